Source: an optimization exercise on an open RTL-to-GDS flow (aim: small area). Production flows keep margins and buffers that such runs may drop. RTL that was checked went through simulation tests only; none was proved equivalent to the original. Runs are listed by start time; runs that overlapped did not see each other's results, and the first one shown may already differ from the original design. Not every run is shown, and edits may drop behaviour that the tests do not exercise. The RTL of runs 4 to 7 was laid out without a check of its function. No activity file was given, so power comes from the tool's default toggle rates.

--- run.sh ---
#!/bin/bash
# synth_recipe.tcl (not shown) runs the flow's synth.tcl, then flattens the netlist and writes it again
# the make line also repeats each setting of config.mk as NAME=value (left out here)
make -C /OpenROAD-flow-scripts/flow DESIGN_CONFIG=/design/flow/config.mk WORK_HOME=/design/flow/orfs CLKGATE_MAP_FILE= SYNTH_SCRIPT=/design/flow/synth_recipe.tcl finish
--- config.mk ---
export PLATFORM = sky130hd
export DESIGN_NAME = sid_top
export DESIGN_NICKNAME = sid_top
export VERILOG_FILES = /design/flow/design.v
export SDC_FILE = /design/flow/constraint.sdc
export NUM_CORES = 4
export LEC_CHECK = 0
export CAP_MARGIN = 20
export CORE_MARGIN = 2
export CORE_UTILIZATION = 40
export SLEW_MARGIN = 20
--- constraint.sdc ---
create_clock -name core_clock -period 15.0 [get_ports {clk}]
set_input_delay 3.0000 -clock core_clock [delete_from_list [all_inputs] [get_ports {clk}]]
set_output_delay 3.0000 -clock core_clock [all_outputs]
set_load 0.01 [all_outputs]
--- design.v ---
module SID_channels(
	input [15:0] freq1,
	input [15:0] freq2,
	input [15:0] freq3,
	input [11:0] pw1,
	input [11:0] pw2,
	input [11:0] pw3,
	input [7:0] ctrl_reg1,
	input [7:0] ctrl_reg2,
	input [7:0] ctrl_reg3,
	input [7:0] atk_dec1,
	input [7:0] atk_dec2,
	input [7:0] atk_dec3,
	input [7:0] sus_rel1,
	input [7:0] sus_rel2,
	input [7:0] sus_rel3,
	input clk,
	input clk_enable,
	input rst,
	output [11:0] sample1,
	output [11:0] sample2,
	output [11:0] sample3,
	output [7:0] ch3_env
);
reg [11:0] samples [2:0];
assign sample1 = samples[0];
assign sample2 = samples[1];
assign sample3 = samples[2];
reg ring_outs [2:0];
reg sync_outs [2:0];
reg [15:0] curr_freq;
reg [11:0] curr_pw;
reg [7:0] curr_ctrl_reg;
reg [7:0] curr_atk_dec;
reg [7:0] curr_sus_rel;
reg curr_ring_in;
reg curr_sync_in;
always @(*) begin
	case(curr_channel)
		0: begin
			curr_freq = freq1;
			curr_pw = pw1;
			curr_ctrl_reg = ctrl_reg1;
			curr_atk_dec = atk_dec1;
			curr_sus_rel = sus_rel1;
			curr_ring_in = ring_outs[2];
			curr_sync_in = sync_outs[2];
		end
		1: begin
			curr_freq = freq2;
			curr_pw = pw2;
			curr_ctrl_reg = ctrl_reg2;
			curr_atk_dec = atk_dec2;
			curr_sus_rel = sus_rel2;
			curr_ring_in = ring_outs[0];
			curr_sync_in = sync_outs[0];
		end
		2: begin
			curr_freq = freq3;
			curr_pw = pw3;
			curr_ctrl_reg = ctrl_reg3;
			curr_atk_dec = atk_dec3;
			curr_sus_rel = sus_rel3;
			curr_ring_in = ring_outs[1];
			curr_sync_in = sync_outs[1];
		end
		3: begin
			curr_freq = 0;
			curr_pw = 0;
			curr_ctrl_reg = 0;
			curr_atk_dec = 0;
			curr_sus_rel = 0;
			curr_ring_in = 0;
			curr_sync_in = 0;
		end
	endcase
end
wire noise    = curr_ctrl_reg[7];
wire square   = curr_ctrl_reg[6];
wire sawtooth = curr_ctrl_reg[5];
wire triangle = curr_ctrl_reg[4];
wire test     = curr_ctrl_reg[3];
wire ringm    = curr_ctrl_reg[2];
wire sync     = curr_ctrl_reg[1];
wire gate     = curr_ctrl_reg[0];
wire [3:0] attack  = curr_atk_dec[7:4];
wire [3:0] decay   = curr_atk_dec[3:0];
wire [3:0] sustain = curr_sus_rel[7:4];
wire [3:0] releas  = curr_sus_rel[3:0];
reg [22:0] lfsr [2:0];
reg [23:0] accum [2:0];
wire lfsr_next = (lfsr[curr_channel][22] ^ lfsr[curr_channel][17]) | test;
wire [23:0] accum_next = accum[curr_channel] + {8'h00, curr_freq};
wire [7:0] noise_sample = {lfsr[curr_channel][20], lfsr[curr_channel][18], lfsr[curr_channel][14], lfsr[curr_channel][11], lfsr[curr_channel][9], lfsr[curr_channel][5], lfsr[curr_channel][2], lfsr[curr_channel][0]};
wire pulse_sample = accum[curr_channel][23:12] >= curr_pw;
wire [11:0] saw_sample = accum[curr_channel][23:12];
wire [11:0] triangle_sample = {accum[curr_channel][22:12], 1'b0} ^ {12{accum[curr_channel][23]}} ^ {12{ringm && curr_ring_in}};
wire [11:0] osc_sample = 
	(square ? {12{pulse_sample}} : 12'hFFF) &
	(sawtooth ? saw_sample : 12'hFFF) &
	(triangle ? triangle_sample : 12'hFFF) &
	(noise ? {noise_sample, 4'b0} : 12'hFFF);
reg [7:0] env_vol [2:0];
reg [4:0] exp_counter [2:0];
reg [14:0] env_counter [2:0];
reg [1:0] adsr_state [2:0];
assign ch3_env = env_vol[2];
wire [7:0] env_vol_curr = env_vol[curr_channel];
reg [4:0] exp_periods [2:0];
wire [4:0] exp_period = exp_periods[curr_channel];
wire [3:0] table_ptr = adsr_state[curr_channel] == 'b01 ? attack : (adsr_state[curr_channel] == 'b10 ? decay : releas);
reg [14:0] adsr_table;
always @(*) begin
	case(table_ptr)
	0:  adsr_table = 8;
	1:  adsr_table = 31;
	2:  adsr_table = 62;
	3:  adsr_table = 94;
	4:  adsr_table = 148;
	5:  adsr_table = 219;
	6:  adsr_table = 266;
	7:  adsr_table = 312;
	8:  adsr_table = 391;
	9:  adsr_table = 976;
	10: adsr_table = 1953;
	11: adsr_table = 3125;
	12: adsr_table = 3906;
	13: adsr_table = 11719;
	14: adsr_table = 19531;
	15: adsr_table = 31250;
	endcase
end
wire [19:0] mul_sample = osc_sample * env_vol[curr_channel]; 
reg [2:0] clk_div;
wire [1:0] curr_channel = clk_div[2:1];
wire env_top = env_counter[curr_channel] == adsr_table;
always @(posedge clk) begin
	if(rst) begin
		lfsr[0]        <= 23'h7fffff;
		lfsr[1]        <= 23'h7fffff;
		lfsr[2]        <= 23'h7fffff;
		accum[0]       <= 24'h555555;
		accum[1]       <= 24'h555555;
		accum[2]       <= 24'h555555;
		adsr_state[0]  <= 'b11;
		adsr_state[1]  <= 'b11;
		adsr_state[2]  <= 'b11;
		exp_counter[0] <= 0;
		exp_counter[1] <= 0;
		exp_counter[2] <= 0;
		env_counter[0] <= 0;
		env_counter[1] <= 0;
		env_counter[2] <= 0;
		env_vol[0]     <= 0;
		env_vol[1]     <= 0;
		env_vol[2]     <= 0;
		ring_outs[0]   <= 0;
		ring_outs[1]   <= 0;
		ring_outs[2]   <= 0;
		sync_outs[0]   <= 0;
		sync_outs[1]   <= 0;
		sync_outs[2]   <= 0;
		samples[0]     <= 0;
		samples[1]     <= 0;
		samples[2]     <= 0;
		clk_div        <= 3'h0;
		exp_periods[0] <= 5'h01;
		exp_periods[1] <= 5'h01;
		exp_periods[2] <= 5'h01;
	end else if(clk_enable) begin
		clk_div <= clk_div + 1;
		if(curr_channel != 3 && clk_div[0] == 1'b0) begin
			sync_outs[curr_channel] <= !accum[curr_channel][23] && accum_next[23];
			ring_outs[curr_channel] <= accum[curr_channel][23];
			samples[curr_channel] <= mul_sample[19:8];
			accum[curr_channel]  <= (sync && curr_sync_in) || test ? 0 : accum_next;
			if(!test && !accum[curr_channel][19] && accum_next[19]) begin
				lfsr[curr_channel][22:1] <= lfsr[curr_channel][21:0];
				lfsr[curr_channel][0] <= lfsr_next;
			end
			exp_counter[curr_channel] <= exp_counter[curr_channel] == exp_period ? 0 : exp_counter[curr_channel] + 1;
			if(exp_counter[curr_channel] == 0 || adsr_state[curr_channel] == 'b01) begin
				env_counter[curr_channel] <= env_counter[curr_channel] + 1;
			end
			if(env_top) env_counter[curr_channel] <= 0;
			if(!gate) adsr_state[curr_channel] <= 'b11;
			case(adsr_state[curr_channel])
				'b01: begin
					if(env_top) env_vol[curr_channel] <= env_vol[curr_channel] + 1;
					if(env_vol[curr_channel] == 255) adsr_state[curr_channel] <= 'b10;
				end
				'b10: begin
					if(env_top && env_vol[curr_channel] != {sustain, sustain}) env_vol[curr_channel] <= env_vol[curr_channel] - 1;
				end
				'b11: begin
					if(env_top && env_vol[curr_channel] != 0) env_vol[curr_channel] <= env_vol[curr_channel] - 1;
					if(gate) begin
						adsr_state[curr_channel] <= 'b01;
					end
				end
			endcase
		end else if(curr_channel != 3 && clk_div[0] == 1'b1) begin
			case(env_vol[curr_channel])
				8'hFF: exp_periods[curr_channel] <= 5'h01;
				8'h5D: exp_periods[curr_channel] <= 5'h02;
				8'h36: exp_periods[curr_channel] <= 5'h04;
				8'h1A: exp_periods[curr_channel] <= 5'h08;
				8'h0E: exp_periods[curr_channel] <= 5'h10;
				8'h06: exp_periods[curr_channel] <= 5'h1E;
				8'h00: exp_periods[curr_channel] <= 5'h01;
				default: exp_periods[curr_channel] <= exp_periods[curr_channel];
			endcase
		end
	end
end
endmodule
module SID_filter(
	output [14:0] sample_out,
	input [11:0] sample_1,
	input [11:0] sample_2,
	input [11:0] sample_3,
	input [10:0] reg_fc,
	input [7:0] res_filt,
	input [7:0] mode_vol,
	input clk,
	input clk_enable,
	input rst,
	output sample_ready
);
wire [16:0] cutoff_lut = {reg_fc, 6'h00};
reg [10:0] res_lut;
always @(*) begin
	case(res_filt[7:4])
		0: res_lut = 11'h5a8;
		1: res_lut = 11'h52b;
		2: res_lut = 11'h4c2;
		3: res_lut = 11'h468;
		4: res_lut = 11'h41b;
		5: res_lut = 11'h3d8;
		6: res_lut = 11'h39d;
		7: res_lut = 11'h368;
		8: res_lut = 11'h339;
		9: res_lut = 11'h30f;
		10: res_lut = 11'h2e9;
		11: res_lut = 11'h2c6;
		12: res_lut = 11'h2a7;
		13: res_lut = 11'h28a;
		14: res_lut = 11'h270;
		15: res_lut = 11'h257;
	endcase
end
wire filt_1 = res_filt[0];
wire filt_2 = res_filt[1];
wire filt_3 = res_filt[2];
wire three_off = mode_vol[7];
wire hp = mode_vol[6];
wire bp = mode_vol[5];
wire lp = mode_vol[4];
wire [3:0] vol = mode_vol[3:0];
reg [14:0] sample_buff;
assign sample_out = sample_buff;
wire [14:0] filt_in_add = (filt_1 ? {3'b000, sample_1} : 15'h0000) + (filt_2 ? {3'b000, sample_2} : 15'h0000) + (filt_3 ? {3'b000, sample_3} : 15'h0000);
wire [15:0] filt_in = {filt_in_add, 1'b0};
reg signed [31:0] high;
reg signed [31:0] band;
reg signed [31:0] low;
reg [2:0] filter_step;
wire signed [31:0] temp1 = (filter_step == 0 ? {6'h00, res_lut} : cutoff_lut) * (filter_step == 2 ? high : band);
wire signed [31:0] temp2 = temp1 >>> 20;
wire signed [31:0] band_low_next = (filter_step == 2 ? band : low) - temp2;
wire signed [31:0] temp4 = temp1 >>> 10;
wire signed [31:0] high_next = temp4 - low - {16'h0000, filt_in};
reg signed [31:0] sample_filtered;
wire signed [31:0] sample_filtered_next = sample_filtered + (filter_step == 1 ? high : (filter_step == 2 ? low : band));
wire signed [31:0] sample_filtered_adj = sample_filtered >>> 1;
assign sample_ready = filter_step == 0;
wire [14:0] sample_buff_next = sample_buff + (filter_step == 1 ? sample_1 : (filter_step == 2 ? sample_2 : (filter_step == 7 ? sample_filtered_adj : sample_3)));
always @(posedge clk) begin
	if(rst) begin
		high        <= 0;
		band        <= 0;
		low         <= 0;
		sample_buff <= 0;
		filter_step <= 0;
	end else if(clk_enable) begin
		filter_step <= filter_step + 1;
		case(filter_step)
			0: begin
				high <= high_next;
				sample_filtered <= 0;
				sample_buff <= 16384;
			end
			1: begin
				low <= band_low_next;
				if(hp) sample_filtered <= sample_filtered_next;
				if(!filt_1) sample_buff <= sample_buff_next;
			end
			2: begin
				band <= band_low_next;
				if(lp) sample_filtered <= sample_filtered_next;
				if(!filt_2) sample_buff <= sample_buff_next;
			end
			3: begin
				if(bp) sample_filtered <= sample_filtered_next;
				if(!filt_3 && !three_off) sample_buff <= sample_buff_next;
			end
			4: begin
			end
			5: begin
			end
			6: begin
			end
			7: begin
				sample_buff <= sample_buff_next;
			end
		endcase
	end
end
endmodule
`default_nettype none
module spi_dac_i(
	input [11:0] sample_in_1,
	input [11:0] sample_in_2,
	input clk,
	input rst,
	output reg spi_le,
	output reg spi_clk,
	output reg spi_dat_1,
	output reg spi_dat_2,
	input sample_ready
);
reg [11:0] spi_dat_buff_0;
reg [11:0] spi_dat_buff_1;
reg [5:0] counter;
always @(posedge clk) begin
	if(rst) begin
		spi_le <= 1;
		spi_clk <= 0;
		spi_dat_1 <= 0;
		spi_dat_2 <= 0;
		counter <= 0;
		spi_dat_buff_0 <= 0;
		spi_dat_buff_1 <= 0;
	end else begin
		if(counter[4] && counter[3]) begin
			spi_dat_buff_0 <= sample_in_1;
			spi_dat_buff_1 <= sample_in_2;
			if(sample_ready) counter <= 0;
			spi_clk <= 0;
			spi_le <= 0;
		end else begin
			spi_le <= 1;
			counter <= counter + 1;
			if(counter[0]) begin
				spi_clk <= 1;
			end else begin
				spi_dat_1 <= spi_dat_buff_0[11];
				spi_dat_2 <= spi_dat_buff_1[11];
				spi_dat_buff_0 <= {spi_dat_buff_0[10:0], 1'b0};
				spi_dat_buff_1 <= {spi_dat_buff_1[10:0], 1'b0};
				spi_clk <= 0;
			end
		end
	end
end
endmodule
/*verilator lint_off WIDTH*/
`default_nettype none
module tt_um_rejunity_sn76489 #( parameter CHANNEL_OUTPUT_BITS = 10,
                                 parameter MASTER_OUTPUT_BITS = 8,
                                 parameter SPI_MASTER_OUTPUT_BITS = 12
) (
    input clk,
    input rst,
    input [7:0] data,
    input we,
    output [SPI_MASTER_OUTPUT_BITS-1:0] spi_master,
    input clk_enable
);
    localparam NUM_TONES = 3;
    localparam NUM_NOISES = 1;
    localparam ATTENUATION_CONTROL_BITS = 4;
    localparam FREQUENCY_COUNTER_BITS = 10;
    localparam NOISE_CONTROL_BITS = 3;
    reg [$clog2(32)-1:0] clk_counter;
    wire clk_master_strobe = clk_counter == 0;
    localparam NUM_CHANNELS = NUM_TONES + NUM_NOISES;    
    reg [ATTENUATION_CONTROL_BITS-1:0]  control_attn[NUM_CHANNELS-1:0];
    reg [FREQUENCY_COUNTER_BITS-1:0]    control_tone_freq[NUM_TONES-1:0];
    reg [NOISE_CONTROL_BITS-1:0]        control_noise[NUM_NOISES-1:0];
    reg [2:0] latch_control_reg;
    reg restart_noise;
    always @(posedge clk) begin
        if (rst) begin
            clk_counter <= 0;
            control_attn[0] <= 4'b1111;
            control_attn[1] <= 4'b1111;
            control_attn[2] <= 4'b1111;
            control_attn[3] <= 4'b1111;
            control_tone_freq[0] <= 1;
            control_tone_freq[1] <= 1;
            control_tone_freq[2] <= 1;
            control_noise[0] <= 3'b100;
            latch_control_reg <= 0;
            restart_noise <= 0;
        end else if(clk_enable) begin
            clk_counter <= clk_counter + 1;                                  
            restart_noise <= 0;
            if (we) begin
                if (data[7] == 1'b1) begin
                    case(data[6:4])
                        3'b000 : control_tone_freq[0][3:0] <= data[3:0];
                        3'b010 : control_tone_freq[1][3:0] <= data[3:0];
                        3'b100 : control_tone_freq[2][3:0] <= data[3:0];
                        3'b110 : 
                            begin 
                                control_noise[0] <= data[2:0];
                                restart_noise <= 1;
                            end
                        3'b001 : control_attn[0] <= data[3:0];
                        3'b011 : control_attn[1] <= data[3:0];
                        3'b101 : control_attn[2] <= data[3:0];
                        3'b111 : control_attn[3] <= data[3:0];
                        default : begin end
                    endcase
                    latch_control_reg <= data[6:4];
                end else begin
                    case(latch_control_reg)
                        3'b000 : control_tone_freq[0][9:4] <= data[5:0];
                        3'b010 : control_tone_freq[1][9:4] <= data[5:0];
                        3'b100 : control_tone_freq[2][9:4] <= data[5:0];
                        3'b001 : control_attn[0] <= data[3:0];
                        3'b011 : control_attn[1] <= data[3:0];
                        3'b101 : control_attn[2] <= data[3:0];
                        3'b111 : control_attn[3] <= data[3:0];
                        default : begin end
                    endcase
                end
            end
        end
    end
    wire                           channels [NUM_CHANNELS-1:0];
    wire [CHANNEL_OUTPUT_BITS-1:0] volumes  [NUM_CHANNELS-1:0];
    genvar i;
    generate
        for (i = 0; i < NUM_TONES; i = i + 1) begin : tone
            tone #(.COUNTER_BITS(FREQUENCY_COUNTER_BITS)) gen (
                .clk(clk),
                .enable(clk_master_strobe),
                .reset(rst),
                .compare(control_tone_freq[i]),
                .out(channels[i])
                );
        end
        for (i = 0; i < NUM_NOISES; i = i + 1) begin : noise
            noise #(.COUNTER_BITS(FREQUENCY_COUNTER_BITS)) gen (
                .clk(clk),
                .enable(clk_master_strobe),
                .reset(rst),
                .restart_noise(restart_noise),
                .control(control_noise[i]),
                .driven_by_tone(channels[NUM_TONES-1]),  
                .out(channels[NUM_TONES+i])
                );
        end
        for (i = 0; i < NUM_CHANNELS; i = i + 1) begin : chan
            attenuation #(.VOLUME_BITS(CHANNEL_OUTPUT_BITS)) attenuation (
                .in(channels[i]),
                .control(control_attn[i]),
                .out(volumes[i])
                );
        end
    endgenerate
    assign spi_master = volumes[0] + volumes[1] + volumes[2] + volumes[3];
endmodule
module attenuation #( parameter CONTROL_BITS = 4, parameter VOLUME_BITS = 14 ) (
    input  wire in,
    input  wire [CONTROL_BITS-1:0] control,
    output reg  [VOLUME_BITS-1:0] out
);
    always @(*) begin
        case(in ? control : 15)  
            0:  out = 1023;
            1:  out = 812;
            2:  out = 645;
            3:  out = 512;
            4:  out = 407;
            5:  out = 323;
            6:  out = 256;
            7:  out = 204;
            8:  out = 162;
            9:  out = 128;
            10: out = 102;
            11: out = 81;
            12: out = 64;
            13: out = 51;
            14: out = 40;
                default:
                    out = 0;
        endcase
    end
endmodule
/*verilator lint_off WIDTH*/
module noise #( parameter LFSR_BITS = 15, LFSR_TAP0 = 0, LFSR_TAP1 = 1, parameter COUNTER_BITS = 10 ) (
    input  wire clk,
    input  wire enable,
    input  wire reset,
    input  wire restart_noise,
    input  wire [2:0] control,
    input  wire driven_by_tone,
    output wire  out
);
    localparam SHIFT_RATE_0 = 16;  
    localparam SHIFT_RATE_1 = 32;  
    localparam SHIFT_RATE_2 = 64;  
    localparam SHIFT_RATE_MAX = SHIFT_RATE_2;
    wire is_white_noise = control[2];
    reg trigger;
    always @(*) begin
        case(control[1:0])
            2'b00:  trigger = counter[$clog2(SHIFT_RATE_0)];
            2'b01:  trigger = counter[$clog2(SHIFT_RATE_1)];
            2'b10:  trigger = counter[$clog2(SHIFT_RATE_2)];
            2'b11:  trigger = driven_by_tone;
        endcase
    end
    reg [$clog2(SHIFT_RATE_MAX):0] counter;
    always @(posedge clk) begin
        if (reset)
            counter <= 0;
        else
            if (enable)
                counter <= counter + 1'b1;
    end
    wire trigger_edge;
    signal_edge signal_edge(
        .clk(clk),
        .reset(reset),
        .signal(trigger),
        .on_posedge(trigger_edge)
    );
    wire reset_lfsr = reset | restart_noise;
    reg [LFSR_BITS-1:0] lfsr;
    always @(posedge clk) begin
        if (reset_lfsr)
            lfsr <= 1'b1 << (LFSR_BITS-1);
        else begin
            if (trigger_edge) begin
                if (is_white_noise) begin
                    lfsr <= {lfsr[LFSR_TAP0] ^ lfsr[LFSR_TAP1], lfsr[LFSR_BITS-1:1]};
                end else begin
                    lfsr <= {lfsr[LFSR_TAP0]                  , lfsr[LFSR_BITS-1:1]};
                end
            end
        end
    end
    assign out = lfsr[0];
endmodule
module signal_edge(
    input  wire clk,
    input  wire reset,
    input  wire signal,
    output wire on_posedge,
    output wire on_negedge,
    output wire on_edge
);
    reg previous_signal_state_0;
    reg previous_signal_state_1;
    always @(posedge clk) begin
        if (reset) begin
            previous_signal_state_0 <= 0;  
            previous_signal_state_1 <= 1;  
        end else begin
            previous_signal_state_0 <= signal;
            previous_signal_state_1 <= signal;
        end
    end
    assign on_edge    = on_posedge | on_negedge;
    assign on_posedge = (previous_signal_state_0 != signal &&  signal);
    assign on_negedge = (previous_signal_state_1 != signal && !signal);
endmodule
module tone #( parameter COUNTER_BITS = 10 ) (
    input  wire clk,
    input  wire enable,
    input  wire reset,
    input  wire [COUNTER_BITS-1:0]  compare,
    output wire out
);
    reg [COUNTER_BITS-1:0] counter;
    reg state;
    always @(posedge clk) begin
        if (reset) begin
            counter <= 0;
            state <= 0;
        end else begin
            if (enable) begin
                if (counter == 0) begin
                    counter <= compare - 1'b1;   
                    state <= ~state;             
                end else begin
                    counter <= counter - 1'b1;
                end
             end
        end
    end
    assign out = state;
endmodule
`default_nettype none
module sid_top(
	output DAC_clk,
	output DAC_le,
	output DAC_dat_1,
	output DAC_dat_2,
	input [5:0] addr,
	input [7:0] bus_in,
	output reg [7:0] bus_out,
	input bus_cyc,
	input bus_we,
	input clk,
	input rst
);
reg [7:0] read_res;
always @(*) begin
	case(addr)
		default: read_res = 8'h00;
		0: read_res = freq_1[7:0];
		1: read_res = freq_1[15:8];
		2: read_res = pw_1[7:0];
		3: read_res = {4'h0, pw_1[11:8]};
		4: read_res = ctrl_1;
		5: read_res = atk_dec_1;
		6: read_res = sus_rel_1;
		7: read_res = freq_2[7:0];
		8: read_res = freq_2[15:8];
		9: read_res = pw_2[7:0];
		10: read_res = {4'h0, pw_2[11:8]};
		11: read_res = ctrl_2;
		12: read_res = atk_dec_2;
		13: read_res = sus_rel_2;
		14: read_res = freq_3[7:0];
		15: read_res = freq_3[15:8];
		16: read_res = pw_3[7:0];
		17: read_res = {4'h0, pw_3[11:8]};
		18: read_res = ctrl_3;
		19: read_res = atk_dec_3;
		20: read_res = sus_rel_3;
		21: read_res = {5'h00, fc[2:0]};
		22: read_res = fc[10:3];
		23: read_res = res_filt;
		24: read_res = mode_vol;
		25: read_res = {6'h20, clk_trg};
		27: read_res = sample_3[11:4];
		28: read_res = ch3_env;
	endcase
end
reg [15:0] freq_1;
reg [11:0] pw_1;
reg [7:0]  ctrl_1;
reg [7:0]  atk_dec_1;
reg [7:0]  sus_rel_1;
reg [15:0] freq_2;
reg [11:0] pw_2;
reg [7:0]  ctrl_2;
reg [7:0]  atk_dec_2;
reg [7:0]  sus_rel_2;
reg [15:0] freq_3;
reg [11:0] pw_3;
reg [7:0]  ctrl_3;
reg [7:0]  atk_dec_3;
reg [7:0]  sus_rel_3;
reg [10:0] fc;
reg [7:0]  res_filt;
reg [7:0]  mode_vol;
wire [11:0] sample_1;
wire [11:0] sample_2;
wire [11:0] sample_3;
wire [7:0] ch3_env;
reg [1:0] clk_ctr;
reg [1:0] clk_trg;
wire enable = clk_trg == 0 || clk_ctr == clk_trg;
always @(posedge clk) begin
    if(rst) begin
        clk_ctr   <= 0;
        clk_trg   <= 0;
        freq_1    <= 0;
        pw_1      <= 12'h800;
        ctrl_1    <= 0;
        atk_dec_1 <= 0;
        sus_rel_1 <= 0;
        freq_2    <= 0;
        pw_2      <= 12'h800;
        ctrl_2    <= 0;
        atk_dec_2 <= 0;
        sus_rel_2 <= 0;
        freq_3    <= 0;
        pw_3      <= 12'h800;
        ctrl_3    <= 0;
        atk_dec_3 <= 0;
        sus_rel_3 <= 0;
        fc        <= 0;
        res_filt  <= 0;
        mode_vol  <= 0;
        bus_out   <= 0;
    end else begin
        if(enable) clk_ctr <= 0;
        else clk_ctr <= clk_ctr + 1;
        if(bus_cyc) bus_out <= read_res;
        if(bus_cyc && bus_we) begin
            case(addr)
                0:  freq_1[7:0]  <= bus_in;
                1:  freq_1[15:8] <= bus_in;
                2:  pw_1[7:0]    <= bus_in;
                3:  pw_1[11:8]   <= bus_in[3:0];
                4:  ctrl_1       <= bus_in;
                5:  atk_dec_1    <= bus_in;
                6:  sus_rel_1    <= bus_in;
                7:  freq_2[7:0]  <= bus_in;
                8:  freq_2[15:8] <= bus_in;
                9:  pw_2[7:0]    <= bus_in;
                10: pw_2[11:8]   <= bus_in[3:0];
                11: ctrl_2       <= bus_in;
                12: atk_dec_2    <= bus_in;
                13: sus_rel_2    <= bus_in;
                14: freq_3[7:0]  <= bus_in;
                15: freq_3[15:8] <= bus_in;
                16: pw_3[7:0]    <= bus_in;
                17: pw_3[11:8]   <= bus_in[3:0];
                18: ctrl_3       <= bus_in;
                19: atk_dec_3    <= bus_in;
                20: sus_rel_3    <= bus_in;
                21: fc[2:0]      <= bus_in[2:0];
                22: fc[10:3]     <= bus_in;
                23: res_filt     <= bus_in;
                24: mode_vol     <= bus_in;
                25: clk_trg      <= bus_in[1:0];
                default: begin
                end
            endcase
        end
    end
end
SID_channels channels(
    .freq1(freq_1),
    .freq2(freq_2),
    .freq3(freq_3),
    .pw1(pw_1),
    .pw2(pw_2),
    .pw3(pw_3),
    .ctrl_reg1(ctrl_1),
    .ctrl_reg2(ctrl_2),
    .ctrl_reg3(ctrl_3),
    .atk_dec1(atk_dec_1),
    .atk_dec2(atk_dec_2),
    .atk_dec3(atk_dec_3),
    .sus_rel1(sus_rel_1),
    .sus_rel2(sus_rel_2),
    .sus_rel3(sus_rel_3),
    .clk(clk),
    .clk_enable(enable),
    .rst(rst),
    .sample1(sample_1),
    .sample2(sample_2),
    .sample3(sample_3),
    .ch3_env(ch3_env)
);
wire [14:0] full_sample_1;
wire sample_ready;
SID_filter filters(
    .sample_out(full_sample_1),
    .sample_1(sample_1),
    .sample_2(sample_2),
    .sample_3(sample_3),
    .reg_fc(fc),
    .res_filt(res_filt),
    .mode_vol(mode_vol),
    .clk(clk),
    .clk_enable(enable),
    .rst(rst),
    .sample_ready(sample_ready)
);
wire [11:0] full_sample_2;
spi_dac_i spi_dac_i(
    .sample_in_1(full_sample_1[14:3]),
    .sample_in_2(full_sample_2),
    .clk(clk),
    .rst(rst),
    .spi_le(DAC_le),
    .spi_clk(DAC_clk),
    .spi_dat_1(DAC_dat_1),
    .spi_dat_2(DAC_dat_2),
    .sample_ready(sample_ready)
);
tt_um_rejunity_sn76489 tt_um_rejunity_sn76489(
    .clk(clk),
    .rst(rst),
    .data(bus_in),
    .we(bus_cyc && bus_we && addr == 31),
    .spi_master(full_sample_2),
    .clk_enable(enable)
);
endmodule
==> metrics.yaml, run 1 <==
grt:
  grt_max_degree: 95
  grt_pass1_vias: 48950
  grt.total_usage_pct: 24.35
  antenna_found_initial: 3
  overflow: 0
  grt_pass1_wl_um: 296300
cells_and_area:
  largest_register: "channels.accum"
  drive_gt1_share_pct: 7.438
  layout_common_cells: "nand2_1 (1,053), nor2_1 (778), inv_1 (500), a21oi_1 (477), dfxtp_1 (468)"
  nFillCells: 14910
  final_common_cell: "nand2_1"
  syn2layout_area_growth_pct: 9.785
  largest_reg_flops: 96
  fin_cells: 8874
  reg_top3: "channels.accum x96, channels.lfsr x92, channels.env_counter x60"
  antenna_cells: 0
  num-nets-final: 7482
worst_setup_path:
  cp-end-kind: "flip-flop"
  required_ns: 15.63
  timing.rr.end: "filters.low[31]$_SDFFE_PP0P_"
  start_kind: "flip-flop"
  cp_max_fo: 29
  crit_top_cell: "fa_1"
  max_stage_delay_ns: 0.76
  r2r_cells: 39
  ff2ff_setup_slack_ns: 3.07
  critPathKind: "reg -> reg"
  critPathLaunch: "filters.filter_step[0]$_SDFFE_PP0N_"
  crit_slowest_cell: "and2_1"
  crit_arrival_ns: 12.56
  timing.rr.start: "filters.filter_step[0]$_SDFFE_PP0N_"
placement:
  gp_congestion: 0.9894
  post-dp-hpwl_um: 142000
  io_buffer_count: 29
  dpl.cell_count: 8695
clock_network:
  cts-htree-levels: 3
  cts.clk_slew.worst_paths_ns: 0.06
  ctsHoldBuffers: 0
  cts_root_buf: "clkbuf_16"
  clockBufferDepth: 3
  cts_post_setup_buffers_inserted: 0
  cts_resized: 0
  worstSkewPairLatency_ns: 0.72
  cts_tree: "yes"
  cts_sinks: 858
  cts_buffers: 95
logic_synthesis:
  netlist_area_mm2: 0.06177
  synth_edf_count: 386
  seq_area_frac_synth_pct: 34.06
  synthArstFlopShare_pct: 0
  synthFlopType: "dfxtp_1"
  ys_warn_count: 15
  syn_inst: 6781
  synth_cell_type_count: 94
  syn_area_per_cell_um2: 9.109
  ys_seq_elements: 858
timing:
  finalSetupViolCount: 0
  slew_headroom_pct: 18.75
  skew_ns: 0.02877
  hold_viol: 0
  finalSetupTns_ns: 0
  rsz0062_at_grt: "no"
  finalCriticalPeriod_ns: 11.93
  final_min_period_over_clock_period_pct: 79.53
  tightestPinTransition_ns: 1.216
  max_freq_mhz: 83.82
  finalMaxSlewViolations: 0
pwr:
  vdd_drop_max_mv: 0.5237
  power_density_mw_per_mm2: 175.2
  power.leakage_uw: 0.02497
job:
  max_cap_violations: 0
floorplanning:
  die-area_mm2: 0.1576
  die_x_um: 397.0
  initial_core_util_pct: 40.19
  coreArea_mm2: 0.1537
  ioPinCount: 30
  die_h_um: 397.0
  rows: 144
hold_path:
  holdPathEnd: "filters.high[21]$_SDFFE_PP0P_"
  min_from: "filters.high[21]$_SDFFE_PP0P_"
  min_path_type: "reg -> reg"
  holdPathStages: 2
drt:
  wl_met1_um: 80540
  first_iter_violations: 4466
  viasPerCell: 5.556
  drc: 0
  routedWlPerCell_um: 21.78
  drt_wl_total_um: 193300
  drt-pass1-iter-count: 6
  dr_wl_met2_um: 90540
  wl_met3_um: 13060
  num_vias: 49310
  antenna_left: 0
  maxUsedRoutingLayer: "met5"
status:
  outcome: "finished clean"
where the power goes:
part	internal, uW	switching [uW]
registers	2690	189
logic	2490	4070
clock network	1420	1030
cells in the mapped netlist, types with 110 or more instances:
cell / count / area (um^2)
a21oi_1: 478 / 2392
and2_1: 110 / 688.2
clkbuf_1: 301 / 1130
dfxtp_1: 472 / 9449
edfxtp_1: 386 / 11590
fa_1: 419 / 8388
ha_1: 297 / 3716
inv_1: 500 / 1877
mux2i_1: 193 / 1932
nand2_1: 1059 / 3975
nand3_1: 131 / 655.6
nor2_1: 785 / 2947
o21ai_0: 187 / 935.9
xnor2_1: 179 / 1568
per-stage QoR:
step / util, % / total power, uW / instance area [um^2] / setup slack [ns] / hold WS [ns]
6_report: 44.13 / 11880 / 67820 / 3.070 / 0.4510
5_1_grt: 44.13 / 12710 / 67820 / 2.451 / 0.4740
2_1_floorplan: - / 7514 / 62070 / 3.476 / 0.4312
4_1_cts: 44.13 / 11820 / 67820 / 3.155 / 0.4536
3_5_place_dp: 42.01 / 9325 / 64560 / 3.212 / 0.4469
3_3_place_gp: 41.99 / 9241 / 64540 / 3.302 / 0.4381
per-layer routing:
layer,vias up,global-route usage [%]
met3,407,3.834
met2,1676,39.90
met5,-,0
met4,4,10.79
li1,22930,-
met1,24290,31.77
layout make-up:
cell class              instances  area (um^2)  area share [%]
multi-input cells            5149        37950           55.95
flip-flops and latches        858        21050           31.04
clock buffers                 136         2669           3.935
well taps                    2044         2557           3.771
inverters                     504         1892           2.790
repair buffers                140         1116           1.646
clock inverters                43        583.1          0.8598
worst max-delay path: cells and delay by family, from the launching register on:
family / cells / cell delay, ns
flops: 1 / 0.35
xor+xnor: 1 / 0.35
fa+ha+maj: 10 / 4.54
compound gates: 19 / 4.01
buf+inv: 3 / 0.25
simple gates: 6 / 2.32
worst max-delay path by stage:
stage                                    end  slack [ns]
2_1_floorplan  filters.band[26]$_SDFFE_PP0P_        3.48
3_3_place_gp   filters.band[31]$_SDFFE_PP0P_        3.30
3_5_place_dp   filters.band[31]$_SDFFE_PP0P_        3.21
4_1_cts        filters.band[31]$_SDFFE_PP0P_        3.15
5_1_grt         filters.low[31]$_SDFFE_PP0P_        2.45
6_report        filters.low[31]$_SDFFE_PP0P_        3.07
cells by family after synthesis:
kind of cell	Yosys count	synth area share, %
mux	287	6.409
buf+inv	855	5.238
fa+ha+maj	717	19.61
other cells	1	0.006071
xor+xnor	273	4.005
flops	858	34.06
compound gates	1247	12.69
simple gates	2543	17.98
==> inputs of run 2 (changes only) <==
--- a/design.v
+++ b/design.v
@@ -17,24 +17,18 @@
 	input clk,
 	input clk_enable,
 	input rst,
-	output [11:0] sample1,
-	output [11:0] sample2,
-	output [11:0] sample3,
-	output [7:0] ch3_env
-);
-reg [11:0] samples [2:0];
-assign sample1 = samples[0];
-assign sample2 = samples[1];
-assign sample3 = samples[2];
-reg ring_outs [2:0];
-reg sync_outs [2:0];
+	input [2:0] clk_div,
+	output reg [11:0] sample1,
+	output reg [11:0] sample2,
+	output reg [11:0] sample3,
+	output reg [7:0] ch3_env
+);
+wire [1:0] curr_channel = clk_div[2:1];
 reg [15:0] curr_freq;
 reg [11:0] curr_pw;
 reg [7:0] curr_ctrl_reg;
 reg [7:0] curr_atk_dec;
 reg [7:0] curr_sus_rel;
-reg curr_ring_in;
-reg curr_sync_in;
 always @(*) begin
 	case(curr_channel)
 		0: begin
@@ -43,8 +37,6 @@
 			curr_ctrl_reg = ctrl_reg1;
 			curr_atk_dec = atk_dec1;
 			curr_sus_rel = sus_rel1;
-			curr_ring_in = ring_outs[2];
-			curr_sync_in = sync_outs[2];
 		end
 		1: begin
 			curr_freq = freq2;
@@ -52,26 +44,13 @@
 			curr_ctrl_reg = ctrl_reg2;
 			curr_atk_dec = atk_dec2;
 			curr_sus_rel = sus_rel2;
-			curr_ring_in = ring_outs[0];
-			curr_sync_in = sync_outs[0];
 		end
-		2: begin
+		default: begin
 			curr_freq = freq3;
 			curr_pw = pw3;
 			curr_ctrl_reg = ctrl_reg3;
 			curr_atk_dec = atk_dec3;
 			curr_sus_rel = sus_rel3;
-			curr_ring_in = ring_outs[1];
-			curr_sync_in = sync_outs[1];
-		end
-		3: begin
-			curr_freq = 0;
-			curr_pw = 0;
-			curr_ctrl_reg = 0;
-			curr_atk_dec = 0;
-			curr_sus_rel = 0;
-			curr_ring_in = 0;
-			curr_sync_in = 0;
 		end
 	endcase
 end
@@ -87,28 +66,27 @@
 wire [3:0] decay   = curr_atk_dec[3:0];
 wire [3:0] sustain = curr_sus_rel[7:4];
 wire [3:0] releas  = curr_sus_rel[3:0];
-reg [22:0] lfsr [2:0];
-reg [23:0] accum [2:0];
-wire lfsr_next = (lfsr[curr_channel][22] ^ lfsr[curr_channel][17]) | test;
-wire [23:0] accum_next = accum[curr_channel] + {8'h00, curr_freq};
-wire [7:0] noise_sample = {lfsr[curr_channel][20], lfsr[curr_channel][18], lfsr[curr_channel][14], lfsr[curr_channel][11], lfsr[curr_channel][9], lfsr[curr_channel][5], lfsr[curr_channel][2], lfsr[curr_channel][0]};
-wire pulse_sample = accum[curr_channel][23:12] >= curr_pw;
-wire [11:0] saw_sample = accum[curr_channel][23:12];
-wire [11:0] triangle_sample = {accum[curr_channel][22:12], 1'b0} ^ {12{accum[curr_channel][23]}} ^ {12{ringm && curr_ring_in}};
+reg [22:0] lfsr0, lfsr1, lfsr2;
+reg [23:0] accum0, accum1, accum2;
+reg [7:0]  env0, env1, env2;
+reg [4:0]  expc0, expc1, expc2;
+reg [14:0] envc0, envc1, envc2;
+reg [1:0]  adsr0, adsr1, adsr2;
+reg [4:0]  expp0, expp1, expp2;
+reg ring_out;
+reg sync_out;
+wire [23:0] accum_next = accum0 + {8'h00, curr_freq};
+wire lfsr_next = (lfsr0[22] ^ lfsr0[17]) | test;
+wire [7:0] noise_sample = {lfsr0[20], lfsr0[18], lfsr0[14], lfsr0[11], lfsr0[9], lfsr0[5], lfsr0[2], lfsr0[0]};
+wire pulse_sample = accum0[23:12] >= curr_pw;
+wire [11:0] saw_sample = accum0[23:12];
+wire [11:0] triangle_sample = {accum0[22:12], 1'b0} ^ {12{accum0[23]}} ^ {12{ringm && ring_out}};
 wire [11:0] osc_sample = 
 	(square ? {12{pulse_sample}} : 12'hFFF) &
 	(sawtooth ? saw_sample : 12'hFFF) &
 	(triangle ? triangle_sample : 12'hFFF) &
 	(noise ? {noise_sample, 4'b0} : 12'hFFF);
-reg [7:0] env_vol [2:0];
-reg [4:0] exp_counter [2:0];
-reg [14:0] env_counter [2:0];
-reg [1:0] adsr_state [2:0];
-assign ch3_env = env_vol[2];
-wire [7:0] env_vol_curr = env_vol[curr_channel];
-reg [4:0] exp_periods [2:0];
-wire [4:0] exp_period = exp_periods[curr_channel];
-wire [3:0] table_ptr = adsr_state[curr_channel] == 'b01 ? attack : (adsr_state[curr_channel] == 'b10 ? decay : releas);
+wire [3:0] table_ptr = adsr0 == 'b01 ? attack : (adsr0 == 'b10 ? decay : releas);
 reg [14:0] adsr_table;
 always @(*) begin
 	case(table_ptr)
@@ -130,87 +108,92 @@
 	15: adsr_table = 31250;
 	endcase
 end
-wire [19:0] mul_sample = osc_sample * env_vol[curr_channel]; 
-reg [2:0] clk_div;
-wire [1:0] curr_channel = clk_div[2:1];
-wire env_top = env_counter[curr_channel] == adsr_table;
+wire [19:0] mul_sample = osc_sample * env0;
+wire env_top = envc0 == adsr_table;
+wire [23:0] n_accum = (sync && sync_out) || test ? 24'h0 : accum_next;
+wire [22:0] n_lfsr = (!test && !accum0[19] && accum_next[19]) ? {lfsr0[21:0], lfsr_next} : lfsr0;
+wire [4:0] n_expc = expc0 == expp0 ? 5'h0 : expc0 + 5'h1;
+reg [14:0] n_envc;
+reg [1:0] n_adsr;
+reg [7:0] n_env;
+always @(*) begin
+	n_envc = envc0;
+	if(expc0 == 0 || adsr0 == 'b01) n_envc = envc0 + 1;
+	if(env_top) n_envc = 0;
+	n_adsr = adsr0;
+	if(!gate) n_adsr = 'b11;
+	n_env = env0;
+	case(adsr0)
+		'b01: begin
+			if(env_top) n_env = env0 + 1;
+			if(env0 == 255) n_adsr = 'b10;
+		end
+		'b10: begin
+			if(env_top && env0 != {sustain, sustain}) n_env = env0 - 1;
+		end
+		'b11: begin
+			if(env_top && env0 != 0) n_env = env0 - 1;
+			if(gate) n_adsr = 'b01;
+		end
+		default: begin
+		end
+	endcase
+end
+reg [4:0] n_expp2;
+always @(*) begin
+	case(env2)
+		8'hFF: n_expp2 = 5'h01;
+		8'h5D: n_expp2 = 5'h02;
+		8'h36: n_expp2 = 5'h04;
+		8'h1A: n_expp2 = 5'h08;
+		8'h0E: n_expp2 = 5'h10;
+		8'h06: n_expp2 = 5'h1E;
+		8'h00: n_expp2 = 5'h01;
+		default: n_expp2 = expp2;
+	endcase
+end
+always @(*) begin
+	case(clk_div)
+		1, 2: ch3_env = env1;
+		3, 4: ch3_env = env0;
+		default: ch3_env = env2;
+	endcase
+end
+wire active = clk_enable && curr_channel != 3;
+wire rotate = active && !clk_div[0];
+wire upd_exp = active && clk_div[0];
 always @(posedge clk) begin
 	if(rst) begin
-		lfsr[0]        <= 23'h7fffff;
-		lfsr[1]        <= 23'h7fffff;
-		lfsr[2]        <= 23'h7fffff;
-		accum[0]       <= 24'h555555;
-		accum[1]       <= 24'h555555;
-		accum[2]       <= 24'h555555;
-		adsr_state[0]  <= 'b11;
-		adsr_state[1]  <= 'b11;
-		adsr_state[2]  <= 'b11;
-		exp_counter[0] <= 0;
-		exp_counter[1] <= 0;
-		exp_counter[2] <= 0;
-		env_counter[0] <= 0;
-		env_counter[1] <= 0;
-		env_counter[2] <= 0;
-		env_vol[0]     <= 0;
-		env_vol[1]     <= 0;
-		env_vol[2]     <= 0;
-		ring_outs[0]   <= 0;
-		ring_outs[1]   <= 0;
-		ring_outs[2]   <= 0;
-		sync_outs[0]   <= 0;
-		sync_outs[1]   <= 0;
-		sync_outs[2]   <= 0;
-		samples[0]     <= 0;
-		samples[1]     <= 0;
-		samples[2]     <= 0;
-		clk_div        <= 3'h0;
-		exp_periods[0] <= 5'h01;
-		exp_periods[1] <= 5'h01;
-		exp_periods[2] <= 5'h01;
-	end else if(clk_enable) begin
-		clk_div <= clk_div + 1;
-		if(curr_channel != 3 && clk_div[0] == 1'b0) begin
-			sync_outs[curr_channel] <= !accum[curr_channel][23] && accum_next[23];
-			ring_outs[curr_channel] <= accum[curr_channel][23];
-			samples[curr_channel] <= mul_sample[19:8];
-			accum[curr_channel]  <= (sync && curr_sync_in) || test ? 0 : accum_next;
-			if(!test && !accum[curr_channel][19] && accum_next[19]) begin
-				lfsr[curr_channel][22:1] <= lfsr[curr_channel][21:0];
-				lfsr[curr_channel][0] <= lfsr_next;
-			end
-			exp_counter[curr_channel] <= exp_counter[curr_channel] == exp_period ? 0 : exp_counter[curr_channel] + 1;
-			if(exp_counter[curr_channel] == 0 || adsr_state[curr_channel] == 'b01) begin
-				env_counter[curr_channel] <= env_counter[curr_channel] + 1;
-			end
-			if(env_top) env_counter[curr_channel] <= 0;
-			if(!gate) adsr_state[curr_channel] <= 'b11;
-			case(adsr_state[curr_channel])
-				'b01: begin
-					if(env_top) env_vol[curr_channel] <= env_vol[curr_channel] + 1;
-					if(env_vol[curr_channel] == 255) adsr_state[curr_channel] <= 'b10;
-				end
-				'b10: begin
-					if(env_top && env_vol[curr_channel] != {sustain, sustain}) env_vol[curr_channel] <= env_vol[curr_channel] - 1;
-				end
-				'b11: begin
-					if(env_top && env_vol[curr_channel] != 0) env_vol[curr_channel] <= env_vol[curr_channel] - 1;
-					if(gate) begin
-						adsr_state[curr_channel] <= 'b01;
-					end
-				end
-			endcase
-		end else if(curr_channel != 3 && clk_div[0] == 1'b1) begin
-			case(env_vol[curr_channel])
-				8'hFF: exp_periods[curr_channel] <= 5'h01;
-				8'h5D: exp_periods[curr_channel] <= 5'h02;
-				8'h36: exp_periods[curr_channel] <= 5'h04;
-				8'h1A: exp_periods[curr_channel] <= 5'h08;
-				8'h0E: exp_periods[curr_channel] <= 5'h10;
-				8'h06: exp_periods[curr_channel] <= 5'h1E;
-				8'h00: exp_periods[curr_channel] <= 5'h01;
-				default: exp_periods[curr_channel] <= exp_periods[curr_channel];
+		lfsr0 <= 23'h7fffff; lfsr1 <= 23'h7fffff; lfsr2 <= 23'h7fffff;
+		accum0 <= 24'h555555; accum1 <= 24'h555555; accum2 <= 24'h555555;
+		adsr0 <= 'b11; adsr1 <= 'b11; adsr2 <= 'b11;
+		expc0 <= 0; expc1 <= 0; expc2 <= 0;
+		envc0 <= 0; envc1 <= 0; envc2 <= 0;
+		env0 <= 0; env1 <= 0; env2 <= 0;
+		expp0 <= 5'h01; expp1 <= 5'h01; expp2 <= 5'h01;
+		ring_out <= 0;
+		sync_out <= 0;
+		sample1 <= 0;
+		sample2 <= 0;
+		sample3 <= 0;
+	end else begin
+		if(rotate) begin
+			lfsr0 <= lfsr1; lfsr1 <= lfsr2; lfsr2 <= n_lfsr;
+			accum0 <= accum1; accum1 <= accum2; accum2 <= n_accum;
+			adsr0 <= adsr1; adsr1 <= adsr2; adsr2 <= n_adsr;
+			expc0 <= expc1; expc1 <= expc2; expc2 <= n_expc;
+			envc0 <= envc1; envc1 <= envc2; envc2 <= n_envc;
+			env0 <= env1; env1 <= env2; env2 <= n_env;
+			expp0 <= expp1; expp1 <= expp2; expp2 <= expp0;
+			ring_out <= accum0[23];
+			sync_out <= !accum0[23] && accum_next[23];
+			case(curr_channel)
+				0: sample1 <= mul_sample[19:8];
+				1: sample2 <= mul_sample[19:8];
+				default: sample3 <= mul_sample[19:8];
 			endcase
 		end
+		if(upd_exp) expp2 <= n_expp2;
 	end
 end
 endmodule
@@ -225,9 +208,9 @@
 	input clk,
 	input clk_enable,
 	input rst,
+	input [2:0] filter_step,
 	output sample_ready
 );
-wire [16:0] cutoff_lut = {reg_fc, 6'h00};
 reg [10:0] res_lut;
 always @(*) begin
 	case(res_filt[7:4])
@@ -256,34 +239,39 @@
 wire hp = mode_vol[6];
 wire bp = mode_vol[5];
 wire lp = mode_vol[4];
-wire [3:0] vol = mode_vol[3:0];
 reg [14:0] sample_buff;
 assign sample_out = sample_buff;
-wire [14:0] filt_in_add = (filt_1 ? {3'b000, sample_1} : 15'h0000) + (filt_2 ? {3'b000, sample_2} : 15'h0000) + (filt_3 ? {3'b000, sample_3} : 15'h0000);
-wire [15:0] filt_in = {filt_in_add, 1'b0};
-reg signed [31:0] high;
-reg signed [31:0] band;
-reg signed [31:0] low;
-reg [2:0] filter_step;
-wire signed [31:0] temp1 = (filter_step == 0 ? {6'h00, res_lut} : cutoff_lut) * (filter_step == 2 ? high : band);
-wire signed [31:0] temp2 = temp1 >>> 20;
-wire signed [31:0] band_low_next = (filter_step == 2 ? band : low) - temp2;
-wire signed [31:0] temp4 = temp1 >>> 10;
-wire signed [31:0] high_next = temp4 - low - {16'h0000, filt_in};
-reg signed [31:0] sample_filtered;
-wire signed [31:0] sample_filtered_next = sample_filtered + (filter_step == 1 ? high : (filter_step == 2 ? low : band));
-wire signed [31:0] sample_filtered_adj = sample_filtered >>> 1;
-assign sample_ready = filter_step == 0;
-wire [14:0] sample_buff_next = sample_buff + (filter_step == 1 ? sample_1 : (filter_step == 2 ? sample_2 : (filter_step == 7 ? sample_filtered_adj : sample_3)));
+wire [14:0] filt_in = (filt_1 ? {3'b000, sample_1} : 15'h0000) + (filt_2 ? {3'b000, sample_2} : 15'h0000) + (filt_3 ? {3'b000, sample_3} : 15'h0000);
+reg [25:0] high;
+reg [31:0] band;
+reg [25:0] low;
+reg [15:0] sample_filtered;
+wire step0 = filter_step == 0;
+wire step2 = filter_step == 2;
+wire [10:0] mul_a = step0 ? res_lut : reg_fc;
+wire [31:0] mul_b = {band[31:26], step2 ? high : band[25:0]};
+wire [31:0] prod = mul_a * mul_b;
+wire [25:0] high_next = {{4{prod[31]}}, prod[31:10]} - low - {10'h000, filt_in, 1'b0};
+wire [31:0] bl_in = step2 ? band : {6'h00, low};
+wire [31:0] band_low_next = bl_in - {{20{prod[25]}}, prod[25:14]};
+reg [15:0] sf_add;
+always @(*) begin
+	case(filter_step)
+		1: sf_add = high[15:0];
+		2: sf_add = low[15:0];
+		default: sf_add = band[15:0];
+	endcase
+end
+wire [15:0] sample_filtered_next = sample_filtered + sf_add;
+assign sample_ready = step0;
+wire [14:0] sample_buff_next = sample_buff + (filter_step == 1 ? {3'b000, sample_1} : (filter_step == 2 ? {3'b000, sample_2} : (filter_step == 7 ? sample_filtered[15:1] : {3'b000, sample_3})));
 always @(posedge clk) begin
 	if(rst) begin
 		high        <= 0;
 		band        <= 0;
 		low         <= 0;
 		sample_buff <= 0;
-		filter_step <= 0;
 	end else if(clk_enable) begin
-		filter_step <= filter_step + 1;
 		case(filter_step)
 			0: begin
 				high <= high_next;
@@ -291,7 +279,7 @@
 				sample_buff <= 16384;
 			end
 			1: begin
-				low <= band_low_next;
+				low <= band_low_next[25:0];
 				if(hp) sample_filtered <= sample_filtered_next;
 				if(!filt_1) sample_buff <= sample_buff_next;
 			end
@@ -304,15 +292,11 @@
 				if(bp) sample_filtered <= sample_filtered_next;
 				if(!filt_3 && !three_off) sample_buff <= sample_buff_next;
 			end
-			4: begin
-			end
-			5: begin
-			end
-			6: begin
-			end
 			7: begin
 				sample_buff <= sample_buff_next;
 			end
+			default: begin
+			end
 		endcase
 	end
 end
@@ -331,7 +315,8 @@
 );
 reg [11:0] spi_dat_buff_0;
 reg [11:0] spi_dat_buff_1;
-reg [5:0] counter;
+reg [4:0] counter;
+wire wait_st = counter[4] && counter[3];
 always @(posedge clk) begin
 	if(rst) begin
 		spi_le <= 1;
@@ -342,23 +327,19 @@
 		spi_dat_buff_0 <= 0;
 		spi_dat_buff_1 <= 0;
 	end else begin
-		if(counter[4] && counter[3]) begin
+		spi_le <= !wait_st;
+		spi_clk <= !wait_st && counter[0];
+		if(wait_st) begin
 			spi_dat_buff_0 <= sample_in_1;
 			spi_dat_buff_1 <= sample_in_2;
 			if(sample_ready) counter <= 0;
-			spi_clk <= 0;
-			spi_le <= 0;
 		end else begin
-			spi_le <= 1;
 			counter <= counter + 1;
-			if(counter[0]) begin
-				spi_clk <= 1;
-			end else begin
+			if(!counter[0]) begin
 				spi_dat_1 <= spi_dat_buff_0[11];
 				spi_dat_2 <= spi_dat_buff_1[11];
 				spi_dat_buff_0 <= {spi_dat_buff_0[10:0], 1'b0};
 				spi_dat_buff_1 <= {spi_dat_buff_1[10:0], 1'b0};
-				spi_clk <= 0;
 			end
 		end
 	end
@@ -375,15 +356,14 @@
     input [7:0] data,
     input we,
     output [SPI_MASTER_OUTPUT_BITS-1:0] spi_master,
-    input clk_enable
+    input clk_enable,
+    input clk_master_strobe
 );
     localparam NUM_TONES = 3;
     localparam NUM_NOISES = 1;
     localparam ATTENUATION_CONTROL_BITS = 4;
     localparam FREQUENCY_COUNTER_BITS = 10;
     localparam NOISE_CONTROL_BITS = 3;
-    reg [$clog2(32)-1:0] clk_counter;
-    wire clk_master_strobe = clk_counter == 0;
     localparam NUM_CHANNELS = NUM_TONES + NUM_NOISES;    
     reg [ATTENUATION_CONTROL_BITS-1:0]  control_attn[NUM_CHANNELS-1:0];
     reg [FREQUENCY_COUNTER_BITS-1:0]    control_tone_freq[NUM_TONES-1:0];
@@ -392,7 +372,6 @@
     reg restart_noise;
     always @(posedge clk) begin
         if (rst) begin
-            clk_counter <= 0;
             control_attn[0] <= 4'b1111;
             control_attn[1] <= 4'b1111;
             control_attn[2] <= 4'b1111;
@@ -404,7 +383,6 @@
             latch_control_reg <= 0;
             restart_noise <= 0;
         end else if(clk_enable) begin
-            clk_counter <= clk_counter + 1;                                  
             restart_noise <= 0;
             if (we) begin
                 if (data[7] == 1'b1) begin
@@ -590,12 +568,12 @@
     reg state;
     always @(posedge clk) begin
         if (reset) begin
-            counter <= 0;
+            counter <= 1;
             state <= 0;
         end else begin
             if (enable) begin
-                if (counter == 0) begin
-                    counter <= compare - 1'b1;   
+                if (counter == 1) begin
+                    counter <= compare;          
                     state <= ~state;             
                 end else begin
                     counter <= counter - 1'b1;
@@ -677,11 +655,13 @@
 wire [7:0] ch3_env;
 reg [1:0] clk_ctr;
 reg [1:0] clk_trg;
+reg [4:0] step_ctr;
 wire enable = clk_trg == 0 || clk_ctr == clk_trg;
 always @(posedge clk) begin
     if(rst) begin
         clk_ctr   <= 0;
         clk_trg   <= 0;
+        step_ctr  <= 0;
         freq_1    <= 0;
         pw_1      <= 12'h800;
         ctrl_1    <= 0;
@@ -704,6 +684,7 @@
     end else begin
         if(enable) clk_ctr <= 0;
         else clk_ctr <= clk_ctr + 1;
+        if(enable) step_ctr <= step_ctr + 1;
         if(bus_cyc) bus_out <= read_res;
         if(bus_cyc && bus_we) begin
             case(addr)
@@ -758,6 +739,7 @@
     .clk(clk),
     .clk_enable(enable),
     .rst(rst),
+    .clk_div(step_ctr[2:0]),
     .sample1(sample_1),
     .sample2(sample_2),
     .sample3(sample_3),
@@ -776,6 +758,7 @@
     .clk(clk),
     .clk_enable(enable),
     .rst(rst),
+    .filter_step(step_ctr[2:0]),
     .sample_ready(sample_ready)
 );
 wire [11:0] full_sample_2;
@@ -796,6 +779,7 @@
     .data(bus_in),
     .we(bus_cyc && bus_we && addr == 31),
     .spi_master(full_sample_2),
-    .clk_enable(enable)
+    .clk_enable(enable),
+    .clk_master_strobe(step_ctr == 0)
 );
 endmodule
==> run 2 against run 1 <==
Power shrank 30%. Cell area shrank 15%. Register-to-register slack gained 0.08 ns. Synthesized cell count shrank 1.5%. Critical endpoint is now filters.band[25]$_SDFFE_PP0P_. Die area shrank 14%. Maximum frequency grew 0.66%. Routed wire length shrank 17%.
==> metrics.yaml, run 2 <==
logic_synthesis:
  ys_seq_elements: 752  # was 858
  synthXorXnorAreaFrac_pct: 3.929  # was 4.005%
  synth_edf_count: 16  # was 386
  ys_warn_count: 15  # unchanged
  synth_cell_type_count: 93  # was 94
  muxShareOfSynthArea_pct: 5.734  # was 6.409%
  syn_area_per_cell_um2: 7.899  # was 9.109 um^2
  synthFlopType: "dfxtp_1"  # unchanged
  seq_area_frac_synth_pct: 28.85  # was 34.06%
  synth_simple_gate_area_share_pct: 21.32  # was 17.98%
  synth_compound_area_share_pct: 15.64  # was 12.69%
  syn_inst: 6677  # was 6,781
  synth_top_family_by_area: "simple AND/OR/NAND/NOR gates"  # was adder cells
  synthArstFlopShare_pct: 0  # unchanged
  synth_top_area_share_pct: 27.94  # was 18.76%
  synth.most_common_cell: "nand2_1"  # unchanged
  yosys.area.top_type: "dfxtp_1"  # was edfxtp_1
  synthTopCellsByArea: "dfxtp_1 (28%), fa_1 (12%), nand2_1 (11%), ha_1 (6.5%), a21oi_1 (5.8%)"  # was edfxtp_1 (19%), dfxtp_1 (15%), fa_1 (14%), nand2_1 (6.4%), ha_1 (6.0%)
  synthAdderAreaFrac_pct: 18.62  # was 19.61%
  synth_common_cells: "nand2_1 (1,553), dfxtp_1 (736), a21oi_1 (613)"  # was nand2_1 (1,059), nor2_1 (785), inv_1 (500)
  netlist_area_mm2: 0.05274  # was 0.06177 mm^2
worst_setup_path:
  cp_max_fo: 31  # was 29
  critPathKind: "reg -> reg"  # unchanged
  cp.depth: 36  # was 39
  crit_slowest_cell: "dfxtp_2"  # was and2_1
  start_kind: "flip-flop"  # unchanged
  crit_top_cell: "fa_1"  # unchanged
  r2r_cells: 36  # was 39
  cp_top_family: "compound AO/OA/AOI/OAI gates"  # was adder cells
  crit_arrival_ns: 12.46  # was 12.56 ns
  ff2ff_setup_slack_ns: 3.15  # was 3.07 ns
  cp-end-kind: "flip-flop"  # unchanged
  required_ns: 15.61  # was 15.63 ns
  cp_num_buf_inv: 3  # unchanged
  max_stage_delay_ns: 1.02  # was 0.76 ns
grt:
  grt_pass1_vias: 43510  # was 48,950
  grt.total_usage_pct: 23.29  # was 24.35%
  grt_pass1_wl_um: 251000  # was 296,300 um
  overflow: 0  # unchanged
  grt_max_degree: 119  # was 95
  antenna_found_initial: 4  # was 3
cells_and_area:
  final_common_cell: "nand2_1"  # unchanged
  drive_gt1_share_pct: 4.952  # was 7.438%
  largest_register: "filters.band"  # was channels.accum
  reg_top3: "filters.band x32, tt_um_rejunity_sn76489.control_tone_freq x30, tt_um_rejunity_sn76489.tone.gen.counter x30"  # was channels.accum x96, channels.lfsr x92, channels.env_counter x60
  nFillCells: 13300  # was 14,910
  syn2layout_area_growth_pct: 8.918  # was 9.785%
  layout_common_cells: "nand2_1 (1,552), dfxtp_1 (734), a21oi_1 (613), nor2_1 (502), inv_1 (436)"  # was nand2_1 (1,053), nor2_1 (778), inv_1 (500), a21oi_1 (477), dfxtp_1 (468)
  fin_cells: 8319  # was 8,874
  num-nets-final: 7106  # was 7,482
  largest_reg_flops: 32  # was 96
drt:
  viasPerCell: 5.521  # was 5.556
  drt_wl_total_um: 159900  # was 193,300 um
  first_iter_violations: 4198  # was 4,466
  drt-pass1-iter-count: 8  # was 6
  routedWlPerCell_um: 19.22  # was 21.78 um
  drc: 0  # unchanged
  num_vias: 45930  # was 49,310
  antenna_left: 0  # unchanged
pwr:
  vdd_drop_max_mv: 0.1603  # was 0.5237 mV
  power_density_mw_per_mm2: 144.4  # was 175.2 mW/mm^2
  power.leakage_uw: 0.02366  # was 0.02497 uW
clock_network:
  cts_post_setup_buffers_inserted: 0  # unchanged
  cts_sinks: 752  # was 858
  cts-htree-levels: 3  # unchanged
  worstSkewPairLatency_ns: 0.69  # was 0.72 ns
  ctsHoldBuffers: 0  # unchanged
  clockBufferDepth: 3  # unchanged
  cts_tree: "yes"  # unchanged
  cts.clk_slew.worst_paths_ns: 0.06  # about the same
  cts_buffers: 83  # was 95
  cts_root_buf: "clkbuf_16"  # unchanged
  cts_resized: 0  # unchanged
timing:
  skew_ns: 0.05090  # was 0.02877 ns
  finalMaxSlewViolations: 0  # unchanged
  max_freq_mhz: 84.37  # was 83.82 MHz
  slew_headroom_pct: 19.31  # was 18.75%
  final_min_period_over_clock_period_pct: 79.01  # was 79.53%
  hold_viol: 0  # unchanged
  tightestPinTransition_ns: 1.201  # was 1.216 ns
  finalSetupTns_ns: 0  # unchanged
  finalSetupViolCount: 0  # unchanged
  finalCriticalPeriod_ns: 11.85  # was 11.93 ns
  rsz0062_at_grt: "no"  # unchanged
placement:
  io_buffer_count: 29  # unchanged
  gp_congestion: 0.9878  # was 0.9894
  post-dp-hpwl_um: 116800  # was 142,000 um
  dpl.cell_count: 8165  # was 8,695
floorplanning:
  die-area_mm2: 0.1348  # was 0.1576 mm^2
  coreArea_mm2: 0.1311  # was 0.1537 mm^2
  initial_core_util_pct: 40.22  # was 40.19%
  ioPinCount: 30  # unchanged
  rows: 133  # was 144
  die_h_um: 367.1  # was 397.0 um
  die_x_um: 367.1  # was 397.0 um
job:
  max_cap_violations: 0  # unchanged
status:
  outcome: "finished clean"  # unchanged
hold_path:
  holdPathStages: 2  # unchanged
  min_path_type: "reg -> reg"  # unchanged
## run 2: where the power goes
part | internal, uW | total (uW) | switching, uW | leakage, uW
clock network | 1360 | 2260 | 907 | 0.00148
logic | 1470 | 3690 | 2220 | 0.0160
registers | 2160 | 2340 | 183 | 0.00613
total | 4980 | 8300 | 3310 | 0.0237
## run 2: per-stage QoR
stage | worst slack, ns | cell area, um^2 | hold slack [ns] | util [%] | total power [uW]
after global routing | 2.525 | 57440 | 0.4675 | 43.81 | 8868
after detailed placement | 3.397 | 54410 | 0.4409 | 41.49 | 6012
after CTS | 3.346 | 57430 | 0.4436 | 43.79 | 8299
after global placement | 3.498 | 54410 | 0.4345 | 41.49 | 5986
after floorplan | 4.274 | 52740 | 0.4312 | - | 5146
final | 3.148 | 57440 | 0.4325 | 43.81 | 8295
## run 2: cell families after synthesis
group,count (synthesis)
compound gates,1335
xor+xnor,234
fa+ha+maj,593
buf+inv,817
flops,752
mux,282
simple gates,2664
## run 2: path summary, 6_finish.rpt
check	from	to
worst max-delay path	step_ctr[1]$_SDFFE_PP0N_	filters.band[25]$_SDFFE_PP0P_
worst min-delay path	channels.expc2[3]$_SDFFE_PP0P_	channels.expc1[3]$_SDFFE_PP0P_
worst max register to register	step_ctr[1]$_SDFFE_PP0N_	filters.band[25]$_SDFFE_PP0P_
worst min register to register	channels.expc2[3]$_SDFFE_PP0P_	channels.expc1[3]$_SDFFE_PP0P_
## run 2: area by class of cell
| class | instances | area, um^2 | share of cell area [%] |
|---|---|---|---|
| antenna | 1 | 2.502 | 0.004356 |
| clock buffer | 120 | 2461 | 4.284 |
| clock inverter | 33 | 554.3 | 0.9649 |
| inverter | 441 | 1658 | 2.886 |
| multi-input combinational | 5108 | 34490 | 60.03 |
| sequential | 752 | 15220 | 26.49 |
| tap | 1755 | 2196 | 3.823 |
| timing repair buffer | 109 | 869.6 | 1.514 |
## run 2: metal layers
| layer | up-vias | track usage (%) | wire length [um] |
|---|---|---|---|
| met5 | - | 0 | 13 |
| met4 | 2 | 8.819 | 6115 |
| met3 | 321 | 3.798 | 11070 |
| met2 | 1421 | 36.27 | 70990 |
| met1 | 22100 | 32.30 | 71740 |
| li1 | 22090 | - | - |
## run 2: worst reg2reg max path: cells and delay by family, from the launching register on
family	cells	cell delay, ns
AO/OA/AOI/OAI	14	3.71
XOR/XNOR	1	0.23
adder cells (fa/ha/maj)	8	3.41
buffers and inverters	3	0.60
flip-flops	1	1.02
multiplexers	1	0.74
AND/OR/NAND/NOR	9	2.03
==> inputs of run 3 (changes only) <==
--- a/config.mk
+++ b/config.mk
@@ -7,5 +7,9 @@
 export LEC_CHECK = 0
 export CAP_MARGIN = 20
 export CORE_MARGIN = 2
-export CORE_UTILIZATION = 40
+export CORE_UTILIZATION = 55
+export CTS_BUF_LIST = sky130_fd_sc_hd__clkbuf_8
+export CTS_CLUSTER_DIAMETER = 50
+export CTS_CLUSTER_SIZE = 12
+export GPL_TIMING_DRIVEN = 0
 export SLEW_MARGIN = 20
==> run 3 against run 2 <==
Sequential share of layout area grew 0.26 points. Worst hold slack gained 0.016 ns. Still clean on timing, DRC and antenna. Global-route usage grew 16 points. First-iteration DRC count grew 33%. Die area shrank 27%. Clock-buffer cell count shrank 17. Clock power shrank 22%. Non-clock buffer count grew 297. Critical endpoint is now filters.high[25]$_SDFFE_PP0P_. Critical path depth grew 11. Maximum frequency shrank 16%. Final cell count shrank 2.1%.
==> metrics.yaml, run 3 <==
cells_and_area:
  largest_reg_flops: 32  # unchanged
  reg_top3: "filters.band x32, tt_um_rejunity_sn76489.control_tone_freq x30, tt_um_rejunity_sn76489.tone.gen.counter x30"  # unchanged
  layout_common_cells: "nand2_1 (1,553), dfxtp_1 (736), a21oi_1 (613), nor2_1 (505), inv_1 (440)"  # was nand2_1 (1,552), dfxtp_1 (734), a21oi_1 (613), nor2_1 (502), inv_1 (436)
  nFillCells: 8991  # was 13,300
  largest_register: "filters.band"  # unchanged
  final_common_cell: "nand2_1"  # unchanged
  multi_input_area_mm2: 0.03450  # was 0.03449 mm^2
  num-nets-final: 7415  # was 7,106
  seq_area_mm2: 0.01521  # was 0.01522 mm^2
  final_cell_area_mm2: 0.05687  # was 0.05744 mm^2
  drive_gt1_share_pct: 4.135  # was 4.952%
  syn2layout_area_growth_pct: 7.838  # was 8.918%
placement:
  gp_congestion: 1.047  # was 0.9878
  preCtsSetupSlack_ns: 1.205  # was 3.397 ns
  io_buffer_count: 23  # was 29
  post-dp-hpwl_um: 152300  # was 116,800 um
  place_area_mm2: 0.05468  # was 0.05441 mm^2
job:
  max_cap_violations: 0  # unchanged
logic_synthesis:
  ys_seq_elements: 752  # unchanged
  syn_area_per_cell_um2: 7.899  # unchanged
  synthTopCellsByArea: "dfxtp_1 (28%), fa_1 (12%), nand2_1 (11%), ha_1 (6.5%), a21oi_1 (5.8%)"  # unchanged
  netlist_area_mm2: 0.05274  # unchanged
  synth_common_cells: "nand2_1 (1,553), dfxtp_1 (736), a21oi_1 (613)"  # unchanged
  synth_top_area_share_pct: 27.94  # unchanged
  yosys.area.top_type: "dfxtp_1"  # unchanged
  syn_inst: 6677  # unchanged
  synthArstFlopShare_pct: 0  # unchanged
  ys_warn_count: 15  # unchanged
  synth_cell_type_count: 93  # unchanged
  synthFlopType: "dfxtp_1"  # unchanged
  seq_area_frac_synth_pct: 28.85  # unchanged
  synth.most_common_cell: "nand2_1"  # unchanged
  synth_edf_count: 16  # unchanged
clock_network:
  cts-htree-levels: 3  # unchanged
  clockBufferDepth: 3  # unchanged
  worstSkewPairLatency_ns: 0.81  # was 0.69 ns
  cts_sinks: 752  # unchanged
  cts.clk_slew.worst_paths_ns: 0.10  # was 0.06 ns
  cts_root_buf: "clkbuf_8"  # was clkbuf_16
  cts_tree: "yes"  # unchanged
  cts_buffers: 95  # was 83
  cts_resized: 0  # unchanged
  ctsHoldBuffers: 0  # unchanged
  cts_post_setup_buffers_inserted: 0  # unchanged
floorplanning:
  ioPinCount: 30  # unchanged
  die-area_mm2: 0.09839  # was 0.1348 mm^2
  die_x_um: 313.7  # was 367.1 um
  coreArea_mm2: 0.09501  # was 0.1311 mm^2
  die_h_um: 313.7  # was 367.1 um
  initial_core_util_pct: 55.51  # was 40.22%
  rows: 113  # was 133
worst_setup_path:
  max_stage_delay_ns: 0.85  # was 1.02 ns
  crit_top_cell: "fa_1"  # unchanged
  critPathKind: "reg -> reg"  # unchanged
  cp_num_buf_inv: 10  # was 3
  crit_slowest_cell: "buf_1"  # was dfxtp_2
  required_ns: 15.69  # was 15.61 ns
  crit_arrival_ns: 14.84  # was 12.46 ns
  start_kind: "flip-flop"  # unchanged
  ff2ff_setup_slack_ns: 0.85  # was 3.15 ns
  cp-end-kind: "flip-flop"  # unchanged
  cp_max_fo: 10  # was 31
  cp_top_family: "adder cells"  # was compound AO/OA/AOI/OAI gates
grt:
  grt.total_usage_pct: 39.24  # was 23.29%
  grt_max_degree: 15  # was 119
  overflow: 0  # unchanged
  grt_pass1_wl_um: 292300  # was 251,000 um
  antenna_found_initial: 6  # was 4
  grt_pass1_vias: 46430  # was 43,510
timing:
  rsz0062_at_grt: "no"  # unchanged
  final_min_period_over_clock_period_pct: 94.34  # was 79.01%
  skew_ns: 0.05727  # was 0.05090 ns
  setup_slack_ns: 0.8485  # was 3.148 ns
  slew_headroom_pct: 12.55  # was 19.31%
  finalSetupTns_ns: 0  # unchanged
  max_freq_mhz: 70.66  # was 84.37 MHz
  finalMaxSlewViolations: 0  # unchanged
  finalCriticalPeriod_ns: 14.15  # was 11.85 ns
  finalSetupViolCount: 0  # unchanged
  tightestPinTransition_ns: 1.312  # was 1.201 ns
  hold_viol: 0  # unchanged
drt:
  drt_wl_total_um: 196400  # was 159,900 um
  viasPerCell: 6.121  # was 5.521
  num_vias: 49840  # was 45,930
  antenna_left: 0  # unchanged
  first_iter_violations: 5567  # was 4,198
  drc: 0  # unchanged
  routedWlPerCell_um: 24.13  # was 19.22 um
  drt-pass1-iter-count: 8  # unchanged
pwr:
  power.leakage_uw: 0.02338  # was 0.02366 uW
  power_density_mw_per_mm2: 140.0  # was 144.4 mW/mm^2
  vdd_drop_max_mv: 0.1011  # was 0.1603 mV
status:
  outcome: "finished clean"  # unchanged
hold_path:
  min_path_type: "reg -> reg"  # unchanged
-- run 3: cell counts after synthesis --
No cell type changed its count.
-- run 3: metrics by stage --
step	utilization [%]	instances	power [uW]	hold slack (ns)
3_3_place_gp	57.42	7965	6081	0.4352
3_5_place_dp	57.55	7971	6110	0.4437
6_report	59.86	8142	7962	0.4490
2_1_floorplan	-	6677	5146	0.4312
5_1_grt	59.85	8137	8462	0.4649
4_1_cts	59.80	8132	7865	0.4332
-- run 3: where the power goes --
part | total, uW | internal [uW] | switching [uW]
combinational | 3880 | 1480 | 2390
sequential | 2320 | 2160 | 168
clock | 1760 | 866 | 896
total | 7960 | 4510 | 3460
-- run 3: final timing paths --
check                                 startpoint                              to  cells after the start
hold / removal    channels.expc1[4]$_SDFFE_PP0P_  channels.expc0[4]$_SDFFE_PP0P_                      2
setup / recovery        step_ctr[1]$_SDFFE_PP0N_   filters.high[25]$_SDFFE_PP0P_                     47
setup reg to reg        step_ctr[1]$_SDFFE_PP0N_   filters.high[25]$_SDFFE_PP0P_                     47
hold reg to reg   channels.expc1[4]$_SDFFE_PP0P_  channels.expc0[4]$_SDFFE_PP0P_                      2
-- run 3: worst min-delay path, stage by stage (launching register included) --
cell	delay, ns
dfxtp_1	0.31
nand2_1	0.05
a21oi_1	0.05
-- run 3: per-layer routing --
metal  vias up  global-route usage, %  wire length (um)
met5         -                      0                86
met4         6                  17.14              9528
met3       479                  7.369             20290
met2      2592                  58.53             83290
met1     24060                  55.41             83240
li1      22700                      -                 -
-- run 3: cell families (layout without fill, tap and decap cells) --
group / Yosys count / in the layout / share of synthesized area (%)
adders and majority gates: 593 / 593 / 18.62
muxes: 282 / 282 / 5.734
xor gates and xnor gates: 234 / 234 / 3.929
AOI/OAI and AO/OA: 1335 / 1335 / 15.64
other: 0 / 9 / 0
and+or+nand+nor: 2664 / 2664 / 21.32
DFF: 752 / 752 / 28.85
buffers and inverters: 817 / 1008 / 5.912
-- run 3: cell type report --
type                    instances  share of cell area (%)
plain buffers                 376                   2.585
clock buffers                 103                   2.493
clock inverters                58                   1.252
multi-input cells            5108                   60.67
flip-flops and latches        752                   26.75
repair buffers                 30                  0.5214
diodes                          9                 0.03960
well taps                    1265                   2.783
inverters                     441                   2.911
==> inputs of run 4 (changes only) <==
--- a/design.v
+++ b/design.v
@@ -72,21 +72,29 @@
 reg [4:0]  expc0, expc1, expc2;
 reg [14:0] envc0, envc1, envc2;
 reg [1:0]  adsr0, adsr1, adsr2;
-reg [4:0]  expp0, expp1, expp2;
+reg [2:0]  expp0, expp1, expp2;
+reg rf0, rf1, rf2;
+wire [22:0] c_lfsr  = rf0 ? 23'h7fffff : lfsr0;
+wire [23:0] c_accum = rf0 ? 24'h555555 : accum0;
+wire [7:0]  c_env   = rf0 ? 8'h00 : env0;
+wire [4:0]  c_expc  = rf0 ? 5'h00 : expc0;
+wire [14:0] c_envc  = rf0 ? 15'h0000 : envc0;
+wire [1:0]  c_adsr  = rf0 ? 'b11 : adsr0;
+wire [2:0]  c_expp  = rf0 ? 3'd0 : expp0;
 reg ring_out;
 reg sync_out;
-wire [23:0] accum_next = accum0 + {8'h00, curr_freq};
-wire lfsr_next = (lfsr0[22] ^ lfsr0[17]) | test;
-wire [7:0] noise_sample = {lfsr0[20], lfsr0[18], lfsr0[14], lfsr0[11], lfsr0[9], lfsr0[5], lfsr0[2], lfsr0[0]};
-wire pulse_sample = accum0[23:12] >= curr_pw;
-wire [11:0] saw_sample = accum0[23:12];
-wire [11:0] triangle_sample = {accum0[22:12], 1'b0} ^ {12{accum0[23]}} ^ {12{ringm && ring_out}};
+wire [23:0] accum_next = c_accum + {8'h00, curr_freq};
+wire lfsr_next = (c_lfsr[22] ^ c_lfsr[17]) | test;
+wire [7:0] noise_sample = {c_lfsr[20], c_lfsr[18], c_lfsr[14], c_lfsr[11], c_lfsr[9], c_lfsr[5], c_lfsr[2], c_lfsr[0]};
+wire pulse_sample = c_accum[23:12] >= curr_pw;
+wire [11:0] saw_sample = c_accum[23:12];
+wire [11:0] triangle_sample = {c_accum[22:12], 1'b0} ^ {12{c_accum[23]}} ^ {12{ringm && ring_out}};
 wire [11:0] osc_sample = 
 	(square ? {12{pulse_sample}} : 12'hFFF) &
 	(sawtooth ? saw_sample : 12'hFFF) &
 	(triangle ? triangle_sample : 12'hFFF) &
 	(noise ? {noise_sample, 4'b0} : 12'hFFF);
-wire [3:0] table_ptr = adsr0 == 'b01 ? attack : (adsr0 == 'b10 ? decay : releas);
+wire [3:0] table_ptr = c_adsr == 'b01 ? attack : (c_adsr == 'b10 ? decay : releas);
 reg [14:0] adsr_table;
 always @(*) begin
 	case(table_ptr)
@@ -108,55 +116,66 @@
 	15: adsr_table = 31250;
 	endcase
 end
-wire [19:0] mul_sample = osc_sample * env0;
-wire env_top = envc0 == adsr_table;
+wire [19:0] mul_sample = osc_sample * c_env;
+wire env_top = c_envc == adsr_table;
 wire [23:0] n_accum = (sync && sync_out) || test ? 24'h0 : accum_next;
-wire [22:0] n_lfsr = (!test && !accum0[19] && accum_next[19]) ? {lfsr0[21:0], lfsr_next} : lfsr0;
-wire [4:0] n_expc = expc0 == expp0 ? 5'h0 : expc0 + 5'h1;
+wire [22:0] n_lfsr = (!test && !c_accum[19] && accum_next[19]) ? {c_lfsr[21:0], lfsr_next} : c_lfsr;
+reg [4:0] exp_period;
+always @(*) begin
+	case(c_expp)
+		0: exp_period = 5'h01;
+		1: exp_period = 5'h02;
+		2: exp_period = 5'h04;
+		3: exp_period = 5'h08;
+		4: exp_period = 5'h10;
+		default: exp_period = 5'h1E;
+	endcase
+end
+wire [4:0] n_expc = c_expc == exp_period ? 5'h0 : c_expc + 5'h1;
 reg [14:0] n_envc;
 reg [1:0] n_adsr;
 reg [7:0] n_env;
 always @(*) begin
-	n_envc = envc0;
-	if(expc0 == 0 || adsr0 == 'b01) n_envc = envc0 + 1;
+	n_envc = c_envc;
+	if(c_expc == 0 || c_adsr == 'b01) n_envc = c_envc + 1;
 	if(env_top) n_envc = 0;
-	n_adsr = adsr0;
+	n_adsr = c_adsr;
 	if(!gate) n_adsr = 'b11;
-	n_env = env0;
-	case(adsr0)
+	n_env = c_env;
+	case(c_adsr)
 		'b01: begin
-			if(env_top) n_env = env0 + 1;
-			if(env0 == 255) n_adsr = 'b10;
+			if(env_top) n_env = c_env + 1;
+			if(c_env == 255) n_adsr = 'b10;
 		end
 		'b10: begin
-			if(env_top && env0 != {sustain, sustain}) n_env = env0 - 1;
+			if(env_top && c_env != {sustain, sustain}) n_env = c_env - 1;
 		end
 		'b11: begin
-			if(env_top && env0 != 0) n_env = env0 - 1;
+			if(env_top && c_env != 0) n_env = c_env - 1;
 			if(gate) n_adsr = 'b01;
 		end
 		default: begin
 		end
 	endcase
 end
-reg [4:0] n_expp2;
+reg [2:0] n_expp2;
 always @(*) begin
 	case(env2)
-		8'hFF: n_expp2 = 5'h01;
-		8'h5D: n_expp2 = 5'h02;
-		8'h36: n_expp2 = 5'h04;
-		8'h1A: n_expp2 = 5'h08;
-		8'h0E: n_expp2 = 5'h10;
-		8'h06: n_expp2 = 5'h1E;
-		8'h00: n_expp2 = 5'h01;
+		8'hFF: n_expp2 = 3'd0;
+		8'h5D: n_expp2 = 3'd1;
+		8'h36: n_expp2 = 3'd2;
+		8'h1A: n_expp2 = 3'd3;
+		8'h0E: n_expp2 = 3'd4;
+		8'h06: n_expp2 = 3'd5;
+		8'h00: n_expp2 = 3'd0;
 		default: n_expp2 = expp2;
 	endcase
 end
 always @(*) begin
 	case(clk_div)
-		1, 2: ch3_env = env1;
-		3, 4: ch3_env = env0;
-		default: ch3_env = env2;
+		1, 2: ch3_env = rf1 ? 8'h00 : env1;
+		3, 4: ch3_env = rf0 ? 8'h00 : env0;
+		default: ch3_env = rf2 ? 8'h00 : env2;
 	endcase
 end
 wire active = clk_enable && curr_channel != 3;
@@ -164,13 +183,7 @@
 wire upd_exp = active && clk_div[0];
 always @(posedge clk) begin
 	if(rst) begin
-		lfsr0 <= 23'h7fffff; lfsr1 <= 23'h7fffff; lfsr2 <= 23'h7fffff;
-		accum0 <= 24'h555555; accum1 <= 24'h555555; accum2 <= 24'h555555;
-		adsr0 <= 'b11; adsr1 <= 'b11; adsr2 <= 'b11;
-		expc0 <= 0; expc1 <= 0; expc2 <= 0;
-		envc0 <= 0; envc1 <= 0; envc2 <= 0;
-		env0 <= 0; env1 <= 0; env2 <= 0;
-		expp0 <= 5'h01; expp1 <= 5'h01; expp2 <= 5'h01;
+		rf0 <= 1; rf1 <= 1; rf2 <= 1;
 		ring_out <= 0;
 		sync_out <= 0;
 		sample1 <= 0;
@@ -178,20 +191,27 @@
 		sample3 <= 0;
 	end else begin
 		if(rotate) begin
+			rf0 <= rf1; rf1 <= rf2; rf2 <= 0;
+			ring_out <= c_accum[23];
+			sync_out <= !c_accum[23] && accum_next[23];
+			case(curr_channel)
+				0: sample1 <= mul_sample[19:8];
+				1: sample2 <= mul_sample[19:8];
+				default: sample3 <= mul_sample[19:8];
+			endcase
+		end
+	end
+end
+always @(posedge clk) begin
+	if(!rst) begin
+		if(rotate) begin
 			lfsr0 <= lfsr1; lfsr1 <= lfsr2; lfsr2 <= n_lfsr;
 			accum0 <= accum1; accum1 <= accum2; accum2 <= n_accum;
 			adsr0 <= adsr1; adsr1 <= adsr2; adsr2 <= n_adsr;
 			expc0 <= expc1; expc1 <= expc2; expc2 <= n_expc;
 			envc0 <= envc1; envc1 <= envc2; envc2 <= n_envc;
 			env0 <= env1; env1 <= env2; env2 <= n_env;
-			expp0 <= expp1; expp1 <= expp2; expp2 <= expp0;
-			ring_out <= accum0[23];
-			sync_out <= !accum0[23] && accum_next[23];
-			case(curr_channel)
-				0: sample1 <= mul_sample[19:8];
-				1: sample2 <= mul_sample[19:8];
-				default: sample3 <= mul_sample[19:8];
-			endcase
+			expp0 <= expp1; expp1 <= expp2; expp2 <= c_expp;
 		end
 		if(upd_exp) expp2 <= n_expp2;
 	end
@@ -211,9 +231,27 @@
 	input [2:0] filter_step,
 	output sample_ready
 );
+wire filt_1 = res_filt[0];
+wire filt_2 = res_filt[1];
+wire filt_3 = res_filt[2];
+wire three_off = mode_vol[7];
+wire hp = mode_vol[6];
+wire bp = mode_vol[5];
+wire lp = mode_vol[4];
+reg [14:0] sample_buff;
+assign sample_out = sample_buff;
+wire [14:0] filt_in = (filt_1 ? {3'b000, sample_1} : 15'h0000) + (filt_2 ? {3'b000, sample_2} : 15'h0000) + (filt_3 ? {3'b000, sample_3} : 15'h0000);
+reg [25:0] high;
+reg [31:0] band;
+reg [25:0] low;
+reg [15:0] sample_filtered;
+reg [3:0]  res_c;    
+reg [10:0] fc_c;     
+reg hp_c, bp_c;
+reg [25:0] acc;
 reg [10:0] res_lut;
 always @(*) begin
-	case(res_filt[7:4])
+	case(res_c)
 		0: res_lut = 11'h5a8;
 		1: res_lut = 11'h52b;
 		2: res_lut = 11'h4c2;
@@ -232,66 +270,61 @@
 		15: res_lut = 11'h257;
 	endcase
 end
-wire filt_1 = res_filt[0];
-wire filt_2 = res_filt[1];
-wire filt_3 = res_filt[2];
-wire three_off = mode_vol[7];
-wire hp = mode_vol[6];
-wire bp = mode_vol[5];
-wire lp = mode_vol[4];
-reg [14:0] sample_buff;
-assign sample_out = sample_buff;
-wire [14:0] filt_in = (filt_1 ? {3'b000, sample_1} : 15'h0000) + (filt_2 ? {3'b000, sample_2} : 15'h0000) + (filt_3 ? {3'b000, sample_3} : 15'h0000);
-reg [25:0] high;
-reg [31:0] band;
-reg [25:0] low;
-reg [15:0] sample_filtered;
-wire step0 = filter_step == 0;
-wire step2 = filter_step == 2;
-wire [10:0] mul_a = step0 ? res_lut : reg_fc;
-wire [31:0] mul_b = {band[31:26], step2 ? high : band[25:0]};
-wire [31:0] prod = mul_a * mul_b;
-wire [25:0] high_next = {{4{prod[31]}}, prod[31:10]} - low - {10'h000, filt_in, 1'b0};
-wire [31:0] bl_in = step2 ? band : {6'h00, low};
-wire [31:0] band_low_next = bl_in - {{20{prod[25]}}, prod[25:14]};
-reg [15:0] sf_add;
+reg [5:0] digit;
 always @(*) begin
 	case(filter_step)
-		1: sf_add = high[15:0];
-		2: sf_add = low[15:0];
-		default: sf_add = band[15:0];
+		1: digit = {1'b0, reg_fc[10:6]};
+		3: digit = {1'b0, res_lut[10:6]};
+		4: digit = res_lut[5:0];
+		5: digit = {1'b0, fc_c[10:6]};
+		default: digit = fc_c[5:0];
 	endcase
 end
-wire [15:0] sample_filtered_next = sample_filtered + sf_add;
-assign sample_ready = step0;
+wire second = !filter_step[0];    
+wire [31:0] mul_b = {band[31:26], filter_step[2] && filter_step[1] || filter_step == 5 ? high : band[25:0]};
+wire [31:0] prod = (second ? {acc, 6'h00} : 32'h0) + digit * mul_b;
+wire [25:0] high_next = {{4{prod[31]}}, prod[31:10]} - high;
+wire [31:0] bl_in = filter_step[2] ? band : {6'h00, low};
+wire [31:0] band_low_next = bl_in - {{20{prod[25]}}, prod[25:14]};
+wire [15:0] sample_filtered_next = sample_filtered + (filter_step == 4 ? high_next[15:0] : band_low_next[15:0]);
+assign sample_ready = filter_step == 0;
 wire [14:0] sample_buff_next = sample_buff + (filter_step == 1 ? {3'b000, sample_1} : (filter_step == 2 ? {3'b000, sample_2} : (filter_step == 7 ? sample_filtered[15:1] : {3'b000, sample_3})));
 always @(posedge clk) begin
 	if(rst) begin
-		high        <= 0;
 		band        <= 0;
 		low         <= 0;
-		sample_buff <= 0;
 	end else if(clk_enable) begin
+		if(!second) acc <= prod[25:0];
 		case(filter_step)
 			0: begin
-				high <= high_next;
+				high <= {11'h000, filt_in, 1'b0} + low;
+				res_c <= res_filt[7:4];
 				sample_filtered <= 0;
 				sample_buff <= 16384;
 			end
 			1: begin
-				low <= band_low_next[25:0];
-				if(hp) sample_filtered <= sample_filtered_next;
+				fc_c[5:0] <= reg_fc[5:0];
+				hp_c <= hp;
 				if(!filt_1) sample_buff <= sample_buff_next;
 			end
 			2: begin
-				band <= band_low_next;
+				fc_c <= reg_fc;
+				low <= band_low_next[25:0];
 				if(lp) sample_filtered <= sample_filtered_next;
 				if(!filt_2) sample_buff <= sample_buff_next;
 			end
 			3: begin
-				if(bp) sample_filtered <= sample_filtered_next;
+				bp_c <= bp;
 				if(!filt_3 && !three_off) sample_buff <= sample_buff_next;
 			end
+			4: begin
+				high <= high_next;
+				if(hp_c) sample_filtered <= sample_filtered_next;
+			end
+			6: begin
+				band <= band_low_next;
+				if(bp_c) sample_filtered <= sample_filtered_next;
+			end
 			7: begin
 				sample_buff <= sample_buff_next;
 			end
--- a/config.mk
+++ b/config.mk
@@ -7,9 +7,8 @@
 export LEC_CHECK = 0
 export CAP_MARGIN = 20
 export CORE_MARGIN = 2
-export CORE_UTILIZATION = 55
+export CORE_UTILIZATION = 40
 export CTS_BUF_LIST = sky130_fd_sc_hd__clkbuf_8
-export CTS_CLUSTER_DIAMETER = 50
-export CTS_CLUSTER_SIZE = 12
-export GPL_TIMING_DRIVEN = 0
+export CTS_CLUSTER_DIAMETER = 60
+export CTS_CLUSTER_SIZE = 18
 export SLEW_MARGIN = 20
==> run 4 against run 3 <==
Still clean. Sequential share of layout area rose by 7.8 points. Clock skew is 0.016 ns higher. Synthesized area down 1.9%. Largest power group is now registers. Maximum frequency rose by 19%. Sequential power increased by 7%. Routed wire length is 21% lower. Cell area down 1.8%. Critical path type unchanged. Synthesized cell count fell by 12%. Critical endpoint is now filters.sample_filtered[15]$_SDFFCE_PN0P_. Worst hold slack got worse by 0.043 ns. Clock-buffer cell count is 15 lower. Critical path depth down 6. Final cell count decreased by 6.7%.
==> metrics.yaml, run 4 <==
worst_setup_path:
  cp_top_family: "compound AO/OA/AOI/OAI gates"  # was adder cells
  cp_num_buf_inv: 2  # was 10
  timing.rr.start: "step_ctr[2]$_SDFFE_PP0N_"  # was step_ctr[1]$_SDFFE_PP0N_
  cp_max_fo: 75  # was 10
  r2r_cells: 41  # was 47
  timing.rr.end: "filters.sample_filtered[15]$_SDFFCE_PN0P_"  # was filters.high[25]$_SDFFE_PP0P_
  cp.depth: 41  # was 47
  critPathKind: "reg -> reg"  # unchanged
  max_stage_delay_ns: 0.93  # was 0.85 ns
  crit_top_cell: "o21ai_0"  # was fa_1
  required_ns: 15.52  # was 15.69 ns
  ff2ff_setup_slack_ns: 3.09  # was 0.85 ns
  crit_arrival_ns: 12.42  # was 14.84 ns
  start_kind: "flip-flop"  # unchanged
  crit_slowest_cell: "dfxtp_4"  # was buf_1
  cp-end-kind: "flip-flop"  # unchanged
cells_and_area:
  seq_area_mm2: 0.01927  # was 0.01521 mm^2
  largest_register: "filters.band"  # unchanged
  final_common_cell: "nand2_1"  # unchanged
  drive_gt1_share_pct: 5.932  # was 4.135%
  nFillCells: 12570  # was 8,991
  num-nets-final: 6320  # was 7,415
  syn2layout_area_growth_pct: 7.971  # was 7.838%
  layout_common_cells: "nand2_1 (964), nor2_1 (629), a21oi_1 (540), dfxtp_1 (449), inv_1 (346)"  # was nand2_1 (1,553), dfxtp_1 (736), a21oi_1 (613), nor2_1 (505), inv_1 (440)
  reg_top3: "filters.band x32, tt_um_rejunity_sn76489.control_tone_freq x30, tt_um_rejunity_sn76489.tone.gen.counter x30"  # unchanged
  largest_reg_flops: 32  # unchanged
  fin_cells: 7599  # was 8,142
  multi_input_area_mm2: 0.03021  # was 0.03450 mm^2
clock_network:
  cts.clk_slew.worst_paths_ns: 0.11  # was 0.10 ns
  cts_resized: 0  # unchanged
  cts_root_buf: "clkbuf_8"  # unchanged
  cts_post_setup_buffers_inserted: 0  # unchanged
  cts_buffers: 85  # was 95
  cts_tree: "yes"  # unchanged
  clockBufferDepth: 3  # unchanged
  worstSkewPairLatency_ns: 0.81  # about the same
  cts-htree-levels: 3  # unchanged
  ctsHoldBuffers: 0  # unchanged
  cts_sinks: 792  # was 752
grt:
  grt_max_degree: 203  # was 15
  antenna_found_initial: 3  # was 6
  grt.total_usage_pct: 23.16  # was 39.24%
  grt_pass1_vias: 40280  # was 46,430
  overflow: 0  # unchanged
  grt_pass1_wl_um: 239600  # was 292,300 um
pwr:
  power_switching_share_pct: 35.44  # was 43.41%
  p_sw_uw: 2048  # was 3456 uW
  power.leakage_uw: 0.02151  # was 0.02338 uW
  power_frac_comb_pct: 26.9  # was 48.7%
  vdd_drop_max_mv: 0.1065  # was 0.1011 mV
  power_density_mw_per_mm2: 103.5  # was 140.0 mW/mm^2
  p_clk_share_pct: 30.2  # was 22.1%
  p_int_uw: 3730  # was 4506 uW
  p_seq_share_pct: 43.0  # was 29.2%
logic_synthesis:
  ys_seq_elements: 792  # was 752
  syn_inst: 5885  # was 6,677
  synth_common_cells: "nand2_1 (964), nor2_1 (634), a21oi_1 (540)"  # was nand2_1 (1,553), dfxtp_1 (736), a21oi_1 (613)
  synthTopCellsByArea: "edfxtp_1 (20%), dfxtp_1 (17%), fa_1 (8.7%), nand2_1 (7.0%), ha_1 (6.9%)"  # was dfxtp_1 (28%), fa_1 (12%), nand2_1 (11%), ha_1 (6.5%), a21oi_1 (5.8%)
  synth_edf_count: 340  # was 16
  synth.most_common_cell: "nand2_1"  # unchanged
  synthArstFlopShare_pct: 0  # unchanged
  syn_area_per_cell_um2: 8.788  # was 7.899 um^2
  synth_cell_type_count: 96  # was 93
  synth_top_area_share_pct: 19.74  # was 27.94%
  synthFlopType: "dfxtp_1"  # unchanged
  netlist_area_mm2: 0.05172  # was 0.05274 mm^2
  yosys.area.top_type: "edfxtp_1"  # was dfxtp_1
  ys_warn_count: 15  # unchanged
  seq_area_frac_synth_pct: 37.24  # was 28.85%
drt:
  antenna_left: 0  # unchanged
  first_iter_violations: 4073  # was 5,567
  routedWlPerCell_um: 20.45  # was 24.13 um
  viasPerCell: 5.572  # was 6.121
  drt-pass1-iter-count: 9  # was 8
  drt_wl_total_um: 155400  # was 196,400 um
  drc: 0  # unchanged
  num_vias: 42340  # was 49,840
floorplanning:
  coreArea_mm2: 0.1280  # was 0.09501 mm^2
  die-area_mm2: 0.1322  # was 0.09839 mm^2
  die_x_um: 363.6  # was 313.7 um
  initial_core_util_pct: 40.40  # was 55.51%
  die_h_um: 363.6  # was 313.7 um
  rows: 131  # was 113
  ioPinCount: 30  # unchanged
timing:
  max_freq_mhz: 83.99  # was 70.66 MHz
  finalSetupTns_ns: 0  # unchanged
  finalMaxSlewViolations: 0  # unchanged
  hold_viol: 0  # unchanged
  slew_headroom_pct: 14.83  # was 12.55%
  finalSetupViolCount: 0  # unchanged
  tightestPinTransition_ns: 1.272  # was 1.312 ns
  final_min_period_over_clock_period_pct: 79.38  # was 94.34%
  finalCriticalPeriod_ns: 11.91  # was 14.15 ns
  skew_ns: 0.07291  # was 0.05727 ns
  rsz0062_at_grt: "no"  # unchanged
hold_path:
  min_path_type: "reg -> reg"  # unchanged
  min_from: "channels.adsr2[0]$_DFFE_PP_"  # was channels.expc1[4]$_SDFFE_PP0P_
  holdPathEnd: "channels.adsr1[0]$_DFFE_PP_"  # was channels.expc0[4]$_SDFFE_PP0P_
  holdPathStages: 0  # was 2
job:
  max_cap_violations: 0  # unchanged
placement:
  post-dp-hpwl_um: 111600  # was 152,300 um
  io_buffer_count: 29  # was 23
  dpl.cell_count: 7435  # was 7,971
  gp_congestion: 0.9545  # was 1.047
status:
  outcome: "finished clean"  # unchanged
run 4: logic make-up after synthesis:
| kind of cell | Yosys count | synth area share, % |
|---|---|---|
| compound gates | 1288 | 15.60 |
| xor+xnor | 232 | 3.943 |
| fa+ha+maj | 508 | 15.54 |
| buf+inv | 623 | 4.589 |
| flops | 792 | 37.24 |
| mux | 212 | 4.243 |
| simple gates | 2230 | 18.85 |
run 4: final cells by class:
class                           instances  area share, %
Multi-Input combinational cell       4470          54.09
Inverter                              348          2.339
Antenna cell                            4        0.01792
Tap cell                             1729          3.874
Sequential cell                       792          34.51
Timing Repair Buffer                   97          1.436
Clock inverter                         71          1.562
Clock buffer                           88          2.169
run 4: metrics by stage:
stage	power, uW	area (um^2)	worst slack [ns]	util (%)	hold WS, ns
final	5778	55840	3.094	43.62	0.4057
after global routing	6082	55840	2.432	43.62	0.4155
after CTS	5809	55810	3.309	43.60	0.4084
after detailed placement	4056	53730	3.346	41.97	0.4045
after global placement	4038	53710	3.477	41.96	0.4003
after floorplan	3665	51720	1.968	-	0.4003
run 4: power groups by stage:
| stage | sequential (uW) | clock (uW) | combinational, uW |
|---|---|---|---|
| 6_report | 2480 | 1740 | 1550 |
| 5_1_grt | 2500 | 1860 | 1720 |
| 4_1_cts | 2480 | 1790 | 1540 |
| 3_5_place_dp | 2530 | 0 | 1530 |
| 3_3_place_gp | 2530 | 0 | 1510 |
| 2_1_floorplan | 2480 | 0 | 1180 |
run 4: how the worst max path moves through the flow:
stage | start | endpoint | slack (ns)
6_report | step_ctr[2]$_SDFFE_PP0N_ | filters.sample_filtered[15]$_SDFFCE_PN0P_ | 3.09
5_1_grt | step_ctr[2]$_SDFFE_PP0N_ | filters.sample_filtered[15]$_SDFFCE_PN0P_ | 2.43
4_1_cts | step_ctr[2]$_SDFFE_PP0N_ | filters.sample_filtered[15]$_SDFFCE_PN0P_ | 3.31
3_5_place_dp | step_ctr[2]$_SDFFE_PP0N_ | filters.sample_filtered[15]$_SDFFCE_PN0P_ | 3.35
3_3_place_gp | step_ctr[2]$_SDFFE_PP0N_ | filters.sample_filtered[15]$_SDFFCE_PN0P_ | 3.48
2_1_floorplan | rst | channels.accum0[0]$_DFFE_PP_ | 1.97
run 4: routing by layer:
layer	global-route usage (%)	wire (um)	up-vias
met2	37.11	70750	1450
met1	31.61	68640	20410
met4	8.226	5777	0
li1	-	-	20190
met3	3.726	10230	289
met5	0	0	-
run 4: worst register-to-register path: cells and delay by family, from the launching register on:
| kind | cells | cell delay, ns |
|---|---|---|
| adders and majority gates | 7 | 2.85 |
| xor gates and xnor gates | 4 | 0.82 |
| DFF | 1 | 0.93 |
| buffers and inverters | 2 | 0.68 |
| and+or+nand+nor | 9 | 1.61 |
| muxes | 1 | 0.41 |
| AOI/OAI and AO/OA | 18 | 4.34 |
==> inputs of run 5 (changes only) <==
--- a/config.mk
+++ b/config.mk
@@ -8,7 +8,7 @@
 export CAP_MARGIN = 20
 export CORE_MARGIN = 2
 export CORE_UTILIZATION = 40
-export CTS_BUF_LIST = sky130_fd_sc_hd__clkbuf_8
-export CTS_CLUSTER_DIAMETER = 60
-export CTS_CLUSTER_SIZE = 18
+export CTS_BUF_LIST = sky130_fd_sc_hd__clkbuf_4
+export CTS_CLUSTER_DIAMETER = 40
+export CTS_CLUSTER_SIZE = 8
 export SLEW_MARGIN = 20
==> run 5 against run 4 <==
Still clean on timing, DRC and antenna. Cell area increased by 0.19%. Clock-buffer cell count up 91. Non-clock buffer count unchanged. Synthesized area unchanged. Die area unchanged. Critical path type unchanged. Largest cell class unchanged.
==> metrics.yaml, run 5 <==
cells_and_area:
  largest_reg_flops: 32  # unchanged
  num-nets-final: 6385  # was 6,320
  multi_input_area_mm2: 0.03021  # unchanged
  final_common_cell: "nand2_1"  # unchanged
  reg_top3: "filters.band x32, tt_um_rejunity_sn76489.control_tone_freq x30, tt_um_rejunity_sn76489.tone.gen.counter x30"  # unchanged
  final_cell_area_mm2: 0.05595  # was 0.05584 mm^2
  nFillCells: 12610  # was 12,570
  drive_gt1_share_pct: 7.255  # was 5.932%
  layout_common_cells: "nand2_1 (964), nor2_1 (629), a21oi_1 (540), dfxtp_1 (449), inv_1 (345)"  # was nand2_1 (964), nor2_1 (629), a21oi_1 (540), dfxtp_1 (449), inv_1 (346)
  syn2layout_area_growth_pct: 8.179  # was 7.971%
  seq_area_mm2: 0.01927  # unchanged
  largest_register: "filters.band"  # unchanged
drt:
  drt_wl_total_um: 156300  # was 155,400 um
  drt-pass1-iter-count: 9  # unchanged
  num_vias: 42880  # was 42,340
  drc: 0  # unchanged
  antenna_left: 0  # unchanged
  routedWlPerCell_um: 20.29  # was 20.45 um
  viasPerCell: 5.567  # was 5.572
  first_iter_violations: 4054  # was 4,073
logic_synthesis:
  synthArstFlopShare_pct: 0  # unchanged
  ys_seq_elements: 792  # unchanged
  syn_inst: 5885  # unchanged
  syn_area_per_cell_um2: 8.788  # unchanged
  synthFlopType: "dfxtp_1"  # unchanged
  synth.most_common_cell: "nand2_1"  # unchanged
  netlist_area_mm2: 0.05172  # unchanged
  synth_edf_count: 340  # unchanged
  ys_warn_count: 15  # unchanged
  synth_top_area_share_pct: 19.74  # unchanged
  yosys.area.top_type: "edfxtp_1"  # unchanged
  synthTopCellsByArea: "edfxtp_1 (20%), dfxtp_1 (17%), fa_1 (8.7%), nand2_1 (7.0%), ha_1 (6.9%)"  # unchanged
  synth_cell_type_count: 96  # unchanged
  seq_area_frac_synth_pct: 37.24  # unchanged
  synth_common_cells: "nand2_1 (964), nor2_1 (634), a21oi_1 (540)"  # unchanged
worst_setup_path:
  crit_top_cell: "o21ai_0"  # unchanged
  cp-end-kind: "flip-flop"  # unchanged
  critPathKind: "reg -> reg"  # unchanged
  timing.rr.end: "filters.sample_filtered[15]$_SDFFCE_PN0P_"  # unchanged
  cp_num_buf_inv: 2  # unchanged
  timing.rr.start: "step_ctr[2]$_SDFFE_PP0N_"  # unchanged
  crit_slowest_cell: "dfxtp_4"  # unchanged
  start_kind: "flip-flop"  # unchanged
  crit_arrival_ns: 12.70  # was 12.42 ns
  r2r_cells: 41  # unchanged
  ff2ff_setup_slack_ns: 3.13  # was 3.09 ns
  cp_max_fo: 75  # unchanged
  max_stage_delay_ns: 0.94  # was 0.93 ns
  cp_top_family: "compound AO/OA/AOI/OAI gates"  # unchanged
  required_ns: 15.83  # was 15.52 ns
placement:
  gp_congestion: 0.9545  # unchanged
  place_area_mm2: 0.05373  # unchanged
  io_buffer_count: 29  # unchanged
  preCtsSetupSlack_ns: 3.346  # unchanged
  post-dp-hpwl_um: 111600  # unchanged
floorplanning:
  initial_core_util_pct: 40.40  # unchanged
  die_x_um: 363.6  # unchanged
  ioPinCount: 30  # unchanged
  die-area_mm2: 0.1322  # unchanged
  die_h_um: 363.6  # unchanged
  coreArea_mm2: 0.1280  # unchanged
  rows: 131  # unchanged
job:
  max_cap_violations: 0  # unchanged
timing:
  tightestPinTransition_ns: 1.245  # was 1.272 ns
  finalCriticalPeriod_ns: 11.87  # was 11.91 ns
  rsz0062_at_grt: "no"  # unchanged
  slew_headroom_pct: 16.71  # was 14.83%
  skew_ns: 0.08960  # was 0.07291 ns
  finalSetupViolCount: 0  # unchanged
  setup_slack_ns: 3.129  # was 3.094 ns
  hold_viol: 0  # unchanged
  final_min_period_over_clock_period_pct: 79.14  # was 79.38%
  finalMaxSlewViolations: 0  # unchanged
  max_freq_mhz: 84.24  # was 83.99 MHz
  finalSetupTns_ns: 0  # unchanged
grt:
  overflow: 0  # unchanged
  grt_pass1_wl_um: 240300  # was 239,600 um
  antenna_found_initial: 4  # was 3
  grt_pass1_vias: 40950  # was 40,280
  grt.total_usage_pct: 23.36  # was 23.16%
  grt_max_degree: 203  # unchanged
hold_path:
  holdPathStages: 0  # unchanged
  min_from: "channels.accum1[18]$_DFFE_PP_"  # was channels.adsr2[0]$_DFFE_PP_
  holdPathEnd: "channels.accum0[18]$_DFFE_PP_"  # was channels.adsr1[0]$_DFFE_PP_
  min_path_type: "reg -> reg"  # unchanged
clock_network:
  cts-htree-levels: 4  # was 3
  ctsHoldBuffers: 0  # unchanged
  cts_post_setup_buffers_inserted: 0  # unchanged
  cts_tree: "yes"  # unchanged
  cts_sinks: 792  # unchanged
  cts_buffers: 150  # was 85
  worstSkewPairLatency_ns: 1.16  # was 0.81 ns
  cts_root_buf: "clkbuf_4"  # was clkbuf_8
  cts_resized: 0  # unchanged
  cts.clk_slew.worst_paths_ns: 0.10  # was 0.11 ns
  clockBufferDepth: 3  # unchanged
pwr:
  power_density_mw_per_mm2: 104.1  # was 103.5 mW/mm^2
  power.leakage_uw: 0.02170  # was 0.02151 uW
  finalPower_uw: 5825  # was 5778 uW
  vdd_drop_max_mv: 0.1045  # was 0.1065 mV
status:
  outcome: "finished clean"  # unchanged
-- run 5: logic make-up after synthesis --
family,share of synthesized area (%)
and+or+nand+nor,18.85
AOI/OAI and AO/OA,15.60
DFF,37.24
buffers and inverters,4.589
adders and majority gates,15.54
xor gates and xnor gates,3.943
muxes,4.243
-- run 5: power breakdown --
group          internal, uW  leakage [uW]  total, uW  switching, uW
combinational           575        0.0139       1550            975
clock                   864       0.00123       1790            930
sequential             2370       0.00659       2480            109
-- run 5: layer usage --
metal / share of wire, % / wire length [um] / GRT usage (%) / vias up
met4: 4.0 / 6323 / 10.01 / 0
met5: 0 / 0 / 0 / -
met3: 7.6 / 11950 / 4.581 / 334
met1: 43 / 67480 / 31.20 / 20490
li1: - / - / - / 20410
met2: 45 / 70560 / 36.82 / 1643
-- run 5: cell type report --
| class | count | area share [%] |
|---|---|---|
| clock inverters | 82 | 1.505 |
| diodes | 6 | 0.02684 |
| well taps | 1729 | 3.867 |
| flip-flops and latches | 792 | 34.44 |
| clock buffers | 179 | 2.402 |
| multi-input cells | 4470 | 53.99 |
| repair buffers | 97 | 1.433 |
| inverters | 348 | 2.335 |
-- run 5: worst max-delay path by stage --
stage	cells after the start	slack [ns]	from	to
6_report	41	3.13	step_ctr[2]$_SDFFE_PP0N_	filters.sample_filtered[15]$_SDFFCE_PN0P_
5_1_grt	41	2.46	step_ctr[2]$_SDFFE_PP0N_	filters.sample_filtered[15]$_SDFFCE_PN0P_
4_1_cts	41	3.35	step_ctr[2]$_SDFFE_PP0N_	filters.sample_filtered[15]$_SDFFCE_PN0P_
3_5_place_dp	41	3.35	step_ctr[2]$_SDFFE_PP0N_	filters.sample_filtered[15]$_SDFFCE_PN0P_
3_3_place_gp	41	3.48	step_ctr[2]$_SDFFE_PP0N_	filters.sample_filtered[15]$_SDFFCE_PN0P_
2_1_floorplan	3	1.97	rst	channels.accum0[0]$_DFFE_PP_
-- run 5: per-stage QoR --
step,cells,util (%),hold slack (ns)
global placement,7435,41.96,0.4003
detailed placement,7435,41.97,0.4045
finish,7703,43.71,0.3623
CTS,7696,43.68,0.3605
global route,7701,43.70,0.3988
floorplan,5885,-,0.4003
==> inputs of run 6 (changes only) <==
--- a/design.v
+++ b/design.v
@@ -240,7 +240,6 @@
 wire lp = mode_vol[4];
 reg [14:0] sample_buff;
 assign sample_out = sample_buff;
-wire [14:0] filt_in = (filt_1 ? {3'b000, sample_1} : 15'h0000) + (filt_2 ? {3'b000, sample_2} : 15'h0000) + (filt_3 ? {3'b000, sample_3} : 15'h0000);
 reg [25:0] high;
 reg [31:0] band;
 reg [25:0] low;
@@ -248,6 +247,7 @@
 reg [3:0]  res_c;    
 reg [10:0] fc_c;     
 reg hp_c, bp_c;
+reg f2_c, f3_c;      
 reg [25:0] acc;
 reg [10:0] res_lut;
 always @(*) begin
@@ -283,10 +283,22 @@
 wire second = !filter_step[0];    
 wire [31:0] mul_b = {band[31:26], filter_step[2] && filter_step[1] || filter_step == 5 ? high : band[25:0]};
 wire [31:0] prod = (second ? {acc, 6'h00} : 32'h0) + digit * mul_b;
-wire [25:0] high_next = {{4{prod[31]}}, prod[31:10]} - high;
-wire [31:0] bl_in = filter_step[2] ? band : {6'h00, low};
-wire [31:0] band_low_next = bl_in - {{20{prod[25]}}, prod[25:14]};
-wire [15:0] sample_filtered_next = sample_filtered + (filter_step == 4 ? high_next[15:0] : band_low_next[15:0]);
+wire step4 = filter_step == 4;
+wire [31:0] sub_a = step4 ? {6'h00, {4{prod[31]}}, prod[31:10]} : (filter_step[2] ? band : {6'h00, low});
+wire [31:0] sub_b = step4 ? {6'h00, high} : {{20{prod[25]}}, prod[25:14]};
+wire [31:0] sub_out = sub_a - sub_b;
+wire [25:0] high_next = sub_out[25:0];
+wire [31:0] band_low_next = sub_out;
+reg [11:0] filt_add;
+always @(*) begin
+	case(filter_step)
+		0: filt_add = filt_1 ? sample_1 : 12'h000;
+		1: filt_add = f2_c ? sample_2 : 12'h000;
+		default: filt_add = f3_c ? sample_3 : 12'h000;
+	endcase
+end
+wire [25:0] high_prep = (filter_step == 0 ? low : high) + {13'h0000, filt_add, 1'b0};
+wire [15:0] sample_filtered_next = sample_filtered + sub_out[15:0];
 assign sample_ready = filter_step == 0;
 wire [14:0] sample_buff_next = sample_buff + (filter_step == 1 ? {3'b000, sample_1} : (filter_step == 2 ? {3'b000, sample_2} : (filter_step == 7 ? sample_filtered[15:1] : {3'b000, sample_3})));
 always @(posedge clk) begin
@@ -297,17 +309,21 @@
 		if(!second) acc <= prod[25:0];
 		case(filter_step)
 			0: begin
-				high <= {11'h000, filt_in, 1'b0} + low;
+				high <= high_prep;
+				f2_c <= filt_2;
+				f3_c <= filt_3;
 				res_c <= res_filt[7:4];
 				sample_filtered <= 0;
 				sample_buff <= 16384;
 			end
 			1: begin
+				high <= high_prep;
 				fc_c[5:0] <= reg_fc[5:0];
 				hp_c <= hp;
 				if(!filt_1) sample_buff <= sample_buff_next;
 			end
 			2: begin
+				high <= high_prep;
 				fc_c <= reg_fc;
 				low <= band_low_next[25:0];
 				if(lp) sample_filtered <= sample_filtered_next;
==> flow/run.sh (new file) <==
#!/bin/bash
# The standard layout, with clock tree synthesis told not to add dummy loads
# (cells that only balance the clock tree) and to use small leaf buffers.
set -euo pipefail
export CTS_ARGS="-sink_clustering_enable -repair_clock_nets -dont_use_dummy_load -buf_list sky130_fd_sc_hd__clkbuf_4 -sink_clustering_size 8 -sink_clustering_max_diameter 40"
bash standard.sh > standard_flow.log 2>&1
==> standard.sh (new file) <==
#!/bin/bash
# synth_recipe.tcl (not shown) runs the flow's synth.tcl, then flattens the netlist and writes it again
# the make line also repeats each setting of config.mk as NAME=value (left out here)
make -C /OpenROAD-flow-scripts/flow DESIGN_CONFIG=/design/flow/config.mk WORK_HOME=/design/flow/orfs CLKGATE_MAP_FILE= SYNTH_SCRIPT=/design/flow/synth_recipe.tcl "${@:-finish}"
==> config.mk (replaced) <==
export PLATFORM = sky130hd
export DESIGN_NAME = sid_top
export DESIGN_NICKNAME = sid_top
export VERILOG_FILES = /design/flow/design.v
export SDC_FILE = /design/flow/constraint.sdc
export NUM_CORES = 4
export LEC_CHECK = 0
export CAP_MARGIN = 0
export CORE_MARGIN = 2
export CORE_UTILIZATION = 40
export SLEW_MARGIN = 0
removed: run.sh
==> run 6 against run 5 <==
Sequential share of layout area rose by 1.5 points. Non-clock buffer count rose by 32. First-iteration DRC count rose by 8.2%. Flip-flop and latch count rose by 2. Utilization fell by 0.90 points. Sequential power rose by 2%. Synthesized cell count fell by 3.3%.
==> metrics.yaml, run 6 <==
status:
  outcome: "finished clean"  # unchanged
logic_synthesis:
  ys_warn_count: 15  # unchanged
  muxShareOfSynthArea_pct: 5.580  # was 4.243%
  ys_seq_elements: 794  # was 792
  synthFlopType: "dfxtp_1"  # unchanged
  synth_common_cells: "nand2_1 (815), nor2_1 (665), a21oi_1 (517)"  # was nand2_1 (964), nor2_1 (634), a21oi_1 (540)
  synth_simple_gate_area_share_pct: 18.18  # was 18.85%
  synthAdderAreaFrac_pct: 14.37  # was 15.54%
  synth.most_common_cell: "nand2_1"  # unchanged
  yosys.area.top_type: "edfxtp_1"  # unchanged
  synth_top_area_share_pct: 20.27  # was 19.74%
  seq_area_frac_synth_pct: 38.12  # was 37.24%
  synthTopCellsByArea: "edfxtp_1 (20%), dfxtp_1 (18%), fa_1 (8.3%), ha_1 (6.1%), nand2_1 (6.0%)"  # was edfxtp_1 (20%), dfxtp_1 (17%), fa_1 (8.7%), nand2_1 (7.0%), ha_1 (6.9%)
  synthArstFlopShare_pct: 0  # unchanged
  synthXorXnorAreaFrac_pct: 3.491  # was 3.943%
  synth_edf_count: 342  # was 340
  syn_area_per_cell_um2: 8.901  # was 8.788 um^2
  syn_inst: 5693  # was 5,885
  synth_compound_area_share_pct: 15.62  # was 15.60%
  synth_cell_type_count: 86  # was 96
  netlist_area_mm2: 0.05067  # was 0.05172 mm^2
  synth_top_family_by_area: "simple AND/OR/NAND/NOR gates"  # unchanged
placement:
  preCtsSetupSlack_ns: 3.201  # was 3.346 ns
  gp_congestion: 0.9778  # was 0.9545
  post-dp-hpwl_um: 110100  # was 111,600 um
  place_area_mm2: 0.05270  # was 0.05373 mm^2
  dpl.cell_count: 7155  # was 7,435
  io_buffer_count: 29  # unchanged
drt:
  antenna_left: 0  # unchanged
  num_vias: 41750  # was 42,880
  drc: 0  # unchanged
  drt_wl_total_um: 153700  # was 156,300 um
  viasPerCell: 5.710  # was 5.567
  first_iter_violations: 4385  # was 4,054
  drt-pass1-iter-count: 9  # unchanged
  routedWlPerCell_um: 21.03  # was 20.29 um
floorplanning:
  rows: 130  # was 131
  coreArea_mm2: 0.1257  # was 0.1280 mm^2
  die-area_mm2: 0.1295  # was 0.1322 mm^2
  ioPinCount: 30  # unchanged
  die_h_um: 359.9  # was 363.6 um
  die_x_um: 359.9  # was 363.6 um
  initial_core_util_pct: 40.30  # was 40.40%
clock_network:
  worstSkewPairLatency_ns: 1.12  # was 1.16 ns
  cts_buffers: 146  # was 150
  cts-htree-levels: 4  # unchanged
  cts_sinks: 794  # was 792
  cts_root_buf: "clkbuf_4"  # unchanged
  cts_post_setup_buffers_inserted: 0  # unchanged
  clockBufferDepth: 3  # unchanged
  cts.clk_slew.worst_paths_ns: 0.09  # was 0.10 ns
  ctsHoldBuffers: 0  # unchanged
  cts_resized: 0  # unchanged
  cts_tree: "yes"  # unchanged
worst_setup_path:
  cp.depth: 31  # was 41
  required_ns: 15.99  # was 15.83 ns
  max_stage_delay_ns: 0.87  # was 0.94 ns
  timing.rr.start: "step_ctr[2]$_SDFFE_PP0N_"  # unchanged
  cp-end-kind: "flip-flop"  # unchanged
  cp_max_fo: 68  # was 75
  ff2ff_setup_slack_ns: 3.00  # was 3.13 ns
  timing.rr.end: "filters.band[31]$_SDFFE_PP0P_"  # was filters.sample_filtered[15]$_SDFFCE_PN0P_
  crit_arrival_ns: 12.99  # was 12.70 ns
  critPathKind: "reg -> reg"  # unchanged
  cp_num_buf_inv: 2  # unchanged
  start_kind: "flip-flop"  # unchanged
  r2r_cells: 31  # was 41
  cp_top_family: "compound AO/OA/AOI/OAI gates"  # unchanged
  crit_slowest_cell: "o21a_1"  # was dfxtp_4
timing:
  final_min_period_over_clock_period_pct: 79.99  # was 79.14%
  finalCriticalPeriod_ns: 12.00  # was 11.87 ns
  finalSetupTns_ns: 0  # unchanged
  whs_ns: 0.3739  # was 0.3623 ns
  setup_slack_ns: 3.002  # was 3.129 ns
  tightestPinTransition_ns: 1.272  # was 1.245 ns
  max_freq_mhz: 83.35  # was 84.24 MHz
  slew_headroom_pct: 14.54  # was 16.71%
  skew_ns: 0.1348  # was 0.08960 ns
  finalMaxSlewViolations: 0  # unchanged
  finalSetupViolCount: 0  # unchanged
  rsz0062_at_grt: "no"  # unchanged
  hold_viol: 0  # unchanged
grt:
  grt_pass1_wl_um: 236700  # was 240,300 um
  grt_pass1_vias: 39650  # was 40,950
  grt_max_degree: 206  # was 203
  overflow: 0  # unchanged
  antenna_found_initial: 4  # unchanged
  grt.total_usage_pct: 23.19  # was 23.36%
cells_and_area:
  final_cell_area_mm2: 0.05383  # was 0.05595 mm^2
  largest_reg_flops: 32  # unchanged
  reg_top3: "filters.band x32, tt_um_rejunity_sn76489.control_tone_freq x30, tt_um_rejunity_sn76489.tone.gen.counter x30"  # unchanged
  nFillCells: 12450  # was 12,610
  drive_gt1_share_pct: 6.282  # was 7.255%
  final_common_cell: "nand2_1"  # unchanged
  fin_cells: 7312  # was 7,703
  largest_register: "filters.band"  # unchanged
  syn2layout_area_growth_pct: 6.220  # was 8.179%
  seq_area_mm2: 0.01933  # was 0.01927 mm^2
  layout_common_cells: "nand2_1 (815), nor2_1 (662), a21oi_1 (516), dfxtp_1 (449), edfxtp_1 (342)"  # was nand2_1 (964), nor2_1 (629), a21oi_1 (540), dfxtp_1 (449), inv_1 (345)
  multi_input_area_mm2: 0.02914  # was 0.03021 mm^2
  num-nets-final: 6127  # was 6,385
job:
  max_cap_violations: 0  # unchanged
hold_path:
  min_from: "channels.expc1[1]$_DFFE_PP_"  # was channels.accum1[18]$_DFFE_PP_
  holdPathEnd: "channels.expc0[1]$_DFFE_PP_"  # was channels.accum0[18]$_DFFE_PP_
  holdPathStages: 0  # unchanged
  min_path_type: "reg -> reg"  # unchanged
pwr:
  power_density_mw_per_mm2: 102.9  # was 104.1 mW/mm^2
  power.leakage_uw: 0.02132  # was 0.02170 uW
  vdd_drop_max_mv: 0.07591  # was 0.1045 mV
-- run 6: cell count changes after synthesis, sizes merged, moves of 17 or more --
| cell | before | now |
|---|---|---|
| nand2 | 964 | 815 |
| mux2i | 172 | 251 |
| inv | 348 | 291 |
| o21ai | 223 | 177 |
| ha | 284 | 246 |
| nor2 | 635 | 665 |
| clkbuf | 235 | 262 |
| and2 | 45 | 21 |
| a21oi | 540 | 517 |
| nor4 | 17 | 38 |
| o22ai | 21 | 39 |
| xor2 | 78 | 60 |
| and3 | 26 | 43 |
| nor2b | 91 | 74 |
-- run 6: routing by layer --
layer	vias up	part of all wire [%]	global-route usage (%)
li1	19850	-	-
met1	19990	44	31.80
met2	1570	45	35.97
met3	339	7.7	4.369
met4	0	3.8	9.326
met5	-	0	0
-- run 6: how the worst max path moves through the flow --
stage,slack (ns),from,endpoint
5_1_grt,2.25,step_ctr[2]$_SDFFE_PP0N_,filters.band[31]$_SDFFE_PP0P_
3_5_place_dp,3.20,step_ctr[2]$_SDFFE_PP0N_,filters.band[31]$_SDFFE_PP0P_
6_report,3.00,step_ctr[2]$_SDFFE_PP0N_,filters.band[31]$_SDFFE_PP0P_
2_1_floorplan,1.67,rst,channels.accum0[0]$_DFFE_PP_
3_3_place_gp,3.35,step_ctr[2]$_SDFFE_PP0N_,filters.band[31]$_SDFFE_PP0P_
4_1_cts,3.19,step_ctr[2]$_SDFFE_PP0N_,filters.band[31]$_SDFFE_PP0P_
-- run 6: logic make-up after synthesis --
kind of cell    after synthesis
compound gates             1251
xor+xnor                    202
fa+ha+maj                   456
mux                         278
buf+inv                     612
simple gates               2100
flops                       794
-- run 6: layout make-up --
type	count	area share (%)
Sequential cell	794	35.91
Multi-Input combinational cell	4287	54.15
Tap cell	1650	3.836
Clock buffer	146	2.036
Timing Repair Buffer	129	1.962
Antenna cell	11	0.05114
Inverter	295	2.057
-- run 6: power breakdown --
group	total [uW]	internal [uW]	leakage (uW)	switching [uW]
registers	2540	2410	0.00680	127
clock network	1220	444	0.000672	776
logic	1780	645	0.0138	1130
-- run 6: through the flow --
step / power (uW) / utilization, %
floorplan: 3867 / -
global placement: 4315 / 41.92
detailed placement: 4342 / 41.92
CTS: 5581 / 42.79
global route: 5892 / 42.81
finish: 5539 / 42.81
==> inputs of run 7 (changes only) <==
--- a/config.mk
+++ b/config.mk
@@ -5,7 +5,7 @@
 export SDC_FILE = /design/flow/constraint.sdc
 export NUM_CORES = 4
 export LEC_CHECK = 0
-export CAP_MARGIN = 0
+export CAP_MARGIN = 20
 export CORE_MARGIN = 2
 export CORE_UTILIZATION = 40
-export SLEW_MARGIN = 0
+export SLEW_MARGIN = 20
==> run 7 against run 6 <==
The layout now fails its checks (slew limit). Clock-buffer cell count rose by 1. Cell area about the same. Via count is 0.59% higher. Non-clock buffer count rose by 1. Clock power barely moved. Sequential power is essentially flat. Final cell count stayed put. Clock skew decreased by 0.019 ns. Flip-flop and latch count stayed put. Synthesized cell count unchanged. Critical path type unchanged. Critical endpoint unchanged. Largest power group unchanged.
==> metrics.yaml, run 7 <==
pwr:
  vdd_drop_max_mv: 0.09327  # was 0.07591 mV
  p_clk_share_pct: 22.3  # was 22.0%
  power.leakage_uw: 0.02133  # was 0.02132 uW
  power_switching_share_pct: 36.95  # was 36.79%
  p_sw_uw: 2054  # was 2038 uW
  p_seq_share_pct: 45.7  # was 45.8%
  power_frac_comb_pct: 32.1  # about the same
  p_int_uw: 3505  # was 3501 uW
  power_density_mw_per_mm2: 103.2  # was 102.9 mW/mm^2
floorplanning:
  initial_core_util_pct: 40.30  # unchanged
  die_h_um: 359.9  # unchanged
  coreArea_mm2: 0.1257  # unchanged
  die-area_mm2: 0.1295  # unchanged
  die_x_um: 359.9  # unchanged
  rows: 130  # unchanged
  ioPinCount: 30  # unchanged
worst_setup_path:
  cp_max_fo: 68  # unchanged
  cp-end-kind: "flip-flop"  # unchanged
  critPathKind: "reg -> reg"  # unchanged
  crit_arrival_ns: 12.86  # was 12.99 ns
  ff2ff_setup_slack_ns: 3.09  # was 3.00 ns
  timing.rr.end: "filters.band[31]$_SDFFE_PP0P_"  # unchanged
  max_stage_delay_ns: 0.85  # was 0.87 ns
  start_kind: "flip-flop"  # unchanged
  required_ns: 15.96  # was 15.99 ns
  r2r_cells: 32  # was 31
  timing.rr.start: "step_ctr[2]$_SDFFE_PP0N_"  # unchanged
  crit_slowest_cell: "and2_0"  # was o21a_1
timing:
  rsz0062_at_grt: "no"  # unchanged
  slew_headroom_pct: -0.4438  # was 14.54%
  skew_ns: 0.1154  # was 0.1348 ns
  setup_slack_ns: 3.094  # was 3.002 ns
  final_min_period_over_clock_period_pct: 79.37  # was 79.99%
  tightestPinTransition_ns: 1.507  # was 1.272 ns
  finalMaxSlewViolations: 30  # was 0
  hold_viol: 0  # unchanged
  finalCriticalPeriod_ns: 11.91  # was 12.00 ns
  finalSetupViolCount: 0  # unchanged
  max_freq_mhz: 83.99  # was 83.35 MHz
  finalSetupTns_ns: 0  # unchanged
  whs_ns: 0.3427  # was 0.3739 ns
logic_synthesis:
  yosys.area.top_type: "edfxtp_1"  # unchanged
  synth_edf_count: 342  # unchanged
  netlist_area_mm2: 0.05067  # unchanged
  synthArstFlopShare_pct: 0  # unchanged
  ys_warn_count: 15  # unchanged
  synth.most_common_cell: "nand2_1"  # unchanged
  synthFlopType: "dfxtp_1"  # unchanged
  synth_common_cells: "nand2_1 (815), nor2_1 (665), a21oi_1 (517)"  # unchanged
  synthTopCellsByArea: "edfxtp_1 (20%), dfxtp_1 (18%), fa_1 (8.3%), ha_1 (6.1%), nand2_1 (6.0%)"  # unchanged
  syn_area_per_cell_um2: 8.901  # unchanged
  ys_seq_elements: 794  # unchanged
  syn_inst: 5693  # unchanged
  seq_area_frac_synth_pct: 38.12  # unchanged
  synth_cell_type_count: 86  # unchanged
  synth_top_area_share_pct: 20.27  # unchanged
status:
  outcome: "failed layout checks"  # was finished clean
  so_faults: "slew limit"
hold_path:
  holdPathStages: 0  # unchanged
  min_path_type: "reg -> reg"  # unchanged
  min_from: "channels.lfsr1[10]$_DFFE_PP_"  # was channels.expc1[1]$_DFFE_PP_
  holdPathEnd: "channels.lfsr0[10]$_DFFE_PP_"  # was channels.expc0[1]$_DFFE_PP_
drt:
  routedWlPerCell_um: 21.09  # was 21.03 um
  num_vias: 42000  # was 41,750
  antenna_left: 0  # unchanged
  viasPerCell: 5.744  # was 5.710
  drt-pass1-iter-count: 6  # was 9
  drc: 0  # unchanged
  first_iter_violations: 4427  # was 4,385
  drt_wl_total_um: 154200  # was 153,700 um
grt:
  grt_pass1_wl_um: 237700  # was 236,700 um
  grt_pass1_vias: 39660  # was 39,650
  grt.total_usage_pct: 23.27  # was 23.19%
  overflow: 0  # unchanged
  grt_max_degree: 206  # unchanged
  antenna_found_initial: 6  # was 4
cells_and_area:
  syn2layout_area_growth_pct: 6.287  # was 6.220%
  final_common_cell: "nand2_1"  # unchanged
  reg_top3: "filters.band x32, tt_um_rejunity_sn76489.control_tone_freq x30, tt_um_rejunity_sn76489.tone.gen.counter x30"  # unchanged
  final_cell_area_mm2: 0.05386  # was 0.05383 mm^2
  nFillCells: 12490  # was 12,450
  largest_reg_flops: 32  # unchanged
  num-nets-final: 6129  # was 6,127
  multi_input_area_mm2: 0.02917  # was 0.02914 mm^2
  post-route-util_pct: 42.84  # was 42.81%
  seq_area_mm2: 0.01933  # unchanged
  layout_common_cells: "nand2_1 (815), nor2_1 (662), a21oi_1 (516), dfxtp_1 (449), edfxtp_1 (342)"  # unchanged
  drive_gt1_share_pct: 6.386  # was 6.282%
  largest_register: "filters.band"  # unchanged
placement:
  place_area_mm2: 0.05271  # was 0.05270 mm^2
  io_buffer_count: 29  # unchanged
  gp_congestion: 0.9778  # unchanged
  post-dp-hpwl_um: 110100  # about the same
  preCtsSetupSlack_ns: 3.157  # was 3.201 ns
clock_network:
  cts_root_buf: "clkbuf_4"  # unchanged
  cts_resized: 0  # unchanged
  cts.clk_slew.worst_paths_ns: 0.09  # about the same
  worstSkewPairLatency_ns: 1.14  # was 1.12 ns
  cts_tree: "yes"  # unchanged
  cts_sinks: 794  # unchanged
  ctsHoldBuffers: 0  # unchanged
  cts_buffers: 147  # was 146
  clockBufferDepth: 3  # unchanged
  cts_post_setup_buffers_inserted: 0  # unchanged
  cts-htree-levels: 4  # unchanged
job:
  max_cap_violations: 0  # unchanged
run 7: per-layer routing:
metal	GRT usage, %	vias up	part of all wire, %
met5	0	-	0.016
met4	9.730	4	3.9
met3	4.334	360	8.0
met2	36.00	1609	44
met1	31.86	20180	44
li1	-	19840	-
run 7: worst max path at each step:
stage / start / endpoint / slack [ns]
5_1_grt: step_ctr[2]$_SDFFE_PP0N_ / filters.band[31]$_SDFFE_PP0P_ / 2.23
6_report: step_ctr[2]$_SDFFE_PP0N_ / filters.band[31]$_SDFFE_PP0P_ / 3.09
3_5_place_dp: step_ctr[2]$_SDFFE_PP0N_ / filters.band[31]$_SDFFE_PP0P_ / 3.16
3_3_place_gp: step_ctr[2]$_SDFFE_PP0N_ / filters.band[31]$_SDFFE_PP0P_ / 3.35
2_1_floorplan: rst / channels.accum0[0]$_DFFE_PP_ / 1.67
4_1_cts: step_ctr[2]$_SDFFE_PP0N_ / filters.band[31]$_SDFFE_PP0P_ / 3.20
run 7: stage by stage:
stage / instances / power, uW
after floorplan: 5693 / 3867
after global placement: 7155 / 4315
after detailed placement: 7155 / 4343
after CTS: 7302 / 5593
after global routing: 7310 / 5907
final: 7312 / 5559
run 7: logic make-up (layout without fill, tap and decap cells):
| logic type | count (synthesis) | count (layout) | synth area share, % |
|---|---|---|---|
| and+or+nand+nor | 2100 | 2100 | 18.18 |
| AOI/OAI and AO/OA | 1251 | 1251 | 15.62 |
| DFF | 794 | 794 | 38.12 |
| buffers and inverters | 612 | 572 | 4.632 |
| adders and majority gates | 456 | 456 | 14.37 |
| muxes | 278 | 278 | 5.580 |
| xor gates and xnor gates | 202 | 202 | 3.491 |
| other | 0 | 9 | 0 |
run 7: power by group through the flow:
stage                     sequential [uW]  clock (uW)  combinational (uW)
after CTS                            2540        1280                1770
after floorplan                      2530           0                1330
after global placement               2580           0                1730
after detailed placement             2580           0                1760
final                                2540        1240                1780
after global routing                 2560        1360                1990
run 7: layout make-up:
type,instances,area share [%]
diodes,9,0.04182
inverters,295,2.056
well taps,1650,3.833
clock buffers,147,2.049
multi-input cells,4287,54.16
repair buffers,130,1.975
flip-flops and latches,794,35.89
run 7: critical path: cells and delay by family (launching register included):
kind | cells | cell delay (ns)
buffers and inverters | 3 | 0.25
xor gates and xnor gates | 1 | 0.55
and+or+nand+nor | 6 | 2.62
DFF | 1 | 0.84
AOI/OAI and AO/OA | 15 | 4.48
adders and majority gates | 7 | 3.04
==> inputs of run 8 (changes only) <==
--- a/design.v
+++ b/design.v
@@ -238,15 +238,14 @@
 wire hp = mode_vol[6];
 wire bp = mode_vol[5];
 wire lp = mode_vol[4];
-reg [14:0] sample_buff;
-assign sample_out = sample_buff;
+reg [15:0] sample_acc;
+assign sample_out = sample_acc[15:1];
 reg [25:0] high;
 reg [31:0] band;
 reg [25:0] low;
-reg [15:0] sample_filtered;
 reg [3:0]  res_c;    
 reg [10:0] fc_c;     
-reg hp_c, bp_c;
+reg hp_c, lp_c, bp_c;
 reg f2_c, f3_c;      
 reg [25:0] acc;
 reg [10:0] res_lut;
@@ -298,9 +297,18 @@
 	endcase
 end
 wire [25:0] high_prep = (filter_step == 0 ? low : high) + {13'h0000, filt_add, 1'b0};
-wire [15:0] sample_filtered_next = sample_filtered + sub_out[15:0];
+reg [15:0] acc_add;
+always @(*) begin
+	case(filter_step)
+		1: acc_add = {3'b000, sample_1, 1'b0};
+		2: acc_add = {3'b000, sample_2, 1'b0};
+		3: acc_add = {3'b000, sample_3, 1'b0};
+		5: acc_add = low[15:0];
+		default: acc_add = sub_out[15:0];
+	endcase
+end
+wire [15:0] sample_acc_next = sample_acc + acc_add;
 assign sample_ready = filter_step == 0;
-wire [14:0] sample_buff_next = sample_buff + (filter_step == 1 ? {3'b000, sample_1} : (filter_step == 2 ? {3'b000, sample_2} : (filter_step == 7 ? sample_filtered[15:1] : {3'b000, sample_3})));
 always @(posedge clk) begin
 	if(rst) begin
 		band        <= 0;
@@ -313,36 +321,35 @@
 				f2_c <= filt_2;
 				f3_c <= filt_3;
 				res_c <= res_filt[7:4];
-				sample_filtered <= 0;
-				sample_buff <= 16384;
+				sample_acc <= 16'h8000;
 			end
 			1: begin
 				high <= high_prep;
 				fc_c[5:0] <= reg_fc[5:0];
 				hp_c <= hp;
-				if(!filt_1) sample_buff <= sample_buff_next;
+				if(!filt_1) sample_acc <= sample_acc_next;
 			end
 			2: begin
 				high <= high_prep;
 				fc_c <= reg_fc;
 				low <= band_low_next[25:0];
-				if(lp) sample_filtered <= sample_filtered_next;
-				if(!filt_2) sample_buff <= sample_buff_next;
+				lp_c <= lp;
+				if(!filt_2) sample_acc <= sample_acc_next;
 			end
 			3: begin
 				bp_c <= bp;
-				if(!filt_3 && !three_off) sample_buff <= sample_buff_next;
+				if(!filt_3 && !three_off) sample_acc <= sample_acc_next;
 			end
 			4: begin
 				high <= high_next;
-				if(hp_c) sample_filtered <= sample_filtered_next;
+				if(hp_c) sample_acc <= sample_acc_next;
 			end
 			6: begin
 				band <= band_low_next;
-				if(bp_c) sample_filtered <= sample_filtered_next;
+				if(bp_c) sample_acc <= sample_acc_next;
 			end
-			7: begin
-				sample_buff <= sample_buff_next;
+			5: begin
+				if(lp_c) sample_acc <= sample_acc_next;
 			end
 			default: begin
 			end
==> run 8 against run 7 <==
The run now finishes clean. Global-route usage is essentially flat. Via count decreased by 2.0%. Non-clock buffer count is 28 lower. Combinational power is 3% lower. Sequential share of layout area about the same.
==> metrics.yaml, run 8 <==
status:
  outcome: "finished clean"  # was failed layout checks
clock_network:
  ctsHoldBuffers: 0  # unchanged
  cts_root_buf: "clkbuf_4"  # unchanged
  cts_tree: "yes"  # unchanged
  clockBufferDepth: 3  # unchanged
  cts_resized: 0  # unchanged
  cts-htree-levels: 4  # unchanged
  cts.clk_slew.worst_paths_ns: 0.09  # about the same
  cts_post_setup_buffers_inserted: 0  # unchanged
  cts_sinks: 780  # was 794
  worstSkewPairLatency_ns: 1.07  # was 1.14 ns
  cts_buffers: 143  # was 147
logic_synthesis:
  yosys.area.top_type: "edfxtp_1"  # unchanged
  ys_warn_count: 15  # unchanged
  synth.most_common_cell: "nand2_1"  # unchanged
  syn_area_per_cell_um2: 8.814  # was 8.901 um^2
  synth_common_cells: "nand2_1 (886), nor2_1 (636), a21oi_1 (543)"  # was nand2_1 (815), nor2_1 (665), a21oi_1 (517)
  synth_cell_type_count: 94  # was 86
  syn_inst: 5644  # was 5,693
  synth_top_area_share_pct: 19.80  # was 20.27%
  ys_seq_elements: 780  # was 794
  synthTopCellsByArea: "edfxtp_1 (20%), dfxtp_1 (18%), fa_1 (8.4%), nand2_1 (6.7%), ha_1 (5.8%)"  # was edfxtp_1 (20%), dfxtp_1 (18%), fa_1 (8.3%), ha_1 (6.1%), nand2_1 (6.0%)
  seq_area_frac_synth_pct: 37.99  # was 38.12%
  synthArstFlopShare_pct: 0  # unchanged
  netlist_area_mm2: 0.04975  # was 0.05067 mm^2
  synth_edf_count: 328  # was 342
  synthFlopType: "dfxtp_1"  # unchanged
timing:
  finalSetupViolCount: 0  # unchanged
  skew_ns: 0.1123  # was 0.1154 ns
  rsz0062_at_grt: "no"  # unchanged
  finalSetupTns_ns: 0  # unchanged
  hold_viol: 0  # unchanged
  slew_headroom_pct: 21.32  # was -0.4438%
  final_min_period_over_clock_period_pct: 83.55  # was 79.37%
  finalMaxSlewViolations: 0  # was 30
  tightestPinTransition_ns: 1.171  # was 1.507 ns
  finalCriticalPeriod_ns: 12.53  # was 11.91 ns
  setup_slack_ns: 2.467  # was 3.094 ns
  max_freq_mhz: 79.79  # was 83.99 MHz
drt:
  num_vias: 41140  # was 42,000
  drc: 0  # unchanged
  viasPerCell: 5.690  # was 5.744
  first_iter_violations: 3938  # was 4,427
  antenna_left: 0  # unchanged
  drt_wl_total_um: 150400  # was 154,200 um
  routedWlPerCell_um: 20.80  # was 21.09 um
  drt-pass1-iter-count: 9  # was 6
floorplanning:
  coreArea_mm2: 0.1236  # was 0.1257 mm^2
  ioPinCount: 30  # unchanged
  die-area_mm2: 0.1272  # was 0.1295 mm^2
  die_h_um: 356.7  # was 359.9 um
  initial_core_util_pct: 40.24  # was 40.30%
  die_x_um: 356.7  # was 359.9 um
  rows: 129  # was 130
grt:
  grt_pass1_vias: 38800  # was 39,660
  grt.total_usage_pct: 23.23  # was 23.27%
  grt_pass1_wl_um: 231800  # was 237,700 um
  grt_max_degree: 205  # was 206
  antenna_found_initial: 6  # unchanged
  overflow: 0  # unchanged
cells_and_area:
  largest_reg_flops: 32  # unchanged
  fin_cells: 7230  # was 7,312
  drive_gt1_share_pct: 6.034  # was 6.386%
  nFillCells: 12350  # was 12,490
  reg_top3: "filters.band x32, tt_um_rejunity_sn76489.control_tone_freq x30, tt_um_rejunity_sn76489.tone.gen.counter x30"  # unchanged
  num-nets-final: 6046  # was 6,129
  syn2layout_area_growth_pct: 5.946  # was 6.287%
  layout_common_cells: "nand2_1 (885), nor2_1 (635), a21oi_1 (542), dfxtp_1 (449), edfxtp_1 (328)"  # was nand2_1 (815), nor2_1 (662), a21oi_1 (516), dfxtp_1 (449), edfxtp_1 (342)
  final_common_cell: "nand2_1"  # unchanged
  largest_register: "filters.band"  # unchanged
worst_setup_path:
  r2r_cells: 37  # was 32
  crit_arrival_ns: 13.39  # was 12.86 ns
  crit_slowest_cell: "dfxtp_4"  # was and2_0
  timing.rr.start: "step_ctr[1]$_SDFFE_PP0N_"  # was step_ctr[2]$_SDFFE_PP0N_
  cp-end-kind: "flip-flop"  # unchanged
  required_ns: 15.85  # was 15.96 ns
  start_kind: "flip-flop"  # unchanged
  max_stage_delay_ns: 0.83  # was 0.85 ns
  critPathKind: "reg -> reg"  # unchanged
  cp_max_fo: 40  # was 68
  timing.rr.end: "filters.band[30]$_SDFFE_PP0P_"  # was filters.band[31]$_SDFFE_PP0P_
  critPathLaunch: "step_ctr[1]$_SDFFE_PP0N_"  # was step_ctr[2]$_SDFFE_PP0N_
  ff2ff_setup_slack_ns: 2.47  # was 3.09 ns
hold_path:
  min_from: "channels.lfsr2[8]$_DFFE_PP_"  # was channels.lfsr1[10]$_DFFE_PP_
  holdPathStages: 0  # unchanged
  holdPathEnd: "channels.lfsr1[8]$_DFFE_PP_"  # was channels.lfsr0[10]$_DFFE_PP_
  min_path_type: "reg -> reg"  # unchanged
job:
  max_cap_violations: 0  # unchanged
placement:
  preCtsSetupSlack_ns: 2.741  # was 3.157 ns
  post-dp-hpwl_um: 106200  # was 110,100 um
  gp_congestion: 1.009  # was 0.9778
  io_buffer_count: 29  # unchanged
  dpl.cell_count: 7079  # was 7,155
pwr:
  power.leakage_uw: 0.02055  # was 0.02133 uW
  vdd_drop_max_mv: 0.07917  # was 0.09327 mV
  power_density_mw_per_mm2: 103.4  # was 103.2 mW/mm^2
[run 8: cell types whose count changed in the layout (fill, tap and decap cells not counted), moves of 15 or more]
| cell | delta |
|---|---|
| xnor2_1 | -15 |
| mux2i_1 | -48 |
| a21oi_1 | +26 |
| o211ai_1 | -21 |
| nor2_1 | -27 |
| a31oi_1 | -18 |
| a211o_1 | +15 |
| nor4_1 | -23 |
| nand2_1 | +70 |
| buf_4 | -29 |
[run 8: layout make-up]
type	count	area, um^2	area share, %
tap	1637	2048	3.886
antenna	8	20.02	0.03798
inverter	282	1059	2.008
multi-input combinational	4278	28730	54.50
timing repair buffer	102	872.1	1.655
clock buffer	143	1074	2.037
sequential	780	18910	35.88
[run 8: metal layers]
| metal | GRT usage (%) | part of all wire [%] |
|---|---|---|
| met1 | 32.48 | 45 |
| met4 | 9.597 | 3.7 |
| met3 | 4.307 | 7.8 |
| met5 | 0 | 0.0073 |
| met2 | 35.28 | 44 |
[run 8: worst max-delay path by stage]
stage | endpoint | slack (ns) | depth (start not counted)
floorplan | channels.accum0[0]$_DFFE_PP_ | 1.64 | 4
finish | filters.band[30]$_SDFFE_PP0P_ | 2.47 | 37
detailed placement | filters.sample_acc[15]$_SDFFCE_PN1P_ | 2.74 | 38
global route | filters.band[30]$_SDFFE_PP0P_ | 1.68 | 37
CTS | filters.band[30]$_SDFFE_PP0P_ | 2.68 | 37
global placement | filters.band[30]$_SDFFE_PP0P_ | 2.96 | 37
[run 8: kinds of logic (layout without fill, tap and decap cells)]
| logic type | Yosys count | after routing | synth area share (%) |
|---|---|---|---|
| AND/OR/NAND/NOR | 2142 | 2142 | 18.95 |
| AO/OA/AOI/OAI | 1268 | 1268 | 16.05 |
| flip-flops | 780 | 780 | 37.99 |
| buffers and inverters | 586 | 527 | 4.545 |
| adder cells (fa/ha/maj) | 441 | 441 | 14.25 |
| multiplexers | 231 | 231 | 4.779 |
| XOR/XNOR | 196 | 196 | 3.451 |
| other | 0 | 8 | 0 |
[run 8: report_power, final]
part | internal, uW | switching (uW) | total [uW]
clock | 435 | 750 | 1180
combinational | 627 | 1090 | 1720
sequential | 2390 | 156 | 2550
[run 8: critical path, delay by kind of cell (launching register included)]
| kind | cells | cell delay, ns |
|---|---|---|
| adder cells (fa/ha/maj) | 7 | 2.94 |
| AND/OR/NAND/NOR | 6 | 2.03 |
| AO/OA/AOI/OAI | 18 | 5.44 |
| buffers and inverters | 5 | 1.05 |
| XOR/XNOR | 1 | 0.10 |
| flip-flops | 1 | 0.83 |
[run 8: metrics by stage]
stage               area (um^2)  util (%)  hold slack (ns)  total power, uW
floorplan                 49750         -           0.4003             3823
global placement          51570     41.71           0.4006             4262
detailed placement        51580     41.72           0.4045             4288
CTS                       52650     42.59           0.3865             5492
global route              52710     42.63           0.4121             5802
finish                    52710     42.63           0.3849             5451
==> inputs of run 9 (changes only) <==
--- a/config.mk
+++ b/config.mk
@@ -5,7 +5,7 @@
 export SDC_FILE = /design/flow/constraint.sdc
 export NUM_CORES = 4
 export LEC_CHECK = 0
-export CAP_MARGIN = 20
+export CAP_MARGIN = 10
 export CORE_MARGIN = 2
 export CORE_UTILIZATION = 40
-export SLEW_MARGIN = 20
+export SLEW_MARGIN = 10
==> run 9 against run 8 <==
Critical path type unchanged. Largest power group unchanged. Flip-flop and latch count stayed put. Critical path depth stayed put. Cell area barely moved. Global-route usage increased by 0.088 points. Worst setup slack got worse by 0.044 ns. Power rose by 0.50%. Maximum frequency is 0.35% lower. Die area unchanged. Still clean. Non-clock buffer count is 1 higher. Via count is 0.31% lower.
==> metrics.yaml, run 9 <==
pwr:
  finalPower_uw: 5478  # was 5451 uW
  vdd_drop_max_mv: 0.08675  # was 0.07917 mV
  power_density_mw_per_mm2: 103.9  # was 103.4 mW/mm^2
  power.leakage_uw: 0.02056  # was 0.02055 uW
clock_network:
  worstSkewPairLatency_ns: 1.11  # was 1.07 ns
  clockBufferDepth: 3  # unchanged
  cts.clk_slew.worst_paths_ns: 0.09  # about the same
  cts-htree-levels: 4  # unchanged
  cts_buffers: 147  # was 143
  cts_sinks: 780  # unchanged
  cts_post_setup_buffers_inserted: 0  # unchanged
  cts_tree: "yes"  # unchanged
  cts_resized: 0  # unchanged
  cts_root_buf: "clkbuf_4"  # unchanged
  ctsHoldBuffers: 0  # unchanged
logic_synthesis:
  synth_common_cells: "nand2_1 (886), nor2_1 (636), a21oi_1 (543)"  # unchanged
  synthTopCellsByArea: "edfxtp_1 (20%), dfxtp_1 (18%), fa_1 (8.4%), nand2_1 (6.7%), ha_1 (5.8%)"  # unchanged
  netlist_area_mm2: 0.04975  # unchanged
  yosys.area.top_type: "edfxtp_1"  # unchanged
  synthArstFlopShare_pct: 0  # unchanged
  seq_area_frac_synth_pct: 37.99  # unchanged
  synth_cell_type_count: 94  # unchanged
  syn_area_per_cell_um2: 8.814  # unchanged
  ys_warn_count: 15  # unchanged
  synth.most_common_cell: "nand2_1"  # unchanged
  ys_seq_elements: 780  # unchanged
  synth_top_area_share_pct: 19.80  # unchanged
  synth_edf_count: 328  # unchanged
  synthFlopType: "dfxtp_1"  # unchanged
  syn_inst: 5644  # unchanged
timing:
  hold_viol: 0  # unchanged
  finalMaxSlewViolations: 0  # unchanged
  tightestPinTransition_ns: 1.312  # was 1.171 ns
  finalSetupTns_ns: 0  # unchanged
  final_min_period_over_clock_period_pct: 83.85  # was 83.55%
  max_freq_mhz: 79.51  # was 79.79 MHz
  slew_headroom_pct: 12.01  # was 21.32%
  finalSetupViolCount: 0  # unchanged
  rsz0062_at_grt: "no"  # unchanged
  finalCriticalPeriod_ns: 12.58  # was 12.53 ns
  skew_ns: 0.1322  # was 0.1123 ns
drt:
  drt_wl_total_um: 150600  # was 150,400 um
  viasPerCell: 5.670  # was 5.690
  drt-pass1-iter-count: 8  # was 9
  routedWlPerCell_um: 20.83  # was 20.80 um
  num_vias: 41010  # was 41,140
  first_iter_violations: 3972  # was 3,938
  antenna_left: 0  # unchanged
  drc: 0  # unchanged
cells_and_area:
  layout_common_cells: "nand2_1 (886), nor2_1 (635), a21oi_1 (542), dfxtp_1 (449), edfxtp_1 (328)"  # was nand2_1 (885), nor2_1 (635), a21oi_1 (542), dfxtp_1 (449), edfxtp_1 (328)
  drive_gt1_share_pct: 5.975  # was 6.034%
  largest_reg_flops: 32  # unchanged
  fin_cells: 7233  # was 7,230
  post-route-util_pct: 42.62  # was 42.63%
  syn2layout_area_growth_pct: 5.928  # was 5.946%
  final_common_cell: "nand2_1"  # unchanged
  reg_top3: "filters.band x32, tt_um_rejunity_sn76489.control_tone_freq x30, tt_um_rejunity_sn76489.tone.gen.counter x30"  # unchanged
  largest_register: "filters.band"  # unchanged
  num-nets-final: 6051  # was 6,046
  final_cell_area_mm2: 0.05270  # was 0.05271 mm^2
  nFillCells: 12350  # about the same
grt:
  grt_pass1_wl_um: 233300  # was 231,800 um
  antenna_found_initial: 4  # was 6
  grt_pass1_vias: 39190  # was 38,800
  grt.total_usage_pct: 23.32  # was 23.23%
  grt_max_degree: 205  # unchanged
  overflow: 0  # unchanged
floorplanning:
  die-area_mm2: 0.1272  # unchanged
  coreArea_mm2: 0.1236  # unchanged
  die_x_um: 356.7  # unchanged
  ioPinCount: 30  # unchanged
  rows: 129  # unchanged
  initial_core_util_pct: 40.24  # unchanged
  die_h_um: 356.7  # unchanged
worst_setup_path:
  critPathKind: "reg -> reg"  # unchanged
  start_kind: "flip-flop"  # unchanged
  required_ns: 15.89  # was 15.85 ns
  max_stage_delay_ns: 0.83  # about the same
  crit_arrival_ns: 13.47  # was 13.39 ns
  cp-end-kind: "flip-flop"  # unchanged
  cp_max_fo: 40  # unchanged
  crit_slowest_cell: "dfxtp_4"  # unchanged
status:
  outcome: "finished clean"  # unchanged
placement:
  place_area_mm2: 0.05157  # was 0.05158 mm^2
  io_buffer_count: 29  # unchanged
  post-dp-hpwl_um: 106100  # was 106,200 um
  gp_congestion: 1.009  # unchanged
  dpl.cell_count: 7079  # unchanged
job:
  max_cap_violations: 0  # unchanged
hold_path:
  min_path_type: "reg -> reg"  # unchanged
run 9: cell types whose count changed in the layout (fill, tap and decap cells not counted), sizes merged:
cell    previous run  this run
clkbuf           143       147
diode              8         6
buf               74        75
run 9: final timing paths:
| kind | start | to | slack (ns) | cells past startpoint |
|---|---|---|---|---|
| setup / recovery | step_ctr[1]$_SDFFE_PP0N_ | filters.band[30]$_SDFFE_PP0P_ | 2.42 | 37 |
| hold / removal | channels.lfsr1[8]$_DFFE_PP_ | channels.lfsr0[8]$_DFFE_PP_ | 0.34 | 0 |
| setup reg to reg | step_ctr[1]$_SDFFE_PP0N_ | filters.band[30]$_SDFFE_PP0P_ | 2.42 | 37 |
| hold reg to reg | channels.lfsr1[8]$_DFFE_PP_ | channels.lfsr0[8]$_DFFE_PP_ | 0.34 | 0 |
run 9: worst max-delay path, delay by kind of cell, from the launching register on:
family | cells | cell delay, ns
xor gates and xnor gates | 1 | 0.10
and+or+nand+nor | 6 | 2.09
AOI/OAI and AO/OA | 18 | 5.39
adders and majority gates | 7 | 2.93
buffers and inverters | 5 | 1.04
DFF | 1 | 0.83
run 9: through the flow:
step	setup slack (ns)	hold slack (ns)
2_1_floorplan	1.636	0.4003
3_3_place_gp	2.960	0.4006
3_5_place_dp	2.808	0.4045
4_1_cts	2.674	0.3315
5_1_grt	1.572	0.3650
6_report	2.423	0.3448
run 9: cell type report:
type | count | area [um^2] | area share (%)
multi-input combinational | 4278 | 28690 | 54.44
sequential | 780 | 18910 | 35.88
tap | 1637 | 2048 | 3.887
clock buffer | 147 | 1104 | 2.094
inverter | 282 | 1059 | 2.009
timing repair buffer | 103 | 875.8 | 1.662
antenna | 6 | 15.01 | 0.02849
run 9: per-layer routing:
layer  global-route usage [%]  up-vias  wire length [um]
li1                         -    19540                 -
met4                    9.731        2              6019
met1                    32.25    19570             67630
met5                        0        -                13
met2                    35.57     1560             66130
met3                    4.609      336             10860
run 9: power breakdown:
part	internal (uW)	switching, uW
Clock	446	766
Combinational	627	1090
Sequential	2390	155
run 9: cells by family after synthesis:
logic type	count (synthesis)	synth area share [%]
AND/OR/NAND/NOR	2142	18.95
flip-flops	780	37.99
AO/OA/AOI/OAI	1268	16.05
adder cells (fa/ha/maj)	441	14.25
XOR/XNOR	196	3.451
multiplexers	231	4.779
buffers and inverters	586	4.545
==> inputs of run 10 (changes only) <==
--- a/design.v
+++ b/design.v
@@ -83,14 +83,15 @@
 wire [2:0]  c_expp  = rf0 ? 3'd0 : expp0;
 reg ring_out;
 reg sync_out;
-wire [23:0] accum_next = c_accum + {8'h00, curr_freq};
+wire [23:0] accum_next;
+rc_add #(24) accum_add(.a(c_accum), .b({8'h00, curr_freq}), .ci(1'b0), .s(accum_next), .co());
 wire lfsr_next = (c_lfsr[22] ^ c_lfsr[17]) | test;
 wire [7:0] noise_sample = {c_lfsr[20], c_lfsr[18], c_lfsr[14], c_lfsr[11], c_lfsr[9], c_lfsr[5], c_lfsr[2], c_lfsr[0]};
-wire pulse_sample = c_accum[23:12] >= curr_pw;
+wire pulse_sample;
+rc_add #(12) pulse_cmp(.a(c_accum[23:12]), .b(~curr_pw), .ci(1'b1), .s(), .co(pulse_sample));
 wire [11:0] saw_sample = c_accum[23:12];
 wire [11:0] triangle_sample = {c_accum[22:12], 1'b0} ^ {12{c_accum[23]}} ^ {12{ringm && ring_out}};
 wire [11:0] osc_sample = 
-	(square ? {12{pulse_sample}} : 12'hFFF) &
 	(sawtooth ? saw_sample : 12'hFFF) &
 	(triangle ? triangle_sample : 12'hFFF) &
 	(noise ? {noise_sample, 4'b0} : 12'hFFF);
@@ -116,7 +117,18 @@
 	15: adsr_table = 31250;
 	endcase
 end
-wire [19:0] mul_sample = osc_sample * c_env;
+wire [12:0] mrow [0:7];
+assign mrow[0] = {1'b0, osc_sample & {12{c_env[0]}}};
+wire [7:0] mlow;
+assign mlow[0] = mrow[0][0];
+genvar mi;
+generate
+	for(mi = 1; mi < 8; mi = mi + 1) begin : mul_row
+		rc_add #(12) row_add(.a(mrow[mi-1][12:1]), .b(osc_sample & {12{c_env[mi]}}), .ci(1'b0), .s(mrow[mi][11:0]), .co(mrow[mi][12]));
+		assign mlow[mi] = mrow[mi][0];
+	end
+endgenerate
+wire [19:0] mul_sample = {mrow[7][12:1], mlow} & {20{!square || pulse_sample}};
 wire env_top = c_envc == adsr_table;
 wire [23:0] n_accum = (sync && sync_out) || test ? 24'h0 : accum_next;
 wire [22:0] n_lfsr = (!test && !c_accum[19] && accum_next[19]) ? {c_lfsr[21:0], lfsr_next} : c_lfsr;
@@ -131,27 +143,33 @@
 		default: exp_period = 5'h1E;
 	endcase
 end
-wire [4:0] n_expc = c_expc == exp_period ? 5'h0 : c_expc + 5'h1;
+wire [4:0] expc_inc;
+rc_add #(5) expc_add(.a(c_expc), .b(5'h00), .ci(1'b1), .s(expc_inc), .co());
+wire [4:0] n_expc = c_expc == exp_period ? 5'h0 : expc_inc;
+wire [14:0] envc_inc;
+rc_add #(15) envc_add(.a(c_envc), .b(15'h0000), .ci(1'b1), .s(envc_inc), .co());
+wire [7:0] env_step;
+rc_add #(8) env_add(.a(c_env), .b({{7{c_adsr != 'b01}}, 1'b1}), .ci(1'b0), .s(env_step), .co());
 reg [14:0] n_envc;
 reg [1:0] n_adsr;
 reg [7:0] n_env;
 always @(*) begin
 	n_envc = c_envc;
-	if(c_expc == 0 || c_adsr == 'b01) n_envc = c_envc + 1;
+	if(c_expc == 0 || c_adsr == 'b01) n_envc = envc_inc;
 	if(env_top) n_envc = 0;
 	n_adsr = c_adsr;
 	if(!gate) n_adsr = 'b11;
 	n_env = c_env;
 	case(c_adsr)
 		'b01: begin
-			if(env_top) n_env = c_env + 1;
+			if(env_top) n_env = env_step;
 			if(c_env == 255) n_adsr = 'b10;
 		end
 		'b10: begin
-			if(env_top && c_env != {sustain, sustain}) n_env = c_env - 1;
+			if(env_top && c_env != {sustain, sustain}) n_env = env_step;
 		end
 		'b11: begin
-			if(env_top && c_env != 0) n_env = c_env - 1;
+			if(env_top && c_env != 0) n_env = env_step;
 			if(gate) n_adsr = 'b01;
 		end
 		default: begin
@@ -296,18 +314,21 @@
 		default: filt_add = f3_c ? sample_3 : 12'h000;
 	endcase
 end
-wire [25:0] high_prep = (filter_step == 0 ? low : high) + {13'h0000, filt_add, 1'b0};
+wire [25:0] high_prep;
+rc_add #(26) prep_add(.a(filter_step == 0 ? low : high), .b({13'h0000, filt_add, 1'b0}), .ci(1'b0), .s(high_prep), .co());
 reg [15:0] acc_add;
 always @(*) begin
 	case(filter_step)
 		1: acc_add = {3'b000, sample_1, 1'b0};
 		2: acc_add = {3'b000, sample_2, 1'b0};
 		3: acc_add = {3'b000, sample_3, 1'b0};
-		5: acc_add = low[15:0];
-		default: acc_add = sub_out[15:0];
+		5: acc_add = high[15:0];
+		6: acc_add = low[15:0];
+		default: acc_add = band[15:0];
 	endcase
 end
-wire [15:0] sample_acc_next = sample_acc + acc_add;
+wire [15:0] sample_acc_next;
+rc_add #(16) sacc_add(.a(sample_acc), .b(acc_add), .ci(1'b0), .s(sample_acc_next), .co());
 assign sample_ready = filter_step == 0;
 always @(posedge clk) begin
 	if(rst) begin
@@ -342,15 +363,17 @@
 			end
 			4: begin
 				high <= high_next;
+			end
+			5: begin
 				if(hp_c) sample_acc <= sample_acc_next;
 			end
 			6: begin
 				band <= band_low_next;
-				if(bp_c) sample_acc <= sample_acc_next;
-			end
-			5: begin
 				if(lp_c) sample_acc <= sample_acc_next;
 			end
+			7: begin
+				if(bp_c) sample_acc <= sample_acc_next;
+			end
 			default: begin
 			end
 		endcase
@@ -373,6 +396,8 @@
 reg [11:0] spi_dat_buff_1;
 reg [4:0] counter;
 wire wait_st = counter[4] && counter[3];
+wire [4:0] counter_inc;
+rc_add #(5) counter_add(.a(counter), .b(5'b00000), .ci(1'b1), .s(counter_inc), .co());
 always @(posedge clk) begin
 	if(rst) begin
 		spi_le <= 1;
@@ -390,7 +415,7 @@
 			spi_dat_buff_1 <= sample_in_2;
 			if(sample_ready) counter <= 0;
 		end else begin
-			counter <= counter + 1;
+			counter <= counter_inc;
 			if(!counter[0]) begin
 				spi_dat_1 <= spi_dat_buff_0[11];
 				spi_dat_2 <= spi_dat_buff_1[11];
@@ -505,7 +530,10 @@
                 );
         end
     endgenerate
-    assign spi_master = volumes[0] + volumes[1] + volumes[2] + volumes[3];
+    wire [10:0] vol01, vol23;
+    rc_add #(10) vol01_add(.a(volumes[0]), .b(volumes[1]), .ci(1'b0), .s(vol01[9:0]), .co(vol01[10]));
+    rc_add #(10) vol23_add(.a(volumes[2]), .b(volumes[3]), .ci(1'b0), .s(vol23[9:0]), .co(vol23[10]));
+    rc_add #(11) vol_add(.a(vol01), .b(vol23), .ci(1'b0), .s(spi_master[10:0]), .co(spi_master[11]));
 endmodule
 module attenuation #( parameter CONTROL_BITS = 4, parameter VOLUME_BITS = 14 ) (
     input  wire in,
@@ -559,12 +587,14 @@
         endcase
     end
     reg [$clog2(SHIFT_RATE_MAX):0] counter;
+    wire [$clog2(SHIFT_RATE_MAX):0] counter_inc;
+    rc_add #($clog2(SHIFT_RATE_MAX)+1) counter_add(.a(counter), .b({($clog2(SHIFT_RATE_MAX)+1){1'b0}}), .ci(1'b1), .s(counter_inc), .co());
     always @(posedge clk) begin
         if (reset)
             counter <= 0;
         else
             if (enable)
-                counter <= counter + 1'b1;
+                counter <= counter_inc;
     end
     wire trigger_edge;
     signal_edge signal_edge(
@@ -622,6 +652,8 @@
 );
     reg [COUNTER_BITS-1:0] counter;
     reg state;
+    wire [COUNTER_BITS-1:0] counter_dec;
+    rc_add #(COUNTER_BITS) counter_sub(.a(counter), .b({COUNTER_BITS{1'b1}}), .ci(1'b0), .s(counter_dec), .co());
     always @(posedge clk) begin
         if (reset) begin
             counter <= 1;
@@ -632,7 +664,7 @@
                     counter <= compare;          
                     state <= ~state;             
                 end else begin
-                    counter <= counter - 1'b1;
+                    counter <= counter_dec;
                 end
              end
         end
@@ -713,6 +745,10 @@
 reg [1:0] clk_trg;
 reg [4:0] step_ctr;
 wire enable = clk_trg == 0 || clk_ctr == clk_trg;
+wire [1:0] clk_ctr_inc;
+wire [4:0] step_ctr_inc;
+rc_add #(2) clk_ctr_add(.a(clk_ctr), .b(2'b00), .ci(1'b1), .s(clk_ctr_inc), .co());
+rc_add #(5) step_ctr_add(.a(step_ctr), .b(5'b00000), .ci(1'b1), .s(step_ctr_inc), .co());
 always @(posedge clk) begin
     if(rst) begin
         clk_ctr   <= 0;
@@ -739,8 +775,8 @@
         bus_out   <= 0;
     end else begin
         if(enable) clk_ctr <= 0;
-        else clk_ctr <= clk_ctr + 1;
-        if(enable) step_ctr <= step_ctr + 1;
+        else clk_ctr <= clk_ctr_inc;
+        if(enable) step_ctr <= step_ctr_inc;
         if(bus_cyc) bus_out <= read_res;
         if(bus_cyc && bus_we) begin
             case(addr)
@@ -839,3 +875,21 @@
     .clk_master_strobe(step_ctr == 0)
 );
 endmodule
+module rc_add #(parameter W = 8) (
+	input [W-1:0] a,
+	input [W-1:0] b,
+	input ci,
+	output [W-1:0] s,
+	output co
+);
+wire [W:0] c;
+assign c[0] = ci;
+genvar i;
+generate
+	for(i = 0; i < W; i = i + 1) begin : bit_
+		assign s[i] = a[i] ^ b[i] ^ c[i];
+		assign c[i+1] = (a[i] & b[i]) | (c[i] & (a[i] ^ b[i]));
+	end
+endgenerate
+assign co = c[W];
+endmodule
--- a/config.mk
+++ b/config.mk
@@ -5,7 +5,7 @@
 export SDC_FILE = /design/flow/constraint.sdc
 export NUM_CORES = 4
 export LEC_CHECK = 0
-export CAP_MARGIN = 10
+export CAP_MARGIN = 20
 export CORE_MARGIN = 2
 export CORE_UTILIZATION = 40
-export SLEW_MARGIN = 10
+export SLEW_MARGIN = 20
==> run 10 against run 9 <==
Still clean. Clock skew shrank 0.0024 ns. Critical path depth unchanged. Cell area is 3.0% lower. Synthesized cell count down 8.8%. Clock power fell by 4%. Worst setup slack lost 1.4 ns. Die area shrank 3.2%. Worst hold slack improved by 0.016 ns. Maximum frequency decreased by 10%. Global-route usage grew 0.24 points. First-iteration DRC count is 4.5% lower. Critical path type unchanged.
==> metrics.yaml, run 10 <==
status:
  outcome: "finished clean"  # unchanged
placement:
  gp_congestion: 0.9649  # was 1.009
  preCtsSetupSlack_ns: 1.131  # was 2.808 ns
  io_buffer_count: 29  # unchanged
  post-dp-hpwl_um: 102200  # was 106,100 um
  dpl.cell_count: 6571  # was 7,079
logic_synthesis:
  synthXorXnorAreaFrac_pct: 1.747  # was 3.451%
  synth_compound_area_share_pct: 14.25  # was 16.05%
  synthAdderAreaFrac_pct: 16.97  # was 14.25%
  ys_seq_elements: 780  # unchanged
  synthArstFlopShare_pct: 0  # unchanged
  synth.most_common_cell: "nand2_1"  # unchanged
  synthTopCellsByArea: "edfxtp_1 (20%), dfxtp_1 (19%), fa_1 (12%), nand2_1 (7.7%), ha_1 (5.1%)"  # was edfxtp_1 (20%), dfxtp_1 (18%), fa_1 (8.4%), nand2_1 (6.7%), ha_1 (5.8%)
  muxShareOfSynthArea_pct: 6.189  # was 4.779%
  synth_simple_gate_area_share_pct: 16.90  # was 18.95%
  synth_edf_count: 328  # unchanged
  synth_cell_type_count: 91  # was 94
  yosys.area.top_type: "edfxtp_1"  # unchanged
  syn_inst: 5147  # was 5,644
  synth_top_area_share_pct: 20.46  # was 19.80%
  seq_area_frac_synth_pct: 39.26  # was 37.99%
  synth_common_cells: "nand2_1 (982), dfxtp_1 (452), a21oi_1 (416)"  # was nand2_1 (886), nor2_1 (636), a21oi_1 (543)
  syn_area_per_cell_um2: 9.353  # was 8.814 um^2
  synth_top_family_by_area: "adder cells"  # was simple AND/OR/NAND/NOR gates
  netlist_area_mm2: 0.04814  # was 0.04975 mm^2
  synthFlopType: "dfxtp_1"  # unchanged
  ys_warn_count: 15  # unchanged
clock_network:
  ctsHoldBuffers: 0  # unchanged
  cts_post_setup_buffers_inserted: 0  # unchanged
  worstSkewPairLatency_ns: 1.11  # about the same
  cts-htree-levels: 4  # unchanged
  cts.clk_slew.worst_paths_ns: 0.10  # was 0.09 ns
  cts_tree: "yes"  # unchanged
  clockBufferDepth: 3  # unchanged
  cts_root_buf: "clkbuf_4"  # unchanged
  cts_sinks: 780  # unchanged
  cts_buffers: 137  # was 147
  cts_resized: 0  # unchanged
drt:
  routedWlPerCell_um: 21.58  # was 20.83 um
  dr_wl_met2_um: 65360  # was 66,130 um
  num_vias: 38230  # was 41,010
  wl_met1_um: 63860  # was 67,630 um
  drt_wl_total_um: 145000  # was 150,600 um
  first_iter_violations: 3792  # was 3,972
  drt-pass1-iter-count: 7  # was 8
  maxUsedRoutingLayer: "met5"  # unchanged
  antenna_left: 0  # unchanged
  viasPerCell: 5.690  # was 5.670
  wl_met3_um: 9914  # was 10,860 um
  drc: 0  # unchanged
timing:
  final_min_period_over_clock_period_pct: 93.40  # was 83.85%
  hold_viol: 0  # unchanged
  tightestPinTransition_ns: 1.178  # was 1.312 ns
  finalSetupTns_ns: 0  # unchanged
  max_freq_mhz: 71.38  # was 79.51 MHz
  finalMaxSlewViolations: 0  # unchanged
  slew_headroom_pct: 21.47  # was 12.01%
  finalSetupViolCount: 0  # unchanged
  finalCriticalPeriod_ns: 14.01  # was 12.58 ns
  skew_ns: 0.1298  # was 0.1322 ns
  rsz0062_at_grt: "no"  # unchanged
  setup_slack_ns: 0.9900  # was 2.423 ns
cells_and_area:
  final_common_cell: "nand2_1"  # unchanged
  seq_area_mm2: 0.01891  # about the same
  post-route-util_pct: 42.72  # was 42.62%
  num-nets-final: 5600  # was 6,051
  reg_top3: "filters.band x32, tt_um_rejunity_sn76489.control_tone_freq x30, tt_um_rejunity_sn76489.tone.gen.counter x30"  # unchanged
  fin_cells: 6719  # was 7,233
  largest_reg_flops: 32  # unchanged
  syn2layout_area_growth_pct: 6.194  # was 5.928%
  drive_gt1_share_pct: 6.884  # was 5.975%
  nFillCells: 11770  # was 12,350
  largest_register: "filters.band"  # unchanged
  layout_common_cells: "nand2_1 (982), dfxtp_1 (449), a21oi_1 (415), nor2_1 (400), edfxtp_1 (328)"  # was nand2_1 (886), nor2_1 (635), a21oi_1 (542), dfxtp_1 (449), edfxtp_1 (328)
  multi_input_area_mm2: 0.02714  # was 0.02869 mm^2
worst_setup_path:
  r2r_cells: 37  # unchanged
  crit_arrival_ns: 15.01  # was 13.47 ns
  crit_top_cell: "fa_1"
  critPathKind: "reg -> reg"  # unchanged
  max_stage_delay_ns: 0.89  # was 0.83 ns
  cp-end-kind: "flip-flop"  # unchanged
  crit_slowest_cell: "o311ai_0"  # was dfxtp_4
  cp_max_fo: 43  # was 40
  required_ns: 16.00  # was 15.89 ns
  start_kind: "flip-flop"  # unchanged
grt:
  overflow: 0  # unchanged
  grt_pass1_wl_um: 224200  # was 233,300 um
  grt_pass1_vias: 36710  # was 39,190
  grt_max_degree: 176  # was 205
  grt.total_usage_pct: 23.56  # was 23.32%
  antenna_found_initial: 3  # was 4
pwr:
  power_frac_comb_pct: 31.2  # was 31.4%
  vdd_drop_max_mv: 0.1104  # was 0.08675 mV
  finalPower_uw: 5347  # was 5478 uW
  power_density_mw_per_mm2: 104.6  # was 103.9 mW/mm^2
  power.leakage_uw: 0.02000  # was 0.02056 uW
  p_seq_share_pct: 47.0  # was 46.5%
  p_int_uw: 3431  # was 3464 uW
  power_switching_share_pct: 35.83  # was 36.76%
  p_sw_uw: 1916  # was 2014 uW
  p_clk_share_pct: 21.8  # was 22.1%
floorplanning:
  die_x_um: 350.9  # was 356.7 um
  initial_core_util_pct: 40.23  # was 40.24%
  rows: 127  # was 129
  die_h_um: 350.9  # was 356.7 um
  die-area_mm2: 0.1231  # was 0.1272 mm^2
  coreArea_mm2: 0.1197  # was 0.1236 mm^2
  ioPinCount: 30  # unchanged
hold_path:
  holdPathStages: 0  # unchanged
  min_path_type: "reg -> reg"  # unchanged
job:
  max_cap_violations: 0  # unchanged
run 10: cell count changes after synthesis, moves of 50 or more:
cell	previous run	this run
a21oi_1	543	416
fa_1	209	285
nand2_1	886	982
nor2_1	636	403
nor3_1	120	62
o21ai_0	180	103
xnor2_1	127	77
xor2_1	69	19
run 10: worst paths after layout:
kind / start / to / slack (ns)
min reg2reg: channels.expc1[3]$_DFFE_PP_ / channels.expc0[3]$_DFFE_PP_ / 0.36
min: channels.expc1[3]$_DFFE_PP_ / channels.expc0[3]$_DFFE_PP_ / 0.36
max: step_ctr[2]$_SDFFE_PP0P_ / channels.sample3[10]$_SDFFE_PP0P_ / 0.99
max reg2reg: step_ctr[2]$_SDFFE_PP0P_ / channels.sample3[10]$_SDFFE_PP0P_ / 0.99
run 10: power by group through the flow:
stage	registers (uW)	logic (uW)	clock network [uW]
after floorplan	2510	1260	0
after global placement	2550	1630	0
after detailed placement	2560	1650	0
after CTS	2510	1660	1200
after global routing	2530	1870	1280
final	2510	1670	1160
run 10: worst max-delay path, delay by kind of cell, from the launching register on:
family	cells	cell delay [ns]
compound gates	3	1.23
xor+xnor	1	0.87
fa+ha+maj	23	9.63
buf+inv	6	0.82
flops	1	0.64
simple gates	4	0.71
run 10: per-stage QoR:
| step | hold slack (ns) | area (um^2) |
|---|---|---|
| final | 0.3609 | 51120 |
| after detailed placement | 0.4045 | 50030 |
| after CTS | 0.3487 | 51060 |
| after global placement | 0.4001 | 50030 |
| after global routing | 0.3509 | 51120 |
| after floorplan | 0.4003 | 48140 |
run 10: area by class of cell:
type                    instances  area share [%]
multi-input cells            3777           53.09
flip-flops and latches        780           36.99
well taps                    1612           3.945
inverters                     296           2.173
clock buffers                 137           2.012
repair buffers                109           1.755
diodes                          8         0.03916
run 10: cell families after synthesis:
group	Yosys count
AO/OA/AOI/OAI	1040
XOR/XNOR	96
adder cells (fa/ha/maj)	482
buffers and inverters	590
flip-flops	780
multiplexers	286
AND/OR/NAND/NOR	1873
run 10: per-layer routing:
layer	GRT usage, %	vias up
li1	-	17800
met1	32.50	18710
met2	36.72	1434
met3	3.495	289
met4	10.33	2
met5	0	-
==> inputs of run 11 (changes only) <==
==> flow/run.sh (replaced) <==
#!/bin/bash
set -euo pipefail
export CTS_ARGS="-sink_clustering_enable -repair_clock_nets -dont_use_dummy_load -buf_list sky130_fd_sc_hd__clkbuf_4 -sink_clustering_size 8 -sink_clustering_max_diameter 40"
export PRE_GLOBAL_PLACE_TCL="$PWD/flow/pre_global_place.tcl"
bash standard.sh > standard_flow.log 2>&1
==> flow/pre_global_place.tcl (new file) <==
remove_buffers
--- a/config.mk
+++ b/config.mk
@@ -8,4 +8,5 @@
 export CAP_MARGIN = 20
 export CORE_MARGIN = 2
 export CORE_UTILIZATION = 40
+export GPL_TIMING_DRIVEN = 0
 export SLEW_MARGIN = 20
==> run 11 against run 10 <==
Global-route usage down 0.90 points. Worst hold slack better by 0.015 ns. Largest power group unchanged. Still clean on timing, DRC and antenna. Clock power about the same. Largest cell class unchanged. Critical endpoint is now channels.sample1[10]$_SDFFE_PP0P_. Via count down 0.95%. Highest routed layer is now met4. Die area unchanged. Non-clock buffer count down 13. Critical path type unchanged. Synthesized cell count unchanged.
==> metrics.yaml, run 11 <==
pwr:
  power_frac_comb_pct: 31.3  # was 31.2%
  p_clk_share_pct: 21.7  # was 21.8%
  vdd_drop_max_mv: 0.08012  # was 0.1104 mV
  power.leakage_uw: 0.02019  # was 0.02000 uW
  power_switching_share_pct: 35.78  # was 35.83%
  p_int_uw: 3442  # was 3431 uW
  p_sw_uw: 1918  # was 1916 uW
  p_seq_share_pct: 47.0  # about the same
  power_density_mw_per_mm2: 103.6  # was 104.6 mW/mm^2
floorplanning:
  die_x_um: 350.9  # unchanged
  rows: 127  # unchanged
  ioPinCount: 30  # unchanged
  die-area_mm2: 0.1231  # unchanged
  initial_core_util_pct: 40.23  # unchanged
  die_h_um: 350.9  # unchanged
  coreArea_mm2: 0.1197  # unchanged
worst_setup_path:
  start_kind: "flip-flop"  # unchanged
  cp_max_fo: 65  # was 43
  cp_num_buf_inv: 9  # was 6
  crit_arrival_ns: 15.12  # was 15.01 ns
  crit_slowest_cell: "o311ai_1"  # was o311ai_0
  r2r_cells: 40  # was 37
  critPathLaunch: "step_ctr[2]$_SDFFE_PP0P_"  # unchanged
  cp_top_family: "adder cells"  # unchanged
  cp-end-kind: "flip-flop"  # unchanged
  max_stage_delay_ns: 0.63  # was 0.89 ns
  crit_top_cell: "fa_1"  # unchanged
  required_ns: 15.94  # was 16.00 ns
  critPathKind: "reg -> reg"  # unchanged
  timing.rr.start: "step_ctr[2]$_SDFFE_PP0P_"  # unchanged
  cp.depth: 40  # was 37
logic_synthesis:
  yosys.area.top_type: "edfxtp_1"  # unchanged
  synth_edf_count: 328  # unchanged
  seq_area_frac_synth_pct: 39.26  # unchanged
  synth_cell_type_count: 91  # unchanged
  synth_top_area_share_pct: 20.46  # unchanged
  ys_warn_count: 15  # unchanged
  synthXorXnorAreaFrac_pct: 1.747  # unchanged
  synthFlopType: "dfxtp_1"  # unchanged
  synthAdderAreaFrac_pct: 16.97  # unchanged
  netlist_area_mm2: 0.04814  # unchanged
  synthArstFlopShare_pct: 0  # unchanged
  synthTopCellsByArea: "edfxtp_1 (20%), dfxtp_1 (19%), fa_1 (12%), nand2_1 (7.7%), ha_1 (5.1%)"  # unchanged
  synth_top_family_by_area: "adder cells"  # unchanged
  synth_simple_gate_area_share_pct: 16.90  # unchanged
  syn_inst: 5147  # unchanged
  synth.most_common_cell: "nand2_1"  # unchanged
  ys_seq_elements: 780  # unchanged
  synth_compound_area_share_pct: 14.25  # unchanged
  synth_common_cells: "nand2_1 (982), dfxtp_1 (452), a21oi_1 (416)"  # unchanged
  muxShareOfSynthArea_pct: 6.189  # unchanged
  syn_area_per_cell_um2: 9.353  # unchanged
timing:
  hold_viol: 0  # unchanged
  finalMaxSlewViolations: 0  # unchanged
  skew_ns: 0.1299  # was 0.1298 ns
  final_min_period_over_clock_period_pct: 94.55  # was 93.40%
  max_freq_mhz: 70.51  # was 71.38 MHz
  finalCriticalPeriod_ns: 14.18  # was 14.01 ns
  whs_ns: 0.3757  # was 0.3609 ns
  rsz0062_at_grt: "no"  # unchanged
  finalSetupViolCount: 0  # unchanged
  finalSetupTns_ns: 0  # unchanged
  tightestPinTransition_ns: 1.123  # was 1.178 ns
  slew_headroom_pct: 24.69  # was 21.47%
cells_and_area:
  num-nets-final: 5586  # was 5,600
  layout_common_cells: "nand2_1 (978), dfxtp_1 (447), a21oi_1 (414), nor2_1 (398), edfxtp_1 (328)"  # was nand2_1 (982), dfxtp_1 (449), a21oi_1 (415), nor2_1 (400), edfxtp_1 (328)
  post-route-util_pct: 43.24  # was 42.72%
  nFillCells: 11670  # was 11,770
  largest_register: "filters.band"  # unchanged
  largest_reg_flops: 32  # unchanged
  multi_input_area_mm2: 0.02730  # was 0.02714 mm^2
  reg_top3: "filters.band x32, tt_um_rejunity_sn76489.control_tone_freq x30, tt_um_rejunity_sn76489.tone.gen.counter x30"  # unchanged
  final_common_cell: "nand2_1"  # unchanged
  drive_gt1_share_pct: 7.257  # was 6.884%
  fin_cells: 6704  # was 6,719
  syn2layout_area_growth_pct: 7.483  # was 6.194%
  seq_area_mm2: 0.01891  # about the same
grt:
  grt_pass1_wl_um: 217900  # was 224,200 um
  grt_max_degree: 121  # was 176
  grt_pass1_vias: 36620  # was 36,710
  overflow: 0  # unchanged
  grt.total_usage_pct: 22.66  # was 23.56%
  antenna_found_initial: 2  # was 3
status:
  outcome: "finished clean"  # unchanged
drt:
  first_iter_violations: 4005  # was 3,792
  drt-pass1-iter-count: 9  # was 7
  antenna_left: 0  # unchanged
  routedWlPerCell_um: 20.84  # was 21.58 um
  drc: 0  # unchanged
  viasPerCell: 5.649  # was 5.690
  num_vias: 37870  # was 38,230
  drt_wl_total_um: 139700  # was 145,000 um
clock_network:
  cts_sinks: 780  # unchanged
  cts_root_buf: "clkbuf_4"  # unchanged
  cts_post_setup_buffers_inserted: 0  # unchanged
  cts_buffers: 136  # was 137
  ctsHoldBuffers: 0  # unchanged
  cts-htree-levels: 4  # unchanged
  cts_tree: "yes"  # unchanged
  worstSkewPairLatency_ns: 1.09  # was 1.11 ns
  cts.clk_slew.worst_paths_ns: 0.09  # was 0.10 ns
  clockBufferDepth: 3  # unchanged
hold_path:
  min_from: "channels.expp1[1]$_DFFE_PP_"  # was channels.expc1[3]$_DFFE_PP_
  min_path_type: "reg -> reg"  # unchanged
  holdPathStages: 0  # unchanged
job:
  max_cap_violations: 0  # unchanged
placement:
  gp_congestion: 0.9701  # was 0.9649
  post-dp-hpwl_um: 100800  # was 102,200 um
  dpl.cell_count: 6560  # was 6,571
  io_buffer_count: 29  # unchanged
[run 11: cell count changes in the layout (fill, tap and decap cells not counted), moves of 6 or more]
cell / before / now
buf_4: 75 / 14
buf_8: 1 / 20
buf_16: 0 / 16
buf_12: 2 / 11
buf_2: 6 / 13
nor3_1: 54 / 48
nor3_2: 8 / 14
[run 11: cell families (layout without fill, tap and decap cells)]
family,count (synthesis),after routing
adder cells (fa/ha/maj),482,482
AO/OA/AOI/OAI,1040,1040
XOR/XNOR,96,96
multiplexers,286,286
flip-flops,780,780
other,0,7
buffers and inverters,590,528
AND/OR/NAND/NOR,1873,1873
[run 11: through the flow]
step / area (um^2) / worst slack (ns) / total power (uW)
after floorplan: 48140 / 1.623 / 3779
after global placement: 49300 / -36.17 / 4210
after detailed placement: 50640 / 0.3827 / 4226
after CTS: 51660 / 0.3333 / 5395
after global routing: 51740 / 0.1876 / 5710
final: 51740 / 0.8168 / 5360
[run 11: layout make-up]
cell class,count,area share [%]
multi-input cells,3777,52.77
flip-flops and latches,780,36.55
well taps,1612,3.898
repair buffers,96,2.616
inverters,296,2.155
clock buffers,136,1.973
diodes,7,0.03385
[run 11: power by group through the flow]
| stage | logic (uW) | registers [uW] | clock network (uW) |
|---|---|---|---|
| global placement | 1580 | 2630 | 0 |
| global route | 1890 | 2540 | 1280 |
| CTS | 1670 | 2520 | 1210 |
| detailed placement | 1660 | 2560 | 0 |
| floorplan | 1260 | 2510 | 0 |
| finish | 1680 | 2520 | 1160 |
[run 11: what timing repair did]
item	4_1_cts	5_1_grt
resized for setup	0	2
setup endpoints to repair	0	9
hold endpoints to repair	0	0
[run 11: worst register-to-register path: cells and delay by family (launching register included)]
family          cells  cell delay [ns]
xor+xnor            1             0.59
simple gates        4             0.89
fa+ha+maj          23             9.52
buf+inv             9             1.44
compound gates      3             1.08
flops               1             0.60
[run 11: layer usage]
layer  vias up  GRT usage [%]  wire length [um]
met2      1272          35.49             62890
met4         0          9.302              5594
met3       319          3.786              8872
li1      17750              -                 -
met5         -              0                 0
met1     18530          31.06             62360
[run 11: worst paths after layout]
kind                                        to  slack [ns]
max reg2reg  channels.sample1[10]$_SDFFE_PP0P_        0.82
min                channels.expp0[1]$_DFFE_PP_        0.38
max          channels.sample1[10]$_SDFFE_PP0P_        0.82
min reg2reg        channels.expp0[1]$_DFFE_PP_        0.38
==> inputs of run 12 (changes only) <==
--- a/design.v
+++ b/design.v
@@ -301,21 +301,30 @@
 wire [31:0] mul_b = {band[31:26], filter_step[2] && filter_step[1] || filter_step == 5 ? high : band[25:0]};
 wire [31:0] prod = (second ? {acc, 6'h00} : 32'h0) + digit * mul_b;
 wire step4 = filter_step == 4;
-wire [31:0] sub_a = step4 ? {6'h00, {4{prod[31]}}, prod[31:10]} : (filter_step[2] ? band : {6'h00, low});
-wire [31:0] sub_b = step4 ? {6'h00, high} : {{20{prod[25]}}, prod[25:14]};
-wire [31:0] sub_out = sub_a - sub_b;
-wire [25:0] high_next = sub_out[25:0];
-wire [31:0] band_low_next = sub_out;
+wire prep = !filter_step[2] && filter_step != 2;
 reg [11:0] filt_add;
 always @(*) begin
-	case(filter_step)
+	case(filter_step[1:0])
 		0: filt_add = filt_1 ? sample_1 : 12'h000;
 		1: filt_add = f2_c ? sample_2 : 12'h000;
 		default: filt_add = f3_c ? sample_3 : 12'h000;
 	endcase
 end
-wire [25:0] high_prep;
-rc_add #(26) prep_add(.a(filter_step == 0 ? low : high), .b({13'h0000, filt_add, 1'b0}), .ci(1'b0), .s(high_prep), .co());
+reg [25:0] sub_a_lo, sub_b_lo;
+always @(*) begin
+	case(filter_step)
+		0, 2: sub_a_lo = low;
+		1, 3: sub_a_lo = high;
+		4: sub_a_lo = {{4{prod[31]}}, prod[31:10]};
+		default: sub_a_lo = band[25:0];
+	endcase
+	if(prep) sub_b_lo = ~{13'h0000, filt_add, 1'b0};
+	else if(step4) sub_b_lo = high;
+	else sub_b_lo = {{14{prod[25]}}, prod[25:14]};
+end
+wire [31:0] sub_out = {band[31:26], sub_a_lo} + ~{{6{prod[25] && !prep}}, sub_b_lo} + {31'h0, !prep};
+wire [25:0] high_next = sub_out[25:0];
+wire [31:0] band_low_next = sub_out;
 reg [15:0] acc_add;
 always @(*) begin
 	case(filter_step)
@@ -338,26 +347,26 @@
 		if(!second) acc <= prod[25:0];
 		case(filter_step)
 			0: begin
-				high <= high_prep;
+				high <= high_next;
 				f2_c <= filt_2;
 				f3_c <= filt_3;
 				res_c <= res_filt[7:4];
 				sample_acc <= 16'h8000;
 			end
 			1: begin
-				high <= high_prep;
+				high <= high_next;
 				fc_c[5:0] <= reg_fc[5:0];
 				hp_c <= hp;
 				if(!filt_1) sample_acc <= sample_acc_next;
 			end
 			2: begin
-				high <= high_prep;
 				fc_c <= reg_fc;
 				low <= band_low_next[25:0];
 				lp_c <= lp;
 				if(!filt_2) sample_acc <= sample_acc_next;
 			end
 			3: begin
+				high <= high_next;
 				bp_c <= bp;
 				if(!filt_3 && !three_off) sample_acc <= sample_acc_next;
 			end
==> flow/run.sh (replaced) <==
#!/bin/bash
# The standard layout, with clock tree synthesis told not to add dummy loads
# (cells that only balance the clock tree) and to use small leaf buffers.
set -euo pipefail
export CTS_ARGS="-sink_clustering_enable -repair_clock_nets -dont_use_dummy_load -buf_list sky130_fd_sc_hd__clkbuf_4 -sink_clustering_size 8 -sink_clustering_max_diameter 40"
bash standard.sh > standard_flow.log 2>&1
--- a/config.mk
+++ b/config.mk
@@ -8,5 +8,4 @@
 export CAP_MARGIN = 20
 export CORE_MARGIN = 2
 export CORE_UTILIZATION = 40
-export GPL_TIMING_DRIVEN = 0
 export SLEW_MARGIN = 20
removed: flow/pre_global_place.tcl
==> run 12 against run 11 <==
Highest routed layer is now met5. Utilization fell by 0.67 points. Power fell by 3.8%. Sequential share of layout area rose by 1.2 points. Sequential power barely moved. Via count fell by 1.6%. Final cell count fell by 2.8%. Critical endpoint is now channels.sample3[10]$_SDFFE_PP0P_. Still clean on timing, DRC and antenna.
==> metrics.yaml, run 12 <==
timing:
  skew_ns: 0.1298  # was 0.1299 ns
  finalSetupTns_ns: 0  # unchanged
  final_min_period_over_clock_period_pct: 88.91  # was 94.55%
  finalMaxSlewViolations: 0  # unchanged
  rsz0062_at_grt: "no"  # unchanged
  hold_viol: 0  # unchanged
  tightestPinTransition_ns: 1.137  # was 1.123 ns
  finalCriticalPeriod_ns: 13.34  # was 14.18 ns
  finalSetupViolCount: 0  # unchanged
  slew_headroom_pct: 24.18  # was 24.69%
  max_freq_mhz: 74.98  # was 70.51 MHz
status:
  outcome: "finished clean"  # unchanged
hold_path:
  min_from: "channels.accum1[9]$_DFFE_PP_"  # was channels.expp1[1]$_DFFE_PP_
  min_path_type: "reg -> reg"  # unchanged
drt:
  viasPerCell: 5.719  # was 5.649
  drt_wl_total_um: 139200  # was 139,700 um
  antenna_left: 0  # unchanged
  routedWlPerCell_um: 21.37  # was 20.84 um
  first_iter_violations: 3773  # was 4,005
  num_vias: 37250  # was 37,870
  drc: 0  # unchanged
  drt-pass1-iter-count: 12  # was 9
clock_network:
  cts_post_setup_buffers_inserted: 0  # unchanged
  clockBufferDepth: 3  # unchanged
  cts_buffers: 144  # was 136
  cts_resized: 0  # unchanged
  cts_root_buf: "clkbuf_4"  # unchanged
  cts.clk_slew.worst_paths_ns: 0.10  # was 0.09 ns
  ctsHoldBuffers: 0  # unchanged
  cts_sinks: 780  # unchanged
  worstSkewPairLatency_ns: 1.08  # was 1.09 ns
  cts-htree-levels: 4  # unchanged
  cts_tree: "yes"  # unchanged
placement:
  io_buffer_count: 29  # unchanged
  post-dp-hpwl_um: 97800  # was 100,800 um
  gp_congestion: 0.9845  # was 0.9701
floorplanning:
  rows: 126  # was 127
  die-area_mm2: 0.1209  # was 0.1231 mm^2
  ioPinCount: 30  # unchanged
  die_x_um: 347.7  # was 350.9 um
  initial_core_util_pct: 40.19  # was 40.23%
  coreArea_mm2: 0.1176  # was 0.1197 mm^2
  die_h_um: 347.7  # was 350.9 um
worst_setup_path:
  required_ns: 15.96  # was 15.94 ns
  crit_slowest_cell: "o311ai_0"  # was o311ai_1
  critPathLaunch: "step_ctr[2]$_SDFFE_PP0P_"  # unchanged
  max_stage_delay_ns: 0.84  # was 0.63 ns
  crit_top_cell: "fa_1"  # unchanged
  timing.rr.start: "step_ctr[2]$_SDFFE_PP0P_"  # unchanged
  cp-end-kind: "flip-flop"  # unchanged
  cp_max_fo: 33  # was 65
  critPathKind: "reg -> reg"  # unchanged
  start_kind: "flip-flop"  # unchanged
  crit_arrival_ns: 14.30  # was 15.12 ns
cells_and_area:
  syn2layout_area_growth_pct: 5.925  # was 7.483%
  post-route-util_pct: 42.57  # was 43.24%
  num-nets-final: 5451  # was 5,586
  largest_register: "filters.band"  # unchanged
  final_common_cell: "nand2_1"  # unchanged
  seq_area_mm2: 0.01891  # about the same
  reg_top3: "filters.band x32, tt_um_rejunity_sn76489.control_tone_freq x30, tt_um_rejunity_sn76489.tone.gen.counter x30"  # unchanged
  largest_reg_flops: 32  # unchanged
  nFillCells: 11570  # was 11,670
  multi_input_area_mm2: 0.02631  # was 0.02730 mm^2
  layout_common_cells: "nand2_1 (890), dfxtp_1 (449), a21oi_1 (416), nor2_1 (403), edfxtp_1 (328)"  # was nand2_1 (978), dfxtp_1 (447), a21oi_1 (414), nor2_1 (398), edfxtp_1 (328)
  drive_gt1_share_pct: 7.118  # was 7.257%
grt:
  grt_max_degree: 198  # was 121
  antenna_found_initial: 4  # was 2
  grt.total_usage_pct: 22.86  # was 22.66%
  overflow: 0  # unchanged
  grt_pass1_vias: 36080  # was 36,620
  grt_pass1_wl_um: 215900  # was 217,900 um
logic_synthesis:
  synth_common_cells: "nand2_1 (890), dfxtp_1 (452), a21oi_1 (416)"  # was nand2_1 (982), dfxtp_1 (452), a21oi_1 (416)
  synthFlopType: "dfxtp_1"  # unchanged
  synthArstFlopShare_pct: 0  # unchanged
  ys_warn_count: 15  # unchanged
  seq_area_frac_synth_pct: 39.98  # was 39.26%
  syn_area_per_cell_um2: 9.402  # was 9.353 um^2
  synthTopCellsByArea: "edfxtp_1 (21%), dfxtp_1 (19%), fa_1 (12%), nand2_1 (7.1%), ha_1 (4.8%)"  # was edfxtp_1 (20%), dfxtp_1 (19%), fa_1 (12%), nand2_1 (7.7%), ha_1 (5.1%)
  yosys.area.top_type: "edfxtp_1"  # unchanged
  synth_edf_count: 328  # unchanged
  synth_top_area_share_pct: 20.84  # was 20.46%
  ys_seq_elements: 780  # unchanged
  syn_inst: 5027  # was 5,147
  synth_cell_type_count: 91  # unchanged
  synth.most_common_cell: "nand2_1"  # unchanged
  netlist_area_mm2: 0.04726  # was 0.04814 mm^2
pwr:
  vdd_drop_max_mv: 0.09576  # was 0.08012 mV
  power.leakage_uw: 0.01907  # was 0.02019 uW
  power_density_mw_per_mm2: 103.0  # was 103.6 mW/mm^2
job:
  max_cap_violations: 0  # unchanged
==> run 12: changes by cell type after synthesis, sizes merged, moves of 25 or more <==
cell	change
nand3b	+25
a32o	-28
o21ai	+29
mux2i	-33
nand2	-92
a22o	+33
==> run 12: layer usage <==
layer  vias to the layer above  GRT usage (%)  wire length (um)
met5                         -              0                29
met1                     18130          30.93             60630
met4                         4          8.791              5420
li1                      17400              -                 -
met3                       309          4.392              9984
met2                      1404          36.17             63090
==> run 12: cell families after synthesis <==
logic type | share of synthesized area, %
buffers and inverters | 4.622
AND/OR/NAND/NOR | 17.05
AO/OA/AOI/OAI | 14.70
flip-flops | 39.98
XOR/XNOR | 1.594
adder cells (fa/ha/maj) | 16.49
multiplexers | 5.554
==> run 12: cell type report <==
| type | instances | share of cell area (%) |
|---|---|---|
| diodes | 4 | 0.01999 |
| clock buffers | 144 | 2.159 |
| inverters | 276 | 2.069 |
| multi-input cells | 3678 | 52.56 |
| flip-flops and latches | 780 | 37.77 |
| well taps | 1536 | 3.839 |
| repair buffers | 95 | 1.592 |
==> run 12: through the flow <==
stage / instance area, um^2 / total power [uW] / hold slack, ns / cells / worst slack (ns)
floorplan: 47270 / 3640 / 0.4003 / 5027 / 1.320
global placement: 48920 / 3980 / 0.4002 / 6364 / 1.921
detailed placement: 48940 / 4006 / 0.4045 / 6364 / 1.662
CTS: 50020 / 5206 / 0.3330 / 6508 / 1.703
global route: 50060 / 5501 / 0.3451 / 6512 / 0.9879
finish: 50060 / 5158 / 0.3463 / 6513 / 1.663
==> run 12: path summary, 6_finish.rpt <==
check | cells past startpoint | slack [ns] | endpoint
setup / recovery | 39 | 1.66 | channels.sample3[10]$_SDFFE_PP0P_
hold / removal | 0 | 0.35 | channels.accum0[9]$_DFFE_PP_
setup reg to reg | 39 | 1.66 | channels.sample3[10]$_SDFFE_PP0P_
hold reg to reg | 0 | 0.35 | channels.accum0[9]$_DFFE_PP_
==> run 12: worst max-delay path, delay by kind of cell (launching register included) <==
family          cells  cell delay (ns)
buf+inv             9             0.70
fa+ha+maj          23             9.52
simple gates        3             0.39
xor+xnor            1             0.81
flops               1             0.60
compound gates      3             1.20
==> run 12: power by group <==
part / switching (uW) / internal [uW]
registers: 131 / 2400
logic: 896 / 536
clock network: 752 / 438
total: 1780 / 3380
==> inputs of run 13 (changes only) <==
--- a/design.v
+++ b/design.v
@@ -263,12 +263,14 @@
 reg [25:0] low;
 reg [3:0]  res_c;    
 reg [10:0] fc_c;     
-reg hp_c, lp_c, bp_c;
+reg [5:0]  fc2_lo;   
 reg f2_c, f3_c;      
-reg [25:0] acc;
+reg hp_c, lp_c, bp_c;
+reg [25:0] acc;      
+wire [2:0] st = filter_step;
 reg [10:0] res_lut;
 always @(*) begin
-	case(res_c)
+	case(st == 0 ? res_filt[7:4] : res_c)
 		0: res_lut = 11'h5a8;
 		1: res_lut = 11'h52b;
 		2: res_lut = 11'h4c2;
@@ -289,45 +291,48 @@
 end
 reg [5:0] digit;
 always @(*) begin
-	case(filter_step)
-		1: digit = {1'b0, reg_fc[10:6]};
-		3: digit = {1'b0, res_lut[10:6]};
-		4: digit = res_lut[5:0];
-		5: digit = {1'b0, fc_c[10:6]};
-		default: digit = fc_c[5:0];
+	case(st)
+		0: digit = {1'b0, res_lut[10:6]};
+		1: digit = res_lut[5:0];
+		3: digit = fc_c[5:0];
+		5: digit = fc2_lo;
+		default: digit = {1'b0, fc_c[10:6]};
 	endcase
 end
-wire second = !filter_step[0];    
-wire [31:0] mul_b = {band[31:26], filter_step[2] && filter_step[1] || filter_step == 5 ? high : band[25:0]};
-wire [31:0] prod = (second ? {acc, 6'h00} : 32'h0) + digit * mul_b;
-wire step4 = filter_step == 4;
-wire prep = !filter_step[2] && filter_step != 2;
+wire second = st[0];
+wire [31:0] mul_b = {band[31:26], st[2] ? high : band[25:0]};
+wire [31:0] prod;
+macc_6x32 macc(.d(digit), .b(mul_b), .acc(acc), .add_acc(second), .p(prod));
 reg [11:0] filt_add;
 always @(*) begin
-	case(filter_step[1:0])
+	case(st[1:0])
 		0: filt_add = filt_1 ? sample_1 : 12'h000;
 		1: filt_add = f2_c ? sample_2 : 12'h000;
 		default: filt_add = f3_c ? sample_3 : 12'h000;
 	endcase
 end
-reg [25:0] sub_a_lo, sub_b_lo;
+wire [25:0] filt_x = {13'h0000, filt_add, 1'b0};
+wire [25:0] prod_term = {{14{acc[19]}}, acc[19:8]};
+reg [25:0] sub_a, sub_b;
 always @(*) begin
-	case(filter_step)
-		0, 2: sub_a_lo = low;
-		1, 3: sub_a_lo = high;
-		4: sub_a_lo = {{4{prod[31]}}, prod[31:10]};
-		default: sub_a_lo = band[25:0];
-	endcase
-	if(prep) sub_b_lo = ~{13'h0000, filt_add, 1'b0};
-	else if(step4) sub_b_lo = high;
-	else sub_b_lo = {{14{prod[25]}}, prod[25:14]};
-end
-wire [31:0] sub_out = {band[31:26], sub_a_lo} + ~{{6{prod[25] && !prep}}, sub_b_lo} + {31'h0, !prep};
-wire [25:0] high_next = sub_out[25:0];
-wire [31:0] band_low_next = sub_out;
+	case(st)
+		0, 4: sub_a = low;
+		2: sub_a = {{4{acc[25]}}, acc[25:4]};
+		6: sub_a = band[25:0];
+		default: sub_a = high;
+	endcase
+	case(st)
+		0, 1: sub_b = filt_x;
+		2: sub_b = ~high;
+		3: sub_b = ~filt_x;
+		default: sub_b = ~prod_term;
+	endcase
+end
+wire [31:0] sub_out;
+cs_add #(32, 16) sub(.a({band[31:26], sub_a}), .b({{6{!(acc[19] && st == 6)}}, sub_b}), .ci(st[2] || st[1]), .s(sub_out));
 reg [15:0] acc_add;
 always @(*) begin
-	case(filter_step)
+	case(st)
 		1: acc_add = {3'b000, sample_1, 1'b0};
 		2: acc_add = {3'b000, sample_2, 1'b0};
 		3: acc_add = {3'b000, sample_3, 1'b0};
@@ -338,57 +343,116 @@
 end
 wire [15:0] sample_acc_next;
 rc_add #(16) sacc_add(.a(sample_acc), .b(acc_add), .ci(1'b0), .s(sample_acc_next), .co());
-assign sample_ready = filter_step == 0;
+assign sample_ready = st == 0;
 always @(posedge clk) begin
 	if(rst) begin
 		band        <= 0;
 		low         <= 0;
 	end else if(clk_enable) begin
-		if(!second) acc <= prod[25:0];
-		case(filter_step)
+		if(!(st[2] && st[1])) acc <= second ? prod[31:6] : prod[25:0];
+		case(st)
 			0: begin
-				high <= high_next;
+				high <= sub_out[25:0];
+				res_c <= res_filt[7:4];
 				f2_c <= filt_2;
 				f3_c <= filt_3;
-				res_c <= res_filt[7:4];
 				sample_acc <= 16'h8000;
 			end
 			1: begin
-				high <= high_next;
-				fc_c[5:0] <= reg_fc[5:0];
+				high <= sub_out[25:0];
+				fc_c <= reg_fc;
 				hp_c <= hp;
 				if(!filt_1) sample_acc <= sample_acc_next;
 			end
 			2: begin
-				fc_c <= reg_fc;
-				low <= band_low_next[25:0];
+				high <= sub_out[25:0];
+				fc_c[10:6] <= reg_fc[10:6];
+				fc2_lo <= reg_fc[5:0];
 				lp_c <= lp;
 				if(!filt_2) sample_acc <= sample_acc_next;
 			end
 			3: begin
-				high <= high_next;
+				high <= sub_out[25:0];
 				bp_c <= bp;
 				if(!filt_3 && !three_off) sample_acc <= sample_acc_next;
 			end
 			4: begin
-				high <= high_next;
+				low <= sub_out[25:0];
 			end
 			5: begin
 				if(hp_c) sample_acc <= sample_acc_next;
 			end
 			6: begin
-				band <= band_low_next;
+				band <= sub_out;
 				if(lp_c) sample_acc <= sample_acc_next;
 			end
 			7: begin
 				if(bp_c) sample_acc <= sample_acc_next;
 			end
-			default: begin
-			end
 		endcase
 	end
 end
 endmodule
+module macc_6x32(
+	input [5:0] d,
+	input [31:0] b,
+	input [25:0] acc,
+	input add_acc,
+	output [31:0] p
+);
+wire [31:0] pp0 = b & {32{d[0]}};
+wire [31:0] pp1 = {b[30:0], 1'b0} & {32{d[1]}};
+wire [31:0] pp2 = {b[29:0], 2'b0} & {32{d[2]}};
+wire [31:0] pp3 = {b[28:0], 3'b0} & {32{d[3]}};
+wire [31:0] pp4 = {b[27:0], 4'b0} & {32{d[4]}};
+wire [31:0] pp5 = {b[26:0], 5'b0} & {32{d[5]}};
+wire [31:0] pa = {acc, 6'b0} & {32{add_acc}};
+wire [31:0] s1, c1, s2, c2, s3, c3, s4, c4, s5, c5;
+csa_32 l1a(.x(pp0), .y(pp1), .z(pp2), .s(s1), .c(c1));
+csa_32 l1b(.x(pp3), .y(pp4), .z(pp5), .s(s2), .c(c2));
+csa_32 l2(.x(s1), .y(c1), .z(pa), .s(s3), .c(c3));
+csa_32 l3(.x(s2), .y(c2), .z(s3), .s(s4), .c(c4));
+csa_32 l4(.x(s4), .y(c4), .z(c3), .s(s5), .c(c5));
+cs_add #(32, 16) fin(.a(s5), .b(c5), .ci(1'b0), .s(p));
+endmodule
+module csa_32(
+	input [31:0] x,
+	input [31:0] y,
+	input [31:0] z,
+	output [31:0] s,
+	output [31:0] c
+);
+assign s = x ^ y ^ z;
+wire [31:0] m = (x & y) | (x & z) | (y & z);
+assign c = {m[30:0], 1'b0};
+endmodule
+module cs_add #(parameter W = 32, parameter K = 16) (
+	input [W-1:0] a,
+	input [W-1:0] b,
+	input ci,
+	output [W-1:0] s
+);
+localparam NB = (W + K - 1) / K;
+wire [NB:0] c;
+assign c[0] = ci;
+genvar i;
+generate
+	for(i = 0; i < NB; i = i + 1) begin : blk
+		localparam LO = i * K;
+		localparam N = (W - LO < K) ? W - LO : K;
+		if(i == 0) begin : first
+			rc_add #(N) add(.a(a[LO+N-1:LO]), .b(b[LO+N-1:LO]), .ci(c[0]), .s(s[LO+N-1:LO]), .co(c[1]));
+		end else begin : sel
+			wire [N-1:0] s0, s1;
+			wire c0, c1;
+			rc_add #(N) add0(.a(a[LO+N-1:LO]), .b(b[LO+N-1:LO]), .ci(1'b0), .s(s0), .co(c0));
+			rc_add #(N) add1(.a(a[LO+N-1:LO]), .b(b[LO+N-1:LO]), .ci(1'b1), .s(s1), .co(c1));
+			assign s[LO+N-1:LO] = c[i] ? s1 : s0;
+			assign c[i+1] = c[i] ? c1 : c0;
+		end
+	end
+endgenerate
+endmodule
 `default_nettype none
 module spi_dac_i(
 	input [11:0] sample_in_1,
==> run 13 against run 12 <==
Critical path type unchanged. Clock-buffer cell count down 4. Utilization grew 0.44 points. Highest routed layer unchanged. Flip-flop and latch count fell by 5. Synthesized area is 1.9% lower. Cell area shrank 1.5%. Via count fell by 4.2%.
==> metrics.yaml, run 13 <==
drt:
  drt_wl_total_um: 135100  # was 139,200 um
  first_iter_violations: 3473  # was 3,773
  num_vias: 35680  # was 37,250
  drt-pass1-iter-count: 8  # was 12
  viasPerCell: 5.628  # was 5.719
  antenna_left: 0  # unchanged
  drc: 0  # unchanged
  routedWlPerCell_um: 21.32  # was 21.37 um
clock_network:
  cts_root_buf: "clkbuf_4"  # unchanged
  clockBufferDepth: 3  # unchanged
  cts-htree-levels: 4  # unchanged
  cts.clk_slew.worst_paths_ns: 0.09  # was 0.10 ns
  cts_tree: "yes"  # unchanged
  cts_buffers: 140  # was 144
  worstSkewPairLatency_ns: 1.06  # was 1.08 ns
  cts_sinks: 775  # was 780
placement:
  gp_congestion: 0.9824  # was 0.9845
  post-dp-hpwl_um: 95470  # was 97,800 um
  io_buffer_count: 29  # unchanged
  preCtsSetupSlack_ns: 0.1524  # was 1.662 ns
  dpl.cell_count: 6193  # was 6,364
pwr:
  power_frac_comb_pct: 24.8  # was 27.8%
  p_sw_uw: 1621  # was 1779 uW
  p_seq_share_pct: 51.3  # was 49.2%
  p_int_uw: 3241  # was 3379 uW
  p_clk_share_pct: 23.9  # was 23.1%
  power_density_mw_per_mm2: 98.60  # was 103.0 mW/mm^2
  vdd_drop_max_mv: 0.06964  # was 0.09576 mV
  finalPower_uw: 4862  # was 5158 uW
  power.leakage_uw: 0.01846  # was 0.01907 uW
  power_switching_share_pct: 33.34  # was 34.49%
timing:
  finalSetupViolCount: 0  # unchanged
  rsz0062_at_grt: "no"  # unchanged
  skew_ns: 0.1764  # was 0.1298 ns
  finalSetupTns_ns: 0  # unchanged
  final_min_period_over_clock_period_pct: 95.57  # was 88.91%
  slew_headroom_pct: 7.581  # was 24.18%
  finalCriticalPeriod_ns: 14.34  # was 13.34 ns
  tightestPinTransition_ns: 1.376  # was 1.137 ns
  hold_viol: 0  # unchanged
  finalMaxSlewViolations: 0  # unchanged
  max_freq_mhz: 69.75  # was 74.98 MHz
  setup_slack_ns: 0.6641  # was 1.663 ns
grt:
  grt_max_degree: 137  # was 198
  grt_pass1_wl_um: 208400  # was 215,900 um
  grt_pass1_vias: 34520  # was 36,080
  overflow: 0  # unchanged
  grt.total_usage_pct: 22.81  # was 22.86%
  antenna_found_initial: 3  # was 4
cells_and_area:
  layout_common_cells: "nand2_1 (810), nor2_1 (495), dfxtp_1 (437), a21oi_1 (367), inv_1 (335)"  # was nand2_1 (890), dfxtp_1 (449), a21oi_1 (416), nor2_1 (403), edfxtp_1 (328)
  reg_top3: "filters.band x32, tt_um_rejunity_sn76489.control_tone_freq x30, tt_um_rejunity_sn76489.tone.gen.counter x30"  # unchanged
  final_common_cell: "nand2_1"  # unchanged
  largest_reg_flops: 32  # unchanged
  drive_gt1_share_pct: 8.435  # was 7.118%
  post-route-util_pct: 43.01  # was 42.57%
  num-nets-final: 5301  # was 5,451
  largest_register: "filters.band"  # unchanged
  fin_cells: 6339  # was 6,513
  syn2layout_area_growth_pct: 6.384  # was 5.925%
worst_setup_path:
  cp_max_fo: 8  # was 33
  required_ns: 15.79  # was 15.96 ns
  cp-end-kind: "flip-flop"  # unchanged
  crit_arrival_ns: 15.13  # was 14.30 ns
  max_stage_delay_ns: 0.57  # was 0.84 ns
  crit_top_cell: "fa_1"  # unchanged
  start_kind: "flip-flop"  # unchanged
  crit_slowest_cell: "fa_1"  # was o311ai_0
  critPathKind: "reg -> reg"  # unchanged
floorplanning:
  rows: 124  # was 126
  initial_core_util_pct: 40.43  # was 40.19%
  ioPinCount: 30  # unchanged
  die-area_mm2: 0.1186  # was 0.1209 mm^2
  die_x_um: 344.4  # was 347.7 um
  coreArea_mm2: 0.1147  # was 0.1176 mm^2
  die_h_um: 344.4  # was 347.7 um
logic_synthesis:
  synth_common_cells: "nand2_1 (810), nor2_1 (497), dfxtp_1 (441)"  # was nand2_1 (890), dfxtp_1 (452), a21oi_1 (416)
  synthTopCellsByArea: "edfxtp_1 (22%), dfxtp_1 (19%), fa_1 (14%), nand2_1 (6.6%), mux2i_1 (4.7%)"  # was edfxtp_1 (21%), dfxtp_1 (19%), fa_1 (12%), nand2_1 (7.1%), ha_1 (4.8%)
  synth_edf_count: 334  # was 328
  syn_inst: 4852  # was 5,027
  synth_top_area_share_pct: 21.64  # was 20.84%
  synth_cell_type_count: 80  # was 91
  synth.most_common_cell: "nand2_1"  # unchanged
  ys_warn_count: 15  # unchanged
  synthFlopType: "dfxtp_1"  # unchanged
  seq_area_frac_synth_pct: 40.69  # was 39.98%
  synthArstFlopShare_pct: 0  # unchanged
  syn_area_per_cell_um2: 9.553  # was 9.402 um^2
  yosys.area.top_type: "edfxtp_1"  # unchanged
  ys_seq_elements: 775  # was 780
  netlist_area_mm2: 0.04635  # was 0.04726 mm^2
hold_path:
  min_path_type: "reg -> reg"  # unchanged
job:
  max_cap_violations: 0  # unchanged
status:
  outcome: "finished clean"  # unchanged
[run 13: cell type report]
class                      count  area [um^2]
multi-input combinational   3450        25220
antenna                        2        5.005
inverter                     338         1269
clock buffer                 140         1051
timing repair buffer         122         1003
tap                         1512         1892
fill                       11150        65350
sequential                   775        18870
[run 13: kinds of logic after synthesis]
logic type               after synthesis  share of synthesized area, %
AO/OA/AOI/OAI                        911                         12.77
XOR/XNOR                              50                         1.004
adder cells (fa/ha/maj)              456                         17.61
buffers and inverters                627                         5.202
flip-flops                           775                         40.69
multiplexers                         279                         6.244
AND/OR/NAND/NOR                     1754                         16.49
[run 13: critical path: cells and delay by family (launching register included)]
kind	cells	cell delay [ns]
adder cells (fa/ha/maj)	31	10.21
multiplexers	3	1.15
XOR/XNOR	5	0.88
AO/OA/AOI/OAI	4	0.77
buffers and inverters	8	0.51
flip-flops	1	0.35
AND/OR/NAND/NOR	2	0.24
[run 13: path summary, 6_finish.rpt]
path	cells past startpoint	to	start	slack, ns
hold / removal	0	channels.expp1[0]$_DFFE_PP_	channels.expp2[0]$_DFFE_PP_	0.30
hold reg to reg	0	channels.expp1[0]$_DFFE_PP_	channels.expp2[0]$_DFFE_PP_	0.30
setup reg to reg	53	filters.acc[25]$_DFFE_PP_	step_ctr[1]$_SDFFE_PP0P_	0.66
setup / recovery	53	filters.acc[25]$_DFFE_PP_	step_ctr[1]$_SDFFE_PP0P_	0.66
[run 13: routing by layer]
| metal | track usage, % | share of wire, % | up-vias |
|---|---|---|---|
| li1 | - | - | 16530 |
| met1 | 30.39 | 42 | 17450 |
| met2 | 35.75 | 45 | 1350 |
| met3 | 4.464 | 7.5 | 350 |
| met4 | 10.63 | 4.7 | 2 |
| met5 | 0 | 0.0096 | - |
[run 13: through the flow]
| step | cell area, um^2 | hold slack, ns |
|---|---|---|
| after global placement | 48140 | 0.4003 |
| after floorplan | 46390 | 0.4003 |
| after global routing | 49310 | 0.2740 |
| final | 49310 | 0.3033 |
| after CTS | 49190 | 0.2995 |
| after detailed placement | 48140 | 0.4045 |
[run 13: timing repair]
action | in CTS | in global routing
buffers inserted | 0 | 3
endpoints found under the setup margin | 0 | 1
gates resized for setup | 0 | 16
hold buffers | 0 | 0
[run 13: power by group through the flow]
stage          Combinational (uW)  Clock, uW  Sequential [uW]
6_report                     1210       1160             2490
5_1_grt                      1360       1280             2510
4_1_cts                      1200       1200             2490
3_5_place_dp                 1200          0             2540
3_3_place_gp                 1180          0             2540
2_1_floorplan                 888          0             2480
==> inputs of run 14 (changes only) <==
--- a/design.v
+++ b/design.v
@@ -261,16 +261,16 @@
 reg [25:0] high;
 reg [31:0] band;
 reg [25:0] low;
-reg [3:0]  res_c;    
-reg [10:0] fc_c;     
-reg [5:0]  fc2_lo;   
+reg [5:0]  digit_r;  
+reg [5:0]  fc_lo;    
+reg [4:0]  fc_hi;    
 reg f2_c, f3_c;      
 reg hp_c, lp_c, bp_c;
 reg [25:0] acc;      
 wire [2:0] st = filter_step;
 reg [10:0] res_lut;
 always @(*) begin
-	case(st == 0 ? res_filt[7:4] : res_c)
+	case(res_filt[7:4])
 		0: res_lut = 11'h5a8;
 		1: res_lut = 11'h52b;
 		2: res_lut = 11'h4c2;
@@ -289,16 +289,7 @@
 		15: res_lut = 11'h257;
 	endcase
 end
-reg [5:0] digit;
-always @(*) begin
-	case(st)
-		0: digit = {1'b0, res_lut[10:6]};
-		1: digit = res_lut[5:0];
-		3: digit = fc_c[5:0];
-		5: digit = fc2_lo;
-		default: digit = {1'b0, fc_c[10:6]};
-	endcase
-end
+wire [5:0] digit = st == 0 ? {1'b0, res_lut[10:6]} : digit_r;
 wire second = st[0];
 wire [31:0] mul_b = {band[31:26], st[2] ? high : band[25:0]};
 wire [31:0] prod;
@@ -353,30 +344,34 @@
 		case(st)
 			0: begin
 				high <= sub_out[25:0];
-				res_c <= res_filt[7:4];
+				digit_r <= res_lut[5:0];
 				f2_c <= filt_2;
 				f3_c <= filt_3;
 				sample_acc <= 16'h8000;
 			end
 			1: begin
 				high <= sub_out[25:0];
-				fc_c <= reg_fc;
+				digit_r <= {1'b0, reg_fc[10:6]};
+				fc_lo <= reg_fc[5:0];
 				hp_c <= hp;
 				if(!filt_1) sample_acc <= sample_acc_next;
 			end
 			2: begin
 				high <= sub_out[25:0];
-				fc_c[10:6] <= reg_fc[10:6];
-				fc2_lo <= reg_fc[5:0];
+				digit_r <= fc_lo;
+				fc_lo <= reg_fc[5:0];
+				fc_hi <= reg_fc[10:6];
 				lp_c <= lp;
 				if(!filt_2) sample_acc <= sample_acc_next;
 			end
 			3: begin
+				digit_r <= {1'b0, fc_hi};
 				high <= sub_out[25:0];
 				bp_c <= bp;
 				if(!filt_3 && !three_off) sample_acc <= sample_acc_next;
 			end
 			4: begin
+				digit_r <= fc_lo;
 				low <= sub_out[25:0];
 			end
 			5: begin
==> run 14 against run 13 <==
Register-to-register slack improved by 0.14 ns. Synthesized cell count decreased by 0.12%. Maximum frequency increased by 0.98%. Clock power about the same. Sequential share of layout area increased by 0.39 points. Highest routed layer is now met4.
==> metrics.yaml, run 14 <==
status:
  outcome: "finished clean"  # unchanged
drt:
  drt_wl_total_um: 134600  # was 135,100 um
  drt-pass1-iter-count: 10  # was 8
  drc: 0  # unchanged
  antenna_left: 0  # unchanged
  first_iter_violations: 3970  # was 3,473
  routedWlPerCell_um: 21.27  # was 21.32 um
  num_vias: 35830  # was 35,680
  viasPerCell: 5.665  # was 5.628
grt:
  grt_max_degree: 99  # was 137
  grt_pass1_wl_um: 208600  # was 208,400 um
  grt_pass1_vias: 34480  # was 34,520
  overflow: 0  # unchanged
  antenna_found_initial: 5  # was 3
  grt.total_usage_pct: 22.78  # was 22.81%
clock_network:
  cts_tree: "yes"  # unchanged
  worstSkewPairLatency_ns: 1.10  # was 1.06 ns
  cts_resized: 0  # unchanged
  cts_sinks: 782  # was 775
  cts_root_buf: "clkbuf_4"  # unchanged
  ctsHoldBuffers: 0  # unchanged
  cts_post_setup_buffers_inserted: 0  # unchanged
  clockBufferDepth: 3  # unchanged
  cts_buffers: 140  # unchanged
  cts.clk_slew.worst_paths_ns: 0.09  # about the same
  cts-htree-levels: 4  # unchanged
floorplanning:
  die-area_mm2: 0.1184  # was 0.1186 mm^2
  ioPinCount: 30  # unchanged
  die_x_um: 344.1  # was 344.4 um
  initial_core_util_pct: 40.41  # was 40.43%
  die_h_um: 344.1  # was 344.4 um
  coreArea_mm2: 0.1145  # was 0.1147 mm^2
  rows: 124  # unchanged
worst_setup_path:
  max_stage_delay_ns: 0.56  # was 0.57 ns
  cp-end-kind: "flip-flop"  # unchanged
  required_ns: 15.78  # was 15.79 ns
  crit_slowest_cell: "fa_1"  # unchanged
  crit_arrival_ns: 14.98  # was 15.13 ns
  crit_top_cell: "fa_1"  # unchanged
  cp_max_fo: 8  # unchanged
  cp_top_family: "adder cells"  # unchanged
  critPathKind: "reg -> reg"  # unchanged
  start_kind: "flip-flop"  # unchanged
  cp_num_buf_inv: 11  # was 8
pwr:
  vdd_drop_max_mv: 0.07535  # was 0.06964 mV
  power_density_mw_per_mm2: 105.1  # was 98.60 mW/mm^2
  power.leakage_uw: 0.01866  # was 0.01846 uW
logic_synthesis:
  synthFlopType: "dfxtp_1"  # unchanged
  synthArstFlopShare_pct: 0  # unchanged
  synth_cell_type_count: 79  # was 80
  synth.most_common_cell: "nand2_1"  # unchanged
  syn_inst: 4846  # was 4,852
  synth_edf_count: 330  # was 334
  syn_area_per_cell_um2: 9.549  # was 9.553 um^2
  ys_seq_elements: 782  # was 775
  synth_top_area_share_pct: 21.41  # was 21.64%
  synthTopCellsByArea: "edfxtp_1 (21%), dfxtp_1 (20%), fa_1 (14%), nand2_1 (6.6%), mux2i_1 (5.0%)"  # was edfxtp_1 (22%), dfxtp_1 (19%), fa_1 (14%), nand2_1 (6.6%), mux2i_1 (4.7%)
  netlist_area_mm2: 0.04627  # was 0.04635 mm^2
  ys_warn_count: 15  # unchanged
  seq_area_frac_synth_pct: 40.97  # was 40.69%
  yosys.area.top_type: "edfxtp_1"  # unchanged
  synth_common_cells: "nand2_1 (811), nor2_1 (516), dfxtp_1 (452)"  # was nand2_1 (810), nor2_1 (497), dfxtp_1 (441)
placement:
  post-dp-hpwl_um: 95110  # was 95,470 um
  dpl.cell_count: 6177  # was 6,193
  gp_congestion: 0.9622  # was 0.9824
  io_buffer_count: 29  # unchanged
timing:
  finalCriticalPeriod_ns: 14.20  # was 14.34 ns
  skew_ns: 0.1492  # was 0.1764 ns
  finalMaxSlewViolations: 0  # unchanged
  slew_headroom_pct: 19.64  # was 7.581%
  max_freq_mhz: 70.44  # was 69.75 MHz
  hold_viol: 0  # unchanged
  rsz0062_at_grt: "no"  # unchanged
  finalSetupViolCount: 0  # unchanged
  final_min_period_over_clock_period_pct: 94.65  # was 95.57%
  tightestPinTransition_ns: 1.196  # was 1.376 ns
  finalSetupTns_ns: 0  # unchanged
hold_path:
  min_path_type: "reg -> reg"  # unchanged
cells_and_area:
  multi_input_area_mm2: 0.02495  # was 0.02522 mm^2
  nFillCells: 11250  # was 11,150
  seq_area_mm2: 0.01897  # was 0.01887 mm^2
  largest_reg_flops: 32  # unchanged
  layout_common_cells: "nand2_1 (811), nor2_1 (510), dfxtp_1 (448), a21oi_1 (355), inv_1 (348)"  # was nand2_1 (810), nor2_1 (495), dfxtp_1 (437), a21oi_1 (367), inv_1 (335)
  drive_gt1_share_pct: 7.969  # was 8.435%
  fin_cells: 6325  # was 6,339
  largest_register: "filters.band"  # unchanged
  reg_top3: "filters.band x32, tt_um_rejunity_sn76489.control_tone_freq x30, tt_um_rejunity_sn76489.tone.gen.counter x30"  # unchanged
  final_common_cell: "nand2_1"  # unchanged
  syn2layout_area_growth_pct: 6.043  # was 6.384%
  num-nets-final: 5283  # was 5,301
job:
  max_cap_violations: 0  # unchanged
## run 14: power by group
| part | internal, uW | leakage (uW) | switching, uW | total [uW] |
|---|---|---|---|---|
| clock | 427 | 0.000644 | 742 | 1170 |
| combinational | 531 | 0.0113 | 876 | 1410 |
| sequential | 2430 | 0.00667 | 153 | 2580 |
## run 14: logic make-up after synthesis
group	share of synthesized area, %
muxes	6.614
xor gates and xnor gates	0.9274
buffers and inverters	5.316
adders and majority gates	17.68
and+or+nand+nor	16.16
DFF	40.97
AOI/OAI and AO/OA	12.33
## run 14: through the flow
stage | hold slack, ns | util, % | area [um^2] | total power, uW | setup WS, ns
CTS | 0.3754 | 42.81 | 49020 | 5196 | 0.8344
global route | 0.3920 | 42.85 | 49070 | 5489 | 0.1983
global placement | 0.4007 | 41.89 | 47960 | 3997 | 0.8891
finish | 0.3808 | 42.86 | 49070 | 5156 | 0.8028
detailed placement | 0.4045 | 41.90 | 47970 | 4028 | 0.8224
floorplan | 0.4003 | - | 46270 | 3633 | 0.5379
## run 14: final cells by class
class	count	area share, %
clock buffers	140	2.142
multi-input cells	3424	50.85
diodes	7	0.03570
flip-flops and latches	782	38.65
well taps	1512	3.855
repair buffers	106	1.754
inverters	354	2.708
## run 14: worst paths after layout
kind                            depth (start not counted)                      endpoint                    startpoint  slack [ns]
worst max-delay path                                   50     filters.acc[25]$_DFFE_PP_      step_ctr[1]$_SDFFE_PP0N_        0.80
worst min-delay path                                    0  channels.accum0[9]$_DFFE_PP_  channels.accum1[9]$_DFFE_PP_        0.38
worst max register to register                         50     filters.acc[25]$_DFFE_PP_      step_ctr[1]$_SDFFE_PP0N_        0.80
worst min register to register                          0  channels.accum0[9]$_DFFE_PP_  channels.accum1[9]$_DFFE_PP_        0.38
## run 14: worst reg2reg max path: cells and delay by family, from the launching register on
| family | cells | cell delay, ns |
|---|---|---|
| adder cells (fa/ha/maj) | 29 | 10.61 |
| AO/OA/AOI/OAI | 1 | 0.12 |
| buffers and inverters | 11 | 0.93 |
| multiplexers | 2 | 0.75 |
| flip-flops | 1 | 0.33 |
| XOR/XNOR | 5 | 0.75 |
| AND/OR/NAND/NOR | 2 | 0.51 |
## run 14: layer usage
metal,global-route usage [%],wire [um]
met5,0,0
met4,10.17,6088
met3,3.853,10090
met2,34.71,59460
met1,31.83,58910
==> inputs of run 15 (changes only) <==
--- a/design.v
+++ b/design.v
@@ -261,16 +261,16 @@
 reg [25:0] high;
 reg [31:0] band;
 reg [25:0] low;
-reg [5:0]  digit_r;  
-reg [5:0]  fc_lo;    
-reg [4:0]  fc_hi;    
+reg [3:0]  res_c;    
+reg [10:0] fc_c;     
+reg [5:0]  fc2_lo;   
 reg f2_c, f3_c;      
 reg hp_c, lp_c, bp_c;
 reg [25:0] acc;      
 wire [2:0] st = filter_step;
 reg [10:0] res_lut;
 always @(*) begin
-	case(res_filt[7:4])
+	case(st == 0 ? res_filt[7:4] : res_c)
 		0: res_lut = 11'h5a8;
 		1: res_lut = 11'h52b;
 		2: res_lut = 11'h4c2;
@@ -289,7 +289,16 @@
 		15: res_lut = 11'h257;
 	endcase
 end
-wire [5:0] digit = st == 0 ? {1'b0, res_lut[10:6]} : digit_r;
+reg [5:0] digit;
+always @(*) begin
+	case(st)
+		0: digit = {1'b0, res_lut[10:6]};
+		1: digit = res_lut[5:0];
+		3: digit = fc_c[5:0];
+		5: digit = fc2_lo;
+		default: digit = {1'b0, fc_c[10:6]};
+	endcase
+end
 wire second = st[0];
 wire [31:0] mul_b = {band[31:26], st[2] ? high : band[25:0]};
 wire [31:0] prod;
@@ -344,34 +353,30 @@
 		case(st)
 			0: begin
 				high <= sub_out[25:0];
-				digit_r <= res_lut[5:0];
+				res_c <= res_filt[7:4];
 				f2_c <= filt_2;
 				f3_c <= filt_3;
 				sample_acc <= 16'h8000;
 			end
 			1: begin
 				high <= sub_out[25:0];
-				digit_r <= {1'b0, reg_fc[10:6]};
-				fc_lo <= reg_fc[5:0];
+				fc_c <= reg_fc;
 				hp_c <= hp;
 				if(!filt_1) sample_acc <= sample_acc_next;
 			end
 			2: begin
 				high <= sub_out[25:0];
-				digit_r <= fc_lo;
-				fc_lo <= reg_fc[5:0];
-				fc_hi <= reg_fc[10:6];
+				fc_c[10:6] <= reg_fc[10:6];
+				fc2_lo <= reg_fc[5:0];
 				lp_c <= lp;
 				if(!filt_2) sample_acc <= sample_acc_next;
 			end
 			3: begin
-				digit_r <= {1'b0, fc_hi};
 				high <= sub_out[25:0];
 				bp_c <= bp;
 				if(!filt_3 && !three_off) sample_acc <= sample_acc_next;
 			end
 			4: begin
-				digit_r <= fc_lo;
 				low <= sub_out[25:0];
 			end
 			5: begin
==> flow/run.sh (replaced) <==
#!/bin/bash
# The standard layout, with clock tree synthesis told not to add dummy loads
# (cells that only balance the clock tree) and to use small leaf buffers.
set -euo pipefail
export CTS_ARGS="-sink_clustering_enable -repair_clock_nets -dont_use_dummy_load -buf_list {sky130_fd_sc_hd__clkbuf_2 sky130_fd_sc_hd__clkbuf_4} -sink_clustering_size 6 -sink_clustering_max_diameter 30"
bash standard.sh > standard_flow.log 2>&1
==> run 15 against run 14 <==
Worst hold slack worse by 0.11 ns. Routed wire length increased by 0.67%. Clock power grew 15%. Register-to-register slack got worse by 0.09 ns. Critical endpoint unchanged. Cell area grew 1.3%. Critical path depth rose by 3. Highest routed layer is now met5. Maximum frequency down 0.60%. Power is 2.1% lower. Worst setup slack worse by 0.086 ns. Critical path type unchanged. Still clean on timing, DRC and antenna. Die area grew 0.16%. Largest cell class unchanged. Sequential power fell by 3%.
==> metrics.yaml, run 15 <==
logic_synthesis:
  syn_area_per_cell_um2: 9.553  # was 9.549 um^2
  ys_warn_count: 15  # unchanged
  synthTopCellsByArea: "edfxtp_1 (22%), dfxtp_1 (19%), fa_1 (14%), nand2_1 (6.6%), mux2i_1 (4.7%)"  # was edfxtp_1 (21%), dfxtp_1 (20%), fa_1 (14%), nand2_1 (6.6%), mux2i_1 (5.0%)
  synth_top_area_share_pct: 21.64  # was 21.41%
  seq_area_frac_synth_pct: 40.69  # was 40.97%
  netlist_area_mm2: 0.04635  # was 0.04627 mm^2
  synth_common_cells: "nand2_1 (810), nor2_1 (497), dfxtp_1 (441)"  # was nand2_1 (811), nor2_1 (516), dfxtp_1 (452)
  ys_seq_elements: 775  # was 782
  synth_cell_type_count: 80  # was 79
  synthArstFlopShare_pct: 0  # unchanged
  synth.most_common_cell: "nand2_1"  # unchanged
  synth_edf_count: 334  # was 330
  yosys.area.top_type: "edfxtp_1"  # unchanged
  syn_inst: 4852  # was 4,846
  synthFlopType: "dfxtp_1"  # unchanged
placement:
  gp_congestion: 0.9824  # was 0.9622
  post-dp-hpwl_um: 95470  # was 95,110 um
  dpl.cell_count: 6193  # was 6,177
  io_buffer_count: 29  # unchanged
pwr:
  vdd_drop_max_mv: 0.05843  # was 0.07535 mV
  p_seq_share_pct: 49.4  # was 50.0%
  finalPower_uw: 5050  # was 5156 uW
  power_frac_comb_pct: 23.9  # was 27.3%
  p_clk_share_pct: 26.7  # was 22.7%
  power_switching_share_pct: 32.84  # was 34.34%
  p_sw_uw: 1659  # was 1770 uW
  power_density_mw_per_mm2: 101.6  # was 105.1 mW/mm^2
  power.leakage_uw: 0.01870  # was 0.01866 uW
  p_int_uw: 3391  # was 3385 uW
clock_network:
  cts-htree-levels: 4  # unchanged
  worstSkewPairLatency_ns: 1.15  # was 1.10 ns
  clockBufferDepth: 3  # unchanged
  cts_root_buf: "clkbuf_4"  # unchanged
  cts.clk_slew.worst_paths_ns: 0.07  # was 0.09 ns
  cts_tree: "yes"  # unchanged
  cts_buffers: 191  # was 140
  cts_sinks: 775  # was 782
  ctsHoldBuffers: 0  # unchanged
cells_and_area:
  syn2layout_area_growth_pct: 7.262  # was 6.043%
  largest_register: "filters.band"  # unchanged
  final_common_cell: "nand2_1"  # unchanged
  post-route-util_pct: 43.36  # was 42.86%
  largest_reg_flops: 32  # unchanged
  num-nets-final: 5353  # was 5,283
  drive_gt1_share_pct: 9.432  # was 7.969%
  fin_cells: 6395  # was 6,325
  layout_common_cells: "nand2_1 (810), nor2_1 (495), dfxtp_1 (437), a21oi_1 (367), inv_1 (335)"  # was nand2_1 (811), nor2_1 (510), dfxtp_1 (448), a21oi_1 (355), inv_1 (348)
  reg_top3: "filters.band x32, tt_um_rejunity_sn76489.control_tone_freq x30, tt_um_rejunity_sn76489.tone.gen.counter x30"  # unchanged
worst_setup_path:
  max_stage_delay_ns: 0.57  # was 0.56 ns
  timing.rr.start: "step_ctr[1]$_SDFFE_PP0P_"  # was step_ctr[1]$_SDFFE_PP0N_
  crit_slowest_cell: "fa_1"  # unchanged
  critPathLaunch: "step_ctr[1]$_SDFFE_PP0P_"  # was step_ctr[1]$_SDFFE_PP0N_
  timing.rr.end: "filters.acc[25]$_DFFE_PP_"  # unchanged
  cp-end-kind: "flip-flop"  # unchanged
  required_ns: 15.80  # was 15.78 ns
  start_kind: "flip-flop"  # unchanged
  ff2ff_setup_slack_ns: 0.72  # was 0.80 ns
  critPathKind: "reg -> reg"  # unchanged
  r2r_cells: 53  # was 50
  endpoint: "filters.acc[25]$_DFFE_PP_"  # unchanged
  crit_arrival_ns: 15.08  # was 14.98 ns
  crit_top_cell: "fa_1"  # unchanged
  cp_max_fo: 8  # unchanged
floorplanning:
  rows: 124  # unchanged
  die-area_mm2: 0.1186  # was 0.1184 mm^2
  die_h_um: 344.4  # was 344.1 um
  ioPinCount: 30  # unchanged
  die_x_um: 344.4  # was 344.1 um
  coreArea_mm2: 0.1147  # was 0.1145 mm^2
  initial_core_util_pct: 40.43  # was 40.41%
drt:
  drt_wl_total_um: 135500  # was 134,600 um
  num_vias: 35940  # was 35,830
  routedWlPerCell_um: 21.18  # was 21.27 um
  drt-pass1-iter-count: 10  # unchanged
  antenna_left: 0  # unchanged
  viasPerCell: 5.620  # was 5.665
  drc: 0  # unchanged
  first_iter_violations: 3703  # was 3,970
timing:
  finalMaxSlewViolations: 0  # unchanged
  finalSetupTns_ns: 0  # unchanged
  tightestPinTransition_ns: 1.275  # was 1.196 ns
  skew_ns: 0.2166  # was 0.1492 ns
  finalCriticalPeriod_ns: 14.28  # was 14.20 ns
  finalSetupViolCount: 0  # unchanged
  hold_viol: 0  # unchanged
  max_freq_mhz: 70.01  # was 70.44 MHz
  rsz0062_at_grt: "no"  # unchanged
  final_min_period_over_clock_period_pct: 95.22  # was 94.65%
  slew_headroom_pct: 14.32  # was 19.64%
grt:
  overflow: 0  # unchanged
  antenna_found_initial: 3  # was 5
  grt.total_usage_pct: 22.84  # was 22.78%
  grt_pass1_vias: 34930  # was 34,480
  grt_max_degree: 137  # was 99
  grt_pass1_wl_um: 209100  # was 208,600 um
status:
  outcome: "finished clean"  # unchanged
job:
  max_cap_violations: 0  # unchanged
hold_path:
  min_path_type: "reg -> reg"  # unchanged
-- run 15: critical path, delay by kind of cell (launching register included) --
family          cells  cell delay, ns
simple gates        2            0.21
flops               1            0.35
fa+ha+maj          31           10.16
xor+xnor            5            0.88
compound gates      4            0.78
mux                 3            1.10
buf+inv             8            0.54
-- run 15: layout make-up --
cell class	instances	area (um^2)
multi-input combinational	3450	25230
inverter	338	1269
clock buffer	191	1434
sequential	775	18870
timing repair buffer	123	1011
tap	1512	1892
antenna	6	15.01
fill	11140	64940
-- run 15: cell families (layout without fill, tap and decap cells) --
kind of cell / after synthesis / in the layout / synth area share, %
compound gates: 911 / 911 / 12.77
simple gates: 1754 / 1754 / 16.49
buf+inv: 627 / 652 / 5.202
fa+ha+maj: 456 / 456 / 17.61
other cells: 0 / 6 / 0
mux: 279 / 279 / 6.244
flops: 775 / 775 / 40.69
xor+xnor: 50 / 50 / 1.004
-- run 15: repair_timing --
action / 4_1_cts / 5_1_grt
setup endpoints to repair: 0 / 1
resized for setup: 0 / 18
setup buffers: 0 / 4
-- run 15: metrics by stage --
| stage | setup slack, ns | instance area (um^2) | hold WS [ns] |
|---|---|---|---|
| after floorplan | 0.09844 | 46390 | 0.4003 |
| after global placement | 0.2246 | 48140 | 0.4003 |
| after detailed placement | 0.1524 | 48140 | 0.4045 |
| after CTS | 0.1751 | 49580 | 0.2797 |
| after global routing | 0.03841 | 49710 | 0.3008 |
| final | 0.7171 | 49720 | 0.2680 |
-- run 15: metal layers --
layer	vias to the layer above	wire length, um	track usage (%)
li1	16700	-	-
met2	1358	62090	36.01
met3	319	10480	4.674
met4	2	5732	10.23
met5	-	20	0
met1	17560	57140	30.30
-- run 15: how the worst min path moves through the flow --
stage,startpoint,endpoint,slack (ns),cells after the start
final,channels.accum2[18]$_SDFFCE_PP0P_,channels.accum1[18]$_DFFE_PP_,0.27,0
after floorplan,channels.accum1[0]$_DFFE_PP_,channels.accum0[0]$_DFFE_PP_,0.40,0
after detailed placement,channels.accum2[19]$_SDFFCE_PP0P_,channels.accum1[19]$_DFFE_PP_,0.40,0
after global placement,channels.accum2[23]$_SDFFCE_PP0P_,channels.accum1[23]$_DFFE_PP_,0.40,0
after global routing,channels.accum2[18]$_SDFFCE_PP0P_,channels.accum1[18]$_DFFE_PP_,0.30,0
after CTS,channels.accum2[18]$_SDFFCE_PP0P_,channels.accum1[18]$_DFFE_PP_,0.28,0
-- run 15: power by group through the flow --
| stage | clock (uW) | combinational [uW] | sequential, uW |
|---|---|---|---|
| floorplan | 0 | 888 | 2480 |
| global placement | 0 | 1180 | 2540 |
| detailed placement | 0 | 1200 | 2540 |
| CTS | 1400 | 1200 | 2490 |
| global route | 1480 | 1360 | 2510 |
| finish | 1350 | 1210 | 2500 |
==> inputs of run 16 (changes only) <==
--- a/design.v
+++ b/design.v
@@ -261,16 +261,16 @@
 reg [25:0] high;
 reg [31:0] band;
 reg [25:0] low;
-reg [3:0]  res_c;    
-reg [10:0] fc_c;     
-reg [5:0]  fc2_lo;   
+reg [5:0]  digit_r;  
+reg [5:0]  fc_lo;    
+reg [4:0]  fc_hi;    
 reg f2_c, f3_c;      
 reg hp_c, lp_c, bp_c;
 reg [25:0] acc;      
 wire [2:0] st = filter_step;
 reg [10:0] res_lut;
 always @(*) begin
-	case(st == 0 ? res_filt[7:4] : res_c)
+	case(res_filt[7:4])
 		0: res_lut = 11'h5a8;
 		1: res_lut = 11'h52b;
 		2: res_lut = 11'h4c2;
@@ -289,16 +289,7 @@
 		15: res_lut = 11'h257;
 	endcase
 end
-reg [5:0] digit;
-always @(*) begin
-	case(st)
-		0: digit = {1'b0, res_lut[10:6]};
-		1: digit = res_lut[5:0];
-		3: digit = fc_c[5:0];
-		5: digit = fc2_lo;
-		default: digit = {1'b0, fc_c[10:6]};
-	endcase
-end
+wire [5:0] digit = st == 0 ? {1'b0, res_lut[10:6]} : digit_r;
 wire second = st[0];
 wire [31:0] mul_b = {band[31:26], st[2] ? high : band[25:0]};
 wire [31:0] prod;
@@ -329,7 +320,7 @@
 	endcase
 end
 wire [31:0] sub_out;
-cs_add #(32, 16) sub(.a({band[31:26], sub_a}), .b({{6{!(acc[19] && st == 6)}}, sub_b}), .ci(st[2] || st[1]), .s(sub_out));
+rc_add #(32) sub(.a({band[31:26], sub_a}), .b({{6{!(acc[19] && st == 6)}}, sub_b}), .ci(st[2] || st[1]), .s(sub_out), .co());
 reg [15:0] acc_add;
 always @(*) begin
 	case(st)
@@ -353,30 +344,34 @@
 		case(st)
 			0: begin
 				high <= sub_out[25:0];
-				res_c <= res_filt[7:4];
+				digit_r <= res_lut[5:0];
 				f2_c <= filt_2;
 				f3_c <= filt_3;
 				sample_acc <= 16'h8000;
 			end
 			1: begin
 				high <= sub_out[25:0];
-				fc_c <= reg_fc;
+				digit_r <= {1'b0, reg_fc[10:6]};
+				fc_lo <= reg_fc[5:0];
 				hp_c <= hp;
 				if(!filt_1) sample_acc <= sample_acc_next;
 			end
 			2: begin
 				high <= sub_out[25:0];
-				fc_c[10:6] <= reg_fc[10:6];
-				fc2_lo <= reg_fc[5:0];
+				digit_r <= fc_lo;
+				fc_lo <= reg_fc[5:0];
+				fc_hi <= reg_fc[10:6];
 				lp_c <= lp;
 				if(!filt_2) sample_acc <= sample_acc_next;
 			end
 			3: begin
+				digit_r <= {1'b0, fc_hi};
 				high <= sub_out[25:0];
 				bp_c <= bp;
 				if(!filt_3 && !three_off) sample_acc <= sample_acc_next;
 			end
 			4: begin
+				digit_r <= fc_lo;
 				low <= sub_out[25:0];
 			end
 			5: begin
==> flow/run.sh (replaced) <==
#!/bin/bash
# The standard layout, with clock tree synthesis told not to add dummy loads
# (cells that only balance the clock tree) and to use small leaf buffers.
set -euo pipefail
export CTS_ARGS="-sink_clustering_enable -repair_clock_nets -dont_use_dummy_load -buf_list sky130_fd_sc_hd__clkbuf_4 -sink_clustering_size 10 -sink_clustering_max_diameter 50"
bash standard.sh > standard_flow.log 2>&1
==> run 16 against run 15 <==
Still clean on timing, DRC and antenna. Synthesized area about the same. Flip-flop and latch count increased by 7. Sequential power increased by 3%. Utilization decreased by 0.68 points. First-iteration DRC count decreased by 4.2%. Worst setup slack got worse by 0.074 ns. Global-route usage decreased by 0.74 points. Largest power group unchanged. Final cell count decreased by 1.9%. Sequential share of layout area increased by 0.81 points. Die area about the same. Cell area decreased by 1.6%. Highest routed layer is now met4.
==> metrics.yaml, run 16 <==
timing:
  hold_viol: 0  # unchanged
  rsz0062_at_grt: "no"  # unchanged
  whs_ns: 0.3628  # was 0.2680 ns
  max_freq_mhz: 69.65  # was 70.01 MHz
  finalSetupViolCount: 0  # unchanged
  finalSetupTns_ns: 0  # unchanged
  setup_slack_ns: 0.6432  # was 0.7171 ns
  skew_ns: 0.1291  # was 0.2166 ns
  finalCriticalPeriod_ns: 14.36  # was 14.28 ns
  tightestPinTransition_ns: 1.239  # was 1.275 ns
  finalMaxSlewViolations: 0  # unchanged
  slew_headroom_pct: 17.10  # was 14.32%
  final_min_period_over_clock_period_pct: 95.71  # was 95.22%
floorplanning:
  ioPinCount: 30  # unchanged
  coreArea_mm2: 0.1147  # unchanged
  initial_core_util_pct: 40.42  # was 40.43%
  die_x_um: 344.4  # about the same
  die_h_um: 344.4  # about the same
  rows: 124  # unchanged
  die-area_mm2: 0.1186  # about the same
logic_synthesis:
  synth.most_common_cell: "nand2_1"  # unchanged
  synth_edf_count: 330  # was 334
  synth_cell_type_count: 85  # was 80
  synthFlopType: "dfxtp_1"  # unchanged
  syn_inst: 4830  # was 4,852
  synthTopCellsByArea: "edfxtp_1 (21%), dfxtp_1 (20%), fa_1 (14%), nand2_1 (6.5%), mux2i_1 (4.4%)"  # was edfxtp_1 (22%), dfxtp_1 (19%), fa_1 (14%), nand2_1 (6.6%), mux2i_1 (4.7%)
  yosys.area.top_type: "edfxtp_1"  # unchanged
  synth_common_cells: "nand2_1 (806), nor2_1 (522), dfxtp_1 (452)"  # was nand2_1 (810), nor2_1 (497), dfxtp_1 (441)
  ys_seq_elements: 782  # was 775
  synth_top_area_share_pct: 21.38  # was 21.64%
  ys_warn_count: 15  # unchanged
  syn_area_per_cell_um2: 9.595  # was 9.553 um^2
  netlist_area_mm2: 0.04634  # was 0.04635 mm^2
  seq_area_frac_synth_pct: 40.91  # was 40.69%
  synthArstFlopShare_pct: 0  # unchanged
cells_and_area:
  fin_cells: 6272  # was 6,395
  layout_common_cells: "nand2_1 (806), nor2_1 (519), dfxtp_1 (448), a21oi_1 (353), inv_1 (342)"  # was nand2_1 (810), nor2_1 (495), dfxtp_1 (437), a21oi_1 (367), inv_1 (335)
  seq_area_mm2: 0.01897  # was 0.01887 mm^2
  final_cell_area_mm2: 0.04893  # was 0.04972 mm^2
  syn2layout_area_growth_pct: 5.586  # was 7.262%
  multi_input_area_mm2: 0.02503  # was 0.02523 mm^2
  reg_top3: "filters.band x32, tt_um_rejunity_sn76489.control_tone_freq x30, tt_um_rejunity_sn76489.tone.gen.counter x30"  # unchanged
  num-nets-final: 5232  # was 5,353
  largest_reg_flops: 32  # unchanged
  nFillCells: 11060  # was 11,140
  largest_register: "filters.band"  # unchanged
  drive_gt1_share_pct: 6.791  # was 9.432%
  final_common_cell: "nand2_1"  # unchanged
clock_network:
  cts-htree-levels: 3  # was 4
  cts_tree: "yes"  # unchanged
  ctsHoldBuffers: 0  # unchanged
  cts_resized: 0  # unchanged
  cts_root_buf: "clkbuf_4"  # unchanged
  cts_sinks: 782  # was 775
  cts_buffers: 105  # was 191
  worstSkewPairLatency_ns: 1.03  # was 1.15 ns
  cts.clk_slew.worst_paths_ns: 0.11  # was 0.07 ns
  cts_post_setup_buffers_inserted: 0  # unchanged
  clockBufferDepth: 3  # unchanged
worst_setup_path:
  crit_top_cell: "fa_1"  # unchanged
  ff2ff_setup_slack_ns: 0.64  # was 0.72 ns
  start_kind: "flip-flop"  # unchanged
  timing.rr.end: "filters.band[31]$_SDFFE_PP0P_"  # was filters.acc[25]$_DFFE_PP_
  crit_slowest_cell: "fa_1"  # unchanged
  cp-end-kind: "flip-flop"  # unchanged
  critPathKind: "reg -> reg"  # unchanged
  max_stage_delay_ns: 0.44  # was 0.57 ns
  timing.rr.start: "step_ctr[1]$_SDFFE_PP0N_"  # was step_ctr[1]$_SDFFE_PP0P_
  cp_max_fo: 30  # was 8
  required_ns: 15.95  # was 15.80 ns
  crit_arrival_ns: 15.31  # was 15.08 ns
  r2r_cells: 43  # was 53
job:
  max_cap_violations: 0  # unchanged
hold_path:
  holdPathStages: 0  # unchanged
  min_from: "channels.expc1[4]$_DFFE_PP_"  # was channels.accum2[18]$_SDFFCE_PP0P_
  holdPathEnd: "channels.expc0[4]$_DFFE_PP_"  # was channels.accum1[18]$_DFFE_PP_
  min_path_type: "reg -> reg"  # unchanged
drt:
  num_vias: 35350  # was 35,940
  wl_met1_um: 58400  # was 57,140 um
  antenna_left: 0  # unchanged
  drt-pass1-iter-count: 10  # unchanged
  dr_wl_met2_um: 56890  # was 62,090 um
  drt_wl_total_um: 130700  # was 135,500 um
  first_iter_violations: 3546  # was 3,703
  viasPerCell: 5.636  # was 5.620
  drc: 0  # unchanged
  routedWlPerCell_um: 20.83  # was 21.18 um
  wl_met3_um: 9845  # was 10,480 um
  maxUsedRoutingLayer: "met4"  # was met5
pwr:
  power.leakage_uw: 0.01858  # was 0.01870 uW
  power_density_mw_per_mm2: 103.4  # was 101.6 mW/mm^2
  vdd_drop_max_mv: 0.08769  # was 0.05843 mV
placement:
  post-dp-hpwl_um: 92420  # was 95,470 um
  place_area_mm2: 0.04811  # was 0.04814 mm^2
  io_buffer_count: 29  # unchanged
  gp_congestion: 1.004  # was 0.9824
  dpl.cell_count: 6162  # was 6,193
  preCtsSetupSlack_ns: 0.6232  # was 0.1524 ns
grt:
  overflow: 0  # unchanged
  grt_pass1_vias: 33810  # was 34,930
  grt_max_degree: 165  # was 137
  grt.total_usage_pct: 22.10  # was 22.84%
  antenna_found_initial: 4  # was 3
  grt_pass1_wl_um: 203500  # was 209,100 um
status:
  outcome: "finished clean"  # unchanged
run 16: cell types whose count changed in the layout (fill, tap and decap cells not counted), moves of 21 or more:
cell | before | now
nor3_1 | 52 | 31
clkbuf_4 | 191 | 106
a211o_1 | 1 | 22
a22o_1 | 33 | 63
nand2b_1 | 62 | 31
nand3b_1 | 30 | 6
or2_2 | 61 | 32
nor2_1 | 495 | 519
run 16: kinds of logic after synthesis:
group | Yosys count | synth area share, %
AOI/OAI and AO/OA | 935 | 13.49
xor gates and xnor gates | 50 | 0.9450
adders and majority gates | 457 | 17.65
buffers and inverters | 635 | 5.286
DFF | 782 | 40.91
muxes | 270 | 6.110
and+or+nand+nor | 1701 | 15.61
run 16: cell type report:
cell class	count	share of cell area, %
Clock buffer	105	1.611
Multi-Input combinational cell	3413	51.15
Tap cell	1512	3.866
Inverter	346	2.659
Antenna cell	4	0.02046
Timing Repair Buffer	110	1.925
Sequential cell	782	38.77
run 16: worst max-delay path by stage:
stage                             start                            end  depth (start not counted)  slack (ns)
6_report       step_ctr[1]$_SDFFE_PP0N_  filters.band[31]$_SDFFE_PP0P_                         43        0.64
5_1_grt        step_ctr[1]$_SDFFE_PP0N_      filters.acc[25]$_DFFE_PP_                         50       0.005
4_1_cts        step_ctr[1]$_SDFFE_PP0N_      filters.acc[25]$_DFFE_PP_                         50        0.58
3_5_place_dp   step_ctr[1]$_SDFFE_PP0N_      filters.acc[25]$_DFFE_PP_                         50        0.62
3_3_place_gp   step_ctr[1]$_SDFFE_PP0N_      filters.acc[25]$_DFFE_PP_                         50        0.65
2_1_floorplan  step_ctr[2]$_SDFFE_PP0N_      filters.acc[25]$_DFFE_PP_                         53        0.22
run 16: report_power, final:
part	internal [uW]	leakage, uW	switching, uW	total [uW]
sequential	2430	0.00668	153	2580
clock	318	0.000483	723	1040
combinational	550	0.0114	887	1440
run 16: routing by layer:
layer  global-route usage (%)  vias to the layer above
met5                        0                        -
met4                    8.804                        0
met3                    3.930                      315
met2                    33.29                     1402
met1                    31.46                    17240
li1                         -                    16390
run 16: metrics by stage:
stage / power (uW) / util (%)
5_1_grt: 5385 / 42.68
3_5_place_dp: 4061 / 41.96
4_1_cts: 5098 / 42.64
6_report: 5059 / 42.68
2_1_floorplan: 3643 / -
3_3_place_gp: 4032 / 41.95
run 16: worst max-delay path, delay by kind of cell, from the launching register on:
family | cells | cell delay, ns
xor gates and xnor gates | 1 | 0.07
AOI/OAI and AO/OA | 2 | 0.36
and+or+nand+nor | 5 | 1.35
buffers and inverters | 4 | 0.87
DFF | 1 | 0.35
adders and majority gates | 31 | 11.27
==> inputs of run 17 (changes only) <==
==> flow/run.sh (replaced) <==
#!/bin/bash
# The standard layout, with clock tree synthesis told not to add dummy loads
# (cells that only balance the clock tree) and to use small leaf buffers.
set -euo pipefail
export CTS_ARGS="-sink_clustering_enable -repair_clock_nets -dont_use_dummy_load -buf_list sky130_fd_sc_hd__clkbuf_4 -sink_clustering_size 8 -sink_clustering_max_diameter 40"
bash standard.sh > standard_flow.log 2>&1
--- a/config.mk
+++ b/config.mk
@@ -5,6 +5,7 @@
 export SDC_FILE = /design/flow/constraint.sdc
 export NUM_CORES = 4
 export LEC_CHECK = 0
+export ABC_AREA = 1
 export CAP_MARGIN = 20
 export CORE_MARGIN = 2
 export CORE_UTILIZATION = 40
==> run 17 against run 16 <==
Worst hold slack gained 0.016 ns. Maximum frequency grew 0.40%. Critical endpoint is now filters.acc[25]$_DFFE_PP_. Critical path depth grew 9. Die area shrank 0.91%. Still clean. Sequential share of layout area grew 0.062 points. Synthesized area shrank 0.92%. Clock-buffer cell count grew 35. Global-route usage grew 0.76 points. Worst setup slack gained 0.057 ns. Clock power grew 13%.
==> metrics.yaml, run 17 <==
status:
  outcome: "finished clean"  # unchanged
timing:
  finalCriticalPeriod_ns: 14.30  # was 14.36 ns
  tightestPinTransition_ns: 1.138  # was 1.239 ns
  slew_headroom_pct: 23.36  # was 17.10%
  max_freq_mhz: 69.93  # was 69.65 MHz
  skew_ns: 0.1459  # was 0.1291 ns
  final_min_period_over_clock_period_pct: 95.33  # was 95.71%
  finalSetupViolCount: 0  # unchanged
  rsz0062_at_grt: "no"  # unchanged
  finalSetupTns_ns: 0  # unchanged
  whs_ns: 0.3792  # was 0.3628 ns
  hold_viol: 0  # unchanged
  finalMaxSlewViolations: 0  # unchanged
clock_network:
  cts_post_setup_buffers_inserted: 0  # unchanged
  worstSkewPairLatency_ns: 1.11  # was 1.03 ns
  cts-htree-levels: 4  # was 3
  cts_root_buf: "clkbuf_4"  # unchanged
  cts_tree: "yes"  # unchanged
  cts.clk_slew.worst_paths_ns: 0.08  # was 0.11 ns
  ctsHoldBuffers: 0  # unchanged
  cts_buffers: 140  # was 105
  cts_resized: 0  # unchanged
  clockBufferDepth: 3  # unchanged
  cts_sinks: 782  # unchanged
floorplanning:
  rows: 124  # unchanged
  die_x_um: 342.8  # was 344.4 um
  die-area_mm2: 0.1175  # was 0.1186 mm^2
  coreArea_mm2: 0.1140  # was 0.1147 mm^2
  ioPinCount: 30  # unchanged
  initial_core_util_pct: 40.26  # was 40.42%
  die_h_um: 342.8  # was 344.4 um
grt:
  grt_pass1_wl_um: 209900  # was 203,500 um
  grt_pass1_vias: 36260  # was 33,810
  grt.total_usage_pct: 22.86  # was 22.10%
  antenna_found_initial: 4  # unchanged
  grt_max_degree: 173  # was 165
  overflow: 0  # unchanged
drt:
  drt-pass1-iter-count: 6  # was 10
  drc: 0  # unchanged
  antenna_left: 0  # unchanged
  routedWlPerCell_um: 19.72  # was 20.83 um
  num_vias: 37300  # was 35,350
  viasPerCell: 5.467  # was 5.636
  drt_wl_total_um: 134600  # was 130,700 um
  first_iter_violations: 3688  # was 3,546
worst_setup_path:
  cp_max_fo: 14  # was 30
  crit_arrival_ns: 15.04  # was 15.31 ns
  timing.rr.start: "step_ctr[1]$_SDFFE_PP0N_"  # unchanged
  timing.rr.end: "filters.acc[25]$_DFFE_PP_"  # was filters.band[31]$_SDFFE_PP0P_
  r2r_cells: 52  # was 43
  required_ns: 15.74  # was 15.95 ns
  ff2ff_setup_slack_ns: 0.70  # was 0.64 ns
  crit_slowest_cell: "fa_1"  # unchanged
  cp-end-kind: "flip-flop"  # unchanged
  crit_top_cell: "fa_1"  # unchanged
  start_kind: "flip-flop"  # unchanged
  critPathKind: "reg -> reg"  # unchanged
  critPathLaunch: "step_ctr[1]$_SDFFE_PP0N_"  # unchanged
  max_stage_delay_ns: 0.53  # was 0.44 ns
pwr:
  power.leakage_uw: 0.02003  # was 0.01858 uW
  power_density_mw_per_mm2: 108.6  # was 103.4 mW/mm^2
  vdd_drop_max_mv: 0.07219  # was 0.08769 mV
cells_and_area:
  final_common_cell: "inv_1"  # was nand2_1
  largest_register: "filters.band"  # unchanged
  reg_top3: "filters.band x32, tt_um_rejunity_sn76489.control_tone_freq x30, tt_um_rejunity_sn76489.tone.gen.counter x30"  # unchanged
  largest_reg_flops: 32  # unchanged
  syn2layout_area_growth_pct: 6.363  # was 5.586%
  drive_gt1_share_pct: 5.539  # was 6.791%
  fin_cells: 6824  # was 6,272
  num-nets-final: 5784  # was 5,232
  layout_common_cells: "inv_1 (767), nand2_1 (739), nor2_1 (591), o21ai_0 (515), dfxtp_1 (449)"  # was nand2_1 (806), nor2_1 (519), dfxtp_1 (448), a21oi_1 (353), inv_1 (342)
  final_cell_area_mm2: 0.04884  # was 0.04893 mm^2
logic_synthesis:
  yosys.area.top_type: "edfxtp_1"  # unchanged
  synth_edf_count: 330  # unchanged
  synthArstFlopShare_pct: 0  # unchanged
  synth_common_cells: "inv_1 (771), nand2_1 (740), nor2_1 (597)"  # was nand2_1 (806), nor2_1 (522), dfxtp_1 (452)
  synth.most_common_cell: "inv_1"  # was nand2_1
  netlist_area_mm2: 0.04592  # was 0.04634 mm^2
  ys_seq_elements: 782  # unchanged
  syn_area_per_cell_um2: 8.626  # was 9.595 um^2
  ys_warn_count: 15  # unchanged
  synth_top_area_share_pct: 21.58  # was 21.38%
  syn_inst: 5323  # was 4,830
  synthFlopType: "dfxtp_1"  # unchanged
  seq_area_frac_synth_pct: 41.29  # was 40.91%
  synth_cell_type_count: 60  # was 85
  synthTopCellsByArea: "edfxtp_1 (22%), dfxtp_1 (20%), fa_1 (14%), inv_1 (6.3%), nand2_1 (6.0%)"  # was edfxtp_1 (21%), dfxtp_1 (20%), fa_1 (14%), nand2_1 (6.5%), mux2i_1 (4.4%)
job:
  max_cap_violations: 0  # unchanged
placement:
  place_area_mm2: 0.04774  # was 0.04811 mm^2
  gp_congestion: 0.9646  # was 1.004
  io_buffer_count: 29  # unchanged
  dpl.cell_count: 6679  # was 6,162
  post-dp-hpwl_um: 94970  # was 92,420 um
hold_path:
  min_from: "channels.accum1[14]$_DFFE_PP_"  # was channels.expc1[4]$_DFFE_PP_
  holdPathStages: 0  # unchanged
  holdPathEnd: "channels.accum0[14]$_DFFE_PP_"  # was channels.expc0[4]$_DFFE_PP_
  min_path_type: "reg -> reg"  # unchanged
## run 17: cell count changes after synthesis, sizes merged, moves of 63 or more
cell   before  now
a21oi     355  431
inv       344  783
mux2i     207    1
nand2     806  741
nand3      84  188
nor2      522  603
nor2b      63    0
o21ai     104  551
## run 17: logic make-up (layout without fill, tap and decap cells)
family	Yosys count	after routing	share of synthesized area [%]
mux	1	1	0.02180
simple gates	1636	1636	14.53
flops	782	782	41.29
fa+ha+maj	456	456	17.79
xor+xnor	31	31	0.5913
compound gates	1355	1355	17.04
buf+inv	1062	1047	8.739
other cells	0	4	0
## run 17: final cells by class
cell class,instances,area [um^2]
fill,11420,65200
sequential,782,18960
tap,1512,1892
inverter,801,3014
antenna,4,10.01
multi-input combinational,3479,23030
timing repair buffer,106,878.3
clock buffer,140,1051
## run 17: where the power goes
part	leakage (uW)	internal (uW)	switching [uW]	total, uW
clock network	0.000644	427	747	1170
registers	0.00676	2460	116	2570
logic	0.0126	513	1050	1560
## run 17: worst max-delay path, delay by kind of cell (launching register included)
kind            cells  cell delay, ns
compound gates      3            0.47
xor+xnor            3            0.49
fa+ha+maj          30           10.95
buf+inv            12            1.09
flops               1            0.31
simple gates        4            0.64
## run 17: routing by layer
layer / global-route usage [%] / up-vias / part of all wire (%)
met5: 0 / - / 0.015
met4: 10.03 / 2 / 4.4
met3: 4.266 / 316 / 7.1
met2: 35.42 / 1379 / 45
met1: 31.21 / 17980 / 44
li1: - / 17630 / -
## run 17: worst max path at each step
stage,to,cells past startpoint
after CTS,filters.acc[25]$_DFFE_PP_,52
after detailed placement,filters.acc[25]$_DFFE_PP_,52
after global placement,filters.acc[25]$_DFFE_PP_,52
final,filters.acc[25]$_DFFE_PP_,52
after global routing,filters.acc[25]$_DFFE_PP_,52
after floorplan,filters.acc[25]$_DFFE_PP_,57
## run 17: metrics by stage
stage	utilization (%)	total power (uW)	setup slack, ns
finish	42.83	5306	0.7007
global route	42.82	5651	0.01373
CTS	42.79	5346	0.3408
detailed placement	41.87	4159	0.3795
global placement	41.86	4138	0.4860
floorplan	-	3661	0.05078
==> inputs of run 18 (changes only) <==
==> flow/run.sh (replaced) <==
#!/bin/bash
# The standard layout, with clock tree synthesis told not to add dummy loads
# (cells that only balance the clock tree) and to use small leaf buffers.
set -euo pipefail
export CTS_ARGS="-sink_clustering_enable -repair_clock_nets -dont_use_dummy_load -buf_list sky130_fd_sc_hd__clkbuf_4 -sink_clustering_size 9 -sink_clustering_max_diameter 45"
bash standard.sh > standard_flow.log 2>&1
==> run 18 against run 17 <==
Clock-buffer cell count is 25 lower. Combinational power barely moved. Global-route usage down 0.17 points. First-iteration DRC count rose by 7.1%. Largest power group unchanged. Highest routed layer unchanged. Via count down 0.46%. Worst hold slack lost 0.040 ns.
==> metrics.yaml, run 18 <==
cells_and_area:
  drive_gt1_share_pct: 5.092  # was 5.539%
  num-nets-final: 5759  # was 5,784
  layout_common_cells: "inv_1 (767), nand2_1 (739), nor2_1 (591), o21ai_0 (515), dfxtp_1 (449)"  # unchanged
  syn2layout_area_growth_pct: 5.938  # was 6.363%
  reg_top3: "filters.band x32, tt_um_rejunity_sn76489.control_tone_freq x30, tt_um_rejunity_sn76489.tone.gen.counter x30"  # unchanged
  final_common_cell: "inv_1"  # unchanged
  seq_area_mm2: 0.01896  # unchanged
  multi_input_area_mm2: 0.02303  # unchanged
  nFillCells: 11430  # was 11,420
  largest_reg_flops: 32  # unchanged
  largest_register: "filters.band"  # unchanged
  final_cell_area_mm2: 0.04864  # was 0.04884 mm^2
  post-route-util_pct: 42.66  # was 42.83%
floorplanning:
  die_h_um: 342.8  # unchanged
  coreArea_mm2: 0.1140  # unchanged
  ioPinCount: 30  # unchanged
  initial_core_util_pct: 40.26  # unchanged
  rows: 124  # unchanged
  die_x_um: 342.8  # unchanged
  die-area_mm2: 0.1175  # unchanged
drt:
  routedWlPerCell_um: 19.76  # was 19.72 um
  dr_wl_met2_um: 60310  # was 60,080 um
  drt-pass1-iter-count: 6  # unchanged
  maxUsedRoutingLayer: "met5"  # unchanged
  viasPerCell: 5.464  # was 5.467
  wl_met3_um: 9416  # was 9561 um
  wl_met1_um: 59130  # was 58,950 um
  drc: 0  # unchanged
  num_vias: 37130  # was 37,300
  antenna_left: 0  # unchanged
  drt_wl_total_um: 134300  # was 134,600 um
  first_iter_violations: 3950  # was 3,688
timing:
  tightestPinTransition_ns: 1.182  # was 1.138 ns
  hold_viol: 0  # unchanged
  slew_headroom_pct: 20.38  # was 23.36%
  finalSetupTns_ns: 0  # unchanged
  final_min_period_over_clock_period_pct: 95.34  # was 95.33%
  skew_ns: 0.1821  # was 0.1459 ns
  finalMaxSlewViolations: 0  # unchanged
  rsz0062_at_grt: "no"  # unchanged
  finalSetupViolCount: 0  # unchanged
  max_freq_mhz: 69.92  # was 69.93 MHz
  finalCriticalPeriod_ns: 14.30  # about the same
logic_synthesis:
  synth_edf_count: 330  # unchanged
  synthArstFlopShare_pct: 0  # unchanged
  muxShareOfSynthArea_pct: 0.02180  # unchanged
  syn_area_per_cell_um2: 8.626  # unchanged
  seq_area_frac_synth_pct: 41.29  # unchanged
  syn_inst: 5323  # unchanged
  synth_common_cells: "inv_1 (771), nand2_1 (740), nor2_1 (597)"  # unchanged
  synthAdderAreaFrac_pct: 17.79  # unchanged
  synth_top_family_by_area: "adder cells"  # unchanged
  synth_top_area_share_pct: 21.58  # unchanged
  netlist_area_mm2: 0.04592  # unchanged
  synth_compound_area_share_pct: 17.04  # unchanged
  synth_simple_gate_area_share_pct: 14.53  # unchanged
  synthTopCellsByArea: "edfxtp_1 (22%), dfxtp_1 (20%), fa_1 (14%), inv_1 (6.3%), nand2_1 (6.0%)"  # unchanged
  ys_seq_elements: 782  # unchanged
  synth_cell_type_count: 60  # unchanged
  synthXorXnorAreaFrac_pct: 0.5913  # unchanged
  synth.most_common_cell: "inv_1"  # unchanged
  yosys.area.top_type: "edfxtp_1"  # unchanged
  synthFlopType: "dfxtp_1"  # unchanged
  ys_warn_count: 15  # unchanged
worst_setup_path:
  start_kind: "flip-flop"  # unchanged
  cp_max_fo: 14  # unchanged
  cp-end-kind: "flip-flop"  # unchanged
  critPathKind: "reg -> reg"  # unchanged
  cp.depth: 52  # unchanged
  cp_top_family: "adder cells"  # unchanged
  crit_arrival_ns: 14.97  # was 15.04 ns
  crit_slowest_cell: "fa_1"  # unchanged
  ff2ff_setup_slack_ns: 0.70  # about the same
  r2r_cells: 52  # unchanged
  timing.rr.end: "filters.acc[25]$_DFFE_PP_"  # unchanged
  timing.rr.start: "step_ctr[1]$_SDFFE_PP0N_"  # unchanged
  crit_top_cell: "fa_1"  # unchanged
  required_ns: 15.67  # was 15.74 ns
  max_stage_delay_ns: 0.52  # was 0.53 ns
  cp_num_buf_inv: 12  # unchanged
pwr:
  p_sw_uw: 1890  # was 1909 uW
  power_switching_share_pct: 36.29  # was 35.99%
  vdd_drop_max_mv: 0.06670  # was 0.07219 mV
  p_seq_share_pct: 49.4  # was 48.5%
  p_clk_share_pct: 20.6  # was 22.1%
  power_density_mw_per_mm2: 107.0  # was 108.6 mW/mm^2
  power.leakage_uw: 0.01991  # was 0.02003 uW
  power_frac_comb_pct: 30.0  # was 29.4%
  p_int_uw: 3317  # was 3396 uW
grt:
  overflow: 0  # unchanged
  antenna_found_initial: 2  # was 4
  grt_pass1_vias: 35990  # was 36,260
  grt_max_degree: 173  # unchanged
  grt_pass1_wl_um: 209400  # was 209,900 um
  grt.total_usage_pct: 22.69  # was 22.86%
placement:
  io_buffer_count: 29  # unchanged
  gp_congestion: 0.9646  # unchanged
  post-dp-hpwl_um: 94970  # unchanged
  place_area_mm2: 0.04774  # unchanged
clock_network:
  clockBufferDepth: 3  # unchanged
  cts_tree: "yes"  # unchanged
  cts_root_buf: "clkbuf_4"  # unchanged
  cts_sinks: 782  # unchanged
  cts.clk_slew.worst_paths_ns: 0.10  # was 0.08 ns
  cts_post_setup_buffers_inserted: 0  # unchanged
  ctsHoldBuffers: 0  # unchanged
  cts-htree-levels: 3  # was 4
  worstSkewPairLatency_ns: 1.03  # was 1.11 ns
  cts_buffers: 115  # was 140
hold_path:
  min_from: "channels.envc1[5]$_DFFE_PP_"  # was channels.accum1[14]$_DFFE_PP_
  holdPathStages: 0  # unchanged
  holdPathEnd: "channels.envc0[5]$_DFFE_PP_"  # was channels.accum0[14]$_DFFE_PP_
  min_path_type: "reg -> reg"  # unchanged
status:
  outcome: "finished clean"  # unchanged
job:
  max_cap_violations: 0  # unchanged
run 18: final cells by class:
cell class	instances	area share, %
multi-input cells	3479	47.35
flip-flops and latches	782	38.98
repair buffers	106	1.806
well taps	1512	3.889
inverters	801	6.197
diodes	1	0.005145
clock buffers	115	1.775
run 18: power groups by stage:
stage	clock, uW	sequential (uW)	combinational, uW
after floorplan	0	2580	1090
after CTS	1110	2570	1560
after global routing	1180	2590	1770
final	1070	2570	1560
after global placement	0	2610	1530
after detailed placement	0	2620	1540
run 18: through the flow:
step           instances  hold WS [ns]  power (uW)  setup WS, ns
2_1_floorplan       5323        0.4003        3661       0.05078
3_3_place_gp        6678        0.4003        4138        0.4860
3_5_place_dp        6679        0.4045        4159        0.3795
4_1_cts             6794        0.3470        5238        0.3703
5_1_grt             6796        0.3636        5540       0.02817
6_report            6796        0.3391        5207        0.6984
run 18: cell families after synthesis:
group | after synthesis
multiplexers | 1
flip-flops | 782
adder cells (fa/ha/maj) | 456
AO/OA/AOI/OAI | 1355
AND/OR/NAND/NOR | 1636
buffers and inverters | 1062
XOR/XNOR | 31
run 18: worst max-delay path by stage:
| stage | slack (ns) | start | end |
|---|---|---|---|
| floorplan | 0.05 | step_ctr[0]$_SDFFE_PP0N_ | filters.acc[25]$_DFFE_PP_ |
| global placement | 0.49 | step_ctr[1]$_SDFFE_PP0N_ | filters.acc[25]$_DFFE_PP_ |
| detailed placement | 0.38 | step_ctr[1]$_SDFFE_PP0N_ | filters.acc[25]$_DFFE_PP_ |
| CTS | 0.37 | step_ctr[1]$_SDFFE_PP0N_ | filters.acc[25]$_DFFE_PP_ |
| global route | 0.03 | step_ctr[1]$_SDFFE_PP0N_ | filters.acc[25]$_DFFE_PP_ |
| finish | 0.70 | step_ctr[1]$_SDFFE_PP0N_ | filters.acc[25]$_DFFE_PP_ |
run 18: layer usage:
layer | vias up | global-route usage, %
li1 | 17570 | -
met1 | 17910 | 31.15
met2 | 1361 | 35.61
met3 | 291 | 3.718
met4 | 2 | 9.384
met5 | - | 0
run 18: what timing repair did:
item / 4_1_cts / 5_1_grt
setup endpoints to repair: 0 / 1
hold endpoints to repair: 0 / 0
gates resized for setup: 0 / 6
==> inputs of run 19 (changes only) <==
--- a/config.mk
+++ b/config.mk
@@ -8,5 +8,5 @@
 export ABC_AREA = 1
 export CAP_MARGIN = 20
 export CORE_MARGIN = 2
-export CORE_UTILIZATION = 40
+export CORE_UTILIZATION = 60
 export SLEW_MARGIN = 20
==> run 19 against run 18 <==
Worst setup slack got worse by 0.078 ns. Routed wire length fell by 2.9%. Utilization up 21 points. Via count rose by 1.1%. Sequential power hardly changed. Global-route usage up 11 points. Cell area down 1.2%.
==> metrics.yaml, run 19 <==
clock_network:
  cts_sinks: 782  # unchanged
  cts_root_buf: "clkbuf_4"  # unchanged
  cts_tree: "yes"  # unchanged
  cts_buffers: 115  # unchanged
  cts-htree-levels: 3  # unchanged
  ctsHoldBuffers: 0  # unchanged
  cts.clk_slew.worst_paths_ns: 0.10  # about the same
  clockBufferDepth: 3  # unchanged
  worstSkewPairLatency_ns: 0.98  # was 1.03 ns
pwr:
  vdd_drop_max_mv: 0.08208  # was 0.06670 mV
  power.leakage_uw: 0.01995  # was 0.01991 uW
  finalPower_uw: 5186  # was 5207 uW
  power_density_mw_per_mm2: 107.9  # was 107.0 mW/mm^2
cells_and_area:
  layout_common_cells: "inv_1 (767), nand2_1 (739), nor2_1 (593), o21ai_0 (515), dfxtp_1 (449)"  # was inv_1 (767), nand2_1 (739), nor2_1 (591), o21ai_0 (515), dfxtp_1 (449)
  num-nets-final: 5763  # was 5,759
  syn2layout_area_growth_pct: 4.690  # was 5.938%
  post-route-util_pct: 63.40  # was 42.66%
  largest_register: "filters.band"  # unchanged
  reg_top3: "filters.band x32, tt_um_rejunity_sn76489.control_tone_freq x30, tt_um_rejunity_sn76489.tone.gen.counter x30"  # unchanged
  largest_reg_flops: 32  # unchanged
  final_common_cell: "inv_1"  # unchanged
  drive_gt1_share_pct: 5.164  # was 5.092%
drt:
  drt-pass1-iter-count: 9  # was 6
  drc: 0  # unchanged
  viasPerCell: 5.986  # was 5.464
  routedWlPerCell_um: 20.80  # was 19.76 um
  antenna_left: 0  # unchanged
  first_iter_violations: 4312  # was 3,950
  drt_wl_total_um: 130400  # was 134,300 um
  num_vias: 37520  # was 37,130
placement:
  post-dp-hpwl_um: 93040  # was 94,970 um
  io_buffer_count: 29  # unchanged
  gp_congestion: 0.9760  # was 0.9646
worst_setup_path:
  crit_slowest_cell: "buf_4"  # was fa_1
  crit_top_cell: "fa_1"  # unchanged
  max_stage_delay_ns: 0.49  # was 0.52 ns
  critPathKind: "reg -> reg"  # unchanged
  cp_num_buf_inv: 7  # was 12
  crit_arrival_ns: 15.17  # was 14.97 ns
  cp_top_family: "adder cells"  # unchanged
  start_kind: "flip-flop"  # unchanged
  cp_max_fo: 56  # was 14
  required_ns: 15.79  # was 15.67 ns
  cp-end-kind: "flip-flop"  # unchanged
logic_synthesis:
  synth_edf_count: 330  # unchanged
  synth_cell_type_count: 60  # unchanged
  ys_seq_elements: 782  # unchanged
  seq_area_frac_synth_pct: 41.29  # unchanged
  syn_inst: 5323  # unchanged
  synth_common_cells: "inv_1 (771), nand2_1 (740), nor2_1 (597)"  # unchanged
  yosys.area.top_type: "edfxtp_1"  # unchanged
  synthArstFlopShare_pct: 0  # unchanged
  netlist_area_mm2: 0.04592  # unchanged
  syn_area_per_cell_um2: 8.626  # unchanged
  synthFlopType: "dfxtp_1"  # unchanged
  synthTopCellsByArea: "edfxtp_1 (22%), dfxtp_1 (20%), fa_1 (14%), inv_1 (6.3%), nand2_1 (6.0%)"  # unchanged
  synth_top_area_share_pct: 21.58  # unchanged
  synth.most_common_cell: "inv_1"  # unchanged
  ys_warn_count: 15  # unchanged
grt:
  grt.total_usage_pct: 33.49  # was 22.69%
  grt_max_degree: 167  # was 173
  grt_pass1_vias: 35650  # was 35,990
  grt_pass1_wl_um: 204300  # was 209,400 um
  antenna_found_initial: 3  # was 2
  overflow: 0  # unchanged
timing:
  rsz0062_at_grt: "no"  # unchanged
  whs_ns: 0.4078  # was 0.3391 ns
  tightestPinTransition_ns: 1.092  # was 1.182 ns
  slew_headroom_pct: 27.17  # was 20.38%
  max_freq_mhz: 69.54  # was 69.92 MHz
  final_min_period_over_clock_period_pct: 95.86  # was 95.34%
  finalSetupTns_ns: 0  # unchanged
  skew_ns: 0.1295  # was 0.1821 ns
  finalMaxSlewViolations: 0  # unchanged
  finalCriticalPeriod_ns: 14.38  # was 14.30 ns
  hold_viol: 0  # unchanged
  finalSetupViolCount: 0  # unchanged
floorplanning:
  coreArea_mm2: 0.07582  # was 0.1140 mm^2
  die-area_mm2: 0.07875  # was 0.1175 mm^2
  die_x_um: 280.6  # was 342.8 um
  ioPinCount: 30  # unchanged
  rows: 101  # was 124
  die_h_um: 280.6  # was 342.8 um
  initial_core_util_pct: 60.56  # was 40.26%
hold_path:
  min_path_type: "reg -> reg"  # unchanged
status:
  outcome: "finished clean"  # unchanged
job:
  max_cap_violations: 0  # unchanged
==> run 19: cell count changes in the layout (fill, tap and decap cells not counted), moves of 2 or more <==
cell     before  now
diode_2       1    4
buf_4        77   75
o21ai_4       3    5
o21ai_2       3    1
nor2_1      591  593
buf_6         0    3
==> run 19: cell families after synthesis <==
| group | Yosys count | synth area share (%) |
|---|---|---|
| buffers and inverters | 1062 | 8.739 |
| adders and majority gates | 456 | 17.79 |
| xor gates and xnor gates | 31 | 0.5913 |
| AOI/OAI and AO/OA | 1355 | 17.04 |
| and+or+nand+nor | 1636 | 14.53 |
| muxes | 1 | 0.02180 |
| DFF | 782 | 41.29 |
==> run 19: through the flow <==
step / instance area [um^2] / std cells / setup slack (ns)
floorplan: 45920 / 5323 / 0.05078
global placement: 47060 / 6144 / 0.4676
detailed placement: 47060 / 6144 / 0.3070
CTS: 47920 / 6259 / 0.2320
global route: 48070 / 6269 / 0.004320
finish: 48070 / 6269 / 0.6205
==> run 19: where the power goes <==
group          internal [uW]  switching, uW  total [uW]
Clock                    347            712        1060
Sequential              2460            109        2570
Combinational            518           1040        1560
==> run 19: cell type report <==
class                           instances  area [um^2]
Antenna cell                            4        10.01
Clock buffer                          115        863.3
Fill cell                            6667        27750
Inverter                              801         3020
Multi-Input combinational cell       3479        23040
Sequential cell                       782        18960
Tap cell                              978         1224
Timing Repair Buffer                  109        942.2
Timing Repair inverter                  1        5.005
==> run 19: path summary, 6_finish.rpt <==
kind                                 start                            end  slack, ns  depth (start not counted)
max reg2reg       step_ctr[0]$_SDFFE_PP0N_  filters.band[31]$_SDFFE_PP0P_       0.62                         47
min reg2reg  channels.accum1[21]$_DFFE_PP_  channels.accum0[21]$_DFFE_PP_       0.41                          0
min          channels.accum1[21]$_DFFE_PP_  channels.accum0[21]$_DFFE_PP_       0.41                          0
max               step_ctr[0]$_SDFFE_PP0N_  filters.band[31]$_SDFFE_PP0P_       0.62                         47
==> run 19: timing repair <==
action	4_1_cts	5_1_grt
buffers inserted	0	3
endpoints found under the setup margin	0	1
resized for setup	0	17
==> run 19: metal layers <==
metal,GRT usage [%],wire [um]
met2,50.91,57500
met1,48.05,55730
met3,6.070,12020
met5,0,0
met4,12.34,5127
==> inputs of run 20 (changes only) <==
==> flow/run.sh (replaced) <==
#!/bin/bash
# The standard layout, with two changes:
# - clock tree synthesis adds no dummy loads (cells that only balance the clock
#   tree) and uses small leaf buffers;
# - the buffer that every input and output port gets is the smallest buffer cell
#   rather than a delay buffer (the resizer may still upsize it).
set -euo pipefail
export CTS_ARGS="-sink_clustering_enable -repair_clock_nets -dont_use_dummy_load -buf_list sky130_fd_sc_hd__clkbuf_4 -sink_clustering_size 9 -sink_clustering_max_diameter 45"
export BUFFER_PORTS_ARGS="-buffer_cell sky130_fd_sc_hd__buf_1"
bash standard.sh > standard_flow.log 2>&1
--- a/config.mk
+++ b/config.mk
@@ -8,5 +8,5 @@
 export ABC_AREA = 1
 export CAP_MARGIN = 20
 export CORE_MARGIN = 2
-export CORE_UTILIZATION = 60
+export CORE_UTILIZATION = 40
 export SLEW_MARGIN = 20
==> run 20 against run 19 <==
Final cell count up 8.6%. Still clean on timing, DRC and antenna. Combinational power about the same. Worst hold slack worse by 0.080 ns. Synthesized cell count unchanged. Largest power group unchanged. Flip-flop and latch count is the same. Global-route usage shrank 11 points. First-iteration DRC count fell by 17%. Via count shrank 0.60%. Sequential share of layout area is 0.41 points lower.
==> metrics.yaml, run 20 <==
status:
  outcome: "finished clean"  # unchanged
timing:
  finalCriticalPeriod_ns: 14.39  # was 14.38 ns
  slew_headroom_pct: 24.16  # was 27.17%
  whs_ns: 0.3275  # was 0.4078 ns
  finalMaxSlewViolations: 0  # unchanged
  tightestPinTransition_ns: 1.138  # was 1.092 ns
  setup_slack_ns: 0.6099  # was 0.6205 ns
  skew_ns: 0.2213  # was 0.1295 ns
  finalSetupViolCount: 0  # unchanged
  hold_viol: 0  # unchanged
  max_freq_mhz: 69.49  # was 69.54 MHz
  final_min_period_over_clock_period_pct: 95.93  # was 95.86%
logic_synthesis:
  syn_area_per_cell_um2: 8.626  # unchanged
  synthArstFlopShare_pct: 0  # unchanged
  ys_warn_count: 15  # unchanged
  netlist_area_mm2: 0.04592  # unchanged
  synth_edf_count: 330  # unchanged
  seq_area_frac_synth_pct: 41.29  # unchanged
  ys_seq_elements: 782  # unchanged
  synthTopCellsByArea: "edfxtp_1 (22%), dfxtp_1 (20%), fa_1 (14%), inv_1 (6.3%), nand2_1 (6.0%)"  # unchanged
  synthFlopType: "dfxtp_1"  # unchanged
  synth_cell_type_count: 60  # unchanged
  synth_top_area_share_pct: 21.58  # unchanged
  yosys.area.top_type: "edfxtp_1"  # unchanged
  syn_inst: 5323  # unchanged
  synth.most_common_cell: "inv_1"  # unchanged
  synth_common_cells: "inv_1 (771), nand2_1 (740), nor2_1 (597)"  # unchanged
floorplanning:
  die-area_mm2: 0.1175  # was 0.07875 mm^2
  initial_core_util_pct: 40.26  # was 60.56%
  die_x_um: 342.8  # was 280.6 um
  ioPinCount: 30  # unchanged
  rows: 124  # was 101
  die_h_um: 342.8  # was 280.6 um
  coreArea_mm2: 0.1140  # was 0.07582 mm^2
cells_and_area:
  num-nets-final: 5769  # was 5,763
  largest_reg_flops: 32  # unchanged
  syn2layout_area_growth_pct: 5.780  # was 4.690%
  layout_common_cells: "inv_1 (767), nand2_1 (740), nor2_1 (589), o21ai_0 (515), dfxtp_1 (449)"  # was inv_1 (767), nand2_1 (739), nor2_1 (593), o21ai_0 (515), dfxtp_1 (449)
  reg_top3: "filters.band x32, tt_um_rejunity_sn76489.control_tone_freq x30, tt_um_rejunity_sn76489.tone.gen.counter x30"  # unchanged
  largest_register: "filters.band"  # unchanged
  drive_gt1_share_pct: 5.309  # was 5.164%
  final_common_cell: "inv_1"  # unchanged
placement:
  post-dp-hpwl_um: 94610  # was 93,040 um
  gp_congestion: 0.9879  # was 0.9760
  io_buffer_count: 29  # unchanged
  preCtsSetupSlack_ns: 0.3830  # was 0.3070 ns
pwr:
  vdd_drop_max_mv: 0.06953  # was 0.08208 mV
  power_frac_comb_pct: 29.9  # was 30.1%
  power.leakage_uw: 0.01989  # was 0.01995 uW
  p_sw_uw: 1875  # was 1865 uW
  finalPower_uw: 5190  # was 5186 uW
  p_int_uw: 3315  # was 3321 uW
  p_seq_share_pct: 49.6  # was 49.5%
  p_clk_share_pct: 20.5  # was 20.4%
  power_density_mw_per_mm2: 106.9  # was 107.9 mW/mm^2
  power_switching_share_pct: 36.13  # was 35.96%
drt:
  routedWlPerCell_um: 19.53  # was 20.80 um
  drt_wl_total_um: 132900  # was 130,400 um
  drc: 0  # unchanged
  viasPerCell: 5.480  # was 5.986
  num_vias: 37300  # was 37,520
  drt-pass1-iter-count: 6  # was 9
  first_iter_violations: 3595  # was 4,312
  antenna_left: 0  # unchanged
grt:
  grt_pass1_wl_um: 206900  # was 204,300 um
  grt_pass1_vias: 35570  # was 35,650
  overflow: 0  # unchanged
  grt.total_usage_pct: 22.46  # was 33.49%
  grt_max_degree: 174  # was 167
  antenna_found_initial: 4  # was 3
clock_network:
  ctsHoldBuffers: 0  # unchanged
  cts_root_buf: "clkbuf_4"  # unchanged
  cts.clk_slew.worst_paths_ns: 0.10  # about the same
  clockBufferDepth: 3  # unchanged
  cts_buffers: 114  # was 115
  cts_sinks: 782  # unchanged
  cts-htree-levels: 3  # unchanged
  cts_tree: "yes"  # unchanged
  worstSkewPairLatency_ns: 1.05  # was 0.98 ns
worst_setup_path:
  critPathKind: "reg -> reg"  # unchanged
  crit_slowest_cell: "fa_1"  # was buf_4
  crit_arrival_ns: 15.03  # was 15.17 ns
  max_stage_delay_ns: 0.55  # was 0.49 ns
  start_kind: "flip-flop"  # unchanged
  cp_max_fo: 7  # was 56
  required_ns: 15.64  # was 15.79 ns
  cp-end-kind: "flip-flop"  # unchanged
  crit_top_cell: "fa_1"  # unchanged
hold_path:
  min_path_type: "reg -> reg"  # unchanged
job:
  max_cap_violations: 0  # unchanged
==> run 20: cell types whose count changed in the layout (fill, tap and decap cells not counted), moves of 3 or more <==
| cell | change |
|---|---|
| nor2_1 | -4 |
| diode_2 | -3 |
| clkdlybuf4s50_1 | -28 |
| buf_4 | +8 |
| buf_1 | +28 |
| nor2_2 | +3 |
==> run 20: power groups by stage <==
| stage | logic (uW) | registers (uW) | clock network [uW] |
|---|---|---|---|
| after floorplan | 1090 | 2580 | 0 |
| final | 1550 | 2570 | 1070 |
| after global placement | 1510 | 2610 | 0 |
| after detailed placement | 1530 | 2620 | 0 |
| after CTS | 1540 | 2570 | 1100 |
| after global routing | 1760 | 2590 | 1170 |
==> run 20: logic make-up (layout without fill, tap and decap cells) <==
logic type | Yosys count | after routing | share of synthesized area [%]
xor gates and xnor gates | 31 | 31 | 0.5913
other | 0 | 1 | 0
muxes | 1 | 1 | 0.02180
DFF | 782 | 782 | 41.29
and+or+nand+nor | 1636 | 1636 | 14.53
AOI/OAI and AO/OA | 1355 | 1355 | 17.04
adders and majority gates | 456 | 456 | 17.79
buffers and inverters | 1062 | 1032 | 8.739
==> run 20: cell type report <==
class                   instances  area, um^2
clock buffers                 114       855.8
flip-flops and latches        782       18960
repair buffers                117       800.8
well taps                    1512        1892
fillers                     11400       65470
inverters                     801        3018
multi-input cells            3479       23040
diodes                          1       2.502
==> run 20: timing repair <==
item,CTS,global route
resized for setup,0,12
hold endpoints to repair,0,0
setup endpoints to repair,0,1
buffers inserted,0,9
==> run 20: routing by layer <==
layer | part of all wire [%] | track usage [%]
met5 | 0.030 | 0
met4 | 3.7 | 8.251
met3 | 7.2 | 3.131
met2 | 45 | 35.37
met1 | 44 | 31.51
==> run 20: worst max-delay path: cells and delay by family (launching register included) <==
kind,cells,cell delay (ns)
flip-flops,1,0.33
AO/OA/AOI/OAI,3,0.36
adder cells (fa/ha/maj),29,10.76
buffers and inverters,12,1.17
XOR/XNOR,3,0.49
AND/OR/NAND/NOR,5,0.85
==> run 20: final timing paths <==
kind / startpoint / end / slack, ns / cells after the start
worst min register to register: channels.lfsr1[17]$_DFFE_PP_ / channels.lfsr0[17]$_DFFE_PP_ / 0.33 / 0
worst max-delay path: step_ctr[1]$_SDFFE_PP0N_ / filters.acc[25]$_DFFE_PP_ / 0.61 / 52
worst min-delay path: channels.lfsr1[17]$_DFFE_PP_ / channels.lfsr0[17]$_DFFE_PP_ / 0.33 / 0
worst max register to register: step_ctr[1]$_SDFFE_PP0N_ / filters.acc[25]$_DFFE_PP_ / 0.61 / 52
==> run 20: through the flow <==
step                      std cells  util, %  cell area [um^2]  TNS [ns]
after detailed placement       6681    41.73             47580         0
final                          6806    42.59             48570         0
after CTS                      6795    42.48             48440         0
after global routing           6806    42.59             48570  -0.01903
after global placement         6681    41.72             47580         0
after floorplan                5323        -             45920         0
==> inputs of run 21 (changes only) <==
--- a/design.v
+++ b/design.v
@@ -328,8 +328,7 @@
 		2: acc_add = {3'b000, sample_2, 1'b0};
 		3: acc_add = {3'b000, sample_3, 1'b0};
 		5: acc_add = high[15:0];
-		6: acc_add = low[15:0];
-		default: acc_add = band[15:0];
+		default: acc_add = sub_out[15:0];
 	endcase
 end
 wire [15:0] sample_acc_next;
@@ -373,15 +372,13 @@
 			4: begin
 				digit_r <= fc_lo;
 				low <= sub_out[25:0];
+				if(lp_c) sample_acc <= sample_acc_next;
 			end
 			5: begin
 				if(hp_c) sample_acc <= sample_acc_next;
 			end
 			6: begin
 				band <= sub_out;
-				if(lp_c) sample_acc <= sample_acc_next;
-			end
-			7: begin
 				if(bp_c) sample_acc <= sample_acc_next;
 			end
 		endcase
==> run 21 against run 20 <==
Worst setup slack gained 0.11 ns. First-iteration DRC count shrank 1.1%. Maximum frequency up 0.78%. Clock-buffer cell count grew 3. Sequential share of layout area is 0.074 points lower. Global-route usage up 0.68 points. Critical path depth unchanged. Largest power group unchanged. Critical path type unchanged. Routed wire length rose by 3.3%. Flip-flop and latch count stayed put. Synthesized cell count increased by 1.1%. Critical endpoint unchanged.
==> metrics.yaml, run 21 <==
status:
  outcome: "finished clean"  # unchanged
cells_and_area:
  nFillCells: 11460  # was 11,400
  largest_register: "filters.band"  # unchanged
  drive_gt1_share_pct: 5.423  # was 5.309%
  layout_common_cells: "nand2_1 (830), inv_1 (786), nor2_1 (582), o21ai_0 (547), dfxtp_1 (449)"  # was inv_1 (767), nand2_1 (740), nor2_1 (589), o21ai_0 (515), dfxtp_1 (449)
  reg_top3: "filters.band x32, tt_um_rejunity_sn76489.control_tone_freq x30, tt_um_rejunity_sn76489.tone.gen.counter x30"  # unchanged
  final_cell_area_mm2: 0.04866  # was 0.04857 mm^2
  final_common_cell: "nand2_1"  # was inv_1
  syn2layout_area_growth_pct: 5.559  # was 5.780%
  num-nets-final: 5824  # was 5,769
  largest_reg_flops: 32  # unchanged
clock_network:
  worstSkewPairLatency_ns: 1.04  # was 1.05 ns
  cts-htree-levels: 3  # unchanged
  cts_root_buf: "clkbuf_4"  # unchanged
  cts_tree: "yes"  # unchanged
  clockBufferDepth: 3  # unchanged
  cts_sinks: 782  # unchanged
  cts.clk_slew.worst_paths_ns: 0.10  # about the same
  cts_buffers: 117  # was 114
worst_setup_path:
  critPathLaunch: "step_ctr[0]$_SDFFE_PP0N_"  # was step_ctr[1]$_SDFFE_PP0N_
  required_ns: 15.68  # was 15.64 ns
  ff2ff_setup_slack_ns: 0.72  # was 0.61 ns
  crit_slowest_cell: "fa_1"  # unchanged
  endpoint: "filters.acc[25]$_DFFE_PP_"  # unchanged
  cp.depth: 52  # unchanged
  crit_top_cell: "fa_1"  # unchanged
  cp_max_fo: 13  # was 7
  start_kind: "flip-flop"  # unchanged
  cp_top_family: "adder cells"  # unchanged
  max_stage_delay_ns: 0.48  # was 0.55 ns
  timing.rr.start: "step_ctr[0]$_SDFFE_PP0N_"  # was step_ctr[1]$_SDFFE_PP0N_
  critPathKind: "reg -> reg"  # unchanged
  timing.rr.end: "filters.acc[25]$_DFFE_PP_"  # unchanged
  cp_num_buf_inv: 10  # was 12
  crit_arrival_ns: 14.96  # was 15.03 ns
  r2r_cells: 52  # unchanged
  cp-end-kind: "flip-flop"  # unchanged
grt:
  antenna_found_initial: 3  # was 4
  grt.total_usage_pct: 23.14  # was 22.46%
  grt.busiest_layer: "met2"  # unchanged
  overflow: 0  # unchanged
  gr-usage-met2_pct: 35.44  # was 35.37%
  grtUsageMet1_pct: 32.57  # was 31.51%
  use_met3_pct: 3.570  # was 3.131%
  grt_pass1_vias: 35530  # was 35,570
  grt_max_degree: 168  # was 174
  grt_pass1_wl_um: 212300  # was 206,900 um
logic_synthesis:
  yosys.area.top_type: "edfxtp_1"  # unchanged
  synthArstFlopShare_pct: 0  # unchanged
  syn_inst: 5381  # was 5,323
  synth_edf_count: 330  # unchanged
  synthTopCellsByArea: "edfxtp_1 (21%), dfxtp_1 (20%), fa_1 (14%), nand2_1 (6.8%), inv_1 (6.4%)"  # was edfxtp_1 (22%), dfxtp_1 (20%), fa_1 (14%), inv_1 (6.3%), nand2_1 (6.0%)
  netlist_area_mm2: 0.04610  # was 0.04592 mm^2
  syn_area_per_cell_um2: 8.567  # was 8.626 um^2
  seq_area_frac_synth_pct: 41.12  # was 41.29%
  synthFlopType: "dfxtp_1"  # unchanged
  ys_seq_elements: 782  # unchanged
  synth.most_common_cell: "nand2_1"  # was inv_1
  synth_cell_type_count: 67  # was 60
  ys_warn_count: 15  # unchanged
  synth_common_cells: "nand2_1 (830), inv_1 (787), nor2_1 (589)"  # was inv_1 (771), nand2_1 (740), nor2_1 (597)
  synth_top_area_share_pct: 21.50  # was 21.58%
placement:
  place_area_mm2: 0.04771  # was 0.04758 mm^2
  io_buffer_count: 29  # unchanged
  gp_congestion: 0.9921  # was 0.9879
  post-dp-hpwl_um: 99070  # was 94,610 um
pwr:
  power_density_mw_per_mm2: 110.9  # was 106.9 mW/mm^2
  power.leakage_uw: 0.02018  # was 0.01989 uW
  vdd_drop_max_mv: 0.07253  # was 0.06953 mV
drt:
  antenna_left: 0  # unchanged
  viasPerCell: 5.464  # was 5.480
  first_iter_violations: 3554  # was 3,595
  num_vias: 37500  # was 37,300
  drt_wl_total_um: 137400  # was 132,900 um
  drc: 0  # unchanged
  routedWlPerCell_um: 20.02  # was 19.53 um
  drt-pass1-iter-count: 8  # was 6
timing:
  tightestPinTransition_ns: 1.139  # was 1.138 ns
  finalMaxSlewViolations: 0  # unchanged
  rsz0062_at_grt: "no"
  finalSetupTns_ns: 0  # unchanged
  skew_ns: 0.1283  # was 0.2213 ns
  slew_headroom_pct: 23.11  # was 24.16%
  finalSetupViolCount: 0  # unchanged
  max_freq_mhz: 70.04  # was 69.49 MHz
  finalCriticalPeriod_ns: 14.28  # was 14.39 ns
  final_min_period_over_clock_period_pct: 95.19  # was 95.93%
  hold_viol: 0  # unchanged
hold_path:
  min_path_type: "reg -> reg"  # unchanged
floorplanning:
  ioPinCount: 30  # unchanged
  coreArea_mm2: 0.1143  # was 0.1140 mm^2
  rows: 124  # unchanged
  die_x_um: 343.5  # was 342.8 um
  die_h_um: 343.5  # was 342.8 um
  initial_core_util_pct: 40.32  # was 40.26%
  die-area_mm2: 0.1180  # was 0.1175 mm^2
job:
  max_cap_violations: 0  # unchanged
[run 21: cell families (layout without fill, tap and decap cells)]
logic type | after synthesis | count (layout) | synth area share [%]
XOR/XNOR | 31 | 31 | 0.5890
other | 0 | 2 | 0
adder cells (fa/ha/maj) | 456 | 456 | 17.72
AO/OA/AOI/OAI | 1317 | 1317 | 16.33
buffers and inverters | 1063 | 1030 | 8.794
flip-flops | 782 | 782 | 41.12
multiplexers | 1 | 1 | 0.02171
AND/OR/NAND/NOR | 1731 | 1731 | 15.43
[run 21: worst min path at each step]
stage | cells past startpoint | slack (ns) | from | end
final | 0 | 0.32 | channels.accum1[16]$_DFFE_PP_ | channels.accum0[16]$_DFFE_PP_
after global routing | 0 | 0.29 | channels.accum1[16]$_DFFE_PP_ | channels.accum0[16]$_DFFE_PP_
after CTS | 0 | 0.30 | channels.accum1[16]$_DFFE_PP_ | channels.accum0[16]$_DFFE_PP_
after detailed placement | 0 | 0.40 | channels.accum1[19]$_DFFE_PP_ | channels.accum0[19]$_DFFE_PP_
after global placement | 0 | 0.40 | channels.accum2[19]$_SDFFCE_PP0P_ | channels.accum1[19]$_DFFE_PP_
after floorplan | 0 | 0.40 | channels.accum1[0]$_DFFE_PP_ | channels.accum0[0]$_DFFE_PP_
[run 21: worst register-to-register path, delay by kind of cell, from the launching register on]
| family | cells | cell delay, ns |
|---|---|---|
| AND/OR/NAND/NOR | 5 | 0.72 |
| adder cells (fa/ha/maj) | 31 | 11.00 |
| flip-flops | 1 | 0.38 |
| XOR/XNOR | 3 | 0.50 |
| buffers and inverters | 10 | 1.05 |
| AO/OA/AOI/OAI | 3 | 0.34 |
[run 21: through the flow]
stage / hold WS (ns) / total power [uW] / cells / setup slack [ns] / util [%]
2_1_floorplan: 0.4003 / 3788 / 5381 / 0.03780 / -
3_3_place_gp: 0.4002 / 4329 / 6740 / 0.4161 / 41.72
3_5_place_dp: 0.4045 / 4353 / 6740 / 0.3270 / 41.72
4_1_cts: 0.2988 / 5440 / 6857 / 0.2358 / 42.49
5_1_grt: 0.2937 / 5761 / 6861 / 0.07971 / 42.55
6_report: 0.3191 / 5399 / 6862 / 0.7219 / 42.56
[run 21: timing repair]
action                                  CTS  global route
endpoints found under the setup margin    0             1
buffers inserted                          0             3
resized for setup                         0             9
hold buffers                              0             0
endpoints found under the hold margin     0             0
[run 21: routing by layer]
metal	vias up	wire, um	part of all wire (%)
met5	-	13	0.0095
met4	2	6327	4.6
li1	17700	-	-
met1	17950	60200	44
met3	343	9895	7.2
met2	1502	60940	44
[run 21: area by class of cell]
| cell class | count | area (um^2) | share of cell area (%) |
|---|---|---|---|
| tap | 1512 | 1892 | 3.888 |
| antenna | 2 | 5.005 | 0.01028 |
| sequential | 782 | 18960 | 38.97 |
| inverter | 810 | 3058 | 6.284 |
| timing repair buffer | 103 | 681.9 | 1.401 |
| multi-input combinational | 3536 | 23180 | 47.64 |
| clock buffer | 117 | 878.3 | 1.805 |
[run 21: power by group]
part           switching (uW)  internal [uW]
sequential                122           2470
combinational            1150            572
clock                     732            353

## what the ideal ports hide
The results above use ideal ports. As a check the final layouts listed here were re-extracted and re-timed, cells and wires unchanged. Step 1 assumes that a clkbuf_16 drives the clock port and a buf_2 every other input. Step 2 adds t to the input delays and takes it off the output delays; t is the mean of the earliest and latest rising clock arrival at the registers after step 1. Input paths then give back, and output paths get back, about the clock's delay inside the block. Slacks: ideal ports / drivers / drivers and shift; pairs: ideal ports / drivers.
run | shift t [ns] | setup WS [ns] | slew at the worst register clock pin (ns) | cell pins on the clock port's net
run 1 | 0.778 | 3.070 / 3.070 / 3.070 | 0.07 / 0.07 | 1
run 2 | 0.754 | 3.148 / 3.148 / 3.148 | 0.07 / 0.07 | 1
run 3 | 0.857 | 0.848 / 0.848 / 0.848 | 0.10 / 0.10 | 1
run 4 | 0.853 | 3.094 / 3.094 / 3.094 | 0.12 / 0.12 | 1
run 5 | 1.185 | 3.129 / 3.129 / 3.129 | 0.11 / 0.11 | 1
run 6 | 1.111 | 3.002 / 3.002 / 3.002 | 0.10 / 0.10 | 1
run 7 | 1.152 | 3.094 / 3.094 / 3.094 | 0.10 / 0.10 | 1
run 8 | 1.090 | 2.467 / 2.467 / 2.467 | 0.11 / 0.11 | 1
run 9 | 1.126 | 2.423 / 2.423 / 2.423 | 0.10 / 0.10 | 1
run 10 | 1.116 | 0.990 / 0.990 / 0.990 | 0.10 / 0.10 | 1
run 11 | 1.094 | 0.817 / 0.817 / 0.817 | 0.10 / 0.10 | 1
run 12 | 1.080 | 1.663 / 1.663 / 1.663 | 0.10 / 0.10 | 1
run 13 | 1.060 | 0.664 / 0.664 / 0.664 | 0.10 / 0.10 | 1
run 14 | 1.090 | 0.803 / 0.803 / 0.803 | 0.10 / 0.10 | 1
run 15 | 1.107 | 0.717 / 0.717 / 0.717 | 0.08 / 0.08 | 1
run 16 | 1.036 | 0.643 / 0.643 / 0.643 | 0.12 / 0.12 | 1
run 17 | 1.114 | 0.701 / 0.701 / 0.701 | 0.10 / 0.10 | 1
run 18 | 1.017 | 0.698 / 0.698 / 0.698 | 0.12 / 0.12 | 1
run 19 | 0.996 | 0.621 / 0.621 / 0.621 | 0.11 / 0.11 | 1
run 20 | 1.009 | 0.610 / 0.610 / 0.610 | 0.11 / 0.11 | 1
run 21 | 1.042 | 0.722 / 0.722 / 0.722 | 0.11 / 0.11 | 1
